What follows belongs to an exercise in optimizing a design on an open flow for small area, a short achievable clock period and few clock cycles per item; a production flow would make more cautious choices. RTL that was checked went through simulation tests only; none was proved equivalent to the original. Runs are listed by start time; runs that overlapped did not see each other's results, and the first one shown may already differ from the original design. The series may have gaps, and a smaller design here may also do less where the tests do not look. The RTL of runs 4, 5, 7 to 11 and 13 was laid out without a check of its function.

[flow/run.sh]
#!/bin/bash
# synth_recipe.tcl (not shown) runs the flow's synth.tcl, then flattens the netlist and writes it again
# the make line also repeats each setting of config.mk as NAME=value (left out here)
make -C /OpenROAD-flow-scripts/flow DESIGN_CONFIG=/design/flow/config.mk WORK_HOME=/design/flow/orfs CLKGATE_MAP_FILE= SYNTH_SCRIPT=/design/flow/synth_recipe.tcl finish
[flow/config.mk]
export PLATFORM = sky130hd
export DESIGN_NAME = mult
export DESIGN_NICKNAME = mult
export VERILOG_FILES = /design/flow/design.v
export SDC_FILE = /design/flow/constraint.sdc
export NUM_CORES = 4
export LEC_CHECK = 0
export ABC_AREA = 0
export CAP_MARGIN = 20
export CORE_MARGIN = 2
export CORE_UTILIZATION = 40
export PLACE_DENSITY = 0.6
export SLEW_MARGIN = 20
[flow/constraint.sdc]
create_clock -name core_clock -period 11.0 [get_ports {aclk}]
set_input_delay 2.2000 -clock core_clock [delete_from_list [all_inputs] [get_ports {aclk}]]
set_output_delay 2.2000 -clock core_clock [all_outputs]
set_load 0.01 [all_outputs]
[flow/design.v]
module mult #(
    parameter int INPUT_WIDTH = 32,
    parameter bit IS_SIGNED   = 1'b0
) (
    input logic aclk,
    input logic arst_n,
    input  logic [              1:0] in_tvalid,
    output logic [              1:0] in_tready,
    input  logic [2*INPUT_WIDTH-1:0] in_tdata,
    output logic                     out_tvalid,
    input  logic                     out_tready,
    output logic [2*INPUT_WIDTH-1:0] out_tdata
);
    logic en;
    logic [INPUT_WIDTH*2-1:0] product_r;
    logic product_valid_r;
    logic [INPUT_WIDTH-1:0] in_tdata0, in_tdata1;
    assign in_tdata0 = in_tdata[INPUT_WIDTH-1:0];
    assign in_tdata1 = in_tdata[2*INPUT_WIDTH-1:INPUT_WIDTH];
    assign en = out_tready || !out_tvalid;
    assign in_tready[0] = en && in_tvalid[1];
    assign in_tready[1] = en && in_tvalid[0];
    always_ff @(posedge aclk) begin
        if (en) begin
            if (IS_SIGNED) product_r <= signed'(in_tdata0) * signed'(in_tdata1);
            else product_r <= in_tdata0 * in_tdata1;
            product_valid_r <= &in_tvalid;
        end
        if (!arst_n) begin
            product_valid_r <= 1'b0;
        end
    end
    assign out_tvalid = product_valid_r;
    assign out_tdata  = product_r;
endmodule
==> impl_metrics.tcl, run 1 <==
set metrics [dict create \
    htreeDepth 3 \
    r2r_start "product_valid_r" \
    synth_top_area_frac 0.509 \
    timing.hold.ws_ns 1.09 \
    synth_cell_types 60 \
    syn-cell-area_sq_um 35200 \
    dp.final_hpwl_mm 80.2 \
    netlist_instances 3742 \
    hold_end "product_r[54]" \
    cts_root_buffer "clkbuf_16" \
    grt_first_pass_wirelength_mm 153 \
    end_kind "register" \
    setup_violations 0 \
    drc 0 \
    coreArea_sq_um 87000 \
    syn_to_final_growth_pct 9.01 \
    hold_violations 0 \
    worst_slew_pin_slew_ns 0.934 \
    die_w_um 301 \
    routed_wirelength_mm 93.4 \
    num_vias 24681 \
    cts_resized 0 \
    drive_above_1_share 0.0398 \
    cap_viol_max_count 0 \
    cts_setup_buffers 0 \
    grt-ovfl-total 0 \
    cp.required_ns 11.10 \
    via_per_inst 4.99 \
    yosysWarnings 1 \
    worstHoldStart "product_valid_r" \
    reg2reg_slack_ns 9.45 \
    cts_buffer_depth 2 \
    grt_max_degree 66 \
    finalClockSkew_ns 0.00853 \
    grt_pass1_vias 27373 \
    r2r_cells 2 \
    slew_headroom 0.378 \
    die_h_um 301 \
    final_antenna_net_count 0 \
    track_usage 0.219 \
    cp-start-kind "input pin" \
    cts_buffers 9 \
    portBuffers 135 \
    synth-async-reset-ratio 0 \
    r2r-end "product_r[5]" \
    firstDrtPassIters 5 \
    cts.clk_slew.worst_paths_ns 0.06 \
    nNetsFinal 5013 \
    crit_fanout 19 \
    hp-class "reg -> reg" \
    yosysTopAreaCell "fa_1" \
    cts_sinks 65 \
    final.min_clock_period_ns 10.41 \
    tritoncts "yes" \
    routedWlPerCell_um 18.9 \
    seq_area_frac_synth 0.0551 \
    whs_path_depth 2 \
    drt-initial-drc-count 1088 \
    rows 108 \
    gp_congestion 0.881 \
    path_class "in -> reg" \
    synthTopCellsByArea "fa_1, and2_1, ha_1" \
    max_freq_mhz 96.1 \
    start_util 0.405 \
    clkLatencyLatePin_ns 0.35 \
    rsz0062_at_grt "no" \
    finalSetupTns_ns 0 \
    synth_edf_count 64 \
    avgSynthCellArea_sq_um 9.42 \
    finalMaxSlewViolations 0 \
    ctsHoldBuffers 0 \
    dieArea_sq_um 90500 \
    io_pins 136 \
    ys_ff_latch 65 \
    outcome "no timing/DRC/antenna violations" \
    ys.flop_type "edfxtp_1" \
    antenna_found_initial 5 \
    worstPathArrival_ns 10.51 \
    timing.final.crit_share 0.946 \
]
cells by family (layout without fill, tap and decap cells):
group / count (synthesis) / in the layout / synth area share
buf+inv: 1082 / 1130 / 0.116
xor+xnor: 64 / 64 / 0.0159
flops: 65 / 65 / 0.0551
fa+ha+maj: 1159 / 1159 / 0.602
simple gates: 1169 / 1169 / 0.172
other cells: 0 / 3 / 0
compound gates: 203 / 203 / 0.0388
layout by cell type, fill, tap and decap left out, drive strengths merged, types with 10 or more instances in the layout:
master and instances:
fa 896, inv 870, and2 605, nand2 480
ha 263, clkdlybuf4s50 135, buf 110, a21oi 85
edfxtp 64, xnor2 40, o21ai 37, nor2 27
xor2 24, a21o 22, nand4 19, nand3 14
o21bai 12, a31oi 11, clkbuf 10
worst max path at each step:
stage | startpoint | end | slack (ns) | depth (start not counted)
after floorplan | in_tdata[16] | product_r[60] | 1.93 | 25
after global placement | in_tdata[16] | product_r[63] | 0.32 | 26
after detailed placement | in_tdata[16] | product_r[63] | 0.23 | 26
after CTS | in_tdata[16] | product_r[63] | 0.60 | 26
after global routing | in_tdata[16] | product_r[63] | 0.14 | 26
final | in_tdata[16] | product_r[63] | 0.59 | 26
area by class of cell:
class | count | area [sq um]
fillers | 8557 | 48600
multi-input cells | 2595 | 29200
inverters | 869 | 3260
repair buffers | 245 | 2230
flip-flops and latches | 65 | 1940
well taps | 1155 | 1450
clock buffers | 10 | 229
clock inverters | 6 | 90.1
diodes | 3 | 7.51
routing by layer:
layer / wire length (um) / global-route usage / vias to the layer above
met5: 0 / 0 / -
met4: 2810 / 0.0596 / 0
met3: 3110 / 0.0185 / 150
met2: 50200 / 0.404 / 548
met1: 37300 / 0.273 / 13050
li1: - / - / 10933
flip-flops by register name, summed over array words and instances (netlist names):
name	flops
product_valid_r	1
product_r	64
cell usage after synthesis, types with 2 or more instances:
cell	instances
fa_1	896
inv_1	868
and2_1	603
nand2_1	478
ha_1	263
clkbuf_1	207
a21oi_1	82
edfxtp_1	64
xnor2_1	40
o21ai_0	31
nor2_1	27
xor2_1	24
a21o_1	22
nand4_1	18
nand3_1	14
o21bai_1	12
a31oi_1	8
o211ai_1	6
a211oi_1	5
and3_1	5
nand2b_1	5
nor3_1	5
o21a_1	4
a21boi_0	3
a31oi_4	3
and3_2	3
o21ai_1	3
o21ai_2	3
o221ai_1	3
a21oi_2	2
a41oi_1	2
buf_2	2
clkbuf_8	2
nand2_2	2
o41ai_1	2
critical path: stages:
cell,delay [ns]
clkdlybuf4s50_1,0.87
buf_4,0.43
and2_1,0.19
fa_1,0.54
inv_1,0.05
fa_1,0.47
inv_1,0.05
fa_1,0.47
fa_1,0.60
fa_1,0.44
fa_1,0.46
fa_1,0.56
inv_1,0.07
fa_1,0.48
inv_1,0.04
ha_1,0.38
a21oi_1,0.09
o21ai_0,0.37
o2111ai_1,0.18
a21oi_1,0.27
nand4_1,0.13
a21oi_1,0.28
o21ai_1,0.18
o41ai_1,0.42
a21oi_1,0.14
xnor2_1,0.13
metrics by stage:
step / area (sq um) / utilization / instances / worst slack, ns
after CTS: 38400 / 0.441 / 4945 / 0.596
after floorplan: 35200 / - / 3742 / 1.93
after global placement: 38100 / 0.438 / 4929 / 0.324
after global routing: 38400 / 0.442 / 4948 / 0.136
final: 38400 / 0.442 / 4948 / 0.593
after detailed placement: 38100 / 0.438 / 4929 / 0.235
Testbench counts, summed over its fixed seeds: cycles 3,208, items 3,200.
Power of run 1 is left out: the tool's default activity adds up to more than one toggle a clock period on the data nets, which glitch-free logic cannot reach.
## Run 2: large edit since run 1, in outline
flow/design.v: 35 -> 2269 lines; modules unchanged: 0
  mult: edited, 35 -> 2240 lines, shown in part
  mult_bsel: new, 10 lines
  mult_fa: new, 10 lines
  mult_ha: new, 9 lines
==> module mult, changes in run 2, first 39 of 2245 lines <==
@@ -13,23 +13,2228 @@
 );
-    logic en;
-    logic [INPUT_WIDTH*2-1:0] product_r;
-    logic product_valid_r;
-    logic [INPUT_WIDTH-1:0] in_tdata0, in_tdata1;
-    assign in_tdata0 = in_tdata[INPUT_WIDTH-1:0];
-    assign in_tdata1 = in_tdata[2*INPUT_WIDTH-1:INPUT_WIDTH];
-    assign en = out_tready || !out_tvalid;
-    assign in_tready[0] = en && in_tvalid[1];
-    assign in_tready[1] = en && in_tvalid[0];
+    logic v1_r, v2_r;
+    logic en1, en2;
+    assign en2 = out_tready || !v2_r;
+    assign en1 = en2 || !v1_r;
+    assign in_tready[0] = en1 && in_tvalid[1];
+    assign in_tready[1] = en1 && in_tvalid[0];
+    logic [31:0] a;
+    logic [15:0] one;
+    logic [15:0] two;
+    logic [15:0] neg;
+    logic [0:0] btop;
+    logic [15:0] one_n, two_n, neg_n;
+    always_comb begin
+        one_n[0] = in_tdata[32] ^ 1'b0;
+        two_n[0] = (in_tdata[33] & ~in_tdata[32] & ~1'b0) | (~in_tdata[33] & in_tdata[32] & 1'b0);
+        neg_n[0] = in_tdata[33];
+        one_n[1] = in_tdata[34] ^ in_tdata[33];
+        two_n[1] = (in_tdata[35] & ~in_tdata[34] & ~in_tdata[33]) | (~in_tdata[35] & in_tdata[34] & in_tdata[33]);
+        neg_n[1] = in_tdata[35];
+        one_n[2] = in_tdata[36] ^ in_tdata[35];
+        two_n[2] = (in_tdata[37] & ~in_tdata[36] & ~in_tdata[35]) | (~in_tdata[37] & in_tdata[36] & in_tdata[35]);
+        neg_n[2] = in_tdata[37];
+        one_n[3] = in_tdata[38] ^ in_tdata[37];
+        two_n[3] = (in_tdata[39] & ~in_tdata[38] & ~in_tdata[37]) | (~in_tdata[39] & in_tdata[38] & in_tdata[37]);
+        neg_n[3] = in_tdata[39];
+        one_n[4] = in_tdata[40] ^ in_tdata[39];
+        two_n[4] = (in_tdata[41] & ~in_tdata[40] & ~in_tdata[39]) | (~in_tdata[41] & in_tdata[40] & in_tdata[39]);
+        neg_n[4] = in_tdata[41];
==> module mult_bsel as of run 2 <==
module mult_bsel (
    input  logic one,
    input  logic two,
    input  logic neg,
    input  logic a1,
    input  logic a0,
    output logic pp
);
    assign pp = ((one & a1) | (two & a0)) ^ neg;
endmodule
==> module mult_fa as of run 2 <==
module mult_fa (
    input  logic a,
    input  logic b,
    input  logic c,
    output logic s,
    output logic co
);
    assign s  = a ^ b ^ c;
    assign co = (a & b) | (a & c) | (b & c);
endmodule
==> module mult_ha as of run 2 <==
module mult_ha (
    input  logic a,
    input  logic b,
    output logic s,
    output logic co
);
    assign s  = a ^ b;
    assign co = a & b;
endmodule
--- a/flow/config.mk
+++ b/flow/config.mk
@@ -12,2 +12,4 @@
 export PLACE_DENSITY = 0.6
+export SETUP_SLACK_MARGIN = 5
 export SLEW_MARGIN = 20
+export SYNTH_HIERARCHICAL = 1
==> run 2 against run 1 <==
  * Synthesized area down 8.9%
  * Sequential cell count up 144
  * Wire length up 23%
  * Setup slack better by 4.5 ns
  * Global-route usage up 5.7 points
  * Maximum frequency up 75%
  * Sequential share of layout area up 12 points
  * Via count down 2.3%
  * Largest cell class unchanged
==> impl_metrics.tcl, run 2 <==
set metrics [dict create \
    outcome "no timing/DRC/antenna violations" \
    synth_top_area_frac 0.299 \
    coreArea_sq_um 79300 \
    worst_slew_pin_slew_ns 0.978 \
    grt_first_pass_wirelength_mm 170 \
    final.min_clock_period_ns 5.94 \
    tritoncts "yes" \
    ys_top_cells_by_count "xnor2_1, a22oi_2, fa_1" \
    yosysTopAreaCell "fa_1" \
    dr_wl_met2_mm 51.0 \
    dp.final_hpwl_mm 68.8 \
    dieArea_sq_um 82600 \
    drt-initial-drc-count 2423 \
    grt-ovfl-total 0 \
    drc 0 \
    cap_viol_max_count 0 \
    hp-class "reg -> reg" \
    io_pins 136 \
    synth-async-reset-ratio 0 \
    syn-cell-area_sq_um 32100 \
    track_usage 0.276 \
    top_layer_used "met5" \
    dp_slack_ns 4.80 \
    slew_headroom 0.348 \
    placedCellCount 3747 \
    seq_area_frac_synth 0.195 \
    timing.final.crit_share 0.540 \
    die_w_um 287 \
    final_area_sq_um 36800 \
    drive_above_1_share 0.267 \
    max_freq_mhz 168 \
    clkLatencyLatePin_ns 0.59 \
    avgSynthCellArea_sq_um 13.0 \
    cts_sinks 209 \
    netlist_instances 2477 \
    rows 103 \
    start_util 0.405 \
    synthTopCellsByArea "fa_1, a22oi_2, edfxtp_1" \
    antenna_found_initial 5 \
    cts.clk_slew.worst_paths_ns 0.07 \
    end_kind "output port" \
    via_per_inst 6.32 \
    finalMaxSlewViolations 0 \
    routedWlPerCell_um 30.0 \
    worst_slack_ns 5.06 \
    fin_cells 3817 \
    portBuffers 135 \
    final_common_cell "xnor2_1" \
    firstDrtPassIters 6 \
    cts_root_buffer "clkbuf_16" \
    hold_violations 0 \
    num_vias 24112 \
    routed_wirelength_mm 114 \
    finalSetupTns_ns 0 \
    final_cell_mix "xnor2_1, a22oi_2, fa_1" \
    syn_to_final_growth_pct 14.6 \
    wl_met3_mm 12.3 \
    htreeDepth 1 \
    grt_max_degree 79 \
    wirelength_met1_mm 45.7 \
    cts_buffers 24 \
    path_class "reg -> out" \
    crit_fanout 5 \
    cts_buffer_depth 3 \
    largest_registers "s_r x64, c_r x63, a x32" \
    synth_cell_types 65 \
    rsz0062_at_grt "yes" \
    regMostFlops "s_r" \
    nNetsFinal 3391 \
    yosysWarnings 7 \
    final_antenna_net_count 0 \
    gp_congestion 0.954 \
    ys_ff_latch 209 \
    dpl_cell_area_sq_um 35400 \
    synth_edf_count 207 \
    finalClockSkew_ns 0.0192 \
    cp-start-kind "register" \
    largest_reg_flops 64 \
    num_antenna_cells 0 \
    ys.flop_type "edfxtp_1" \
    die_h_um 287 \
    setup_violations 0 \
    worstPathArrival_ns 3.74 \
    grt_pass1_vias 26183 \
    synth_most_common_cell "xnor2_1" \
    cp.required_ns 8.80 \
]
==> run 2: cell types whose count changed in the layout (fill, tap and decap cells not counted), sizes merged, moves of 416 or more <==
cell,change
inv,-822
and2,-566
fa,-416
a22oi,+530
nand2,-418
xnor2,+525
==> run 2: area by class of cell <==
cell class | instances | area, sq um
tap | 1050 | 1310
clock buffer | 28 | 616
inverter | 45 | 171
clock inverter | 16 | 214
multi-input combinational | 2226 | 26100
timing repair buffer | 243 | 2170
sequential | 209 | 6260
fill | 7104 | 42400
==> run 2: Yosys stat by module, one instance, submodules excluded <==
module / copies in the design / cells inside / flip-flops and latches
mult_ha: 30 / 1 / 0
mult_fa: 480 / 1 / 0
mult_bsel: 528 / 2 / 0
mult: 1 / 911 / 209
==> run 2: cells by family (layout without fill, tap and decap cells) <==
group | after synthesis | count (layout) | share of synthesized area
compound gates | 773 | 773 | 0.256
xor+xnor | 603 | 603 | 0.164
fa+ha+maj | 573 | 573 | 0.335
buf+inv | 73 | 332 | 0.00892
flops | 209 | 209 | 0.195
mux | 1 | 1 | 0.000351
other cells | 1 | 32 | 0.000117
simple gates | 244 | 244 | 0.0400
==> run 2: path summary, 6_finish.rpt <==
kind	startpoint	cells after the start	to	slack, ns
min	v1_r	1	v2_r	0.61
max	c_r[5]	13	out_tdata[48]	5.06
max reg2reg	a[12]	10	c_r[32]	6.06
min reg2reg	v1_r	1	v2_r	0.61
==> run 2: critical path: stages, from the launching register on <==
cell           delay, ns
edfxtp_1            0.38
ha_2                0.40
o211ai_2            0.17
a211oi_2            0.28
a21oi_2             0.12
o311ai_4            0.31
a211oi_4            0.10
buf_4               0.17
o21ai_4             0.25
buf_4               0.17
a21boi_2            0.07
o31ai_2             0.28
xor2_1              0.17
dlygate4sd2_1       0.28
==> run 2: routing by layer <==
metal,track usage,up-vias
li1,-,9698
met3,0.0752,408
met5,0,-
met1,0.361,12441
met4,0.119,4
met2,0.429,1561
==> run 2: repair_timing <==
item / in CTS / in global routing
hold buffers: 0 / 0
pin swaps: 22 / 13
buffers inserted: 21 / 5
setup endpoints to repair: 33 / 29
gates resized for setup: 67 / 34
==> run 2: stage by stage <==
step,hold slack [ns],util
floorplan,0.460,-
global placement,0.509,0.447
detailed placement,0.536,0.447
CTS,0.612,0.462
global route,0.635,0.464
finish,0.610,0.464
Testbench counts for the RTL of run 2, summed over its fixed seeds: cycles 3,216, items 3,200.
Power of run 2 is not shown: the default activity estimate is doubtful for this run.
==> run 3, diff against run 2 <==
==> flow/flow/run.sh (new file) <==
#!/bin/bash
# Standard layout, with the timing repair aimed below the clock period: the
# repair steps keep SETUP_SLACK_MARGIN of setup slack, so the layout's achieved
# period comes out near (clock period - margin).
set -euo pipefail
bash standard.sh SETUP_SLACK_MARGIN=6 finish > flow_make.log 2>&1
==> flow/standard.sh (new file) <==
#!/bin/bash
# synth_recipe.tcl (not shown) runs the flow's synth.tcl, then flattens the netlist and writes it again
# the make line also repeats each setting of config.mk as NAME=value (left out here)
make -C /OpenROAD-flow-scripts/flow DESIGN_CONFIG=/design/flow/config.mk WORK_HOME=/design/flow/orfs CLKGATE_MAP_FILE= SYNTH_SCRIPT=/design/flow/synth_recipe.tcl "${@:-finish}"
--- a/flow/config.mk
+++ b/flow/config.mk
@@ -12,3 +12,2 @@
 export PLACE_DENSITY = 0.6
-export SETUP_SLACK_MARGIN = 5
 export SLEW_MARGIN = 20
removed: flow/run.sh
==> run 3 against run 2 <==
  * Register-to-register slack gained 0.04 ns
  * Count of clock-buffer cells in the layout up 1
  * Global-route usage is 0.99 points higher
  * Sequential share of layout area decreased by 0.53 points
  * Setup slack improved by 0.20 ns
  * Critical path depth increased by 1
  * Hold slack better by 0.26 ns
  * Sequential cell count unchanged
  * Still clean on timing, DRC and antenna
  * Critical path type unchanged
  * Final area is 3.2% higher
==> impl_metrics.tcl, run 3 <==
set metrics [dict create \
    met3_usage 0.0775 \
    firstDrtPassIters 7 \
    outcome "no timing/DRC/antenna violations" \
    cap_viol_max_count 0 \
    crit_slowest_cell "edfxtp_1" \
    die_w_um 287 \
    max_freq_mhz 174 \
    synth_cell_types 65 \
    grt-busiest-layer "met2" \
    path_class "reg -> out" \
    portBuffers 135 \
    grt_util_met1 0.380 \
    setup_violations 0 \
    routedWlPerCell_um 30.5 \
    largest_registers "s_r x64, c_r x63, a x32" \
    routed_wirelength_mm 119 \
    syn-cell-area_sq_um 32100 \
    cts_root_buffer "clkbuf_16" \
    drc 0 \
    finalSetupTns_ns 0 \
    synth_edf_count 207 \
    synth_compound_area_frac 0.256 \
    cts_buffers 25 \
    hp-class "reg -> reg" \
    synthMuxAreaShare 0.000351 \
    worstPathArrival_ns 3.54 \
    multi_input_area_sq_um 27000 \
    synth_adder_area_share 0.335 \
    htreeDepth 1 \
    synth_top_area_frac 0.299 \
    avgSynthCellArea_sq_um 13.0 \
    track_usage 0.286 \
    netlist_instances 2477 \
    coreArea_sq_um 79300 \
    cts_buffer_depth 3 \
    nNetsFinal 3459 \
    dp.final_hpwl_mm 70.4 \
    synthSimpleGateAreaFrac 0.0400 \
    dieArea_sq_um 82600 \
    hold_violations 0 \
    yosysTopAreaCell "fa_1" \
    timing.final.crit_share 0.522 \
    via_per_inst 6.28 \
    drive_above_1_share 0.341 \
    largest_reg_flops 64 \
    slew_headroom 0.333 \
    ff_latch_area_sq_um 6260 \
    critPathMaxStageDelay_ns 0.37 \
    rsz0062_at_grt "yes" \
    final.min_clock_period_ns 5.74 \
    cp.required_ns 8.80 \
    tritoncts "yes" \
    worst_slew_pin_slew_ns 1.00 \
    finalMaxSlewViolations 0 \
    cp-start-kind "register" \
    finalClockSkew_ns 0.0248 \
    ys_top_cells_by_count "xnor2_1, a22oi_2, fa_1" \
    grt_pass1_vias 26749 \
    path_cells "ha_2 > ha_4 > a211oi_4 > o211ai_1 > a21oi_2 > o311ai_4 > a211oi_4 > buf_6 > o21ai_4 > a21boi_2 > buf_4 > o31ai_4 > xor2_1 > buf_2" \
    synthTopCellsByArea "fa_1, a22oi_2, edfxtp_1" \
    io_pins 136 \
    grt_max_degree 75 \
    final_common_cell "xnor2_1" \
    grt-ovfl-total 0 \
    final_antenna_net_count 0 \
    seq_area_frac_synth 0.195 \
    crit_top_cell "a211oi_4" \
    ys.flop_type "edfxtp_1" \
    yosysWarnings 7 \
    reg2reg_slack_ns 6.10 \
    syn_to_final_growth_pct 18.3 \
    regMostFlops "s_r" \
    synth_xor_area_frac 0.164 \
    grt_first_pass_wirelength_mm 176 \
    final_cell_mix "xnor2_1, a22oi_2, fa_1" \
    drt-initial-drc-count 2392 \
    die_h_um 287 \
    ys_ff_latch 209 \
    num_vias 24380 \
    start_util 0.405 \
    grt.met2_usage 0.446 \
    synth_top_family_by_area "adder cells" \
    cts.clk_slew.worst_paths_ns 0.07 \
    rows 103 \
    antenna_found_initial 6 \
    cts_sinks 209 \
    end_kind "output port" \
    crit_fanout 3 \
    synth_most_common_cell "xnor2_1" \
    clkLatencyLatePin_ns 0.59 \
    ctsHoldBuffers 0 \
    synth-async-reset-ratio 0 \
    num-fill-cells 6908 \
    gp_congestion 0.956 \
]
[run 3: changes by cell type in the layout (fill, tap and decap cells not counted), sizes merged]
cell and change:
buf +117, clkbuf +1, dlygate4sd2 -8, nand2 +3
diode +1, clkdlybuf4s50 -39, inv -1, clkinvlp +3
dlymetal6s2s -8, bufinv -3, clkdlybuf4s15 +2
[run 3: final timing paths]
kind / from / cells past startpoint / endpoint
worst max-delay path: s_r[0] / 14 / out_tdata[48]
worst min-delay path: v1_r / 1 / v2_r
worst max register to register: a[13] / 10 / c_r[29]
worst min register to register: v1_r / 1 / v2_r
[run 3: metrics by stage]
step	util	area, sq um	setup slack [ns]	hold WS [ns]	cells
finish	0.479	38000	5.26	0.869	3885
global route	0.479	38000	5.21	0.913	3884
CTS	0.472	37400	5.33	0.885	3850
detailed placement	0.447	35400	4.73	0.600	3746
global placement	0.447	35400	4.78	0.587	3746
floorplan	-	32300	5.83	0.577	2508
[run 3: per-layer routing]
| metal | routed length [um] | vias to the layer above |
|---|---|---|
| li1 | - | 9843 |
| met1 | 48200 | 12650 |
| met2 | 53100 | 1534 |
| met4 | 4670 | 6 |
| met3 | 12600 | 347 |
| met5 | 108 | - |
[run 3: per-module statistics from Yosys, one instance, submodules excluded]
module,area [sq um],flops+latches,copies in the design,cells inside
mult_bsel,21.3,0,528,2
mult,10900,209,1,911
mult_ha,12.5,0,30,1
mult_fa,20.0,0,480,1
[run 3: what timing repair did]
action	4_1_cts	5_1_grt
gates resized for setup	405	77
pin swaps	76	67
gates cloned	3	0
buffers inserted	57	33
hold endpoints to repair	0	0
setup endpoints to repair	71	57
[run 3: cell families (layout without fill, tap and decap cells)]
kind of cell / after synthesis / count (layout)
AO/OA/AOI/OAI: 773 / 773
XOR/XNOR: 603 / 603
adder cells (fa/ha/maj): 573 / 573
AND/OR/NAND/NOR: 244 / 247
flip-flops: 209 / 209
buffers and inverters: 73 / 396
other: 1 / 33
multiplexers: 1 / 1
[run 3: cell type report]
| type | instances | area share |
|---|---|---|
| antenna | 1 | 0.0000659 |
| clock buffer | 29 | 0.0169 |
| clock inverter | 15 | 0.00349 |
| inverter | 45 | 0.00454 |
| multi-input combinational | 2229 | 0.710 |
| sequential | 209 | 0.165 |
| tap | 1050 | 0.0346 |
| timing repair buffer | 307 | 0.0662 |
[run 3: worst max-delay path: cells and delay by family, from the launching register on]
family          cells  cell delay, ns
compound gates      8            1.56
buf+inv             3            0.44
fa+ha+maj           2            0.39
flops               1            0.37
xor+xnor            1            0.17
Power of run 3 is not shown: the default activity estimate is doubtful for this run.
==> run 4, diff against run 3 <==
--- a/flow/design.v
+++ b/flow/design.v
@@ -13,6 +13,7 @@
 );
-    logic v1_r, v2_r;
+    logic v1_r, v2_r;       
+    logic room_r;           
     logic en1, en2;
     assign en2 = out_tready || !v2_r;
-    assign en1 = en2 || !v1_r;
+    assign en1 = out_tready || room_r;
     assign in_tready[0] = en1 && in_tvalid[1];
@@ -20,10 +21,8 @@
     logic [31:0] a;
-    logic [15:0] one;
-    logic [15:0] two;
-    logic [15:0] neg;
-    logic [0:0] btop;
+    logic [15:0] one, two, neg;
+    logic btop;
     logic [15:0] one_n, two_n, neg_n;
     always_comb begin
-        one_n[0] = in_tdata[32] ^ 1'b0;
-        two_n[0] = (in_tdata[33] & ~in_tdata[32] & ~1'b0) | (~in_tdata[33] & in_tdata[32] & 1'b0);
+        one_n[0] = in_tdata[32];
+        two_n[0] = in_tdata[33] & ~in_tdata[32];
         neg_n[0] = in_tdata[33];
@@ -75,4 +74,3 @@
     end
-    wire pp0_0;
-    mult_bsel u_pp0_0 (.one(one[0]), .two(two[0]), .neg(neg[0]), .a1(a[0]), .a0(1'b0), .pp(pp0_0));
+    wire pp0_0 = (one[0] & a[0]) ^ neg[0];
     wire pp0_1;
@@ -139,6 +137,4 @@
     mult_bsel u_pp0_31 (.one(one[0]), .two(two[0]), .neg(neg[0]), .a1(a[31]), .a0(a[30]), .pp(pp0_31));
-    wire pp0_32;
-    mult_bsel u_pp0_32 (.one(one[0]), .two(two[0]), .neg(neg[0]), .a1(1'b0), .a0(a[31]), .pp(pp0_32));
-    wire pp1_0;
-    mult_bsel u_pp1_0 (.one(one[1]), .two(two[1]), .neg(neg[1]), .a1(a[0]), .a0(1'b0), .pp(pp1_0));
+    wire pp0_32 = (two[0] & a[31]) ^ neg[0];
+    wire pp1_0 = (one[1] & a[0]) ^ neg[1];
     wire pp1_1;
@@ -205,6 +201,4 @@
     mult_bsel u_pp1_31 (.one(one[1]), .two(two[1]), .neg(neg[1]), .a1(a[31]), .a0(a[30]), .pp(pp1_31));
-    wire pp1_32;
-    mult_bsel u_pp1_32 (.one(one[1]), .two(two[1]), .neg(neg[1]), .a1(1'b0), .a0(a[31]), .pp(pp1_32));
-    wire pp2_0;
-    mult_bsel u_pp2_0 (.one(one[2]), .two(two[2]), .neg(neg[2]), .a1(a[0]), .a0(1'b0), .pp(pp2_0));
+    wire pp1_32 = (two[1] & a[31]) ^ neg[1];
+    wire pp2_0 = (one[2] & a[0]) ^ neg[2];
     wire pp2_1;
@@ -271,6 +265,4 @@
     mult_bsel u_pp2_31 (.one(one[2]), .two(two[2]), .neg(neg[2]), .a1(a[31]), .a0(a[30]), .pp(pp2_31));
-    wire pp2_32;
-    mult_bsel u_pp2_32 (.one(one[2]), .two(two[2]), .neg(neg[2]), .a1(1'b0), .a0(a[31]), .pp(pp2_32));
-    wire pp3_0;
-    mult_bsel u_pp3_0 (.one(one[3]), .two(two[3]), .neg(neg[3]), .a1(a[0]), .a0(1'b0), .pp(pp3_0));
+    wire pp2_32 = (two[2] & a[31]) ^ neg[2];
+    wire pp3_0 = (one[3] & a[0]) ^ neg[3];
     wire pp3_1;
@@ -337,6 +329,4 @@
     mult_bsel u_pp3_31 (.one(one[3]), .two(two[3]), .neg(neg[3]), .a1(a[31]), .a0(a[30]), .pp(pp3_31));
-    wire pp3_32;
-    mult_bsel u_pp3_32 (.one(one[3]), .two(two[3]), .neg(neg[3]), .a1(1'b0), .a0(a[31]), .pp(pp3_32));
-    wire pp4_0;
-    mult_bsel u_pp4_0 (.one(one[4]), .two(two[4]), .neg(neg[4]), .a1(a[0]), .a0(1'b0), .pp(pp4_0));
+    wire pp3_32 = (two[3] & a[31]) ^ neg[3];
+    wire pp4_0 = (one[4] & a[0]) ^ neg[4];
     wire pp4_1;
@@ -403,6 +393,4 @@
     mult_bsel u_pp4_31 (.one(one[4]), .two(two[4]), .neg(neg[4]), .a1(a[31]), .a0(a[30]), .pp(pp4_31));
-    wire pp4_32;
-    mult_bsel u_pp4_32 (.one(one[4]), .two(two[4]), .neg(neg[4]), .a1(1'b0), .a0(a[31]), .pp(pp4_32));
-    wire pp5_0;
-    mult_bsel u_pp5_0 (.one(one[5]), .two(two[5]), .neg(neg[5]), .a1(a[0]), .a0(1'b0), .pp(pp5_0));
+    wire pp4_32 = (two[4] & a[31]) ^ neg[4];
+    wire pp5_0 = (one[5] & a[0]) ^ neg[5];
     wire pp5_1;
@@ -469,6 +457,4 @@
     mult_bsel u_pp5_31 (.one(one[5]), .two(two[5]), .neg(neg[5]), .a1(a[31]), .a0(a[30]), .pp(pp5_31));
-    wire pp5_32;
-    mult_bsel u_pp5_32 (.one(one[5]), .two(two[5]), .neg(neg[5]), .a1(1'b0), .a0(a[31]), .pp(pp5_32));
-    wire pp6_0;
-    mult_bsel u_pp6_0 (.one(one[6]), .two(two[6]), .neg(neg[6]), .a1(a[0]), .a0(1'b0), .pp(pp6_0));
+    wire pp5_32 = (two[5] & a[31]) ^ neg[5];
+    wire pp6_0 = (one[6] & a[0]) ^ neg[6];
     wire pp6_1;
@@ -535,6 +521,4 @@
     mult_bsel u_pp6_31 (.one(one[6]), .two(two[6]), .neg(neg[6]), .a1(a[31]), .a0(a[30]), .pp(pp6_31));
-    wire pp6_32;
-    mult_bsel u_pp6_32 (.one(one[6]), .two(two[6]), .neg(neg[6]), .a1(1'b0), .a0(a[31]), .pp(pp6_32));
-    wire pp7_0;
-    mult_bsel u_pp7_0 (.one(one[7]), .two(two[7]), .neg(neg[7]), .a1(a[0]), .a0(1'b0), .pp(pp7_0));
+    wire pp6_32 = (two[6] & a[31]) ^ neg[6];
+    wire pp7_0 = (one[7] & a[0]) ^ neg[7];
     wire pp7_1;
@@ -601,6 +585,4 @@
     mult_bsel u_pp7_31 (.one(one[7]), .two(two[7]), .neg(neg[7]), .a1(a[31]), .a0(a[30]), .pp(pp7_31));
-    wire pp7_32;
-    mult_bsel u_pp7_32 (.one(one[7]), .two(two[7]), .neg(neg[7]), .a1(1'b0), .a0(a[31]), .pp(pp7_32));
-    wire pp8_0;
-    mult_bsel u_pp8_0 (.one(one[8]), .two(two[8]), .neg(neg[8]), .a1(a[0]), .a0(1'b0), .pp(pp8_0));
+    wire pp7_32 = (two[7] & a[31]) ^ neg[7];
+    wire pp8_0 = (one[8] & a[0]) ^ neg[8];
     wire pp8_1;
@@ -667,6 +649,4 @@
     mult_bsel u_pp8_31 (.one(one[8]), .two(two[8]), .neg(neg[8]), .a1(a[31]), .a0(a[30]), .pp(pp8_31));
-    wire pp8_32;
-    mult_bsel u_pp8_32 (.one(one[8]), .two(two[8]), .neg(neg[8]), .a1(1'b0), .a0(a[31]), .pp(pp8_32));
-    wire pp9_0;
-    mult_bsel u_pp9_0 (.one(one[9]), .two(two[9]), .neg(neg[9]), .a1(a[0]), .a0(1'b0), .pp(pp9_0));
+    wire pp8_32 = (two[8] & a[31]) ^ neg[8];
+    wire pp9_0 = (one[9] & a[0]) ^ neg[9];
     wire pp9_1;
@@ -733,6 +713,4 @@
     mult_bsel u_pp9_31 (.one(one[9]), .two(two[9]), .neg(neg[9]), .a1(a[31]), .a0(a[30]), .pp(pp9_31));
-    wire pp9_32;
-    mult_bsel u_pp9_32 (.one(one[9]), .two(two[9]), .neg(neg[9]), .a1(1'b0), .a0(a[31]), .pp(pp9_32));
-    wire pp10_0;
-    mult_bsel u_pp10_0 (.one(one[10]), .two(two[10]), .neg(neg[10]), .a1(a[0]), .a0(1'b0), .pp(pp10_0));
+    wire pp9_32 = (two[9] & a[31]) ^ neg[9];
+    wire pp10_0 = (one[10] & a[0]) ^ neg[10];
     wire pp10_1;
@@ -799,6 +777,4 @@
     mult_bsel u_pp10_31 (.one(one[10]), .two(two[10]), .neg(neg[10]), .a1(a[31]), .a0(a[30]), .pp(pp10_31));
-    wire pp10_32;
-    mult_bsel u_pp10_32 (.one(one[10]), .two(two[10]), .neg(neg[10]), .a1(1'b0), .a0(a[31]), .pp(pp10_32));
-    wire pp11_0;
-    mult_bsel u_pp11_0 (.one(one[11]), .two(two[11]), .neg(neg[11]), .a1(a[0]), .a0(1'b0), .pp(pp11_0));
+    wire pp10_32 = (two[10] & a[31]) ^ neg[10];
+    wire pp11_0 = (one[11] & a[0]) ^ neg[11];
     wire pp11_1;
@@ -865,6 +841,4 @@
     mult_bsel u_pp11_31 (.one(one[11]), .two(two[11]), .neg(neg[11]), .a1(a[31]), .a0(a[30]), .pp(pp11_31));
-    wire pp11_32;
-    mult_bsel u_pp11_32 (.one(one[11]), .two(two[11]), .neg(neg[11]), .a1(1'b0), .a0(a[31]), .pp(pp11_32));
-    wire pp12_0;
-    mult_bsel u_pp12_0 (.one(one[12]), .two(two[12]), .neg(neg[12]), .a1(a[0]), .a0(1'b0), .pp(pp12_0));
+    wire pp11_32 = (two[11] & a[31]) ^ neg[11];
+    wire pp12_0 = (one[12] & a[0]) ^ neg[12];
     wire pp12_1;
@@ -931,6 +905,4 @@
     mult_bsel u_pp12_31 (.one(one[12]), .two(two[12]), .neg(neg[12]), .a1(a[31]), .a0(a[30]), .pp(pp12_31));
-    wire pp12_32;
-    mult_bsel u_pp12_32 (.one(one[12]), .two(two[12]), .neg(neg[12]), .a1(1'b0), .a0(a[31]), .pp(pp12_32));
-    wire pp13_0;
-    mult_bsel u_pp13_0 (.one(one[13]), .two(two[13]), .neg(neg[13]), .a1(a[0]), .a0(1'b0), .pp(pp13_0));
+    wire pp12_32 = (two[12] & a[31]) ^ neg[12];
+    wire pp13_0 = (one[13] & a[0]) ^ neg[13];
     wire pp13_1;
@@ -997,6 +969,4 @@
     mult_bsel u_pp13_31 (.one(one[13]), .two(two[13]), .neg(neg[13]), .a1(a[31]), .a0(a[30]), .pp(pp13_31));
-    wire pp13_32;
-    mult_bsel u_pp13_32 (.one(one[13]), .two(two[13]), .neg(neg[13]), .a1(1'b0), .a0(a[31]), .pp(pp13_32));
-    wire pp14_0;
-    mult_bsel u_pp14_0 (.one(one[14]), .two(two[14]), .neg(neg[14]), .a1(a[0]), .a0(1'b0), .pp(pp14_0));
+    wire pp13_32 = (two[13] & a[31]) ^ neg[13];
+    wire pp14_0 = (one[14] & a[0]) ^ neg[14];
     wire pp14_1;
@@ -1063,6 +1033,4 @@
     mult_bsel u_pp14_31 (.one(one[14]), .two(two[14]), .neg(neg[14]), .a1(a[31]), .a0(a[30]), .pp(pp14_31));
-    wire pp14_32;
-    mult_bsel u_pp14_32 (.one(one[14]), .two(two[14]), .neg(neg[14]), .a1(1'b0), .a0(a[31]), .pp(pp14_32));
-    wire pp15_0;
-    mult_bsel u_pp15_0 (.one(one[15]), .two(two[15]), .neg(neg[15]), .a1(a[0]), .a0(1'b0), .pp(pp15_0));
+    wire pp14_32 = (two[14] & a[31]) ^ neg[14];
+    wire pp15_0 = (one[15] & a[0]) ^ neg[15];
     wire pp15_1;
@@ -1129,68 +1097,35 @@
     mult_bsel u_pp15_31 (.one(one[15]), .two(two[15]), .neg(neg[15]), .a1(a[31]), .a0(a[30]), .pp(pp15_31));
-    wire pp15_32;
-    mult_bsel u_pp15_32 (.one(one[15]), .two(two[15]), .neg(neg[15]), .a1(1'b0), .a0(a[31]), .pp(pp15_32));
-    wire pp16_0;
-    assign pp16_0 = btop & a[0];
-    wire pp16_1;
-    assign pp16_1 = btop & a[1];
-    wire pp16_2;
-    assign pp16_2 = btop & a[2];
-    wire pp16_3;
-    assign pp16_3 = btop & a[3];
-    wire pp16_4;
-    assign pp16_4 = btop & a[4];
-    wire pp16_5;
-    assign pp16_5 = btop & a[5];
-    wire pp16_6;
-    assign pp16_6 = btop & a[6];
-    wire pp16_7;
-    assign pp16_7 = btop & a[7];
-    wire pp16_8;
-    assign pp16_8 = btop & a[8];
-    wire pp16_9;
-    assign pp16_9 = btop & a[9];
-    wire pp16_10;
-    assign pp16_10 = btop & a[10];
-    wire pp16_11;
-    assign pp16_11 = btop & a[11];
-    wire pp16_12;
-    assign pp16_12 = btop & a[12];
-    wire pp16_13;
-    assign pp16_13 = btop & a[13];
-    wire pp16_14;
-    assign pp16_14 = btop & a[14];
-    wire pp16_15;
-    assign pp16_15 = btop & a[15];
-    wire pp16_16;
-    assign pp16_16 = btop & a[16];
-    wire pp16_17;
-    assign pp16_17 = btop & a[17];
-    wire pp16_18;
-    assign pp16_18 = btop & a[18];
-    wire pp16_19;
-    assign pp16_19 = btop & a[19];
-    wire pp16_20;
-    assign pp16_20 = btop & a[20];
-    wire pp16_21;
-    assign pp16_21 = btop & a[21];
-    wire pp16_22;
-    assign pp16_22 = btop & a[22];
-    wire pp16_23;
-    assign pp16_23 = btop & a[23];
-    wire pp16_24;
-    assign pp16_24 = btop & a[24];
-    wire pp16_25;
-    assign pp16_25 = btop & a[25];
-    wire pp16_26;
-    assign pp16_26 = btop & a[26];
-    wire pp16_27;
-    assign pp16_27 = btop & a[27];
-    wire pp16_28;
-    assign pp16_28 = btop & a[28];
-    wire pp16_29;
-    assign pp16_29 = btop & a[29];
-    wire pp16_30;
-    assign pp16_30 = btop & a[30];
-    wire pp16_31;
-    assign pp16_31 = btop & a[31];
+    wire pp15_32 = (two[15] & a[31]) ^ neg[15];
+    wire pp16_0 = btop & a[0];
+    wire pp16_1 = btop & a[1];
+    wire pp16_2 = btop & a[2];
+    wire pp16_3 = btop & a[3];
+    wire pp16_4 = btop & a[4];
+    wire pp16_5 = btop & a[5];
+    wire pp16_6 = btop & a[6];
+    wire pp16_7 = btop & a[7];
+    wire pp16_8 = btop & a[8];
+    wire pp16_9 = btop & a[9];
+    wire pp16_10 = btop & a[10];
+    wire pp16_11 = btop & a[11];
+    wire pp16_12 = btop & a[12];
+    wire pp16_13 = btop & a[13];
+    wire pp16_14 = btop & a[14];
+    wire pp16_15 = btop & a[15];
+    wire pp16_16 = btop & a[16];
+    wire pp16_17 = btop & a[17];
+    wire pp16_18 = btop & a[18];
+    wire pp16_19 = btop & a[19];
+    wire pp16_20 = btop & a[20];
+    wire pp16_21 = btop & a[21];
+    wire pp16_22 = btop & a[22];
+    wire pp16_23 = btop & a[23];
+    wire pp16_24 = btop & a[24];
+    wire pp16_25 = btop & a[25];
+    wire pp16_26 = btop & a[26];
+    wire pp16_27 = btop & a[27];
+    wire pp16_28 = btop & a[28];
+    wire pp16_29 = btop & a[29];
+    wire pp16_30 = btop & a[30];
+    wire pp16_31 = btop & a[31];
     wire hs1, hc2;
@@ -1206,3 +1141,3 @@
     wire hs11, hc12;
-    mult_ha u_hs11 (.a(fc6), .b(hc8), .s(hs11), .co(hc12));
+    mult_ha u_hs11 (.a(hc8), .b(fc6), .s(hs11), .co(hc12));
     wire fs13, fc14;
@@ -1218,3 +1153,3 @@
     wire hs23, hc24;
-    mult_ha u_hs23 (.a(fc16), .b(hc18), .s(hs23), .co(hc24));
+    mult_ha u_hs23 (.a(hc18), .b(fc16), .s(hs23), .co(hc24));
     wire fs25, fc26;
@@ -1354,3 +1289,3 @@
     wire fs159, fc160;
-    mult_fa u_fs159 (.a(fc140), .b(fs155), .c(fs157), .s(fs159), .co(fc160));
+    mult_fa u_fs159 (.a(fs155), .b(fc140), .c(fs157), .s(fs159), .co(fc160));
     wire hs161, hc162;
@@ -1432,3 +1367,3 @@
     wire fs237, fc238;
-    mult_fa u_fs237 (.a(fs231), .b(fc214), .c(fs233), .s(fs237), .co(fc238));
+    mult_fa u_fs237 (.a(fs231), .b(fs233), .c(fc214), .s(fs237), .co(fc238));
     wire fs239, fc240;
@@ -1454,3 +1389,3 @@
     wire fs259, fc260;
-    mult_fa u_fs259 (.a(fc234), .b(fc236), .c(fs255), .s(fs259), .co(fc260));
+    mult_fa u_fs259 (.a(fc234), .b(fs255), .c(fc236), .s(fs259), .co(fc260));
     wire fs261, fc262;
@@ -1552,5 +1487,5 @@
     wire fs357, fc358;
-    mult_fa u_fs357 (.a(fs349), .b(fs351), .c(fc330), .s(fs357), .co(fc358));
+    mult_fa u_fs357 (.a(fs349), .b(fs351), .c(fs353), .s(fs357), .co(fc358));
     wire fs359, fc360;
-    mult_fa u_fs359 (.a(fs353), .b(fc332), .c(fs355), .s(fs359), .co(fc360));
+    mult_fa u_fs359 (.a(fc330), .b(fc332), .c(fs355), .s(fs359), .co(fc360));
     wire fs361, fc362;
@@ -1580,5 +1515,5 @@
     wire fs385, fc386;
-    mult_fa u_fs385 (.a(fs379), .b(fc354), .c(fc356), .s(fs385), .co(fc386));
+    mult_fa u_fs385 (.a(fs379), .b(fc354), .c(fs381), .s(fs385), .co(fc386));
     wire fs387, fc388;
-    mult_fa u_fs387 (.a(fs381), .b(fs383), .c(fc358), .s(fs387), .co(fc388));
+    mult_fa u_fs387 (.a(fc356), .b(fs383), .c(fc358), .s(fs387), .co(fc388));
     wire fs389, fc390;
@@ -1668,3 +1603,3 @@
     wire fs473, fc474;
-    mult_fa u_fs473 (.a(fc440), .b(fs467), .c(fc442), .s(fs473), .co(fc474));
+    mult_fa u_fs473 (.a(fs467), .b(fc440), .c(fc442), .s(fs473), .co(fc474));
     wire fs475, fc476;
@@ -1816,5 +1751,5 @@
     wire fs621, fc622;
-    mult_fa u_fs621 (.a(fs613), .b(fs615), .c(fc590), .s(fs621), .co(fc622));
+    mult_fa u_fs621 (.a(fs613), .b(fs615), .c(fs617), .s(fs621), .co(fc622));
     wire fs623, fc624;
-    mult_fa u_fs623 (.a(fc592), .b(fs617), .c(fs619), .s(fs623), .co(fc624));
+    mult_fa u_fs623 (.a(fc590), .b(fc592), .c(fs619), .s(fs623), .co(fc624));
     wire fs625, fc626;
@@ -1846,3 +1781,3 @@
     wire fs651, fc652;
-    mult_fa u_fs651 (.a(fc620), .b(fs645), .c(fs647), .s(fs651), .co(fc652));
+    mult_fa u_fs651 (.a(fs645), .b(fc620), .c(fs647), .s(fs651), .co(fc652));
     wire fs653, fc654;
@@ -1872,3 +1807,3 @@
     wire fs677, fc678;
-    mult_fa u_fs677 (.a(fc648), .b(fs671), .c(fs673), .s(fs677), .co(fc678));
+    mult_fa u_fs677 (.a(fs671), .b(fc648), .c(fs673), .s(fs677), .co(fc678));
     wire fs679, fc680;
@@ -1946,5 +1881,5 @@
     wire fs751, fc752;
-    mult_fa u_fs751 (.a(fs745), .b(fc724), .c(fc726), .s(fs751), .co(fc752));
+    mult_fa u_fs751 (.a(fs745), .b(fs747), .c(fc724), .s(fs751), .co(fc752));
     wire fs753, fc754;
-    mult_fa u_fs753 (.a(fs747), .b(fs749), .c(fc728), .s(fs753), .co(fc754));
+    mult_fa u_fs753 (.a(fc726), .b(fs749), .c(fc728), .s(fs753), .co(fc754));
     wire fs755, fc756;
@@ -1968,5 +1903,5 @@
     wire fs773, fc774;
-    mult_fa u_fs773 (.a(fs767), .b(fc748), .c(fc750), .s(fs773), .co(fc774));
+    mult_fa u_fs773 (.a(fs767), .b(fc748), .c(fs769), .s(fs773), .co(fc774));
     wire fs775, fc776;
-    mult_fa u_fs775 (.a(fs769), .b(fs771), .c(fc752), .s(fs775), .co(fc776));
+    mult_fa u_fs775 (.a(fc750), .b(fs771), .c(fc752), .s(fs775), .co(fc776));
     wire fs777, fc778;
@@ -2032,3 +1967,3 @@
     wire fs837, fc838;
-    mult_fa u_fs837 (.a(fc814), .b(fs833), .c(fc816), .s(fs837), .co(fc838));
+    mult_fa u_fs837 (.a(fs833), .b(fc814), .c(fc816), .s(fs837), .co(fc838));
     wire fs839, fc840;
@@ -2128,5 +2063,5 @@
     wire fs933, fc934;
-    mult_fa u_fs933 (.a(fc916), .b(fs929), .c(fc918), .s(fs933), .co(fc934));
+    mult_fa u_fs933 (.a(fc916), .b(fs929), .c(fs931), .s(fs933), .co(fc934));
     wire fs935, fc936;
-    mult_fa u_fs935 (.a(fs931), .b(fc920), .c(fs933), .s(fs935), .co(fc936));
+    mult_fa u_fs935 (.a(fc918), .b(fc920), .c(fs933), .s(fs935), .co(fc936));
     wire fs937, fc938;
@@ -2182,3 +2117,3 @@
     wire fs987, fc988;
-    mult_fa u_fs987 (.a(fs983), .b(fc978), .c(fs985), .s(fs987), .co(fc988));
+    mult_fa u_fs987 (.a(fs983), .b(fs985), .c(fc978), .s(fs987), .co(fc988));
     wire fs989, fc990;
@@ -2217,9 +2152,12 @@
     wire [63:0] rc = {fs1019, fs1017, fs1015, fs1011, fs1007, fs1001, fs995, fs987, fs979, fs969, fs959, fs947, fs935, fs921, fs907, fs891, fs875, fs857, fs839, fs819, fs799, fs777, fs755, fs731, fs707, fs681, fs655, fs627, fs599, fs569, fs539, fs509, hs479, hs449, hs419, hs391, hs363, hs337, hs311, hs287, hs263, hs241, hs219, hs199, hs179, hs161, hs143, hs127, hs111, hs97, hs83, hs71, hs59, hs49, hs39, hs31, hs23, hs17, hs11, hs7, hs3, hs1, 1'b0, pp0_0};
-    logic [63:0] s_r, c_r;
+    wire [20:0] lo_sum = {1'b0, rs[19:0]} + {1'b0, rc[19:0]};
+    logic [19:0] lo_r;
+    logic lc_r;
+    logic [63:20] s_r, c_r;
     always_ff @(posedge aclk) begin
         if (en1) begin
-            a <= in_tdata[31:0];
-            one <= one_n;
-            two <= two_n;
-            neg <= neg_n;
+            a    <= in_tdata[31:0];
+            one  <= one_n;
+            two  <= two_n;
+            neg  <= neg_n;
             btop <= in_tdata[63];
@@ -2228,9 +2166,13 @@
         if (en2) begin
-            s_r  <= rs;
-            c_r  <= rc;
+            lo_r <= lo_sum[19:0];
+            lc_r <= lo_sum[20];
+            s_r  <= rs[63:20];
+            c_r  <= rc[63:20];
             v2_r <= v1_r;
         end
+        room_r <= !((en1 ? &in_tvalid : v1_r) && (en2 ? v1_r : v2_r));
         if (!arst_n) begin
-            v1_r <= 1'b0;
-            v2_r <= 1'b0;
+            v1_r   <= 1'b0;
+            v2_r   <= 1'b0;
+            room_r <= 1'b1;
         end
@@ -2238,3 +2180,3 @@
     assign out_tvalid = v2_r;
-    assign out_tdata  = s_r + c_r;
+    assign out_tdata  = {s_r + c_r + {{(43){1'b0}}, lc_r}, lo_r};
 endmodule
==> flow/flow/run.sh (replaced) <==
#!/bin/bash
# The standard layout with three changes to how it is made:
#  - flow/downsize.tcl (before floorplan) sets every combinational cell to the
#    smallest drive strength of its function; the repair steps size up what
#    the placed loads and timing need,
#  - buffers that synthesis inserted are removed at floorplan (the repair
#    steps buffer the placed nets instead),
#  - the timing repair keeps SETUP_SLACK_MARGIN ns of setup slack, so it
#    aims below the clock period.
# make's output goes to flow_make.log; each ORFS step logs under orfs/logs.
set -euo pipefail
here=$(pwd)
bash standard.sh SETUP_SLACK_MARGIN=6.2 REMOVE_ABC_BUFFERS=1 \
  PRE_FLOORPLAN_TCL="$here/flow/downsize.tcl" finish > flow_make.log 2>&1
==> flow/flow/downsize.tcl (new file) <==
# Before floorplan: give every combinational cell the smallest drive strength
# of its function, so that repair_design and repair_timing size up only the
# cells that the placed design's loads and timing need. Registers, clock
# buffers, tie cells and physical cells are left as synthesis made them.
set dont_use {}
if {[info exists ::env(DONT_USE_CELLS)]} { set dont_use $::env(DONT_USE_CELLS) }
set db [ord::get_db]
set smallest [dict create]
foreach lib [$db getLibs] {
  foreach m [$lib getMasters] {
    set n [$m getName]
    if {![regexp {^(sky130_fd_sc_hd__[a-z0-9]+)_([0-9]+)$} $n -> base drv]} { continue }
    set skip 0
    foreach pat $dont_use { if {[string match $pat $n]} { set skip 1 } }
    if {$skip} { continue }
    set area [expr {[$m getWidth] * [$m getHeight]}]
    if {![dict exists $smallest $base] || $area < [lindex [dict get $smallest $base] 1]} {
      dict set smallest $base [list $m $area]
    }
  }
}
set swapped 0
foreach inst [[ord::get_db_block] getInsts] {
  set m [$inst getMaster]
  set n [$m getName]
  if {![regexp {^(sky130_fd_sc_hd__([a-z0-9]+))_([0-9]+)$} $n -> base short drv]} { continue }
  if {[regexp {^(df|edf|sdf|dl|clk|conb|tap|fill|decap|diode|lpflow)} $short]} { continue }
  if {![dict exists $smallest $base]} { continue }
  set new [lindex [dict get $smallest $base] 0]
  if {$new ne $m && [$new getName] ne $n} {
    if {[$inst swapMaster $new]} { incr swapped }
  }
}
puts "downsize: $swapped cells set to their smallest drive strength"
==> run 4 against run 3 <==
  * Clock skew increased by 0.0015 ns
  * Wire length decreased by 13%
  * Register-to-register slack improved by 0.11 ns
  * Sequential cell count decreased by 17
  * Via count decreased by 6.2%
  * Maximum frequency decreased by 1.5%
  * Count of clock-buffer cells in the layout decreased by 11
  * First-iteration DRC count increased by 26%
  * Sequential share of layout area increased by 0.79 points
  * Core utilization decreased by 0.31 points
  * Global-route usage decreased by 0.087 points
  * Critical path type unchanged
  * Highest routed layer unchanged
==> impl_metrics.tcl, run 4 <==
set metrics [dict create \
    crit_fanout 2 \
    io_pins 136 \
    r2r-end "c_r[32]" \
    crit_top_cell "fa_2" \
    timing.final.crit_share 0.530 \
    rows 97 \
    cts_root_buffer "clkbuf_16" \
    cts.clk_slew.worst_paths_ns 0.08 \
    portBuffers 135 \
    routed_wirelength_mm 103 \
    r2r_start "a[25]" \
    worst_slack_ns 5.17 \
    largest_registers "c_r x44, s_r x44, a x32" \
    tritoncts "yes" \
    nNetsFinal 3261 \
    crit_slowest_cell "edfxtp_1" \
    cap_viol_max_count 0 \
    gp_congestion 0.920 \
    final.min_clock_period_ns 5.83 \
    final_antenna_net_count 0 \
    cp.depth 14 \
    r2r_cells 10 \
    cts_buffers 17 \
    start_util 0.402 \
    dp.final_hpwl_mm 59.3 \
    firstDrtPassIters 8 \
    hp-class "reg -> reg" \
    routedWlPerCell_um 28.7 \
    netlist_instances 2334 \
    startpoint "c_r[20]" \
    max_freq_mhz 172 \
    finalMaxSlewViolations 0 \
    via_per_inst 6.40 \
    grt_max_degree 81 \
    rsz0062_at_grt "yes" \
    slew_headroom 0.325 \
    htreeDepth 4 \
    grt-ovfl-total 0 \
    timing.hold.ws_ns 0.500 \
    hold_violations 0 \
    finalSetupTns_ns 0 \
    antenna_found_initial 3 \
    worstPathArrival_ns 3.63 \
    die_w_um 269 \
    final_cell_mix "xnor2_1, a22oi_1, fa_1" \
    path_cells "fa_2 > inv_2 > fa_2 > nand2b_4 > a21oi_4 > o21ba_4 > o2111ai_4 > a31oi_4 > a221o_1 > buf_6 > a311oi_4 > o21ai_1 > xor2_1 > buf_2" \
    yosysWarnings 7 \
    path_class "reg -> out" \
    drive_above_1_share 0.118 \
    num-fill-cells 6244 \
    final_common_cell "xnor2_1" \
    worst_slew_pin_slew_ns 1.01 \
    reg2reg_slack_ns 6.21 \
    path_buf_inv 3 \
    num_vias 22872 \
    finalClockSkew_ns 0.0262 \
    crit_family "compound AO/OA/AOI/OAI gates" \
    cts_buffer_depth 2 \
    cp-endpoint "out_tdata[60]" \
    drc 0 \
    grt_pass1_vias 24865 \
    outcome "no timing/DRC/antenna violations" \
    cp-start-kind "register" \
    cp.required_ns 8.80 \
    die_h_um 269 \
    dp_slack_ns 4.72 \
    cts_sinks 192 \
    dieArea_sq_um 72300 \
    coreArea_sq_um 69800 \
    end_kind "output port" \
    setup_violations 0 \
    clkLatencyLatePin_ns 0.52 \
    critPathMaxStageDelay_ns 0.41 \
    drt-initial-drc-count 3021 \
    track_usage 0.285 \
    grt_first_pass_wirelength_mm 153 \
]
run 4: worst min-delay path by stage:
| stage | end | cells past startpoint | slack, ns | start |
|---|---|---|---|---|
| 2_1_floorplan | room_r | 1 | 0.45 | v1_r |
| 3_3_place_gp | room_r | 1 | 0.46 | v1_r |
| 3_5_place_dp | room_r | 1 | 0.49 | v1_r |
| 4_1_cts | room_r | 1 | 0.50 | v1_r |
| 5_1_grt | room_r | 1 | 0.54 | v1_r |
| 6_report | room_r | 1 | 0.50 | v1_r |
run 4: what timing repair did:
action,CTS,global route
buffers inserted,39,18
gates resized for setup,313,135
pin swaps,41,35
endpoints found under the setup margin,49,48
gates cloned,0,4
hold buffers,0,0
run 4: per-layer routing:
layer  GRT usage  part of all wire  vias up
met1       0.365              0.38    11519
met5           0           0.00019        -
li1            -                 -     9135
met2       0.435              0.44     1790
met4       0.147             0.053        2
met3      0.0867              0.13      426
run 4: per-stage QoR:
step | instance area [sq um] | cells | utilization
CTS | 32500 | 3549 | 0.466
global placement | 31200 | 3478 | 0.447
global route | 33200 | 3573 | 0.476
finish | 33200 | 3574 | 0.476
floorplan | 28000 | 2321 | -
detailed placement | 31200 | 3478 | 0.447
run 4: cell type report:
cell class	instances	area, sq um	share of cell area
antenna	3	7.51	0.000226
timing repair buffer	278	2800	0.0842
tap	940	1180	0.0354
inverter	49	188	0.00565
sequential	192	5740	0.173
clock inverter	14	166	0.00501
multi-input combinational	2080	22700	0.684
clock buffer	18	429	0.0129
Power of run 4 is not shown: the default activity estimate is doubtful for this run.
## Run 5: large edit since run 4, in outline
flow/design.v: 2211 -> 2938 lines; modules unchanged: 3
  mult: edited, 2182 -> 2855 lines, shown in part
  mult_gpnn: new, 8 lines
  mult_gpnnx: new, 11 lines
  mult_gpnp: new, 8 lines
  mult_gppn: new, 8 lines
  mult_gppp: new, 8 lines
  mult_gpppx: new, 11 lines
==> module mult as of run 5, first 50 of 2855 lines <==
module mult #(
    parameter int INPUT_WIDTH = 32,
    parameter bit IS_SIGNED   = 1'b0
) (
    input logic aclk,
    input logic arst_n,
    input  logic [              1:0] in_tvalid,
    output logic [              1:0] in_tready,
    input  logic [2*INPUT_WIDTH-1:0] in_tdata,
    output logic                     out_tvalid,
    input  logic                     out_tready,
    output logic [2*INPUT_WIDTH-1:0] out_tdata
);
    logic v1_r, v2_r;       
    logic room_r;           
    logic en1, en2;
    assign en2 = out_tready || !v2_r;
    assign en1 = out_tready || room_r;
    assign in_tready[0] = en1 && in_tvalid[1];
    assign in_tready[1] = en1 && in_tvalid[0];
    logic [31:0] a;
    logic [31:0] b;
    wire one0 = b[0];
    wire two0 = b[1] & ~b[0];
    wire neg0 = b[1];
    wire one1 = b[2] ^ b[1];
    wire two1 = (b[3] & ~b[2] & ~b[1]) | (~b[3] & b[2] & b[1]);
    wire neg1 = b[3];
    wire one2 = b[4] ^ b[3];
    wire two2 = (b[5] & ~b[4] & ~b[3]) | (~b[5] & b[4] & b[3]);
    wire neg2 = b[5];
    wire one3 = b[6] ^ b[5];
    wire two3 = (b[7] & ~b[6] & ~b[5]) | (~b[7] & b[6] & b[5]);
    wire neg3 = b[7];
    wire one4 = b[8] ^ b[7];
    wire two4 = (b[9] & ~b[8] & ~b[7]) | (~b[9] & b[8] & b[7]);
    wire neg4 = b[9];
    wire one5 = b[10] ^ b[9];
    wire two5 = (b[11] & ~b[10] & ~b[9]) | (~b[11] & b[10] & b[9]);
    wire neg5 = b[11];
    wire one6 = b[12] ^ b[11];
    wire two6 = (b[13] & ~b[12] & ~b[11]) | (~b[13] & b[12] & b[11]);
    wire neg6 = b[13];
    wire one7 = b[14] ^ b[13];
    wire two7 = (b[15] & ~b[14] & ~b[13]) | (~b[15] & b[14] & b[13]);
    wire neg7 = b[15];
    wire one8 = b[16] ^ b[15];
    wire two8 = (b[17] & ~b[16] & ~b[15]) | (~b[17] & b[16] & b[15]);
    wire neg8 = b[17];
    wire one9 = b[18] ^ b[17];
==> module mult_gpnn as of run 5 <==
module mult_gpnn (
    input  logic gh,
    input  logic ph,
    input  logic gl,
    output logic g
);
    assign g = (~gh | (~ph & ~gl));
endmodule
==> module mult_gpnnx as of run 5 <==
module mult_gpnnx (
    input  logic gh,
    input  logic ph,
    input  logic gl,
    input  logic pl,
    output logic g,
    output logic p
);
    assign g = (~gh | (~ph & ~gl));
    assign p = (~ph & ~pl);
endmodule
==> module mult_gpnp as of run 5 <==
module mult_gpnp (
    input  logic gh,
    input  logic ph,
    input  logic gl,
    output logic g
);
    assign g = (~gh | (~ph & gl));
endmodule
==> module mult_gppn as of run 5 <==
module mult_gppn (
    input  logic gh,
    input  logic ph,
    input  logic gl,
    output logic g
);
    assign g = ~(gh | (ph & ~gl));
endmodule
==> module mult_gppp as of run 5 <==
module mult_gppp (
    input  logic gh,
    input  logic ph,
    input  logic gl,
    output logic g
);
    assign g = ~(gh | (ph & gl));
endmodule
==> module mult_gpppx as of run 5 <==
module mult_gpppx (
    input  logic gh,
    input  logic ph,
    input  logic gl,
    input  logic pl,
    output logic g,
    output logic p
);
    assign g = ~(gh | (ph & gl));
    assign p = ~(ph & pl);
endmodule
==> run 5 against run 4 <==
  * Sequential cell count shrank 16
  * Non-clock buffer count grew 189
  * Highest routed layer unchanged
  * Sequential share of layout area shrank 3.6 points
  * First-iteration DRC count grew 21%
  * Wire length grew 21%
  * Die area grew 0.62%
  * Critical path type is now reg -> reg
  * Cell count grew 11%
  * Register-to-register slack lost 0.19 ns
  * Core utilization grew 7.5 points
  * Global-route usage grew 4.6 points
==> impl_metrics.tcl, run 5 <==
set metrics [dict create \
    finalMaxSlewViolations 0 \
    cap_viol_max_count 0 \
    cts_root_buffer "clkbuf_16" \
    cp-start-kind "register" \
    crit_fanout 4 \
    start_util 0.403 \
    final_antenna_net_count 0 \
    dieArea_sq_um 72800 \
    end_kind "register" \
    reg2reg_slack_ns 6.02 \
    cp.depth 18 \
    slew_headroom 0.268 \
    path_class "reg -> reg" \
    worstPathArrival_ns 5.23 \
    grt-ovfl-total 0 \
    cts_buffer_depth 2 \
    final.min_clock_period_ns 4.98 \
    crit_family "adder cells" \
    startpoint "b[14]" \
    largest_registers "c_r x44, s_r x44" \
    io_pins 136 \
    die_h_um 270 \
    path_cells "buf_4 > xor2_4 > buf_12 > a22oi_1 > xnor2_1 > fa_2 > fa_2 > fa_1 > fa_1 > ha_4 > ha_4 > ha_4 > a21oi_2 > o21ai_1 > a21oi_1 > o21ai_1 > a21oi_1 > inv_1" \
    timing.final.crit_share 0.453 \
    num-fill-cells 5786 \
    tritoncts "yes" \
    worst_slew_pin_slew_ns 1.09 \
    via_per_inst 6.61 \
    path_buf_inv 3 \
    grt_max_degree 72 \
    antenna_found_initial 7 \
    gp_congestion 0.927 \
    rows 97 \
    critPathMaxStageDelay_ns 0.58 \
    yosysWarnings 7 \
    ff_latch_area_sq_um 5260 \
    drive_above_1_share 0.315 \
    r2r-end "lc_r" \
    cts_buffers 17 \
    num_vias 26235 \
    clkLatencyLatePin_ns 0.51 \
    cp-endpoint "lc_r" \
    crit_top_cell "ha_4" \
    netlist_instances 2551 \
    cts.clk_slew.worst_paths_ns 0.07 \
    rsz0062_at_grt "yes" \
    final_common_cell "xnor2_1" \
    final_cell_mix "xnor2_1, a22oi_1, fa_1" \
    htreeDepth 4 \
    finalSetupTns_ns 0 \
    die_w_um 270 \
    drt-initial-drc-count 3670 \
    grt_first_pass_wirelength_mm 179 \
    r2r_cells 18 \
    setup_violations 0 \
    track_usage 0.331 \
    dp.final_hpwl_mm 71.4 \
    r2r_start "b[14]" \
    cts_sinks 176 \
    firstDrtPassIters 10 \
    coreArea_sq_um 70000 \
    grt_pass1_vias 27468 \
    multi_input_area_sq_um 26100 \
    crit_slowest_cell "fa_1" \
    routedWlPerCell_um 31.4 \
    cp.required_ns 11.25 \
    routed_wirelength_mm 125 \
    hold_violations 0 \
    max_freq_mhz 201 \
    drc 0 \
    hp-class "reg -> reg" \
    outcome "no timing/DRC/antenna violations" \
    portBuffers 135 \
    finalClockSkew_ns 0.0293 \
    nNetsFinal 3657 \
]
[run 5: worst min path at each step]
stage | startpoint | slack (ns) | to | cells past startpoint
final | v1_r | 0.50 | room_r | 1
after global routing | v1_r | 0.55 | room_r | 1
after CTS | v1_r | 0.50 | room_r | 1
after detailed placement | v1_r | 0.48 | room_r | 1
after global placement | v1_r | 0.45 | v2_r | 2
after floorplan | v1_r | 0.45 | v2_r | 2
[run 5: layout make-up]
type / count / share of cell area
tap: 940 / 0.0305
antenna: 1 / 0.0000649
multi-input combinational: 2301 / 0.676
clock inverter: 12 / 0.00269
sequential: 176 / 0.136
timing repair buffer: 467 / 0.138
clock buffer: 20 / 0.0113
inverter: 51 / 0.00539
[run 5: worst register-to-register path, cell delays in order, from the launching register on]
cell and delay (ns):
edfxtp_1 0.48, buf_4 0.21, xor2_4 0.22, buf_12 0.17, a22oi_1 0.10, xnor2_1 0.30
fa_2 0.52, fa_2 0.41, fa_1 0.58, fa_1 0.46, ha_4 0.19, ha_4 0.27
ha_4 0.21, a21oi_2 0.13, o21ai_1 0.08, a21oi_1 0.13, o21ai_1 0.08, a21oi_1 0.14
inv_1 0.06
[run 5: timing repair]
| action | CTS | global route |
|---|---|---|
| pin swaps | 166 | 190 |
| endpoints found under the setup margin | 119 | 80 |
| gates resized for setup | 723 | 331 |
| cloned | 32 | 6 |
| setup buffers | 153 | 53 |
| hold buffers | 0 | 0 |
| hold endpoints to repair | 0 | 0 |
[run 5: layer usage]
metal  vias to the layer above  wire length [um]  track usage
li1                      10206                 -            -
met1                     13019             45100        0.416
met2                      2307             51800        0.480
met3                       689             19000        0.141
met4                        14              8670        0.181
met5                         -               103            0
[run 5: metrics by stage]
stage	utilization	hold WS (ns)	setup slack (ns)	instances	area, sq um
after CTS	0.527	0.499	6.04	3908	36900
after global routing	0.551	0.547	5.91	3967	38600
after detailed placement	0.451	0.480	5.12	3691	31600
after floorplan	-	0.448	3.96	2528	28200
final	0.551	0.502	6.02	3968	38600
after global placement	0.451	0.452	5.16	3691	31600
Power of run 5 is not shown: the default activity estimate is doubtful for this run.
--- run 6: outline of the changes from run 5 ---
flow/design.v: 2938 -> 2945 lines; modules unchanged: 9
  mult: edited, 2855 -> 2862 lines, shown in part
==> module mult as of run 6, first 41 of 2862 lines <==
module mult #(
    parameter int INPUT_WIDTH = 32,
    parameter bit IS_SIGNED   = 1'b0
) (
    input logic aclk,
    input logic arst_n,
    input  logic [              1:0] in_tvalid,
    output logic [              1:0] in_tready,
    input  logic [2*INPUT_WIDTH-1:0] in_tdata,
    output logic                     out_tvalid,
    input  logic                     out_tready,
    output logic [2*INPUT_WIDTH-1:0] out_tdata
);
    logic v1_r, v2_r;       
    logic room_r;           
    logic en1, en2;
    assign en2 = out_tready || !v2_r;
    assign en1 = out_tready || room_r;
    assign in_tready[0] = en1 && in_tvalid[1];
    assign in_tready[1] = en1 && in_tvalid[0];
    logic [31:0] a;
    logic [15:0] one, two, neg;
    logic btop;
    logic [15:0] one_n, two_n, neg_n;
    always_comb begin
        one_n[0] = in_tdata[32];
        two_n[0] = in_tdata[33] & ~in_tdata[32];
        neg_n[0] = in_tdata[33];
        one_n[1] = in_tdata[34] ^ in_tdata[33];
        two_n[1] = (in_tdata[35] & ~in_tdata[34] & ~in_tdata[33]) | (~in_tdata[35] & in_tdata[34] & in_tdata[33]);
        neg_n[1] = in_tdata[35];
        one_n[2] = in_tdata[36] ^ in_tdata[35];
        two_n[2] = (in_tdata[37] & ~in_tdata[36] & ~in_tdata[35]) | (~in_tdata[37] & in_tdata[36] & in_tdata[35]);
        neg_n[2] = in_tdata[37];
        one_n[3] = in_tdata[38] ^ in_tdata[37];
        two_n[3] = (in_tdata[39] & ~in_tdata[38] & ~in_tdata[37]) | (~in_tdata[39] & in_tdata[38] & in_tdata[37]);
        neg_n[3] = in_tdata[39];
        one_n[4] = in_tdata[40] ^ in_tdata[39];
        two_n[4] = (in_tdata[41] & ~in_tdata[40] & ~in_tdata[39]) | (~in_tdata[41] & in_tdata[40] & in_tdata[39]);
        neg_n[4] = in_tdata[41];
        one_n[5] = in_tdata[42] ^ in_tdata[41];
==> run 6 against run 5 <==
  * Sequential share of layout area increased by 2.7 points
  * Core utilization decreased by 5.7 points
  * Still clean
  * Final area decreased by 8.7%
==> impl_metrics.tcl, run 6 <==
set metrics [dict create \
    final_antenna_net_count 0 \
    final.min_clock_period_ns 4.83 \
    rows 98 \
    num_vias 24176 \
    grt_pass1_vias 25904 \
    die_h_um 272 \
    slew_headroom 0.409 \
    hold_violations 0 \
    nNetsFinal 3476 \
    via_per_inst 6.37 \
    cts.clk_slew.worst_paths_ns 0.07 \
    cp-start-kind "input pin" \
    cts_sinks 192 \
    setup_violations 0 \
    routed_wirelength_mm 111 \
    grt_first_pass_wirelength_mm 166 \
    max_freq_mhz 207 \
    num_antenna_cells 0 \
    yosysWarnings 7 \
    finalClockSkew_ns 0.0154 \
    gp_congestion 0.924 \
    timing.final.crit_share 0.439 \
    path_cells "buf_8 > nor2_4 > nor2b_1 > buf_2" \
    drt-initial-drc-count 2791 \
    tritoncts "yes" \
    io_pins 136 \
    ctsHoldBuffers 0 \
    coreArea_sq_um 71200 \
    worstPathArrival_ns 2.63 \
    cts_buffer_depth 2 \
    dieArea_sq_um 73800 \
    multi_input_area_sq_um 24500 \
    path_class "in -> out" \
    finalMaxSlewViolations 0 \
    worst_slew_pin_slew_ns 0.887 \
    rsz0062_at_grt "yes" \
    cts_root_buffer "clkbuf_16" \
    routedWlPerCell_um 29.3 \
    ff_latch_area_sq_um 5740 \
    cts_buffers 17 \
    antenna_found_initial 5 \
    firstDrtPassIters 8 \
    outcome "no timing/DRC/antenna violations" \
    final_common_cell "xnor2_1" \
    hp-class "reg -> reg" \
    critPathMaxStageDelay_ns 0.14 \
    start_util 0.402 \
    crit_fanout 4 \
    clkLatencyLatePin_ns 0.49 \
    cap_viol_max_count 0 \
    htreeDepth 4 \
    grt-ovfl-total 0 \
    track_usage 0.300 \
    drive_above_1_share 0.176 \
    drc 0 \
    portBuffers 135 \
    grt_max_degree 69 \
    final_cell_mix "xnor2_1, fa_1, a22oi_1" \
    dp.final_hpwl_mm 68.4 \
    finalSetupTns_ns 0 \
    netlist_instances 2532 \
    die_w_um 272 \
    end_kind "output port" \
    num-fill-cells 6320 \
    largest_registers "c_r x44, s_r x44, a x32" \
    crit_slowest_cell "buf_2" \
    cp.required_ns 8.80 \
]
[run 6: routing by layer]
metal	global-route usage	part of all wire	vias up
met5	0	0.00066	-
met4	0.116	0.040	10
li1	-	-	9777
met2	0.456	0.44	1768
met3	0.0978	0.13	371
met1	0.399	0.39	12250
[run 6: per-stage QoR]
| stage | hold slack [ns] | area (sq um) | cells | util | setup WS [ns] |
|---|---|---|---|---|---|
| 3_3_place_gp | 0.454 | 31800 | 3696 | 0.447 | 5.28 |
| 5_1_grt | 0.533 | 35200 | 3795 | 0.494 | 6.09 |
| 3_5_place_dp | 0.475 | 31800 | 3696 | 0.447 | 5.25 |
| 2_1_floorplan | 0.443 | 28600 | 2524 | - | 5.55 |
| 6_report | 0.490 | 35200 | 3795 | 0.494 | 6.17 |
| 4_1_cts | 0.492 | 34500 | 3782 | 0.485 | 6.11 |
[run 6: what timing repair did]
| item | CTS | global route |
|---|---|---|
| cloned | 8 | 1 |
| buffers inserted | 47 | 12 |
| gates resized for setup | 502 | 176 |
| pin swaps | 72 | 39 |
| endpoints found under the setup margin | 53 | 51 |
[run 6: critical path, delay by kind of cell]
family / cells / cell delay (ns)
buf+inv: 2 / 0.24
simple gates: 2 / 0.18
[run 6: worst paths after layout]
check	startpoint	depth (start not counted)	slack, ns	end
max	out_tready	4	6.17	in_tready[1]
min	v1_r	2	0.49	v2_r
min reg2reg	v1_r	2	0.49	v2_r
max reg2reg	one[2]	16	6.28	lc_r
[run 6: layout make-up]
cell class	count	share of cell area
repair buffers	290	0.0876
clock inverters	14	0.00366
inverters	50	0.00537
flip-flops and latches	192	0.163
multi-input cells	2282	0.695
clock buffers	17	0.0121
well taps	950	0.0338
Testbench counts for the RTL of run 6, summed over its fixed seeds: cycles 3,216, items 3,200.
Power of run 6 is not shown: the default activity estimate is doubtful for this run.
--- run 7: outline of the changes from run 6 ---
flow/design.v: 2945 -> 2881 lines; modules unchanged: 9
  mult: edited, 2862 -> 2798 lines, shown in part
==> module mult, changes in run 7, first 38 of 852 lines <==
@@ -2333,3 +2333,159 @@
     logic lc_r;
-    logic [63:20] s_r, c_r;
+    wire hhg0_0, hhp0_0;
+    mult_ha u_hhh0 (.a(rs[46]), .b(rc[46]), .s(hhp0_0), .co(hhg0_0));
+    wire hhg0_1, hhp0_1;
+    mult_ha u_hhh1 (.a(rs[47]), .b(rc[47]), .s(hhp0_1), .co(hhg0_1));
+    wire hhg0_2, hhp0_2;
+    mult_ha u_hhh2 (.a(rs[48]), .b(rc[48]), .s(hhp0_2), .co(hhg0_2));
+    wire hhg0_3, hhp0_3;
+    mult_ha u_hhh3 (.a(rs[49]), .b(rc[49]), .s(hhp0_3), .co(hhg0_3));
+    wire hhg0_4, hhp0_4;
+    mult_ha u_hhh4 (.a(rs[50]), .b(rc[50]), .s(hhp0_4), .co(hhg0_4));
+    wire hhg0_5, hhp0_5;
+    mult_ha u_hhh5 (.a(rs[51]), .b(rc[51]), .s(hhp0_5), .co(hhg0_5));
+    wire hhg0_6, hhp0_6;
+    mult_ha u_hhh6 (.a(rs[52]), .b(rc[52]), .s(hhp0_6), .co(hhg0_6));
+    wire hhg0_7, hhp0_7;
+    mult_ha u_hhh7 (.a(rs[53]), .b(rc[53]), .s(hhp0_7), .co(hhg0_7));
+    wire hhg0_8, hhp0_8;
+    mult_ha u_hhh8 (.a(rs[54]), .b(rc[54]), .s(hhp0_8), .co(hhg0_8));
+    wire hhg0_9, hhp0_9;
+    mult_ha u_hhh9 (.a(rs[55]), .b(rc[55]), .s(hhp0_9), .co(hhg0_9));
+    wire hhg0_10, hhp0_10;
+    mult_ha u_hhh10 (.a(rs[56]), .b(rc[56]), .s(hhp0_10), .co(hhg0_10));
+    wire hhg0_11, hhp0_11;
+    mult_ha u_hhh11 (.a(rs[57]), .b(rc[57]), .s(hhp0_11), .co(hhg0_11));
+    wire hhg0_12, hhp0_12;
+    mult_ha u_hhh12 (.a(rs[58]), .b(rc[58]), .s(hhp0_12), .co(hhg0_12));
+    wire hhg0_13, hhp0_13;
+    mult_ha u_hhh13 (.a(rs[59]), .b(rc[59]), .s(hhp0_13), .co(hhg0_13));
+    wire hhg0_14, hhp0_14;
+    mult_ha u_hhh14 (.a(rs[60]), .b(rc[60]), .s(hhp0_14), .co(hhg0_14));
+    wire hhg0_15, hhp0_15;
+    mult_ha u_hhh15 (.a(rs[61]), .b(rc[61]), .s(hhp0_15), .co(hhg0_15));
+    wire hhg0_16, hhp0_16;
+    mult_ha u_hhh16 (.a(rs[62]), .b(rc[62]), .s(hhp0_16), .co(hhg0_16));
+    wire hhg0_17, hhp0_17;
--- a/flow/flow/run.sh
+++ b/flow/flow/run.sh
@@ -1,3 +1,3 @@
 #!/bin/bash
-# The standard layout with three changes to how it is made:
+# The standard layout with four changes to how it is made:
 #  - flow/downsize.tcl (before floorplan) sets every combinational cell to the
@@ -7,2 +7,3 @@
 #    steps buffer the placed nets instead),
+#  - the port buffers start as buf_1 (repair sizes them up where needed),
 #  - the timing repair keeps SETUP_SLACK_MARGIN ns of setup slack, so it
@@ -13,2 +14,3 @@
 bash standard.sh SETUP_SLACK_MARGIN=6.2 REMOVE_ABC_BUFFERS=1 \
+  "BUFFER_PORTS_ARGS=-buffer_cell sky130_fd_sc_hd__buf_1" \
   PRE_FLOORPLAN_TCL="$here/flow/downsize.tcl" finish > flow_make.log 2>&1
--- a/flow/config.mk
+++ b/flow/config.mk
@@ -10,4 +10,4 @@
 export CORE_MARGIN = 2
-export CORE_UTILIZATION = 40
-export PLACE_DENSITY = 0.6
+export CORE_UTILIZATION = 55
+export PLACE_DENSITY = 0.7
 export SLEW_MARGIN = 20
==> run 7 against run 6 <==
  * Cell count down 8.7%
  * Critical path depth increased by 9
  * Critical path type is now reg -> out
  * Still clean
  * Final area is 5.0% lower
  * Count of clock-buffer cells in the layout unchanged
  * Clock skew rose by 0.029 ns
==> impl_metrics.tcl, run 7 <==
set metrics [dict create \
    placedCellCount 3350 \
    final_common_cell "xnor2_1" \
    rsz0062_at_grt "yes" \
    r2r_start "a[27]" \
    nNetsFinal 3423 \
    grt_pass1_vias 26065 \
    fin_util 0.667 \
    slew_headroom 0.344 \
    hold_end "room_r" \
    whs_path_depth 1 \
    largest_reg_flops 32 \
    cts.clk_slew.worst_paths_ns 0.11 \
    outcome "no timing/DRC/antenna violations" \
    rows 82 \
    worst_slew_pin_slew_ns 0.983 \
    ctsHoldBuffers 0 \
    antenna_found_initial 2 \
    tritoncts "yes" \
    start_util 0.557 \
    drive_above_1_share 0.157 \
    cts_sinks 174 \
    finalSetupTns_ns 0 \
    finalClockSkew_ns 0.0440 \
    dp.final_hpwl_mm 61.0 \
    num_vias 24221 \
    clkLatencyLatePin_ns 0.52 \
    via_per_inst 6.99 \
    gp_congestion 0.965 \
    grt_first_pass_wirelength_mm 151 \
    cap_viol_max_count 0 \
    reg2reg_slack_ns 6.27 \
    dieArea_sq_um 52600 \
    coreArea_sq_um 50200 \
    final_cell_mix "xnor2_1, a22oi_1, fa_1" \
    cp.required_ns 8.80 \
    final_antenna_net_count 0 \
    htreeDepth 4 \
    num_antenna_cells 0 \
    final.min_clock_period_ns 5.39 \
    worstHoldStart "v1_r" \
    routedWlPerCell_um 29.3 \
    cts_buffers 17 \
    largest_registers "a x32, c_r x26, s_r x26" \
    setup_violations 0 \
    crit_fanout 4 \
    end_kind "output port" \
    yosysWarnings 7 \
    drc 0 \
    portBuffers 135 \
    max_freq_mhz 185 \
    die_w_um 229 \
    cts_buffer_depth 2 \
    regMostFlops "a" \
    timing.final.crit_share 0.490 \
    drt-initial-drc-count 3435 \
    grt-ovfl-total 0 \
    die_h_um 229 \
    timing.hold.ws_ns 0.506 \
    cts_root_buffer "clkbuf_16" \
    io_pins 136 \
    worstPathArrival_ns 3.19 \
    finalMaxSlewViolations 0 \
    r2r_cells 15 \
    r2r-end "hi_r[63]" \
    firstDrtPassIters 12 \
    path_class "reg -> out" \
    fin_cells 3464 \
    routed_wirelength_mm 101 \
    hold_violations 0 \
    track_usage 0.379 \
    grt_max_degree 81 \
    netlist_instances 2466 \
    cp-start-kind "register" \
    hp-class "reg -> reg" \
]
-- run 7: final cells by class --
class                   count  area (sq um)
repair buffers            302          2670
multi-input cells        2227         23900
well taps                 672           841
fillers                  3793         16700
inverters                  57           216
clock buffers              17           425
flip-flops and latches    174          5190
clock inverters            15           195
-- run 7: worst max path at each step --
stage	from	to	slack (ns)	cells past startpoint
final	s_r[39]	out_tdata[60]	5.61	13
after global routing	s_r[39]	out_tdata[60]	5.48	13
after CTS	c_r[25]	out_tdata[60]	5.69	13
after detailed placement	s_r[21]	out_tdata[59]	5.12	11
after global placement	s_r[21]	out_tdata[59]	5.25	11
after floorplan	btop	hi_r[62]	5.33	12
-- run 7: repair_timing --
item / in CTS / in global routing
buffers inserted: 49 / 27
endpoints found under the setup margin: 72 / 50
gates cloned: 0 / 6
gates resized for setup: 265 / 281
pin swaps: 36 / 47
-- run 7: worst max-delay path, cell delays in order (launching register included) --
cell	delay, ns
edfxtp_1	0.45
ha_4	0.33
nand2_4	0.06
nor2_4	0.12
nand2_2	0.10
o21ai_2	0.20
a21oi_4	0.05
buf_12	0.14
nand4b_1	0.20
buf_6	0.17
or3_4	0.39
nor3_4	0.13
xor2_1	0.15
buf_2	0.14
-- run 7: per-stage QoR --
step | area (sq um) | worst slack [ns]
finish | 33500 | 5.61
global placement | 29900 | 5.25
detailed placement | 29900 | 5.12
global route | 33500 | 5.48
CTS | 32100 | 5.69
floorplan | 27900 | 5.33
-- run 7: routing by layer --
layer  GRT usage  up-vias  wire length (um)
li1            -     9556                 -
met1       0.468    11935             35400
met2       0.585     2139             45100
met3       0.126      587             14300
met4       0.209        4              6480
met5      0.0119        -               100
Power of run 7 is not shown: default switching activity piles up to over one toggle a cycle in this logic, so the estimate is an artifact.
==> run 8, diff against run 7 <==
--- a/flow/design.v
+++ b/flow/design.v
@@ -2795,3 +2795,21 @@
     assign hi_ones[63] = &hi_r[62:46];
-    wire [63:46] hi_out = hi_r ^ ({18{mc}} & hi_ones);
+    wire [63:46] hi_out;
+    mult_inc u_inc46 (.h(hi_r[46]), .o(hi_ones[46]), .c(mc), .y(hi_out[46]));
+    mult_inc u_inc47 (.h(hi_r[47]), .o(hi_ones[47]), .c(mc), .y(hi_out[47]));
+    mult_inc u_inc48 (.h(hi_r[48]), .o(hi_ones[48]), .c(mc), .y(hi_out[48]));
+    mult_inc u_inc49 (.h(hi_r[49]), .o(hi_ones[49]), .c(mc), .y(hi_out[49]));
+    mult_inc u_inc50 (.h(hi_r[50]), .o(hi_ones[50]), .c(mc), .y(hi_out[50]));
+    mult_inc u_inc51 (.h(hi_r[51]), .o(hi_ones[51]), .c(mc), .y(hi_out[51]));
+    mult_inc u_inc52 (.h(hi_r[52]), .o(hi_ones[52]), .c(mc), .y(hi_out[52]));
+    mult_inc u_inc53 (.h(hi_r[53]), .o(hi_ones[53]), .c(mc), .y(hi_out[53]));
+    mult_inc u_inc54 (.h(hi_r[54]), .o(hi_ones[54]), .c(mc), .y(hi_out[54]));
+    mult_inc u_inc55 (.h(hi_r[55]), .o(hi_ones[55]), .c(mc), .y(hi_out[55]));
+    mult_inc u_inc56 (.h(hi_r[56]), .o(hi_ones[56]), .c(mc), .y(hi_out[56]));
+    mult_inc u_inc57 (.h(hi_r[57]), .o(hi_ones[57]), .c(mc), .y(hi_out[57]));
+    mult_inc u_inc58 (.h(hi_r[58]), .o(hi_ones[58]), .c(mc), .y(hi_out[58]));
+    mult_inc u_inc59 (.h(hi_r[59]), .o(hi_ones[59]), .c(mc), .y(hi_out[59]));
+    mult_inc u_inc60 (.h(hi_r[60]), .o(hi_ones[60]), .c(mc), .y(hi_out[60]));
+    mult_inc u_inc61 (.h(hi_r[61]), .o(hi_ones[61]), .c(mc), .y(hi_out[61]));
+    mult_inc u_inc62 (.h(hi_r[62]), .o(hi_ones[62]), .c(mc), .y(hi_out[62]));
+    mult_inc u_inc63 (.h(hi_r[63]), .o(hi_ones[63]), .c(mc), .y(hi_out[63]));
     assign out_tdata  = {hi_out[63], hi_out[62], hi_out[61], hi_out[60], hi_out[59], hi_out[58], hi_out[57], hi_out[56], hi_out[55], hi_out[54], hi_out[53], hi_out[52], hi_out[51], hi_out[50], hi_out[49], hi_out[48], hi_out[47], hi_out[46], (hap0_25 ^ ~hag5_1421), (hap0_24 ^ ~hag5_1420), (hap0_23 ^ ~hag5_1419), (hap0_22 ^ ~hag5_1418), (hap0_21 ^ ~hag5_1417), (hap0_20 ^ ~hag5_1416), (hap0_19 ^ ~hag5_1415), (hap0_18 ^ ~hag5_1414), (hap0_17 ^ ~hag5_1413), (hap0_16 ^ ~hag5_1412), (hap0_15 ^ hag4_1389), (hap0_14 ^ hag4_1388), (hap0_13 ^ hag4_1387), (hap0_12 ^ hag4_1386), (hap0_11 ^ hag4_1385), (hap0_10 ^ hag4_1384), (hap0_9 ^ hag4_1383), (hap0_8 ^ hag4_1382), (hap0_7 ^ ~hag3_1343), (hap0_6 ^ ~hag3_1342), (hap0_5 ^ ~hag3_1341), (hap0_4 ^ ~hag3_1340), (hap0_3 ^ hag2_1293), (hap0_2 ^ hag2_1292), (hap0_1 ^ ~hag1_1241), (hap0_0 ^ lc_r), lo_r};
@@ -2818,2 +2836,10 @@
 endmodule
+module mult_inc (
+    input  logic h,
+    input  logic o,
+    input  logic c,
+    output logic y
+);
+    assign y = h ^ (c & o);
+endmodule
 module mult_ha (
--- a/flow/config.mk
+++ b/flow/config.mk
@@ -10,4 +10,4 @@
 export CORE_MARGIN = 2
-export CORE_UTILIZATION = 55
-export PLACE_DENSITY = 0.7
+export CORE_UTILIZATION = 45
+export PLACE_DENSITY = 0.65
 export SLEW_MARGIN = 20
==> run 8 against run 7 <==
  * Wire length shrank 0.27%
  * Largest cell class unchanged
  * Count of clock-buffer cells in the layout unchanged
  * Via count is 2.5% lower
  * Critical path type is now in -> out
  * Highest routed layer unchanged
==> impl_metrics.tcl, run 8 <==
set metrics [dict create \
    worst_slew_pin_slew_ns 0.972 \
    num-fill-cells 5275 \
    dpl_cell_area_sq_um 30200 \
    drive_above_1_share 0.130 \
    largest_reg_flops 32 \
    final_cell_mix "xnor2_1, fa_1, a22oi_1" \
    drc 0 \
    num_vias 23605 \
    grt-ovfl-total 0 \
    finalSetupTns_ns 0 \
    gp_congestion 0.948 \
    largest_registers "a x32, c_r x26, s_r x26" \
    cts.clk_slew.worst_paths_ns 0.07 \
    portBuffers 135 \
    final_antenna_net_count 0 \
    tritoncts "yes" \
    cp-start-kind "input pin" \
    clkLatencyLatePin_ns 0.50 \
    slew_headroom 0.352 \
    num_antenna_cells 0 \
    final_common_cell "xnor2_1" \
    crit_fanout 3 \
    multi_input_area_sq_um 23700 \
    yosysWarnings 7 \
    via_per_inst 6.56 \
    max_freq_mhz 201 \
    ff_latch_area_sq_um 5190 \
    dp.final_hpwl_mm 61.1 \
    timing.final.crit_share 0.453 \
    hp-class "reg -> reg" \
    grt_pass1_vias 25552 \
    die_h_um 254 \
    cap_viol_max_count 0 \
    final_area_sq_um 33000 \
    firstDrtPassIters 6 \
    worstPathArrival_ns 2.78 \
    cts_sinks 174 \
    grt_max_degree 69 \
    path_class "in -> out" \
    routed_wirelength_mm 101 \
    dieArea_sq_um 64300 \
    routedWlPerCell_um 28.1 \
    cts_buffer_depth 2 \
    finalMaxSlewViolations 0 \
    cts_root_buffer "clkbuf_16" \
    antenna_found_initial 1 \
    nNetsFinal 3391 \
    fin_util 0.536 \
    io_pins 136 \
    cts_buffers 17 \
    coreArea_sq_um 61600 \
    htreeDepth 4 \
    netlist_instances 2482 \
    track_usage 0.314 \
    regMostFlops "a" \
    rows 91 \
    die_w_um 254 \
    finalClockSkew_ns 0.0206 \
    drt-initial-drc-count 2984 \
    outcome "no timing/DRC/antenna violations" \
    grt_first_pass_wirelength_mm 151 \
    final.min_clock_period_ns 4.98 \
    setup_violations 0 \
    hold_violations 0 \
    rsz0062_at_grt "yes" \
    end_kind "output port" \
    start_util 0.455 \
    cp.required_ns 8.80 \
]
-- run 8: routing by layer --
layer,vias to the layer above,GRT usage,share of wire
met5,-,0,0.00012
met4,2,0.155,0.047
met3,380,0.0976,0.13
met2,1881,0.491,0.45
met1,11835,0.393,0.37
li1,9507,-,-
-- run 8: through the flow --
step                std cells  setup slack, ns  hold slack, ns
global route             3597             5.90           0.531
finish                   3597             6.02           0.501
detailed placement       3528             5.15           0.479
global placement         3528             5.21           0.456
floorplan                2474             3.24           0.440
CTS                      3573             5.96           0.501
-- run 8: final cells by class --
cell class,instances,share of cell area
clock buffers,17,0.0129
clock inverters,14,0.00508
inverters,56,0.00656
multi-input cells,2247,0.719
flip-flops and latches,174,0.157
well taps,837,0.0317
repair buffers,252,0.0677
-- run 8: worst max-delay path, stage by stage --
cell and delay (ns):
buf_12 0.10, or2_4 0.23, and2_4 0.14, buf_6 0.11
-- run 8: repair_timing --
| action | in CTS | in global routing |
|---|---|---|
| buffers inserted | 11 | 20 |
| gates cloned | 3 | 4 |
| gates resized for setup | 226 | 252 |
| pin swaps | 10 | 35 |
| hold buffers | 0 | 0 |
| setup endpoints to repair | 61 | 51 |
| hold endpoints to repair | 0 | 0 |
-- run 8: path summary, 6_finish.rpt --
path,startpoint,to,slack (ns),cells after the start
setup reg to reg,one[7],c_r[30],6.23,11
hold reg to reg,v1_r,v2_r,0.50,1
setup / recovery,out_tready,in_tready[0],6.02,4
hold / removal,v1_r,v2_r,0.50,1
Power of run 8 is left out for the same reason.
==> run 9, diff against run 8 <==
--- a/flow/design.v
+++ b/flow/design.v
@@ -2334,37 +2334,57 @@
     wire hhg0_0, hhp0_0;
-    mult_ha u_hhh0 (.a(rs[46]), .b(rc[46]), .s(hhp0_0), .co(hhg0_0));
+    mult_ha u_hhh0 (.a(rs[36]), .b(rc[36]), .s(hhp0_0), .co(hhg0_0));
     wire hhg0_1, hhp0_1;
-    mult_ha u_hhh1 (.a(rs[47]), .b(rc[47]), .s(hhp0_1), .co(hhg0_1));
+    mult_ha u_hhh1 (.a(rs[37]), .b(rc[37]), .s(hhp0_1), .co(hhg0_1));
     wire hhg0_2, hhp0_2;
-    mult_ha u_hhh2 (.a(rs[48]), .b(rc[48]), .s(hhp0_2), .co(hhg0_2));
+    mult_ha u_hhh2 (.a(rs[38]), .b(rc[38]), .s(hhp0_2), .co(hhg0_2));
     wire hhg0_3, hhp0_3;
-    mult_ha u_hhh3 (.a(rs[49]), .b(rc[49]), .s(hhp0_3), .co(hhg0_3));
+    mult_ha u_hhh3 (.a(rs[39]), .b(rc[39]), .s(hhp0_3), .co(hhg0_3));
     wire hhg0_4, hhp0_4;
-    mult_ha u_hhh4 (.a(rs[50]), .b(rc[50]), .s(hhp0_4), .co(hhg0_4));
+    mult_ha u_hhh4 (.a(rs[40]), .b(rc[40]), .s(hhp0_4), .co(hhg0_4));
     wire hhg0_5, hhp0_5;
-    mult_ha u_hhh5 (.a(rs[51]), .b(rc[51]), .s(hhp0_5), .co(hhg0_5));
+    mult_ha u_hhh5 (.a(rs[41]), .b(rc[41]), .s(hhp0_5), .co(hhg0_5));
     wire hhg0_6, hhp0_6;
-    mult_ha u_hhh6 (.a(rs[52]), .b(rc[52]), .s(hhp0_6), .co(hhg0_6));
+    mult_ha u_hhh6 (.a(rs[42]), .b(rc[42]), .s(hhp0_6), .co(hhg0_6));
     wire hhg0_7, hhp0_7;
-    mult_ha u_hhh7 (.a(rs[53]), .b(rc[53]), .s(hhp0_7), .co(hhg0_7));
+    mult_ha u_hhh7 (.a(rs[43]), .b(rc[43]), .s(hhp0_7), .co(hhg0_7));
     wire hhg0_8, hhp0_8;
-    mult_ha u_hhh8 (.a(rs[54]), .b(rc[54]), .s(hhp0_8), .co(hhg0_8));
+    mult_ha u_hhh8 (.a(rs[44]), .b(rc[44]), .s(hhp0_8), .co(hhg0_8));
     wire hhg0_9, hhp0_9;
-    mult_ha u_hhh9 (.a(rs[55]), .b(rc[55]), .s(hhp0_9), .co(hhg0_9));
+    mult_ha u_hhh9 (.a(rs[45]), .b(rc[45]), .s(hhp0_9), .co(hhg0_9));
     wire hhg0_10, hhp0_10;
-    mult_ha u_hhh10 (.a(rs[56]), .b(rc[56]), .s(hhp0_10), .co(hhg0_10));
+    mult_ha u_hhh10 (.a(rs[46]), .b(rc[46]), .s(hhp0_10), .co(hhg0_10));
     wire hhg0_11, hhp0_11;
-    mult_ha u_hhh11 (.a(rs[57]), .b(rc[57]), .s(hhp0_11), .co(hhg0_11));
+    mult_ha u_hhh11 (.a(rs[47]), .b(rc[47]), .s(hhp0_11), .co(hhg0_11));
     wire hhg0_12, hhp0_12;
-    mult_ha u_hhh12 (.a(rs[58]), .b(rc[58]), .s(hhp0_12), .co(hhg0_12));
+    mult_ha u_hhh12 (.a(rs[48]), .b(rc[48]), .s(hhp0_12), .co(hhg0_12));
     wire hhg0_13, hhp0_13;
-    mult_ha u_hhh13 (.a(rs[59]), .b(rc[59]), .s(hhp0_13), .co(hhg0_13));
+    mult_ha u_hhh13 (.a(rs[49]), .b(rc[49]), .s(hhp0_13), .co(hhg0_13));
     wire hhg0_14, hhp0_14;
-    mult_ha u_hhh14 (.a(rs[60]), .b(rc[60]), .s(hhp0_14), .co(hhg0_14));
+    mult_ha u_hhh14 (.a(rs[50]), .b(rc[50]), .s(hhp0_14), .co(hhg0_14));
     wire hhg0_15, hhp0_15;
-    mult_ha u_hhh15 (.a(rs[61]), .b(rc[61]), .s(hhp0_15), .co(hhg0_15));
+    mult_ha u_hhh15 (.a(rs[51]), .b(rc[51]), .s(hhp0_15), .co(hhg0_15));
     wire hhg0_16, hhp0_16;
-    mult_ha u_hhh16 (.a(rs[62]), .b(rc[62]), .s(hhp0_16), .co(hhg0_16));
+    mult_ha u_hhh16 (.a(rs[52]), .b(rc[52]), .s(hhp0_16), .co(hhg0_16));
     wire hhg0_17, hhp0_17;
-    mult_ha u_hhh17 (.a(rs[63]), .b(rc[63]), .s(hhp0_17), .co(hhg0_17));
+    mult_ha u_hhh17 (.a(rs[53]), .b(rc[53]), .s(hhp0_17), .co(hhg0_17));
+    wire hhg0_18, hhp0_18;
+    mult_ha u_hhh18 (.a(rs[54]), .b(rc[54]), .s(hhp0_18), .co(hhg0_18));
+    wire hhg0_19, hhp0_19;
+    mult_ha u_hhh19 (.a(rs[55]), .b(rc[55]), .s(hhp0_19), .co(hhg0_19));
+    wire hhg0_20, hhp0_20;
+    mult_ha u_hhh20 (.a(rs[56]), .b(rc[56]), .s(hhp0_20), .co(hhg0_20));
+    wire hhg0_21, hhp0_21;
+    mult_ha u_hhh21 (.a(rs[57]), .b(rc[57]), .s(hhp0_21), .co(hhg0_21));
+    wire hhg0_22, hhp0_22;
+    mult_ha u_hhh22 (.a(rs[58]), .b(rc[58]), .s(hhp0_22), .co(hhg0_22));
+    wire hhg0_23, hhp0_23;
+    mult_ha u_hhh23 (.a(rs[59]), .b(rc[59]), .s(hhp0_23), .co(hhg0_23));
+    wire hhg0_24, hhp0_24;
+    mult_ha u_hhh24 (.a(rs[60]), .b(rc[60]), .s(hhp0_24), .co(hhg0_24));
+    wire hhg0_25, hhp0_25;
+    mult_ha u_hhh25 (.a(rs[61]), .b(rc[61]), .s(hhp0_25), .co(hhg0_25));
+    wire hhg0_26, hhp0_26;
+    mult_ha u_hhh26 (.a(rs[62]), .b(rc[62]), .s(hhp0_26), .co(hhg0_26));
+    wire hhg0_27, hhp0_27;
+    mult_ha u_hhh27 (.a(rs[63]), .b(rc[63]), .s(hhp0_27), .co(hhg0_27));
     wire hhg1_1140;
@@ -2403,89 +2423,189 @@
     mult_gpppx u_hhg1_1171 (.gh(hhg0_17), .ph(hhp0_17), .gl(hhg0_16), .pl(hhp0_16), .g(hhg1_1171), .p(hhp1_1172));
-    wire hhg2_1173;
-    mult_gpnp u_hhg2_1173 (.gh(hhg1_1141), .ph(hhp1_1142), .gl(hhg0_0), .g(hhg2_1173));
-    wire hhg2_1174;
-    mult_gpnn u_hhg2_1174 (.gh(hhg1_1143), .ph(hhp1_1144), .gl(hhg1_1140), .g(hhg2_1174));
-    wire hhg2_1175, hhp2_1176;
-    mult_gpnnx u_hhg2_1175 (.gh(hhg1_1145), .ph(hhp1_1146), .gl(hhg1_1141), .pl(hhp1_1142), .g(hhg2_1175), .p(hhp2_1176));
-    wire hhg2_1177, hhp2_1178;
-    mult_gpnnx u_hhg2_1177 (.gh(hhg1_1147), .ph(hhp1_1148), .gl(hhg1_1143), .pl(hhp1_1144), .g(hhg2_1177), .p(hhp2_1178));
-    wire hhg2_1179, hhp2_1180;
-    mult_gpnnx u_hhg2_1179 (.gh(hhg1_1149), .ph(hhp1_1150), .gl(hhg1_1145), .pl(hhp1_1146), .g(hhg2_1179), .p(hhp2_1180));
-    wire hhg2_1181, hhp2_1182;
-    mult_gpnnx u_hhg2_1181 (.gh(hhg1_1151), .ph(hhp1_1152), .gl(hhg1_1147), .pl(hhp1_1148), .g(hhg2_1181), .p(hhp2_1182));
-    wire hhg2_1183, hhp2_1184;
-    mult_gpnnx u_hhg2_1183 (.gh(hhg1_1153), .ph(hhp1_1154), .gl(hhg1_1149), .pl(hhp1_1150), .g(hhg2_1183), .p(hhp2_1184));
-    wire hhg2_1185, hhp2_1186;
-    mult_gpnnx u_hhg2_1185 (.gh(hhg1_1155), .ph(hhp1_1156), .gl(hhg1_1151), .pl(hhp1_1152), .g(hhg2_1185), .p(hhp2_1186));
-    wire hhg2_1187, hhp2_1188;
-    mult_gpnnx u_hhg2_1187 (.gh(hhg1_1157), .ph(hhp1_1158), .gl(hhg1_1153), .pl(hhp1_1154), .g(hhg2_1187), .p(hhp2_1188));
-    wire hhg2_1189, hhp2_1190;
-    mult_gpnnx u_hhg2_1189 (.gh(hhg1_1159), .ph(hhp1_1160), .gl(hhg1_1155), .pl(hhp1_1156), .g(hhg2_1189), .p(hhp2_1190));
-    wire hhg2_1191, hhp2_1192;
-    mult_gpnnx u_hhg2_1191 (.gh(hhg1_1161), .ph(hhp1_1162), .gl(hhg1_1157), .pl(hhp1_1158), .g(hhg2_1191), .p(hhp2_1192));
-    wire hhg2_1193, hhp2_1194;
-    mult_gpnnx u_hhg2_1193 (.gh(hhg1_1163), .ph(hhp1_1164), .gl(hhg1_1159), .pl(hhp1_1160), .g(hhg2_1193), .p(hhp2_1194));
+    wire hhg1_1173, hhp1_1174;
+    mult_gpppx u_hhg1_1173 (.gh(hhg0_18), .ph(hhp0_18), .gl(hhg0_17), .pl(hhp0_17), .g(hhg1_1173), .p(hhp1_1174));
+    wire hhg1_1175, hhp1_1176;
+    mult_gpppx u_hhg1_1175 (.gh(hhg0_19), .ph(hhp0_19), .gl(hhg0_18), .pl(hhp0_18), .g(hhg1_1175), .p(hhp1_1176));
+    wire hhg1_1177, hhp1_1178;
+    mult_gpppx u_hhg1_1177 (.gh(hhg0_20), .ph(hhp0_20), .gl(hhg0_19), .pl(hhp0_19), .g(hhg1_1177), .p(hhp1_1178));
+    wire hhg1_1179, hhp1_1180;
+    mult_gpppx u_hhg1_1179 (.gh(hhg0_21), .ph(hhp0_21), .gl(hhg0_20), .pl(hhp0_20), .g(hhg1_1179), .p(hhp1_1180));
+    wire hhg1_1181, hhp1_1182;
+    mult_gpppx u_hhg1_1181 (.gh(hhg0_22), .ph(hhp0_22), .gl(hhg0_21), .pl(hhp0_21), .g(hhg1_1181), .p(hhp1_1182));
+    wire hhg1_1183, hhp1_1184;
+    mult_gpppx u_hhg1_1183 (.gh(hhg0_23), .ph(hhp0_23), .gl(hhg0_22), .pl(hhp0_22), .g(hhg1_1183), .p(hhp1_1184));
+    wire hhg1_1185, hhp1_1186;
+    mult_gpppx u_hhg1_1185 (.gh(hhg0_24), .ph(hhp0_24), .gl(hhg0_23), .pl(hhp0_23), .g(hhg1_1185), .p(hhp1_1186));
+    wire hhg1_1187, hhp1_1188;
+    mult_gpppx u_hhg1_1187 (.gh(hhg0_25), .ph(hhp0_25), .gl(hhg0_24), .pl(hhp0_24), .g(hhg1_1187), .p(hhp1_1188));
+    wire hhg1_1189, hhp1_1190;
+    mult_gpppx u_hhg1_1189 (.gh(hhg0_26), .ph(hhp0_26), .gl(hhg0_25), .pl(hhp0_25), .g(hhg1_1189), .p(hhp1_1190));
+    wire hhg1_1191, hhp1_1192;
+    mult_gpppx u_hhg1_1191 (.gh(hhg0_27), .ph(hhp0_27), .gl(hhg0_26), .pl(hhp0_26), .g(hhg1_1191), .p(hhp1_1192));
+    wire hhg2_1193;
+    mult_gpnp u_hhg2_1193 (.gh(hhg1_1141), .ph(hhp1_1142), .gl(hhg0_0), .g(hhg2_1193));
+    wire hhg2_1194;
+    mult_gpnn u_hhg2_1194 (.gh(hhg1_1143), .ph(hhp1_1144), .gl(hhg1_1140), .g(hhg2_1194));
     wire hhg2_1195, hhp2_1196;
-    mult_gpnnx u_hhg2_1195 (.gh(hhg1_1165), .ph(hhp1_1166), .gl(hhg1_1161), .pl(hhp1_1162), .g(hhg2_1195), .p(hhp2_1196));
+    mult_gpnnx u_hhg2_1195 (.gh(hhg1_1145), .ph(hhp1_1146), .gl(hhg1_1141), .pl(hhp1_1142), .g(hhg2_1195), .p(hhp2_1196));
     wire hhg2_1197, hhp2_1198;
-    mult_gpnnx u_hhg2_1197 (.gh(hhg1_1167), .ph(hhp1_1168), .gl(hhg1_1163), .pl(hhp1_1164), .g(hhg2_1197), .p(hhp2_1198));
+    mult_gpnnx u_hhg2_1197 (.gh(hhg1_1147), .ph(hhp1_1148), .gl(hhg1_1143), .pl(hhp1_1144), .g(hhg2_1197), .p(hhp2_1198));
     wire hhg2_1199, hhp2_1200;
-    mult_gpnnx u_hhg2_1199 (.gh(hhg1_1169), .ph(hhp1_1170), .gl(hhg1_1165), .pl(hhp1_1166), .g(hhg2_1199), .p(hhp2_1200));
+    mult_gpnnx u_hhg2_1199 (.gh(hhg1_1149), .ph(hhp1_1150), .gl(hhg1_1145), .pl(hhp1_1146), .g(hhg2_1199), .p(hhp2_1200));
     wire hhg2_1201, hhp2_1202;
-    mult_gpnnx u_hhg2_1201 (.gh(hhg1_1171), .ph(hhp1_1172), .gl(hhg1_1167), .pl(hhp1_1168), .g(hhg2_1201), .p(hhp2_1202));
-    wire hhg3_1203;
-    mult_gppp u_hhg3_1203 (.gh(hhg2_1175), .ph(hhp2_1176), .gl(hhg0_0), .g(hhg3_1203));
-    wire hhg3_1204;
-    mult_gppn u_hhg3_1204 (.gh(hhg2_1177), .ph(hhp2_1178), .gl(hhg1_1140), .g(hhg3_1204));
-    wire hhg3_1205;
-    mult_gppp u_hhg3_1205 (.gh(hhg2_1179), .ph(hhp2_1180), .gl(hhg2_1173), .g(hhg3_1205));
-    wire hhg3_1206;
-    mult_gppp u_hhg3_1206 (.gh(hhg2_1181), .ph(hhp2_1182), .gl(hhg2_1174), .g(hhg3_1206));
-    wire hhg3_1207, hhp3_1208;
-    mult_gpppx u_hhg3_1207 (.gh(hhg2_1183), .ph(hhp2_1184), .gl(hhg2_1175), .pl(hhp2_1176), .g(hhg3_1207), .p(hhp3_1208));
-    wire hhg3_1209, hhp3_1210;
-    mult_gpppx u_hhg3_1209 (.gh(hhg2_1185), .ph(hhp2_1186), .gl(hhg2_1177), .pl(hhp2_1178), .g(hhg3_1209), .p(hhp3_1210));
-    wire hhg3_1211, hhp3_1212;
-    mult_gpppx u_hhg3_1211 (.gh(hhg2_1187), .ph(hhp2_1188), .gl(hhg2_1179), .pl(hhp2_1180), .g(hhg3_1211), .p(hhp3_1212));
-    wire hhg3_1213, hhp3_1214;
-    mult_gpppx u_hhg3_1213 (.gh(hhg2_1189), .ph(hhp2_1190), .gl(hhg2_1181), .pl(hhp2_1182), .g(hhg3_1213), .p(hhp3_1214));
-    wire hhg3_1215, hhp3_1216;
-    mult_gpppx u_hhg3_1215 (.gh(hhg2_1191), .ph(hhp2_1192), .gl(hhg2_1183), .pl(hhp2_1184), .g(hhg3_1215), .p(hhp3_1216));
-    wire hhg3_1217, hhp3_1218;
-    mult_gpppx u_hhg3_1217 (.gh(hhg2_1193), .ph(hhp2_1194), .gl(hhg2_1185), .pl(hhp2_1186), .g(hhg3_1217), .p(hhp3_1218));
-    wire hhg3_1219, hhp3_1220;
-    mult_gpppx u_hhg3_1219 (.gh(hhg2_1195), .ph(hhp2_1196), .gl(hhg2_1187), .pl(hhp2_1188), .g(hhg3_1219), .p(hhp3_1220));
-    wire hhg3_1221, hhp3_1222;
-    mult_gpppx u_hhg3_1221 (.gh(hhg2_1197), .ph(hhp2_1198), .gl(hhg2_1189), .pl(hhp2_1190), .g(hhg3_1221), .p(hhp3_1222));
-    wire hhg3_1223, hhp3_1224;
-    mult_gpppx u_hhg3_1223 (.gh(hhg2_1199), .ph(hhp2_1200), .gl(hhg2_1191), .pl(hhp2_1192), .g(hhg3_1223), .p(hhp3_1224));
-    wire hhg3_1225, hhp3_1226;
-    mult_gpppx u_hhg3_1225 (.gh(hhg2_1201), .ph(hhp2_1202), .gl(hhg2_1193), .pl(hhp2_1194), .g(hhg3_1225), .p(hhp3_1226));
-    wire hhg4_1227;
-    mult_gpnp u_hhg4_1227 (.gh(hhg3_1207), .ph(hhp3_1208), .gl(hhg0_0), .g(hhg4_1227));
-    wire hhg4_1228;
-    mult_gpnn u_hhg4_1228 (.gh(hhg3_1209), .ph(hhp3_1210), .gl(hhg1_1140), .g(hhg4_1228));
-    wire hhg4_1229;
-    mult_gpnp u_hhg4_1229 (.gh(hhg3_1211), .ph(hhp3_1212), .gl(hhg2_1173), .g(hhg4_1229));
-    wire hhg4_1230;
-    mult_gpnp u_hhg4_1230 (.gh(hhg3_1213), .ph(hhp3_1214), .gl(hhg2_1174), .g(hhg4_1230));
-    wire hhg4_1231;
-    mult_gpnn u_hhg4_1231 (.gh(hhg3_1215), .ph(hhp3_1216), .gl(hhg3_1203), .g(hhg4_1231));
-    wire hhg4_1232;
-    mult_gpnn u_hhg4_1232 (.gh(hhg3_1217), .ph(hhp3_1218), .gl(hhg3_1204), .g(hhg4_1232));
-    wire hhg4_1233;
-    mult_gpnn u_hhg4_1233 (.gh(hhg3_1219), .ph(hhp3_1220), .gl(hhg3_1205), .g(hhg4_1233));
-    wire hhg4_1234;
-    mult_gpnn u_hhg4_1234 (.gh(hhg3_1221), .ph(hhp3_1222), .gl(hhg3_1206), .g(hhg4_1234));
-    wire hhg4_1235, hhp4_1236;
-    mult_gpnnx u_hhg4_1235 (.gh(hhg3_1223), .ph(hhp3_1224), .gl(hhg3_1207), .pl(hhp3_1208), .g(hhg4_1235), .p(hhp4_1236));
-    wire hhg4_1237, hhp4_1238;
-    mult_gpnnx u_hhg4_1237 (.gh(hhg3_1225), .ph(hhp3_1226), .gl(hhg3_1209), .pl(hhp3_1210), .g(hhg4_1237), .p(hhp4_1238));
-    wire hhg5_1239;
-    mult_gppp u_hhg5_1239 (.gh(hhg4_1235), .ph(hhp4_1236), .gl(hhg0_0), .g(hhg5_1239));
-    wire hhg5_1240;
-    mult_gppn u_hhg5_1240 (.gh(hhg4_1237), .ph(hhp4_1238), .gl(hhg1_1140), .g(hhg5_1240));
-    wire [63:46] hi_sum = {(hhp0_17 ^ ~hhg5_1239), (hhp0_16 ^ hhg4_1234), (hhp0_15 ^ hhg4_1233), (hhp0_14 ^ hhg4_1232), (hhp0_13 ^ hhg4_1231), (hhp0_12 ^ hhg4_1230), (hhp0_11 ^ hhg4_1229), (hhp0_10 ^ hhg4_1228), (hhp0_9 ^ hhg4_1227), (hhp0_8 ^ ~hhg3_1206), (hhp0_7 ^ ~hhg3_1205), (hhp0_6 ^ ~hhg3_1204), (hhp0_5 ^ ~hhg3_1203), (hhp0_4 ^ hhg2_1174), (hhp0_3 ^ hhg2_1173), (hhp0_2 ^ ~hhg1_1140), (hhp0_1 ^ hhg0_0), hhp0_0};
-    logic [63:46] hi_r;
-    logic [45:20] s_r, c_r;
+    mult_gpnnx u_hhg2_1201 (.gh(hhg1_1151), .ph(hhp1_1152), .gl(hhg1_1147), .pl(hhp1_1148), .g(hhg2_1201), .p(hhp2_1202));
+    wire hhg2_1203, hhp2_1204;
+    mult_gpnnx u_hhg2_1203 (.gh(hhg1_1153), .ph(hhp1_1154), .gl(hhg1_1149), .pl(hhp1_1150), .g(hhg2_1203), .p(hhp2_1204));
+    wire hhg2_1205, hhp2_1206;
+    mult_gpnnx u_hhg2_1205 (.gh(hhg1_1155), .ph(hhp1_1156), .gl(hhg1_1151), .pl(hhp1_1152), .g(hhg2_1205), .p(hhp2_1206));
+    wire hhg2_1207, hhp2_1208;
+    mult_gpnnx u_hhg2_1207 (.gh(hhg1_1157), .ph(hhp1_1158), .gl(hhg1_1153), .pl(hhp1_1154), .g(hhg2_1207), .p(hhp2_1208));
+    wire hhg2_1209, hhp2_1210;
+    mult_gpnnx u_hhg2_1209 (.gh(hhg1_1159), .ph(hhp1_1160), .gl(hhg1_1155), .pl(hhp1_1156), .g(hhg2_1209), .p(hhp2_1210));
+    wire hhg2_1211, hhp2_1212;
+    mult_gpnnx u_hhg2_1211 (.gh(hhg1_1161), .ph(hhp1_1162), .gl(hhg1_1157), .pl(hhp1_1158), .g(hhg2_1211), .p(hhp2_1212));
+    wire hhg2_1213, hhp2_1214;
+    mult_gpnnx u_hhg2_1213 (.gh(hhg1_1163), .ph(hhp1_1164), .gl(hhg1_1159), .pl(hhp1_1160), .g(hhg2_1213), .p(hhp2_1214));
+    wire hhg2_1215, hhp2_1216;
+    mult_gpnnx u_hhg2_1215 (.gh(hhg1_1165), .ph(hhp1_1166), .gl(hhg1_1161), .pl(hhp1_1162), .g(hhg2_1215), .p(hhp2_1216));
+    wire hhg2_1217, hhp2_1218;
+    mult_gpnnx u_hhg2_1217 (.gh(hhg1_1167), .ph(hhp1_1168), .gl(hhg1_1163), .pl(hhp1_1164), .g(hhg2_1217), .p(hhp2_1218));
+    wire hhg2_1219, hhp2_1220;
+    mult_gpnnx u_hhg2_1219 (.gh(hhg1_1169), .ph(hhp1_1170), .gl(hhg1_1165), .pl(hhp1_1166), .g(hhg2_1219), .p(hhp2_1220));
+    wire hhg2_1221, hhp2_1222;
+    mult_gpnnx u_hhg2_1221 (.gh(hhg1_1171), .ph(hhp1_1172), .gl(hhg1_1167), .pl(hhp1_1168), .g(hhg2_1221), .p(hhp2_1222));
+    wire hhg2_1223, hhp2_1224;
+    mult_gpnnx u_hhg2_1223 (.gh(hhg1_1173), .ph(hhp1_1174), .gl(hhg1_1169), .pl(hhp1_1170), .g(hhg2_1223), .p(hhp2_1224));
+    wire hhg2_1225, hhp2_1226;
+    mult_gpnnx u_hhg2_1225 (.gh(hhg1_1175), .ph(hhp1_1176), .gl(hhg1_1171), .pl(hhp1_1172), .g(hhg2_1225), .p(hhp2_1226));
+    wire hhg2_1227, hhp2_1228;
+    mult_gpnnx u_hhg2_1227 (.gh(hhg1_1177), .ph(hhp1_1178), .gl(hhg1_1173), .pl(hhp1_1174), .g(hhg2_1227), .p(hhp2_1228));
+    wire hhg2_1229, hhp2_1230;
+    mult_gpnnx u_hhg2_1229 (.gh(hhg1_1179), .ph(hhp1_1180), .gl(hhg1_1175), .pl(hhp1_1176), .g(hhg2_1229), .p(hhp2_1230));
+    wire hhg2_1231, hhp2_1232;
+    mult_gpnnx u_hhg2_1231 (.gh(hhg1_1181), .ph(hhp1_1182), .gl(hhg1_1177), .pl(hhp1_1178), .g(hhg2_1231), .p(hhp2_1232));
+    wire hhg2_1233, hhp2_1234;
+    mult_gpnnx u_hhg2_1233 (.gh(hhg1_1183), .ph(hhp1_1184), .gl(hhg1_1179), .pl(hhp1_1180), .g(hhg2_1233), .p(hhp2_1234));
+    wire hhg2_1235, hhp2_1236;
+    mult_gpnnx u_hhg2_1235 (.gh(hhg1_1185), .ph(hhp1_1186), .gl(hhg1_1181), .pl(hhp1_1182), .g(hhg2_1235), .p(hhp2_1236));
+    wire hhg2_1237, hhp2_1238;
+    mult_gpnnx u_hhg2_1237 (.gh(hhg1_1187), .ph(hhp1_1188), .gl(hhg1_1183), .pl(hhp1_1184), .g(hhg2_1237), .p(hhp2_1238));
+    wire hhg2_1239, hhp2_1240;
+    mult_gpnnx u_hhg2_1239 (.gh(hhg1_1189), .ph(hhp1_1190), .gl(hhg1_1185), .pl(hhp1_1186), .g(hhg2_1239), .p(hhp2_1240));
+    wire hhg2_1241, hhp2_1242;
+    mult_gpnnx u_hhg2_1241 (.gh(hhg1_1191), .ph(hhp1_1192), .gl(hhg1_1187), .pl(hhp1_1188), .g(hhg2_1241), .p(hhp2_1242));
+    wire hhg3_1243;
+    mult_gppp u_hhg3_1243 (.gh(hhg2_1195), .ph(hhp2_1196), .gl(hhg0_0), .g(hhg3_1243));
+    wire hhg3_1244;
+    mult_gppn u_hhg3_1244 (.gh(hhg2_1197), .ph(hhp2_1198), .gl(hhg1_1140), .g(hhg3_1244));
+    wire hhg3_1245;
+    mult_gppp u_hhg3_1245 (.gh(hhg2_1199), .ph(hhp2_1200), .gl(hhg2_1193), .g(hhg3_1245));
+    wire hhg3_1246;
+    mult_gppp u_hhg3_1246 (.gh(hhg2_1201), .ph(hhp2_1202), .gl(hhg2_1194), .g(hhg3_1246));
+    wire hhg3_1247, hhp3_1248;
+    mult_gpppx u_hhg3_1247 (.gh(hhg2_1203), .ph(hhp2_1204), .gl(hhg2_1195), .pl(hhp2_1196), .g(hhg3_1247), .p(hhp3_1248));
+    wire hhg3_1249, hhp3_1250;
+    mult_gpppx u_hhg3_1249 (.gh(hhg2_1205), .ph(hhp2_1206), .gl(hhg2_1197), .pl(hhp2_1198), .g(hhg3_1249), .p(hhp3_1250));
+    wire hhg3_1251, hhp3_1252;
+    mult_gpppx u_hhg3_1251 (.gh(hhg2_1207), .ph(hhp2_1208), .gl(hhg2_1199), .pl(hhp2_1200), .g(hhg3_1251), .p(hhp3_1252));
+    wire hhg3_1253, hhp3_1254;
+    mult_gpppx u_hhg3_1253 (.gh(hhg2_1209), .ph(hhp2_1210), .gl(hhg2_1201), .pl(hhp2_1202), .g(hhg3_1253), .p(hhp3_1254));
+    wire hhg3_1255, hhp3_1256;
+    mult_gpppx u_hhg3_1255 (.gh(hhg2_1211), .ph(hhp2_1212), .gl(hhg2_1203), .pl(hhp2_1204), .g(hhg3_1255), .p(hhp3_1256));
+    wire hhg3_1257, hhp3_1258;
+    mult_gpppx u_hhg3_1257 (.gh(hhg2_1213), .ph(hhp2_1214), .gl(hhg2_1205), .pl(hhp2_1206), .g(hhg3_1257), .p(hhp3_1258));
+    wire hhg3_1259, hhp3_1260;
+    mult_gpppx u_hhg3_1259 (.gh(hhg2_1215), .ph(hhp2_1216), .gl(hhg2_1207), .pl(hhp2_1208), .g(hhg3_1259), .p(hhp3_1260));
+    wire hhg3_1261, hhp3_1262;
+    mult_gpppx u_hhg3_1261 (.gh(hhg2_1217), .ph(hhp2_1218), .gl(hhg2_1209), .pl(hhp2_1210), .g(hhg3_1261), .p(hhp3_1262));
+    wire hhg3_1263, hhp3_1264;
+    mult_gpppx u_hhg3_1263 (.gh(hhg2_1219), .ph(hhp2_1220), .gl(hhg2_1211), .pl(hhp2_1212), .g(hhg3_1263), .p(hhp3_1264));
+    wire hhg3_1265, hhp3_1266;
+    mult_gpppx u_hhg3_1265 (.gh(hhg2_1221), .ph(hhp2_1222), .gl(hhg2_1213), .pl(hhp2_1214), .g(hhg3_1265), .p(hhp3_1266));
+    wire hhg3_1267, hhp3_1268;
+    mult_gpppx u_hhg3_1267 (.gh(hhg2_1223), .ph(hhp2_1224), .gl(hhg2_1215), .pl(hhp2_1216), .g(hhg3_1267), .p(hhp3_1268));
+    wire hhg3_1269, hhp3_1270;
+    mult_gpppx u_hhg3_1269 (.gh(hhg2_1225), .ph(hhp2_1226), .gl(hhg2_1217), .pl(hhp2_1218), .g(hhg3_1269), .p(hhp3_1270));
+    wire hhg3_1271, hhp3_1272;
+    mult_gpppx u_hhg3_1271 (.gh(hhg2_1227), .ph(hhp2_1228), .gl(hhg2_1219), .pl(hhp2_1220), .g(hhg3_1271), .p(hhp3_1272));
+    wire hhg3_1273, hhp3_1274;
+    mult_gpppx u_hhg3_1273 (.gh(hhg2_1229), .ph(hhp2_1230), .gl(hhg2_1221), .pl(hhp2_1222), .g(hhg3_1273), .p(hhp3_1274));
+    wire hhg3_1275, hhp3_1276;
+    mult_gpppx u_hhg3_1275 (.gh(hhg2_1231), .ph(hhp2_1232), .gl(hhg2_1223), .pl(hhp2_1224), .g(hhg3_1275), .p(hhp3_1276));
+    wire hhg3_1277, hhp3_1278;
+    mult_gpppx u_hhg3_1277 (.gh(hhg2_1233), .ph(hhp2_1234), .gl(hhg2_1225), .pl(hhp2_1226), .g(hhg3_1277), .p(hhp3_1278));
+    wire hhg3_1279, hhp3_1280;
+    mult_gpppx u_hhg3_1279 (.gh(hhg2_1235), .ph(hhp2_1236), .gl(hhg2_1227), .pl(hhp2_1228), .g(hhg3_1279), .p(hhp3_1280));
+    wire hhg3_1281, hhp3_1282;
+    mult_gpppx u_hhg3_1281 (.gh(hhg2_1237), .ph(hhp2_1238), .gl(hhg2_1229), .pl(hhp2_1230), .g(hhg3_1281), .p(hhp3_1282));
+    wire hhg3_1283, hhp3_1284;
+    mult_gpppx u_hhg3_1283 (.gh(hhg2_1239), .ph(hhp2_1240), .gl(hhg2_1231), .pl(hhp2_1232), .g(hhg3_1283), .p(hhp3_1284));
+    wire hhg3_1285, hhp3_1286;
+    mult_gpppx u_hhg3_1285 (.gh(hhg2_1241), .ph(hhp2_1242), .gl(hhg2_1233), .pl(hhp2_1234), .g(hhg3_1285), .p(hhp3_1286));
+    wire hhg4_1287;
+    mult_gpnp u_hhg4_1287 (.gh(hhg3_1247), .ph(hhp3_1248), .gl(hhg0_0), .g(hhg4_1287));
+    wire hhg4_1288;
+    mult_gpnn u_hhg4_1288 (.gh(hhg3_1249), .ph(hhp3_1250), .gl(hhg1_1140), .g(hhg4_1288));
+    wire hhg4_1289;
+    mult_gpnp u_hhg4_1289 (.gh(hhg3_1251), .ph(hhp3_1252), .gl(hhg2_1193), .g(hhg4_1289));
+    wire hhg4_1290;
+    mult_gpnp u_hhg4_1290 (.gh(hhg3_1253), .ph(hhp3_1254), .gl(hhg2_1194), .g(hhg4_1290));
+    wire hhg4_1291;
+    mult_gpnn u_hhg4_1291 (.gh(hhg3_1255), .ph(hhp3_1256), .gl(hhg3_1243), .g(hhg4_1291));
+    wire hhg4_1292;
+    mult_gpnn u_hhg4_1292 (.gh(hhg3_1257), .ph(hhp3_1258), .gl(hhg3_1244), .g(hhg4_1292));
+    wire hhg4_1293;
+    mult_gpnn u_hhg4_1293 (.gh(hhg3_1259), .ph(hhp3_1260), .gl(hhg3_1245), .g(hhg4_1293));
+    wire hhg4_1294;
+    mult_gpnn u_hhg4_1294 (.gh(hhg3_1261), .ph(hhp3_1262), .gl(hhg3_1246), .g(hhg4_1294));
+    wire hhg4_1295, hhp4_1296;
+    mult_gpnnx u_hhg4_1295 (.gh(hhg3_1263), .ph(hhp3_1264), .gl(hhg3_1247), .pl(hhp3_1248), .g(hhg4_1295), .p(hhp4_1296));
+    wire hhg4_1297, hhp4_1298;
+    mult_gpnnx u_hhg4_1297 (.gh(hhg3_1265), .ph(hhp3_1266), .gl(hhg3_1249), .pl(hhp3_1250), .g(hhg4_1297), .p(hhp4_1298));
+    wire hhg4_1299, hhp4_1300;
+    mult_gpnnx u_hhg4_1299 (.gh(hhg3_1267), .ph(hhp3_1268), .gl(hhg3_1251), .pl(hhp3_1252), .g(hhg4_1299), .p(hhp4_1300));
+    wire hhg4_1301, hhp4_1302;
+    mult_gpnnx u_hhg4_1301 (.gh(hhg3_1269), .ph(hhp3_1270), .gl(hhg3_1253), .pl(hhp3_1254), .g(hhg4_1301), .p(hhp4_1302));
+    wire hhg4_1303, hhp4_1304;
+    mult_gpnnx u_hhg4_1303 (.gh(hhg3_1271), .ph(hhp3_1272), .gl(hhg3_1255), .pl(hhp3_1256), .g(hhg4_1303), .p(hhp4_1304));
+    wire hhg4_1305, hhp4_1306;
+    mult_gpnnx u_hhg4_1305 (.gh(hhg3_1273), .ph(hhp3_1274), .gl(hhg3_1257), .pl(hhp3_1258), .g(hhg4_1305), .p(hhp4_1306));
+    wire hhg4_1307, hhp4_1308;
+    mult_gpnnx u_hhg4_1307 (.gh(hhg3_1275), .ph(hhp3_1276), .gl(hhg3_1259), .pl(hhp3_1260), .g(hhg4_1307), .p(hhp4_1308));
+    wire hhg4_1309, hhp4_1310;
+    mult_gpnnx u_hhg4_1309 (.gh(hhg3_1277), .ph(hhp3_1278), .gl(hhg3_1261), .pl(hhp3_1262), .g(hhg4_1309), .p(hhp4_1310));
+    wire hhg4_1311, hhp4_1312;
+    mult_gpnnx u_hhg4_1311 (.gh(hhg3_1279), .ph(hhp3_1280), .gl(hhg3_1263), .pl(hhp3_1264), .g(hhg4_1311), .p(hhp4_1312));
+    wire hhg4_1313, hhp4_1314;
+    mult_gpnnx u_hhg4_1313 (.gh(hhg3_1281), .ph(hhp3_1282), .gl(hhg3_1265), .pl(hhp3_1266), .g(hhg4_1313), .p(hhp4_1314));
+    wire hhg4_1315, hhp4_1316;
+    mult_gpnnx u_hhg4_1315 (.gh(hhg3_1283), .ph(hhp3_1284), .gl(hhg3_1267), .pl(hhp3_1268), .g(hhg4_1315), .p(hhp4_1316));
+    wire hhg4_1317, hhp4_1318;
+    mult_gpnnx u_hhg4_1317 (.gh(hhg3_1285), .ph(hhp3_1286), .gl(hhg3_1269), .pl(hhp3_1270), .g(hhg4_1317), .p(hhp4_1318));
+    wire hhg5_1319;
+    mult_gppp u_hhg5_1319 (.gh(hhg4_1295), .ph(hhp4_1296), .gl(hhg0_0), .g(hhg5_1319));
+    wire hhg5_1320;
+    mult_gppn u_hhg5_1320 (.gh(hhg4_1297), .ph(hhp4_1298), .gl(hhg1_1140), .g(hhg5_1320));
+    wire hhg5_1321;
+    mult_gppp u_hhg5_1321 (.gh(hhg4_1299), .ph(hhp4_1300), .gl(hhg2_1193), .g(hhg5_1321));
+    wire hhg5_1322;
+    mult_gppp u_hhg5_1322 (.gh(hhg4_1301), .ph(hhp4_1302), .gl(hhg2_1194), .g(hhg5_1322));
+    wire hhg5_1323;
+    mult_gppn u_hhg5_1323 (.gh(hhg4_1303), .ph(hhp4_1304), .gl(hhg3_1243), .g(hhg5_1323));
+    wire hhg5_1324;
+    mult_gppn u_hhg5_1324 (.gh(hhg4_1305), .ph(hhp4_1306), .gl(hhg3_1244), .g(hhg5_1324));
+    wire hhg5_1325;
+    mult_gppn u_hhg5_1325 (.gh(hhg4_1307), .ph(hhp4_1308), .gl(hhg3_1245), .g(hhg5_1325));
+    wire hhg5_1326;
+    mult_gppn u_hhg5_1326 (.gh(hhg4_1309), .ph(hhp4_1310), .gl(hhg3_1246), .g(hhg5_1326));
+    wire hhg5_1327;
+    mult_gppp u_hhg5_1327 (.gh(hhg4_1311), .ph(hhp4_1312), .gl(hhg4_1287), .g(hhg5_1327));
+    wire hhg5_1328;
+    mult_gppp u_hhg5_1328 (.gh(hhg4_1313), .ph(hhp4_1314), .gl(hhg4_1288), .g(hhg5_1328));
+    wire hhg5_1329;
+    mult_gppp u_hhg5_1329 (.gh(hhg4_1315), .ph(hhp4_1316), .gl(hhg4_1289), .g(hhg5_1329));
+    wire hhg5_1330;
+    mult_gppp u_hhg5_1330 (.gh(hhg4_1317), .ph(hhp4_1318), .gl(hhg4_1290), .g(hhg5_1330));
+    wire [63:36] hi_sum = {(hhp0_27 ^ ~hhg5_1329), (hhp0_26 ^ ~hhg5_1328), (hhp0_25 ^ ~hhg5_1327), (hhp0_24 ^ ~hhg5_1326), (hhp0_23 ^ ~hhg5_1325), (hhp0_22 ^ ~hhg5_1324), (hhp0_21 ^ ~hhg5_1323), (hhp0_20 ^ ~hhg5_1322), (hhp0_19 ^ ~hhg5_1321), (hhp0_18 ^ ~hhg5_1320), (hhp0_17 ^ ~hhg5_1319), (hhp0_16 ^ hhg4_1294), (hhp0_15 ^ hhg4_1293), (hhp0_14 ^ hhg4_1292), (hhp0_13 ^ hhg4_1291), (hhp0_12 ^ hhg4_1290), (hhp0_11 ^ hhg4_1289), (hhp0_10 ^ hhg4_1288), (hhp0_9 ^ hhg4_1287), (hhp0_8 ^ ~hhg3_1246), (hhp0_7 ^ ~hhg3_1245), (hhp0_6 ^ ~hhg3_1244), (hhp0_5 ^ ~hhg3_1243), (hhp0_4 ^ hhg2_1194), (hhp0_3 ^ hhg2_1193), (hhp0_2 ^ ~hhg1_1140), (hhp0_1 ^ hhg0_0), hhp0_0};
+    logic [63:36] hi_r;
+    logic [35:20] s_r, c_r;
     always_ff @(posedge aclk) begin
@@ -2503,4 +2623,4 @@
             hi_r <= hi_sum;
-            s_r  <= rs[45:20];
-            c_r  <= rc[45:20];
+            s_r  <= rs[35:20];
+            c_r  <= rc[35:20];
             v2_r <= v1_r;
@@ -2547,251 +2667,151 @@
     mult_ha u_hah15 (.a(s_r[35]), .b(c_r[35]), .s(hap0_15), .co(hag0_15));
-    wire hag0_16, hap0_16;
-    mult_ha u_hah16 (.a(s_r[36]), .b(c_r[36]), .s(hap0_16), .co(hag0_16));
-    wire hag0_17, hap0_17;
-    mult_ha u_hah17 (.a(s_r[37]), .b(c_r[37]), .s(hap0_17), .co(hag0_17));
-    wire hag0_18, hap0_18;
-    mult_ha u_hah18 (.a(s_r[38]), .b(c_r[38]), .s(hap0_18), .co(hag0_18));
-    wire hag0_19, hap0_19;
-    mult_ha u_hah19 (.a(s_r[39]), .b(c_r[39]), .s(hap0_19), .co(hag0_19));
-    wire hag0_20, hap0_20;
-    mult_ha u_hah20 (.a(s_r[40]), .b(c_r[40]), .s(hap0_20), .co(hag0_20));
-    wire hag0_21, hap0_21;
-    mult_ha u_hah21 (.a(s_r[41]), .b(c_r[41]), .s(hap0_21), .co(hag0_21));
-    wire hag0_22, hap0_22;
-    mult_ha u_hah22 (.a(s_r[42]), .b(c_r[42]), .s(hap0_22), .co(hag0_22));
-    wire hag0_23, hap0_23;
-    mult_ha u_hah23 (.a(s_r[43]), .b(c_r[43]), .s(hap0_23), .co(hag0_23));
-    wire hag0_24, hap0_24;
-    mult_ha u_hah24 (.a(s_r[44]), .b(c_r[44]), .s(hap0_24), .co(hag0_24));
-    wire hag0_25, hap0_25;
-    mult_ha u_hah25 (.a(s_r[45]), .b(c_r[45]), .s(hap0_25), .co(hag0_25));
-    wire hag1_1241;
-    mult_gppp u_hag1_1241 (.gh(hag0_0), .ph(hap0_0), .gl(lc_r), .g(hag1_1241));
-    wire hag1_1242, hap1_1243;
-    mult_gpppx u_hag1_1242 (.gh(hag0_1), .ph(hap0_1), .gl(hag0_0), .pl(hap0_0), .g(hag1_1242), .p(hap1_1243));
-    wire hag1_1244, hap1_1245;
-    mult_gpppx u_hag1_1244 (.gh(hag0_2), .ph(hap0_2), .gl(hag0_1), .pl(hap0_1), .g(hag1_1244), .p(hap1_1245));
-    wire hag1_1246, hap1_1247;
-    mult_gpppx u_hag1_1246 (.gh(hag0_3), .ph(hap0_3), .gl(hag0_2), .pl(hap0_2), .g(hag1_1246), .p(hap1_1247));
-    wire hag1_1248, hap1_1249;
-    mult_gpppx u_hag1_1248 (.gh(hag0_4), .ph(hap0_4), .gl(hag0_3), .pl(hap0_3), .g(hag1_1248), .p(hap1_1249));
-    wire hag1_1250, hap1_1251;
-    mult_gpppx u_hag1_1250 (.gh(hag0_5), .ph(hap0_5), .gl(hag0_4), .pl(hap0_4), .g(hag1_1250), .p(hap1_1251));
-    wire hag1_1252, hap1_1253;
-    mult_gpppx u_hag1_1252 (.gh(hag0_6), .ph(hap0_6), .gl(hag0_5), .pl(hap0_5), .g(hag1_1252), .p(hap1_1253));
-    wire hag1_1254, hap1_1255;
-    mult_gpppx u_hag1_1254 (.gh(hag0_7), .ph(hap0_7), .gl(hag0_6), .pl(hap0_6), .g(hag1_1254), .p(hap1_1255));
-    wire hag1_1256, hap1_1257;
-    mult_gpppx u_hag1_1256 (.gh(hag0_8), .ph(hap0_8), .gl(hag0_7), .pl(hap0_7), .g(hag1_1256), .p(hap1_1257));
-    wire hag1_1258, hap1_1259;
-    mult_gpppx u_hag1_1258 (.gh(hag0_9), .ph(hap0_9), .gl(hag0_8), .pl(hap0_8), .g(hag1_1258), .p(hap1_1259));
-    wire hag1_1260, hap1_1261;
-    mult_gpppx u_hag1_1260 (.gh(hag0_10), .ph(hap0_10), .gl(hag0_9), .pl(hap0_9), .g(hag1_1260), .p(hap1_1261));
-    wire hag1_1262, hap1_1263;
-    mult_gpppx u_hag1_1262 (.gh(hag0_11), .ph(hap0_11), .gl(hag0_10), .pl(hap0_10), .g(hag1_1262), .p(hap1_1263));
-    wire hag1_1264, hap1_1265;
-    mult_gpppx u_hag1_1264 (.gh(hag0_12), .ph(hap0_12), .gl(hag0_11), .pl(hap0_11), .g(hag1_1264), .p(hap1_1265));
-    wire hag1_1266, hap1_1267;
-    mult_gpppx u_hag1_1266 (.gh(hag0_13), .ph(hap0_13), .gl(hag0_12), .pl(hap0_12), .g(hag1_1266), .p(hap1_1267));
-    wire hag1_1268, hap1_1269;
-    mult_gpppx u_hag1_1268 (.gh(hag0_14), .ph(hap0_14), .gl(hag0_13), .pl(hap0_13), .g(hag1_1268), .p(hap1_1269));
-    wire hag1_1270, hap1_1271;
-    mult_gpppx u_hag1_1270 (.gh(hag0_15), .ph(hap0_15), .gl(hag0_14), .pl(hap0_14), .g(hag1_1270), .p(hap1_1271));
-    wire hag1_1272, hap1_1273;
-    mult_gpppx u_hag1_1272 (.gh(hag0_16), .ph(hap0_16), .gl(hag0_15), .pl(hap0_15), .g(hag1_1272), .p(hap1_1273));
-    wire hag1_1274, hap1_1275;
-    mult_gpppx u_hag1_1274 (.gh(hag0_17), .ph(hap0_17), .gl(hag0_16), .pl(hap0_16), .g(hag1_1274), .p(hap1_1275));
-    wire hag1_1276, hap1_1277;
-    mult_gpppx u_hag1_1276 (.gh(hag0_18), .ph(hap0_18), .gl(hag0_17), .pl(hap0_17), .g(hag1_1276), .p(hap1_1277));
-    wire hag1_1278, hap1_1279;
-    mult_gpppx u_hag1_1278 (.gh(hag0_19), .ph(hap0_19), .gl(hag0_18), .pl(hap0_18), .g(hag1_1278), .p(hap1_1279));
-    wire hag1_1280, hap1_1281;
-    mult_gpppx u_hag1_1280 (.gh(hag0_20), .ph(hap0_20), .gl(hag0_19), .pl(hap0_19), .g(hag1_1280), .p(hap1_1281));
-    wire hag1_1282, hap1_1283;
-    mult_gpppx u_hag1_1282 (.gh(hag0_21), .ph(hap0_21), .gl(hag0_20), .pl(hap0_20), .g(hag1_1282), .p(hap1_1283));
-    wire hag1_1284, hap1_1285;
-    mult_gpppx u_hag1_1284 (.gh(hag0_22), .ph(hap0_22), .gl(hag0_21), .pl(hap0_21), .g(hag1_1284), .p(hap1_1285));
-    wire hag1_1286, hap1_1287;
-    mult_gpppx u_hag1_1286 (.gh(hag0_23), .ph(hap0_23), .gl(hag0_22), .pl(hap0_22), .g(hag1_1286), .p(hap1_1287));
-    wire hag1_1288, hap1_1289;
-    mult_gpppx u_hag1_1288 (.gh(hag0_24), .ph(hap0_24), .gl(hag0_23), .pl(hap0_23), .g(hag1_1288), .p(hap1_1289));
-    wire hag1_1290, hap1_1291;
-    mult_gpppx u_hag1_1290 (.gh(hag0_25), .ph(hap0_25), .gl(hag0_24), .pl(hap0_24), .g(hag1_1290), .p(hap1_1291));
-    wire hag2_1292;
-    mult_gpnp u_hag2_1292 (.gh(hag1_1242), .ph(hap1_1243), .gl(lc_r), .g(hag2_1292));
-    wire hag2_1293;
-    mult_gpnn u_hag2_1293 (.gh(hag1_1244), .ph(hap1_1245), .gl(hag1_1241), .g(hag2_1293));
-    wire hag2_1294, hap2_1295;
-    mult_gpnnx u_hag2_1294 (.gh(hag1_1246), .ph(hap1_1247), .gl(hag1_1242), .pl(hap1_1243), .g(hag2_1294), .p(hap2_1295));
-    wire hag2_1296, hap2_1297;
-    mult_gpnnx u_hag2_1296 (.gh(hag1_1248), .ph(hap1_1249), .gl(hag1_1244), .pl(hap1_1245), .g(hag2_1296), .p(hap2_1297));
-    wire hag2_1298, hap2_1299;
-    mult_gpnnx u_hag2_1298 (.gh(hag1_1250), .ph(hap1_1251), .gl(hag1_1246), .pl(hap1_1247), .g(hag2_1298), .p(hap2_1299));
-    wire hag2_1300, hap2_1301;
-    mult_gpnnx u_hag2_1300 (.gh(hag1_1252), .ph(hap1_1253), .gl(hag1_1248), .pl(hap1_1249), .g(hag2_1300), .p(hap2_1301));
-    wire hag2_1302, hap2_1303;
-    mult_gpnnx u_hag2_1302 (.gh(hag1_1254), .ph(hap1_1255), .gl(hag1_1250), .pl(hap1_1251), .g(hag2_1302), .p(hap2_1303));
-    wire hag2_1304, hap2_1305;
-    mult_gpnnx u_hag2_1304 (.gh(hag1_1256), .ph(hap1_1257), .gl(hag1_1252), .pl(hap1_1253), .g(hag2_1304), .p(hap2_1305));
-    wire hag2_1306, hap2_1307;
-    mult_gpnnx u_hag2_1306 (.gh(hag1_1258), .ph(hap1_1259), .gl(hag1_1254), .pl(hap1_1255), .g(hag2_1306), .p(hap2_1307));
-    wire hag2_1308, hap2_1309;
-    mult_gpnnx u_hag2_1308 (.gh(hag1_1260), .ph(hap1_1261), .gl(hag1_1256), .pl(hap1_1257), .g(hag2_1308), .p(hap2_1309));
-    wire hag2_1310, hap2_1311;
-    mult_gpnnx u_hag2_1310 (.gh(hag1_1262), .ph(hap1_1263), .gl(hag1_1258), .pl(hap1_1259), .g(hag2_1310), .p(hap2_1311));
-    wire hag2_1312, hap2_1313;
-    mult_gpnnx u_hag2_1312 (.gh(hag1_1264), .ph(hap1_1265), .gl(hag1_1260), .pl(hap1_1261), .g(hag2_1312), .p(hap2_1313));
-    wire hag2_1314, hap2_1315;
-    mult_gpnnx u_hag2_1314 (.gh(hag1_1266), .ph(hap1_1267), .gl(hag1_1262), .pl(hap1_1263), .g(hag2_1314), .p(hap2_1315));
-    wire hag2_1316, hap2_1317;
-    mult_gpnnx u_hag2_1316 (.gh(hag1_1268), .ph(hap1_1269), .gl(hag1_1264), .pl(hap1_1265), .g(hag2_1316), .p(hap2_1317));
-    wire hag2_1318, hap2_1319;
-    mult_gpnnx u_hag2_1318 (.gh(hag1_1270), .ph(hap1_1271), .gl(hag1_1266), .pl(hap1_1267), .g(hag2_1318), .p(hap2_1319));
-    wire hag2_1320, hap2_1321;
-    mult_gpnnx u_hag2_1320 (.gh(hag1_1272), .ph(hap1_1273), .gl(hag1_1268), .pl(hap1_1269), .g(hag2_1320), .p(hap2_1321));
-    wire hag2_1322, hap2_1323;
-    mult_gpnnx u_hag2_1322 (.gh(hag1_1274), .ph(hap1_1275), .gl(hag1_1270), .pl(hap1_1271), .g(hag2_1322), .p(hap2_1323));
-    wire hag2_1324, hap2_1325;
-    mult_gpnnx u_hag2_1324 (.gh(hag1_1276), .ph(hap1_1277), .gl(hag1_1272), .pl(hap1_1273), .g(hag2_1324), .p(hap2_1325));
-    wire hag2_1326, hap2_1327;
-    mult_gpnnx u_hag2_1326 (.gh(hag1_1278), .ph(hap1_1279), .gl(hag1_1274), .pl(hap1_1275), .g(hag2_1326), .p(hap2_1327));
-    wire hag2_1328, hap2_1329;
-    mult_gpnnx u_hag2_1328 (.gh(hag1_1280), .ph(hap1_1281), .gl(hag1_1276), .pl(hap1_1277), .g(hag2_1328), .p(hap2_1329));
-    wire hag2_1330, hap2_1331;
-    mult_gpnnx u_hag2_1330 (.gh(hag1_1282), .ph(hap1_1283), .gl(hag1_1278), .pl(hap1_1279), .g(hag2_1330), .p(hap2_1331));
-    wire hag2_1332, hap2_1333;
-    mult_gpnnx u_hag2_1332 (.gh(hag1_1284), .ph(hap1_1285), .gl(hag1_1280), .pl(hap1_1281), .g(hag2_1332), .p(hap2_1333));
-    wire hag2_1334, hap2_1335;
-    mult_gpnnx u_hag2_1334 (.gh(hag1_1286), .ph(hap1_1287), .gl(hag1_1282), .pl(hap1_1283), .g(hag2_1334), .p(hap2_1335));
-    wire hag2_1336, hap2_1337;
-    mult_gpnnx u_hag2_1336 (.gh(hag1_1288), .ph(hap1_1289), .gl(hag1_1284), .pl(hap1_1285), .g(hag2_1336), .p(hap2_1337));
-    wire hag2_1338, hap2_1339;
-    mult_gpnnx u_hag2_1338 (.gh(hag1_1290), .ph(hap1_1291), .gl(hag1_1286), .pl(hap1_1287), .g(hag2_1338), .p(hap2_1339));
-    wire hag3_1340;
-    mult_gppp u_hag3_1340 (.gh(hag2_1294), .ph(hap2_1295), .gl(lc_r), .g(hag3_1340));
-    wire hag3_1341;
-    mult_gppn u_hag3_1341 (.gh(hag2_1296), .ph(hap2_1297), .gl(hag1_1241), .g(hag3_1341));
-    wire hag3_1342;
-    mult_gppp u_hag3_1342 (.gh(hag2_1298), .ph(hap2_1299), .gl(hag2_1292), .g(hag3_1342));
-    wire hag3_1343;
-    mult_gppp u_hag3_1343 (.gh(hag2_1300), .ph(hap2_1301), .gl(hag2_1293), .g(hag3_1343));
-    wire hag3_1344, hap3_1345;
-    mult_gpppx u_hag3_1344 (.gh(hag2_1302), .ph(hap2_1303), .gl(hag2_1294), .pl(hap2_1295), .g(hag3_1344), .p(hap3_1345));
-    wire hag3_1346, hap3_1347;
-    mult_gpppx u_hag3_1346 (.gh(hag2_1304), .ph(hap2_1305), .gl(hag2_1296), .pl(hap2_1297), .g(hag3_1346), .p(hap3_1347));
-    wire hag3_1348, hap3_1349;
-    mult_gpppx u_hag3_1348 (.gh(hag2_1306), .ph(hap2_1307), .gl(hag2_1298), .pl(hap2_1299), .g(hag3_1348), .p(hap3_1349));
-    wire hag3_1350, hap3_1351;
-    mult_gpppx u_hag3_1350 (.gh(hag2_1308), .ph(hap2_1309), .gl(hag2_1300), .pl(hap2_1301), .g(hag3_1350), .p(hap3_1351));
-    wire hag3_1352, hap3_1353;
-    mult_gpppx u_hag3_1352 (.gh(hag2_1310), .ph(hap2_1311), .gl(hag2_1302), .pl(hap2_1303), .g(hag3_1352), .p(hap3_1353));
-    wire hag3_1354, hap3_1355;
-    mult_gpppx u_hag3_1354 (.gh(hag2_1312), .ph(hap2_1313), .gl(hag2_1304), .pl(hap2_1305), .g(hag3_1354), .p(hap3_1355));
-    wire hag3_1356, hap3_1357;
-    mult_gpppx u_hag3_1356 (.gh(hag2_1314), .ph(hap2_1315), .gl(hag2_1306), .pl(hap2_1307), .g(hag3_1356), .p(hap3_1357));
-    wire hag3_1358, hap3_1359;
-    mult_gpppx u_hag3_1358 (.gh(hag2_1316), .ph(hap2_1317), .gl(hag2_1308), .pl(hap2_1309), .g(hag3_1358), .p(hap3_1359));
-    wire hag3_1360, hap3_1361;
-    mult_gpppx u_hag3_1360 (.gh(hag2_1318), .ph(hap2_1319), .gl(hag2_1310), .pl(hap2_1311), .g(hag3_1360), .p(hap3_1361));
-    wire hag3_1362, hap3_1363;
-    mult_gpppx u_hag3_1362 (.gh(hag2_1320), .ph(hap2_1321), .gl(hag2_1312), .pl(hap2_1313), .g(hag3_1362), .p(hap3_1363));
-    wire hag3_1364, hap3_1365;
-    mult_gpppx u_hag3_1364 (.gh(hag2_1322), .ph(hap2_1323), .gl(hag2_1314), .pl(hap2_1315), .g(hag3_1364), .p(hap3_1365));
-    wire hag3_1366, hap3_1367;
-    mult_gpppx u_hag3_1366 (.gh(hag2_1324), .ph(hap2_1325), .gl(hag2_1316), .pl(hap2_1317), .g(hag3_1366), .p(hap3_1367));
-    wire hag3_1368, hap3_1369;
-    mult_gpppx u_hag3_1368 (.gh(hag2_1326), .ph(hap2_1327), .gl(hag2_1318), .pl(hap2_1319), .g(hag3_1368), .p(hap3_1369));
-    wire hag3_1370, hap3_1371;
-    mult_gpppx u_hag3_1370 (.gh(hag2_1328), .ph(hap2_1329), .gl(hag2_1320), .pl(hap2_1321), .g(hag3_1370), .p(hap3_1371));
-    wire hag3_1372, hap3_1373;
-    mult_gpppx u_hag3_1372 (.gh(hag2_1330), .ph(hap2_1331), .gl(hag2_1322), .pl(hap2_1323), .g(hag3_1372), .p(hap3_1373));
-    wire hag3_1374, hap3_1375;
-    mult_gpppx u_hag3_1374 (.gh(hag2_1332), .ph(hap2_1333), .gl(hag2_1324), .pl(hap2_1325), .g(hag3_1374), .p(hap3_1375));
-    wire hag3_1376, hap3_1377;
-    mult_gpppx u_hag3_1376 (.gh(hag2_1334), .ph(hap2_1335), .gl(hag2_1326), .pl(hap2_1327), .g(hag3_1376), .p(hap3_1377));
-    wire hag3_1378, hap3_1379;
-    mult_gpppx u_hag3_1378 (.gh(hag2_1336), .ph(hap2_1337), .gl(hag2_1328), .pl(hap2_1329), .g(hag3_1378), .p(hap3_1379));
-    wire hag3_1380, hap3_1381;
-    mult_gpppx u_hag3_1380 (.gh(hag2_1338), .ph(hap2_1339), .gl(hag2_1330), .pl(hap2_1331), .g(hag3_1380), .p(hap3_1381));
-    wire hag4_1382;
-    mult_gpnp u_hag4_1382 (.gh(hag3_1344), .ph(hap3_1345), .gl(lc_r), .g(hag4_1382));
-    wire hag4_1383;
-    mult_gpnn u_hag4_1383 (.gh(hag3_1346), .ph(hap3_1347), .gl(hag1_1241), .g(hag4_1383));
-    wire hag4_1384;
-    mult_gpnp u_hag4_1384 (.gh(hag3_1348), .ph(hap3_1349), .gl(hag2_1292), .g(hag4_1384));
-    wire hag4_1385;
-    mult_gpnp u_hag4_1385 (.gh(hag3_1350), .ph(hap3_1351), .gl(hag2_1293), .g(hag4_1385));
-    wire hag4_1386;
-    mult_gpnn u_hag4_1386 (.gh(hag3_1352), .ph(hap3_1353), .gl(hag3_1340), .g(hag4_1386));
-    wire hag4_1387;
-    mult_gpnn u_hag4_1387 (.gh(hag3_1354), .ph(hap3_1355), .gl(hag3_1341), .g(hag4_1387));
-    wire hag4_1388;
-    mult_gpnn u_hag4_1388 (.gh(hag3_1356), .ph(hap3_1357), .gl(hag3_1342), .g(hag4_1388));
-    wire hag4_1389;
-    mult_gpnn u_hag4_1389 (.gh(hag3_1358), .ph(hap3_1359), .gl(hag3_1343), .g(hag4_1389));
-    wire hag4_1390, hap4_1391;
-    mult_gpnnx u_hag4_1390 (.gh(hag3_1360), .ph(hap3_1361), .gl(hag3_1344), .pl(hap3_1345), .g(hag4_1390), .p(hap4_1391));
-    wire hag4_1392, hap4_1393;
-    mult_gpnnx u_hag4_1392 (.gh(hag3_1362), .ph(hap3_1363), .gl(hag3_1346), .pl(hap3_1347), .g(hag4_1392), .p(hap4_1393));
-    wire hag4_1394, hap4_1395;
-    mult_gpnnx u_hag4_1394 (.gh(hag3_1364), .ph(hap3_1365), .gl(hag3_1348), .pl(hap3_1349), .g(hag4_1394), .p(hap4_1395));
-    wire hag4_1396, hap4_1397;
-    mult_gpnnx u_hag4_1396 (.gh(hag3_1366), .ph(hap3_1367), .gl(hag3_1350), .pl(hap3_1351), .g(hag4_1396), .p(hap4_1397));
-    wire hag4_1398, hap4_1399;
-    mult_gpnnx u_hag4_1398 (.gh(hag3_1368), .ph(hap3_1369), .gl(hag3_1352), .pl(hap3_1353), .g(hag4_1398), .p(hap4_1399));
-    wire hag4_1400, hap4_1401;
-    mult_gpnnx u_hag4_1400 (.gh(hag3_1370), .ph(hap3_1371), .gl(hag3_1354), .pl(hap3_1355), .g(hag4_1400), .p(hap4_1401));
-    wire hag4_1402, hap4_1403;
-    mult_gpnnx u_hag4_1402 (.gh(hag3_1372), .ph(hap3_1373), .gl(hag3_1356), .pl(hap3_1357), .g(hag4_1402), .p(hap4_1403));
-    wire hag4_1404, hap4_1405;
-    mult_gpnnx u_hag4_1404 (.gh(hag3_1374), .ph(hap3_1375), .gl(hag3_1358), .pl(hap3_1359), .g(hag4_1404), .p(hap4_1405));
-    wire hag4_1406, hap4_1407;
-    mult_gpnnx u_hag4_1406 (.gh(hag3_1376), .ph(hap3_1377), .gl(hag3_1360), .pl(hap3_1361), .g(hag4_1406), .p(hap4_1407));
-    wire hag4_1408, hap4_1409;
-    mult_gpnnx u_hag4_1408 (.gh(hag3_1378), .ph(hap3_1379), .gl(hag3_1362), .pl(hap3_1363), .g(hag4_1408), .p(hap4_1409));
-    wire hag4_1410, hap4_1411;
-    mult_gpnnx u_hag4_1410 (.gh(hag3_1380), .ph(hap3_1381), .gl(hag3_1364), .pl(hap3_1365), .g(hag4_1410), .p(hap4_1411));
-    wire hag5_1412;
-    mult_gppp u_hag5_1412 (.gh(hag4_1390), .ph(hap4_1391), .gl(lc_r), .g(hag5_1412));
-    wire hag5_1413;
-    mult_gppn u_hag5_1413 (.gh(hag4_1392), .ph(hap4_1393), .gl(hag1_1241), .g(hag5_1413));
-    wire hag5_1414;
-    mult_gppp u_hag5_1414 (.gh(hag4_1394), .ph(hap4_1395), .gl(hag2_1292), .g(hag5_1414));
-    wire hag5_1415;
-    mult_gppp u_hag5_1415 (.gh(hag4_1396), .ph(hap4_1397), .gl(hag2_1293), .g(hag5_1415));
-    wire hag5_1416;
-    mult_gppn u_hag5_1416 (.gh(hag4_1398), .ph(hap4_1399), .gl(hag3_1340), .g(hag5_1416));
-    wire hag5_1417;
-    mult_gppn u_hag5_1417 (.gh(hag4_1400), .ph(hap4_1401), .gl(hag3_1341), .g(hag5_1417));
-    wire hag5_1418;
-    mult_gppn u_hag5_1418 (.gh(hag4_1402), .ph(hap4_1403), .gl(hag3_1342), .g(hag5_1418));
-    wire hag5_1419;
-    mult_gppn u_hag5_1419 (.gh(hag4_1404), .ph(hap4_1405), .gl(hag3_1343), .g(hag5_1419));
-    wire hag5_1420;
-    mult_gppp u_hag5_1420 (.gh(hag4_1406), .ph(hap4_1407), .gl(hag4_1382), .g(hag5_1420));
-    wire hag5_1421;
-    mult_gppp u_hag5_1421 (.gh(hag4_1408), .ph(hap4_1409), .gl(hag4_1383), .g(hag5_1421));
+    wire hag1_1331;
+    mult_gppp u_hag1_1331 (.gh(hag0_0), .ph(hap0_0), .gl(lc_r), .g(hag1_1331));
+    wire hag1_1332, hap1_1333;
+    mult_gpppx u_hag1_1332 (.gh(hag0_1), .ph(hap0_1), .gl(hag0_0), .pl(hap0_0), .g(hag1_1332), .p(hap1_1333));
+    wire hag1_1334, hap1_1335;
+    mult_gpppx u_hag1_1334 (.gh(hag0_2), .ph(hap0_2), .gl(hag0_1), .pl(hap0_1), .g(hag1_1334), .p(hap1_1335));
+    wire hag1_1336, hap1_1337;
+    mult_gpppx u_hag1_1336 (.gh(hag0_3), .ph(hap0_3), .gl(hag0_2), .pl(hap0_2), .g(hag1_1336), .p(hap1_1337));
+    wire hag1_1338, hap1_1339;
+    mult_gpppx u_hag1_1338 (.gh(hag0_4), .ph(hap0_4), .gl(hag0_3), .pl(hap0_3), .g(hag1_1338), .p(hap1_1339));
+    wire hag1_1340, hap1_1341;
+    mult_gpppx u_hag1_1340 (.gh(hag0_5), .ph(hap0_5), .gl(hag0_4), .pl(hap0_4), .g(hag1_1340), .p(hap1_1341));
+    wire hag1_1342, hap1_1343;
+    mult_gpppx u_hag1_1342 (.gh(hag0_6), .ph(hap0_6), .gl(hag0_5), .pl(hap0_5), .g(hag1_1342), .p(hap1_1343));
+    wire hag1_1344, hap1_1345;
+    mult_gpppx u_hag1_1344 (.gh(hag0_7), .ph(hap0_7), .gl(hag0_6), .pl(hap0_6), .g(hag1_1344), .p(hap1_1345));
+    wire hag1_1346, hap1_1347;
+    mult_gpppx u_hag1_1346 (.gh(hag0_8), .ph(hap0_8), .gl(hag0_7), .pl(hap0_7), .g(hag1_1346), .p(hap1_1347));
+    wire hag1_1348, hap1_1349;
+    mult_gpppx u_hag1_1348 (.gh(hag0_9), .ph(hap0_9), .gl(hag0_8), .pl(hap0_8), .g(hag1_1348), .p(hap1_1349));
+    wire hag1_1350, hap1_1351;
+    mult_gpppx u_hag1_1350 (.gh(hag0_10), .ph(hap0_10), .gl(hag0_9), .pl(hap0_9), .g(hag1_1350), .p(hap1_1351));
+    wire hag1_1352, hap1_1353;
+    mult_gpppx u_hag1_1352 (.gh(hag0_11), .ph(hap0_11), .gl(hag0_10), .pl(hap0_10), .g(hag1_1352), .p(hap1_1353));
+    wire hag1_1354, hap1_1355;
+    mult_gpppx u_hag1_1354 (.gh(hag0_12), .ph(hap0_12), .gl(hag0_11), .pl(hap0_11), .g(hag1_1354), .p(hap1_1355));
+    wire hag1_1356, hap1_1357;
+    mult_gpppx u_hag1_1356 (.gh(hag0_13), .ph(hap0_13), .gl(hag0_12), .pl(hap0_12), .g(hag1_1356), .p(hap1_1357));
+    wire hag1_1358, hap1_1359;
+    mult_gpppx u_hag1_1358 (.gh(hag0_14), .ph(hap0_14), .gl(hag0_13), .pl(hap0_13), .g(hag1_1358), .p(hap1_1359));
+    wire hag1_1360, hap1_1361;
+    mult_gpppx u_hag1_1360 (.gh(hag0_15), .ph(hap0_15), .gl(hag0_14), .pl(hap0_14), .g(hag1_1360), .p(hap1_1361));
+    wire hag2_1362;
+    mult_gpnp u_hag2_1362 (.gh(hag1_1332), .ph(hap1_1333), .gl(lc_r), .g(hag2_1362));
+    wire hag2_1363;
+    mult_gpnn u_hag2_1363 (.gh(hag1_1334), .ph(hap1_1335), .gl(hag1_1331), .g(hag2_1363));
+    wire hag2_1364, hap2_1365;
+    mult_gpnnx u_hag2_1364 (.gh(hag1_1336), .ph(hap1_1337), .gl(hag1_1332), .pl(hap1_1333), .g(hag2_1364), .p(hap2_1365));
+    wire hag2_1366, hap2_1367;
+    mult_gpnnx u_hag2_1366 (.gh(hag1_1338), .ph(hap1_1339), .gl(hag1_1334), .pl(hap1_1335), .g(hag2_1366), .p(hap2_1367));
+    wire hag2_1368, hap2_1369;
+    mult_gpnnx u_hag2_1368 (.gh(hag1_1340), .ph(hap1_1341), .gl(hag1_1336), .pl(hap1_1337), .g(hag2_1368), .p(hap2_1369));
+    wire hag2_1370, hap2_1371;
+    mult_gpnnx u_hag2_1370 (.gh(hag1_1342), .ph(hap1_1343), .gl(hag1_1338), .pl(hap1_1339), .g(hag2_1370), .p(hap2_1371));
+    wire hag2_1372, hap2_1373;
+    mult_gpnnx u_hag2_1372 (.gh(hag1_1344), .ph(hap1_1345), .gl(hag1_1340), .pl(hap1_1341), .g(hag2_1372), .p(hap2_1373));
+    wire hag2_1374, hap2_1375;
+    mult_gpnnx u_hag2_1374 (.gh(hag1_1346), .ph(hap1_1347), .gl(hag1_1342), .pl(hap1_1343), .g(hag2_1374), .p(hap2_1375));
+    wire hag2_1376, hap2_1377;
+    mult_gpnnx u_hag2_1376 (.gh(hag1_1348), .ph(hap1_1349), .gl(hag1_1344), .pl(hap1_1345), .g(hag2_1376), .p(hap2_1377));
+    wire hag2_1378, hap2_1379;
+    mult_gpnnx u_hag2_1378 (.gh(hag1_1350), .ph(hap1_1351), .gl(hag1_1346), .pl(hap1_1347), .g(hag2_1378), .p(hap2_1379));
+    wire hag2_1380, hap2_1381;
+    mult_gpnnx u_hag2_1380 (.gh(hag1_1352), .ph(hap1_1353), .gl(hag1_1348), .pl(hap1_1349), .g(hag2_1380), .p(hap2_1381));
+    wire hag2_1382, hap2_1383;
+    mult_gpnnx u_hag2_1382 (.gh(hag1_1354), .ph(hap1_1355), .gl(hag1_1350), .pl(hap1_1351), .g(hag2_1382), .p(hap2_1383));
+    wire hag2_1384, hap2_1385;
+    mult_gpnnx u_hag2_1384 (.gh(hag1_1356), .ph(hap1_1357), .gl(hag1_1352), .pl(hap1_1353), .g(hag2_1384), .p(hap2_1385));
+    wire hag2_1386, hap2_1387;
+    mult_gpnnx u_hag2_1386 (.gh(hag1_1358), .ph(hap1_1359), .gl(hag1_1354), .pl(hap1_1355), .g(hag2_1386), .p(hap2_1387));
+    wire hag2_1388, hap2_1389;
+    mult_gpnnx u_hag2_1388 (.gh(hag1_1360), .ph(hap1_1361), .gl(hag1_1356), .pl(hap1_1357), .g(hag2_1388), .p(hap2_1389));
+    wire hag3_1390;
+    mult_gppp u_hag3_1390 (.gh(hag2_1364), .ph(hap2_1365), .gl(lc_r), .g(hag3_1390));
+    wire hag3_1391;
+    mult_gppn u_hag3_1391 (.gh(hag2_1366), .ph(hap2_1367), .gl(hag1_1331), .g(hag3_1391));
+    wire hag3_1392;
+    mult_gppp u_hag3_1392 (.gh(hag2_1368), .ph(hap2_1369), .gl(hag2_1362), .g(hag3_1392));
+    wire hag3_1393;
+    mult_gppp u_hag3_1393 (.gh(hag2_1370), .ph(hap2_1371), .gl(hag2_1363), .g(hag3_1393));
+    wire hag3_1394, hap3_1395;
+    mult_gpppx u_hag3_1394 (.gh(hag2_1372), .ph(hap2_1373), .gl(hag2_1364), .pl(hap2_1365), .g(hag3_1394), .p(hap3_1395));
+    wire hag3_1396, hap3_1397;
+    mult_gpppx u_hag3_1396 (.gh(hag2_1374), .ph(hap2_1375), .gl(hag2_1366), .pl(hap2_1367), .g(hag3_1396), .p(hap3_1397));
+    wire hag3_1398, hap3_1399;
+    mult_gpppx u_hag3_1398 (.gh(hag2_1376), .ph(hap2_1377), .gl(hag2_1368), .pl(hap2_1369), .g(hag3_1398), .p(hap3_1399));
+    wire hag3_1400, hap3_1401;
+    mult_gpppx u_hag3_1400 (.gh(hag2_1378), .ph(hap2_1379), .gl(hag2_1370), .pl(hap2_1371), .g(hag3_1400), .p(hap3_1401));
+    wire hag3_1402, hap3_1403;
+    mult_gpppx u_hag3_1402 (.gh(hag2_1380), .ph(hap2_1381), .gl(hag2_1372), .pl(hap2_1373), .g(hag3_1402), .p(hap3_1403));
+    wire hag3_1404, hap3_1405;
+    mult_gpppx u_hag3_1404 (.gh(hag2_1382), .ph(hap2_1383), .gl(hag2_1374), .pl(hap2_1375), .g(hag3_1404), .p(hap3_1405));
+    wire hag3_1406, hap3_1407;
+    mult_gpppx u_hag3_1406 (.gh(hag2_1384), .ph(hap2_1385), .gl(hag2_1376), .pl(hap2_1377), .g(hag3_1406), .p(hap3_1407));
+    wire hag3_1408, hap3_1409;
+    mult_gpppx u_hag3_1408 (.gh(hag2_1386), .ph(hap2_1387), .gl(hag2_1378), .pl(hap2_1379), .g(hag3_1408), .p(hap3_1409));
+    wire hag3_1410, hap3_1411;
+    mult_gpppx u_hag3_1410 (.gh(hag2_1388), .ph(hap2_1389), .gl(hag2_1380), .pl(hap2_1381), .g(hag3_1410), .p(hap3_1411));
+    wire hag4_1412;
+    mult_gpnp u_hag4_1412 (.gh(hag3_1394), .ph(hap3_1395), .gl(lc_r), .g(hag4_1412));
+    wire hag4_1413;
+    mult_gpnn u_hag4_1413 (.gh(hag3_1396), .ph(hap3_1397), .gl(hag1_1331), .g(hag4_1413));
+    wire hag4_1414;
+    mult_gpnp u_hag4_1414 (.gh(hag3_1398), .ph(hap3_1399), .gl(hag2_1362), .g(hag4_1414));
+    wire hag4_1415;
+    mult_gpnp u_hag4_1415 (.gh(hag3_1400), .ph(hap3_1401), .gl(hag2_1363), .g(hag4_1415));
+    wire hag4_1416;
+    mult_gpnn u_hag4_1416 (.gh(hag3_1402), .ph(hap3_1403), .gl(hag3_1390), .g(hag4_1416));
+    wire hag4_1417;
+    mult_gpnn u_hag4_1417 (.gh(hag3_1404), .ph(hap3_1405), .gl(hag3_1391), .g(hag4_1417));
+    wire hag4_1418;
+    mult_gpnn u_hag4_1418 (.gh(hag3_1406), .ph(hap3_1407), .gl(hag3_1392), .g(hag4_1418));
+    wire hag4_1419;
+    mult_gpnn u_hag4_1419 (.gh(hag3_1408), .ph(hap3_1409), .gl(hag3_1393), .g(hag4_1419));
+    wire hag4_1420, hap4_1421;
+    mult_gpnnx u_hag4_1420 (.gh(hag3_1410), .ph(hap3_1411), .gl(hag3_1394), .pl(hap3_1395), .g(hag4_1420), .p(hap4_1421));
     wire hag5_1422;
-    mult_gppp u_hag5_1422 (.gh(hag4_1410), .ph(hap4_1411), .gl(hag4_1384), .g(hag5_1422));
+    mult_gppp u_hag5_1422 (.gh(hag4_1420), .ph(hap4_1421), .gl(lc_r), .g(hag5_1422));
     wire mc = ~hag5_1422;
-    logic [63:46] hi_ones;     
-    assign hi_ones[46] = 1'b1;
-    assign hi_ones[47] = &hi_r[46:46];
-    assign hi_ones[48] = &hi_r[47:46];
-    assign hi_ones[49] = &hi_r[48:46];
-    assign hi_ones[50] = &hi_r[49:46];
-    assign hi_ones[51] = &hi_r[50:46];
-    assign hi_ones[52] = &hi_r[51:46];
-    assign hi_ones[53] = &hi_r[52:46];
-    assign hi_ones[54] = &hi_r[53:46];
-    assign hi_ones[55] = &hi_r[54:46];
-    assign hi_ones[56] = &hi_r[55:46];
-    assign hi_ones[57] = &hi_r[56:46];
-    assign hi_ones[58] = &hi_r[57:46];
-    assign hi_ones[59] = &hi_r[58:46];
-    assign hi_ones[60] = &hi_r[59:46];
-    assign hi_ones[61] = &hi_r[60:46];
-    assign hi_ones[62] = &hi_r[61:46];
-    assign hi_ones[63] = &hi_r[62:46];
-    wire [63:46] hi_out;
+    logic [63:36] hi_ones;     
+    assign hi_ones[36] = 1'b1;
+    assign hi_ones[37] = &hi_r[36:36];
+    assign hi_ones[38] = &hi_r[37:36];
+    assign hi_ones[39] = &hi_r[38:36];
+    assign hi_ones[40] = &hi_r[39:36];
+    assign hi_ones[41] = &hi_r[40:36];
+    assign hi_ones[42] = &hi_r[41:36];
+    assign hi_ones[43] = &hi_r[42:36];
+    assign hi_ones[44] = &hi_r[43:36];
+    assign hi_ones[45] = &hi_r[44:36];
+    assign hi_ones[46] = &hi_r[45:36];
+    assign hi_ones[47] = &hi_r[46:36];
+    assign hi_ones[48] = &hi_r[47:36];
+    assign hi_ones[49] = &hi_r[48:36];
+    assign hi_ones[50] = &hi_r[49:36];
+    assign hi_ones[51] = &hi_r[50:36];
+    assign hi_ones[52] = &hi_r[51:36];
+    assign hi_ones[53] = &hi_r[52:36];
+    assign hi_ones[54] = &hi_r[53:36];
+    assign hi_ones[55] = &hi_r[54:36];
+    assign hi_ones[56] = &hi_r[55:36];
+    assign hi_ones[57] = &hi_r[56:36];
+    assign hi_ones[58] = &hi_r[57:36];
+    assign hi_ones[59] = &hi_r[58:36];
+    assign hi_ones[60] = &hi_r[59:36];
+    assign hi_ones[61] = &hi_r[60:36];
+    assign hi_ones[62] = &hi_r[61:36];
+    assign hi_ones[63] = &hi_r[62:36];
+    wire [63:36] hi_out;
+    mult_inc u_inc36 (.h(hi_r[36]), .o(hi_ones[36]), .c(mc), .y(hi_out[36]));
+    mult_inc u_inc37 (.h(hi_r[37]), .o(hi_ones[37]), .c(mc), .y(hi_out[37]));
+    mult_inc u_inc38 (.h(hi_r[38]), .o(hi_ones[38]), .c(mc), .y(hi_out[38]));
+    mult_inc u_inc39 (.h(hi_r[39]), .o(hi_ones[39]), .c(mc), .y(hi_out[39]));
+    mult_inc u_inc40 (.h(hi_r[40]), .o(hi_ones[40]), .c(mc), .y(hi_out[40]));
+    mult_inc u_inc41 (.h(hi_r[41]), .o(hi_ones[41]), .c(mc), .y(hi_out[41]));
+    mult_inc u_inc42 (.h(hi_r[42]), .o(hi_ones[42]), .c(mc), .y(hi_out[42]));
+    mult_inc u_inc43 (.h(hi_r[43]), .o(hi_ones[43]), .c(mc), .y(hi_out[43]));
+    mult_inc u_inc44 (.h(hi_r[44]), .o(hi_ones[44]), .c(mc), .y(hi_out[44]));
+    mult_inc u_inc45 (.h(hi_r[45]), .o(hi_ones[45]), .c(mc), .y(hi_out[45]));
     mult_inc u_inc46 (.h(hi_r[46]), .o(hi_ones[46]), .c(mc), .y(hi_out[46]));
@@ -2814,3 +2834,3 @@
     mult_inc u_inc63 (.h(hi_r[63]), .o(hi_ones[63]), .c(mc), .y(hi_out[63]));
-    assign out_tdata  = {hi_out[63], hi_out[62], hi_out[61], hi_out[60], hi_out[59], hi_out[58], hi_out[57], hi_out[56], hi_out[55], hi_out[54], hi_out[53], hi_out[52], hi_out[51], hi_out[50], hi_out[49], hi_out[48], hi_out[47], hi_out[46], (hap0_25 ^ ~hag5_1421), (hap0_24 ^ ~hag5_1420), (hap0_23 ^ ~hag5_1419), (hap0_22 ^ ~hag5_1418), (hap0_21 ^ ~hag5_1417), (hap0_20 ^ ~hag5_1416), (hap0_19 ^ ~hag5_1415), (hap0_18 ^ ~hag5_1414), (hap0_17 ^ ~hag5_1413), (hap0_16 ^ ~hag5_1412), (hap0_15 ^ hag4_1389), (hap0_14 ^ hag4_1388), (hap0_13 ^ hag4_1387), (hap0_12 ^ hag4_1386), (hap0_11 ^ hag4_1385), (hap0_10 ^ hag4_1384), (hap0_9 ^ hag4_1383), (hap0_8 ^ hag4_1382), (hap0_7 ^ ~hag3_1343), (hap0_6 ^ ~hag3_1342), (hap0_5 ^ ~hag3_1341), (hap0_4 ^ ~hag3_1340), (hap0_3 ^ hag2_1293), (hap0_2 ^ hag2_1292), (hap0_1 ^ ~hag1_1241), (hap0_0 ^ lc_r), lo_r};
+    assign out_tdata  = {hi_out[63], hi_out[62], hi_out[61], hi_out[60], hi_out[59], hi_out[58], hi_out[57], hi_out[56], hi_out[55], hi_out[54], hi_out[53], hi_out[52], hi_out[51], hi_out[50], hi_out[49], hi_out[48], hi_out[47], hi_out[46], hi_out[45], hi_out[44], hi_out[43], hi_out[42], hi_out[41], hi_out[40], hi_out[39], hi_out[38], hi_out[37], hi_out[36], (hap0_15 ^ hag4_1419), (hap0_14 ^ hag4_1418), (hap0_13 ^ hag4_1417), (hap0_12 ^ hag4_1416), (hap0_11 ^ hag4_1415), (hap0_10 ^ hag4_1414), (hap0_9 ^ hag4_1413), (hap0_8 ^ hag4_1412), (hap0_7 ^ ~hag3_1393), (hap0_6 ^ ~hag3_1392), (hap0_5 ^ ~hag3_1391), (hap0_4 ^ ~hag3_1390), (hap0_3 ^ hag2_1363), (hap0_2 ^ hag2_1362), (hap0_1 ^ ~hag1_1331), (hap0_0 ^ lc_r), lo_r};
 endmodule
==> run 9 against run 8 <==
  * Cell count increased by 5.0%
  * Sequential share of layout area down 2.2 points
  * Via count rose by 9.1%
  * First-iteration DRC count is 30% higher
  * Highest routed layer unchanged
  * Sequential cell count down 10
  * Wire length rose by 17%
  * Synthesized cell count rose by 1.9%
  * Core utilization grew 5.0 points
  * Non-clock buffer count up 131
  * Global-route usage up 5.3 points
==> impl_metrics.tcl, run 9 <==
set metrics [dict create \
    r2r_cells 16 \
    grt-ovfl-total 0 \
    die_h_um 253 \
    hp-class "reg -> reg" \
    cp-start-kind "register" \
    netlist_instances 2528 \
    cts_buffer_depth 2 \
    track_usage 0.366 \
    rsz0062_at_grt "yes" \
    die_w_um 253 \
    grt_util_met1 0.425 \
    reg2reg_slack_ns 5.59 \
    clkLatencyLatePin_ns 0.52 \
    r2r_start "neg[12]" \
    crit_slowest_cell "fa_2" \
    grt-busiest-layer "met2" \
    antenna_found_initial 2 \
    largest_reg_flops 32 \
    grt_pass1_vias 27361 \
    worstHoldStart "v1_r" \
    drt-initial-drc-count 3886 \
    hold_end "room_r" \
    grt_max_degree 62 \
    firstDrtPassIters 10 \
    tritoncts "yes" \
    via_per_inst 6.82 \
    cts_sinks 164 \
    setup_violations 0 \
    largest_registers "a x32, hi_r x28, lo_r x20" \
    final.min_clock_period_ns 5.41 \
    final_cell_mix "xnor2_1, a22oi_1, fa_1" \
    ctsHoldBuffers 0 \
    cts_buffers 17 \
    worst_slack_ns 5.59 \
    start_util 0.455 \
    rows 91 \
    portBuffers 135 \
    hold_violations 0 \
    drive_above_1_share 0.241 \
    cap_viol_max_count 0 \
    regMostFlops "a" \
    worst_slew_pin_slew_ns 1.10 \
    final_common_cell "xnor2_1" \
    grt.met2_usage 0.541 \
    cp.required_ns 11.27 \
    cts.clk_slew.worst_paths_ns 0.08 \
    finalSetupTns_ns 0 \
    htreeDepth 4 \
    timing.final.crit_share 0.492 \
    yosysWarnings 7 \
    num-fill-cells 4964 \
    path_class "reg -> reg" \
    whs_path_depth 1 \
    num_vias 25744 \
    met3_usage 0.169 \
    io_pins 136 \
    grt_first_pass_wirelength_mm 171 \
    end_kind "register" \
    critPathMaxStageDelay_ns 0.62 \
    dp_slack_ns 4.66 \
    max_freq_mhz 185 \
    dieArea_sq_um 64200 \
    final_antenna_net_count 0 \
    worstPathArrival_ns 5.68 \
    dp.final_hpwl_mm 64.9 \
    finalMaxSlewViolations 0 \
    routed_wirelength_mm 118 \
    r2r-end "hi_r[47]" \
    coreArea_sq_um 61600 \
    outcome "no timing/DRC/antenna violations" \
    finalClockSkew_ns 0.0291 \
    crit_fanout 35 \
    cts_root_buffer "clkbuf_16" \
    path_cells "buf_6 > xnor2_1 > fa_1 > fa_2 > fa_1 > fa_2 > fa_1 > fa_2 > ha_4 > a21oi_4 > buf_6 > o21ai_4 > a21oi_2 > o21ai_2 > buf_4 > xor2_1" \
    slew_headroom 0.266 \
    gp_congestion 0.924 \
    nNetsFinal 3567 \
    routedWlPerCell_um 31.3 \
    drc 0 \
]
## run 9: cell type report
| class | instances | area, sq um | share of cell area |
|---|---|---|---|
| Antenna cell | 2 | 5.00 | 0.000139 |
| Sequential cell | 164 | 4890 | 0.136 |
| Tap cell | 837 | 1050 | 0.0290 |
| Timing Repair inverter | 1 | 7.51 | 0.000208 |
| Inverter | 61 | 234 | 0.00648 |
| Multi-Input combinational cell | 2296 | 25200 | 0.697 |
| Timing Repair Buffer | 383 | 4120 | 0.114 |
| Clock inverter | 15 | 201 | 0.00558 |
| Clock buffer | 17 | 425 | 0.0118 |
## run 9: metal layers
layer | routed length, um | vias to the layer above
met3 | 18000 | 801
met2 | 50800 | 2342
met1 | 39900 | 12665
li1 | - | 9930
met5 | 132 | -
met4 | 9370 | 6
## run 9: how the worst max path moves through the flow
| stage | from | to | slack, ns | depth (start not counted) |
|---|---|---|---|---|
| after floorplan | out_tready | in_tready[0] | 3.24 | 2 |
| after global placement | btop | hi_r[63] | 4.72 | 15 |
| after detailed placement | btop | hi_r[51] | 4.66 | 14 |
| after CTS | one[12] | hi_r[55] | 5.75 | 18 |
| after global routing | a[11] | hi_r[56] | 5.49 | 17 |
| final | neg[12] | hi_r[47] | 5.59 | 16 |
## run 9: through the flow
stage | cells | area [sq um] | util | hold WS [ns]
finish | 3776 | 36100 | 0.586 | 0.481
global route | 3774 | 36100 | 0.586 | 0.524
CTS | 3734 | 34700 | 0.564 | 0.490
detailed placement | 3571 | 30100 | 0.489 | 0.474
global placement | 3571 | 30100 | 0.489 | 0.453
floorplan | 2518 | 28000 | - | 0.440
## run 9: what timing repair did
action                     in CTS  in global routing
cloned                         36                  2
pin swaps                     121                108
setup buffers                  95                 38
gates resized for setup       538                233
setup endpoints to repair      79                 72
## run 9: worst max-delay path: cells and delay by family (launching register included)
| kind | cells | cell delay [ns] |
|---|---|---|
| compound gates | 4 | 0.53 |
| flops | 1 | 0.34 |
| buf+inv | 3 | 0.73 |
| xor+xnor | 2 | 0.37 |
| fa+ha+maj | 7 | 3.13 |
Power of run 9 is left out for the same reason.
==> run 10, diff against run 9 <==
--- a/flow/design.v
+++ b/flow/design.v
@@ -18,4 +18,4 @@
     assign en1 = out_tready || room_r;
-    assign in_tready[0] = en1 && in_tvalid[1];
-    assign in_tready[1] = en1 && in_tvalid[0];
+    mult_rdy u_rdy0 (.t(out_tready), .r(room_r), .v(in_tvalid[1]), .y(in_tready[0]));
+    mult_rdy u_rdy1 (.t(out_tready), .r(room_r), .v(in_tvalid[0]), .y(in_tready[1]));
     logic [31:0] a;
@@ -2334,57 +2334,37 @@
     wire hhg0_0, hhp0_0;
-    mult_ha u_hhh0 (.a(rs[36]), .b(rc[36]), .s(hhp0_0), .co(hhg0_0));
+    mult_ha u_hhh0 (.a(rs[46]), .b(rc[46]), .s(hhp0_0), .co(hhg0_0));
     wire hhg0_1, hhp0_1;
-    mult_ha u_hhh1 (.a(rs[37]), .b(rc[37]), .s(hhp0_1), .co(hhg0_1));
+    mult_ha u_hhh1 (.a(rs[47]), .b(rc[47]), .s(hhp0_1), .co(hhg0_1));
     wire hhg0_2, hhp0_2;
-    mult_ha u_hhh2 (.a(rs[38]), .b(rc[38]), .s(hhp0_2), .co(hhg0_2));
+    mult_ha u_hhh2 (.a(rs[48]), .b(rc[48]), .s(hhp0_2), .co(hhg0_2));
     wire hhg0_3, hhp0_3;
-    mult_ha u_hhh3 (.a(rs[39]), .b(rc[39]), .s(hhp0_3), .co(hhg0_3));
+    mult_ha u_hhh3 (.a(rs[49]), .b(rc[49]), .s(hhp0_3), .co(hhg0_3));
     wire hhg0_4, hhp0_4;
-    mult_ha u_hhh4 (.a(rs[40]), .b(rc[40]), .s(hhp0_4), .co(hhg0_4));
+    mult_ha u_hhh4 (.a(rs[50]), .b(rc[50]), .s(hhp0_4), .co(hhg0_4));
     wire hhg0_5, hhp0_5;
-    mult_ha u_hhh5 (.a(rs[41]), .b(rc[41]), .s(hhp0_5), .co(hhg0_5));
+    mult_ha u_hhh5 (.a(rs[51]), .b(rc[51]), .s(hhp0_5), .co(hhg0_5));
     wire hhg0_6, hhp0_6;
-    mult_ha u_hhh6 (.a(rs[42]), .b(rc[42]), .s(hhp0_6), .co(hhg0_6));
+    mult_ha u_hhh6 (.a(rs[52]), .b(rc[52]), .s(hhp0_6), .co(hhg0_6));
     wire hhg0_7, hhp0_7;
-    mult_ha u_hhh7 (.a(rs[43]), .b(rc[43]), .s(hhp0_7), .co(hhg0_7));
+    mult_ha u_hhh7 (.a(rs[53]), .b(rc[53]), .s(hhp0_7), .co(hhg0_7));
     wire hhg0_8, hhp0_8;
-    mult_ha u_hhh8 (.a(rs[44]), .b(rc[44]), .s(hhp0_8), .co(hhg0_8));
+    mult_ha u_hhh8 (.a(rs[54]), .b(rc[54]), .s(hhp0_8), .co(hhg0_8));
     wire hhg0_9, hhp0_9;
-    mult_ha u_hhh9 (.a(rs[45]), .b(rc[45]), .s(hhp0_9), .co(hhg0_9));
+    mult_ha u_hhh9 (.a(rs[55]), .b(rc[55]), .s(hhp0_9), .co(hhg0_9));
     wire hhg0_10, hhp0_10;
-    mult_ha u_hhh10 (.a(rs[46]), .b(rc[46]), .s(hhp0_10), .co(hhg0_10));
+    mult_ha u_hhh10 (.a(rs[56]), .b(rc[56]), .s(hhp0_10), .co(hhg0_10));
     wire hhg0_11, hhp0_11;
-    mult_ha u_hhh11 (.a(rs[47]), .b(rc[47]), .s(hhp0_11), .co(hhg0_11));
+    mult_ha u_hhh11 (.a(rs[57]), .b(rc[57]), .s(hhp0_11), .co(hhg0_11));
     wire hhg0_12, hhp0_12;
-    mult_ha u_hhh12 (.a(rs[48]), .b(rc[48]), .s(hhp0_12), .co(hhg0_12));
+    mult_ha u_hhh12 (.a(rs[58]), .b(rc[58]), .s(hhp0_12), .co(hhg0_12));
     wire hhg0_13, hhp0_13;
-    mult_ha u_hhh13 (.a(rs[49]), .b(rc[49]), .s(hhp0_13), .co(hhg0_13));
+    mult_ha u_hhh13 (.a(rs[59]), .b(rc[59]), .s(hhp0_13), .co(hhg0_13));
     wire hhg0_14, hhp0_14;
-    mult_ha u_hhh14 (.a(rs[50]), .b(rc[50]), .s(hhp0_14), .co(hhg0_14));
+    mult_ha u_hhh14 (.a(rs[60]), .b(rc[60]), .s(hhp0_14), .co(hhg0_14));
     wire hhg0_15, hhp0_15;
-    mult_ha u_hhh15 (.a(rs[51]), .b(rc[51]), .s(hhp0_15), .co(hhg0_15));
+    mult_ha u_hhh15 (.a(rs[61]), .b(rc[61]), .s(hhp0_15), .co(hhg0_15));
     wire hhg0_16, hhp0_16;
-    mult_ha u_hhh16 (.a(rs[52]), .b(rc[52]), .s(hhp0_16), .co(hhg0_16));
+    mult_ha u_hhh16 (.a(rs[62]), .b(rc[62]), .s(hhp0_16), .co(hhg0_16));
     wire hhg0_17, hhp0_17;
-    mult_ha u_hhh17 (.a(rs[53]), .b(rc[53]), .s(hhp0_17), .co(hhg0_17));
-    wire hhg0_18, hhp0_18;
-    mult_ha u_hhh18 (.a(rs[54]), .b(rc[54]), .s(hhp0_18), .co(hhg0_18));
-    wire hhg0_19, hhp0_19;
-    mult_ha u_hhh19 (.a(rs[55]), .b(rc[55]), .s(hhp0_19), .co(hhg0_19));
-    wire hhg0_20, hhp0_20;
-    mult_ha u_hhh20 (.a(rs[56]), .b(rc[56]), .s(hhp0_20), .co(hhg0_20));
-    wire hhg0_21, hhp0_21;
-    mult_ha u_hhh21 (.a(rs[57]), .b(rc[57]), .s(hhp0_21), .co(hhg0_21));
-    wire hhg0_22, hhp0_22;
-    mult_ha u_hhh22 (.a(rs[58]), .b(rc[58]), .s(hhp0_22), .co(hhg0_22));
-    wire hhg0_23, hhp0_23;
-    mult_ha u_hhh23 (.a(rs[59]), .b(rc[59]), .s(hhp0_23), .co(hhg0_23));
-    wire hhg0_24, hhp0_24;
-    mult_ha u_hhh24 (.a(rs[60]), .b(rc[60]), .s(hhp0_24), .co(hhg0_24));
-    wire hhg0_25, hhp0_25;
-    mult_ha u_hhh25 (.a(rs[61]), .b(rc[61]), .s(hhp0_25), .co(hhg0_25));
-    wire hhg0_26, hhp0_26;
-    mult_ha u_hhh26 (.a(rs[62]), .b(rc[62]), .s(hhp0_26), .co(hhg0_26));
-    wire hhg0_27, hhp0_27;
-    mult_ha u_hhh27 (.a(rs[63]), .b(rc[63]), .s(hhp0_27), .co(hhg0_27));
+    mult_ha u_hhh17 (.a(rs[63]), .b(rc[63]), .s(hhp0_17), .co(hhg0_17));
     wire hhg1_1140;
@@ -2423,189 +2403,89 @@
     mult_gpppx u_hhg1_1171 (.gh(hhg0_17), .ph(hhp0_17), .gl(hhg0_16), .pl(hhp0_16), .g(hhg1_1171), .p(hhp1_1172));
-    wire hhg1_1173, hhp1_1174;
-    mult_gpppx u_hhg1_1173 (.gh(hhg0_18), .ph(hhp0_18), .gl(hhg0_17), .pl(hhp0_17), .g(hhg1_1173), .p(hhp1_1174));
-    wire hhg1_1175, hhp1_1176;
-    mult_gpppx u_hhg1_1175 (.gh(hhg0_19), .ph(hhp0_19), .gl(hhg0_18), .pl(hhp0_18), .g(hhg1_1175), .p(hhp1_1176));
-    wire hhg1_1177, hhp1_1178;
-    mult_gpppx u_hhg1_1177 (.gh(hhg0_20), .ph(hhp0_20), .gl(hhg0_19), .pl(hhp0_19), .g(hhg1_1177), .p(hhp1_1178));
-    wire hhg1_1179, hhp1_1180;
-    mult_gpppx u_hhg1_1179 (.gh(hhg0_21), .ph(hhp0_21), .gl(hhg0_20), .pl(hhp0_20), .g(hhg1_1179), .p(hhp1_1180));
-    wire hhg1_1181, hhp1_1182;
-    mult_gpppx u_hhg1_1181 (.gh(hhg0_22), .ph(hhp0_22), .gl(hhg0_21), .pl(hhp0_21), .g(hhg1_1181), .p(hhp1_1182));
-    wire hhg1_1183, hhp1_1184;
-    mult_gpppx u_hhg1_1183 (.gh(hhg0_23), .ph(hhp0_23), .gl(hhg0_22), .pl(hhp0_22), .g(hhg1_1183), .p(hhp1_1184));
-    wire hhg1_1185, hhp1_1186;
-    mult_gpppx u_hhg1_1185 (.gh(hhg0_24), .ph(hhp0_24), .gl(hhg0_23), .pl(hhp0_23), .g(hhg1_1185), .p(hhp1_1186));
-    wire hhg1_1187, hhp1_1188;
-    mult_gpppx u_hhg1_1187 (.gh(hhg0_25), .ph(hhp0_25), .gl(hhg0_24), .pl(hhp0_24), .g(hhg1_1187), .p(hhp1_1188));
-    wire hhg1_1189, hhp1_1190;
-    mult_gpppx u_hhg1_1189 (.gh(hhg0_26), .ph(hhp0_26), .gl(hhg0_25), .pl(hhp0_25), .g(hhg1_1189), .p(hhp1_1190));
-    wire hhg1_1191, hhp1_1192;
-    mult_gpppx u_hhg1_1191 (.gh(hhg0_27), .ph(hhp0_27), .gl(hhg0_26), .pl(hhp0_26), .g(hhg1_1191), .p(hhp1_1192));
-    wire hhg2_1193;
-    mult_gpnp u_hhg2_1193 (.gh(hhg1_1141), .ph(hhp1_1142), .gl(hhg0_0), .g(hhg2_1193));
-    wire hhg2_1194;
-    mult_gpnn u_hhg2_1194 (.gh(hhg1_1143), .ph(hhp1_1144), .gl(hhg1_1140), .g(hhg2_1194));
+    wire hhg2_1173;
+    mult_gpnp u_hhg2_1173 (.gh(hhg1_1141), .ph(hhp1_1142), .gl(hhg0_0), .g(hhg2_1173));
+    wire hhg2_1174;
+    mult_gpnn u_hhg2_1174 (.gh(hhg1_1143), .ph(hhp1_1144), .gl(hhg1_1140), .g(hhg2_1174));
+    wire hhg2_1175, hhp2_1176;
+    mult_gpnnx u_hhg2_1175 (.gh(hhg1_1145), .ph(hhp1_1146), .gl(hhg1_1141), .pl(hhp1_1142), .g(hhg2_1175), .p(hhp2_1176));
+    wire hhg2_1177, hhp2_1178;
+    mult_gpnnx u_hhg2_1177 (.gh(hhg1_1147), .ph(hhp1_1148), .gl(hhg1_1143), .pl(hhp1_1144), .g(hhg2_1177), .p(hhp2_1178));
+    wire hhg2_1179, hhp2_1180;
+    mult_gpnnx u_hhg2_1179 (.gh(hhg1_1149), .ph(hhp1_1150), .gl(hhg1_1145), .pl(hhp1_1146), .g(hhg2_1179), .p(hhp2_1180));
+    wire hhg2_1181, hhp2_1182;
+    mult_gpnnx u_hhg2_1181 (.gh(hhg1_1151), .ph(hhp1_1152), .gl(hhg1_1147), .pl(hhp1_1148), .g(hhg2_1181), .p(hhp2_1182));
+    wire hhg2_1183, hhp2_1184;
+    mult_gpnnx u_hhg2_1183 (.gh(hhg1_1153), .ph(hhp1_1154), .gl(hhg1_1149), .pl(hhp1_1150), .g(hhg2_1183), .p(hhp2_1184));
+    wire hhg2_1185, hhp2_1186;
+    mult_gpnnx u_hhg2_1185 (.gh(hhg1_1155), .ph(hhp1_1156), .gl(hhg1_1151), .pl(hhp1_1152), .g(hhg2_1185), .p(hhp2_1186));
+    wire hhg2_1187, hhp2_1188;
+    mult_gpnnx u_hhg2_1187 (.gh(hhg1_1157), .ph(hhp1_1158), .gl(hhg1_1153), .pl(hhp1_1154), .g(hhg2_1187), .p(hhp2_1188));
+    wire hhg2_1189, hhp2_1190;
+    mult_gpnnx u_hhg2_1189 (.gh(hhg1_1159), .ph(hhp1_1160), .gl(hhg1_1155), .pl(hhp1_1156), .g(hhg2_1189), .p(hhp2_1190));
+    wire hhg2_1191, hhp2_1192;
+    mult_gpnnx u_hhg2_1191 (.gh(hhg1_1161), .ph(hhp1_1162), .gl(hhg1_1157), .pl(hhp1_1158), .g(hhg2_1191), .p(hhp2_1192));
+    wire hhg2_1193, hhp2_1194;
+    mult_gpnnx u_hhg2_1193 (.gh(hhg1_1163), .ph(hhp1_1164), .gl(hhg1_1159), .pl(hhp1_1160), .g(hhg2_1193), .p(hhp2_1194));
     wire hhg2_1195, hhp2_1196;
-    mult_gpnnx u_hhg2_1195 (.gh(hhg1_1145), .ph(hhp1_1146), .gl(hhg1_1141), .pl(hhp1_1142), .g(hhg2_1195), .p(hhp2_1196));
+    mult_gpnnx u_hhg2_1195 (.gh(hhg1_1165), .ph(hhp1_1166), .gl(hhg1_1161), .pl(hhp1_1162), .g(hhg2_1195), .p(hhp2_1196));
     wire hhg2_1197, hhp2_1198;
-    mult_gpnnx u_hhg2_1197 (.gh(hhg1_1147), .ph(hhp1_1148), .gl(hhg1_1143), .pl(hhp1_1144), .g(hhg2_1197), .p(hhp2_1198));
+    mult_gpnnx u_hhg2_1197 (.gh(hhg1_1167), .ph(hhp1_1168), .gl(hhg1_1163), .pl(hhp1_1164), .g(hhg2_1197), .p(hhp2_1198));
     wire hhg2_1199, hhp2_1200;
-    mult_gpnnx u_hhg2_1199 (.gh(hhg1_1149), .ph(hhp1_1150), .gl(hhg1_1145), .pl(hhp1_1146), .g(hhg2_1199), .p(hhp2_1200));
+    mult_gpnnx u_hhg2_1199 (.gh(hhg1_1169), .ph(hhp1_1170), .gl(hhg1_1165), .pl(hhp1_1166), .g(hhg2_1199), .p(hhp2_1200));
     wire hhg2_1201, hhp2_1202;
-    mult_gpnnx u_hhg2_1201 (.gh(hhg1_1151), .ph(hhp1_1152), .gl(hhg1_1147), .pl(hhp1_1148), .g(hhg2_1201), .p(hhp2_1202));
-    wire hhg2_1203, hhp2_1204;
-    mult_gpnnx u_hhg2_1203 (.gh(hhg1_1153), .ph(hhp1_1154), .gl(hhg1_1149), .pl(hhp1_1150), .g(hhg2_1203), .p(hhp2_1204));
-    wire hhg2_1205, hhp2_1206;
-    mult_gpnnx u_hhg2_1205 (.gh(hhg1_1155), .ph(hhp1_1156), .gl(hhg1_1151), .pl(hhp1_1152), .g(hhg2_1205), .p(hhp2_1206));
-    wire hhg2_1207, hhp2_1208;
-    mult_gpnnx u_hhg2_1207 (.gh(hhg1_1157), .ph(hhp1_1158), .gl(hhg1_1153), .pl(hhp1_1154), .g(hhg2_1207), .p(hhp2_1208));
-    wire hhg2_1209, hhp2_1210;
-    mult_gpnnx u_hhg2_1209 (.gh(hhg1_1159), .ph(hhp1_1160), .gl(hhg1_1155), .pl(hhp1_1156), .g(hhg2_1209), .p(hhp2_1210));
-    wire hhg2_1211, hhp2_1212;
-    mult_gpnnx u_hhg2_1211 (.gh(hhg1_1161), .ph(hhp1_1162), .gl(hhg1_1157), .pl(hhp1_1158), .g(hhg2_1211), .p(hhp2_1212));
-    wire hhg2_1213, hhp2_1214;
-    mult_gpnnx u_hhg2_1213 (.gh(hhg1_1163), .ph(hhp1_1164), .gl(hhg1_1159), .pl(hhp1_1160), .g(hhg2_1213), .p(hhp2_1214));
-    wire hhg2_1215, hhp2_1216;
-    mult_gpnnx u_hhg2_1215 (.gh(hhg1_1165), .ph(hhp1_1166), .gl(hhg1_1161), .pl(hhp1_1162), .g(hhg2_1215), .p(hhp2_1216));
-    wire hhg2_1217, hhp2_1218;
-    mult_gpnnx u_hhg2_1217 (.gh(hhg1_1167), .ph(hhp1_1168), .gl(hhg1_1163), .pl(hhp1_1164), .g(hhg2_1217), .p(hhp2_1218));
-    wire hhg2_1219, hhp2_1220;
-    mult_gpnnx u_hhg2_1219 (.gh(hhg1_1169), .ph(hhp1_1170), .gl(hhg1_1165), .pl(hhp1_1166), .g(hhg2_1219), .p(hhp2_1220));
-    wire hhg2_1221, hhp2_1222;
-    mult_gpnnx u_hhg2_1221 (.gh(hhg1_1171), .ph(hhp1_1172), .gl(hhg1_1167), .pl(hhp1_1168), .g(hhg2_1221), .p(hhp2_1222));
-    wire hhg2_1223, hhp2_1224;
-    mult_gpnnx u_hhg2_1223 (.gh(hhg1_1173), .ph(hhp1_1174), .gl(hhg1_1169), .pl(hhp1_1170), .g(hhg2_1223), .p(hhp2_1224));
-    wire hhg2_1225, hhp2_1226;
-    mult_gpnnx u_hhg2_1225 (.gh(hhg1_1175), .ph(hhp1_1176), .gl(hhg1_1171), .pl(hhp1_1172), .g(hhg2_1225), .p(hhp2_1226));
-    wire hhg2_1227, hhp2_1228;
-    mult_gpnnx u_hhg2_1227 (.gh(hhg1_1177), .ph(hhp1_1178), .gl(hhg1_1173), .pl(hhp1_1174), .g(hhg2_1227), .p(hhp2_1228));
-    wire hhg2_1229, hhp2_1230;
-    mult_gpnnx u_hhg2_1229 (.gh(hhg1_1179), .ph(hhp1_1180), .gl(hhg1_1175), .pl(hhp1_1176), .g(hhg2_1229), .p(hhp2_1230));
-    wire hhg2_1231, hhp2_1232;
-    mult_gpnnx u_hhg2_1231 (.gh(hhg1_1181), .ph(hhp1_1182), .gl(hhg1_1177), .pl(hhp1_1178), .g(hhg2_1231), .p(hhp2_1232));
-    wire hhg2_1233, hhp2_1234;
-    mult_gpnnx u_hhg2_1233 (.gh(hhg1_1183), .ph(hhp1_1184), .gl(hhg1_1179), .pl(hhp1_1180), .g(hhg2_1233), .p(hhp2_1234));
-    wire hhg2_1235, hhp2_1236;
-    mult_gpnnx u_hhg2_1235 (.gh(hhg1_1185), .ph(hhp1_1186), .gl(hhg1_1181), .pl(hhp1_1182), .g(hhg2_1235), .p(hhp2_1236));
-    wire hhg2_1237, hhp2_1238;
-    mult_gpnnx u_hhg2_1237 (.gh(hhg1_1187), .ph(hhp1_1188), .gl(hhg1_1183), .pl(hhp1_1184), .g(hhg2_1237), .p(hhp2_1238));
-    wire hhg2_1239, hhp2_1240;
-    mult_gpnnx u_hhg2_1239 (.gh(hhg1_1189), .ph(hhp1_1190), .gl(hhg1_1185), .pl(hhp1_1186), .g(hhg2_1239), .p(hhp2_1240));
-    wire hhg2_1241, hhp2_1242;
-    mult_gpnnx u_hhg2_1241 (.gh(hhg1_1191), .ph(hhp1_1192), .gl(hhg1_1187), .pl(hhp1_1188), .g(hhg2_1241), .p(hhp2_1242));
-    wire hhg3_1243;
-    mult_gppp u_hhg3_1243 (.gh(hhg2_1195), .ph(hhp2_1196), .gl(hhg0_0), .g(hhg3_1243));
-    wire hhg3_1244;
-    mult_gppn u_hhg3_1244 (.gh(hhg2_1197), .ph(hhp2_1198), .gl(hhg1_1140), .g(hhg3_1244));
-    wire hhg3_1245;
-    mult_gppp u_hhg3_1245 (.gh(hhg2_1199), .ph(hhp2_1200), .gl(hhg2_1193), .g(hhg3_1245));
-    wire hhg3_1246;
-    mult_gppp u_hhg3_1246 (.gh(hhg2_1201), .ph(hhp2_1202), .gl(hhg2_1194), .g(hhg3_1246));
-    wire hhg3_1247, hhp3_1248;
-    mult_gpppx u_hhg3_1247 (.gh(hhg2_1203), .ph(hhp2_1204), .gl(hhg2_1195), .pl(hhp2_1196), .g(hhg3_1247), .p(hhp3_1248));
-    wire hhg3_1249, hhp3_1250;
-    mult_gpppx u_hhg3_1249 (.gh(hhg2_1205), .ph(hhp2_1206), .gl(hhg2_1197), .pl(hhp2_1198), .g(hhg3_1249), .p(hhp3_1250));
-    wire hhg3_1251, hhp3_1252;
-    mult_gpppx u_hhg3_1251 (.gh(hhg2_1207), .ph(hhp2_1208), .gl(hhg2_1199), .pl(hhp2_1200), .g(hhg3_1251), .p(hhp3_1252));
-    wire hhg3_1253, hhp3_1254;
-    mult_gpppx u_hhg3_1253 (.gh(hhg2_1209), .ph(hhp2_1210), .gl(hhg2_1201), .pl(hhp2_1202), .g(hhg3_1253), .p(hhp3_1254));
-    wire hhg3_1255, hhp3_1256;
-    mult_gpppx u_hhg3_1255 (.gh(hhg2_1211), .ph(hhp2_1212), .gl(hhg2_1203), .pl(hhp2_1204), .g(hhg3_1255), .p(hhp3_1256));
-    wire hhg3_1257, hhp3_1258;
-    mult_gpppx u_hhg3_1257 (.gh(hhg2_1213), .ph(hhp2_1214), .gl(hhg2_1205), .pl(hhp2_1206), .g(hhg3_1257), .p(hhp3_1258));
-    wire hhg3_1259, hhp3_1260;
-    mult_gpppx u_hhg3_1259 (.gh(hhg2_1215), .ph(hhp2_1216), .gl(hhg2_1207), .pl(hhp2_1208), .g(hhg3_1259), .p(hhp3_1260));
-    wire hhg3_1261, hhp3_1262;
-    mult_gpppx u_hhg3_1261 (.gh(hhg2_1217), .ph(hhp2_1218), .gl(hhg2_1209), .pl(hhp2_1210), .g(hhg3_1261), .p(hhp3_1262));
-    wire hhg3_1263, hhp3_1264;
-    mult_gpppx u_hhg3_1263 (.gh(hhg2_1219), .ph(hhp2_1220), .gl(hhg2_1211), .pl(hhp2_1212), .g(hhg3_1263), .p(hhp3_1264));
-    wire hhg3_1265, hhp3_1266;
-    mult_gpppx u_hhg3_1265 (.gh(hhg2_1221), .ph(hhp2_1222), .gl(hhg2_1213), .pl(hhp2_1214), .g(hhg3_1265), .p(hhp3_1266));
-    wire hhg3_1267, hhp3_1268;
-    mult_gpppx u_hhg3_1267 (.gh(hhg2_1223), .ph(hhp2_1224), .gl(hhg2_1215), .pl(hhp2_1216), .g(hhg3_1267), .p(hhp3_1268));
-    wire hhg3_1269, hhp3_1270;
-    mult_gpppx u_hhg3_1269 (.gh(hhg2_1225), .ph(hhp2_1226), .gl(hhg2_1217), .pl(hhp2_1218), .g(hhg3_1269), .p(hhp3_1270));
-    wire hhg3_1271, hhp3_1272;
-    mult_gpppx u_hhg3_1271 (.gh(hhg2_1227), .ph(hhp2_1228), .gl(hhg2_1219), .pl(hhp2_1220), .g(hhg3_1271), .p(hhp3_1272));
-    wire hhg3_1273, hhp3_1274;
-    mult_gpppx u_hhg3_1273 (.gh(hhg2_1229), .ph(hhp2_1230), .gl(hhg2_1221), .pl(hhp2_1222), .g(hhg3_1273), .p(hhp3_1274));
-    wire hhg3_1275, hhp3_1276;
-    mult_gpppx u_hhg3_1275 (.gh(hhg2_1231), .ph(hhp2_1232), .gl(hhg2_1223), .pl(hhp2_1224), .g(hhg3_1275), .p(hhp3_1276));
-    wire hhg3_1277, hhp3_1278;
-    mult_gpppx u_hhg3_1277 (.gh(hhg2_1233), .ph(hhp2_1234), .gl(hhg2_1225), .pl(hhp2_1226), .g(hhg3_1277), .p(hhp3_1278));
-    wire hhg3_1279, hhp3_1280;
-    mult_gpppx u_hhg3_1279 (.gh(hhg2_1235), .ph(hhp2_1236), .gl(hhg2_1227), .pl(hhp2_1228), .g(hhg3_1279), .p(hhp3_1280));
-    wire hhg3_1281, hhp3_1282;
-    mult_gpppx u_hhg3_1281 (.gh(hhg2_1237), .ph(hhp2_1238), .gl(hhg2_1229), .pl(hhp2_1230), .g(hhg3_1281), .p(hhp3_1282));
-    wire hhg3_1283, hhp3_1284;
-    mult_gpppx u_hhg3_1283 (.gh(hhg2_1239), .ph(hhp2_1240), .gl(hhg2_1231), .pl(hhp2_1232), .g(hhg3_1283), .p(hhp3_1284));
-    wire hhg3_1285, hhp3_1286;
-    mult_gpppx u_hhg3_1285 (.gh(hhg2_1241), .ph(hhp2_1242), .gl(hhg2_1233), .pl(hhp2_1234), .g(hhg3_1285), .p(hhp3_1286));
-    wire hhg4_1287;
-    mult_gpnp u_hhg4_1287 (.gh(hhg3_1247), .ph(hhp3_1248), .gl(hhg0_0), .g(hhg4_1287));
-    wire hhg4_1288;
-    mult_gpnn u_hhg4_1288 (.gh(hhg3_1249), .ph(hhp3_1250), .gl(hhg1_1140), .g(hhg4_1288));
-    wire hhg4_1289;
-    mult_gpnp u_hhg4_1289 (.gh(hhg3_1251), .ph(hhp3_1252), .gl(hhg2_1193), .g(hhg4_1289));
-    wire hhg4_1290;
-    mult_gpnp u_hhg4_1290 (.gh(hhg3_1253), .ph(hhp3_1254), .gl(hhg2_1194), .g(hhg4_1290));
-    wire hhg4_1291;
-    mult_gpnn u_hhg4_1291 (.gh(hhg3_1255), .ph(hhp3_1256), .gl(hhg3_1243), .g(hhg4_1291));
-    wire hhg4_1292;
-    mult_gpnn u_hhg4_1292 (.gh(hhg3_1257), .ph(hhp3_1258), .gl(hhg3_1244), .g(hhg4_1292));
-    wire hhg4_1293;
-    mult_gpnn u_hhg4_1293 (.gh(hhg3_1259), .ph(hhp3_1260), .gl(hhg3_1245), .g(hhg4_1293));
-    wire hhg4_1294;
-    mult_gpnn u_hhg4_1294 (.gh(hhg3_1261), .ph(hhp3_1262), .gl(hhg3_1246), .g(hhg4_1294));
-    wire hhg4_1295, hhp4_1296;
-    mult_gpnnx u_hhg4_1295 (.gh(hhg3_1263), .ph(hhp3_1264), .gl(hhg3_1247), .pl(hhp3_1248), .g(hhg4_1295), .p(hhp4_1296));
-    wire hhg4_1297, hhp4_1298;
-    mult_gpnnx u_hhg4_1297 (.gh(hhg3_1265), .ph(hhp3_1266), .gl(hhg3_1249), .pl(hhp3_1250), .g(hhg4_1297), .p(hhp4_1298));
-    wire hhg4_1299, hhp4_1300;
-    mult_gpnnx u_hhg4_1299 (.gh(hhg3_1267), .ph(hhp3_1268), .gl(hhg3_1251), .pl(hhp3_1252), .g(hhg4_1299), .p(hhp4_1300));
-    wire hhg4_1301, hhp4_1302;
-    mult_gpnnx u_hhg4_1301 (.gh(hhg3_1269), .ph(hhp3_1270), .gl(hhg3_1253), .pl(hhp3_1254), .g(hhg4_1301), .p(hhp4_1302));
-    wire hhg4_1303, hhp4_1304;
-    mult_gpnnx u_hhg4_1303 (.gh(hhg3_1271), .ph(hhp3_1272), .gl(hhg3_1255), .pl(hhp3_1256), .g(hhg4_1303), .p(hhp4_1304));
-    wire hhg4_1305, hhp4_1306;
-    mult_gpnnx u_hhg4_1305 (.gh(hhg3_1273), .ph(hhp3_1274), .gl(hhg3_1257), .pl(hhp3_1258), .g(hhg4_1305), .p(hhp4_1306));
-    wire hhg4_1307, hhp4_1308;
-    mult_gpnnx u_hhg4_1307 (.gh(hhg3_1275), .ph(hhp3_1276), .gl(hhg3_1259), .pl(hhp3_1260), .g(hhg4_1307), .p(hhp4_1308));
-    wire hhg4_1309, hhp4_1310;
-    mult_gpnnx u_hhg4_1309 (.gh(hhg3_1277), .ph(hhp3_1278), .gl(hhg3_1261), .pl(hhp3_1262), .g(hhg4_1309), .p(hhp4_1310));
-    wire hhg4_1311, hhp4_1312;
-    mult_gpnnx u_hhg4_1311 (.gh(hhg3_1279), .ph(hhp3_1280), .gl(hhg3_1263), .pl(hhp3_1264), .g(hhg4_1311), .p(hhp4_1312));
-    wire hhg4_1313, hhp4_1314;
-    mult_gpnnx u_hhg4_1313 (.gh(hhg3_1281), .ph(hhp3_1282), .gl(hhg3_1265), .pl(hhp3_1266), .g(hhg4_1313), .p(hhp4_1314));
-    wire hhg4_1315, hhp4_1316;
-    mult_gpnnx u_hhg4_1315 (.gh(hhg3_1283), .ph(hhp3_1284), .gl(hhg3_1267), .pl(hhp3_1268), .g(hhg4_1315), .p(hhp4_1316));
-    wire hhg4_1317, hhp4_1318;
-    mult_gpnnx u_hhg4_1317 (.gh(hhg3_1285), .ph(hhp3_1286), .gl(hhg3_1269), .pl(hhp3_1270), .g(hhg4_1317), .p(hhp4_1318));
-    wire hhg5_1319;
-    mult_gppp u_hhg5_1319 (.gh(hhg4_1295), .ph(hhp4_1296), .gl(hhg0_0), .g(hhg5_1319));
-    wire hhg5_1320;
-    mult_gppn u_hhg5_1320 (.gh(hhg4_1297), .ph(hhp4_1298), .gl(hhg1_1140), .g(hhg5_1320));
-    wire hhg5_1321;
-    mult_gppp u_hhg5_1321 (.gh(hhg4_1299), .ph(hhp4_1300), .gl(hhg2_1193), .g(hhg5_1321));
-    wire hhg5_1322;
-    mult_gppp u_hhg5_1322 (.gh(hhg4_1301), .ph(hhp4_1302), .gl(hhg2_1194), .g(hhg5_1322));
-    wire hhg5_1323;
-    mult_gppn u_hhg5_1323 (.gh(hhg4_1303), .ph(hhp4_1304), .gl(hhg3_1243), .g(hhg5_1323));
-    wire hhg5_1324;
-    mult_gppn u_hhg5_1324 (.gh(hhg4_1305), .ph(hhp4_1306), .gl(hhg3_1244), .g(hhg5_1324));
-    wire hhg5_1325;
-    mult_gppn u_hhg5_1325 (.gh(hhg4_1307), .ph(hhp4_1308), .gl(hhg3_1245), .g(hhg5_1325));
-    wire hhg5_1326;
-    mult_gppn u_hhg5_1326 (.gh(hhg4_1309), .ph(hhp4_1310), .gl(hhg3_1246), .g(hhg5_1326));
-    wire hhg5_1327;
-    mult_gppp u_hhg5_1327 (.gh(hhg4_1311), .ph(hhp4_1312), .gl(hhg4_1287), .g(hhg5_1327));
-    wire hhg5_1328;
-    mult_gppp u_hhg5_1328 (.gh(hhg4_1313), .ph(hhp4_1314), .gl(hhg4_1288), .g(hhg5_1328));
-    wire hhg5_1329;
-    mult_gppp u_hhg5_1329 (.gh(hhg4_1315), .ph(hhp4_1316), .gl(hhg4_1289), .g(hhg5_1329));
-    wire hhg5_1330;
-    mult_gppp u_hhg5_1330 (.gh(hhg4_1317), .ph(hhp4_1318), .gl(hhg4_1290), .g(hhg5_1330));
-    wire [63:36] hi_sum = {(hhp0_27 ^ ~hhg5_1329), (hhp0_26 ^ ~hhg5_1328), (hhp0_25 ^ ~hhg5_1327), (hhp0_24 ^ ~hhg5_1326), (hhp0_23 ^ ~hhg5_1325), (hhp0_22 ^ ~hhg5_1324), (hhp0_21 ^ ~hhg5_1323), (hhp0_20 ^ ~hhg5_1322), (hhp0_19 ^ ~hhg5_1321), (hhp0_18 ^ ~hhg5_1320), (hhp0_17 ^ ~hhg5_1319), (hhp0_16 ^ hhg4_1294), (hhp0_15 ^ hhg4_1293), (hhp0_14 ^ hhg4_1292), (hhp0_13 ^ hhg4_1291), (hhp0_12 ^ hhg4_1290), (hhp0_11 ^ hhg4_1289), (hhp0_10 ^ hhg4_1288), (hhp0_9 ^ hhg4_1287), (hhp0_8 ^ ~hhg3_1246), (hhp0_7 ^ ~hhg3_1245), (hhp0_6 ^ ~hhg3_1244), (hhp0_5 ^ ~hhg3_1243), (hhp0_4 ^ hhg2_1194), (hhp0_3 ^ hhg2_1193), (hhp0_2 ^ ~hhg1_1140), (hhp0_1 ^ hhg0_0), hhp0_0};
-    logic [63:36] hi_r;
-    logic [35:20] s_r, c_r;
+    mult_gpnnx u_hhg2_1201 (.gh(hhg1_1171), .ph(hhp1_1172), .gl(hhg1_1167), .pl(hhp1_1168), .g(hhg2_1201), .p(hhp2_1202));
+    wire hhg3_1203;
+    mult_gppp u_hhg3_1203 (.gh(hhg2_1175), .ph(hhp2_1176), .gl(hhg0_0), .g(hhg3_1203));
+    wire hhg3_1204;
+    mult_gppn u_hhg3_1204 (.gh(hhg2_1177), .ph(hhp2_1178), .gl(hhg1_1140), .g(hhg3_1204));
+    wire hhg3_1205;
+    mult_gppp u_hhg3_1205 (.gh(hhg2_1179), .ph(hhp2_1180), .gl(hhg2_1173), .g(hhg3_1205));
+    wire hhg3_1206;
+    mult_gppp u_hhg3_1206 (.gh(hhg2_1181), .ph(hhp2_1182), .gl(hhg2_1174), .g(hhg3_1206));
+    wire hhg3_1207, hhp3_1208;
+    mult_gpppx u_hhg3_1207 (.gh(hhg2_1183), .ph(hhp2_1184), .gl(hhg2_1175), .pl(hhp2_1176), .g(hhg3_1207), .p(hhp3_1208));
+    wire hhg3_1209, hhp3_1210;
+    mult_gpppx u_hhg3_1209 (.gh(hhg2_1185), .ph(hhp2_1186), .gl(hhg2_1177), .pl(hhp2_1178), .g(hhg3_1209), .p(hhp3_1210));
+    wire hhg3_1211, hhp3_1212;
+    mult_gpppx u_hhg3_1211 (.gh(hhg2_1187), .ph(hhp2_1188), .gl(hhg2_1179), .pl(hhp2_1180), .g(hhg3_1211), .p(hhp3_1212));
+    wire hhg3_1213, hhp3_1214;
+    mult_gpppx u_hhg3_1213 (.gh(hhg2_1189), .ph(hhp2_1190), .gl(hhg2_1181), .pl(hhp2_1182), .g(hhg3_1213), .p(hhp3_1214));
+    wire hhg3_1215, hhp3_1216;
+    mult_gpppx u_hhg3_1215 (.gh(hhg2_1191), .ph(hhp2_1192), .gl(hhg2_1183), .pl(hhp2_1184), .g(hhg3_1215), .p(hhp3_1216));
+    wire hhg3_1217, hhp3_1218;
+    mult_gpppx u_hhg3_1217 (.gh(hhg2_1193), .ph(hhp2_1194), .gl(hhg2_1185), .pl(hhp2_1186), .g(hhg3_1217), .p(hhp3_1218));
+    wire hhg3_1219, hhp3_1220;
+    mult_gpppx u_hhg3_1219 (.gh(hhg2_1195), .ph(hhp2_1196), .gl(hhg2_1187), .pl(hhp2_1188), .g(hhg3_1219), .p(hhp3_1220));
+    wire hhg3_1221, hhp3_1222;
+    mult_gpppx u_hhg3_1221 (.gh(hhg2_1197), .ph(hhp2_1198), .gl(hhg2_1189), .pl(hhp2_1190), .g(hhg3_1221), .p(hhp3_1222));
+    wire hhg3_1223, hhp3_1224;
+    mult_gpppx u_hhg3_1223 (.gh(hhg2_1199), .ph(hhp2_1200), .gl(hhg2_1191), .pl(hhp2_1192), .g(hhg3_1223), .p(hhp3_1224));
+    wire hhg3_1225, hhp3_1226;
+    mult_gpppx u_hhg3_1225 (.gh(hhg2_1201), .ph(hhp2_1202), .gl(hhg2_1193), .pl(hhp2_1194), .g(hhg3_1225), .p(hhp3_1226));
+    wire hhg4_1227;
+    mult_gpnp u_hhg4_1227 (.gh(hhg3_1207), .ph(hhp3_1208), .gl(hhg0_0), .g(hhg4_1227));
+    wire hhg4_1228;
+    mult_gpnn u_hhg4_1228 (.gh(hhg3_1209), .ph(hhp3_1210), .gl(hhg1_1140), .g(hhg4_1228));
+    wire hhg4_1229;
+    mult_gpnp u_hhg4_1229 (.gh(hhg3_1211), .ph(hhp3_1212), .gl(hhg2_1173), .g(hhg4_1229));
+    wire hhg4_1230;
+    mult_gpnp u_hhg4_1230 (.gh(hhg3_1213), .ph(hhp3_1214), .gl(hhg2_1174), .g(hhg4_1230));
+    wire hhg4_1231;
+    mult_gpnn u_hhg4_1231 (.gh(hhg3_1215), .ph(hhp3_1216), .gl(hhg3_1203), .g(hhg4_1231));
+    wire hhg4_1232;
+    mult_gpnn u_hhg4_1232 (.gh(hhg3_1217), .ph(hhp3_1218), .gl(hhg3_1204), .g(hhg4_1232));
+    wire hhg4_1233;
+    mult_gpnn u_hhg4_1233 (.gh(hhg3_1219), .ph(hhp3_1220), .gl(hhg3_1205), .g(hhg4_1233));
+    wire hhg4_1234;
+    mult_gpnn u_hhg4_1234 (.gh(hhg3_1221), .ph(hhp3_1222), .gl(hhg3_1206), .g(hhg4_1234));
+    wire hhg4_1235, hhp4_1236;
+    mult_gpnnx u_hhg4_1235 (.gh(hhg3_1223), .ph(hhp3_1224), .gl(hhg3_1207), .pl(hhp3_1208), .g(hhg4_1235), .p(hhp4_1236));
+    wire hhg4_1237, hhp4_1238;
+    mult_gpnnx u_hhg4_1237 (.gh(hhg3_1225), .ph(hhp3_1226), .gl(hhg3_1209), .pl(hhp3_1210), .g(hhg4_1237), .p(hhp4_1238));
+    wire hhg5_1239;
+    mult_gppp u_hhg5_1239 (.gh(hhg4_1235), .ph(hhp4_1236), .gl(hhg0_0), .g(hhg5_1239));
+    wire hhg5_1240;
+    mult_gppn u_hhg5_1240 (.gh(hhg4_1237), .ph(hhp4_1238), .gl(hhg1_1140), .g(hhg5_1240));
+    wire [63:46] hi_sum = {(hhp0_17 ^ ~hhg5_1239), (hhp0_16 ^ hhg4_1234), (hhp0_15 ^ hhg4_1233), (hhp0_14 ^ hhg4_1232), (hhp0_13 ^ hhg4_1231), (hhp0_12 ^ hhg4_1230), (hhp0_11 ^ hhg4_1229), (hhp0_10 ^ hhg4_1228), (hhp0_9 ^ hhg4_1227), (hhp0_8 ^ ~hhg3_1206), (hhp0_7 ^ ~hhg3_1205), (hhp0_6 ^ ~hhg3_1204), (hhp0_5 ^ ~hhg3_1203), (hhp0_4 ^ hhg2_1174), (hhp0_3 ^ hhg2_1173), (hhp0_2 ^ ~hhg1_1140), (hhp0_1 ^ hhg0_0), hhp0_0};
+    logic [63:46] hi_r;
+    logic [45:20] s_r, c_r;
     always_ff @(posedge aclk) begin
@@ -2623,4 +2503,4 @@
             hi_r <= hi_sum;
-            s_r  <= rs[35:20];
-            c_r  <= rc[35:20];
+            s_r  <= rs[45:20];
+            c_r  <= rc[45:20];
             v2_r <= v1_r;
@@ -2667,151 +2547,251 @@
     mult_ha u_hah15 (.a(s_r[35]), .b(c_r[35]), .s(hap0_15), .co(hag0_15));
-    wire hag1_1331;
-    mult_gppp u_hag1_1331 (.gh(hag0_0), .ph(hap0_0), .gl(lc_r), .g(hag1_1331));
-    wire hag1_1332, hap1_1333;
-    mult_gpppx u_hag1_1332 (.gh(hag0_1), .ph(hap0_1), .gl(hag0_0), .pl(hap0_0), .g(hag1_1332), .p(hap1_1333));
-    wire hag1_1334, hap1_1335;
-    mult_gpppx u_hag1_1334 (.gh(hag0_2), .ph(hap0_2), .gl(hag0_1), .pl(hap0_1), .g(hag1_1334), .p(hap1_1335));
-    wire hag1_1336, hap1_1337;
-    mult_gpppx u_hag1_1336 (.gh(hag0_3), .ph(hap0_3), .gl(hag0_2), .pl(hap0_2), .g(hag1_1336), .p(hap1_1337));
-    wire hag1_1338, hap1_1339;
-    mult_gpppx u_hag1_1338 (.gh(hag0_4), .ph(hap0_4), .gl(hag0_3), .pl(hap0_3), .g(hag1_1338), .p(hap1_1339));
-    wire hag1_1340, hap1_1341;
-    mult_gpppx u_hag1_1340 (.gh(hag0_5), .ph(hap0_5), .gl(hag0_4), .pl(hap0_4), .g(hag1_1340), .p(hap1_1341));
-    wire hag1_1342, hap1_1343;
-    mult_gpppx u_hag1_1342 (.gh(hag0_6), .ph(hap0_6), .gl(hag0_5), .pl(hap0_5), .g(hag1_1342), .p(hap1_1343));
-    wire hag1_1344, hap1_1345;
-    mult_gpppx u_hag1_1344 (.gh(hag0_7), .ph(hap0_7), .gl(hag0_6), .pl(hap0_6), .g(hag1_1344), .p(hap1_1345));
-    wire hag1_1346, hap1_1347;
-    mult_gpppx u_hag1_1346 (.gh(hag0_8), .ph(hap0_8), .gl(hag0_7), .pl(hap0_7), .g(hag1_1346), .p(hap1_1347));
-    wire hag1_1348, hap1_1349;
-    mult_gpppx u_hag1_1348 (.gh(hag0_9), .ph(hap0_9), .gl(hag0_8), .pl(hap0_8), .g(hag1_1348), .p(hap1_1349));
-    wire hag1_1350, hap1_1351;
-    mult_gpppx u_hag1_1350 (.gh(hag0_10), .ph(hap0_10), .gl(hag0_9), .pl(hap0_9), .g(hag1_1350), .p(hap1_1351));
-    wire hag1_1352, hap1_1353;
-    mult_gpppx u_hag1_1352 (.gh(hag0_11), .ph(hap0_11), .gl(hag0_10), .pl(hap0_10), .g(hag1_1352), .p(hap1_1353));
-    wire hag1_1354, hap1_1355;
-    mult_gpppx u_hag1_1354 (.gh(hag0_12), .ph(hap0_12), .gl(hag0_11), .pl(hap0_11), .g(hag1_1354), .p(hap1_1355));
-    wire hag1_1356, hap1_1357;
-    mult_gpppx u_hag1_1356 (.gh(hag0_13), .ph(hap0_13), .gl(hag0_12), .pl(hap0_12), .g(hag1_1356), .p(hap1_1357));
-    wire hag1_1358, hap1_1359;
-    mult_gpppx u_hag1_1358 (.gh(hag0_14), .ph(hap0_14), .gl(hag0_13), .pl(hap0_13), .g(hag1_1358), .p(hap1_1359));
-    wire hag1_1360, hap1_1361;
-    mult_gpppx u_hag1_1360 (.gh(hag0_15), .ph(hap0_15), .gl(hag0_14), .pl(hap0_14), .g(hag1_1360), .p(hap1_1361));
-    wire hag2_1362;
-    mult_gpnp u_hag2_1362 (.gh(hag1_1332), .ph(hap1_1333), .gl(lc_r), .g(hag2_1362));
-    wire hag2_1363;
-    mult_gpnn u_hag2_1363 (.gh(hag1_1334), .ph(hap1_1335), .gl(hag1_1331), .g(hag2_1363));
-    wire hag2_1364, hap2_1365;
-    mult_gpnnx u_hag2_1364 (.gh(hag1_1336), .ph(hap1_1337), .gl(hag1_1332), .pl(hap1_1333), .g(hag2_1364), .p(hap2_1365));
-    wire hag2_1366, hap2_1367;
-    mult_gpnnx u_hag2_1366 (.gh(hag1_1338), .ph(hap1_1339), .gl(hag1_1334), .pl(hap1_1335), .g(hag2_1366), .p(hap2_1367));
-    wire hag2_1368, hap2_1369;
-    mult_gpnnx u_hag2_1368 (.gh(hag1_1340), .ph(hap1_1341), .gl(hag1_1336), .pl(hap1_1337), .g(hag2_1368), .p(hap2_1369));
-    wire hag2_1370, hap2_1371;
-    mult_gpnnx u_hag2_1370 (.gh(hag1_1342), .ph(hap1_1343), .gl(hag1_1338), .pl(hap1_1339), .g(hag2_1370), .p(hap2_1371));
-    wire hag2_1372, hap2_1373;
-    mult_gpnnx u_hag2_1372 (.gh(hag1_1344), .ph(hap1_1345), .gl(hag1_1340), .pl(hap1_1341), .g(hag2_1372), .p(hap2_1373));
-    wire hag2_1374, hap2_1375;
-    mult_gpnnx u_hag2_1374 (.gh(hag1_1346), .ph(hap1_1347), .gl(hag1_1342), .pl(hap1_1343), .g(hag2_1374), .p(hap2_1375));
-    wire hag2_1376, hap2_1377;
-    mult_gpnnx u_hag2_1376 (.gh(hag1_1348), .ph(hap1_1349), .gl(hag1_1344), .pl(hap1_1345), .g(hag2_1376), .p(hap2_1377));
-    wire hag2_1378, hap2_1379;
-    mult_gpnnx u_hag2_1378 (.gh(hag1_1350), .ph(hap1_1351), .gl(hag1_1346), .pl(hap1_1347), .g(hag2_1378), .p(hap2_1379));
-    wire hag2_1380, hap2_1381;
-    mult_gpnnx u_hag2_1380 (.gh(hag1_1352), .ph(hap1_1353), .gl(hag1_1348), .pl(hap1_1349), .g(hag2_1380), .p(hap2_1381));
-    wire hag2_1382, hap2_1383;
-    mult_gpnnx u_hag2_1382 (.gh(hag1_1354), .ph(hap1_1355), .gl(hag1_1350), .pl(hap1_1351), .g(hag2_1382), .p(hap2_1383));
-    wire hag2_1384, hap2_1385;
-    mult_gpnnx u_hag2_1384 (.gh(hag1_1356), .ph(hap1_1357), .gl(hag1_1352), .pl(hap1_1353), .g(hag2_1384), .p(hap2_1385));
-    wire hag2_1386, hap2_1387;
-    mult_gpnnx u_hag2_1386 (.gh(hag1_1358), .ph(hap1_1359), .gl(hag1_1354), .pl(hap1_1355), .g(hag2_1386), .p(hap2_1387));
-    wire hag2_1388, hap2_1389;
-    mult_gpnnx u_hag2_1388 (.gh(hag1_1360), .ph(hap1_1361), .gl(hag1_1356), .pl(hap1_1357), .g(hag2_1388), .p(hap2_1389));
-    wire hag3_1390;
-    mult_gppp u_hag3_1390 (.gh(hag2_1364), .ph(hap2_1365), .gl(lc_r), .g(hag3_1390));
-    wire hag3_1391;
-    mult_gppn u_hag3_1391 (.gh(hag2_1366), .ph(hap2_1367), .gl(hag1_1331), .g(hag3_1391));
-    wire hag3_1392;
-    mult_gppp u_hag3_1392 (.gh(hag2_1368), .ph(hap2_1369), .gl(hag2_1362), .g(hag3_1392));
-    wire hag3_1393;
-    mult_gppp u_hag3_1393 (.gh(hag2_1370), .ph(hap2_1371), .gl(hag2_1363), .g(hag3_1393));
-    wire hag3_1394, hap3_1395;
-    mult_gpppx u_hag3_1394 (.gh(hag2_1372), .ph(hap2_1373), .gl(hag2_1364), .pl(hap2_1365), .g(hag3_1394), .p(hap3_1395));
-    wire hag3_1396, hap3_1397;
-    mult_gpppx u_hag3_1396 (.gh(hag2_1374), .ph(hap2_1375), .gl(hag2_1366), .pl(hap2_1367), .g(hag3_1396), .p(hap3_1397));
-    wire hag3_1398, hap3_1399;
-    mult_gpppx u_hag3_1398 (.gh(hag2_1376), .ph(hap2_1377), .gl(hag2_1368), .pl(hap2_1369), .g(hag3_1398), .p(hap3_1399));
-    wire hag3_1400, hap3_1401;
-    mult_gpppx u_hag3_1400 (.gh(hag2_1378), .ph(hap2_1379), .gl(hag2_1370), .pl(hap2_1371), .g(hag3_1400), .p(hap3_1401));
-    wire hag3_1402, hap3_1403;
-    mult_gpppx u_hag3_1402 (.gh(hag2_1380), .ph(hap2_1381), .gl(hag2_1372), .pl(hap2_1373), .g(hag3_1402), .p(hap3_1403));
-    wire hag3_1404, hap3_1405;
-    mult_gpppx u_hag3_1404 (.gh(hag2_1382), .ph(hap2_1383), .gl(hag2_1374), .pl(hap2_1375), .g(hag3_1404), .p(hap3_1405));
-    wire hag3_1406, hap3_1407;
-    mult_gpppx u_hag3_1406 (.gh(hag2_1384), .ph(hap2_1385), .gl(hag2_1376), .pl(hap2_1377), .g(hag3_1406), .p(hap3_1407));
-    wire hag3_1408, hap3_1409;
-    mult_gpppx u_hag3_1408 (.gh(hag2_1386), .ph(hap2_1387), .gl(hag2_1378), .pl(hap2_1379), .g(hag3_1408), .p(hap3_1409));
-    wire hag3_1410, hap3_1411;
-    mult_gpppx u_hag3_1410 (.gh(hag2_1388), .ph(hap2_1389), .gl(hag2_1380), .pl(hap2_1381), .g(hag3_1410), .p(hap3_1411));
-    wire hag4_1412;
-    mult_gpnp u_hag4_1412 (.gh(hag3_1394), .ph(hap3_1395), .gl(lc_r), .g(hag4_1412));
-    wire hag4_1413;
-    mult_gpnn u_hag4_1413 (.gh(hag3_1396), .ph(hap3_1397), .gl(hag1_1331), .g(hag4_1413));
-    wire hag4_1414;
-    mult_gpnp u_hag4_1414 (.gh(hag3_1398), .ph(hap3_1399), .gl(hag2_1362), .g(hag4_1414));
-    wire hag4_1415;
-    mult_gpnp u_hag4_1415 (.gh(hag3_1400), .ph(hap3_1401), .gl(hag2_1363), .g(hag4_1415));
-    wire hag4_1416;
-    mult_gpnn u_hag4_1416 (.gh(hag3_1402), .ph(hap3_1403), .gl(hag3_1390), .g(hag4_1416));
-    wire hag4_1417;
-    mult_gpnn u_hag4_1417 (.gh(hag3_1404), .ph(hap3_1405), .gl(hag3_1391), .g(hag4_1417));
-    wire hag4_1418;
-    mult_gpnn u_hag4_1418 (.gh(hag3_1406), .ph(hap3_1407), .gl(hag3_1392), .g(hag4_1418));
-    wire hag4_1419;
-    mult_gpnn u_hag4_1419 (.gh(hag3_1408), .ph(hap3_1409), .gl(hag3_1393), .g(hag4_1419));
-    wire hag4_1420, hap4_1421;
-    mult_gpnnx u_hag4_1420 (.gh(hag3_1410), .ph(hap3_1411), .gl(hag3_1394), .pl(hap3_1395), .g(hag4_1420), .p(hap4_1421));
+    wire hag0_16, hap0_16;
+    mult_ha u_hah16 (.a(s_r[36]), .b(c_r[36]), .s(hap0_16), .co(hag0_16));
+    wire hag0_17, hap0_17;
+    mult_ha u_hah17 (.a(s_r[37]), .b(c_r[37]), .s(hap0_17), .co(hag0_17));
+    wire hag0_18, hap0_18;
+    mult_ha u_hah18 (.a(s_r[38]), .b(c_r[38]), .s(hap0_18), .co(hag0_18));
+    wire hag0_19, hap0_19;
+    mult_ha u_hah19 (.a(s_r[39]), .b(c_r[39]), .s(hap0_19), .co(hag0_19));
+    wire hag0_20, hap0_20;
+    mult_ha u_hah20 (.a(s_r[40]), .b(c_r[40]), .s(hap0_20), .co(hag0_20));
+    wire hag0_21, hap0_21;
+    mult_ha u_hah21 (.a(s_r[41]), .b(c_r[41]), .s(hap0_21), .co(hag0_21));
+    wire hag0_22, hap0_22;
+    mult_ha u_hah22 (.a(s_r[42]), .b(c_r[42]), .s(hap0_22), .co(hag0_22));
+    wire hag0_23, hap0_23;
+    mult_ha u_hah23 (.a(s_r[43]), .b(c_r[43]), .s(hap0_23), .co(hag0_23));
+    wire hag0_24, hap0_24;
+    mult_ha u_hah24 (.a(s_r[44]), .b(c_r[44]), .s(hap0_24), .co(hag0_24));
+    wire hag0_25, hap0_25;
+    mult_ha u_hah25 (.a(s_r[45]), .b(c_r[45]), .s(hap0_25), .co(hag0_25));
+    wire hag1_1241;
+    mult_gppp u_hag1_1241 (.gh(hag0_0), .ph(hap0_0), .gl(lc_r), .g(hag1_1241));
+    wire hag1_1242, hap1_1243;
+    mult_gpppx u_hag1_1242 (.gh(hag0_1), .ph(hap0_1), .gl(hag0_0), .pl(hap0_0), .g(hag1_1242), .p(hap1_1243));
+    wire hag1_1244, hap1_1245;
+    mult_gpppx u_hag1_1244 (.gh(hag0_2), .ph(hap0_2), .gl(hag0_1), .pl(hap0_1), .g(hag1_1244), .p(hap1_1245));
+    wire hag1_1246, hap1_1247;
+    mult_gpppx u_hag1_1246 (.gh(hag0_3), .ph(hap0_3), .gl(hag0_2), .pl(hap0_2), .g(hag1_1246), .p(hap1_1247));
+    wire hag1_1248, hap1_1249;
+    mult_gpppx u_hag1_1248 (.gh(hag0_4), .ph(hap0_4), .gl(hag0_3), .pl(hap0_3), .g(hag1_1248), .p(hap1_1249));
+    wire hag1_1250, hap1_1251;
+    mult_gpppx u_hag1_1250 (.gh(hag0_5), .ph(hap0_5), .gl(hag0_4), .pl(hap0_4), .g(hag1_1250), .p(hap1_1251));
+    wire hag1_1252, hap1_1253;
+    mult_gpppx u_hag1_1252 (.gh(hag0_6), .ph(hap0_6), .gl(hag0_5), .pl(hap0_5), .g(hag1_1252), .p(hap1_1253));
+    wire hag1_1254, hap1_1255;
+    mult_gpppx u_hag1_1254 (.gh(hag0_7), .ph(hap0_7), .gl(hag0_6), .pl(hap0_6), .g(hag1_1254), .p(hap1_1255));
+    wire hag1_1256, hap1_1257;
+    mult_gpppx u_hag1_1256 (.gh(hag0_8), .ph(hap0_8), .gl(hag0_7), .pl(hap0_7), .g(hag1_1256), .p(hap1_1257));
+    wire hag1_1258, hap1_1259;
+    mult_gpppx u_hag1_1258 (.gh(hag0_9), .ph(hap0_9), .gl(hag0_8), .pl(hap0_8), .g(hag1_1258), .p(hap1_1259));
+    wire hag1_1260, hap1_1261;
+    mult_gpppx u_hag1_1260 (.gh(hag0_10), .ph(hap0_10), .gl(hag0_9), .pl(hap0_9), .g(hag1_1260), .p(hap1_1261));
+    wire hag1_1262, hap1_1263;
+    mult_gpppx u_hag1_1262 (.gh(hag0_11), .ph(hap0_11), .gl(hag0_10), .pl(hap0_10), .g(hag1_1262), .p(hap1_1263));
+    wire hag1_1264, hap1_1265;
+    mult_gpppx u_hag1_1264 (.gh(hag0_12), .ph(hap0_12), .gl(hag0_11), .pl(hap0_11), .g(hag1_1264), .p(hap1_1265));
+    wire hag1_1266, hap1_1267;
+    mult_gpppx u_hag1_1266 (.gh(hag0_13), .ph(hap0_13), .gl(hag0_12), .pl(hap0_12), .g(hag1_1266), .p(hap1_1267));
+    wire hag1_1268, hap1_1269;
+    mult_gpppx u_hag1_1268 (.gh(hag0_14), .ph(hap0_14), .gl(hag0_13), .pl(hap0_13), .g(hag1_1268), .p(hap1_1269));
+    wire hag1_1270, hap1_1271;
+    mult_gpppx u_hag1_1270 (.gh(hag0_15), .ph(hap0_15), .gl(hag0_14), .pl(hap0_14), .g(hag1_1270), .p(hap1_1271));
+    wire hag1_1272, hap1_1273;
+    mult_gpppx u_hag1_1272 (.gh(hag0_16), .ph(hap0_16), .gl(hag0_15), .pl(hap0_15), .g(hag1_1272), .p(hap1_1273));
+    wire hag1_1274, hap1_1275;
+    mult_gpppx u_hag1_1274 (.gh(hag0_17), .ph(hap0_17), .gl(hag0_16), .pl(hap0_16), .g(hag1_1274), .p(hap1_1275));
+    wire hag1_1276, hap1_1277;
+    mult_gpppx u_hag1_1276 (.gh(hag0_18), .ph(hap0_18), .gl(hag0_17), .pl(hap0_17), .g(hag1_1276), .p(hap1_1277));
+    wire hag1_1278, hap1_1279;
+    mult_gpppx u_hag1_1278 (.gh(hag0_19), .ph(hap0_19), .gl(hag0_18), .pl(hap0_18), .g(hag1_1278), .p(hap1_1279));
+    wire hag1_1280, hap1_1281;
+    mult_gpppx u_hag1_1280 (.gh(hag0_20), .ph(hap0_20), .gl(hag0_19), .pl(hap0_19), .g(hag1_1280), .p(hap1_1281));
+    wire hag1_1282, hap1_1283;
+    mult_gpppx u_hag1_1282 (.gh(hag0_21), .ph(hap0_21), .gl(hag0_20), .pl(hap0_20), .g(hag1_1282), .p(hap1_1283));
+    wire hag1_1284, hap1_1285;
+    mult_gpppx u_hag1_1284 (.gh(hag0_22), .ph(hap0_22), .gl(hag0_21), .pl(hap0_21), .g(hag1_1284), .p(hap1_1285));
+    wire hag1_1286, hap1_1287;
+    mult_gpppx u_hag1_1286 (.gh(hag0_23), .ph(hap0_23), .gl(hag0_22), .pl(hap0_22), .g(hag1_1286), .p(hap1_1287));
+    wire hag1_1288, hap1_1289;
+    mult_gpppx u_hag1_1288 (.gh(hag0_24), .ph(hap0_24), .gl(hag0_23), .pl(hap0_23), .g(hag1_1288), .p(hap1_1289));
+    wire hag1_1290, hap1_1291;
+    mult_gpppx u_hag1_1290 (.gh(hag0_25), .ph(hap0_25), .gl(hag0_24), .pl(hap0_24), .g(hag1_1290), .p(hap1_1291));
+    wire hag2_1292;
+    mult_gpnp u_hag2_1292 (.gh(hag1_1242), .ph(hap1_1243), .gl(lc_r), .g(hag2_1292));
+    wire hag2_1293;
+    mult_gpnn u_hag2_1293 (.gh(hag1_1244), .ph(hap1_1245), .gl(hag1_1241), .g(hag2_1293));
+    wire hag2_1294, hap2_1295;
+    mult_gpnnx u_hag2_1294 (.gh(hag1_1246), .ph(hap1_1247), .gl(hag1_1242), .pl(hap1_1243), .g(hag2_1294), .p(hap2_1295));
+    wire hag2_1296, hap2_1297;
+    mult_gpnnx u_hag2_1296 (.gh(hag1_1248), .ph(hap1_1249), .gl(hag1_1244), .pl(hap1_1245), .g(hag2_1296), .p(hap2_1297));
+    wire hag2_1298, hap2_1299;
+    mult_gpnnx u_hag2_1298 (.gh(hag1_1250), .ph(hap1_1251), .gl(hag1_1246), .pl(hap1_1247), .g(hag2_1298), .p(hap2_1299));
+    wire hag2_1300, hap2_1301;
+    mult_gpnnx u_hag2_1300 (.gh(hag1_1252), .ph(hap1_1253), .gl(hag1_1248), .pl(hap1_1249), .g(hag2_1300), .p(hap2_1301));
+    wire hag2_1302, hap2_1303;
+    mult_gpnnx u_hag2_1302 (.gh(hag1_1254), .ph(hap1_1255), .gl(hag1_1250), .pl(hap1_1251), .g(hag2_1302), .p(hap2_1303));
+    wire hag2_1304, hap2_1305;
+    mult_gpnnx u_hag2_1304 (.gh(hag1_1256), .ph(hap1_1257), .gl(hag1_1252), .pl(hap1_1253), .g(hag2_1304), .p(hap2_1305));
+    wire hag2_1306, hap2_1307;
+    mult_gpnnx u_hag2_1306 (.gh(hag1_1258), .ph(hap1_1259), .gl(hag1_1254), .pl(hap1_1255), .g(hag2_1306), .p(hap2_1307));
+    wire hag2_1308, hap2_1309;
+    mult_gpnnx u_hag2_1308 (.gh(hag1_1260), .ph(hap1_1261), .gl(hag1_1256), .pl(hap1_1257), .g(hag2_1308), .p(hap2_1309));
+    wire hag2_1310, hap2_1311;
+    mult_gpnnx u_hag2_1310 (.gh(hag1_1262), .ph(hap1_1263), .gl(hag1_1258), .pl(hap1_1259), .g(hag2_1310), .p(hap2_1311));
+    wire hag2_1312, hap2_1313;
+    mult_gpnnx u_hag2_1312 (.gh(hag1_1264), .ph(hap1_1265), .gl(hag1_1260), .pl(hap1_1261), .g(hag2_1312), .p(hap2_1313));
+    wire hag2_1314, hap2_1315;
+    mult_gpnnx u_hag2_1314 (.gh(hag1_1266), .ph(hap1_1267), .gl(hag1_1262), .pl(hap1_1263), .g(hag2_1314), .p(hap2_1315));
+    wire hag2_1316, hap2_1317;
+    mult_gpnnx u_hag2_1316 (.gh(hag1_1268), .ph(hap1_1269), .gl(hag1_1264), .pl(hap1_1265), .g(hag2_1316), .p(hap2_1317));
+    wire hag2_1318, hap2_1319;
+    mult_gpnnx u_hag2_1318 (.gh(hag1_1270), .ph(hap1_1271), .gl(hag1_1266), .pl(hap1_1267), .g(hag2_1318), .p(hap2_1319));
+    wire hag2_1320, hap2_1321;
+    mult_gpnnx u_hag2_1320 (.gh(hag1_1272), .ph(hap1_1273), .gl(hag1_1268), .pl(hap1_1269), .g(hag2_1320), .p(hap2_1321));
+    wire hag2_1322, hap2_1323;
+    mult_gpnnx u_hag2_1322 (.gh(hag1_1274), .ph(hap1_1275), .gl(hag1_1270), .pl(hap1_1271), .g(hag2_1322), .p(hap2_1323));
+    wire hag2_1324, hap2_1325;
+    mult_gpnnx u_hag2_1324 (.gh(hag1_1276), .ph(hap1_1277), .gl(hag1_1272), .pl(hap1_1273), .g(hag2_1324), .p(hap2_1325));
+    wire hag2_1326, hap2_1327;
+    mult_gpnnx u_hag2_1326 (.gh(hag1_1278), .ph(hap1_1279), .gl(hag1_1274), .pl(hap1_1275), .g(hag2_1326), .p(hap2_1327));
+    wire hag2_1328, hap2_1329;
+    mult_gpnnx u_hag2_1328 (.gh(hag1_1280), .ph(hap1_1281), .gl(hag1_1276), .pl(hap1_1277), .g(hag2_1328), .p(hap2_1329));
+    wire hag2_1330, hap2_1331;
+    mult_gpnnx u_hag2_1330 (.gh(hag1_1282), .ph(hap1_1283), .gl(hag1_1278), .pl(hap1_1279), .g(hag2_1330), .p(hap2_1331));
+    wire hag2_1332, hap2_1333;
+    mult_gpnnx u_hag2_1332 (.gh(hag1_1284), .ph(hap1_1285), .gl(hag1_1280), .pl(hap1_1281), .g(hag2_1332), .p(hap2_1333));
+    wire hag2_1334, hap2_1335;
+    mult_gpnnx u_hag2_1334 (.gh(hag1_1286), .ph(hap1_1287), .gl(hag1_1282), .pl(hap1_1283), .g(hag2_1334), .p(hap2_1335));
+    wire hag2_1336, hap2_1337;
+    mult_gpnnx u_hag2_1336 (.gh(hag1_1288), .ph(hap1_1289), .gl(hag1_1284), .pl(hap1_1285), .g(hag2_1336), .p(hap2_1337));
+    wire hag2_1338, hap2_1339;
+    mult_gpnnx u_hag2_1338 (.gh(hag1_1290), .ph(hap1_1291), .gl(hag1_1286), .pl(hap1_1287), .g(hag2_1338), .p(hap2_1339));
+    wire hag3_1340;
+    mult_gppp u_hag3_1340 (.gh(hag2_1294), .ph(hap2_1295), .gl(lc_r), .g(hag3_1340));
+    wire hag3_1341;
+    mult_gppn u_hag3_1341 (.gh(hag2_1296), .ph(hap2_1297), .gl(hag1_1241), .g(hag3_1341));
+    wire hag3_1342;
+    mult_gppp u_hag3_1342 (.gh(hag2_1298), .ph(hap2_1299), .gl(hag2_1292), .g(hag3_1342));
+    wire hag3_1343;
+    mult_gppp u_hag3_1343 (.gh(hag2_1300), .ph(hap2_1301), .gl(hag2_1293), .g(hag3_1343));
+    wire hag3_1344, hap3_1345;
+    mult_gpppx u_hag3_1344 (.gh(hag2_1302), .ph(hap2_1303), .gl(hag2_1294), .pl(hap2_1295), .g(hag3_1344), .p(hap3_1345));
+    wire hag3_1346, hap3_1347;
+    mult_gpppx u_hag3_1346 (.gh(hag2_1304), .ph(hap2_1305), .gl(hag2_1296), .pl(hap2_1297), .g(hag3_1346), .p(hap3_1347));
+    wire hag3_1348, hap3_1349;
+    mult_gpppx u_hag3_1348 (.gh(hag2_1306), .ph(hap2_1307), .gl(hag2_1298), .pl(hap2_1299), .g(hag3_1348), .p(hap3_1349));
+    wire hag3_1350, hap3_1351;
+    mult_gpppx u_hag3_1350 (.gh(hag2_1308), .ph(hap2_1309), .gl(hag2_1300), .pl(hap2_1301), .g(hag3_1350), .p(hap3_1351));
+    wire hag3_1352, hap3_1353;
+    mult_gpppx u_hag3_1352 (.gh(hag2_1310), .ph(hap2_1311), .gl(hag2_1302), .pl(hap2_1303), .g(hag3_1352), .p(hap3_1353));
+    wire hag3_1354, hap3_1355;
+    mult_gpppx u_hag3_1354 (.gh(hag2_1312), .ph(hap2_1313), .gl(hag2_1304), .pl(hap2_1305), .g(hag3_1354), .p(hap3_1355));
+    wire hag3_1356, hap3_1357;
+    mult_gpppx u_hag3_1356 (.gh(hag2_1314), .ph(hap2_1315), .gl(hag2_1306), .pl(hap2_1307), .g(hag3_1356), .p(hap3_1357));
+    wire hag3_1358, hap3_1359;
+    mult_gpppx u_hag3_1358 (.gh(hag2_1316), .ph(hap2_1317), .gl(hag2_1308), .pl(hap2_1309), .g(hag3_1358), .p(hap3_1359));
+    wire hag3_1360, hap3_1361;
+    mult_gpppx u_hag3_1360 (.gh(hag2_1318), .ph(hap2_1319), .gl(hag2_1310), .pl(hap2_1311), .g(hag3_1360), .p(hap3_1361));
+    wire hag3_1362, hap3_1363;
+    mult_gpppx u_hag3_1362 (.gh(hag2_1320), .ph(hap2_1321), .gl(hag2_1312), .pl(hap2_1313), .g(hag3_1362), .p(hap3_1363));
+    wire hag3_1364, hap3_1365;
+    mult_gpppx u_hag3_1364 (.gh(hag2_1322), .ph(hap2_1323), .gl(hag2_1314), .pl(hap2_1315), .g(hag3_1364), .p(hap3_1365));
+    wire hag3_1366, hap3_1367;
+    mult_gpppx u_hag3_1366 (.gh(hag2_1324), .ph(hap2_1325), .gl(hag2_1316), .pl(hap2_1317), .g(hag3_1366), .p(hap3_1367));
+    wire hag3_1368, hap3_1369;
+    mult_gpppx u_hag3_1368 (.gh(hag2_1326), .ph(hap2_1327), .gl(hag2_1318), .pl(hap2_1319), .g(hag3_1368), .p(hap3_1369));
+    wire hag3_1370, hap3_1371;
+    mult_gpppx u_hag3_1370 (.gh(hag2_1328), .ph(hap2_1329), .gl(hag2_1320), .pl(hap2_1321), .g(hag3_1370), .p(hap3_1371));
+    wire hag3_1372, hap3_1373;
+    mult_gpppx u_hag3_1372 (.gh(hag2_1330), .ph(hap2_1331), .gl(hag2_1322), .pl(hap2_1323), .g(hag3_1372), .p(hap3_1373));
+    wire hag3_1374, hap3_1375;
+    mult_gpppx u_hag3_1374 (.gh(hag2_1332), .ph(hap2_1333), .gl(hag2_1324), .pl(hap2_1325), .g(hag3_1374), .p(hap3_1375));
+    wire hag3_1376, hap3_1377;
+    mult_gpppx u_hag3_1376 (.gh(hag2_1334), .ph(hap2_1335), .gl(hag2_1326), .pl(hap2_1327), .g(hag3_1376), .p(hap3_1377));
+    wire hag3_1378, hap3_1379;
+    mult_gpppx u_hag3_1378 (.gh(hag2_1336), .ph(hap2_1337), .gl(hag2_1328), .pl(hap2_1329), .g(hag3_1378), .p(hap3_1379));
+    wire hag3_1380, hap3_1381;
+    mult_gpppx u_hag3_1380 (.gh(hag2_1338), .ph(hap2_1339), .gl(hag2_1330), .pl(hap2_1331), .g(hag3_1380), .p(hap3_1381));
+    wire hag4_1382;
+    mult_gpnp u_hag4_1382 (.gh(hag3_1344), .ph(hap3_1345), .gl(lc_r), .g(hag4_1382));
+    wire hag4_1383;
+    mult_gpnn u_hag4_1383 (.gh(hag3_1346), .ph(hap3_1347), .gl(hag1_1241), .g(hag4_1383));
+    wire hag4_1384;
+    mult_gpnp u_hag4_1384 (.gh(hag3_1348), .ph(hap3_1349), .gl(hag2_1292), .g(hag4_1384));
+    wire hag4_1385;
+    mult_gpnp u_hag4_1385 (.gh(hag3_1350), .ph(hap3_1351), .gl(hag2_1293), .g(hag4_1385));
+    wire hag4_1386;
+    mult_gpnn u_hag4_1386 (.gh(hag3_1352), .ph(hap3_1353), .gl(hag3_1340), .g(hag4_1386));
+    wire hag4_1387;
+    mult_gpnn u_hag4_1387 (.gh(hag3_1354), .ph(hap3_1355), .gl(hag3_1341), .g(hag4_1387));
+    wire hag4_1388;
+    mult_gpnn u_hag4_1388 (.gh(hag3_1356), .ph(hap3_1357), .gl(hag3_1342), .g(hag4_1388));
+    wire hag4_1389;
+    mult_gpnn u_hag4_1389 (.gh(hag3_1358), .ph(hap3_1359), .gl(hag3_1343), .g(hag4_1389));
+    wire hag4_1390, hap4_1391;
+    mult_gpnnx u_hag4_1390 (.gh(hag3_1360), .ph(hap3_1361), .gl(hag3_1344), .pl(hap3_1345), .g(hag4_1390), .p(hap4_1391));
+    wire hag4_1392, hap4_1393;
+    mult_gpnnx u_hag4_1392 (.gh(hag3_1362), .ph(hap3_1363), .gl(hag3_1346), .pl(hap3_1347), .g(hag4_1392), .p(hap4_1393));
+    wire hag4_1394, hap4_1395;
+    mult_gpnnx u_hag4_1394 (.gh(hag3_1364), .ph(hap3_1365), .gl(hag3_1348), .pl(hap3_1349), .g(hag4_1394), .p(hap4_1395));
+    wire hag4_1396, hap4_1397;
+    mult_gpnnx u_hag4_1396 (.gh(hag3_1366), .ph(hap3_1367), .gl(hag3_1350), .pl(hap3_1351), .g(hag4_1396), .p(hap4_1397));
+    wire hag4_1398, hap4_1399;
+    mult_gpnnx u_hag4_1398 (.gh(hag3_1368), .ph(hap3_1369), .gl(hag3_1352), .pl(hap3_1353), .g(hag4_1398), .p(hap4_1399));
+    wire hag4_1400, hap4_1401;
+    mult_gpnnx u_hag4_1400 (.gh(hag3_1370), .ph(hap3_1371), .gl(hag3_1354), .pl(hap3_1355), .g(hag4_1400), .p(hap4_1401));
+    wire hag4_1402, hap4_1403;
+    mult_gpnnx u_hag4_1402 (.gh(hag3_1372), .ph(hap3_1373), .gl(hag3_1356), .pl(hap3_1357), .g(hag4_1402), .p(hap4_1403));
+    wire hag4_1404, hap4_1405;
+    mult_gpnnx u_hag4_1404 (.gh(hag3_1374), .ph(hap3_1375), .gl(hag3_1358), .pl(hap3_1359), .g(hag4_1404), .p(hap4_1405));
+    wire hag4_1406, hap4_1407;
+    mult_gpnnx u_hag4_1406 (.gh(hag3_1376), .ph(hap3_1377), .gl(hag3_1360), .pl(hap3_1361), .g(hag4_1406), .p(hap4_1407));
+    wire hag4_1408, hap4_1409;
+    mult_gpnnx u_hag4_1408 (.gh(hag3_1378), .ph(hap3_1379), .gl(hag3_1362), .pl(hap3_1363), .g(hag4_1408), .p(hap4_1409));
+    wire hag4_1410, hap4_1411;
+    mult_gpnnx u_hag4_1410 (.gh(hag3_1380), .ph(hap3_1381), .gl(hag3_1364), .pl(hap3_1365), .g(hag4_1410), .p(hap4_1411));
+    wire hag5_1412;
+    mult_gppp u_hag5_1412 (.gh(hag4_1390), .ph(hap4_1391), .gl(lc_r), .g(hag5_1412));
+    wire hag5_1413;
+    mult_gppn u_hag5_1413 (.gh(hag4_1392), .ph(hap4_1393), .gl(hag1_1241), .g(hag5_1413));
+    wire hag5_1414;
+    mult_gppp u_hag5_1414 (.gh(hag4_1394), .ph(hap4_1395), .gl(hag2_1292), .g(hag5_1414));
+    wire hag5_1415;
+    mult_gppp u_hag5_1415 (.gh(hag4_1396), .ph(hap4_1397), .gl(hag2_1293), .g(hag5_1415));
+    wire hag5_1416;
+    mult_gppn u_hag5_1416 (.gh(hag4_1398), .ph(hap4_1399), .gl(hag3_1340), .g(hag5_1416));
+    wire hag5_1417;
+    mult_gppn u_hag5_1417 (.gh(hag4_1400), .ph(hap4_1401), .gl(hag3_1341), .g(hag5_1417));
+    wire hag5_1418;
+    mult_gppn u_hag5_1418 (.gh(hag4_1402), .ph(hap4_1403), .gl(hag3_1342), .g(hag5_1418));
+    wire hag5_1419;
+    mult_gppn u_hag5_1419 (.gh(hag4_1404), .ph(hap4_1405), .gl(hag3_1343), .g(hag5_1419));
+    wire hag5_1420;
+    mult_gppp u_hag5_1420 (.gh(hag4_1406), .ph(hap4_1407), .gl(hag4_1382), .g(hag5_1420));
+    wire hag5_1421;
+    mult_gppp u_hag5_1421 (.gh(hag4_1408), .ph(hap4_1409), .gl(hag4_1383), .g(hag5_1421));
     wire hag5_1422;
-    mult_gppp u_hag5_1422 (.gh(hag4_1420), .ph(hap4_1421), .gl(lc_r), .g(hag5_1422));
+    mult_gppp u_hag5_1422 (.gh(hag4_1410), .ph(hap4_1411), .gl(hag4_1384), .g(hag5_1422));
     wire mc = ~hag5_1422;
-    logic [63:36] hi_ones;     
-    assign hi_ones[36] = 1'b1;
-    assign hi_ones[37] = &hi_r[36:36];
-    assign hi_ones[38] = &hi_r[37:36];
-    assign hi_ones[39] = &hi_r[38:36];
-    assign hi_ones[40] = &hi_r[39:36];
-    assign hi_ones[41] = &hi_r[40:36];
-    assign hi_ones[42] = &hi_r[41:36];
-    assign hi_ones[43] = &hi_r[42:36];
-    assign hi_ones[44] = &hi_r[43:36];
-    assign hi_ones[45] = &hi_r[44:36];
-    assign hi_ones[46] = &hi_r[45:36];
-    assign hi_ones[47] = &hi_r[46:36];
-    assign hi_ones[48] = &hi_r[47:36];
-    assign hi_ones[49] = &hi_r[48:36];
-    assign hi_ones[50] = &hi_r[49:36];
-    assign hi_ones[51] = &hi_r[50:36];
-    assign hi_ones[52] = &hi_r[51:36];
-    assign hi_ones[53] = &hi_r[52:36];
-    assign hi_ones[54] = &hi_r[53:36];
-    assign hi_ones[55] = &hi_r[54:36];
-    assign hi_ones[56] = &hi_r[55:36];
-    assign hi_ones[57] = &hi_r[56:36];
-    assign hi_ones[58] = &hi_r[57:36];
-    assign hi_ones[59] = &hi_r[58:36];
-    assign hi_ones[60] = &hi_r[59:36];
-    assign hi_ones[61] = &hi_r[60:36];
-    assign hi_ones[62] = &hi_r[61:36];
-    assign hi_ones[63] = &hi_r[62:36];
-    wire [63:36] hi_out;
-    mult_inc u_inc36 (.h(hi_r[36]), .o(hi_ones[36]), .c(mc), .y(hi_out[36]));
-    mult_inc u_inc37 (.h(hi_r[37]), .o(hi_ones[37]), .c(mc), .y(hi_out[37]));
-    mult_inc u_inc38 (.h(hi_r[38]), .o(hi_ones[38]), .c(mc), .y(hi_out[38]));
-    mult_inc u_inc39 (.h(hi_r[39]), .o(hi_ones[39]), .c(mc), .y(hi_out[39]));
-    mult_inc u_inc40 (.h(hi_r[40]), .o(hi_ones[40]), .c(mc), .y(hi_out[40]));
-    mult_inc u_inc41 (.h(hi_r[41]), .o(hi_ones[41]), .c(mc), .y(hi_out[41]));
-    mult_inc u_inc42 (.h(hi_r[42]), .o(hi_ones[42]), .c(mc), .y(hi_out[42]));
-    mult_inc u_inc43 (.h(hi_r[43]), .o(hi_ones[43]), .c(mc), .y(hi_out[43]));
-    mult_inc u_inc44 (.h(hi_r[44]), .o(hi_ones[44]), .c(mc), .y(hi_out[44]));
-    mult_inc u_inc45 (.h(hi_r[45]), .o(hi_ones[45]), .c(mc), .y(hi_out[45]));
+    logic [63:46] hi_ones;     
+    assign hi_ones[46] = 1'b1;
+    assign hi_ones[47] = &hi_r[46:46];
+    assign hi_ones[48] = &hi_r[47:46];
+    assign hi_ones[49] = &hi_r[48:46];
+    assign hi_ones[50] = &hi_r[49:46];
+    assign hi_ones[51] = &hi_r[50:46];
+    assign hi_ones[52] = &hi_r[51:46];
+    assign hi_ones[53] = &hi_r[52:46];
+    assign hi_ones[54] = &hi_r[53:46];
+    assign hi_ones[55] = &hi_r[54:46];
+    assign hi_ones[56] = &hi_r[55:46];
+    assign hi_ones[57] = &hi_r[56:46];
+    assign hi_ones[58] = &hi_r[57:46];
+    assign hi_ones[59] = &hi_r[58:46];
+    assign hi_ones[60] = &hi_r[59:46];
+    assign hi_ones[61] = &hi_r[60:46];
+    assign hi_ones[62] = &hi_r[61:46];
+    assign hi_ones[63] = &hi_r[62:46];
+    wire [63:46] hi_out;
     mult_inc u_inc46 (.h(hi_r[46]), .o(hi_ones[46]), .c(mc), .y(hi_out[46]));
@@ -2834,3 +2814,3 @@
     mult_inc u_inc63 (.h(hi_r[63]), .o(hi_ones[63]), .c(mc), .y(hi_out[63]));
-    assign out_tdata  = {hi_out[63], hi_out[62], hi_out[61], hi_out[60], hi_out[59], hi_out[58], hi_out[57], hi_out[56], hi_out[55], hi_out[54], hi_out[53], hi_out[52], hi_out[51], hi_out[50], hi_out[49], hi_out[48], hi_out[47], hi_out[46], hi_out[45], hi_out[44], hi_out[43], hi_out[42], hi_out[41], hi_out[40], hi_out[39], hi_out[38], hi_out[37], hi_out[36], (hap0_15 ^ hag4_1419), (hap0_14 ^ hag4_1418), (hap0_13 ^ hag4_1417), (hap0_12 ^ hag4_1416), (hap0_11 ^ hag4_1415), (hap0_10 ^ hag4_1414), (hap0_9 ^ hag4_1413), (hap0_8 ^ hag4_1412), (hap0_7 ^ ~hag3_1393), (hap0_6 ^ ~hag3_1392), (hap0_5 ^ ~hag3_1391), (hap0_4 ^ ~hag3_1390), (hap0_3 ^ hag2_1363), (hap0_2 ^ hag2_1362), (hap0_1 ^ ~hag1_1331), (hap0_0 ^ lc_r), lo_r};
+    assign out_tdata  = {hi_out[63], hi_out[62], hi_out[61], hi_out[60], hi_out[59], hi_out[58], hi_out[57], hi_out[56], hi_out[55], hi_out[54], hi_out[53], hi_out[52], hi_out[51], hi_out[50], hi_out[49], hi_out[48], hi_out[47], hi_out[46], (hap0_25 ^ ~hag5_1421), (hap0_24 ^ ~hag5_1420), (hap0_23 ^ ~hag5_1419), (hap0_22 ^ ~hag5_1418), (hap0_21 ^ ~hag5_1417), (hap0_20 ^ ~hag5_1416), (hap0_19 ^ ~hag5_1415), (hap0_18 ^ ~hag5_1414), (hap0_17 ^ ~hag5_1413), (hap0_16 ^ ~hag5_1412), (hap0_15 ^ hag4_1389), (hap0_14 ^ hag4_1388), (hap0_13 ^ hag4_1387), (hap0_12 ^ hag4_1386), (hap0_11 ^ hag4_1385), (hap0_10 ^ hag4_1384), (hap0_9 ^ hag4_1383), (hap0_8 ^ hag4_1382), (hap0_7 ^ ~hag3_1343), (hap0_6 ^ ~hag3_1342), (hap0_5 ^ ~hag3_1341), (hap0_4 ^ ~hag3_1340), (hap0_3 ^ hag2_1293), (hap0_2 ^ hag2_1292), (hap0_1 ^ ~hag1_1241), (hap0_0 ^ lc_r), lo_r};
 endmodule
@@ -2856,2 +2836,10 @@
 endmodule
+module mult_rdy (
+    input  logic t,
+    input  logic r,
+    input  logic v,
+    output logic y
+);
+    assign y = (t | r) & v;
+endmodule
 module mult_inc (
==> run 10 against run 9 <==
  * Still clean
  * Die area about the same
  * Highest routed layer is now met4
  * Sequential share of layout area up 2.2 points
  * Global-route usage fell by 5.4 points
==> impl_metrics.tcl, run 10 <==
set metrics [dict create \
    grt_max_degree 81 \
    outcome "no timing/DRC/antenna violations" \
    slew_headroom 0.433 \
    crit_fanout 18 \
    drive_above_1_share 0.122 \
    grt_first_pass_wirelength_mm 151 \
    num_vias 23612 \
    cap_viol_max_count 0 \
    routedWlPerCell_um 28.4 \
    final_cell_mix "xnor2_1, fa_1, a22oi_1" \
    dp.final_hpwl_mm 62.1 \
    track_usage 0.313 \
    hp-class "reg -> reg" \
    grt_pass1_vias 25657 \
    tritoncts "yes" \
    regMostFlops "a" \
    dpl_cell_area_sq_um 30200 \
    drt-initial-drc-count 3304 \
    routed_wirelength_mm 102 \
    portBuffers 135 \
    finalClockSkew_ns 0.0205 \
    nNetsFinal 3395 \
    finalMaxSlewViolations 0 \
    cts_buffers 17 \
    final_area_sq_um 33100 \
    path_class "reg -> out" \
    largest_reg_flops 32 \
    cts_root_buffer "clkbuf_16" \
    largest_registers "a x32, c_r x26, s_r x26" \
    finalSetupTns_ns 0 \
    yosysWarnings 7 \
    final_common_cell "xnor2_1" \
    path_cells "ha_4 > a21oi_4 > o21ai_2 > a21oi_2 > o21ai_4 > a21oi_4 > clkinvlp_4 > buf_6 > nand2_1 > xnor2_1 > buf_2" \
    drc 0 \
    crit_top_cell "a21oi_4" \
    critPathMaxStageDelay_ns 0.43 \
    dieArea_sq_um 64300 \
    htreeDepth 4 \
    hold_violations 0 \
    io_pins 136 \
    final.min_clock_period_ns 4.96 \
    setup_violations 0 \
    cts_sinks 174 \
    cts.clk_slew.worst_paths_ns 0.07 \
    rows 91 \
    die_w_um 254 \
    netlist_instances 2482 \
    worst_slew_pin_slew_ns 0.850 \
    end_kind "output port" \
    coreArea_sq_um 61600 \
    crit_slowest_cell "edfxtp_1" \
    rsz0062_at_grt "yes" \
    die_h_um 254 \
    max_freq_mhz 202 \
    start_util 0.455 \
    worstPathArrival_ns 2.76 \
    grt-ovfl-total 0 \
    ctsHoldBuffers 0 \
    via_per_inst 6.55 \
    cp.required_ns 8.80 \
    cts_buffer_depth 2 \
    clkLatencyLatePin_ns 0.51 \
    cp-start-kind "register" \
    timing.final.crit_share 0.451 \
    gp_congestion 0.938 \
    antenna_found_initial 0 \
    firstDrtPassIters 9 \
    final_antenna_net_count 0 \
]
==> run 10: layout make-up <==
cell class | count | area [sq um]
sequential | 174 | 5190
tap | 837 | 1050
timing repair buffer | 259 | 2400
multi-input combinational | 2244 | 23600
inverter | 56 | 216
clock buffer | 17 | 425
fill | 5289 | 28500
antenna | 1 | 2.50
clock inverter | 15 | 196
==> run 10: stage by stage <==
step | util | std cells | setup slack (ns) | hold WS (ns)
after floorplan | - | 2474 | 5.33 | 0.440
after global placement | 0.490 | 3527 | 5.40 | 0.453
after detailed placement | 0.490 | 3527 | 5.35 | 0.472
after CTS | 0.516 | 3571 | 6.00 | 0.492
after global routing | 0.537 | 3602 | 5.91 | 0.525
final | 0.537 | 3603 | 6.04 | 0.492
==> run 10: critical path, delay by kind of cell, from the launching register on <==
family                     cells  cell delay [ns]
adders and majority gates      1             0.29
AOI/OAI and AO/OA              5             0.86
xor gates and xnor gates       1             0.13
buffers and inverters          3             0.46
DFF                            1             0.43
and+or+nand+nor                1             0.08
==> run 10: path summary, 6_finish.rpt <==
check	start	end	slack (ns)	cells after the start
worst max-delay path	s_r[25]	out_tdata[58]	6.04	11
worst min-delay path	v1_r	room_r	0.49	1
worst max register to register	a[16]	hi_r[63]	6.24	15
worst min register to register	v1_r	room_r	0.49	1
==> run 10: what timing repair did <==
action                     4_1_cts  5_1_grt
setup buffers                   12       19
pin swaps                        9       28
setup endpoints to repair       59       53
gates cloned                     0       11
gates resized for setup        217      222
==> run 10: layer usage <==
metal  wire (um)  vias to the layer above  GRT usage
li1            -                     9516          -
met1       37200                    11771      0.392
met2       45400                     1942      0.485
met3       14700                      383      0.102
met4        4950                        0      0.156
met5           0                        -   0.000772
Power of run 10 is left out for the same reason.
==> run 11, diff against run 10 <==
--- a/flow/design.v
+++ b/flow/design.v
@@ -2775,3 +2775,3 @@
     mult_gppp u_hag5_1422 (.gh(hag4_1410), .ph(hap4_1411), .gl(hag4_1384), .g(hag5_1422));
-    wire mc = ~hag5_1422;
+    wire mcn = hag5_1422;     
     logic [63:46] hi_ones;     
@@ -2796,20 +2796,20 @@
     wire [63:46] hi_out;
-    mult_inc u_inc46 (.h(hi_r[46]), .o(hi_ones[46]), .c(mc), .y(hi_out[46]));
-    mult_inc u_inc47 (.h(hi_r[47]), .o(hi_ones[47]), .c(mc), .y(hi_out[47]));
-    mult_inc u_inc48 (.h(hi_r[48]), .o(hi_ones[48]), .c(mc), .y(hi_out[48]));
-    mult_inc u_inc49 (.h(hi_r[49]), .o(hi_ones[49]), .c(mc), .y(hi_out[49]));
-    mult_inc u_inc50 (.h(hi_r[50]), .o(hi_ones[50]), .c(mc), .y(hi_out[50]));
-    mult_inc u_inc51 (.h(hi_r[51]), .o(hi_ones[51]), .c(mc), .y(hi_out[51]));
-    mult_inc u_inc52 (.h(hi_r[52]), .o(hi_ones[52]), .c(mc), .y(hi_out[52]));
-    mult_inc u_inc53 (.h(hi_r[53]), .o(hi_ones[53]), .c(mc), .y(hi_out[53]));
-    mult_inc u_inc54 (.h(hi_r[54]), .o(hi_ones[54]), .c(mc), .y(hi_out[54]));
-    mult_inc u_inc55 (.h(hi_r[55]), .o(hi_ones[55]), .c(mc), .y(hi_out[55]));
-    mult_inc u_inc56 (.h(hi_r[56]), .o(hi_ones[56]), .c(mc), .y(hi_out[56]));
-    mult_inc u_inc57 (.h(hi_r[57]), .o(hi_ones[57]), .c(mc), .y(hi_out[57]));
-    mult_inc u_inc58 (.h(hi_r[58]), .o(hi_ones[58]), .c(mc), .y(hi_out[58]));
-    mult_inc u_inc59 (.h(hi_r[59]), .o(hi_ones[59]), .c(mc), .y(hi_out[59]));
-    mult_inc u_inc60 (.h(hi_r[60]), .o(hi_ones[60]), .c(mc), .y(hi_out[60]));
-    mult_inc u_inc61 (.h(hi_r[61]), .o(hi_ones[61]), .c(mc), .y(hi_out[61]));
-    mult_inc u_inc62 (.h(hi_r[62]), .o(hi_ones[62]), .c(mc), .y(hi_out[62]));
-    mult_inc u_inc63 (.h(hi_r[63]), .o(hi_ones[63]), .c(mc), .y(hi_out[63]));
+    mult_incn u_inc46 (.h(hi_r[46]), .o(hi_ones[46]), .cn(mcn), .y(hi_out[46]));
+    mult_incn u_inc47 (.h(hi_r[47]), .o(hi_ones[47]), .cn(mcn), .y(hi_out[47]));
+    mult_incn u_inc48 (.h(hi_r[48]), .o(hi_ones[48]), .cn(mcn), .y(hi_out[48]));
+    mult_incn u_inc49 (.h(hi_r[49]), .o(hi_ones[49]), .cn(mcn), .y(hi_out[49]));
+    mult_incn u_inc50 (.h(hi_r[50]), .o(hi_ones[50]), .cn(mcn), .y(hi_out[50]));
+    mult_incn u_inc51 (.h(hi_r[51]), .o(hi_ones[51]), .cn(mcn), .y(hi_out[51]));
+    mult_incn u_inc52 (.h(hi_r[52]), .o(hi_ones[52]), .cn(mcn), .y(hi_out[52]));
+    mult_incn u_inc53 (.h(hi_r[53]), .o(hi_ones[53]), .cn(mcn), .y(hi_out[53]));
+    mult_incn u_inc54 (.h(hi_r[54]), .o(hi_ones[54]), .cn(mcn), .y(hi_out[54]));
+    mult_incn u_inc55 (.h(hi_r[55]), .o(hi_ones[55]), .cn(mcn), .y(hi_out[55]));
+    mult_incn u_inc56 (.h(hi_r[56]), .o(hi_ones[56]), .cn(mcn), .y(hi_out[56]));
+    mult_incn u_inc57 (.h(hi_r[57]), .o(hi_ones[57]), .cn(mcn), .y(hi_out[57]));
+    mult_incn u_inc58 (.h(hi_r[58]), .o(hi_ones[58]), .cn(mcn), .y(hi_out[58]));
+    mult_incn u_inc59 (.h(hi_r[59]), .o(hi_ones[59]), .cn(mcn), .y(hi_out[59]));
+    mult_incn u_inc60 (.h(hi_r[60]), .o(hi_ones[60]), .cn(mcn), .y(hi_out[60]));
+    mult_incn u_inc61 (.h(hi_r[61]), .o(hi_ones[61]), .cn(mcn), .y(hi_out[61]));
+    mult_incn u_inc62 (.h(hi_r[62]), .o(hi_ones[62]), .cn(mcn), .y(hi_out[62]));
+    mult_incn u_inc63 (.h(hi_r[63]), .o(hi_ones[63]), .cn(mcn), .y(hi_out[63]));
     assign out_tdata  = {hi_out[63], hi_out[62], hi_out[61], hi_out[60], hi_out[59], hi_out[58], hi_out[57], hi_out[56], hi_out[55], hi_out[54], hi_out[53], hi_out[52], hi_out[51], hi_out[50], hi_out[49], hi_out[48], hi_out[47], hi_out[46], (hap0_25 ^ ~hag5_1421), (hap0_24 ^ ~hag5_1420), (hap0_23 ^ ~hag5_1419), (hap0_22 ^ ~hag5_1418), (hap0_21 ^ ~hag5_1417), (hap0_20 ^ ~hag5_1416), (hap0_19 ^ ~hag5_1415), (hap0_18 ^ ~hag5_1414), (hap0_17 ^ ~hag5_1413), (hap0_16 ^ ~hag5_1412), (hap0_15 ^ hag4_1389), (hap0_14 ^ hag4_1388), (hap0_13 ^ hag4_1387), (hap0_12 ^ hag4_1386), (hap0_11 ^ hag4_1385), (hap0_10 ^ hag4_1384), (hap0_9 ^ hag4_1383), (hap0_8 ^ hag4_1382), (hap0_7 ^ ~hag3_1343), (hap0_6 ^ ~hag3_1342), (hap0_5 ^ ~hag3_1341), (hap0_4 ^ ~hag3_1340), (hap0_3 ^ hag2_1293), (hap0_2 ^ hag2_1292), (hap0_1 ^ ~hag1_1241), (hap0_0 ^ lc_r), lo_r};
@@ -2852,2 +2852,10 @@
 endmodule
+module mult_incn (
+    input  logic h,
+    input  logic o,
+    input  logic cn,
+    output logic y
+);
+    assign y = h ^ (~cn & o);
+endmodule
 module mult_ha (
==> run 11 against run 10 <==
  * Still clean on timing, DRC and antenna
  * Non-clock buffer count is 38 higher
  * Cell count is 1.2% higher
  * Register-to-register slack better by 0.03 ns
  * Count of clock-buffer cells in the layout stayed put
  * Die area is 0.24% higher
  * Global-route usage is 0.58 points lower
  * Setup slack better by 0.079 ns
  * Largest cell class unchanged
==> impl_metrics.tcl, run 11 <==
set metrics [dict create \
    hold_end "room_r" \
    startpoint "s_r[25]" \
    clkLatencyLatePin_ns 0.52 \
    firstDrtPassIters 9 \
    cap_viol_max_count 0 \
    dieArea_sq_um 64500 \
    end_kind "output port" \
    hp-class "reg -> reg" \
    timing.final.crit_share 0.444 \
    track_usage 0.307 \
    yosysWarnings 7 \
    hold_violations 0 \
    final.min_clock_period_ns 4.88 \
    die_w_um 254 \
    io_pins 136 \
    final_cell_mix "xnor2_1, fa_1, a22oi_1" \
    largest_registers "a x32, c_r x26, s_r x26" \
    routedWlPerCell_um 28.0 \
    routed_wirelength_mm 102 \
    finalClockSkew_ns 0.0285 \
    worst_slack_ns 6.12 \
    r2r-end "lo_r[18]" \
    worstHoldStart "v1_r" \
    tritoncts "yes" \
    num_vias 23870 \
    dp.final_hpwl_mm 62.1 \
    largest_reg_flops 32 \
    cts_root_buffer "clkbuf_16" \
    dpl_cell_area_sq_um 30300 \
    ctsHoldBuffers 0 \
    portBuffers 135 \
    netlist_instances 2488 \
    gp_congestion 0.943 \
    final_area_sq_um 34100 \
    cts_sinks 174 \
    max_freq_mhz 205 \
    slew_headroom 0.318 \
    fin_util 0.552 \
    setup_violations 0 \
    crit_fanout 5 \
    r2r_start "a[15]" \
    final_antenna_net_count 0 \
    regMostFlops "a" \
    nNetsFinal 3439 \
    drc 0 \
    rsz0062_at_grt "yes" \
    grt_first_pass_wirelength_mm 149 \
    dp_slack_ns 5.58 \
    cp-start-kind "register" \
    rows 91 \
    r2r_cells 16 \
    grt_pass1_vias 25407 \
    cts_buffer_depth 2 \
    htreeDepth 4 \
    grt-ovfl-total 0 \
    drt-initial-drc-count 3364 \
    grt_max_degree 81 \
    drive_above_1_share 0.161 \
    start_util 0.455 \
    final_common_cell "xnor2_1" \
    reg2reg_slack_ns 6.27 \
    finalMaxSlewViolations 0 \
    cp.required_ns 8.80 \
    die_h_um 254 \
    path_class "reg -> out" \
    coreArea_sq_um 61700 \
    worstPathArrival_ns 2.68 \
    antenna_found_initial 3 \
    worst_slew_pin_slew_ns 1.02 \
    cts.clk_slew.worst_paths_ns 0.10 \
    num-fill-cells 5243 \
    outcome "no timing/DRC/antenna violations" \
    finalSetupTns_ns 0 \
    whs_path_depth 1 \
    via_per_inst 6.55 \
    cts_buffers 17 \
]
==> run 11: worst max path at each step <==
stage                         end
floorplan                hi_r[62]
CTS                 out_tdata[48]
finish              out_tdata[59]
global route        out_tdata[36]
global placement         hi_r[62]
detailed placement       hi_r[62]
==> run 11: per-stage QoR <==
step	cells	hold slack [ns]
detailed placement	3537	0.478
finish	3647	0.484
CTS	3595	0.485
global route	3646	0.556
floorplan	2480	0.440
global placement	3537	0.452
==> run 11: area by class of cell <==
type                       instances  area [sq um]  area share
antenna                            1          2.50   0.0000734
clock buffer                      17           425      0.0125
clock inverter                    15           221     0.00650
inverter                          57           215     0.00632
multi-input combinational       2249         24100       0.707
sequential                       174          5190       0.152
tap                              837          1050      0.0307
timing repair buffer             297          2890      0.0848
==> run 11: critical path, cell delays in order (launching register included) <==
cell and delay (ns):
edfxtp_1 0.43, ha_4 0.28, a21oi_4 0.17, o21ai_2 0.09, a21oi_2 0.22, o21ai_4 0.10
a21oi_4 0.16, buf_12 0.15, buf_12 0.13, nand2b_4 0.13, xnor2_2 0.11, buf_2 0.16
==> run 11: repair_timing <==
item,CTS,global route
setup endpoints to repair,58,55
gates cloned,2,15
pin swaps,26,55
buffers inserted,24,36
gates resized for setup,248,311
==> run 11: metal layers <==
metal / wire (um) / track usage
met1: 38500 / 0.406
met3: 14300 / 0.0896
met4: 5040 / 0.138
met2: 44400 / 0.466
met5: 19 / 0
Power of run 11 is left out for the same reason.
==> run 12, diff against run 11 <==
==> flow/design.v: back to that of run 6 <==
--- a/flow/config.mk
+++ b/flow/config.mk
@@ -10,4 +10,4 @@
 export CORE_MARGIN = 2
-export CORE_UTILIZATION = 45
-export PLACE_DENSITY = 0.65
+export CORE_UTILIZATION = 55
+export PLACE_DENSITY = 0.7
 export SLEW_MARGIN = 20
==> run 12 against run 11 <==
  * Sequential share of layout area rose by 1.9 points
  * Synthesized cell count up 1.8%
  * Sequential cell count grew 18
  * Highest routed layer unchanged
==> impl_metrics.tcl, run 12 <==
set metrics [dict create \
    fin_cells 3482 \
    dp.final_hpwl_mm 66.5 \
    timing.final.crit_share 0.438 \
    firstDrtPassIters 11 \
    dp_slack_ns 5.91 \
    num_vias 24300 \
    drc 0 \
    die_h_um 232 \
    cts_buffer_depth 2 \
    grt_max_degree 84 \
    drive_above_1_share 0.148 \
    drt-initial-drc-count 3620 \
    largest_registers "c_r x44, s_r x44, a x32" \
    routed_wirelength_mm 106 \
    whs_path_depth 2 \
    crit_family "buffers and inverters" \
    grt-ovfl-total 0 \
    final_common_cell "xnor2_1" \
    crit_fanout 3 \
    cts_buffers 17 \
    rsz0062_at_grt "yes" \
    path_buf_inv 2 \
    worst_slew_pin_slew_ns 1.03 \
    slew_headroom 0.316 \
    grt_first_pass_wirelength_mm 156 \
    path_class "in -> out" \
    io_pins 136 \
    end_kind "output port" \
    critPathMaxStageDelay_ns 0.16 \
    htreeDepth 4 \
    path_cells "clkbuf_2 > nor2b_1 > clkbuf_2" \
    num_antenna_cells 0 \
    max_freq_mhz 208 \
    hold_violations 0 \
    portBuffers 135 \
    worstHoldStart "v1_r" \
    crit_slowest_cell "nor2b_1" \
    die_w_um 232 \
    final_cell_mix "xnor2_1, a22oi_1, fa_1" \
    ff_latch_area_sq_um 5740 \
    rows 83 \
    nNetsFinal 3433 \
    r2r_cells 10 \
    outcome "no timing/DRC/antenna violations" \
    placedCellCount 3422 \
    dieArea_sq_um 53900 \
    timing.hold.ws_ns 0.482 \
    via_per_inst 6.98 \
    track_usage 0.390 \
    grt_pass1_vias 25888 \
    clkLatencyLatePin_ns 0.50 \
    r2r-end "c_r[32]" \
    worstPathArrival_ns 2.61 \
    setup_violations 0 \
    final.min_clock_period_ns 4.81 \
    r2r_start "a[26]" \
    crit_top_cell "clkbuf_2" \
    final_antenna_net_count 0 \
    cts_root_buffer "clkbuf_16" \
    netlist_instances 2532 \
    gp_congestion 0.921 \
    start_util 0.557 \
    cp-start-kind "input pin" \
    coreArea_sq_um 51400 \
    cp.required_ns 8.80 \
    hold_end "v2_r" \
    cts.clk_slew.worst_paths_ns 0.08 \
    multi_input_area_sq_um 24300 \
    hp-class "reg -> reg" \
    worst_slack_ns 6.19 \
    cap_viol_max_count 0 \
    routedWlPerCell_um 30.3 \
    num-fill-cells 4069 \
    antenna_found_initial 2 \
    cts_sinks 192 \
    finalMaxSlewViolations 0 \
    finalSetupTns_ns 0 \
    reg2reg_slack_ns 6.28 \
    finalClockSkew_ns 0.0187 \
    yosysWarnings 7 \
    tritoncts "yes" \
]
run 12: repair_timing:
| item | in CTS | in global routing |
|---|---|---|
| setup buffers | 20 | 9 |
| pin swaps | 20 | 39 |
| hold endpoints to repair | 0 | 0 |
| hold buffers | 0 | 0 |
| resized for setup | 247 | 301 |
| setup endpoints to repair | 47 | 36 |
run 12: cell type report:
cell class / instances / area share
Clock buffer: 17 / 0.0127
Clock inverter: 14 / 0.00494
Timing Repair Buffer: 247 / 0.0528
Multi-Input combinational cell: 2282 / 0.727
Sequential cell: 192 / 0.172
Tap cell: 680 / 0.0255
Inverter: 50 / 0.00562
run 12: worst max path at each step:
stage / from / end / slack [ns] / cells past startpoint
after floorplan: out_tready / v2_r / 5.55 / 2
after global placement: one[1] / lc_r / 5.50 / 15
after detailed placement: s_r[20] / out_tdata[51] / 5.91 / 8
after CTS: c_r[45] / out_tdata[58] / 6.14 / 9
after global routing: s_r[37] / out_tdata[60] / 6.06 / 9
final: in_tvalid[1] / in_tready[0] / 6.19 / 3
run 12: metal layers:
layer | global-route usage | routed length (um) | vias to the layer above
li1 | - | - | 9696
met1 | 0.534 | 40200 | 12176
met2 | 0.564 | 46000 | 2051
met3 | 0.144 | 15200 | 375
met4 | 0.155 | 4130 | 2
met5 | 0 | 18 | -
run 12: metrics by stage:
stage / cell area, sq um / util
6_report: 33400 / 0.650
5_1_grt: 33400 / 0.650
4_1_cts: 32100 / 0.625
3_5_place_dp: 30600 / 0.595
3_3_place_gp: 30600 / 0.595
2_1_floorplan: 28600 / -
run 12: worst min-delay path: stages (launching register included):
cell	delay [ns]
dfxtp_1	0.33
inv_1	0.05
a21boi_0	0.06
Testbench counts for the RTL of run 12, summed over its fixed seeds: cycles 3,216, items 3,200.
Power of run 12 is not shown: the default activity estimate is doubtful for this run.
==> run 13, diff against run 12 <==
--- a/flow/design.v
+++ b/flow/design.v
@@ -18,4 +18,4 @@
     assign en1 = out_tready || room_r;
-    assign in_tready[0] = en1 && in_tvalid[1];
-    assign in_tready[1] = en1 && in_tvalid[0];
+    mult_rdy u_rdy0 (.t(out_tready), .r(room_r), .v(in_tvalid[1]), .y(in_tready[0]));
+    mult_rdy u_rdy1 (.t(out_tready), .r(room_r), .v(in_tvalid[0]), .y(in_tready[1]));
     logic [31:0] a;
@@ -2882,2 +2882,26 @@
 endmodule
+module mult_rdy (
+    input  logic t,
+    input  logic r,
+    input  logic v,
+    output logic y
+);
+    assign y = (t | r) & v;
+endmodule
+module mult_inc (
+    input  logic h,
+    input  logic o,
+    input  logic c,
+    output logic y
+);
+    assign y = h ^ (c & o);
+endmodule
+module mult_incn (
+    input  logic h,
+    input  logic o,
+    input  logic cn,
+    output logic y
+);
+    assign y = h ^ (~cn & o);
+endmodule
 module mult_ha (
--- a/flow/flow/run.sh
+++ b/flow/flow/run.sh
@@ -13,3 +13,3 @@
 here=$(pwd)
-bash standard.sh SETUP_SLACK_MARGIN=6.2 REMOVE_ABC_BUFFERS=1 \
+bash standard.sh SETUP_SLACK_MARGIN=6.3 REMOVE_ABC_BUFFERS=1 \
   "BUFFER_PORTS_ARGS=-buffer_cell sky130_fd_sc_hd__buf_1" \
==> run 13 against run 12 <==
  * Non-clock buffer count is 63 higher
  * Sequential share of layout area decreased by 0.75 points
  * Critical path depth unchanged
  * Register-to-register slack better by 0.07 ns
  * Largest cell class unchanged
  * Final area up 4.6%
  * Setup slack improved by 0.013 ns
  * Hold slack better by 0.019 ns
  * Critical endpoint is now in_tready[1]
  * Highest routed layer unchanged
  * Count of clock-buffer cells in the layout unchanged
==> impl_metrics.tcl, run 13 <==
set metrics [dict create \
    cts.clk_slew.worst_paths_ns 0.08 \
    routedWlPerCell_um 29.6 \
    rsz0062_at_grt "yes" \
    tritoncts "yes" \
    firstDrtPassIters 12 \
    wl_met3_mm 14.0 \
    wirelength_met1_mm 39.6 \
    drc 0 \
    via_per_inst 6.96 \
    cap_viol_max_count 0 \
    drive_above_1_share 0.203 \
    path_class "in -> out" \
    antenna_found_initial 5 \
    cts_buffers 17 \
    slew_headroom 0.402 \
    finalClockSkew_ns 0.0144 \
    num-fill-cells 3799 \
    r2r_cells 12 \
    clkLatencyLatePin_ns 0.50 \
    nNetsFinal 3496 \
    final_cell_mix "xnor2_1, a22oi_1, fa_1" \
    end_kind "output port" \
    htreeDepth 4 \
    top_layer_used "met5" \
    num_vias 24670 \
    dieArea_sq_um 53900 \
    track_usage 0.378 \
    cp.required_ns 8.80 \
    critPathMaxStageDelay_ns 0.16 \
    dp.final_hpwl_mm 66.0 \
    num_antenna_cells 0 \
    cp-start-kind "input pin" \
    io_pins 136 \
    final_antenna_net_count 0 \
    grt_max_degree 69 \
    final.min_clock_period_ns 4.80 \
    die_w_um 232 \
    hp-class "reg -> reg" \
    outcome "no timing/DRC/antenna violations" \
    crit_family "buffers and inverters" \
    multi_input_area_sq_um 25100 \
    rows 83 \
    ctsHoldBuffers 0 \
    setup_violations 0 \
    yosysWarnings 7 \
    path_cells "buf_8 > o21a_1 > buf_2" \
    crit_fanout 3 \
    netlist_instances 2532 \
    coreArea_sq_um 51400 \
    grt_first_pass_wirelength_mm 152 \
    reg2reg_slack_ns 6.35 \
    cp.depth 3 \
    finalMaxSlewViolations 0 \
    grt-ovfl-total 0 \
    gp_congestion 0.954 \
    cts_sinks 192 \
    cts_buffer_depth 2 \
    finalSetupTns_ns 0 \
    crit_slowest_cell "o21a_1" \
    dr_wl_met2_mm 45.9 \
    portBuffers 135 \
    hold_violations 0 \
    path_buf_inv 2 \
    routed_wirelength_mm 105 \
    max_freq_mhz 208 \
    ff_latch_area_sq_um 5740 \
    start_util 0.557 \
    worstPathArrival_ns 2.60 \
    largest_registers "c_r x44, s_r x44, a x32" \
    worst_slew_pin_slew_ns 0.897 \
    cts_root_buffer "clkbuf_16" \
    whs_path_depth 2 \
    drt-initial-drc-count 3455 \
    die_h_um 232 \
    grt_pass1_vias 25222 \
    final_common_cell "xnor2_1" \
    timing.final.crit_share 0.436 \
]
==> run 13: through the flow <==
stage	cell area, sq um	util	hold slack [ns]	setup WS, ns	std cells
after floorplan	28600	-	0.440	5.27	2524
after global placement	30600	0.595	0.452	5.97	3422
after detailed placement	30600	0.595	0.483	5.97	3422
after CTS	32600	0.635	0.495	6.19	3464
after global routing	35000	0.680	0.522	6.16	3546
final	35000	0.680	0.501	6.20	3546
==> run 13: final cells by class <==
cell class / count / share of cell area
clock buffer: 17 / 0.0122
clock inverter: 15 / 0.00558
multi-input combinational: 2282 / 0.718
timing repair buffer: 310 / 0.0704
tap: 680 / 0.0243
inverter: 50 / 0.00537
sequential: 192 / 0.164
==> run 13: what timing repair did <==
action,4_1_cts,5_1_grt
resized for setup,346,387
setup endpoints to repair,46,53
cloned,0,9
buffers inserted,10,73
pin swaps,29,123
==> run 13: final timing paths <==
check,end,from
worst max-delay path,in_tready[1],out_tready
worst min-delay path,v2_r,v1_r
worst max register to register,c_r[32],two[1]
worst min register to register,v2_r,v1_r
==> run 13: routing by layer <==
metal / GRT usage / vias to the layer above
met2: 0.556 / 1984
met3: 0.120 / 477
li1: - / 9838
met4: 0.152 / 10
met5: 0 / -
met1: 0.520 / 12361
==> run 13: worst min-delay path, stage by stage (launching register included) <==
cell and delay [ns]:
dfxtp_1 0.32, inv_1 0.08, a21oi_1 0.06
Power of run 13 is not shown: the default activity estimate is doubtful for this run.
==> run 14, diff against run 13 <==
--- a/flow/design.v
+++ b/flow/design.v
@@ -18,4 +18,4 @@
     assign en1 = out_tready || room_r;
-    mult_rdy u_rdy0 (.t(out_tready), .r(room_r), .v(in_tvalid[1]), .y(in_tready[0]));
-    mult_rdy u_rdy1 (.t(out_tready), .r(room_r), .v(in_tvalid[0]), .y(in_tready[1]));
+    assign in_tready[0] = en1 && in_tvalid[1];
+    assign in_tready[1] = en1 && in_tvalid[0];
     logic [31:0] a;
@@ -2882,26 +2882,2 @@
 endmodule
-module mult_rdy (
-    input  logic t,
-    input  logic r,
-    input  logic v,
-    output logic y
-);
-    assign y = (t | r) & v;
-endmodule
-module mult_inc (
-    input  logic h,
-    input  logic o,
-    input  logic c,
-    output logic y
-);
-    assign y = h ^ (c & o);
-endmodule
-module mult_incn (
-    input  logic h,
-    input  logic o,
-    input  logic cn,
-    output logic y
-);
-    assign y = h ^ (~cn & o);
-endmodule
 module mult_ha (
--- a/flow/flow/run.sh
+++ b/flow/flow/run.sh
@@ -13,3 +13,3 @@
 here=$(pwd)
-bash standard.sh SETUP_SLACK_MARGIN=6.3 REMOVE_ABC_BUFFERS=1 \
+bash standard.sh SETUP_SLACK_MARGIN=6.05 REMOVE_ABC_BUFFERS=1 \
   "BUFFER_PORTS_ARGS=-buffer_cell sky130_fd_sc_hd__buf_1" \
==> run 14 against run 13 <==
  * Critical path depth rose by 6
  * Maximum frequency down 3.4%
  * Global-route usage rose by 1.0 points
  * Via count decreased by 2.4%
  * Setup slack got worse by 0.17 ns
  * Final area down 8.3%
  * Register-to-register slack worse by 0.32 ns
  * First-iteration DRC count is 1.8% higher
  * Highest routed layer is now met4
==> impl_metrics.tcl, run 14 <==
set metrics [dict create \
    hold_violations 0 \
    track_usage 0.388 \
    portBuffers 135 \
    drive_above_1_share 0.0926 \
    io_pins 136 \
    cts_sinks 192 \
    routed_wirelength_mm 104 \
    yosysWarnings 7 \
    crit_slowest_cell "edfxtp_1" \
    crit_top_cell "fa_1" \
    cap_viol_max_count 0 \
    path_class "reg -> reg" \
    dpl_cell_area_sq_um 30600 \
    reg2reg_slack_ns 6.03 \
    grt.met2_usage 0.556 \
    drt-initial-drc-count 3516 \
    tritoncts "yes" \
    cp-start-kind "register" \
    timing.hold.ws_ns 0.482 \
    final_area_sq_um 32100 \
    die_w_um 232 \
    grt-ovfl-total 0 \
    htreeDepth 4 \
    die_h_um 232 \
    setup_violations 0 \
    worstHoldStart "v1_r" \
    num_antenna_cells 0 \
    rsz0062_at_grt "yes" \
    firstDrtPassIters 10 \
    path_buf_inv 1 \
    finalMaxSlewViolations 0 \
    via_per_inst 6.95 \
    r2r_cells 9 \
    coreArea_sq_um 51400 \
    finalSetupTns_ns 0 \
    final_antenna_net_count 0 \
    final_cell_mix "xnor2_1, a22oi_1, fa_1" \
    ctsHoldBuffers 0 \
    start_util 0.557 \
    cts_buffer_depth 2 \
    grt-busiest-layer "met2" \
    crit_family "adder cells" \
    slew_headroom 0.327 \
    grt_util_met1 0.533 \
    final_common_cell "xnor2_1" \
    whs_path_depth 2 \
    startpoint "two[14]" \
    netlist_instances 2532 \
    r2r-end "c_r[37]" \
    dieArea_sq_um 53900 \
    hp-class "reg -> reg" \
    worst_slew_pin_slew_ns 1.01 \
    cts_root_buffer "clkbuf_16" \
    cp.required_ns 11.20 \
    rows 83 \
    cts.clk_slew.worst_paths_ns 0.09 \
    worstPathArrival_ns 5.16 \
    path_cells "buf_4 > a22oi_1 > xnor2_1 > fa_1 > fa_1 > fa_1 > fa_1 > fa_1 > fa_1" \
    final.min_clock_period_ns 4.97 \
    r2r_start "two[14]" \
    grt_first_pass_wirelength_mm 155 \
    timing.final.crit_share 0.452 \
    largest_registers "c_r x44, s_r x44, a x32" \
    outcome "no timing/DRC/antenna violations" \
    crit_fanout 17 \
    end_kind "register" \
    dp.final_hpwl_mm 66.5 \
    drc 0 \
    critPathMaxStageDelay_ns 0.95 \
    grt_max_degree 84 \
    cts_buffers 17 \
    nNetsFinal 3416 \
    num_vias 24076 \
    grt_pass1_vias 25633 \
    met3_usage 0.142 \
    cp.depth 9 \
    hold_end "v2_r" \
    clkLatencyLatePin_ns 0.50 \
    antenna_found_initial 0 \
    max_freq_mhz 201 \
    routedWlPerCell_um 29.9 \
    gp_congestion 0.921 \
    finalClockSkew_ns 0.0168 \
]
==> run 14: changes by cell type in the layout (fill, tap and decap cells not counted), moves of 26 or more <==
cell	delta
a21oi_1	+47
nor2_4	-36
nand2_4	-26
nand2_1	+51
ha_4	-45
a21oi_4	-36
buf_4	-59
nor2_1	+26
o21ai_0	+29
==> run 14: repair_timing <==
action,CTS,global route
gates resized for setup,70,214
pin swaps,4,13
buffers inserted,8,4
endpoints found under the setup margin,34,31
==> run 14: tightest hold or removal path, delay by kind of cell, from the launching register on <==
kind                   cells  cell delay [ns]
AOI/OAI and AO/OA          1             0.06
buffers and inverters      1             0.05
DFF                        1             0.33
==> run 14: final cells by class <==
class                   instances  area [sq um]
multi-input cells            2282         23200
clock inverters                14           165
flip-flops and latches        192          5740
clock buffers                  17           425
inverters                      50           188
well taps                     680           851
fillers                      4240         19300
repair buffers                230          1490
==> run 14: worst max path at each step <==
stage / to / slack (ns)
after floorplan: v2_r / 5.55
after global placement: lc_r / 5.50
after detailed placement: out_tdata[51] / 5.91
after CTS: out_tdata[60] / 6.00
after global routing: out_tdata[53] / 5.92
final: c_r[37] / 6.03
==> run 14: layer usage <==
layer  routed length, um  vias to the layer above
met5                   0                        -
met4                4240                        0
met3               15200                      400
met2               44300                     2047
met1               39900                    11958
li1                    -                     9671
==> run 14: metrics by stage <==
stage          utilization  setup WS [ns]  instances
5_1_grt              0.624           5.92       3465
3_5_place_dp         0.595           5.91       3422
4_1_cts              0.611           6.00       3461
2_1_floorplan            -           5.55       2524
6_report             0.624           6.03       3465
3_3_place_gp         0.595           5.50       3421
Testbench counts for the RTL of run 14, summed over its fixed seeds: cycles 3,216, items 3,200.
Power of run 14 is not shown: the default activity estimate is doubtful for this run.
==> run 15, diff against run 14 <==
--- a/flow/flow/run.sh
+++ b/flow/flow/run.sh
@@ -13,3 +13,3 @@
 here=$(pwd)
-bash standard.sh SETUP_SLACK_MARGIN=6.05 REMOVE_ABC_BUFFERS=1 \
+bash standard.sh SETUP_SLACK_MARGIN=5.8 REMOVE_ABC_BUFFERS=1 \
   "BUFFER_PORTS_ARGS=-buffer_cell sky130_fd_sc_hd__buf_1" \
==> run 15 against run 14 <==
  * Critical path depth is the same
  * Count of clock-buffer cells in the layout is the same
  * Setup slack got worse by 0.10 ns
  * Critical path type is now reg -> out
  * Sequential share of layout area rose by 0.40 points
  * Register-to-register slack got worse by 0.09 ns
  * First-iteration DRC count down 0.74%
  * Synthesized cell count stayed put
  * Still clean
  * Cell count decreased by 0.26%
  * Final area fell by 2.2%
==> impl_metrics.tcl, run 15 <==
set metrics [dict create \
    cts.clk_slew.worst_paths_ns 0.09 \
    antenna_found_initial 0 \
    grt-ovfl-total 0 \
    start_util 0.557 \
    rsz0062_at_grt "yes" \
    portBuffers 135 \
    worstHoldStart "v1_r" \
    tritoncts "yes" \
    final.min_clock_period_ns 5.07 \
    cap_viol_max_count 0 \
    grt_max_degree 84 \
    finalSetupTns_ns 0 \
    io_pins 136 \
    htreeDepth 4 \
    cts_root_buffer "clkbuf_16" \
    fin_cells 3456 \
    final_cell_mix "xnor2_1, a22oi_1, fa_1" \
    outcome "no timing/DRC/antenna violations" \
    critPathMaxStageDelay_ns 0.45 \
    final_antenna_net_count 0 \
    timing.hold.ws_ns 0.480 \
    max_freq_mhz 197 \
    hold_violations 0 \
    r2r_start "a[13]" \
    startpoint "s_r[41]" \
    crit_fanout 4 \
    rows 83 \
    routedWlPerCell_um 29.9 \
    firstDrtPassIters 7 \
    coreArea_sq_um 51400 \
    routed_wirelength_mm 103 \
    drt-initial-drc-count 3490 \
    yosysWarnings 7 \
    grt_pass1_vias 25557 \
    clkLatencyLatePin_ns 0.50 \
    cts_buffers 17 \
    crit_top_cell "nand2_1" \
    timing.final.crit_share 0.461 \
    final_common_cell "xnor2_1" \
    gp_congestion 0.921 \
    cts_sinks 192 \
    crit_slowest_cell "ha_1" \
    placedCellCount 3422 \
    num_antenna_cells 0 \
    slew_headroom 0.324 \
    num_vias 23862 \
    drive_above_1_share 0.0515 \
    netlist_instances 2532 \
    end_kind "output port" \
    drc 0 \
    finalClockSkew_ns 0.0164 \
    cp-start-kind "register" \
    path_class "reg -> out" \
    largest_registers "c_r x44, s_r x44, a x32" \
    num-fill-cells 4323 \
    fin_util 0.610 \
    finalMaxSlewViolations 0 \
    setup_violations 0 \
    track_usage 0.387 \
    path_cells "ha_1 > nand2_1 > nor2_1 > nand2_1 > nor2_1 > nand2_1 > o21ai_0 > xor2_1 > buf_1" \
    dp.final_hpwl_mm 66.5 \
    worstPathArrival_ns 2.87 \
    via_per_inst 6.90 \
    cp.required_ns 8.80 \
    dieArea_sq_um 53900 \
    hp-class "reg -> reg" \
    grt_first_pass_wirelength_mm 154 \
    ctsHoldBuffers 0 \
    die_h_um 232 \
    die_w_um 232 \
    worst_slew_pin_slew_ns 1.01 \
    nNetsFinal 3407 \
    cts_buffer_depth 2 \
]
==> run 15: path summary, 6_finish.rpt <==
kind                                 endpoint  slack [ns]  depth (start not counted)
worst min-delay path                     v2_r        0.48                          2
worst max-delay path            out_tdata[56]        5.93                          9
worst min register to register           v2_r        0.48                          2
worst max register to register           lc_r        5.94                         16
==> run 15: final cells by class <==
cell class              count  area, sq um  area share
clock buffers              17          425      0.0136
well taps                 680          851      0.0271
multi-input cells        2282        22800       0.727
clock inverters            14          165     0.00527
repair buffers            221         1200      0.0383
flip-flops and latches    192         5740       0.183
inverters                  50          188     0.00598
==> run 15: timing repair <==
item / 4_1_cts / 5_1_grt
pin swaps: 0 / 1
setup endpoints to repair: 15 / 15
gates cloned: 0 / 0
buffers inserted: 0 / 3
resized for setup: 10 / 37
==> run 15: critical path, delay by kind of cell, from the launching register on <==
family / cells / cell delay (ns)
adders and majority gates: 1 / 0.45
AOI/OAI and AO/OA: 1 / 0.40
DFF: 1 / 0.41
xor gates and xnor gates: 1 / 0.23
buffers and inverters: 1 / 0.18
and+or+nand+nor: 5 / 0.71
==> run 15: per-stage QoR <==
stage	setup slack (ns)	cell area, sq um
2_1_floorplan	5.55	28600
3_5_place_dp	5.91	30600
4_1_cts	5.83	31200
3_3_place_gp	5.50	30600
5_1_grt	5.80	31400
6_report	5.93	31400
==> run 15: per-layer routing <==
| metal | vias to the layer above | wire length [um] | GRT usage |
|---|---|---|---|
| met4 | 0 | 4370 | 0.158 |
| met1 | 11863 | 39800 | 0.531 |
| met3 | 390 | 15200 | 0.141 |
| met2 | 1978 | 43900 | 0.555 |
| met5 | - | 0 | 0 |
| li1 | 9631 | - | - |
Power of run 15 is not shown: the default activity estimate is doubtful for this run.
==> run 16, diff against run 15 <==
--- a/flow/flow/run.sh
+++ b/flow/flow/run.sh
@@ -13,3 +13,3 @@
 here=$(pwd)
-bash standard.sh SETUP_SLACK_MARGIN=5.8 REMOVE_ABC_BUFFERS=1 \
+bash standard.sh SETUP_SLACK_MARGIN=6.05 REMOVE_ABC_BUFFERS=1 \
   "BUFFER_PORTS_ARGS=-buffer_cell sky130_fd_sc_hd__buf_1" \
--- a/flow/config.mk
+++ b/flow/config.mk
@@ -10,4 +10,4 @@
 export CORE_MARGIN = 2
-export CORE_UTILIZATION = 55
-export PLACE_DENSITY = 0.7
+export CORE_UTILIZATION = 45
+export PLACE_DENSITY = 0.65
 export SLEW_MARGIN = 20
==> run 16 against run 15 <==
  * Still clean on timing, DRC and antenna
  * Clock skew increased by 0.0011 ns
  * Global-route usage down 7.2 points
  * Register-to-register slack better by 0.27 ns
  * Via count is 1.1% lower
  * Die area rose by 22%
  * Hold slack improved by 0.030 ns
  * Maximum frequency rose by 3.3%
  * Synthesized cell count is the same
  * Sequential share of layout area decreased by 0.51 points
  * Core utilization fell by 9.8 points
  * Final area rose by 2.9%
  * First-iteration DRC count down 5.1%
  * Largest cell class unchanged
==> impl_metrics.tcl, run 16 <==
set metrics [dict create \
    outcome "no timing/DRC/antenna violations" \
    cts_buffer_depth 2 \
    ctsHoldBuffers 0 \
    crit_slowest_cell "nor2_2" \
    cp.required_ns 8.80 \
    portBuffers 135 \
    netlist_instances 2532 \
    slew_headroom 0.370 \
    r2r_start "a[9]" \
    coreArea_sq_um 63000 \
    final_antenna_net_count 0 \
    drc 0 \
    r2r-end "lc_r" \
    die_h_um 256 \
    crit_family "buffers and inverters" \
    hold_end "v2_r" \
    final.min_clock_period_ns 4.91 \
    grt-ovfl-total 0 \
    final_common_cell "xnor2_1" \
    track_usage 0.315 \
    nNetsFinal 3411 \
    reg2reg_slack_ns 6.21 \
    via_per_inst 6.51 \
    die_w_um 256 \
    rows 92 \
    cts_root_buffer "clkbuf_16" \
    hold_violations 0 \
    path_buf_inv 2 \
    cap_viol_max_count 0 \
    dp.final_hpwl_mm 67.7 \
    max_freq_mhz 204 \
    end_kind "output port" \
    timing.final.crit_share 0.446 \
    path_class "in -> out" \
    grt_first_pass_wirelength_mm 156 \
    cp-start-kind "input pin" \
    path_cells "buf_2 > nor2_2 > nor2b_1 > buf_1" \
    grt_max_degree 78 \
    finalClockSkew_ns 0.0176 \
    drive_above_1_share 0.0867 \
    setup_violations 0 \
    htreeDepth 4 \
    worst_slew_pin_slew_ns 0.944 \
    firstDrtPassIters 9 \
    cts_sinks 192 \
    drt-initial-drc-count 3313 \
    critPathMaxStageDelay_ns 0.17 \
    worstPathArrival_ns 2.71 \
    num_vias 23610 \
    routedWlPerCell_um 28.6 \
    cts_buffers 17 \
    r2r_cells 16 \
    dieArea_sq_um 65700 \
    clkLatencyLatePin_ns 0.50 \
    tritoncts "yes" \
    largest_registers "c_r x44, s_r x44, a x32" \
    antenna_found_initial 2 \
    rsz0062_at_grt "yes" \
    grt_pass1_vias 25387 \
    gp_congestion 0.918 \
    cts.clk_slew.worst_paths_ns 0.08 \
    finalMaxSlewViolations 0 \
    io_pins 136 \
    crit_fanout 5 \
    start_util 0.455 \
    routed_wirelength_mm 104 \
    hp-class "reg -> reg" \
    finalSetupTns_ns 0 \
    worstHoldStart "v1_r" \
    yosysWarnings 7 \
    whs_path_depth 2 \
    final_cell_mix "xnor2_1, a22oi_1, fa_1" \
]
run 16: worst reg2reg max path, cell delays in order, from the launching register on:
cell and delay (ns):
edfxtp_1 0.36, buf_8 0.30, a22oi_1 0.21, xnor2_1 0.22, fa_1 0.51, fa_2 0.39
fa_1 0.59, fa_1 0.43, ha_1 0.19, ha_1 0.27, ha_1 0.33, a21oi_1 0.18
o21ai_0 0.13, a21oi_1 0.15, o21ai_0 0.10, a21oi_1 0.15, inv_1 0.05
run 16: per-layer routing:
metal | share of wire | global-route usage | vias up
met3 | 0.13 | 0.102 | 310
met4 | 0.036 | 0.119 | 2
met1 | 0.40 | 0.427 | 11927
li1 | - | - | 9640
met2 | 0.44 | 0.470 | 1731
met5 | 0.0014 | 0 | -
run 16: timing repair:
action,in CTS,in global routing
pin swaps,4,12
setup buffers,2,2
gates resized for setup,67,206
setup endpoints to repair,34,26
run 16: metrics by stage:
stage / worst slack (ns) / utilization / hold slack, ns / cells / instance area (sq um)
6_report: 6.09 / 0.512 / 0.509 / 3628 / 32300
5_1_grt: 5.99 / 0.512 / 0.550 / 3627 / 32300
4_1_cts: 5.98 / 0.503 / 0.524 / 3625 / 31600
3_5_place_dp: 5.95 / 0.490 / 0.511 / 3591 / 30800
3_3_place_gp: 5.58 / 0.489 / 0.451 / 3589 / 30800
2_1_floorplan: 5.55 / - / 0.443 / 2524 / 28600
run 16: layout make-up:
cell class | count | area, sq um
diodes | 1 | 2.50
clock buffers | 17 | 425
clock inverters | 15 | 196
fillers | 5684 | 30700
inverters | 50 | 189
multi-input cells | 2282 | 23200
flip-flops and latches | 192 | 5740
well taps | 846 | 1060
repair buffers | 225 | 1480
run 16: worst max path at each step:
| stage | cells past startpoint | slack (ns) | from | to |
|---|---|---|---|---|
| 6_report | 4 | 6.09 | out_tready | in_tready[1] |
| 5_1_grt | 9 | 5.99 | s_r[29] | out_tdata[52] |
| 4_1_cts | 9 | 5.98 | s_r[24] | out_tdata[54] |
| 3_5_place_dp | 8 | 5.95 | lc_r | out_tdata[63] |
| 3_3_place_gp | 15 | 5.58 | two[0] | lc_r |
| 2_1_floorplan | 2 | 5.55 | out_tready | v2_r |
Power of run 16 is not shown: the default activity estimate is doubtful for this run.
==> run 17, diff against run 16 <==
--- a/flow/flow/run.sh
+++ b/flow/flow/run.sh
@@ -13,3 +13,3 @@
 here=$(pwd)
-bash standard.sh SETUP_SLACK_MARGIN=6.05 REMOVE_ABC_BUFFERS=1 \
+bash standard.sh SETUP_SLACK_MARGIN=6.15 REMOVE_ABC_BUFFERS=1 \
   "BUFFER_PORTS_ARGS=-buffer_cell sky130_fd_sc_hd__buf_1" \
==> run 17 against run 16 <==
  * Still clean on timing, DRC and antenna
  * Final area up 1.5%
  * Non-clock buffer count up 4
  * Die area unchanged
  * Cell count is 0.11% higher
  * Global-route usage is 0.13 points higher
  * Sequential share of layout area decreased by 0.27 points
  * Via count is 0.82% higher
  * Synthesized cell count stayed put
  * Maximum frequency grew 1.9%
  * Setup slack better by 0.093 ns
  * Critical path type unchanged
  * Critical endpoint unchanged
==> impl_metrics.tcl, run 17 <==
set metrics [dict create \
    start_util 0.455 \
    slew_headroom 0.365 \
    whs_path_depth 2 \
    dp.final_hpwl_mm 67.7 \
    portBuffers 135 \
    setup_violations 0 \
    tritoncts "yes" \
    worstPathArrival_ns 2.61 \
    drt-initial-drc-count 3225 \
    final_cell_mix "xnor2_1, a22oi_1, fa_1" \
    finalSetupTns_ns 0 \
    final.min_clock_period_ns 4.81 \
    num-fill-cells 5569 \
    die_w_um 256 \
    cp-start-kind "input pin" \
    finalMaxSlewViolations 0 \
    cp.required_ns 8.80 \
    grt-ovfl-total 0 \
    final_antenna_net_count 0 \
    yosysWarnings 7 \
    path_class "in -> out" \
    ctsHoldBuffers 0 \
    worst_slew_pin_slew_ns 0.953 \
    r2r_cells 16 \
    clkLatencyLatePin_ns 0.49 \
    via_per_inst 6.55 \
    reg2reg_slack_ns 6.23 \
    r2r-end "lc_r" \
    cts_root_buffer "clkbuf_16" \
    dieArea_sq_um 65700 \
    worstHoldStart "v1_r" \
    final_common_cell "xnor2_1" \
    htreeDepth 4 \
    hold_violations 0 \
    cap_viol_max_count 0 \
    coreArea_sq_um 63000 \
    end_kind "output port" \
    nNetsFinal 3415 \
    cts_buffers 17 \
    largest_registers "c_r x44, s_r x44, a x32" \
    cts.clk_slew.worst_paths_ns 0.07 \
    grt_first_pass_wirelength_mm 157 \
    num_vias 23803 \
    cts_sinks 192 \
    crit_fanout 5 \
    grt_pass1_vias 25491 \
    antenna_found_initial 1 \
    finalClockSkew_ns 0.0173 \
    hold_end "v2_r" \
    netlist_instances 2532 \
    routed_wirelength_mm 104 \
    firstDrtPassIters 6 \
    io_pins 136 \
    grt_max_degree 78 \
    outcome "no timing/DRC/antenna violations" \
    routedWlPerCell_um 28.7 \
    r2r_start "a[3]" \
    die_h_um 256 \
    hp-class "reg -> reg" \
    rsz0062_at_grt "yes" \
    gp_congestion 0.918 \
    drive_above_1_share 0.110 \
    timing.final.crit_share 0.438 \
    max_freq_mhz 208 \
    cts_buffer_depth 2 \
    track_usage 0.316 \
    drc 0 \
    rows 92 \
]
[run 17: layer usage]
| metal | vias up | track usage | share of wire |
|---|---|---|---|
| met3 | 316 | 0.104 | 0.13 |
| li1 | 9649 | - | - |
| met4 | 2 | 0.121 | 0.035 |
| met2 | 1790 | 0.472 | 0.44 |
| met5 | - | 0 | 0.0014 |
| met1 | 12046 | 0.427 | 0.39 |
[run 17: area by class of cell]
class / count / area, sq um / share of cell area
Tap cell: 846 / 1060 / 0.0323
Timing Repair Buffer: 229 / 1560 / 0.0475
Clock buffer: 17 / 425 / 0.0130
Antenna cell: 1 / 2.50 / 0.0000764
Multi-Input combinational cell: 2282 / 23600 / 0.720
Sequential cell: 192 / 5740 / 0.175
Inverter: 50 / 189 / 0.00577
Clock inverter: 15 / 196 / 0.00600
[run 17: critical path: stages]
cell     delay (ns)
buf_4          0.13
nor2_4         0.09
nor2b_1        0.05
buf_2          0.13
[run 17: worst max-delay path by stage]
stage / start / slack (ns) / to / cells after the start
after floorplan: out_tready / 5.55 / v2_r / 2
after global placement: two[0] / 5.58 / lc_r / 15
after detailed placement: lc_r / 5.95 / out_tdata[63] / 8
after CTS: c_r[35] / 6.13 / out_tdata[52] / 9
after global routing: one[5] / 6.04 / lc_r / 16
final: out_tready / 6.19 / in_tready[1] / 4
[run 17: stage by stage]
stage          hold slack (ns)  utilization  instances  area [sq um]  worst slack (ns)
2_1_floorplan            0.443            -       2524         28600              5.55
3_3_place_gp             0.451        0.489       3589         30800              5.58
3_5_place_dp             0.511        0.490       3591         30800              5.95
4_1_cts                  0.524        0.510       3630         32100              6.13
5_1_grt                  0.550        0.520       3631         32800              6.04
6_report                 0.512        0.520       3632         32800              6.19
[run 17: timing repair]
item | in CTS | in global routing
buffers inserted | 7 | 1
pin swaps | 16 | 16
setup endpoints to repair | 39 | 30
gates resized for setup | 193 | 191
Power of run 17 is not shown: the default activity estimate is doubtful for this run.

-- what the ideal ports hide --
No port has a modelled driver above. Below, the same layouts with a new extraction and two added sets of constraints.
Step 1: set_driving_cell puts a clkbuf_16 on aclk and a buf_2 on each other input, an assumption about the parent block.
Step 2 adds t to the input delays and takes it off the output delays; t is the mean of the earliest and latest rising clock arrival at the registers after step 1. Input paths then give back, and output paths get back, about the clock's delay inside the block.
Slacks: ideal / step 1 / step 2; pairs: ideal / step 1.
run	shift t [ns]	slack for setup (ns)	hold slack, ns	worst setup path at the end	slew at the worst register clock pin (ns)
run 1	0.399	0.593 / 0.584 / 0.185	1.087 / 1.087 / 1.087	input to register	0.07 / 0.07
run 2	0.635	5.060 / 5.000 / 5.074	0.610 / 0.610 / 0.610	input to output	0.07 / 0.07
run 3	0.639	5.261 / 5.200 / 5.840	0.869 / 0.869 / 0.869	register to output	0.07 / 0.07
run 4	0.566	5.174 / 5.113 / 5.679	0.500 / 0.500 / 0.500	register to output	0.10 / 0.10
run 5	0.556	6.019 / 6.019 / 6.019	0.502 / 0.502 / 0.502	register to register	0.09 / 0.09
run 6	0.544	6.173 / 6.124 / 6.132	0.490 / 0.490 / 0.490	input to output	0.08 / 0.08
run 7	0.558	5.608 / 5.550 / 6.108	0.506 / 0.506 / 0.506	register to output	0.11 / 0.11
run 8	0.554	6.016 / 5.965 / 5.965	0.501 / 0.501 / 0.501	input to output	0.08 / 0.08
run 9	0.572	5.588 / 5.588 / 5.588	0.481 / 0.481 / 0.481	register to register	0.11 / 0.11
run 10	0.567	6.041 / 5.972 / 6.172	0.492 / 0.492 / 0.492	input to output	0.09 / 0.09
run 11	0.567	6.121 / 6.057 / 6.166	0.484 / 0.484 / 0.484	input to output	0.10 / 0.10
run 12	0.556	6.186 / 6.125 / 6.138	0.482 / 0.482 / 0.482	input to output	0.09 / 0.09
run 13	0.550	6.199 / 6.159 / 6.159	0.501 / 0.501 / 0.501	input to output	0.08 / 0.08
run 14	0.556	6.033 / 5.999 / 6.033	0.482 / 0.482 / 0.482	register to register	0.09 / 0.09
run 15	0.554	5.929 / 5.867 / 5.935	0.480 / 0.480 / 0.480	register to register	0.09 / 0.09
run 16	0.546	6.093 / 6.071 / 6.071	0.509 / 0.509 / 0.509	input to output	0.08 / 0.08
run 17	0.544	6.187 / 6.140 / 6.162	0.512 / 0.512 / 0.512	input to output	0.08 / 0.08
After both steps setup and hold are still met in every run listed. For run 1, which loses most, drivers alone change the setup slack by -0.009 ns; drivers and shift together by -0.408 ns.
